From an optimization exercise on the open Yosys and OpenROAD flow, aimed at a short achievable clock period and few clock cycles; shortcuts taken in it are not production practice.
RTL that was checked went through simulation tests only; none was proved equivalent to the original.
Order is by start time. A run may have started before the one above it ended, and the first run may already hold edits.
Not every run is shown, and edits may drop behaviour that the tests do not exercise.
No functional check of the RTL was part of runs 2, 3, 5 to 11, 13, 15, 16, 20 to 22, 24 to 26, 28 and 29.
Power figures rest on the tool's default switching activity, not on a simulated workload.

$ cat flow/run.sh
#!/bin/bash
# synth_recipe.tcl (not shown) runs the flow's synth.tcl, then flattens the netlist and writes it again
# the make line also repeats each setting of config.mk as NAME=value (left out here)
make -C /OpenROAD-flow-scripts/flow DESIGN_CONFIG=/design/flow/config.mk WORK_HOME=/design/flow/orfs CLKGATE_MAP_FILE= SYNTH_SCRIPT=/design/flow/synth_recipe.tcl finish
$ cat flow/config.mk
export PLATFORM = sky130hd
export DESIGN_NAME = cpu_8b
export DESIGN_NICKNAME = cpu_8b
export VERILOG_FILES = /design/flow/design.v
export SDC_FILE = /design/flow/constraint.sdc
export NUM_CORES = 4
export LEC_CHECK = 0
export CAP_MARGIN = 20
export CORE_MARGIN = 2
export CORE_UTILIZATION = 40
export SLEW_MARGIN = 20
$ cat flow/constraint.sdc
create_clock -name core_clock -period 5.0 [get_ports {clk}]
set_input_delay 1.0000 -clock core_clock [delete_from_list [all_inputs] [get_ports {clk}]]
set_output_delay 1.0000 -clock core_clock [all_outputs]
set_load 0.01 [all_outputs]
$ cat flow/design.v
module control_unit(
    input wire [7:0] instr,          
    input wire [2:0] state,          
    input wire zf,                   
    input wire reset,                
    output reg [2:0] next_state,     
    output reg pc_we,                
    output reg pc_sel,               
    output reg pc_jmp_sel,           
    output reg [3:0] pc_offset,      
    output reg addr_sel,             
    output reg [3:0] addr_offset,    
    output reg mem_sel,              
    output reg mem_we,               
    output reg [2:0] alu_opcode,     
    output reg alu_sel_a,            
    output reg alu_sel_b,            
    output reg alu_we,               
    output reg zf_we,                
    output reg ir_we,                
    output reg a_sel,                
    output reg a_we,                 
    output reg b_sel,                
    output reg b_we,                 
    output reg halt                  
);
    localparam ADD    = 3'b000;
    localparam AND    = 3'b001;
    localparam NOT    = 3'b010;
    localparam LOAD   = 3'b011;
    localparam STORE  = 3'b100;
    localparam JUMP   = 3'b101;
    localparam JUMPz  = 3'b110;
    localparam HALT   = 3'b111;
    localparam FETCH      = 3'b000; 
    localparam DECODE     = 3'b001;
    localparam EXECUTE    = 3'b010;
    localparam MEMORY     = 3'b011;
    localparam WRITEBACK  = 3'b100;
    localparam HALT_STATE = 3'b101;
    localparam IDLE       = 3'b110;
    always @(*) begin
        pc_we = 0;               
        pc_sel = 0;              
        pc_jmp_sel = 0;          
        pc_offset = 4'b0000;     
        addr_sel = 0;            
        addr_offset = 4'b0000;   
        mem_sel = 0;             
        mem_we = 0;              
        alu_opcode = 3'b000;     
        alu_sel_a = 0;           
        alu_sel_b = 0;           
        alu_we = 0;              
        zf_we = 0;               
        ir_we = 0;               
        a_sel = 0;               
        a_we = 0;                
        b_sel = 0;               
        b_we = 0;                
        halt = 0;                
        next_state = FETCH;      
        if (reset) begin
            next_state = FETCH;      
        end
        else begin
            case (state)
                FETCH: begin                     
                    next_state = DECODE;         
                    pc_we = 1;                   
                    ir_we = 1;                   
                end
                DECODE: begin    
                    case (instr[7:5])       
                        ADD, AND, NOT, JUMP, JUMPz: begin
                            next_state = EXECUTE;       
                        end
                        LOAD, STORE: begin
                            next_state = MEMORY;
                        end
                        HALT: begin
                            next_state = HALT_STATE;
                        end
                    endcase
                end
                EXECUTE: begin                           
                    case (instr[7:5])
                        ADD, AND: begin
                            alu_opcode = instr[7:5];     
                            alu_sel_a = instr[3];        
                            alu_sel_b = instr[2];        
                            alu_we = 1;                  
                            zf_we = 1;                   
                            next_state = WRITEBACK;
                        end
                        NOT: begin
                            alu_opcode = instr[7:5];     
                            alu_sel_a = instr[3];        
                            alu_we = 1;                  
                            zf_we = 1;                   
                            next_state = WRITEBACK;
                        end
                        JUMP: begin
                            pc_jmp_sel = instr[4];       
                            pc_offset = instr[3:0];      
                            pc_sel = 1;                  
                            pc_we = 1;                   
                            next_state = IDLE;
                        end
                        JUMPz: begin
                            if (zf == 1) begin
                                pc_jmp_sel = instr[4];   
                                pc_offset = instr[3:0];  
                                pc_sel = 1;              
                                pc_we = 1;               
                            end
                            next_state = IDLE;
                        end
                    endcase
                end
                MEMORY: begin                                    
                    case (instr[7:5])
                        LOAD: begin
                            addr_offset = instr[3:0];    
                            addr_sel = 1;                
                            next_state = WRITEBACK;
                        end
                        STORE: begin
                            addr_offset = instr[3:0];    
                            addr_sel = 1;                
                            mem_sel = instr[4];          
                            mem_we = 1;                  
                            next_state = IDLE;
                        end
                    endcase
                end
                WRITEBACK: begin                         
                    case (instr[7:5])
                        ADD, AND, NOT: begin
                            if (instr[4] == 0) begin
                                a_sel = 1;               
                                a_we = 1;                
                            end else begin
                                b_sel = 1;               
                                b_we = 1;                
                            end
                            next_state = FETCH;
                        end
                        LOAD: begin
                            if (instr[4] == 0) begin
                                a_we = 1;            
                            end else begin
                                b_we = 1;            
                            end
                            next_state = FETCH;
                        end
                    endcase
                end 
                HALT_STATE: begin
                    halt = 1;
                    next_state = HALT_STATE;
                end
                IDLE: begin
                    next_state = FETCH;
                end
            endcase
        end
    end
endmodule
module alu(
    input wire [2:0] opcode,         
    input wire [7:0] a,              
    input wire [7:0] b,              
    output reg [7:0] y,              
    output reg zf                    
);
    localparam ADD = 3'b000;         
    localparam AND = 3'b001;         
    localparam NOT = 3'b010;         
always @(*) begin
    zf = 0;
    case (opcode)
        ADD: begin             
            y = a + b;
        end
        AND: begin              
            y = a & b;
        end
        NOT: begin              
            y = ~a;
        end
        default: begin               
            y = 8'b00000000;
        end
    endcase
    if (y == 8'b00000000) begin
        zf = 1;
    end
end
endmodule
module register #(
    parameter WIDTH = 8
)(
    input wire clk,                  
    input wire rst,                  
    input wire we,                   
    input wire [WIDTH-1:0] d,        
    output reg [WIDTH-1:0] q         
);
    always @(posedge clk) begin      
        if (rst) begin
            q <= {WIDTH{1'b0}};      
        end else if (we) begin
            q <= d;                  
        end
    end
endmodule
module mux_2to1 (
    input wire [7:0] in0,    
    input wire [7:0] in1,    
    input wire sel,          
    output wire [7:0] out    
);
    assign out = sel ? in1 : in0;
endmodule
module adder(
    input wire [7:0] a,
    input wire [7:0] b,
    output wire [7:0] sum
);
    assign sum = a + b;
endmodule
module zext(
    input wire [3:0] in,
    output wire [7:0] out
);
assign out = {4'b0000, in};
endmodule
module cpu_8b(
    input wire clk,
    input wire rst,
    output wire halt,
    output wire mem_we,
    output wire [7:0] mem_addr,
    output wire [7:0] mem_wdata,
    input wire [7:0] mem_rdata
);
    wire [7:0] mem_d_i;
    wire [7:0] mem_d_o;
    assign mem_wdata = mem_d_i;
    assign mem_d_o = mem_rdata;
    wire [2:0] alu_opcode;
    wire [7:0] alu_a;
    wire [7:0] alu_b;
    wire a_we;
    wire [7:0] a_reg_i;
    wire [7:0] a_reg_o;
    wire b_we;
    wire [7:0] b_reg_i;
    wire [7:0] b_reg_o;
    wire alu_we;
    wire [7:0] alu_res_next;
    wire [7:0] alu_res;
    wire zf_we;
    wire zf_next;
    wire zf;
    wire ir_we;
    wire [7:0] instr;
    wire [2:0] next_state;
    wire [2:0] state;
    wire pc_we;
    wire [7:0] pc_next;
    wire [7:0] pc;
    wire alu_sel_a;
    wire alu_sel_b;
    wire a_sel;
    wire b_sel;
    wire mem_sel;
    wire [7:0] offset_addr;
    wire addr_sel;
    wire [7:0] addr_offset_zext;
    wire [3:0] addr_offset;
    wire [3:0] pc_offset;
    wire [7:0] pc_offset_zext;
    wire [7:0] inc_pc;
    wire [7:0] new_pc;
    wire pc_sel;
    wire [7:0] jmp_reg_val;
    wire pc_jmp_sel;
    control_unit cpu_control(
        .instr(instr),
        .state(state),
        .zf(zf),
        .reset(rst),
        .next_state(next_state),
        .pc_we(pc_we),
        .pc_sel(pc_sel),
        .pc_jmp_sel(pc_jmp_sel),
        .pc_offset(pc_offset),
        .addr_sel(addr_sel),
        .addr_offset(addr_offset),
        .mem_sel(mem_sel),
        .mem_we(mem_we),
        .alu_opcode(alu_opcode),
        .alu_sel_a(alu_sel_a),
        .alu_sel_b(alu_sel_b),
        .alu_we(alu_we),
        .zf_we(zf_we),
        .ir_we(ir_we),
        .a_sel(a_sel),
        .a_we(a_we),
        .b_sel(b_sel),
        .b_we(b_we),
        .halt(halt)
    );
    alu alu_unit(
        .opcode(alu_opcode),
        .a(alu_a),
        .b(alu_b),
        .y(alu_res_next),
        .zf(zf_next)
    );
    register #(.WIDTH(8)) a_register(
        .clk(clk),
        .rst(rst),
        .we(a_we),
        .d(a_reg_i),
        .q(a_reg_o)
    );
    register #(.WIDTH(8)) b_register(
        .clk(clk),
        .rst(rst),
        .we(b_we),
        .d(b_reg_i),
        .q(b_reg_o)
    );
    register #(.WIDTH(8)) alu_register(
        .clk(clk),
        .rst(rst),
        .we(alu_we),
        .d(alu_res_next),
        .q(alu_res)
    );
    register #(.WIDTH(1)) zf_register(
        .clk(clk),
        .rst(rst),
        .we(zf_we),
        .d(zf_next),
        .q(zf)
    );
    register #(.WIDTH(8)) instruction_register(
        .clk(clk),
        .rst(rst),
        .we(ir_we),
        .d(mem_d_o),
        .q(instr)
    );
    register #(.WIDTH(3)) state_register(
        .clk(clk),
        .rst(rst),
        .we(1'b1),
        .d(next_state),
        .q(state)
    );
    register #(.WIDTH(8)) program_counter(
        .clk(clk),
        .rst(rst),
        .we(pc_we),
        .d(pc_next),
        .q(pc)
    );
    mux_2to1 alu_a_mux(
        .in0(a_reg_o),
        .in1(b_reg_o),
        .sel(alu_sel_a),
        .out(alu_a)
    );
    mux_2to1 alu_b_mux(
        .in0(a_reg_o),
        .in1(b_reg_o),
        .sel(alu_sel_b),
        .out(alu_b)
    );
    mux_2to1 a_register_mux(
        .in0(mem_d_o),
        .in1(alu_res),
        .sel(a_sel),
        .out(a_reg_i)
    );
    mux_2to1 b_register_mux(
        .in0(mem_d_o),
        .in1(alu_res),
        .sel(b_sel),
        .out(b_reg_i)
    );
    mux_2to1 mem_data_mux(
        .in0(a_reg_o),
        .in1(b_reg_o),
        .sel(mem_sel),
        .out(mem_d_i)
    );
    mux_2to1 mem_addr_mux(
        .in0(pc),
        .in1(offset_addr),
        .sel(addr_sel),
        .out(mem_addr)
    );
    adder addr_adder(
        .a(addr_offset_zext),
        .b(pc),
        .sum(offset_addr)
    );
    zext addr_zext(
        .in(addr_offset),
        .out(addr_offset_zext)
    );
    zext pc_zext(
        .in(pc_offset),
        .out(pc_offset_zext)
    );
    mux_2to1 pc_mux(
        .in0(inc_pc),
        .in1(new_pc),
        .sel(pc_sel),
        .out(pc_next)
    );
    adder inc_pc_adder(
        .a(pc),
        .b(8'b00000001),
        .sum(inc_pc)
    );
    adder new_pc_adder(
        .a(pc_offset_zext),
        .b(jmp_reg_val),
        .sum(new_pc)
    );
    mux_2to1 jump_mux(
        .in0(a_reg_o),
        .in1(b_reg_o),
        .sel(pc_jmp_sel),
        .out(jmp_reg_val)
    );
endmodule
==> results of run 1 <==
[per-stage QoR]
| stage | instance area, sq um | cells |
|---|---|---|
| 3_3_place_gp | 4066 | 590 |
| 3_5_place_dp | 4066 | 590 |
| 2_1_floorplan | 3654 | 462 |
| 5_1_grt | 4165 | 598 |
| 4_1_cts | 4158 | 598 |
| 6_report | 4165 | 598 |
[report_power, final]
part	switching, uW	internal [uW]
clock network	142	100
logic	190	148
registers	58.4	411
[tightest hold or removal path, stage by stage (launching register included)]
cell	delay, ns
dfxtp_1	0.33
nand2_1	0.05
a21oi_1	0.05
[layout make-up]
cell class	instances	share of cell area, %
well taps	108	3.244
inverters	22	1.983
flip-flops and latches	47	22.59
multi-input cells	370	60.56
clock buffers	5	1.652
repair buffers	43	9.432
clock inverters	3	0.5407
[repair_timing]
action,4_1_cts,5_1_grt
buffers inserted,0,0
setup endpoints to repair,0,2
gates resized for setup,0,3
[flip-flops by register name, indices dropped and copies added, names as in the netlist, named ones only]
register and cells:
program_counter.q 8, alu_register.q 8, state_register.q 3, a_register.q 8, zf_register.q 1, b_register.q 8, instruction_register.q 8
[Yosys cell counts (7+ instances only)]
master | count | area share [%]
nor2_1 | 61 | 6.3
nand2_1 | 55 | 5.7
dfxtp_1 | 47 | 26
a21oi_1 | 27 | 3.7
mux2_2 | 24 | 7.4
a211oi_1 | 22 | 4.5
inv_1 | 21 | 2.2
o21ai_0 | 20 | 2.7
mux2i_1 | 19 | 5.2
ha_1 | 18 | 6.2
nand3_1 | 14 | 1.9
clkbuf_1 | 13 | 1.3
xnor2_1 | 12 | 2.9
nor2b_1 | 10 | 1.7
and2_1 | 7 | 1.2
nor3_1 | 7 | 0.96
xor2_1 | 7 | 1.7
[cells by family (layout without fill, tap and decap cells)]
family	count (synthesis)	in the layout	share of synthesized area [%]
AND/OR/NAND/NOR	183	183	24.62
AO/OA/AOI/OAI	103	103	18.77
flip-flops	47	47	25.75
buffers and inverters	45	73	5.479
multiplexers	44	44	13.01
adder cells (fa/ha/maj)	21	21	7.808
XOR/XNOR	19	19	4.555
[path summary, 6_finish.rpt]
path	from	end	slack [ns]	cells after the start
setup / recovery	rst	mem_addr[7]	0.24	15
hold / removal	alu_register.q[0]$_SDFFE_PP0P_	alu_register.q[0]$_SDFFE_PP0P_	0.48	2
setup reg to reg	instruction_register.q[6]$_SDFFE_PP0P_	zf_register.q$_SDFFE_PP0P_	0.92	12
hold reg to reg	alu_register.q[0]$_SDFFE_PP0P_	alu_register.q[0]$_SDFFE_PP0P_	0.48	2
[routing by layer]
| metal | GRT usage (%) | vias to the layer above | share of wire [%] |
|---|---|---|---|
| met3 | 2.249 | 9 | 3.5 |
| li1 | - | 1701 | - |
| met2 | 35.14 | 65 | 49 |
| met4 | 4.953 | 0 | 1.3 |
| met5 | 0 | - | 0 |
| met1 | 27.07 | 1592 | 46 |
==> impl_metrics.prom, run 1 <==
# TYPE chip_impl_metric gauge
chip_impl_info{name="critPathTopFamily",value="buffers and inverters"} 1
chip_impl_metric{name="clock-skew-final",unit="ns"} 0.01712
chip_impl_metric{name="least_setup_slack_across_all_paths_after_layout",unit="ns"} 0.2353
chip_impl_metric{name="first_global_vias",unit=""} 3106
chip_impl_metric{name="avgSynthCellArea",unit="sq um"} 7.908
chip_impl_metric{name="clock.fmax",unit="MHz"} 209.9
chip_impl_metric{name="weighted_congestion_at_the_end_of_routability_driven_global_placement",unit=""} 0.9447
chip_impl_metric{name="worst_setup_hold_path_clk_slew",unit="ns"} 0.10
chip_impl_metric{name="critPathBufInv",unit=""} 4
chip_impl_info{name="commonest_cells_after_routing_fill_and_taps_aside",value="nor2_1, nand2_1, dfxtp_1"} 1
chip_impl_metric{name="static-leakage-power",unit="uW"} 0.001689
chip_impl_info{name="layout_commonest_cell",value="nor2_1"} 1
chip_impl_metric{name="path_max_fanout",unit=""} 5
chip_impl_metric{name="cts.sink_count",unit=""} 47
chip_impl_metric{name="cap_viol_max_count",unit=""} 0
chip_impl_metric{name="clock_tree.htree_level_count",unit=""} 2
chip_impl_metric{name="route.detailed.vias_per_inst",unit=""} 5.630
chip_impl_metric{name="floorplan.die.height",unit="microns"} 99.57
chip_impl_info{name="setup_repair_after_global_routing_missed_its_margin",value="no"} 1
chip_impl_metric{name="fin_tns_setup",unit="ns"} 0
chip_impl_info{name="cp-end-kind",value="output pin"} 1
chip_impl_metric{name="report.final.setup_viol",unit=""} 0
chip_impl_metric{name="antenna_cells_inserted",unit=""} 0
chip_impl_info{name="holdCritPathClass",value="flop to flop"} 1
chip_impl_info{name="crit_path_launch_type",value="primary input"} 1
chip_impl_metric{name="ys_warn_count",unit=""} 5
chip_impl_metric{name="synth_seq_area_share",unit="%"} 25.75
chip_impl_metric{name="route.final.wire_length",unit="microns"} 9841
chip_impl_metric{name="slew_headroom",unit="%"} 59.51
chip_impl_info{name="worstSetupPathType",value="primary input to output pin"} 1
chip_impl_metric{name="maximum_vdd_ir_drop",unit="mV"} 0.1057
chip_impl_metric{name="proportion_of_synthesized_flip_flops_having_asynchronous_set_or_reset",unit="%"} 0
chip_impl_info{name="clockRootBuffer",value="clkbuf_8"} 1
chip_impl_metric{name="area_delta_synth_final",unit="%"} 14.01
chip_impl_metric{name="synth-seq-cells",unit=""} 47
chip_impl_info{name="dominantRegCellSynth",value="dfxtp_1"} 1
chip_impl_metric{name="netlist_instances",unit=""} 462
chip_impl_metric{name="post-route-min-period",unit="ns"} 4.765
chip_impl_metric{name="num-nets-final",unit=""} 520
chip_impl_metric{name="num_rows",unit=""} 34
chip_impl_metric{name="grt_max_degree",unit=""} 32
chip_impl_metric{name="drc_violation_count_after_routing",unit=""} 0
chip_impl_metric{name="antenna_violations_before_repair",unit=""} 0
chip_impl_metric{name="max_slew.worst_pin.slew",unit="ns"} 0.6040
chip_impl_metric{name="postLayoutCoreUtil",unit="%"} 47.30
chip_impl_metric{name="hold_slack",unit="ns"} 0.4773
chip_impl_metric{name="synth_edf_count",unit=""} 0
chip_impl_metric{name="dpl.hpwl",unit="microns"} 7648
chip_impl_metric{name="timing.final.crit_share",unit="%"} 95.29
chip_impl_metric{name="worstPathArrival",unit="ns"} 3.76
chip_impl_metric{name="worst_ep_required_time",unit="ns"} 4.00
chip_impl_metric{name="design.die.area",unit="sq um"} 9914
chip_impl_metric{name="final_antenna_net_count",unit=""} 0
chip_impl_metric{name="io_buffers",unit=""} 27
chip_impl_metric{name="drt_pass1_iterations",unit=""} 5
chip_impl_metric{name="cts-root-to-sink-buffers",unit=""} 2
chip_impl_metric{name="fill_cells",unit=""} 866
chip_impl_metric{name="detailedRoute.firstIterationViolations",unit=""} 179
chip_impl_metric{name="seqCellArea",unit="sq um"} 940.9
chip_impl_metric{name="floorplan.core_area",unit="sq um"} 8806
chip_impl_metric{name="detailroute.via_count",unit=""} 3367
chip_impl_metric{name="yosys.cell_types.count",unit=""} 64
chip_impl_metric{name="routedWlPerCell",unit="microns"} 16.46
chip_impl_metric{name="starting_density",unit="%"} 41.49
chip_impl_metric{name="power_per_cell_area",unit="nW/um^2"} 252.3
chip_impl_info{name="result_of_the_run",value="finished clean"} 1
chip_impl_metric{name="chipWidth",unit="microns"} 99.57
chip_impl_metric{name="worst_skew_pair.late_latency",unit="ns"} 0.31
chip_impl_metric{name="multi_input_comb_area",unit="sq um"} 2522
chip_impl_metric{name="number_of_hold_violations_in_the_final_report",unit=""} 0
chip_impl_metric{name="grt-ovfl-total",unit=""} 0
chip_impl_metric{name="place_worst_setup_slack",unit="ns"} 0.1170
chip_impl_metric{name="final_max_slew_viol_count",unit=""} 0
chip_impl_metric{name="timing.critical_path.slowest_cell_delay",unit="ns"} 0.55
chip_impl_metric{name="numCtsBuffers",unit=""} 5
chip_impl_info{name="critical_path.cell_chain",value="clkdlybuf4s50_1 > nor2_2 > nand2_1 > nor2b_1 > buf_4 > nand2_1 > inv_1 > ha_1 > a21o_1 > a21oi_1 > o21ai_0 > nand3_1 > nor2_1 > xor2_1 > clkdlybuf4s50_1"} 1
chip_impl_metric{name="post_synth_instance_area",unit="sq um"} 3654
chip_impl_info{name="cts_tree",value="yes"} 1
chip_impl_metric{name="total_power",unit="uW"} 1051
chip_impl_metric{name="drive_above_1_share",unit="%"} 13.47
chip_impl_info{name="worst_path_max_delay_cell",value="clkdlybuf4s50_1"} 1
chip_impl_metric{name="first_pass_grt_wire_length",unit="microns"} 16190
chip_impl_metric{name="num_io_pins",unit=""} 28
chip_impl_metric{name="grtUsageTotal",unit="%"} 20.31
chip_impl_metric{name="post_cts_hold_buffer_count",unit=""} 0
Testbench counts, summed over its fixed seeds: cycles 97,468.
==> run 2: changes to the inputs <==
--- a/flow/design.v
+++ b/flow/design.v
@@ -245,199 +245,123 @@
     output wire [7:0] mem_wdata,
     input wire [7:0] mem_rdata
 );
-    wire [7:0] mem_d_i;
-    wire [7:0] mem_d_o;
-    assign mem_wdata = mem_d_i;
-    assign mem_d_o = mem_rdata;
-    wire [2:0] alu_opcode;
-    wire [7:0] alu_a;
-    wire [7:0] alu_b;
-    wire a_we;
-    wire [7:0] a_reg_i;
-    wire [7:0] a_reg_o;
-    wire b_we;
-    wire [7:0] b_reg_i;
-    wire [7:0] b_reg_o;
-    wire alu_we;
-    wire [7:0] alu_res_next;
-    wire [7:0] alu_res;
-    wire zf_we;
-    wire zf_next;
-    wire zf;
-    wire ir_we;
-    wire [7:0] instr;
-    wire [2:0] next_state;
-    wire [2:0] state;
-    wire pc_we;
-    wire [7:0] pc_next;
-    wire [7:0] pc;
-    wire alu_sel_a;
-    wire alu_sel_b;
-    wire a_sel;
-    wire b_sel;
-    wire mem_sel;
-    wire [7:0] offset_addr;
-    wire addr_sel;
-    wire [7:0] addr_offset_zext;
-    wire [3:0] addr_offset;
-    wire [3:0] pc_offset;
-    wire [7:0] pc_offset_zext;
-    wire [7:0] inc_pc;
-    wire [7:0] new_pc;
-    wire pc_sel;
-    wire [7:0] jmp_reg_val;
-    wire pc_jmp_sel;
-    control_unit cpu_control(
-        .instr(instr),
-        .state(state),
-        .zf(zf),
-        .reset(rst),
-        .next_state(next_state),
-        .pc_we(pc_we),
-        .pc_sel(pc_sel),
-        .pc_jmp_sel(pc_jmp_sel),
-        .pc_offset(pc_offset),
-        .addr_sel(addr_sel),
-        .addr_offset(addr_offset),
-        .mem_sel(mem_sel),
-        .mem_we(mem_we),
-        .alu_opcode(alu_opcode),
-        .alu_sel_a(alu_sel_a),
-        .alu_sel_b(alu_sel_b),
-        .alu_we(alu_we),
-        .zf_we(zf_we),
-        .ir_we(ir_we),
-        .a_sel(a_sel),
-        .a_we(a_we),
-        .b_sel(b_sel),
-        .b_we(b_we),
-        .halt(halt)
-    );
-    alu alu_unit(
-        .opcode(alu_opcode),
-        .a(alu_a),
-        .b(alu_b),
-        .y(alu_res_next),
-        .zf(zf_next)
-    );
-    register #(.WIDTH(8)) a_register(
-        .clk(clk),
-        .rst(rst),
-        .we(a_we),
-        .d(a_reg_i),
-        .q(a_reg_o)
-    );
-    register #(.WIDTH(8)) b_register(
-        .clk(clk),
-        .rst(rst),
-        .we(b_we),
-        .d(b_reg_i),
-        .q(b_reg_o)
-    );
-    register #(.WIDTH(8)) alu_register(
-        .clk(clk),
-        .rst(rst),
-        .we(alu_we),
-        .d(alu_res_next),
-        .q(alu_res)
-    );
-    register #(.WIDTH(1)) zf_register(
-        .clk(clk),
-        .rst(rst),
-        .we(zf_we),
-        .d(zf_next),
-        .q(zf)
-    );
-    register #(.WIDTH(8)) instruction_register(
-        .clk(clk),
-        .rst(rst),
-        .we(ir_we),
-        .d(mem_d_o),
-        .q(instr)
-    );
-    register #(.WIDTH(3)) state_register(
-        .clk(clk),
-        .rst(rst),
-        .we(1'b1),
-        .d(next_state),
-        .q(state)
-    );
-    register #(.WIDTH(8)) program_counter(
-        .clk(clk),
-        .rst(rst),
-        .we(pc_we),
-        .d(pc_next),
-        .q(pc)
-    );
-    mux_2to1 alu_a_mux(
-        .in0(a_reg_o),
-        .in1(b_reg_o),
-        .sel(alu_sel_a),
-        .out(alu_a)
-    );
-    mux_2to1 alu_b_mux(
-        .in0(a_reg_o),
-        .in1(b_reg_o),
-        .sel(alu_sel_b),
-        .out(alu_b)
-    );
-    mux_2to1 a_register_mux(
-        .in0(mem_d_o),
-        .in1(alu_res),
-        .sel(a_sel),
-        .out(a_reg_i)
-    );
-    mux_2to1 b_register_mux(
-        .in0(mem_d_o),
-        .in1(alu_res),
-        .sel(b_sel),
-        .out(b_reg_i)
-    );
-    mux_2to1 mem_data_mux(
-        .in0(a_reg_o),
-        .in1(b_reg_o),
-        .sel(mem_sel),
-        .out(mem_d_i)
-    );
-    mux_2to1 mem_addr_mux(
-        .in0(pc),
-        .in1(offset_addr),
-        .sel(addr_sel),
-        .out(mem_addr)
-    );
-    adder addr_adder(
-        .a(addr_offset_zext),
-        .b(pc),
-        .sum(offset_addr)
-    );
-    zext addr_zext(
-        .in(addr_offset),
-        .out(addr_offset_zext)
-    );
-    zext pc_zext(
-        .in(pc_offset),
-        .out(pc_offset_zext)
-    );
-    mux_2to1 pc_mux(
-        .in0(inc_pc),
-        .in1(new_pc),
-        .sel(pc_sel),
-        .out(pc_next)
-    );
-    adder inc_pc_adder(
-        .a(pc),
-        .b(8'b00000001),
-        .sum(inc_pc)
-    );
-    adder new_pc_adder(
-        .a(pc_offset_zext),
-        .b(jmp_reg_val),
-        .sum(new_pc)
-    );
-    mux_2to1 jump_mux(
-        .in0(a_reg_o),
-        .in1(b_reg_o),
-        .sel(pc_jmp_sel),
-        .out(jmp_reg_val)
-    );
+    reg [7:0] ra, rb;
+    reg zf;
+    reg halted;
+    reg [7:0] pc;         
+    reg [7:0] addr;
+    reg we;
+    reg [7:0] wdata;
+    reg rvalid;           
+    reg s;                
+    reg w;                
+    reg lp;               
+    reg lpr;              
+    reg ld;               
+    reg ldr;              
+    assign halt = halted;
+    assign mem_we = we;
+    assign mem_addr = addr;
+    assign mem_wdata = wdata;
+    wire [7:0] ins = mem_rdata;
+    wire [2:0] op = ins[7:5];
+    wire [3:0] off = ins[3:0];
+    wire is_alu = (op == 3'd0) | (op == 3'd1) | (op == 3'd2);
+    wire is_ld = (op == 3'd3);
+    wire is_st = (op == 3'd4);
+    wire is_jmp = (op == 3'd5);
+    wire is_jz = (op == 3'd6);
+    wire is_halt = (op == 3'd7);
+    wire taken = is_jmp | (is_jz & zf);
+    wire rd3 = is_alu;                        
+    wire rd2 = (op == 3'd0) | (op == 3'd1);   
+    wire rd4 = is_st | taken;                 
+    wire wr4 = is_alu;                        
+    wire hz = lp & ((rd3 & (ins[3] == lpr)) | (rd2 & (ins[2] == lpr)) |
+                    ((rd4 | wr4) & (ins[4] == lpr)));
+    wire ex = rvalid & ~halted & ~hz;
+    wire [7:0] sa = ins[3] ? rb : ra;
+    wire [7:0] sb = ins[2] ? rb : ra;
+    wire [7:0] r4 = ins[4] ? rb : ra;
+    reg [7:0] y;
+    always @(*) begin
+        case (op[1:0])
+            2'd0: y = sa + sb;
+            2'd1: y = sa & sb;
+            default: y = ~sa;
+        endcase
+    end
+    wire [7:0] pc1 = pc + 8'd1;
+    wire [7:0] pc2 = pc + 8'd2;
+    wire [7:0] ea = pc1 + {4'd0, off};
+    wire [7:0] tgt = r4 + {4'd0, off};
+    always @(posedge clk) begin
+        if (rst) begin
+            ra <= 8'd0;
+            rb <= 8'd0;
+            zf <= 1'b0;
+            halted <= 1'b0;
+            pc <= 8'd0;
+            addr <= 8'd0;
+            we <= 1'b0;
+            wdata <= 8'd0;
+            rvalid <= 1'b1;
+            s <= 1'b0;
+            w <= 1'b0;
+            lp <= 1'b0;
+            lpr <= 1'b0;
+            ld <= 1'b0;
+            ldr <= 1'b0;
+        end else begin
+            we <= 1'b0;
+            lp <= 1'b0;
+            ld <= lp;
+            ldr <= lpr;
+            s <= 1'b0;
+            w <= 1'b0;
+            rvalid <= 1'b0;
+            if (ld) begin
+                if (ldr) rb <= mem_rdata;
+                else ra <= mem_rdata;
+            end
+            if (ex) begin
+                if (is_alu) begin
+                    if (ins[4]) rb <= y;
+                    else ra <= y;
+                    zf <= (y == 8'd0);
+                end
+                if (is_halt) halted <= 1'b1;
+                pc <= taken ? tgt : pc1;
+                if (is_ld) begin
+                    addr <= ea;
+                    lp <= 1'b1;
+                    lpr <= ins[4];
+                    rvalid <= s;
+                end else if (is_st) begin
+                    addr <= ea;
+                    we <= 1'b1;
+                    wdata <= r4;
+                    rvalid <= s & (off != 4'd0);
+                    w <= (off == 4'd0);
+                end else if (taken) begin
+                    addr <= tgt;
+                    w <= 1'b1;
+                end else if (s) begin
+                    addr <= pc2;
+                    rvalid <= 1'b1;
+                    s <= 1'b1;
+                end else begin
+                    addr <= pc1;
+                    w <= 1'b1;
+                end
+            end else if (w & ~rvalid) begin
+                addr <= pc1;
+                rvalid <= 1'b1;
+                s <= 1'b1;
+            end else begin
+                addr <= pc;
+                w <= 1'b1;
+            end
+        end
+    end
 endmodule
==> impl_metrics.prom, run 2 <==
# TYPE chip_impl_metric gauge
chip_impl_info{name="setup_repair_after_global_routing_missed_its_margin",value="no"} 1
chip_impl_info{name="dominantRegCellSynth",value="dfxtp_1"} 1
chip_impl_metric{name="max_slew.worst_pin.slew",unit="ns"} 0.8050
chip_impl_metric{name="drt_pass1_iterations",unit=""} 5
chip_impl_info{name="critPathTopFamily",value="compound AO/OA/AOI/OAI gates"} 1
chip_impl_metric{name="clock.fmax",unit="MHz"} 255.5
chip_impl_info{name="worstSetupPathType",value="primary input to flop"} 1
chip_impl_info{name="yosys.cell_count.top_type",value="nor2_1"} 1
chip_impl_metric{name="slew_headroom",unit="%"} 46.22
chip_impl_metric{name="maximum_vdd_ir_drop",unit="mV"} 0.1128
chip_impl_metric{name="timing.final.crit_share",unit="%"} 78.26
chip_impl_metric{name="chipWidth",unit="microns"} 101.6
chip_impl_info{name="synth_top_cell_by_area",value="dfxtp_1"} 1
chip_impl_metric{name="numCtsBuffers",unit=""} 5
chip_impl_metric{name="grt_max_degree",unit=""} 52
chip_impl_info{name="layout_commonest_cell",value="nor2_1"} 1
chip_impl_metric{name="postCtsSetupBuffers",unit=""} 0
chip_impl_metric{name="final_max_slew_viol_count",unit=""} 0
chip_impl_metric{name="synth.top_cell.area_share",unit="%"} 26.26
chip_impl_info{name="post_synth_main_area_contributors",value="dfxtp_1, ha_1, nor2_1"} 1
chip_impl_metric{name="cap_viol_max_count",unit=""} 0
chip_impl_info{name="yosys-top-cells-count",value="nor2_1, dfxtp_1, nand2_1"} 1
chip_impl_metric{name="placed_cells_incl_taps",unit=""} 611
chip_impl_metric{name="starting_density",unit="%"} 41.25
chip_impl_info{name="cts_tree",value="yes"} 1
chip_impl_metric{name="post_cts.resized_instances",unit=""} 0
chip_impl_metric{name="area_delta_synth_final",unit="%"} 11.06
chip_impl_metric{name="proportion_of_synthesized_flip_flops_having_asynchronous_set_or_reset",unit="%"} 0
chip_impl_metric{name="netlist_instances",unit=""} 480
chip_impl_metric{name="cts.sink_count",unit=""} 50
chip_impl_metric{name="drc_violation_count_after_routing",unit=""} 0
chip_impl_metric{name="floorplan.core_area",unit="sq um"} 9240
chip_impl_info{name="cp-end-kind",value="flop"} 1
chip_impl_metric{name="grtUsageTotal",unit="%"} 21.69
chip_impl_metric{name="post-route-min-period",unit="ns"} 3.913
chip_impl_metric{name="cts-root-to-sink-buffers",unit=""} 2
chip_impl_metric{name="num_io_pins",unit=""} 28
chip_impl_metric{name="antenna_violations_before_repair",unit=""} 0
chip_impl_metric{name="route.final.wire_length",unit="microns"} 10880
chip_impl_metric{name="report.final.setup_viol",unit=""} 0
chip_impl_metric{name="worst_ep_required_time",unit="ns"} 5.21
chip_impl_metric{name="first_pass_grt_wire_length",unit="microns"} 17640
chip_impl_metric{name="number_of_hold_violations_in_the_final_report",unit=""} 0
chip_impl_metric{name="timing.critical_path.slowest_cell_delay",unit="ns"} 0.55
chip_impl_metric{name="num-nets-final",unit=""} 520
chip_impl_metric{name="hold_slack",unit="ns"} 0.4979
chip_impl_metric{name="first_global_vias",unit=""} 3392
chip_impl_metric{name="yosys.cell_types.count",unit=""} 59
chip_impl_metric{name="route.detailed.vias_per_inst",unit=""} 5.924
chip_impl_metric{name="clock_tree.htree_level_count",unit=""} 2
chip_impl_info{name="critical_path.cell_chain",value="clkdlybuf4s50_1 > mux2_2 > ha_1 > fa_1 > a211oi_1 > o21ai_0 > and4_1 > nor3_1 > nor2_1 > a311oi_1"} 1
chip_impl_metric{name="worst_setup_hold_path_clk_slew",unit="ns"} 0.09
chip_impl_metric{name="routedWlPerCell",unit="microns"} 17.61
chip_impl_metric{name="instances_no_fill",unit=""} 618
chip_impl_metric{name="path_max_fanout",unit=""} 4
chip_impl_metric{name="io_buffers",unit=""} 27
chip_impl_metric{name="antenna_cells_inserted",unit=""} 0
chip_impl_metric{name="post_cts_hold_buffer_count",unit=""} 0
chip_impl_info{name="worst_path_max_delay_cell",value="clkdlybuf4s50_1"} 1
chip_impl_metric{name="detailedRoute.firstIterationViolations",unit=""} 217
chip_impl_metric{name="fin_tns_setup",unit="ns"} 0
chip_impl_info{name="result_of_the_run",value="finished clean"} 1
chip_impl_metric{name="avgSynthCellArea",unit="sq um"} 7.940
chip_impl_metric{name="least_setup_slack_across_all_paths_after_layout",unit="ns"} 1.087
chip_impl_metric{name="grt-ovfl-total",unit=""} 0
chip_impl_metric{name="synth_edf_count",unit=""} 0
chip_impl_metric{name="power_per_cell_area",unit="nW/um^2"} 249.0
chip_impl_metric{name="static-leakage-power",unit="uW"} 0.001557
chip_impl_metric{name="clock-skew-final",unit="ns"} 0.008167
chip_impl_info{name="clockRootBuffer",value="clkbuf_8"} 1
chip_impl_metric{name="synth_seq_area_share",unit="%"} 26.26
chip_impl_metric{name="final_antenna_net_count",unit=""} 0
chip_impl_metric{name="drive_above_1_share",unit="%"} 8.793
chip_impl_metric{name="design.die.area",unit="sq um"} 10320
chip_impl_info{name="commonest_cells_after_routing_fill_and_taps_aside",value="nor2_1, dfxtp_1, nand2_1"} 1
chip_impl_info{name="crit_path_launch_type",value="primary input"} 1
chip_impl_info{name="holdCritPathClass",value="flop to flop"} 1
chip_impl_metric{name="detailroute.via_count",unit=""} 3661
chip_impl_metric{name="floorplan.die.height",unit="microns"} 101.6
chip_impl_metric{name="place_worst_setup_slack",unit="ns"} 0.8237
chip_impl_metric{name="worst_skew_pair.late_latency",unit="ns"} 0.30
chip_impl_metric{name="dpl.hpwl",unit="microns"} 7847
chip_impl_metric{name="synth-seq-cells",unit=""} 50
chip_impl_metric{name="worstPathArrival",unit="ns"} 4.12
chip_impl_metric{name="post_synth_instance_area",unit="sq um"} 3811
chip_impl_metric{name="num_rows",unit=""} 35
chip_impl_metric{name="ys_warn_count",unit=""} 1
chip_impl_metric{name="critPathBufInv",unit=""} 1
chip_impl_metric{name="weighted_congestion_at_the_end_of_routability_driven_global_placement",unit=""} 0.8727
run 2: cell count changes after synthesis, moves of 8 or more:
| cell | previous run | this run |
|---|---|---|
| nor3_1 | 7 | 21 |
| o211ai_1 | 0 | 8 |
| buf_2 | 3 | 13 |
| nand2_1 | 55 | 36 |
| inv_1 | 21 | 9 |
| a311oi_1 | 1 | 11 |
run 2: cell families after synthesis:
family          share of synthesized area [%]
mux                                     9.061
simple gates                            22.49
buf+inv                                 4.563
xor+xnor                                6.205
flops                                   26.26
compound gates                          23.93
fa+ha+maj                               7.485
run 2: worst paths after layout:
path	depth (start not counted)	slack (ns)	to	from
worst max-delay path	10	1.09	rb[6]$_SDFF_PP0_	mem_rdata[3]
worst min-delay path	2	0.50	wdata[2]$_SDFFE_PP0P_	wdata[2]$_SDFFE_PP0P_
worst max register to register	9	2.05	rb[6]$_SDFF_PP0_	ra[0]$_SDFF_PP0_
worst min register to register	2	0.50	wdata[2]$_SDFFE_PP0P_	wdata[2]$_SDFFE_PP0P_
run 2: power by group:
group | internal, uW | total, uW | switching, uW
Clock | 94.3 | 226 | 131
Combinational | 155 | 358 | 203
Sequential | 431 | 470 | 39.0
run 2: layout make-up:
cell class,instances,area [sq um]
Clock inverter,2,10.01
Sequential cell,50,1001
Timing Repair Buffer,34,317.8
Inverter,9,33.78
Multi-Input combinational cell,389,2640
Clock buffer,5,68.82
Tap cell,129,161.4
Fill cell,938,5007
run 2: layer usage:
layer | GRT usage (%) | up-vias | wire, microns
li1 | - | 1779 | -
met1 | 30.27 | 1725 | 4992
met5 | 0 | - | 0
met3 | 3.106 | 25 | 643
met2 | 33.60 | 132 | 4935
met4 | 8.628 | 0 | 311
run 2: stage by stage:
step           power [uW]  cell area, sq um  util (%)
6_report             1054              4233     45.81
4_1_cts              1062              4229     45.77
5_1_grt              1127              4233     45.81
2_1_floorplan       723.0              3811         -
3_3_place_gp        828.3              4150     44.92
3_5_place_dp        833.3              4150     44.92
run 2: worst min-delay path, delay by kind of cell, from the launching register on:
family | cells | cell delay [ns]
and+or+nand+nor | 2 | 0.14
DFF | 1 | 0.32
==> run 3: changes to the inputs <==
--- a/flow/config.mk
+++ b/flow/config.mk
@@ -5,7 +5,10 @@
 export SDC_FILE = /design/flow/constraint.sdc
 export NUM_CORES = 4
 export LEC_CHECK = 0
+export ABC_CLOCK_PERIOD_IN_PS = 1500
 export CAP_MARGIN = 20
 export CORE_MARGIN = 2
 export CORE_UTILIZATION = 40
+export SETUP_SLACK_MARGIN = 3.3
 export SLEW_MARGIN = 20
+export TNS_END_PERCENT = 100
==> impl_metrics.prom, run 3 <==
# TYPE chip_impl_metric gauge
chip_impl_info{name="result_of_the_run",value="finished clean"} 1
chip_impl_metric{name="avgSynthCellArea",unit="sq um"} 7.940
chip_impl_metric{name="max_slew.worst_pin.slew",unit="ns"} 0.7255
chip_impl_metric{name="multi_input_comb_area",unit="sq um"} 3431
chip_impl_metric{name="report.final.setup_viol",unit=""} 0
chip_impl_metric{name="netlist_instances",unit=""} 480
chip_impl_metric{name="ys_warn_count",unit=""} 1
chip_impl_metric{name="timing.final.crit_share",unit="%"} 61.11
chip_impl_metric{name="route.detailed.vias_per_inst",unit=""} 6.015
chip_impl_metric{name="routedWlPerCell",unit="microns"} 19.39
chip_impl_metric{name="yosys.cell_types.count",unit=""} 59
chip_impl_metric{name="maximum_vdd_ir_drop",unit="mV"} 0.1582
chip_impl_info{name="crit_path_launch_type",value="primary input"} 1
chip_impl_metric{name="final_max_slew_viol_count",unit=""} 0
chip_impl_metric{name="cap_viol_max_count",unit=""} 0
chip_impl_metric{name="p_int",unit="uW"} 829.6
chip_impl_metric{name="first_pass_grt_wire_length",unit="microns"} 20230
chip_impl_metric{name="num_rows",unit=""} 35
chip_impl_metric{name="num-nets-final",unit=""} 579
chip_impl_metric{name="area_delta_synth_final",unit="%"} 47.67
chip_impl_metric{name="starting_density",unit="%"} 41.25
chip_impl_info{name="commonest_cells_after_routing_fill_and_taps_aside",value="nor2_1, buf_4, dfxtp_1"} 1
chip_impl_metric{name="cts-root-to-sink-buffers",unit=""} 2
chip_impl_metric{name="post-route-min-period",unit="ns"} 3.055
chip_impl_metric{name="cts.sink_count",unit=""} 50
chip_impl_metric{name="design.die.area",unit="sq um"} 10320
chip_impl_metric{name="number_of_hold_violations_in_the_final_report",unit=""} 0
chip_impl_info{name="r2r-start",value="ra[0]$_SDFF_PP0_"} 1
chip_impl_info{name="yosys.cell_count.top_type",value="nor2_1"} 1
chip_impl_metric{name="chipWidth",unit="microns"} 101.6
chip_impl_info{name="hold_end",value="wdata[1]$_SDFFE_PP0P_"} 1
chip_impl_metric{name="route.final.wire_length",unit="microns"} 13150
chip_impl_metric{name="power_per_cell_area",unit="nW/um^2"} 232.3
chip_impl_metric{name="drc_violation_count_after_routing",unit=""} 0
chip_impl_metric{name="seqCellArea",unit="sq um"} 1020
chip_impl_metric{name="detailedRoute.firstIterationViolations",unit=""} 414
chip_impl_metric{name="grtUsageTotal",unit="%"} 25.03
chip_impl_metric{name="io_buffers",unit=""} 27
chip_impl_metric{name="worst_skew_pair.late_latency",unit="ns"} 0.31
chip_impl_metric{name="floorplan.die.height",unit="microns"} 101.6
chip_impl_metric{name="switching_share",unit="%"} 36.55
chip_impl_metric{name="synth.top_cell.area_share",unit="%"} 26.26
chip_impl_metric{name="placed_cells_incl_taps",unit=""} 611
chip_impl_metric{name="path_max_fanout",unit=""} 5
chip_impl_metric{name="min_delay_path_depth",unit=""} 2
chip_impl_info{name="hold_path_startpoint",value="wdata[1]$_SDFFE_PP0P_"} 1
chip_impl_metric{name="total_switching_power",unit="uW"} 477.9
chip_impl_metric{name="instances_no_fill",unit=""} 678
chip_impl_metric{name="clock_tree.htree_level_count",unit=""} 2
chip_impl_info{name="synth_top_cell_by_area",value="dfxtp_1"} 1
chip_impl_info{name="cp-end-kind",value="flop"} 1
chip_impl_metric{name="place_worst_setup_slack",unit="ns"} 0.6176
chip_impl_metric{name="fin_tns_setup",unit="ns"} 0
chip_impl_metric{name="detailroute.via_count",unit=""} 4078
chip_impl_metric{name="synth_edf_count",unit=""} 0
chip_impl_metric{name="grt-ovfl-total",unit=""} 0
chip_impl_metric{name="first_global_vias",unit=""} 3810
chip_impl_metric{name="drive_above_1_share",unit="%"} 43.53
chip_impl_info{name="reg2reg_capture_point",value="zf$_SDFFE_PP0P_"} 1
chip_impl_info{name="post_synth_main_area_contributors",value="dfxtp_1, ha_1, nor2_1"} 1
chip_impl_metric{name="clock.fmax",unit="MHz"} 327.3
chip_impl_metric{name="share_clk_of_total_power",unit="%"} 22.7
chip_impl_metric{name="drt_pass1_iterations",unit=""} 6
chip_impl_metric{name="least_setup_slack_across_all_paths_after_layout",unit="ns"} 1.945
chip_impl_metric{name="numCtsBuffers",unit=""} 5
chip_impl_metric{name="static-leakage-power",unit="uW"} 0.002096
chip_impl_metric{name="clock-skew-final",unit="ns"} 0.005241
chip_impl_metric{name="total_power",unit="uW"} 1308
chip_impl_info{name="clockRootBuffer",value="clkbuf_8"} 1
chip_impl_metric{name="floorplan.core_area",unit="sq um"} 9240
chip_impl_metric{name="pwr-share-seq",unit="%"} 36.3
chip_impl_metric{name="synth-seq-cells",unit=""} 50
chip_impl_metric{name="slew_headroom",unit="%"} 51.42
chip_impl_info{name="dominantRegCellSynth",value="dfxtp_1"} 1
chip_impl_metric{name="weighted_congestion_at_the_end_of_routability_driven_global_placement",unit=""} 0.8664
chip_impl_metric{name="flop2flop_setup_slack",unit="ns"} 2.39
chip_impl_metric{name="post_synth_instance_area",unit="sq um"} 3811
chip_impl_info{name="cts_tree",value="yes"} 1
chip_impl_metric{name="num_io_pins",unit=""} 28
chip_impl_metric{name="postLayoutCoreUtil",unit="%"} 60.91
chip_impl_info{name="worstSetupPathType",value="primary input to flop"} 1
chip_impl_metric{name="worstRegToRegCells",unit=""} 8
chip_impl_metric{name="grt_max_degree",unit=""} 52
chip_impl_metric{name="final_antenna_net_count",unit=""} 0
chip_impl_metric{name="antenna_cells_inserted",unit=""} 0
chip_impl_info{name="setup_repair_after_global_routing_missed_its_margin",value="yes"} 1
chip_impl_metric{name="synth_seq_area_share",unit="%"} 26.26
chip_impl_metric{name="worst_setup_hold_path_clk_slew",unit="ns"} 0.10
chip_impl_metric{name="antenna_violations_before_repair",unit=""} 0
chip_impl_metric{name="dpl.hpwl",unit="microns"} 7575
chip_impl_metric{name="power_frac_comb",unit="%"} 41.0
chip_impl_metric{name="worstPathArrival",unit="ns"} 3.29
chip_impl_info{name="holdCritPathClass",value="flop to flop"} 1
chip_impl_info{name="yosys-top-cells-count",value="nor2_1, dfxtp_1, nand2_1"} 1
chip_impl_metric{name="fill_cells",unit=""} 744
chip_impl_info{name="layout_commonest_cell",value="nor2_1"} 1
chip_impl_metric{name="worst_ep_required_time",unit="ns"} 5.24
chip_impl_metric{name="proportion_of_synthesized_flip_flops_having_asynchronous_set_or_reset",unit="%"} 0
-- run 3: cell counts after synthesis --
No cell type changed its count.
-- run 3: final cells by class --
| cell class | instances | share of cell area, % |
|---|---|---|
| Clock buffer | 5 | 1.223 |
| Clock inverter | 3 | 0.7114 |
| Inverter | 9 | 0.6003 |
| Multi-Input combinational cell | 392 | 60.96 |
| Sequential cell | 50 | 18.12 |
| Tap cell | 129 | 2.868 |
| Timing Repair Buffer | 90 | 15.52 |
-- run 3: worst max-delay path, cell delays in order --
cell and delay (ns):
buf_12 0.11, buf_8 0.13, mux2_4 0.32, ha_4 0.23, or3_1 0.36, a31o_1 0.24, a211o_1 0.25, and3b_2 0.22
or2_1 0.21, o31ai_1 0.22
-- run 3: worst max path at each step --
stage                             from               to  slack, ns
after global routing      mem_rdata[3]  zf$_SDFFE_PP0P_       1.87
after detailed placement  mem_rdata[2]  zf$_SDFFE_PP0P_       0.62
after floorplan           mem_rdata[3]  zf$_SDFFE_PP0P_       1.64
after global placement    mem_rdata[2]  zf$_SDFFE_PP0P_       0.60
after CTS                 mem_rdata[3]  zf$_SDFFE_PP0P_       1.99
final                     mem_rdata[3]  zf$_SDFFE_PP0P_       1.94
-- run 3: per-layer routing --
layer  up-vias  global-route usage [%]  wire length [microns]
met1      1975                   35.63                   5814
met5         -                       0                      0
met3        30                   3.934                    924
met4         0                   8.524                    244
met2       175                   38.41                   6161
li1       1898                       -                      -
-- run 3: through the flow --
step                      hold WS [ns]  area, sq um
after CTS                       0.5036         5213
after detailed placement        0.4839         4323
after global placement          0.4793         4323
final                           0.4989         5628
after global routing            0.5230         5628
after floorplan                 0.4680         4098
-- run 3: timing repair --
item                                   4_1_cts  5_1_grt
buffers inserted                            38       15
cloned                                       4        2
setup endpoints to repair                   66       65
endpoints found under the hold margin        0        0
pin swaps                                   59       41
gates resized for setup                    232       64
hold buffers                                 0        0
-- run 3: cell families after synthesis --
| group | synth area share (%) |
|---|---|
| mux | 9.061 |
| buf+inv | 4.563 |
| compound gates | 23.93 |
| xor+xnor | 6.205 |
| simple gates | 22.49 |
| fa+ha+maj | 7.485 |
| flops | 26.26 |
-- run 3: power by group through the flow --
stage	registers (uW)	clock network, uW	logic [uW]
6_report	475	297	536
5_1_grt	480	313	577
4_1_cts	470	301	460
3_5_place_dp	478	0	367
3_3_place_gp	477	0	365
2_1_floorplan	465	0	294
==> run 4: changes to the inputs <==
--- a/flow/design.v
+++ b/flow/design.v
@@ -246,7 +246,7 @@
     input wire [7:0] mem_rdata
 );
     reg [7:0] ra, rb;
-    reg zf;
+    reg [7:0] res;        
     reg halted;
     reg [7:0] pc;         
     reg [7:0] addr;
@@ -259,47 +259,65 @@
     reg lpr;              
     reg ld;               
     reg ldr;              
+    reg kl;               
+    reg fw;
+    reg [1:0] fop;
+    reg f4, f3, f2;
     assign halt = halted;
     assign mem_we = we;
     assign mem_addr = addr;
     assign mem_wdata = wdata;
+    wire zf = (res == 8'd0);
     wire [7:0] ins = mem_rdata;
     wire [2:0] op = ins[7:5];
     wire [3:0] off = ins[3:0];
-    wire is_alu = (op == 3'd0) | (op == 3'd1) | (op == 3'd2);
+    wire is_add = (op == 3'd0);
+    wire is_alu = (op[2:1] == 2'b00) | (op == 3'd2);
     wire is_ld = (op == 3'd3);
     wire is_st = (op == 3'd4);
     wire is_jmp = (op == 3'd5);
     wire is_jz = (op == 3'd6);
     wire is_halt = (op == 3'd7);
     wire taken = is_jmp | (is_jz & zf);
-    wire rd3 = is_alu;                        
-    wire rd2 = (op == 3'd0) | (op == 3'd1);   
-    wire rd4 = is_st | taken;                 
-    wire wr4 = is_alu;                        
-    wire hz = lp & ((rd3 & (ins[3] == lpr)) | (rd2 & (ins[2] == lpr)) |
-                    ((rd4 | wr4) & (ins[4] == lpr)));
-    wire ex = rvalid & ~halted & ~hz;
-    wire [7:0] sa = ins[3] ? rb : ra;
-    wire [7:0] sb = ins[2] ? rb : ra;
-    wire [7:0] r4 = ins[4] ? rb : ra;
-    reg [7:0] y;
+    wire u3 = ins[3] == lpr;
+    wire u2 = ins[2] == lpr;
+    wire u4 = ins[4] == lpr;
+    wire rd_l = is_alu & (u3 | (~op[1] & u2));       
+    wire stall = lp & ((is_add & (ins[3] ^ ins[2]) & rd_l) |
+                       ((is_st | taken) & u4));
+    wire defer = lp & is_alu & rd_l & ~stall;          
+    wire kill = lp & is_alu & ~rd_l & u4;              
+    wire ex = rvalid & ~halted & ~stall;
+    wire [7:0] aa = ra + ra;
+    wire [7:0] ab = ra + rb;
+    wire [7:0] bb = rb + rb;
+    wire [7:0] nd = ra & rb;
+    wire [7:0] y_add = ins[3] ? (ins[2] ? bb : ab) : (ins[2] ? ab : aa);
+    wire [7:0] y_and = ins[3] ? (ins[2] ? rb : nd) : (ins[2] ? nd : ra);
+    wire [7:0] y_not = ins[3] ? ~rb : ~ra;
+    wire [7:0] y = op[1] ? y_not : (op[0] ? y_and : y_add);
+    wire [7:0] fs3 = (f3 == ldr) ? mem_rdata : (f3 ? rb : ra);
+    wire [7:0] fs2 = (f2 == ldr) ? mem_rdata : (f2 ? rb : ra);
+    reg [7:0] yf;
     always @(*) begin
-        case (op[1:0])
-            2'd0: y = sa + sb;
-            2'd1: y = sa & sb;
-            default: y = ~sa;
+        case (fop)
+            2'd0: yf = {fs3[6:0], 1'b0};
+            2'd1: yf = fs3 & fs2;
+            default: yf = ~fs3;
         endcase
     end
     wire [7:0] pc1 = pc + 8'd1;
     wire [7:0] pc2 = pc + 8'd2;
     wire [7:0] ea = pc1 + {4'd0, off};
-    wire [7:0] tgt = r4 + {4'd0, off};
+    wire [7:0] ta = ra + {4'd0, off};
+    wire [7:0] tb = rb + {4'd0, off};
+    wire [7:0] tgt = ins[4] ? tb : ta;
+    wire wr_alu = ex & is_alu & ~defer;
     always @(posedge clk) begin
         if (rst) begin
             ra <= 8'd0;
             rb <= 8'd0;
-            zf <= 1'b0;
+            res <= 8'd1;
             halted <= 1'b0;
             pc <= 8'd0;
             addr <= 8'd0;
@@ -312,24 +330,39 @@
             lpr <= 1'b0;
             ld <= 1'b0;
             ldr <= 1'b0;
+            kl <= 1'b0;
+            fw <= 1'b0;
+            fop <= 2'd0;
+            f4 <= 1'b0;
+            f3 <= 1'b0;
+            f2 <= 1'b0;
         end else begin
             we <= 1'b0;
             lp <= 1'b0;
             ld <= lp;
             ldr <= lpr;
+            kl <= ex & kill;
+            fw <= ex & defer;
+            fop <= op[1:0];
+            f4 <= ins[4];
+            f3 <= ins[3];
+            f2 <= ins[2];
             s <= 1'b0;
             w <= 1'b0;
             rvalid <= 1'b0;
-            if (ld) begin
-                if (ldr) rb <= mem_rdata;
-                else ra <= mem_rdata;
+            if (ld & ~kl & ~ldr & ~(fw & ~f4)) ra <= mem_rdata;
+            if (ld & ~kl & ldr & ~(fw & f4)) rb <= mem_rdata;
+            if (fw) begin
+                if (f4) rb <= yf;
+                else ra <= yf;
+                res <= yf;
+            end
+            if (wr_alu) begin
+                if (ins[4]) rb <= y;
+                else ra <= y;
+                res <= y;
             end
             if (ex) begin
-                if (is_alu) begin
-                    if (ins[4]) rb <= y;
-                    else ra <= y;
-                    zf <= (y == 8'd0);
-                end
                 if (is_halt) halted <= 1'b1;
                 pc <= taken ? tgt : pc1;
                 if (is_ld) begin
@@ -340,7 +373,7 @@
                 end else if (is_st) begin
                     addr <= ea;
                     we <= 1'b1;
-                    wdata <= r4;
+                    wdata <= ins[4] ? rb : ra;
                     rvalid <= s & (off != 4'd0);
                     w <= (off == 4'd0);
                 end else if (taken) begin
==> impl_metrics.prom, run 4 <==
# TYPE chip_impl_metric gauge
chip_impl_metric{name="synth.top_cell.area_share",unit="%"} 23.71
chip_impl_metric{name="synth-seq-cells",unit=""} 64
chip_impl_metric{name="floorplan.die.height",unit="microns"} 120.2
chip_impl_metric{name="final_design_area_no_fill",unit="sq um"} 7569
chip_impl_metric{name="proportion_of_synthesized_flip_flops_having_asynchronous_set_or_reset",unit="%"} 0
chip_impl_metric{name="static-leakage-power",unit="uW"} 0.002861
chip_impl_info{name="setup_repair_after_global_routing_missed_its_margin",value="yes"} 1
chip_impl_metric{name="share_of_synthesized_area_spent_on_multiplexers",unit="%"} 13.25
chip_impl_metric{name="synth_simple_gate_area_share",unit="%"} 19.50
chip_impl_metric{name="maximum_vdd_ir_drop",unit="mV"} 0.2083
chip_impl_info{name="cts_tree",value="yes"} 1
chip_impl_metric{name="yosys.cell_types.count",unit=""} 78
chip_impl_metric{name="total_power",unit="uW"} 1893
chip_impl_info{name="clockRootBuffer",value="clkbuf_16"} 1
chip_impl_info{name="critical_path.cell_chain",value="buf_12 > mux2_4 > ha_4 > inv_2 > fa_2 > nand2b_4 > a221oi_2 > xor2_1 > nand2_1 > a22oi_2 > o221ai_2"} 1
chip_impl_metric{name="timing.final.crit_share",unit="%"} 54.16
chip_impl_metric{name="final_max_slew_viol_count",unit=""} 0
chip_impl_metric{name="fraction_of_the_mapped_netlist_area_in_compound_gates",unit="%"} 27.12
chip_impl_info{name="worstSetupPathType",value="primary input to flop"} 1
chip_impl_metric{name="slew_headroom",unit="%"} 35.98
chip_impl_metric{name="avgSynthCellArea",unit="sq um"} 8.004
chip_impl_metric{name="synthAdderAreaFrac",unit="%"} 5.512
chip_impl_metric{name="synth_edf_count",unit=""} 0
chip_impl_info{name="crit_path_launch_type",value="primary input"} 1
chip_impl_metric{name="postLayoutCoreUtil",unit="%"} 57.15
chip_impl_metric{name="clock-skew-final",unit="ns"} 0.01238
chip_impl_metric{name="floorplan.core_area",unit="sq um"} 13240
chip_impl_metric{name="detailedRoute.firstIterationViolations",unit=""} 479
chip_impl_metric{name="timing.critical_path.slowest_cell_delay",unit="ns"} 0.36
chip_impl_info{name="cp-end-kind",value="flop"} 1
chip_impl_metric{name="synth-xor-area-share",unit="%"} 4.354
chip_impl_metric{name="clock.fmax",unit="MHz"} 369.2
chip_impl_metric{name="critPathBufInv",unit=""} 2
chip_impl_info{name="critPathTopFamily",value="compound AO/OA/AOI/OAI gates"} 1
chip_impl_metric{name="post-route-min-period",unit="ns"} 2.708
chip_impl_metric{name="grt_max_degree",unit=""} 50
chip_impl_metric{name="final_antenna_net_count",unit=""} 0
chip_impl_info{name="post_synth_main_area_contributors",value="dfxtp_1, mux2i_1, nand2_1"} 1
chip_impl_metric{name="first_global_vias",unit=""} 5762
chip_impl_metric{name="netlist_instances",unit=""} 675
chip_impl_metric{name="weighted_congestion_at_the_end_of_routability_driven_global_placement",unit=""} 0.9469
chip_impl_metric{name="cts.sink_count",unit=""} 64
chip_impl_info{name="result_of_the_run",value="finished clean"} 1
chip_impl_metric{name="worst_skew_pair.late_latency",unit="ns"} 0.35
chip_impl_metric{name="antenna_violations_before_repair",unit=""} 0
chip_impl_info{name="yosys-top-cells-count",value="nand2_1, dfxtp_1, nor2_1"} 1
chip_impl_info{name="layout_commonest_cell",value="nand2_1"} 1
chip_impl_info{name="commonest_cells_after_routing_fill_and_taps_aside",value="nand2_1, buf_4, mux2i_1"} 1
chip_impl_metric{name="starting_density",unit="%"} 40.80
chip_impl_metric{name="chipWidth",unit="microns"} 120.2
chip_impl_metric{name="route.final.wire_length",unit="microns"} 20240
chip_impl_metric{name="worst_ep_required_time",unit="ns"} 5.22
chip_impl_metric{name="max_slew.worst_pin.slew",unit="ns"} 0.9591
chip_impl_metric{name="area_delta_synth_final",unit="%"} 40.09
chip_impl_info{name="yosys.cell_count.top_type",value="nand2_1"} 1
chip_impl_metric{name="post_cts_hold_buffer_count",unit=""} 0
chip_impl_metric{name="design.die.area",unit="sq um"} 14450
chip_impl_metric{name="drt_pass1_iterations",unit=""} 9
chip_impl_metric{name="path_max_fanout",unit=""} 5
chip_impl_metric{name="io_buffers",unit=""} 27
chip_impl_metric{name="dpl.hpwl",unit="microns"} 12770
chip_impl_metric{name="detailroute.via_count",unit=""} 5857
chip_impl_metric{name="post_synth_instance_area",unit="sq um"} 5403
chip_impl_metric{name="fin_tns_setup",unit="ns"} 0
chip_impl_info{name="combinational_family_with_the_most_area_after_synthesis",value="compound AO/OA/AOI/OAI gates"} 1
chip_impl_metric{name="power_per_cell_area",unit="nW/um^2"} 250.1
chip_impl_metric{name="synth_seq_area_share",unit="%"} 23.71
chip_impl_metric{name="drc_violation_count_after_routing",unit=""} 0
chip_impl_metric{name="routedWlPerCell",unit="microns"} 21.81
chip_impl_info{name="holdCritPathClass",value="flop to flop"} 1
chip_impl_metric{name="worst_setup_hold_path_clk_slew",unit="ns"} 0.06
chip_impl_metric{name="worstPathArrival",unit="ns"} 2.92
chip_impl_metric{name="num-nets-final",unit=""} 779
chip_impl_metric{name="route.detailed.vias_per_inst",unit=""} 6.311
chip_impl_metric{name="first_pass_grt_wire_length",unit="microns"} 31590
chip_impl_metric{name="fill_cells",unit=""} 1185
chip_impl_metric{name="cap_viol_max_count",unit=""} 0
chip_impl_info{name="worst_path_max_delay_cell",value="fa_2"} 1
chip_impl_metric{name="num_rows",unit=""} 42
chip_impl_metric{name="clock_tree.htree_level_count",unit=""} 3
chip_impl_metric{name="grt-ovfl-total",unit=""} 0
chip_impl_metric{name="report.final.setup_viol",unit=""} 0
chip_impl_metric{name="grtUsageTotal",unit="%"} 28.07
chip_impl_metric{name="number_of_hold_violations_in_the_final_report",unit=""} 0
chip_impl_metric{name="num_io_pins",unit=""} 28
chip_impl_info{name="dominantRegCellSynth",value="dfxtp_1"} 1
chip_impl_metric{name="cts-root-to-sink-buffers",unit=""} 2
chip_impl_metric{name="placed_cell_area",unit="sq um"} 5983
chip_impl_metric{name="numCtsBuffers",unit=""} 9
chip_impl_metric{name="ys_warn_count",unit=""} 1
chip_impl_metric{name="drive_above_1_share",unit="%"} 38.16
chip_impl_metric{name="hold_slack",unit="ns"} 0.4852
chip_impl_info{name="synth_top_cell_by_area",value="dfxtp_1"} 1
chip_impl_metric{name="antenna_cells_inserted",unit=""} 0
## run 4: cell types whose count changed after synthesis, moves of 7 or more
cell | previous run | this run
a21oi_1 | 27 | 48
a311oi_1 | 11 | 1
buf_4 | 1 | 8
clkbuf_1 | 12 | 19
dfxtp_1 | 50 | 64
inv_1 | 9 | 19
mux2i_1 | 12 | 49
nand2_1 | 36 | 71
o211ai_1 | 8 | 20
o21ai_0 | 21 | 32
o22ai_1 | 0 | 14
## run 4: what timing repair did
| action | in CTS | in global routing |
|---|---|---|
| gates resized for setup | 272 | 39 |
| pin swaps | 50 | 26 |
| setup endpoints to repair | 78 | 76 |
| cloned | 5 | 0 |
| buffers inserted | 55 | 14 |
## run 4: cell type report
class	count	area, sq um	area share [%]
Clock buffer	10	239.0	3.158
Sequential cell	64	1313	17.34
Timing Repair Buffer	110	1107	14.63
Inverter	19	98.84	1.306
Clock inverter	6	67.56	0.8927
Multi-Input combinational cell	543	4523	59.76
Tap cell	176	220.2	2.910
## run 4: final timing paths
| path | cells past startpoint | slack (ns) | end | from |
|---|---|---|---|---|
| min | 2 | 0.49 | halted$_SDFFE_PP0P_ | halted$_SDFFE_PP0P_ |
| min reg2reg | 2 | 0.49 | halted$_SDFFE_PP0P_ | halted$_SDFFE_PP0P_ |
| max | 11 | 2.29 | addr[6]$_SDFF_PP0_ | mem_rdata[4] |
| max reg2reg | 10 | 2.43 | addr[6]$_SDFF_PP0_ | pc[0]$_SDFFE_PP0N_ |
## run 4: logic make-up (layout without fill, tap and decap cells)
family	count (synthesis)	after routing
and+or+nand+nor	215	215
AOI/OAI and AO/OA	211	213
buffers and inverters	70	145
muxes	67	67
DFF	64	64
xor gates and xnor gates	26	26
adders and majority gates	22	22
## run 4: per-layer routing
layer / share of wire (%) / wire length, microns / vias to the layer above / global-route usage, %
met3: 7.1 / 1427 / 69 / 4.717
met5: 0 / 0 / - / 0
met1: 40 / 8179 / 2845 / 34.66
li1: - / - / 2652 / -
met2: 48 / 9723 / 291 / 47.09
met4: 4.5 / 906 / 0 / 14.32
## run 4: where the power goes
part,total [uW],switching [uW],leakage (uW),internal [uW]
sequential,604,56.4,0.000533,548
clock,660,259,0.000145,401
combinational,628,338,0.00218,290
total,1890,653,0.00286,1240
## run 4: through the flow
| step | setup WS [ns] | cells |
|---|---|---|
| detailed placement | 1.166 | 838 |
| CTS | 2.312 | 914 |
| floorplan | 1.946 | 675 |
| finish | 2.292 | 928 |
| global route | 2.220 | 928 |
| global placement | 1.228 | 838 |
## run 4: worst reg2reg max path, cell delays in order, from the launching register on
cell	delay, ns
dfxtp_1	0.54
ha_1	0.31
nand2b_1	0.16
nand2_1	0.11
ha_1	0.36
a21o_1	0.21
a21oi_2	0.21
nor3_1	0.10
xor2_1	0.17
a22oi_2	0.16
o221ai_2	0.11
Testbench counts for the RTL of run 4, summed over its fixed seeds: cycles 35,084.
==> run 5: changes to the inputs <==
--- a/flow/design.v
+++ b/flow/design.v
@@ -249,7 +249,10 @@
     reg [7:0] res;        
     reg halted;
     reg [7:0] pc;         
-    reg [7:0] addr;
+    reg [7:0] pc1;        
+    reg pcfix;            
+    reg [7:0] sq, tq;
+    reg sel;              
     reg we;
     reg [7:0] wdata;
     reg rvalid;           
@@ -265,10 +268,120 @@
     reg f4, f3, f2;
     assign halt = halted;
     assign mem_we = we;
-    assign mem_addr = addr;
+    assign mem_addr = sel ? tq : sq;
     assign mem_wdata = wdata;
-    wire zf = (res == 8'd0);
-    wire [7:0] ins = mem_rdata;
+    wire [7:0] pcv, pcv1, pc2, seq, nox, aa, ab, bb, nd;
+    wire [3:0] pc1h1, rah1, rbh1;
+    wire [79:0] te, ta, tb;
+    wire zf, e0, wnr, lpa, lpb;
+    cpu_pre pre(
+        .ra(ra), .rb(rb), .res(res), .pc(pc), .pc1(pc1), .tq(tq), .pcfix(pcfix),
+        .halted(halted), .rvalid(rvalid), .s(s), .w(w), .lp(lp), .lpr(lpr),
+        .pcv(pcv), .pcv1(pcv1), .pc2(pc2), .seq(seq), .nox(nox),
+        .pc1h1(pc1h1), .rah1(rah1), .rbh1(rbh1), .te(te), .ta(ta), .tb(tb),
+        .aa(aa), .ab(ab), .bb(bb), .nd(nd),
+        .zf(zf), .e0(e0), .wnr(wnr), .lpa(lpa), .lpb(lpb)
+    );
+    wire [7:0] n_ra, n_rb, n_res, n_pc, n_pc1, n_sq, n_tq, n_wdata;
+    wire n_pcfix, n_sel, n_halted, n_we, n_rvalid, n_s, n_w, n_lp, n_lpr;
+    wire n_ld, n_ldr, n_kl, n_fw, n_f4, n_f3, n_f2;
+    wire [1:0] n_fop;
+    cpu_nxt nxt(
+        .rst(rst), .ins(mem_rdata),
+        .ra(ra), .rb(rb), .res(res), .pc(pc), .wdata(wdata),
+        .halted(halted), .s(s), .lp(lp), .lpr(lpr),
+        .ld(ld), .ldr(ldr), .kl(kl), .fw(fw), .fop(fop), .f4(f4), .f3(f3), .f2(f2),
+        .pc1(pc1), .pcv(pcv), .pcv1(pcv1), .pc2(pc2), .seq(seq), .nox(nox),
+        .pc1h1(pc1h1), .rah1(rah1), .rbh1(rbh1), .te(te), .ta(ta), .tb(tb),
+        .aa(aa), .ab(ab), .bb(bb), .nd(nd),
+        .zf(zf), .e0(e0), .wnr(wnr), .lpa(lpa), .lpb(lpb),
+        .n_ra(n_ra), .n_rb(n_rb), .n_res(n_res), .n_pc(n_pc), .n_pc1(n_pc1), .n_pcfix(n_pcfix),
+        .n_sq(n_sq), .n_tq(n_tq), .n_sel(n_sel),
+        .n_wdata(n_wdata), .n_halted(n_halted), .n_we(n_we), .n_rvalid(n_rvalid),
+        .n_s(n_s), .n_w(n_w), .n_lp(n_lp), .n_lpr(n_lpr), .n_ld(n_ld), .n_ldr(n_ldr),
+        .n_kl(n_kl), .n_fw(n_fw), .n_fop(n_fop), .n_f4(n_f4), .n_f3(n_f3), .n_f2(n_f2)
+    );
+    always @(posedge clk) begin
+        ra <= n_ra;
+        rb <= n_rb;
+        res <= n_res;
+        halted <= n_halted;
+        pc <= n_pc;
+        pc1 <= n_pc1;
+        pcfix <= n_pcfix;
+        sq <= n_sq;
+        tq <= n_tq;
+        sel <= n_sel;
+        we <= n_we;
+        wdata <= n_wdata;
+        rvalid <= n_rvalid;
+        s <= n_s;
+        w <= n_w;
+        lp <= n_lp;
+        lpr <= n_lpr;
+        ld <= n_ld;
+        ldr <= n_ldr;
+        kl <= n_kl;
+        fw <= n_fw;
+        fop <= n_fop;
+        f4 <= n_f4;
+        f3 <= n_f3;
+        f2 <= n_f2;
+    end
+endmodule
+module cpu_pre(
+    input wire [7:0] ra, rb, res, pc, pc1, tq,
+    input wire pcfix, halted, rvalid, s, w, lp, lpr,
+    output wire [7:0] pcv, pcv1, pc2, seq, nox,
+    output wire [3:0] pc1h1, rah1, rbh1,
+    output wire [79:0] te, ta, tb,
+    output wire [7:0] aa, ab, bb, nd,
+    output wire zf, e0, wnr, lpa, lpb
+);
+    assign pcv = pcfix ? tq : pc;
+    assign pcv1 = pcfix ? tq + 8'd1 : pc1;
+    assign pc2 = pc1 + 8'd1;
+    assign seq = s ? pc2 : pc1;
+    assign wnr = w & ~rvalid;
+    assign nox = wnr ? pcv1 : pcv;
+    assign pc1h1 = pc1[7:4] + 4'd1;
+    assign rah1 = ra[7:4] + 4'd1;
+    assign rbh1 = rb[7:4] + 4'd1;
+    genvar k;
+    generate
+        for (k = 0; k < 16; k = k + 1) begin : tab
+            assign te[5*k +: 5] = {1'b0, pc1[3:0]} + k;
+            assign ta[5*k +: 5] = {1'b0, ra[3:0]} + k;
+            assign tb[5*k +: 5] = {1'b0, rb[3:0]} + k;
+        end
+    endgenerate
+    assign aa = ra + ra;
+    assign ab = ra + rb;
+    assign bb = rb + rb;
+    assign nd = ra & rb;
+    assign zf = (res == 8'd0);
+    assign e0 = rvalid & ~halted;
+    assign lpa = lp & ~lpr;
+    assign lpb = lp & lpr;
+endmodule
+module cpu_nxt(
+    input wire rst,
+    input wire [7:0] ins,
+    input wire [7:0] ra, rb, res, pc, wdata,
+    input wire halted, s, lp, lpr, ld, ldr, kl, fw,
+    input wire [1:0] fop,
+    input wire f4, f3, f2,
+    input wire [7:0] pc1, pcv, pcv1, pc2, seq, nox,
+    input wire [3:0] pc1h1, rah1, rbh1,
+    input wire [79:0] te, ta, tb,
+    input wire [7:0] aa, ab, bb, nd,
+    input wire zf, e0, wnr, lpa, lpb,
+    output reg [7:0] n_ra, n_rb, n_res, n_pc, n_pc1, n_sq, n_tq, n_wdata,
+    output reg n_pcfix, n_sel, n_halted, n_we, n_rvalid, n_s, n_w, n_lp, n_lpr,
+    output reg n_ld, n_ldr, n_kl, n_fw,
+    output reg [1:0] n_fop,
+    output reg n_f4, n_f3, n_f2
+);
     wire [2:0] op = ins[7:5];
     wire [3:0] off = ins[3:0];
     wire is_add = (op == 3'd0);
@@ -279,25 +392,22 @@
     wire is_jz = (op == 3'd6);
     wire is_halt = (op == 3'd7);
     wire taken = is_jmp | (is_jz & zf);
-    wire u3 = ins[3] == lpr;
-    wire u2 = ins[2] == lpr;
-    wire u4 = ins[4] == lpr;
-    wire rd_l = is_alu & (u3 | (~op[1] & u2));       
-    wire stall = lp & ((is_add & (ins[3] ^ ins[2]) & rd_l) |
-                       ((is_st | taken) & u4));
-    wire defer = lp & is_alu & rd_l & ~stall;          
-    wire kill = lp & is_alu & ~rd_l & u4;              
-    wire ex = rvalid & ~halted & ~stall;
-    wire [7:0] aa = ra + ra;
-    wire [7:0] ab = ra + rb;
-    wire [7:0] bb = rb + rb;
-    wire [7:0] nd = ra & rb;
-    wire [7:0] y_add = ins[3] ? (ins[2] ? bb : ab) : (ins[2] ? ab : aa);
-    wire [7:0] y_and = ins[3] ? (ins[2] ? rb : nd) : (ins[2] ? nd : ra);
+    wire ldst = is_ld | is_st;
+    wire u3 = ins[3] ? lpb : lpa;
+    wire u2 = ins[2] ? lpb : lpa;
+    wire u4 = ins[4] ? lpb : lpa;
+    wire defer = is_alu & (u3 | (~op[1] & u2));   
+    wire x32 = ins[3] ^ ins[2];
+    wire stall = (is_add & lp & x32) |
+                 ((is_st | taken) & u4);
+    wire kill = is_alu & ~defer & u4;
+    wire ex = e0 & ~stall;
+    wire [7:0] y_add = x32 ? ab : (ins[3] ? bb : aa);
+    wire [7:0] y_and = x32 ? nd : (ins[3] ? rb : ra);
     wire [7:0] y_not = ins[3] ? ~rb : ~ra;
     wire [7:0] y = op[1] ? y_not : (op[0] ? y_and : y_add);
-    wire [7:0] fs3 = (f3 == ldr) ? mem_rdata : (f3 ? rb : ra);
-    wire [7:0] fs2 = (f2 == ldr) ? mem_rdata : (f2 ? rb : ra);
+    wire [7:0] fs3 = (f3 == ldr) ? ins : (f3 ? rb : ra);
+    wire [7:0] fs2 = (f2 == ldr) ? ins : (f2 ? rb : ra);
     reg [7:0] yf;
     always @(*) begin
         case (fop)
@@ -306,95 +416,107 @@
             default: yf = ~fs3;
         endcase
     end
-    wire [7:0] pc1 = pc + 8'd1;
-    wire [7:0] pc2 = pc + 8'd2;
-    wire [7:0] ea = pc1 + {4'd0, off};
-    wire [7:0] ta = ra + {4'd0, off};
-    wire [7:0] tb = rb + {4'd0, off};
-    wire [7:0] tgt = ins[4] ? tb : ta;
-    wire wr_alu = ex & is_alu & ~defer;
-    always @(posedge clk) begin
-        if (rst) begin
-            ra <= 8'd0;
-            rb <= 8'd0;
-            res <= 8'd1;
-            halted <= 1'b0;
-            pc <= 8'd0;
-            addr <= 8'd0;
-            we <= 1'b0;
-            wdata <= 8'd0;
-            rvalid <= 1'b1;
-            s <= 1'b0;
-            w <= 1'b0;
-            lp <= 1'b0;
-            lpr <= 1'b0;
-            ld <= 1'b0;
-            ldr <= 1'b0;
-            kl <= 1'b0;
-            fw <= 1'b0;
-            fop <= 2'd0;
-            f4 <= 1'b0;
-            f3 <= 1'b0;
-            f2 <= 1'b0;
-        end else begin
-            we <= 1'b0;
-            lp <= 1'b0;
-            ld <= lp;
-            ldr <= lpr;
-            kl <= ex & kill;
-            fw <= ex & defer;
-            fop <= op[1:0];
-            f4 <= ins[4];
-            f3 <= ins[3];
-            f2 <= ins[2];
-            s <= 1'b0;
-            w <= 1'b0;
-            rvalid <= 1'b0;
-            if (ld & ~kl & ~ldr & ~(fw & ~f4)) ra <= mem_rdata;
-            if (ld & ~kl & ldr & ~(fw & f4)) rb <= mem_rdata;
-            if (fw) begin
-                if (f4) rb <= yf;
-                else ra <= yf;
-                res <= yf;
-            end
-            if (wr_alu) begin
-                if (ins[4]) rb <= y;
-                else ra <= y;
-                res <= y;
-            end
-            if (ex) begin
-                if (is_halt) halted <= 1'b1;
-                pc <= taken ? tgt : pc1;
-                if (is_ld) begin
-                    addr <= ea;
-                    lp <= 1'b1;
-                    lpr <= ins[4];
-                    rvalid <= s;
-                end else if (is_st) begin
-                    addr <= ea;
-                    we <= 1'b1;
-                    wdata <= ins[4] ? rb : ra;
-                    rvalid <= s & (off != 4'd0);
-                    w <= (off == 4'd0);
-                end else if (taken) begin
-                    addr <= tgt;
-                    w <= 1'b1;
-                end else if (s) begin
-                    addr <= pc2;
-                    rvalid <= 1'b1;
-                    s <= 1'b1;
-                end else begin
-                    addr <= pc1;
-                    w <= 1'b1;
-                end
-            end else if (w & ~rvalid) begin
-                addr <= pc1;
-                rvalid <= 1'b1;
-                s <= 1'b1;
+    function [7:0] addoff(input [7:0] b, input [3:0] h1, input [79:0] t,
+                          input [3:0] o);
+        reg [4:0] lo;
+        begin
+            lo = t[5*o +: 5];
+            addoff = {lo[4] ? h1 : b[7:4], lo[3:0]};
+        end
+    endfunction
+    wire [7:0] ea = addoff(pc1, pc1h1, te, off);
+    wire [7:0] tga = addoff(ra, rah1, ta, off);
+    wire [7:0] tgb = addoff(rb, rbh1, tb, off);
+    wire wr_alu = e0 & is_alu & ~defer;
+    always @(*) begin
+        n_ra = ra;
+        n_rb = rb;
+        n_res = res;
+        n_halted = halted | (e0 & is_halt);
+        n_wdata = ins[4] ? rb : ra;
+        n_lp = e0 & is_ld;
+        n_lpr = ins[4];
+        n_ld = lp;
+        n_ldr = lpr;
+        n_kl = e0 & kill;
+        n_fw = e0 & defer & ~stall;
+        n_fop = op[1:0];
+        n_f4 = ins[4];
+        n_f3 = ins[3];
+        n_f2 = ins[2];
+        if (ld & ~kl & ~ldr & ~(fw & ~f4)) n_ra = ins;
+        if (ld & ~kl & ldr & ~(fw & f4)) n_rb = ins;
+        if (fw) begin
+            if (f4) n_rb = yf;
+            else n_ra = yf;
+            n_res = yf;
+        end
+        if (wr_alu) begin
+            if (ins[4]) n_rb = y;
+            else n_ra = y;
+            n_res = y;
+        end
+        n_tq = ldst ? ea : (ins[4] ? tgb : tga);
+        n_sel = ex & (ldst | taken);
+        n_sq = e0 ? (stall ? pc : seq) : nox;
+        n_pc = ex ? pc1 : pcv;
+        n_pc1 = ex ? pc2 : pcv1;
+        n_pcfix = ex & taken;
+        n_we = 1'b0;
+        n_s = 1'b0;
+        n_w = 1'b0;
+        if (e0) begin
+            if (is_ld) begin
+                n_rvalid = s;
+            end else if (is_st) begin
+                n_we = 1'b1;
+                n_rvalid = s & (off != 4'd0);
+                n_w = (off == 4'd0);
+            end else if (taken) begin
+                n_rvalid = 1'b0;
+                n_w = 1'b1;
             end else begin
-                addr <= pc;
-                w <= 1'b1;
+                n_rvalid = s;
+                n_s = s;
+                n_w = ~s;
             end
+        end else begin
+            n_rvalid = wnr;
+            n_s = wnr;
+            n_w = ~wnr;
+        end
+        if (stall & e0) begin
+            n_we = 1'b0;
+            n_rvalid = 1'b0;
+            n_s = 1'b0;
+            n_w = 1'b1;
+        end
+        if (rst) begin
+            n_ra = 8'd0;
+            n_rb = 8'd0;
+            n_res = 8'd1;
+            n_halted = 1'b0;
+            n_pc = 8'd0;
+            n_pc1 = 8'd1;
+            n_pcfix = 1'b0;
+            n_sq = 8'd0;
+            n_tq = 8'd0;
+            n_sel = 1'b0;
+            n_we = 1'b0;
+            n_wdata = 8'd0;
+            n_rvalid = 1'b1;
+            n_s = 1'b0;
+            n_w = 1'b0;
+            n_lp = 1'b0;
+            n_lpr = 1'b0;
+            n_ld = 1'b0;
+            n_ldr = 1'b0;
+            n_kl = 1'b0;
+            n_fw = 1'b0;
+            n_fop = 2'd0;
+            n_f4 = 1'b0;
+            n_f3 = 1'b0;
+            n_f2 = 1'b0;
         end
     end
 endmodule
--- a/flow/config.mk
+++ b/flow/config.mk
@@ -5,10 +5,10 @@
 export SDC_FILE = /design/flow/constraint.sdc
 export NUM_CORES = 4
 export LEC_CHECK = 0
-export ABC_CLOCK_PERIOD_IN_PS = 1500
 export CAP_MARGIN = 20
 export CORE_MARGIN = 2
 export CORE_UTILIZATION = 40
 export SETUP_SLACK_MARGIN = 3.3
 export SLEW_MARGIN = 20
+export SYNTH_HIERARCHICAL = 1
 export TNS_END_PERCENT = 100
==> impl_metrics.prom, run 5 <==
# TYPE chip_impl_metric gauge
chip_impl_info{name="result_of_the_run",value="finished clean"} 1
chip_impl_metric{name="antenna_cells_inserted",unit=""} 0
chip_impl_metric{name="power_per_cell_area",unit="nW/um^2"} 245.3
chip_impl_metric{name="floorplan.die.height",unit="microns"} 163.8
chip_impl_metric{name="proportion_of_synthesized_flip_flops_having_asynchronous_set_or_reset",unit="%"} 0
chip_impl_info{name="yosys.cell_count.top_type",value="buf_4"} 1
chip_impl_metric{name="grt.met1_usage",unit="%"} 29.60
chip_impl_info{name="reg2reg_capture_point",value="res[4]$_DFF_P_"} 1
chip_impl_metric{name="first_pass_grt_wire_length",unit="microns"} 47130
chip_impl_metric{name="io_buffers",unit=""} 27
chip_impl_metric{name="dpl.hpwl",unit="microns"} 17080
chip_impl_metric{name="grt_max_degree",unit=""} 50
chip_impl_metric{name="timing.final.crit_share",unit="%"} 52.25
chip_impl_info{name="post_synth_main_area_contributors",value="dfxtp_1, mux4_2, buf_4"} 1
chip_impl_metric{name="first_global_vias",unit=""} 8363
chip_impl_metric{name="floorplan.core_area",unit="sq um"} 25110
chip_impl_metric{name="detailedRoute.firstIterationViolations",unit=""} 975
chip_impl_metric{name="grt_use_met2",unit="%"} 36.65
chip_impl_metric{name="fin_tns_setup",unit="ns"} 0
chip_impl_metric{name="cts-root-to-sink-buffers",unit=""} 2
chip_impl_metric{name="yosys.cell_types.count",unit=""} 74
chip_impl_metric{name="static-leakage-power",unit="uW"} 0.005132
chip_impl_metric{name="post-route-min-period",unit="ns"} 2.613
chip_impl_info{name="cp-endpoint",value="res[4]$_DFF_P_"} 1
chip_impl_info{name="r2r-start",value="ra[1]$_DFF_P_"} 1
chip_impl_info{name="clockRootBuffer",value="clkbuf_16"} 1
chip_impl_metric{name="drive_above_1_share",unit="%"} 45.77
chip_impl_metric{name="routedWlPerCell",unit="microns"} 20.11
chip_impl_info{name="synth_top_cell_by_area",value="dfxtp_1"} 1
chip_impl_info{name="dominantRegCellSynth",value="dfxtp_1"} 1
chip_impl_metric{name="drt_pass1_iterations",unit=""} 6
chip_impl_metric{name="synth.top_cell.area_share",unit="%"} 16.08
chip_impl_info{name="commonest_cells_after_routing_fill_and_taps_aside",value="nand2_1, buf_4, nor2_1"} 1
chip_impl_info{name="holdCritPathClass",value="flop to flop"} 1
chip_impl_metric{name="synth-seq-cells",unit=""} 82
chip_impl_info{name="layout_commonest_cell",value="nand2_1"} 1
chip_impl_metric{name="synth_edf_count",unit=""} 0
chip_impl_metric{name="post_synth_instance_area",unit="sq um"} 10210
chip_impl_metric{name="numCtsBuffers",unit=""} 9
chip_impl_metric{name="final_max_slew_viol_count",unit=""} 0
chip_impl_metric{name="worst_setup_hold_path_clk_slew",unit="ns"} 0.08
chip_impl_metric{name="grt-ovfl-total",unit=""} 0
chip_impl_metric{name="path_max_fanout",unit=""} 4
chip_impl_metric{name="weighted_congestion_at_the_end_of_routability_driven_global_placement",unit=""} 0.8464
chip_impl_info{name="global_route.peak_usage_layer",value="met2"} 1
chip_impl_metric{name="least_setup_slack_across_all_paths_after_layout",unit="ns"} 2.387
chip_impl_metric{name="report.final.setup_viol",unit=""} 0
chip_impl_metric{name="starting_density",unit="%"} 40.66
chip_impl_metric{name="chipWidth",unit="microns"} 163.8
chip_impl_metric{name="max_slew.worst_pin.slew",unit="ns"} 0.7508
chip_impl_metric{name="detailroute.via_count",unit=""} 8649
chip_impl_metric{name="num_rows",unit=""} 58
chip_impl_metric{name="maximum_vdd_ir_drop",unit="mV"} 0.1987
chip_impl_metric{name="worst_skew_pair.late_latency",unit="ns"} 0.37
chip_impl_metric{name="route.final.wire_length",unit="microns"} 30140
chip_impl_metric{name="avgSynthCellArea",unit="sq um"} 8.593
chip_impl_info{name="crit_path_launch_type",value="flop"} 1
chip_impl_info{name="startpoint_of_the_most_critical_setup_path",value="ra[1]$_DFF_P_"} 1
chip_impl_metric{name="worstPathArrival",unit="ns"} 2.86
chip_impl_metric{name="min_delay_path_depth",unit=""} 1
chip_impl_info{name="worstSetupPathType",value="flop to flop"} 1
chip_impl_metric{name="slew_headroom",unit="%"} 49.80
chip_impl_metric{name="num-nets-final",unit=""} 1223
chip_impl_metric{name="num_io_pins",unit=""} 28
chip_impl_metric{name="final_antenna_net_count",unit=""} 0
chip_impl_metric{name="number_of_hold_violations_in_the_final_report",unit=""} 0
chip_impl_metric{name="worstRegToRegCells",unit=""} 12
chip_impl_metric{name="design.die.area",unit="sq um"} 26820
chip_impl_metric{name="cap_viol_max_count",unit=""} 0
chip_impl_metric{name="grtUsageTotal",unit="%"} 22.56
chip_impl_metric{name="place_worst_setup_slack",unit="ns"} 1.073
chip_impl_metric{name="clock-skew-final",unit="ns"} 0.01796
chip_impl_metric{name="worst_ep_required_time",unit="ns"} 5.25
chip_impl_metric{name="cts.sink_count",unit=""} 82
chip_impl_info{name="cp-end-kind",value="flop"} 1
chip_impl_metric{name="clock.fmax",unit="MHz"} 382.8
chip_impl_metric{name="area_delta_synth_final",unit="%"} 23.54
chip_impl_metric{name="ys_warn_count",unit=""} 8
chip_impl_info{name="yosys-top-cells-count",value="buf_4, nand2_1, dfxtp_1"} 1
chip_impl_metric{name="flop2flop_setup_slack",unit="ns"} 2.39
chip_impl_metric{name="netlist_instances",unit=""} 1188
chip_impl_metric{name="antenna_violations_before_repair",unit=""} 0
chip_impl_info{name="setup_repair_after_global_routing_missed_its_margin",value="yes"} 1
chip_impl_metric{name="synth_seq_area_share",unit="%"} 16.08
chip_impl_metric{name="groute.layer.met3.usage",unit="%"} 4.217
chip_impl_metric{name="drc_violation_count_after_routing",unit=""} 0
chip_impl_metric{name="route.detailed.vias_per_inst",unit=""} 5.770
chip_impl_metric{name="clock_tree.htree_level_count",unit=""} 3
chip_impl_info{name="cts_tree",value="yes"} 1
run 5: changes by cell type in the layout (fill, tap and decap cells not counted), moves of 33 or more:
| cell | delta |
|---|---|
| mux2_2 | +33 |
| buf_4 | +48 |
| nand2_1 | +41 |
| inv_1 | +38 |
| mux4_2 | +65 |
run 5: kinds of logic (layout without fill, tap and decap cells):
kind of cell,after synthesis,after routing,share of synthesized area (%)
other,1,5,0.03673
DFF,82,82,16.08
adders and majority gates,49,49,6.079
muxes,192,192,28.59
buffers and inverters,290,261,17.02
AOI/OAI and AO/OA,224,225,14.54
and+or+nand+nor,298,303,13.19
xor gates and xnor gates,52,52,4.461
run 5: worst min path at each step:
stage / slack, ns / end / from
after global routing: 0.51 / ldr$_DFF_P_ / lpr$_DFF_P_
final: 0.50 / ldr$_DFF_P_ / lpr$_DFF_P_
after floorplan: 0.45 / ldr$_DFF_P_ / lpr$_DFF_P_
after CTS: 0.49 / ldr$_DFF_P_ / lpr$_DFF_P_
after global placement: 0.47 / ldr$_DFF_P_ / lpr$_DFF_P_
after detailed placement: 0.48 / ldr$_DFF_P_ / lpr$_DFF_P_
run 5: critical path, stage by stage (launching register included):
cell	delay [ns]
dfxtp_4	0.41
clkinvlp_4	0.14
buf_6	0.13
fa_2	0.37
nor2b_2	0.15
o21ai_2	0.08
a21boi_2	0.20
nor2_1	0.08
mux4_2	0.50
nor2_4	0.13
a21oi_4	0.06
a32oi_1	0.15
nand2_1	0.06
run 5: metal layers:
layer  routed length [microns]  up-vias
met5                         0        -
met1                     12890     4212
met2                     14210      330
met4                      1185        0
met3                      1854       72
li1                          -     4035
run 5: metrics by stage:
stage	cells	utilization, %	hold slack (ns)	instance area [sq um]	power, uW
detailed placement	1343	38.31	0.4802	9620	1926
finish	1499	50.23	0.4961	12610	3094
floorplan	1192	-	0.4531	10540	1951
CTS	1474	47.53	0.4894	11940	2964
global route	1499	50.23	0.5094	12610	3249
global placement	1343	38.31	0.4672	9620	1906
run 5: layout make-up:
cell class / count / area [sq um]
Sequential cell: 82 / 1717
Multi-Input combinational cell: 826 / 7844
Clock inverter: 5 / 60.06
Inverter: 68 / 322.8
Fill cell: 2250 / 12500
Timing Repair Buffer: 177 / 2003
Tap cell: 330 / 412.9
Clock buffer: 11 / 252.7
run 5: power breakdown:
| group | internal, uW | leakage (uW) | switching [uW] | total [uW] |
|---|---|---|---|---|
| logic | 799 | 0.00429 | 750 | 1550 |
| clock network | 417 | 0.000152 | 314 | 731 |
| registers | 719 | 0.000688 | 94.2 | 814 |
| total | 1940 | 0.00513 | 1160 | 3090 |
run 5: modules after synthesis, one instance, submodules excluded:
module | cell area (sq um) | copies in the design | cells | flip-flops and latches
cpu_8b | 1773 | 1 | 91 | 82
cpu_nxt | 5127 | 1 | 635 | 0
cpu_pre | 3308 | 1 | 462 | 0
run 5: what timing repair did:
action | 4_1_cts | 5_1_grt
gates cloned | 17 | 0
pin swaps | 59 | 70
hold buffers | 0 | 0
gates resized for setup | 329 | 131
setup endpoints to repair | 97 | 84
setup buffers | 98 | 25
==> run 6: changes to the inputs <==
--- a/flow/design.v
+++ b/flow/design.v
@@ -249,7 +249,6 @@
     reg [7:0] res;        
     reg halted;
     reg [7:0] pc;         
-    reg [7:0] pc1;        
     reg pcfix;            
     reg [7:0] sq, tq;
     reg sel;              
@@ -270,19 +269,19 @@
     assign mem_we = we;
     assign mem_addr = sel ? tq : sq;
     assign mem_wdata = wdata;
-    wire [7:0] pcv, pcv1, pc2, seq, nox, aa, ab, bb, nd;
+    wire [7:0] pcv, pc1, seq, nox, aa, ab, bb, nd;
     wire [3:0] pc1h1, rah1, rbh1;
     wire [79:0] te, ta, tb;
     wire zf, e0, wnr, lpa, lpb;
     cpu_pre pre(
-        .ra(ra), .rb(rb), .res(res), .pc(pc), .pc1(pc1), .tq(tq), .pcfix(pcfix),
+        .ra(ra), .rb(rb), .res(res), .pc(pc), .tq(tq), .pcfix(pcfix),
         .halted(halted), .rvalid(rvalid), .s(s), .w(w), .lp(lp), .lpr(lpr),
-        .pcv(pcv), .pcv1(pcv1), .pc2(pc2), .seq(seq), .nox(nox),
+        .pcv(pcv), .pc1(pc1), .seq(seq), .nox(nox),
         .pc1h1(pc1h1), .rah1(rah1), .rbh1(rbh1), .te(te), .ta(ta), .tb(tb),
         .aa(aa), .ab(ab), .bb(bb), .nd(nd),
         .zf(zf), .e0(e0), .wnr(wnr), .lpa(lpa), .lpb(lpb)
     );
-    wire [7:0] n_ra, n_rb, n_res, n_pc, n_pc1, n_sq, n_tq, n_wdata;
+    wire [7:0] n_ra, n_rb, n_res, n_pc, n_sq, n_tq, n_wdata;
     wire n_pcfix, n_sel, n_halted, n_we, n_rvalid, n_s, n_w, n_lp, n_lpr;
     wire n_ld, n_ldr, n_kl, n_fw, n_f4, n_f3, n_f2;
     wire [1:0] n_fop;
@@ -291,11 +290,11 @@
         .ra(ra), .rb(rb), .res(res), .pc(pc), .wdata(wdata),
         .halted(halted), .s(s), .lp(lp), .lpr(lpr),
         .ld(ld), .ldr(ldr), .kl(kl), .fw(fw), .fop(fop), .f4(f4), .f3(f3), .f2(f2),
-        .pc1(pc1), .pcv(pcv), .pcv1(pcv1), .pc2(pc2), .seq(seq), .nox(nox),
+        .pcv(pcv), .pc1(pc1), .seq(seq), .nox(nox),
         .pc1h1(pc1h1), .rah1(rah1), .rbh1(rbh1), .te(te), .ta(ta), .tb(tb),
         .aa(aa), .ab(ab), .bb(bb), .nd(nd),
         .zf(zf), .e0(e0), .wnr(wnr), .lpa(lpa), .lpb(lpb),
-        .n_ra(n_ra), .n_rb(n_rb), .n_res(n_res), .n_pc(n_pc), .n_pc1(n_pc1), .n_pcfix(n_pcfix),
+        .n_ra(n_ra), .n_rb(n_rb), .n_res(n_res), .n_pc(n_pc), .n_pcfix(n_pcfix),
         .n_sq(n_sq), .n_tq(n_tq), .n_sel(n_sel),
         .n_wdata(n_wdata), .n_halted(n_halted), .n_we(n_we), .n_rvalid(n_rvalid),
         .n_s(n_s), .n_w(n_w), .n_lp(n_lp), .n_lpr(n_lpr), .n_ld(n_ld), .n_ldr(n_ldr),
@@ -307,7 +306,6 @@
         res <= n_res;
         halted <= n_halted;
         pc <= n_pc;
-        pc1 <= n_pc1;
         pcfix <= n_pcfix;
         sq <= n_sq;
         tq <= n_tq;
@@ -330,18 +328,18 @@
     end
 endmodule
 module cpu_pre(
-    input wire [7:0] ra, rb, res, pc, pc1, tq,
+    input wire [7:0] ra, rb, res, pc, tq,
     input wire pcfix, halted, rvalid, s, w, lp, lpr,
-    output wire [7:0] pcv, pcv1, pc2, seq, nox,
+    output wire [7:0] pcv, pc1, seq, nox,
     output wire [3:0] pc1h1, rah1, rbh1,
     output wire [79:0] te, ta, tb,
     output wire [7:0] aa, ab, bb, nd,
     output wire zf, e0, wnr, lpa, lpb
 );
     assign pcv = pcfix ? tq : pc;
-    assign pcv1 = pcfix ? tq + 8'd1 : pc1;
-    assign pc2 = pc1 + 8'd1;
-    assign seq = s ? pc2 : pc1;
+    assign pc1 = pc + 8'd1;
+    wire [7:0] pcv1 = pcv + 8'd1;
+    assign seq = s ? pc + 8'd2 : pc1;
     assign wnr = w & ~rvalid;
     assign nox = wnr ? pcv1 : pcv;
     assign pc1h1 = pc1[7:4] + 4'd1;
@@ -371,12 +369,12 @@
     input wire halted, s, lp, lpr, ld, ldr, kl, fw,
     input wire [1:0] fop,
     input wire f4, f3, f2,
-    input wire [7:0] pc1, pcv, pcv1, pc2, seq, nox,
+    input wire [7:0] pcv, pc1, seq, nox,
     input wire [3:0] pc1h1, rah1, rbh1,
     input wire [79:0] te, ta, tb,
     input wire [7:0] aa, ab, bb, nd,
     input wire zf, e0, wnr, lpa, lpb,
-    output reg [7:0] n_ra, n_rb, n_res, n_pc, n_pc1, n_sq, n_tq, n_wdata,
+    output reg [7:0] n_ra, n_rb, n_res, n_pc, n_sq, n_tq, n_wdata,
     output reg n_pcfix, n_sel, n_halted, n_we, n_rvalid, n_s, n_w, n_lp, n_lpr,
     output reg n_ld, n_ldr, n_kl, n_fw,
     output reg [1:0] n_fop,
@@ -397,13 +395,12 @@
     wire u2 = ins[2] ? lpb : lpa;
     wire u4 = ins[4] ? lpb : lpa;
     wire defer = is_alu & (u3 | (~op[1] & u2));   
-    wire x32 = ins[3] ^ ins[2];
-    wire stall = (is_add & lp & x32) |
+    wire stall = (is_add & lp & (ins[3] ? ~ins[2] : ins[2])) |
                  ((is_st | taken) & u4);
     wire kill = is_alu & ~defer & u4;
     wire ex = e0 & ~stall;
-    wire [7:0] y_add = x32 ? ab : (ins[3] ? bb : aa);
-    wire [7:0] y_and = x32 ? nd : (ins[3] ? rb : ra);
+    wire [7:0] y_add = ins[3] ? (ins[2] ? bb : ab) : (ins[2] ? ab : aa);
+    wire [7:0] y_and = ins[3] ? (ins[2] ? rb : nd) : (ins[2] ? nd : ra);
     wire [7:0] y_not = ins[3] ? ~rb : ~ra;
     wire [7:0] y = op[1] ? y_not : (op[0] ? y_and : y_add);
     wire [7:0] fs3 = (f3 == ldr) ? ins : (f3 ? rb : ra);
@@ -460,7 +457,6 @@
         n_sel = ex & (ldst | taken);
         n_sq = e0 ? (stall ? pc : seq) : nox;
         n_pc = ex ? pc1 : pcv;
-        n_pc1 = ex ? pc2 : pcv1;
         n_pcfix = ex & taken;
         n_we = 1'b0;
         n_s = 1'b0;
@@ -497,7 +493,6 @@
             n_res = 8'd1;
             n_halted = 1'b0;
             n_pc = 8'd0;
-            n_pc1 = 8'd1;
             n_pcfix = 1'b0;
             n_sq = 8'd0;
             n_tq = 8'd0;
==> impl_metrics.prom, run 6 <==
# TYPE chip_impl_metric gauge
chip_impl_info{name="layout_commonest_cell",value="buf_4"} 1
chip_impl_metric{name="synth_edf_count",unit=""} 0
chip_impl_metric{name="route.detailed.vias_per_inst",unit=""} 5.942
chip_impl_metric{name="post_cts_hold_buffer_count",unit=""} 0
chip_impl_metric{name="first_global_vias",unit=""} 8208
chip_impl_metric{name="route.final.wire_length",unit="microns"} 31010
chip_impl_metric{name="share_clk_of_total_power",unit="%"} 25.1
chip_impl_metric{name="total_power",unit="uW"} 2891
chip_impl_metric{name="post-route-min-period",unit="ns"} 2.911
chip_impl_info{name="yosys.cell_count.top_type",value="buf_4"} 1
chip_impl_info{name="dominantRegCellSynth",value="dfxtp_1"} 1
chip_impl_metric{name="drc_violation_count_after_routing",unit=""} 0
chip_impl_info{name="clockRootBuffer",value="clkbuf_16"} 1
chip_impl_info{name="critical_path.cell_chain",value="buf_12 > ha_4 > nand2_4 > xor2_4 > buf_6 > nor3_1 > mux4_2 > mux2i_4 > buf_4 > mux2_4 > nor3_2 > nor4_1 > nor4b_2"} 1
chip_impl_metric{name="cts.sink_count",unit=""} 74
chip_impl_metric{name="proportion_of_synthesized_flip_flops_having_asynchronous_set_or_reset",unit="%"} 0
chip_impl_metric{name="synth.top_cell.area_share",unit="%"} 14.85
chip_impl_info{name="cts_tree",value="yes"} 1
chip_impl_metric{name="final_antenna_net_count",unit=""} 0
chip_impl_metric{name="slew_headroom",unit="%"} 47.32
chip_impl_metric{name="num-nets-final",unit=""} 1208
chip_impl_metric{name="worstPathArrival",unit="ns"} 3.13
chip_impl_info{name="crit_path_launch_type",value="flop"} 1
chip_impl_metric{name="timing.final.crit_share",unit="%"} 58.23
chip_impl_metric{name="first_pass_grt_wire_length",unit="microns"} 47220
chip_impl_info{name="commonest_cells_after_routing_fill_and_taps_aside",value="buf_4, mux2i_1, nor2_1"} 1
chip_impl_metric{name="antenna_cells_inserted",unit=""} 0
chip_impl_metric{name="cap_viol_max_count",unit=""} 0
chip_impl_metric{name="drt_pass1_iterations",unit=""} 5
chip_impl_metric{name="clock_tree.htree_level_count",unit=""} 3
chip_impl_metric{name="pwr-share-seq",unit="%"} 25.0
chip_impl_metric{name="design.die.area",unit="sq um"} 26220
chip_impl_metric{name="final_max_slew_viol_count",unit=""} 0
chip_impl_metric{name="avgSynthCellArea",unit="sq um"} 8.638
chip_impl_metric{name="p_int",unit="uW"} 1839
chip_impl_metric{name="yosys.cell_types.count",unit=""} 79
chip_impl_info{name="result_of_the_run",value="finished clean"} 1
chip_impl_info{name="worst_path_max_delay_cell",value="mux4_2"} 1
chip_impl_metric{name="max_slew.worst_pin.slew",unit="ns"} 0.7872
chip_impl_info{name="holdCritPathClass",value="flop to flop"} 1
chip_impl_metric{name="num_rows",unit=""} 57
chip_impl_metric{name="dpl.hpwl",unit="microns"} 18080
chip_impl_metric{name="cts-root-to-sink-buffers",unit=""} 2
chip_impl_metric{name="grt_max_degree",unit=""} 51
chip_impl_metric{name="routedWlPerCell",unit="microns"} 20.91
chip_impl_metric{name="synth-seq-cells",unit=""} 74
chip_impl_metric{name="total_switching_power",unit="uW"} 1052
chip_impl_metric{name="io_buffers",unit=""} 27
chip_impl_metric{name="post_synth_instance_area",unit="sq um"} 9977
chip_impl_metric{name="fin_tns_setup",unit="ns"} 0
chip_impl_info{name="cp-end-kind",value="flop"} 1
chip_impl_metric{name="fill_cells",unit=""} 2115
chip_impl_metric{name="detailedRoute.firstIterationViolations",unit=""} 746
chip_impl_metric{name="grtUsageTotal",unit="%"} 22.75
chip_impl_metric{name="synth_seq_area_share",unit="%"} 14.85
chip_impl_info{name="worstSetupPathType",value="flop to flop"} 1
chip_impl_metric{name="worst_skew_pair.late_latency",unit="ns"} 0.35
chip_impl_metric{name="grt-ovfl-total",unit=""} 0
chip_impl_info{name="setup_repair_after_global_routing_missed_its_margin",value="yes"} 1
chip_impl_metric{name="multi_input_comb_area",unit="sq um"} 7746
chip_impl_metric{name="switching_share",unit="%"} 36.38
chip_impl_metric{name="placed_cells_incl_taps",unit=""} 1310
chip_impl_metric{name="seqCellArea",unit="sq um"} 1541
chip_impl_metric{name="chipWidth",unit="microns"} 161.9
chip_impl_metric{name="flop2flop_setup_slack",unit="ns"} 2.09
chip_impl_metric{name="numCtsBuffers",unit=""} 9
chip_impl_metric{name="detailroute.via_count",unit=""} 8812
chip_impl_metric{name="static-leakage-power",unit="uW"} 0.005204
chip_impl_metric{name="num_io_pins",unit=""} 28
chip_impl_info{name="yosys-top-cells-count",value="buf_4, mux2i_1, nand2_1"} 1
chip_impl_metric{name="clock-skew-final",unit="ns"} 0.01298
chip_impl_metric{name="floorplan.core_area",unit="sq um"} 24390
chip_impl_metric{name="worst_setup_hold_path_clk_slew",unit="ns"} 0.07
chip_impl_metric{name="weighted_congestion_at_the_end_of_routability_driven_global_placement",unit=""} 0.8433
chip_impl_metric{name="path_max_fanout",unit=""} 7
chip_impl_info{name="synth_top_cell_by_area",value="dfxtp_1"} 1
chip_impl_metric{name="starting_density",unit="%"} 40.90
chip_impl_metric{name="antenna_violations_before_repair",unit=""} 0
chip_impl_metric{name="power_per_cell_area",unit="nW/um^2"} 230.4
chip_impl_metric{name="ys_warn_count",unit=""} 8
chip_impl_metric{name="power_frac_comb",unit="%"} 49.9
chip_impl_metric{name="netlist_instances",unit=""} 1155
chip_impl_metric{name="report.final.setup_viol",unit=""} 0
chip_impl_metric{name="clock.fmax",unit="MHz"} 343.5
chip_impl_info{name="post_synth_main_area_contributors",value="dfxtp_1, mux4_2, buf_4"} 1
chip_impl_metric{name="drive_above_1_share",unit="%"} 42.02
chip_impl_metric{name="worst_ep_required_time",unit="ns"} 5.22
chip_impl_metric{name="maximum_vdd_ir_drop",unit="mV"} 0.1835
chip_impl_metric{name="timing.critical_path.slowest_cell_delay",unit="ns"} 0.51
chip_impl_metric{name="instances_no_fill",unit=""} 1483
chip_impl_metric{name="number_of_hold_violations_in_the_final_report",unit=""} 0
chip_impl_metric{name="area_delta_synth_final",unit="%"} 25.77
chip_impl_metric{name="floorplan.die.height",unit="microns"} 161.9
## run 6: changes by cell type after synthesis, moves of 9 or more
cell	change
nor3_1	+12
o22ai_1	+18
a31oi_1	-17
mux2_2	-17
mux2i_1	+24
mux4_2	-11
or3_1	+9
nand3_1	+13
nand2_1	-54
a21oi_1	-22
## run 6: area by class of cell
cell class	instances	share of cell area (%)
inverter	69	2.563
timing repair inverter	1	0.04986
clock buffer	9	1.795
multi-input combinational	798	61.73
clock inverter	7	0.7877
tap	324	3.231
sequential	74	12.28
timing repair buffer	201	17.56
## run 6: worst paths after layout
| path | to | cells past startpoint | startpoint |
|---|---|---|---|
| worst min-delay path | ldr$_DFF_P_ | 1 | lpr$_DFF_P_ |
| worst max-delay path | tq[7]$_DFF_P_ | 13 | pc[1]$_DFF_P_ |
| worst min register to register | ldr$_DFF_P_ | 1 | lpr$_DFF_P_ |
| worst max register to register | tq[7]$_DFF_P_ | 13 | pc[1]$_DFF_P_ |
## run 6: what timing repair did
| action | CTS | global route |
|---|---|---|
| resized for setup | 270 | 91 |
| pin swaps | 19 | 36 |
| buffers inserted | 120 | 26 |
| setup endpoints to repair | 88 | 74 |
| cloned | 8 | 3 |
## run 6: modules after synthesis (local to each module, per instance)
module	copies in the design	cell area, sq um
cpu_8b	1	1613
cpu_nxt	1	5102
cpu_pre	1	3262
## run 6: worst max-delay path, delay by kind of cell, from the launching register on
family | cells | cell delay [ns]
AND/OR/NAND/NOR | 5 | 0.46
adder cells (fa/ha/maj) | 1 | 0.17
XOR/XNOR | 1 | 0.28
flip-flops | 1 | 0.38
buffers and inverters | 3 | 0.47
multiplexers | 3 | 1.02
## run 6: power groups by stage
stage               Combinational, uW  Clock (uW)  Sequential [uW]
floorplan                        1050           0              702
global placement                  961           0              763
detailed placement                974           0              765
CTS                              1280         726              715
global route                     1530         750              726
finish                           1440         725              723
## run 6: cells by family (layout without fill, tap and decap cells)
family	count (synthesis)	count (layout)	synth area share, %
fa+ha+maj	44	44	5.593
flops	74	74	14.85
xor+xnor	60	60	5.907
mux	189	189	27.20
buf+inv	287	287	17.48
other cells	1	5	0.03759
simple gates	279	279	13.62
compound gates	221	221	15.31
## run 6: per-stage QoR
step	hold WS (ns)	util [%]	instance area (sq um)	worst slack, ns
after floorplan	0.4531	-	10670	1.950
after global placement	0.4974	39.69	9681	1.415
after detailed placement	0.5038	39.69	9681	1.357
after CTS	0.5118	48.81	11910	2.151
after global routing	0.5248	51.45	12550	2.016
final	0.5095	51.45	12550	2.089
## run 6: routing by layer
layer,track usage [%],wire length (microns),part of all wire [%],up-vias
met5,0,0,0,-
met4,5.551,700,2.3,0
met3,2.656,2201,7.1,63
met2,36.81,14410,46,370
met1,32.43,13700,44,4365
li1,-,-,-,4014
==> run 7: changes to the inputs <==
--- a/flow/design.v
+++ b/flow/design.v
@@ -249,9 +249,9 @@
     reg [7:0] res;        
     reg halted;
     reg [7:0] pc;         
+    reg [7:0] pc1;        
     reg pcfix;            
     reg [7:0] sq, tq;
-    reg sel;              
     reg we;
     reg [7:0] wdata;
     reg rvalid;           
@@ -267,82 +267,149 @@
     reg f4, f3, f2;
     assign halt = halted;
     assign mem_we = we;
-    assign mem_addr = sel ? tq : sq;
+    assign mem_addr = sq | tq;
     assign mem_wdata = wdata;
-    wire [7:0] pcv, pc1, seq, nox, aa, ab, bb, nd;
-    wire [3:0] pc1h1, rah1, rbh1;
+    wire [7:0] ins = mem_rdata;
+    wire [7:0] pcv, pcv1, pc2, seq, nox, ab, nd;
+    wire [3:0] peh, pe1, rah1, rbh1;
     wire [79:0] te, ta, tb;
     wire zf, e0, wnr, lpa, lpb;
     cpu_pre pre(
-        .ra(ra), .rb(rb), .res(res), .pc(pc), .tq(tq), .pcfix(pcfix),
+        .ra(ra), .rb(rb), .res(res), .pc(pc), .pc1(pc1), .tq(tq), .pcfix(pcfix),
         .halted(halted), .rvalid(rvalid), .s(s), .w(w), .lp(lp), .lpr(lpr),
-        .pcv(pcv), .pc1(pc1), .seq(seq), .nox(nox),
-        .pc1h1(pc1h1), .rah1(rah1), .rbh1(rbh1), .te(te), .ta(ta), .tb(tb),
-        .aa(aa), .ab(ab), .bb(bb), .nd(nd),
-        .zf(zf), .e0(e0), .wnr(wnr), .lpa(lpa), .lpb(lpb)
+        .pcv(pcv), .pcv1(pcv1), .pc2(pc2), .seq(seq), .nox(nox),
+        .pe1(pe1), .rah1(rah1), .rbh1(rbh1), .te(te), .ta(ta), .tb(tb),
+        .ab(ab), .nd(nd), .zf(zf), .e0(e0), .wnr(wnr), .lpa(lpa), .lpb(lpb)
     );
-    wire [7:0] n_ra, n_rb, n_res, n_pc, n_sq, n_tq, n_wdata;
-    wire n_pcfix, n_sel, n_halted, n_we, n_rvalid, n_s, n_w, n_lp, n_lpr;
-    wire n_ld, n_ldr, n_kl, n_fw, n_f4, n_f3, n_f2;
-    wire [1:0] n_fop;
-    cpu_nxt nxt(
-        .rst(rst), .ins(mem_rdata),
-        .ra(ra), .rb(rb), .res(res), .pc(pc), .wdata(wdata),
-        .halted(halted), .s(s), .lp(lp), .lpr(lpr),
-        .ld(ld), .ldr(ldr), .kl(kl), .fw(fw), .fop(fop), .f4(f4), .f3(f3), .f2(f2),
-        .pcv(pcv), .pc1(pc1), .seq(seq), .nox(nox),
-        .pc1h1(pc1h1), .rah1(rah1), .rbh1(rbh1), .te(te), .ta(ta), .tb(tb),
-        .aa(aa), .ab(ab), .bb(bb), .nd(nd),
-        .zf(zf), .e0(e0), .wnr(wnr), .lpa(lpa), .lpb(lpb),
-        .n_ra(n_ra), .n_rb(n_rb), .n_res(n_res), .n_pc(n_pc), .n_pcfix(n_pcfix),
-        .n_sq(n_sq), .n_tq(n_tq), .n_sel(n_sel),
-        .n_wdata(n_wdata), .n_halted(n_halted), .n_we(n_we), .n_rvalid(n_rvalid),
-        .n_s(n_s), .n_w(n_w), .n_lp(n_lp), .n_lpr(n_lpr), .n_ld(n_ld), .n_ldr(n_ldr),
-        .n_kl(n_kl), .n_fw(n_fw), .n_fop(n_fop), .n_f4(n_f4), .n_f3(n_f3), .n_f2(n_f2)
+    wire ex, stall, defer, kill, is_ld, is_st, is_halt, taken;
+    wire [7:0] gsel;      
+    wire wra, wrb, wrr;   
+    wire ge, ga, gb;      
+    wire gs, gp, gn;      
+    cpu_dec dec(
+        .rst(rst), .ins(ins[7:2]), .e0(e0), .zf(zf), .lp(lp), .lpa(lpa), .lpb(lpb),
+        .ex(ex), .stall(stall), .defer(defer), .kill(kill),
+        .is_ld(is_ld), .is_st(is_st), .is_halt(is_halt), .taken(taken),
+        .gsel(gsel), .wra(wra), .wrb(wrb), .wrr(wrr),
+        .ge(ge), .ga(ga), .gb(gb), .gs(gs), .gp(gp), .gn(gn)
     );
+    wire [7:0] yf;
+    cpu_fwd fwd(.ins(ins), .ra(ra), .rb(rb), .fop(fop), .f3(f3), .f2(f2),
+                .ldr(ldr), .yf(yf));
+    wire zr = ~rst & ~e0;
+    wire fwa = fw & ~f4;
+    wire fwb = fw & f4;
+    wire lda = ld & ~kl & ~ldr & ~fwa;
+    wire ldb = ld & ~kl & ldr & ~fwb;
+    wire [7:0] za = fwa ? yf : (lda ? ins : ra);
+    wire [7:0] zb = fwb ? yf : (ldb ? ins : rb);
+    wire [7:0] zres = fw ? yf : res;
+    wire [7:0] n_ra, n_rb, n_res0;
+    wire [7:0] n_res = {n_res0[7:1], n_res0[0] | rst};   
+    cpu_wr wr_a(.rst(rst), .e0(e0), .wr(wra), .gsel(gsel), .ra(ra), .rb(rb), .nd(nd),
+                .ab(ab), .hold(ra), .zr(zr), .z(za), .d(n_ra));
+    cpu_wr wr_b(.rst(rst), .e0(e0), .wr(wrb), .gsel(gsel), .ra(ra), .rb(rb), .nd(nd),
+                .ab(ab), .hold(rb), .zr(zr), .z(zb), .d(n_rb));
+    cpu_wr wr_r(.rst(rst), .e0(e0), .wr(wrr), .gsel(gsel), .ra(ra), .rb(rb), .nd(nd),
+                .ab(ab), .hold(res), .zr(zr), .z(zres), .d(n_res0));
+    wire [4:0] le, la, lb;
+    cpu_lk lk_e(.o(ins[3:0]), .t(te), .y(le));
+    cpu_lk lk_a(.o(ins[3:0]), .t(ta), .y(la));
+    cpu_lk lk_b(.o(ins[3:0]), .t(tb), .y(lb));
+    wire [7:0] n_tq, n_sq;
+    cpu_tq tqs(.ge(ge), .ga(ga), .gb(gb), .le(le), .la(la), .lb(lb),
+               .eh(pc1[7:4]), .eh1(pe1), .ah(ra[7:4]), .ah1(rah1),
+               .bh(rb[7:4]), .bh1(rbh1), .d(n_tq));
+    cpu_sq sqs(.gs(gs), .gp(gp), .gn(gn), .seq(seq), .pc(pc), .nox(nox), .d(n_sq));
     always @(posedge clk) begin
         ra <= n_ra;
         rb <= n_rb;
         res <= n_res;
-        halted <= n_halted;
-        pc <= n_pc;
-        pcfix <= n_pcfix;
-        sq <= n_sq;
         tq <= n_tq;
-        sel <= n_sel;
-        we <= n_we;
-        wdata <= n_wdata;
-        rvalid <= n_rvalid;
-        s <= n_s;
-        w <= n_w;
-        lp <= n_lp;
-        lpr <= n_lpr;
-        ld <= n_ld;
-        ldr <= n_ldr;
-        kl <= n_kl;
-        fw <= n_fw;
-        fop <= n_fop;
-        f4 <= n_f4;
-        f3 <= n_f3;
-        f2 <= n_f2;
+        sq <= n_sq;
+        if (rst) begin
+            halted <= 1'b0;
+            pc <= 8'd0;
+            pc1 <= 8'd1;
+            pcfix <= 1'b0;
+            we <= 1'b0;
+            wdata <= 8'd0;
+            rvalid <= 1'b1;
+            s <= 1'b0;
+            w <= 1'b0;
+            lp <= 1'b0;
+            lpr <= 1'b0;
+            ld <= 1'b0;
+            ldr <= 1'b0;
+            kl <= 1'b0;
+            fw <= 1'b0;
+            fop <= 2'd0;
+            f4 <= 1'b0;
+            f3 <= 1'b0;
+            f2 <= 1'b0;
+        end else begin
+            halted <= halted | (e0 & is_halt);
+            pc <= ex ? pc1 : pcv;
+            pc1 <= ex ? pc2 : pcv1;
+            pcfix <= ex & taken;
+            we <= ex & is_st;
+            wdata <= ins[4] ? rb : ra;
+            lp <= e0 & is_ld;
+            lpr <= ins[4];
+            ld <= lp;
+            ldr <= lpr;
+            kl <= e0 & kill;
+            fw <= e0 & defer & ~stall;
+            fop <= ins[6:5];
+            f4 <= ins[4];
+            f3 <= ins[3];
+            f2 <= ins[2];
+            if (e0 & ~stall) begin
+                if (is_ld) begin
+                    rvalid <= s;
+                    s <= 1'b0;
+                    w <= 1'b0;
+                end else if (is_st) begin
+                    rvalid <= s & (ins[3:0] != 4'd0);
+                    s <= 1'b0;
+                    w <= (ins[3:0] == 4'd0);
+                end else if (taken) begin
+                    rvalid <= 1'b0;
+                    s <= 1'b0;
+                    w <= 1'b1;
+                end else begin
+                    rvalid <= s;
+                    s <= s;
+                    w <= ~s;
+                end
+            end else if (e0) begin
+                rvalid <= 1'b0;
+                s <= 1'b0;
+                w <= 1'b1;
+            end else begin
+                rvalid <= wnr;
+                s <= wnr;
+                w <= ~wnr;
+            end
+        end
     end
 endmodule
 module cpu_pre(
-    input wire [7:0] ra, rb, res, pc, tq,
+    input wire [7:0] ra, rb, res, pc, pc1, tq,
     input wire pcfix, halted, rvalid, s, w, lp, lpr,
-    output wire [7:0] pcv, pc1, seq, nox,
-    output wire [3:0] pc1h1, rah1, rbh1,
+    output wire [7:0] pcv, pcv1, pc2, seq, nox,
+    output wire [3:0] pe1, rah1, rbh1,
     output wire [79:0] te, ta, tb,
-    output wire [7:0] aa, ab, bb, nd,
+    output wire [7:0] ab, nd,
     output wire zf, e0, wnr, lpa, lpb
 );
     assign pcv = pcfix ? tq : pc;
-    assign pc1 = pc + 8'd1;
-    wire [7:0] pcv1 = pcv + 8'd1;
-    assign seq = s ? pc + 8'd2 : pc1;
+    assign pcv1 = pcfix ? tq + 8'd1 : pc1;
+    assign pc2 = pc1 + 8'd1;
+    assign seq = s ? pc2 : pc1;
     assign wnr = w & ~rvalid;
     assign nox = wnr ? pcv1 : pcv;
-    assign pc1h1 = pc1[7:4] + 4'd1;
+    assign pe1 = pc1[7:4] + 4'd1;
     assign rah1 = ra[7:4] + 4'd1;
     assign rbh1 = rb[7:4] + 4'd1;
     genvar k;
@@ -353,59 +420,70 @@
             assign tb[5*k +: 5] = {1'b0, rb[3:0]} + k;
         end
     endgenerate
-    assign aa = ra + ra;
     assign ab = ra + rb;
-    assign bb = rb + rb;
     assign nd = ra & rb;
     assign zf = (res == 8'd0);
     assign e0 = rvalid & ~halted;
     assign lpa = lp & ~lpr;
     assign lpb = lp & lpr;
 endmodule
-module cpu_nxt(
+module cpu_dec(
     input wire rst,
-    input wire [7:0] ins,
-    input wire [7:0] ra, rb, res, pc, wdata,
-    input wire halted, s, lp, lpr, ld, ldr, kl, fw,
-    input wire [1:0] fop,
-    input wire f4, f3, f2,
-    input wire [7:0] pcv, pc1, seq, nox,
-    input wire [3:0] pc1h1, rah1, rbh1,
-    input wire [79:0] te, ta, tb,
-    input wire [7:0] aa, ab, bb, nd,
-    input wire zf, e0, wnr, lpa, lpb,
-    output reg [7:0] n_ra, n_rb, n_res, n_pc, n_sq, n_tq, n_wdata,
-    output reg n_pcfix, n_sel, n_halted, n_we, n_rvalid, n_s, n_w, n_lp, n_lpr,
-    output reg n_ld, n_ldr, n_kl, n_fw,
-    output reg [1:0] n_fop,
-    output reg n_f4, n_f3, n_f2
+    input wire [7:2] ins,
+    input wire e0, zf, lp, lpa, lpb,
+    output wire ex, stall, defer, kill, is_ld, is_st, is_halt, taken,
+    output wire [7:0] gsel,
+    output wire wra, wrb, wrr,
+    output wire ge, ga, gb, gs, gp, gn
 );
     wire [2:0] op = ins[7:5];
-    wire [3:0] off = ins[3:0];
     wire is_add = (op == 3'd0);
-    wire is_alu = (op[2:1] == 2'b00) | (op == 3'd2);
-    wire is_ld = (op == 3'd3);
-    wire is_st = (op == 3'd4);
+    wire is_and = (op == 3'd1);
+    wire is_not = (op == 3'd2);
+    wire is_alu = is_add | is_and | is_not;
+    assign is_ld = (op == 3'd3);
+    assign is_st = (op == 3'd4);
     wire is_jmp = (op == 3'd5);
     wire is_jz = (op == 3'd6);
-    wire is_halt = (op == 3'd7);
-    wire taken = is_jmp | (is_jz & zf);
+    assign is_halt = (op == 3'd7);
+    assign taken = is_jmp | (is_jz & zf);
     wire ldst = is_ld | is_st;
     wire u3 = ins[3] ? lpb : lpa;
     wire u2 = ins[2] ? lpb : lpa;
     wire u4 = ins[4] ? lpb : lpa;
-    wire defer = is_alu & (u3 | (~op[1] & u2));   
-    wire stall = (is_add & lp & (ins[3] ? ~ins[2] : ins[2])) |
-                 ((is_st | taken) & u4);
-    wire kill = is_alu & ~defer & u4;
-    wire ex = e0 & ~stall;
-    wire [7:0] y_add = ins[3] ? (ins[2] ? bb : ab) : (ins[2] ? ab : aa);
-    wire [7:0] y_and = ins[3] ? (ins[2] ? rb : nd) : (ins[2] ? nd : ra);
-    wire [7:0] y_not = ins[3] ? ~rb : ~ra;
-    wire [7:0] y = op[1] ? y_not : (op[0] ? y_and : y_add);
+    assign defer = is_alu & (u3 | (~op[1] & u2));
+    assign stall = (is_add & lp & (ins[3] != ins[2])) | ((is_st | taken) & u4);
+    assign kill = is_alu & ~defer & u4;
+    assign ex = e0 & ~stall;
+    wire b3 = ins[3], b2 = ins[2];
+    assign gsel[0] = is_add & (b3 != b2);      
+    assign gsel[1] = is_add & ~b3 & ~b2;       
+    assign gsel[2] = is_add & b3 & b2;         
+    assign gsel[3] = is_and & (b3 != b2);      
+    assign gsel[4] = (is_and & ~b3 & ~b2);     
+    assign gsel[5] = (is_and & b3 & b2);       
+    assign gsel[6] = is_not & ~b3;             
+    assign gsel[7] = is_not & b3;              
+    wire wr = e0 & is_alu & ~defer & ~rst;
+    assign wra = wr & ~ins[4];
+    assign wrb = wr & ins[4];
+    assign wrr = wr;
+    wire sel = ex & (ldst | taken) & ~rst;
+    assign ge = sel & ldst;
+    assign ga = sel & ~ldst & ~ins[4];
+    assign gb = sel & ~ldst & ins[4];
+    assign gs = ex & ~(ldst | taken) & ~rst;
+    assign gp = e0 & stall & ~rst;
+    assign gn = ~e0 & ~rst;
+endmodule
+module cpu_fwd(
+    input wire [7:0] ins, ra, rb,
+    input wire [1:0] fop,
+    input wire f3, f2, ldr,
+    output reg [7:0] yf
+);
     wire [7:0] fs3 = (f3 == ldr) ? ins : (f3 ? rb : ra);
     wire [7:0] fs2 = (f2 == ldr) ? ins : (f2 ? rb : ra);
-    reg [7:0] yf;
     always @(*) begin
         case (fop)
             2'd0: yf = {fs3[6:0], 1'b0};
@@ -413,105 +491,66 @@
             default: yf = ~fs3;
         endcase
     end
-    function [7:0] addoff(input [7:0] b, input [3:0] h1, input [79:0] t,
-                          input [3:0] o);
-        reg [4:0] lo;
-        begin
-            lo = t[5*o +: 5];
-            addoff = {lo[4] ? h1 : b[7:4], lo[3:0]};
-        end
-    endfunction
-    wire [7:0] ea = addoff(pc1, pc1h1, te, off);
-    wire [7:0] tga = addoff(ra, rah1, ta, off);
-    wire [7:0] tgb = addoff(rb, rbh1, tb, off);
-    wire wr_alu = e0 & is_alu & ~defer;
-    always @(*) begin
-        n_ra = ra;
-        n_rb = rb;
-        n_res = res;
-        n_halted = halted | (e0 & is_halt);
-        n_wdata = ins[4] ? rb : ra;
-        n_lp = e0 & is_ld;
-        n_lpr = ins[4];
-        n_ld = lp;
-        n_ldr = lpr;
-        n_kl = e0 & kill;
-        n_fw = e0 & defer & ~stall;
-        n_fop = op[1:0];
-        n_f4 = ins[4];
-        n_f3 = ins[3];
-        n_f2 = ins[2];
-        if (ld & ~kl & ~ldr & ~(fw & ~f4)) n_ra = ins;
-        if (ld & ~kl & ldr & ~(fw & f4)) n_rb = ins;
-        if (fw) begin
-            if (f4) n_rb = yf;
-            else n_ra = yf;
-            n_res = yf;
-        end
-        if (wr_alu) begin
-            if (ins[4]) n_rb = y;
-            else n_ra = y;
-            n_res = y;
-        end
-        n_tq = ldst ? ea : (ins[4] ? tgb : tga);
-        n_sel = ex & (ldst | taken);
-        n_sq = e0 ? (stall ? pc : seq) : nox;
-        n_pc = ex ? pc1 : pcv;
-        n_pcfix = ex & taken;
-        n_we = 1'b0;
-        n_s = 1'b0;
-        n_w = 1'b0;
-        if (e0) begin
-            if (is_ld) begin
-                n_rvalid = s;
-            end else if (is_st) begin
-                n_we = 1'b1;
-                n_rvalid = s & (off != 4'd0);
-                n_w = (off == 4'd0);
-            end else if (taken) begin
-                n_rvalid = 1'b0;
-                n_w = 1'b1;
-            end else begin
-                n_rvalid = s;
-                n_s = s;
-                n_w = ~s;
-            end
-        end else begin
-            n_rvalid = wnr;
-            n_s = wnr;
-            n_w = ~wnr;
-        end
-        if (stall & e0) begin
-            n_we = 1'b0;
-            n_rvalid = 1'b0;
-            n_s = 1'b0;
-            n_w = 1'b1;
-        end
-        if (rst) begin
-            n_ra = 8'd0;
-            n_rb = 8'd0;
-            n_res = 8'd1;
-            n_halted = 1'b0;
-            n_pc = 8'd0;
-            n_pcfix = 1'b0;
-            n_sq = 8'd0;
-            n_tq = 8'd0;
-            n_sel = 1'b0;
-            n_we = 1'b0;
-            n_wdata = 8'd0;
-            n_rvalid = 1'b1;
-            n_s = 1'b0;
-            n_w = 1'b0;
-            n_lp = 1'b0;
-            n_lpr = 1'b0;
-            n_ld = 1'b0;
-            n_ldr = 1'b0;
-            n_kl = 1'b0;
-            n_fw = 1'b0;
-            n_fop = 2'd0;
-            n_f4 = 1'b0;
-            n_f3 = 1'b0;
-            n_f2 = 1'b0;
-        end
-    end
+endmodule
+module cpu_wr(
+    input wire rst, e0, wr,
+    input wire [7:0] gsel,
+    input wire [7:0] ra, rb, nd, ab, hold,
+    input wire zr,
+    input wire [7:0] z,
+    output wire [7:0] d
+);
+    wire [7:0] r;
+    cpu_wr_rest rest(.rst(rst), .e0(e0), .wr(wr), .gsel(gsel[7:1]), .ra(ra), .rb(rb),
+                     .nd(nd), .hold(hold), .zr(zr), .z(z), .r(r));
+    cpu_or_and fin(.g(wr & gsel[0]), .a(ab), .r(r), .d(d));
+endmodule
+module cpu_wr_rest(
+    input wire rst, e0, wr,
+    input wire [7:1] gsel,
+    input wire [7:0] ra, rb, nd, hold,
+    input wire zr,
+    input wire [7:0] z,
+    output wire [7:0] r
+);
+    wire [7:0] aa = {ra[6:0], 1'b0};
+    wire [7:0] bb = {rb[6:0], 1'b0};
+    wire h = e0 & ~wr & ~rst;
+    assign r = ({8{wr & gsel[1]}} & aa) | ({8{wr & gsel[2]}} & bb) |
+               ({8{wr & gsel[3]}} & nd) | ({8{wr & gsel[4]}} & ra) |
+               ({8{wr & gsel[5]}} & rb) | ({8{wr & gsel[6]}} & ~ra) |
+               ({8{wr & gsel[7]}} & ~rb) | ({8{h}} & hold) | ({8{zr}} & z);
+endmodule
+module cpu_or_and(
+    input wire g,
+    input wire [7:0] a, r,
+    output wire [7:0] d
+);
+    assign d = ({8{g}} & a) | r;
+endmodule
+module cpu_lk(
+    input wire [3:0] o,
+    input wire [79:0] t,
+    output wire [4:0] y
+);
+    assign y = t[5*o +: 5];
+endmodule
+module cpu_tq(
+    input wire ge, ga, gb,
+    input wire [4:0] le, la, lb,
+    input wire [3:0] eh, eh1, ah, ah1, bh, bh1,
+    output wire [7:0] d
+);
+    wire [3:0] he = le[4] ? eh1 : eh;
+    wire [3:0] ha = la[4] ? ah1 : ah;
+    wire [3:0] hb = lb[4] ? bh1 : bh;
+    assign d = ({8{ge}} & {he, le[3:0]}) | ({8{ga}} & {ha, la[3:0]}) |
+               ({8{gb}} & {hb, lb[3:0]});
+endmodule
+module cpu_sq(
+    input wire gs, gp, gn,
+    input wire [7:0] seq, pc, nox,
+    output wire [7:0] d
+);
+    assign d = ({8{gs}} & seq) | ({8{gp}} & pc) | ({8{gn}} & nox);
 endmodule
==> impl_metrics.prom, run 7 <==
# TYPE chip_impl_metric gauge
chip_impl_info{name="result_of_the_run",value="finished clean"} 1
chip_impl_metric{name="drt_pass1_iterations",unit=""} 8
chip_impl_metric{name="netlist_instances",unit=""} 1223
chip_impl_metric{name="synth.top_cell.area_share",unit="%"} 14.96
chip_impl_metric{name="timing.critical_path.slowest_cell_delay",unit="ns"} 0.40
chip_impl_metric{name="synth-seq-cells",unit=""} 80
chip_impl_metric{name="report.final.setup_viol",unit=""} 0
chip_impl_metric{name="power_per_cell_area",unit="nW/um^2"} 169.4
chip_impl_metric{name="route.detailed.vias_per_inst",unit=""} 6.087
chip_impl_metric{name="post_cts_hold_buffer_count",unit=""} 0
chip_impl_metric{name="weighted_congestion_at_the_end_of_routability_driven_global_placement",unit=""} 0.8325
chip_impl_info{name="holdCritPathClass",value="flop to flop"} 1
chip_impl_metric{name="final_antenna_net_count",unit=""} 0
chip_impl_info{name="yosys.cell_count.top_type",value="buf_4"} 1
chip_impl_metric{name="pwr-share-seq",unit="%"} 31.4
chip_impl_metric{name="hold_slack",unit="ns"} 0.4829
chip_impl_metric{name="path_max_fanout",unit=""} 7
chip_impl_info{name="commonest_cells_after_routing_fill_and_taps_aside",value="buf_4, mux2i_1, inv_1"} 1
chip_impl_info{name="dominantRegCellSynth",value="dfxtp_1"} 1
chip_impl_metric{name="post_synth_instance_area",unit="sq um"} 10700
chip_impl_metric{name="antenna_violations_before_repair",unit=""} 0
chip_impl_metric{name="num_io_pins",unit=""} 28
chip_impl_info{name="worst_path_max_delay_cell",value="nor2b_1"} 1
chip_impl_metric{name="clock-skew-final",unit="ns"} 0.009590
chip_impl_info{name="critical_path.cell_chain",value="buf_12 > buf_12 > buf_4 > buf_4 > nor2b_1 > a22oi_2 > nand3_2 > mux2_2 > a222oi_1 > inv_1"} 1
chip_impl_metric{name="dpl.hpwl",unit="microns"} 19380
chip_impl_metric{name="grt-ovfl-total",unit=""} 0
chip_impl_metric{name="switching_share",unit="%"} 33.13
chip_impl_metric{name="power_frac_comb",unit="%"} 35.7
chip_impl_metric{name="grtUsageTotal",unit="%"} 23.40
chip_impl_metric{name="first_global_vias",unit=""} 9101
chip_impl_metric{name="timing.final.crit_share",unit="%"} 52.00
chip_impl_metric{name="yosys.cell_types.count",unit=""} 77
chip_impl_metric{name="clock.fmax",unit="MHz"} 384.6
chip_impl_metric{name="floorplan.core_area",unit="sq um"} 26130
chip_impl_metric{name="slew_headroom",unit="%"} 45.49
chip_impl_metric{name="grt_max_degree",unit=""} 46
chip_impl_metric{name="p_int",unit="uW"} 1470
chip_impl_metric{name="io_buffers",unit=""} 27
chip_impl_metric{name="synth_edf_count",unit=""} 0
chip_impl_metric{name="post-route-min-period",unit="ns"} 2.600
chip_impl_metric{name="synth_seq_area_share",unit="%"} 14.96
chip_impl_metric{name="number_of_hold_violations_in_the_final_report",unit=""} 0
chip_impl_metric{name="drive_above_1_share",unit="%"} 39.12
chip_impl_metric{name="route.final.wire_length",unit="microns"} 33790
chip_impl_metric{name="starting_density",unit="%"} 40.96
chip_impl_metric{name="share_clk_of_total_power",unit="%"} 32.9
chip_impl_metric{name="worst_skew_pair.late_latency",unit="ns"} 0.35
chip_impl_metric{name="avgSynthCellArea",unit="sq um"} 8.751
chip_impl_metric{name="design.die.area",unit="sq um"} 28080
chip_impl_metric{name="worst_setup_hold_path_clk_slew",unit="ns"} 0.07
chip_impl_metric{name="area_delta_synth_final",unit="%"} 21.19
chip_impl_info{name="crit_path_launch_type",value="primary input"} 1
chip_impl_metric{name="detailedRoute.firstIterationViolations",unit=""} 1035
chip_impl_metric{name="drc_violation_count_after_routing",unit=""} 0
chip_impl_metric{name="cts-root-to-sink-buffers",unit=""} 2
chip_impl_info{name="synth_top_cell_by_area",value="dfxtp_1"} 1
chip_impl_metric{name="antenna_cells_inserted",unit=""} 0
chip_impl_metric{name="num-nets-final",unit=""} 1284
chip_impl_info{name="yosys-top-cells-count",value="buf_4, mux2i_1, inv_1"} 1
chip_impl_metric{name="first_pass_grt_wire_length",unit="microns"} 52110
chip_impl_info{name="post_synth_main_area_contributors",value="dfxtp_1, mux4_2, mux2i_1"} 1
chip_impl_metric{name="critPathBufInv",unit=""} 5
chip_impl_info{name="worstSetupPathType",value="primary input to flop"} 1
chip_impl_metric{name="fin_tns_setup",unit="ns"} 0
chip_impl_metric{name="maximum_vdd_ir_drop",unit="mV"} 0.1624
chip_impl_metric{name="final_design_area_no_fill",unit="sq um"} 12970
chip_impl_metric{name="cts.sink_count",unit=""} 80
chip_impl_metric{name="clock_tree.htree_level_count",unit=""} 3
chip_impl_info{name="layout_commonest_cell",value="buf_4"} 1
chip_impl_info{name="cts_tree",value="yes"} 1
chip_impl_metric{name="worst_ep_required_time",unit="ns"} 5.23
chip_impl_metric{name="worstPathArrival",unit="ns"} 2.83
chip_impl_metric{name="numCtsBuffers",unit=""} 9
chip_impl_metric{name="cap_viol_max_count",unit=""} 0
chip_impl_info{name="setup_repair_after_global_routing_missed_its_margin",value="yes"} 1
chip_impl_metric{name="chipWidth",unit="microns"} 167.6
chip_impl_info{name="critPathTopFamily",value="simple AND/OR/NAND/NOR gates"} 1
chip_impl_metric{name="static-leakage-power",unit="uW"} 0.005609
chip_impl_info{name="clockRootBuffer",value="clkbuf_16"} 1
chip_impl_metric{name="proportion_of_synthesized_flip_flops_having_asynchronous_set_or_reset",unit="%"} 0
chip_impl_metric{name="ys_warn_count",unit=""} 8
chip_impl_metric{name="floorplan.die.height",unit="microns"} 167.6
chip_impl_metric{name="flop2flop_setup_slack",unit="ns"} 2.44
chip_impl_metric{name="max_slew.worst_pin.slew",unit="ns"} 0.8165
chip_impl_metric{name="num_rows",unit=""} 59
chip_impl_metric{name="detailroute.via_count",unit=""} 9539
chip_impl_metric{name="total_switching_power",unit="uW"} 728.1
chip_impl_info{name="cp-end-kind",value="flop"} 1
chip_impl_metric{name="routedWlPerCell",unit="microns"} 21.56
chip_impl_metric{name="placed_cell_area",unit="sq um"} 10270
chip_impl_metric{name="final_max_slew_viol_count",unit=""} 0
-- run 7: layout make-up --
| type | count | area [sq um] |
|---|---|---|
| clock buffer | 11 | 252.7 |
| clock inverter | 5 | 62.56 |
| fill | 2380 | 13160 |
| inverter | 90 | 384.1 |
| multi-input combinational | 855 | 8053 |
| sequential | 80 | 1698 |
| tap | 335 | 419.2 |
| timing repair buffer | 191 | 2102 |
-- run 7: worst register-to-register path: cells and delay by family (launching register included) --
family                   cells  cell delay (ns)
adder cells (fa/ha/maj)      1             0.26
multiplexers                 2             0.79
flip-flops                   1             0.38
buffers and inverters        2             0.23
AND/OR/NAND/NOR              2             0.26
AO/OA/AOI/OAI                2             0.52
-- run 7: path summary, 6_finish.rpt --
check	startpoint	depth (start not counted)	to
worst max-delay path	mem_rdata[2]	10	tq[7]$_DFF_P_
worst min-delay path	pc[0]$_SDFF_PP0_	2	sq[0]$_DFF_P_
worst max register to register	rb[3]$_DFF_P_	9	tq[5]$_DFF_P_
worst min register to register	pc[0]$_SDFF_PP0_	2	sq[0]$_DFF_P_
-- run 7: per-layer routing --
layer  up-vias  global-route usage [%]  share of wire, %
met1      4678                   32.42                45
met5         -                       0                 0
li1       4363                       -                 -
met2       446                   38.16                46
met3        52                   3.758               7.4
met4         0                   5.747               1.8
-- run 7: logic make-up (layout without fill, tap and decap cells) --
kind of cell               count (synthesis)  after routing  synth area share, %
AOI/OAI and AO/OA                        239            239                17.50
xor gates and xnor gates                  57             57                4.735
adders and majority gates                 47             47                5.565
buffers and inverters                    292            297                16.60
DFF                                       80             80                14.96
muxes                                    195            195                25.72
other                                      1              3              0.03504
and+or+nand+nor                          312            314                14.88
-- run 7: metrics by stage --
stage	worst slack (ns)	std cells	utilization, %	total power, uW
after global placement	1.073	1409	39.31	1262
after detailed placement	1.002	1409	39.31	1272
after CTS	2.430	1535	47.68	2148
after floorplan	2.300	1225	-	1237
after global routing	2.278	1567	49.64	2278
final	2.400	1567	49.64	2198
-- run 7: what timing repair did --
action,CTS,global route
endpoints found under the hold margin,0,0
pin swaps,81,48
setup buffers,94,30
gates cloned,16,2
setup endpoints to repair,94,81
resized for setup,319,69
-- run 7: power by group through the flow --
stage / Sequential, uW / Clock, uW / Combinational (uW)
floorplan: 701 / 0 / 537
CTS: 690 / 729 / 730
global route: 693 / 751 / 834
finish: 690 / 723 / 785
detailed placement: 728 / 0 / 544
global placement: 727 / 0 / 534
-- run 7: modules after synthesis (local to each module, per instance), a selection --
| module | area (sq um) | cells | flip-flops and latches |
|---|---|---|---|
| cpu_or_and | 71.32 | 9 | 0 |
| cpu_pre | 3203 | 464 | 0 |
| cpu_sq | 120.1 | 18 | 0 |
| cpu_wr_rest | 481.7 | 58 | 0 |
| cpu_dec | 331.6 | 50 | 0 |
| cpu_8b | 2660 | 239 | 80 |
| cpu_tq | 259.0 | 31 | 0 |
| cpu_lk | 600.6 | 47 | 0 |
| cpu_fwd | 649.4 | 76 | 0 |
==> run 8: changes to the inputs <==
--- a/flow/config.mk
+++ b/flow/config.mk
@@ -7,8 +7,9 @@
 export LEC_CHECK = 0
 export CAP_MARGIN = 20
 export CORE_MARGIN = 2
-export CORE_UTILIZATION = 40
-export SETUP_SLACK_MARGIN = 3.3
+export CORE_UTILIZATION = 60
+export PLACE_DENSITY = 0.7
+export SETUP_SLACK_MARGIN = 3.0
 export SLEW_MARGIN = 20
 export SYNTH_HIERARCHICAL = 1
 export TNS_END_PERCENT = 100
==> impl_metrics.prom, run 8 <==
# TYPE chip_impl_metric gauge
chip_impl_metric{name="drive_above_1_share",unit="%"} 37.49
chip_impl_info{name="commonest_cells_after_routing_fill_and_taps_aside",value="buf_4, mux2i_1, nand2_1"} 1
chip_impl_metric{name="static-leakage-power",unit="uW"} 0.005638
chip_impl_info{name="cp-end-kind",value="flop"} 1
chip_impl_info{name="cts_tree",value="yes"} 1
chip_impl_metric{name="numCtsBuffers",unit=""} 9
chip_impl_metric{name="io_buffers",unit=""} 27
chip_impl_metric{name="hold_slack",unit="ns"} 0.4882
chip_impl_metric{name="worst_ep_required_time",unit="ns"} 5.23
chip_impl_metric{name="chipWidth",unit="microns"} 137.6
chip_impl_info{name="worstSetupPathType",value="flop to flop"} 1
chip_impl_metric{name="num_rows",unit=""} 48
chip_impl_metric{name="detailedRoute.firstIterationViolations",unit=""} 1185
chip_impl_metric{name="cts.sink_count",unit=""} 80
chip_impl_metric{name="cts-root-to-sink-buffers",unit=""} 2
chip_impl_metric{name="clock-skew-final",unit="ns"} 0.01067
chip_impl_info{name="yosys-top-cells-count",value="buf_4, mux2i_1, inv_1"} 1
chip_impl_metric{name="first_global_vias",unit=""} 9366
chip_impl_metric{name="placed_cell_area",unit="sq um"} 10120
chip_impl_metric{name="design.die.area",unit="sq um"} 18920
chip_impl_metric{name="clock.fmax",unit="MHz"} 374.0
chip_impl_metric{name="synth-seq-cells",unit=""} 80
chip_impl_metric{name="dpl.hpwl",unit="microns"} 17960
chip_impl_metric{name="post-route-min-period",unit="ns"} 2.674
chip_impl_metric{name="synth.top_cell.area_share",unit="%"} 14.96
chip_impl_metric{name="antenna_cells_inserted",unit=""} 0
chip_impl_metric{name="worstPathArrival",unit="ns"} 2.90
chip_impl_metric{name="synth_edf_count",unit=""} 0
chip_impl_info{name="clockRootBuffer",value="clkbuf_16"} 1
chip_impl_metric{name="num_io_pins",unit=""} 28
chip_impl_info{name="layout_commonest_cell",value="buf_4"} 1
chip_impl_metric{name="fill_cells",unit=""} 1147
chip_impl_metric{name="route.final.wire_length",unit="microns"} 34900
chip_impl_metric{name="timing.final.crit_share",unit="%"} 53.47
chip_impl_info{name="holdCritPathClass",value="flop to flop"} 1
chip_impl_metric{name="worst_skew_pair.late_latency",unit="ns"} 0.35
chip_impl_metric{name="number_of_hold_violations_in_the_final_report",unit=""} 0
chip_impl_metric{name="clock_tree.htree_level_count",unit=""} 3
chip_impl_metric{name="post_synth_instance_area",unit="sq um"} 10700
chip_impl_info{name="crit_path_launch_type",value="flop"} 1
chip_impl_metric{name="path_max_fanout",unit=""} 4
chip_impl_metric{name="detailroute.via_count",unit=""} 10120
chip_impl_metric{name="grt-ovfl-total",unit=""} 0
chip_impl_metric{name="grt_max_degree",unit=""} 46
chip_impl_info{name="setup_repair_after_global_routing_missed_its_margin",value="yes"} 1
chip_impl_metric{name="netlist_instances",unit=""} 1223
chip_impl_metric{name="maximum_vdd_ir_drop",unit="mV"} 0.1796
chip_impl_metric{name="floorplan.die.height",unit="microns"} 137.6
chip_impl_metric{name="max_slew.worst_pin.slew",unit="ns"} 0.7769
chip_impl_metric{name="power_per_cell_area",unit="nW/um^2"} 175.3
chip_impl_info{name="result_of_the_run",value="finished clean"} 1
chip_impl_metric{name="synth_seq_area_share",unit="%"} 14.96
chip_impl_metric{name="report.final.setup_viol",unit=""} 0
chip_impl_metric{name="yosys.cell_types.count",unit=""} 77
chip_impl_metric{name="area_delta_synth_final",unit="%"} 20.26
chip_impl_metric{name="grtUsageTotal",unit="%"} 35.48
chip_impl_info{name="synth_top_cell_by_area",value="dfxtp_1"} 1
chip_impl_metric{name="weighted_congestion_at_the_end_of_routability_driven_global_placement",unit=""} 0.8562
chip_impl_metric{name="first_pass_grt_wire_length",unit="microns"} 52100
chip_impl_metric{name="num-nets-final",unit=""} 1287
chip_impl_metric{name="route.detailed.vias_per_inst",unit=""} 6.929
chip_impl_info{name="yosys.cell_count.top_type",value="buf_4"} 1
chip_impl_metric{name="worst_setup_hold_path_clk_slew",unit="ns"} 0.07
chip_impl_metric{name="final_antenna_net_count",unit=""} 0
chip_impl_metric{name="multi_input_comb_area",unit="sq um"} 8048
chip_impl_metric{name="cap_viol_max_count",unit=""} 0
chip_impl_info{name="post_synth_main_area_contributors",value="dfxtp_1, mux4_2, mux2i_1"} 1
chip_impl_metric{name="ys_warn_count",unit=""} 8
chip_impl_metric{name="slew_headroom",unit="%"} 48.13
chip_impl_metric{name="avgSynthCellArea",unit="sq um"} 8.751
chip_impl_metric{name="seqCellArea",unit="sq um"} 1683
chip_impl_metric{name="starting_density",unit="%"} 61.66
chip_impl_metric{name="final_max_slew_viol_count",unit=""} 0
chip_impl_metric{name="floorplan.core_area",unit="sq um"} 17360
chip_impl_metric{name="drt_pass1_iterations",unit=""} 6
chip_impl_metric{name="proportion_of_synthesized_flip_flops_having_asynchronous_set_or_reset",unit="%"} 0
chip_impl_metric{name="antenna_violations_before_repair",unit=""} 0
chip_impl_metric{name="final_design_area_no_fill",unit="sq um"} 12870
chip_impl_metric{name="fin_tns_setup",unit="ns"} 0
chip_impl_metric{name="routedWlPerCell",unit="microns"} 23.91
chip_impl_metric{name="drc_violation_count_after_routing",unit=""} 0
chip_impl_metric{name="post_cts_hold_buffer_count",unit=""} 0
chip_impl_info{name="dominantRegCellSynth",value="dfxtp_1"} 1
-- run 8: cell count changes in the layout (fill, tap and decap cells not counted), moves of 5 or more --
cell and delta:
buf_6 -11, dfxtp_1 +6, dlygate4sd2_1 +6, ha_1 -5
-- run 8: power breakdown --
| group | internal (uW) | switching (uW) |
|---|---|---|
| logic | 407 | 403 |
| clock network | 445 | 309 |
| registers | 655 | 37.1 |
-- run 8: final timing paths --
path | cells past startpoint | end | slack (ns) | startpoint
hold / removal | 2 | sq[2]$_DFF_P_ | 0.49 | pc[2]$_SDFF_PP0_
setup reg to reg | 10 | tq[6]$_DFF_P_ | 2.33 | rb[1]$_DFF_P_
setup / recovery | 10 | tq[6]$_DFF_P_ | 2.33 | rb[1]$_DFF_P_
hold reg to reg | 2 | sq[2]$_DFF_P_ | 0.49 | pc[2]$_SDFF_PP0_
-- run 8: cells by family (layout without fill, tap and decap cells) --
kind of cell               after synthesis  in the layout  synth area share, %
buffers and inverters                  292            301                16.60
other                                    1              3              0.03504
DFF                                     80             80                14.96
and+or+nand+nor                        312            313                14.88
AOI/OAI and AO/OA                      239            239                17.50
xor gates and xnor gates                57             57                4.735
muxes                                  195            195                25.72
adders and majority gates               47             47                5.565
-- run 8: per-module statistics from Yosys (local to each module, per instance) --
module       flops+latches  cells inside  copies in the design
cpu_pre                  0           464                     1
cpu_lk                   0            47                     3
cpu_fwd                  0            76                     1
cpu_8b                  80           239                     1
cpu_sq                   0            18                     1
cpu_or_and               0             9                     3
cpu_dec                  0            50                     1
cpu_wr                   0             1                     3
cpu_wr_rest              0            58                     3
cpu_tq                   0            31                     1
-- run 8: layout make-up --
| cell class | count | area share (%) |
|---|---|---|
| well taps | 225 | 2.187 |
| repair buffers | 195 | 16.68 |
| clock inverters | 7 | 0.8068 |
| inverters | 90 | 2.975 |
| flip-flops and latches | 80 | 13.07 |
| clock buffers | 9 | 1.750 |
| multi-input cells | 854 | 62.53 |
-- run 8: through the flow --
step | setup slack, ns | power, uW | utilization [%] | instances
finish | 2.326 | 2256 | 74.16 | 1460
global route | 2.270 | 2325 | 74.16 | 1460
CTS | 2.457 | 2183 | 71.58 | 1439
floorplan | 2.300 | 1237 | - | 1225
global placement | 1.273 | 1250 | 58.28 | 1297
detailed placement | 1.243 | 1259 | 58.28 | 1297
-- run 8: per-layer routing --
| layer | vias to the layer above | routed length [microns] | share of wire, % | GRT usage, % |
|---|---|---|---|---|
| met4 | 0 | 2015 | 5.8 | 14.26 |
| met5 | - | 0 | 0 | 0 |
| met3 | 183 | 3495 | 10 | 6.917 |
| li1 | 4371 | - | - | - |
| met2 | 735 | 16010 | 46 | 57.85 |
| met1 | 4827 | 13380 | 38 | 46.22 |
-- run 8: timing repair --
item / CTS / global route
setup buffers: 111 / 19
pin swaps: 82 / 42
resized for setup: 280 / 66
cloned: 15 / 2
endpoints found under the setup margin: 92 / 74
-- run 8: critical path, stage by stage, from the launching register on --
cell	delay, ns
dfxtp_4	0.39
inv_8	0.08
ha_4	0.15
inv_1	0.06
a21o_1	0.19
mux4_2	0.51
a22oi_2	0.26
nand3_4	0.16
mux2_4	0.32
a222oi_1	0.34
inv_1	0.07
==> run 9: changes to the inputs <==
--- a/flow/config.mk
+++ b/flow/config.mk
@@ -7,9 +7,7 @@
 export LEC_CHECK = 0
 export CAP_MARGIN = 20
 export CORE_MARGIN = 2
-export CORE_UTILIZATION = 60
-export PLACE_DENSITY = 0.7
-export SETUP_SLACK_MARGIN = 3.0
+export CORE_UTILIZATION = 40
+export SETUP_SLACK_MARGIN = 2.7
 export SLEW_MARGIN = 20
 export SYNTH_HIERARCHICAL = 1
-export TNS_END_PERCENT = 100
==> impl_metrics.prom, run 9 <==
# TYPE chip_impl_metric gauge
chip_impl_info{name="result_of_the_run",value="finished clean"} 1
chip_impl_metric{name="io_buffers",unit=""} 27
chip_impl_metric{name="worstPathArrival",unit="ns"} 2.81
chip_impl_metric{name="slew_headroom",unit="%"} 46.46
chip_impl_metric{name="design.die.area",unit="sq um"} 28080
chip_impl_info{name="dominantRegCellSynth",value="dfxtp_1"} 1
chip_impl_metric{name="worst_skew_pair.late_latency",unit="ns"} 0.35
chip_impl_metric{name="chipWidth",unit="microns"} 167.6
chip_impl_metric{name="synth.top_cell.area_share",unit="%"} 14.96
chip_impl_metric{name="ys_warn_count",unit=""} 8
chip_impl_info{name="r2r-start",value="pc1[2]$_SDFF_PP0_"} 1
chip_impl_info{name="layout_commonest_cell",value="buf_4"} 1
chip_impl_info{name="critPathTopFamily",value="buffers and inverters"} 1
chip_impl_metric{name="clock.fmax",unit="MHz"} 387.2
chip_impl_metric{name="power_per_cell_area",unit="nW/um^2"} 173.4
chip_impl_metric{name="detailedRoute.firstIterationViolations",unit=""} 1075
chip_impl_metric{name="drt_pass1_iterations",unit=""} 7
chip_impl_metric{name="clock_tree.htree_level_count",unit=""} 3
chip_impl_metric{name="number_of_hold_violations_in_the_final_report",unit=""} 0
chip_impl_metric{name="worst_setup_hold_path_clk_slew",unit="ns"} 0.06
chip_impl_info{name="worst_path_max_delay_cell",value="a222oi_1"} 1
chip_impl_metric{name="antenna_violations_before_repair",unit=""} 0
chip_impl_info{name="critical_path.cell_chain",value="buf_12 > buf_4 > bufbuf_16 > nor2b_2 > a22oi_2 > nand3_4 > mux2_4 > a222oi_1 > inv_1"} 1
chip_impl_info{name="synth_top_cell_by_area",value="dfxtp_1"} 1
chip_impl_metric{name="route.final.wire_length",unit="microns"} 33220
chip_impl_info{name="reg2reg_capture_point",value="tq[3]$_DFF_P_"} 1
chip_impl_metric{name="starting_density",unit="%"} 40.96
chip_impl_info{name="yosys.cell_count.top_type",value="buf_4"} 1
chip_impl_metric{name="proportion_of_synthesized_flip_flops_having_asynchronous_set_or_reset",unit="%"} 0
chip_impl_metric{name="detailroute.via_count",unit=""} 9445
chip_impl_info{name="worstSetupPathType",value="primary input to flop"} 1
chip_impl_metric{name="clock-skew-final",unit="ns"} 0.004934
chip_impl_metric{name="placed_cells_incl_taps",unit=""} 1406
chip_impl_info{name="clockRootBuffer",value="clkbuf_16"} 1
chip_impl_metric{name="timing.final.crit_share",unit="%"} 51.65
chip_impl_metric{name="instances_no_fill",unit=""} 1546
chip_impl_metric{name="min_delay_path_depth",unit=""} 2
chip_impl_metric{name="route.detailed.vias_per_inst",unit=""} 6.109
chip_impl_metric{name="critPathBufInv",unit=""} 4
chip_impl_metric{name="final_max_slew_viol_count",unit=""} 0
chip_impl_info{name="commonest_cells_after_routing_fill_and_taps_aside",value="buf_4, mux2i_1, nand2_1"} 1
chip_impl_metric{name="post_synth_instance_area",unit="sq um"} 10700
chip_impl_metric{name="static-leakage-power",unit="uW"} 0.005562
chip_impl_metric{name="floorplan.core_area",unit="sq um"} 26130
chip_impl_metric{name="max_slew.worst_pin.slew",unit="ns"} 0.8020
chip_impl_metric{name="first_pass_grt_wire_length",unit="microns"} 51170
chip_impl_metric{name="grt-ovfl-total",unit=""} 0
chip_impl_metric{name="antenna_cells_inserted",unit=""} 0
chip_impl_metric{name="first_global_vias",unit=""} 8945
chip_impl_info{name="hold_end",value="sq[2]$_DFF_P_"} 1
chip_impl_metric{name="num-nets-final",unit=""} 1264
chip_impl_metric{name="numCtsBuffers",unit=""} 9
chip_impl_metric{name="post-route-min-period",unit="ns"} 2.583
chip_impl_metric{name="num_io_pins",unit=""} 28
chip_impl_metric{name="cts.sink_count",unit=""} 80
chip_impl_metric{name="netlist_instances",unit=""} 1223
chip_impl_info{name="cp-end-kind",value="flop"} 1
chip_impl_metric{name="weighted_congestion_at_the_end_of_routability_driven_global_placement",unit=""} 0.8461
chip_impl_metric{name="drive_above_1_share",unit="%"} 36.42
chip_impl_info{name="holdCritPathClass",value="flop to flop"} 1
chip_impl_metric{name="grt_max_degree",unit=""} 46
chip_impl_metric{name="least_setup_slack_across_all_paths_after_layout",unit="ns"} 2.417
chip_impl_metric{name="synth-seq-cells",unit=""} 80
chip_impl_metric{name="area_delta_synth_final",unit="%"} 20.06
chip_impl_metric{name="yosys.cell_types.count",unit=""} 77
chip_impl_metric{name="synth_edf_count",unit=""} 0
chip_impl_info{name="hold_path_startpoint",value="pc[2]$_SDFF_PP0_"} 1
chip_impl_metric{name="place_worst_setup_slack",unit="ns"} 1.152
chip_impl_metric{name="timing.critical_path.slowest_cell_delay",unit="ns"} 0.34
chip_impl_metric{name="grtUsageTotal",unit="%"} 22.96
chip_impl_metric{name="cts-root-to-sink-buffers",unit=""} 2
chip_impl_metric{name="synth_seq_area_share",unit="%"} 14.96
chip_impl_metric{name="flop2flop_setup_slack",unit="ns"} 2.43
chip_impl_metric{name="post_cts_hold_buffer_count",unit=""} 0
chip_impl_metric{name="worstRegToRegCells",unit=""} 11
chip_impl_metric{name="num_rows",unit=""} 59
chip_impl_metric{name="maximum_vdd_ir_drop",unit="mV"} 0.1710
chip_impl_info{name="cts_tree",value="yes"} 1
chip_impl_info{name="crit_path_launch_type",value="primary input"} 1
chip_impl_metric{name="cap_viol_max_count",unit=""} 0
chip_impl_info{name="setup_repair_after_global_routing_missed_its_margin",value="yes"} 1
chip_impl_metric{name="fin_tns_setup",unit="ns"} 0
chip_impl_metric{name="worst_ep_required_time",unit="ns"} 5.23
chip_impl_metric{name="path_max_fanout",unit=""} 5
chip_impl_metric{name="drc_violation_count_after_routing",unit=""} 0
chip_impl_info{name="post_synth_main_area_contributors",value="dfxtp_1, mux4_2, mux2i_1"} 1
chip_impl_metric{name="avgSynthCellArea",unit="sq um"} 8.751
chip_impl_metric{name="dpl.hpwl",unit="microns"} 18780
chip_impl_metric{name="report.final.setup_viol",unit=""} 0
chip_impl_metric{name="routedWlPerCell",unit="microns"} 21.49
chip_impl_metric{name="floorplan.die.height",unit="microns"} 167.6
chip_impl_metric{name="final_antenna_net_count",unit=""} 0
chip_impl_info{name="yosys-top-cells-count",value="buf_4, mux2i_1, inv_1"} 1
run 9: cell counts after synthesis:
Identical to the previous run, type by type.
run 9: final cells by class:
type / count / area (sq um)
inverters: 90 / 389.1
well taps: 335 / 419.2
clock buffers: 9 / 225.2
flip-flops and latches: 80 / 1678
fillers: 2387 / 13280
multi-input cells: 855 / 8077
clock inverters: 6 / 116.4
repair buffers: 171 / 1946
run 9: power breakdown:
part / internal, uW / switching, uW
clock: 489 / 295
sequential: 656 / 40.0
combinational: 378 / 369
total: 1520 / 704
run 9: per-layer routing:
layer	global-route usage (%)	wire length, microns	vias up
li1	-	-	4320
met1	31.07	14550	4700
met2	37.16	15580	372
met3	4.562	2378	53
met4	6.692	710	0
met5	0	0	-
run 9: per-stage QoR:
stage                     utilization (%)  cell area [sq um]  power (uW)  hold slack [ns]
after detailed placement            39.19              10240        1260           0.4801
after floorplan                         -              10910        1237           0.4452
final                               49.17              12850        2228           0.4979
after global placement              39.19              10240        1253           0.4698
after global routing                49.17              12850        2318           0.5072
after CTS                           47.06              12300        2174           0.4947
run 9: cells by family (layout without fill, tap and decap cells):
kind of cell | Yosys count | count (layout) | share of synthesized area [%]
buf+inv | 292 | 276 | 16.60
fa+ha+maj | 47 | 47 | 5.565
compound gates | 239 | 239 | 17.50
other cells | 1 | 3 | 0.03504
simple gates | 312 | 314 | 14.88
xor+xnor | 57 | 57 | 4.735
flops | 80 | 80 | 14.96
mux | 195 | 195 | 25.72
run 9: worst min-delay path, cell delays in order (launching register included):
cell,delay (ns)
dfxtp_1,0.33
a222oi_1,0.09
inv_1,0.06
run 9: how the worst max path moves through the flow:
| stage | start | endpoint | slack [ns] | cells after the start |
|---|---|---|---|---|
| 2_1_floorplan | mem_rdata[0] | tq[5]$_DFF_P_ | 2.30 | 7 |
| 3_3_place_gp | mem_rdata[7] | tq[3]$_DFF_P_ | 1.20 | 6 |
| 3_5_place_dp | mem_rdata[7] | tq[3]$_DFF_P_ | 1.15 | 6 |
| 4_1_cts | mem_rdata[0] | res[0]$_DFF_P_ | 2.47 | 9 |
| 5_1_grt | ra[2]$_DFF_P_ | tq[3]$_DFF_P_ | 2.32 | 10 |
| 6_report | mem_rdata[2] | tq[6]$_DFF_P_ | 2.42 | 9 |
run 9: modules after synthesis, one instance, submodules excluded:
module / cells / flops+latches / cell area (sq um) / copies in the design
cpu_or_and: 9 / 0 / 71.32 / 3
cpu_wr: 1 / 0 / 6.256 / 3
cpu_lk: 47 / 0 / 600.6 / 3
cpu_dec: 50 / 0 / 331.6 / 1
cpu_8b: 239 / 80 / 2660 / 1
cpu_tq: 31 / 0 / 259.0 / 1
cpu_wr_rest: 58 / 0 / 481.7 / 3
cpu_fwd: 76 / 0 / 649.4 / 1
cpu_pre: 464 / 0 / 3203 / 1
cpu_sq: 18 / 0 / 120.1 / 1
run 9: timing repair:
item                                    4_1_cts  5_1_grt
buffers inserted                             88       15
endpoints found under the setup margin       73       67
pin swaps                                    50       51
gates resized for setup                     220       82
gates cloned                                 16        6
==> run 10: changes to the inputs <==
==> flow/design.v (replaced) <==
module control_unit(
    input wire [7:0] instr,          
    input wire [2:0] state,          
    input wire zf,                   
    input wire reset,                
    output reg [2:0] next_state,     
    output reg pc_we,                
    output reg pc_sel,               
    output reg pc_jmp_sel,           
    output reg [3:0] pc_offset,      
    output reg addr_sel,             
    output reg [3:0] addr_offset,    
    output reg mem_sel,              
    output reg mem_we,               
    output reg [2:0] alu_opcode,     
    output reg alu_sel_a,            
    output reg alu_sel_b,            
    output reg alu_we,               
    output reg zf_we,                
    output reg ir_we,                
    output reg a_sel,                
    output reg a_we,                 
    output reg b_sel,                
    output reg b_we,                 
    output reg halt                  
);
    localparam ADD    = 3'b000;
    localparam AND    = 3'b001;
    localparam NOT    = 3'b010;
    localparam LOAD   = 3'b011;
    localparam STORE  = 3'b100;
    localparam JUMP   = 3'b101;
    localparam JUMPz  = 3'b110;
    localparam HALT   = 3'b111;
    localparam FETCH      = 3'b000; 
    localparam DECODE     = 3'b001;
    localparam EXECUTE    = 3'b010;
    localparam MEMORY     = 3'b011;
    localparam WRITEBACK  = 3'b100;
    localparam HALT_STATE = 3'b101;
    localparam IDLE       = 3'b110;
    always @(*) begin
        pc_we = 0;               
        pc_sel = 0;              
        pc_jmp_sel = 0;          
        pc_offset = 4'b0000;     
        addr_sel = 0;            
        addr_offset = 4'b0000;   
        mem_sel = 0;             
        mem_we = 0;              
        alu_opcode = 3'b000;     
        alu_sel_a = 0;           
        alu_sel_b = 0;           
        alu_we = 0;              
        zf_we = 0;               
        ir_we = 0;               
        a_sel = 0;               
        a_we = 0;                
        b_sel = 0;               
        b_we = 0;                
        halt = 0;                
        next_state = FETCH;      
        if (reset) begin
            next_state = FETCH;      
        end
        else begin
            case (state)
                FETCH: begin                     
                    next_state = DECODE;         
                    pc_we = 1;                   
                    ir_we = 1;                   
                end
                DECODE: begin    
                    case (instr[7:5])       
                        ADD, AND, NOT, JUMP, JUMPz: begin
                            next_state = EXECUTE;       
                        end
                        LOAD, STORE: begin
                            next_state = MEMORY;
                        end
                        HALT: begin
                            next_state = HALT_STATE;
                        end
                    endcase
                end
                EXECUTE: begin                           
                    case (instr[7:5])
                        ADD, AND: begin
                            alu_opcode = instr[7:5];     
                            alu_sel_a = instr[3];        
                            alu_sel_b = instr[2];        
                            alu_we = 1;                  
                            zf_we = 1;                   
                            next_state = WRITEBACK;
                        end
                        NOT: begin
                            alu_opcode = instr[7:5];     
                            alu_sel_a = instr[3];        
                            alu_we = 1;                  
                            zf_we = 1;                   
                            next_state = WRITEBACK;
                        end
                        JUMP: begin
                            pc_jmp_sel = instr[4];       
                            pc_offset = instr[3:0];      
                            pc_sel = 1;                  
                            pc_we = 1;                   
                            next_state = IDLE;
                        end
                        JUMPz: begin
                            if (zf == 1) begin
                                pc_jmp_sel = instr[4];   
                                pc_offset = instr[3:0];  
                                pc_sel = 1;              
                                pc_we = 1;               
                            end
                            next_state = IDLE;
                        end
                    endcase
                end
                MEMORY: begin                                    
                    case (instr[7:5])
                        LOAD: begin
                            addr_offset = instr[3:0];    
                            addr_sel = 1;                
                            next_state = WRITEBACK;
                        end
                        STORE: begin
                            addr_offset = instr[3:0];    
                            addr_sel = 1;                
                            mem_sel = instr[4];          
                            mem_we = 1;                  
                            next_state = IDLE;
                        end
                    endcase
                end
                WRITEBACK: begin                         
                    case (instr[7:5])
                        ADD, AND, NOT: begin
                            if (instr[4] == 0) begin
                                a_sel = 1;               
                                a_we = 1;                
                            end else begin
                                b_sel = 1;               
                                b_we = 1;                
                            end
                            next_state = FETCH;
                        end
                        LOAD: begin
                            if (instr[4] == 0) begin
                                a_we = 1;            
                            end else begin
                                b_we = 1;            
                            end
                            next_state = FETCH;
                        end
                    endcase
                end 
                HALT_STATE: begin
                    halt = 1;
                    next_state = HALT_STATE;
                end
                IDLE: begin
                    next_state = FETCH;
                end
            endcase
        end
    end
endmodule
module alu(
    input wire [2:0] opcode,         
    input wire [7:0] a,              
    input wire [7:0] b,              
    output reg [7:0] y,              
    output reg zf                    
);
    localparam ADD = 3'b000;         
    localparam AND = 3'b001;         
    localparam NOT = 3'b010;         
always @(*) begin
    zf = 0;
    case (opcode)
        ADD: begin             
            y = a + b;
        end
        AND: begin              
            y = a & b;
        end
        NOT: begin              
            y = ~a;
        end
        default: begin               
            y = 8'b00000000;
        end
    endcase
    if (y == 8'b00000000) begin
        zf = 1;
    end
end
endmodule
module register #(
    parameter WIDTH = 8
)(
    input wire clk,                  
    input wire rst,                  
    input wire we,                   
    input wire [WIDTH-1:0] d,        
    output reg [WIDTH-1:0] q         
);
    always @(posedge clk) begin      
        if (rst) begin
            q <= {WIDTH{1'b0}};      
        end else if (we) begin
            q <= d;                  
        end
    end
endmodule
module mux_2to1 (
    input wire [7:0] in0,    
    input wire [7:0] in1,    
    input wire sel,          
    output wire [7:0] out    
);
    assign out = sel ? in1 : in0;
endmodule
module adder(
    input wire [7:0] a,
    input wire [7:0] b,
    output wire [7:0] sum
);
    assign sum = a + b;
endmodule
module zext(
    input wire [3:0] in,
    output wire [7:0] out
);
assign out = {4'b0000, in};
endmodule
module cpu_8b(
    input wire clk,
    input wire rst,
    output wire halt,
    output wire mem_we,
    output wire [7:0] mem_addr,
    output wire [7:0] mem_wdata,
    input wire [7:0] mem_rdata
);
    reg [7:0] ra, rb;
    reg [7:0] res;        
    reg halted;
    reg [7:0] ir;         
    reg irv;
    reg [7:0] ipc;        
    reg [7:0] ib;         
    reg ibv;
    reg [7:0] aq;         
    reg we;
    reg [7:0] wdata;
    reg pki;              
    reg pkl;              
    reg pkr;              
    reg rki;              
    reg rkl;              
    reg rkr;              
    reg kl;               
    reg [7:0] rpc;
    reg [7:0] fp;         
    assign halt = halted;
    assign mem_we = we;
    assign mem_addr = aq;
    assign mem_wdata = wdata;
    wire [2:0] op = ir[7:5];
    wire [3:0] off = ir[3:0];
    wire is_add = (op == 3'd0);
    wire is_and = (op == 3'd1);
    wire is_not = (op == 3'd2);
    wire is_alu = is_add | is_and | is_not;
    wire is_ld = (op == 3'd3);
    wire is_st = (op == 3'd4);
    wire is_jmp = (op == 3'd5);
    wire is_jz = (op == 3'd6);
    wire is_halt = (op == 3'd7);
    wire zf = (res == 8'd0);
    wire taken = is_jmp | (is_jz & zf);
    wire rd3 = is_alu;
    wire rd2 = is_add | is_and;
    wire rd4 = is_st | taken;
    wire reads_a = (rd3 & ~ir[3]) | (rd2 & ~ir[2]) | (rd4 & ~ir[4]);
    wire reads_b = (rd3 & ir[3]) | (rd2 & ir[2]) | (rd4 & ir[4]);
    wire fwd_ok = is_and | is_not | is_st | (is_add & (ir[3] == ir[2]));
    wire ldv = rkl & ~kl;                   
    wire stall = irv & ((pkl & (pkr ? reads_b : reads_a)) | (ldv & (rkr ? reads_b : reads_a) & ~fwd_ok));
    wire ex = irv & ~halted & ~stall;
    wire fwa = ldv & ~rkr;
    wire fwb = ldv & rkr;
    wire [7:0] va = fwa ? mem_rdata : ra;
    wire [7:0] vb = fwb ? mem_rdata : rb;
    wire [7:0] s3 = ir[3] ? vb : va;
    wire [7:0] s2 = ir[2] ? vb : va;
    wire [7:0] r4 = ir[4] ? vb : va;
    wire fwd = ldv & (rkr ? reads_b : reads_a);
    wire [7:0] sum = fwd ? {s3[6:0], 1'b0} : ((ir[3] ^ ir[2]) ? ra + rb :
                                             (ir[3] ? {rb[6:0], 1'b0} : {ra[6:0], 1'b0}));
    wire [7:0] y = is_add ? sum : (is_and ? (s3 & s2) : ~s3);
    wire [7:0] ea = ipc + 8'd1 + {4'd0, off};
    wire [7:0] tgt = (ir[4] ? rb : ra) + {4'd0, off};
    wire [1:0] n_ib = {1'b0, ibv};
    wire [1:0] n_rd = n_ib + {1'b0, rki};
    wire [1:0] n_all = n_rd + {1'b0, pki};
    wire st_fetch = ex & is_st & ({2'b00, off} <= {2'b00, n_all});
    wire drop_ib = (ex & taken) | (st_fetch & ibv & (off == 4'd0));
    wire drop_rd = (ex & taken) | (st_fetch & rki & ({2'b00, n_ib} >= {2'b00, off}));
    wire drop_f = (ex & taken) | (st_fetch & pki & ({2'b00, n_rd} >= {2'b00, off}));
    wire e0 = irv & ~ex;
    wire e1 = ibv & ~drop_ib;
    wire e2 = rki & ~drop_rd;
    wire over = e0 & e1 & e2;               
    wire fin = pki & ~drop_f & ~over;       
    wire nirv = e0 | e1 | e2;
    wire nibv = (e0 & (e1 | e2)) | (~e0 & e1 & e2);
    wire room = ({1'b0, nirv} + {1'b0, nibv} + {1'b0, fin}) <= 2'd2;
    wire nx_halt = ibv ? (ib[7:5] == 3'd7) : (rki & (mem_rdata[7:5] == 3'd7));
    wire nx_ok = ~irv | (ex & ~is_st & ~taken);
    wire early_halt = nx_halt & nx_ok & (ibv | rki);
    always @(posedge clk) begin
        if (rst) begin
            ra <= 8'd0;
            rb <= 8'd0;
            res <= 8'd1;
            halted <= 1'b0;
            ir <= 8'd0;
            irv <= 1'b0;
            ipc <= 8'd0;
            ib <= 8'd0;
            ibv <= 1'b0;
            aq <= 8'd0;
            we <= 1'b0;
            wdata <= 8'd0;
            pki <= 1'b0;
            pkl <= 1'b0;
            pkr <= 1'b0;
            rki <= 1'b1;
            rkl <= 1'b0;
            rkr <= 1'b0;
            kl <= 1'b0;
            rpc <= 8'd0;
            fp <= 8'd1;
        end else begin
            if (ldv & ~rkr & ~(ex & is_alu & ~ir[4])) ra <= mem_rdata;
            if (ldv & rkr & ~(ex & is_alu & ir[4])) rb <= mem_rdata;
            if (ex & is_alu) begin
                if (ir[4]) rb <= y;
                else ra <= y;
                res <= y;
            end
            if ((ex & is_halt) | early_halt) halted <= 1'b1;
            irv <= nirv;
            ibv <= nibv;
            if (e0) begin
                if (~e1 & e2) ib <= mem_rdata;
            end else if (e1) begin
                ir <= ib;
                ipc <= ipc + 8'd1;
                if (e2) ib <= mem_rdata;
            end else if (e2) begin
                ir <= mem_rdata;
                ipc <= rpc;
            end
            rki <= fin;
            rkl <= pkl;
            rkr <= pkr;
            kl <= ex & pkl & is_alu & (ir[4] == pkr);
            rpc <= aq;
            we <= 1'b0;
            pki <= 1'b0;
            pkl <= 1'b0;
            pkr <= ir[4];
            wdata <= r4;
            if (ex & is_ld) begin
                aq <= ea;
                pkl <= 1'b1;
            end else if (ex & is_st) begin
                aq <= ea;
                we <= 1'b1;
                if (st_fetch) begin
                    pki <= 1'b1;
                    fp <= ea + 8'd1;
                end
            end else if (ex & taken) begin
                aq <= tgt;
                pki <= 1'b1;
                fp <= tgt + 8'd1;
            end else if (over) begin
                fp <= rpc;
            end else if (room) begin
                aq <= fp;
                pki <= 1'b1;
                fp <= fp + 8'd1;
            end
        end
    end
endmodule
--- a/flow/config.mk
+++ b/flow/config.mk
@@ -8,6 +8,6 @@
 export CAP_MARGIN = 20
 export CORE_MARGIN = 2
 export CORE_UTILIZATION = 40
-export SETUP_SLACK_MARGIN = 2.7
+export SETUP_SLACK_MARGIN = 3.3
 export SLEW_MARGIN = 20
-export SYNTH_HIERARCHICAL = 1
+export TNS_END_PERCENT = 100
==> impl_metrics.prom, run 10 <==
# TYPE chip_impl_metric gauge
chip_impl_info{name="result_of_the_run",value="finished clean"} 1
chip_impl_metric{name="path_max_fanout",unit=""} 7
chip_impl_metric{name="fin_tns_setup",unit="ns"} 0
chip_impl_metric{name="dpl.hpwl",unit="microns"} 15720
chip_impl_metric{name="post_cts_hold_buffer_count",unit=""} 0
chip_impl_metric{name="post-route-min-period",unit="ns"} 3.895
chip_impl_metric{name="first_global_vias",unit=""} 6754
chip_impl_metric{name="route.detailed.vias_per_inst",unit=""} 6.092
chip_impl_info{name="synth_top_cell_by_area",value="dfxtp_1"} 1
chip_impl_metric{name="worstPathArrival",unit="ns"} 4.17
chip_impl_metric{name="area_delta_synth_final",unit="%"} 42.53
chip_impl_metric{name="numCtsBuffers",unit=""} 9
chip_impl_metric{name="antenna_violations_before_repair",unit=""} 0
chip_impl_metric{name="floorplan.core_area",unit="sq um"} 16410
chip_impl_metric{name="synth_edf_count",unit=""} 0
chip_impl_metric{name="synth-xor-area-share",unit="%"} 4.747
chip_impl_metric{name="max_slew.worst_pin.slew",unit="ns"} 0.7348
chip_impl_metric{name="clock_tree.htree_level_count",unit=""} 3
chip_impl_metric{name="grtUsageTotal",unit="%"} 27.53
chip_impl_metric{name="power_per_cell_area",unit="nW/um^2"} 354.7
chip_impl_info{name="cts_tree",value="yes"} 1
chip_impl_metric{name="first_pass_grt_wire_length",unit="microns"} 37920
chip_impl_info{name="post_synth_main_area_contributors",value="dfxtp_1, mux2i_1, ha_1"} 1
chip_impl_metric{name="detailroute.via_count",unit=""} 7048
chip_impl_metric{name="synth.top_cell.area_share",unit="%"} 27.43
chip_impl_metric{name="cap_viol_max_count",unit=""} 0
chip_impl_metric{name="timing.critical_path.slowest_cell_delay",unit="ns"} 0.43
chip_impl_metric{name="proportion_of_synthesized_flip_flops_having_asynchronous_set_or_reset",unit="%"} 0
chip_impl_metric{name="worst_setup_hold_path_clk_slew",unit="ns"} 0.07
chip_impl_metric{name="final_antenna_net_count",unit=""} 0
chip_impl_info{name="cp-end-kind",value="flop"} 1
chip_impl_metric{name="antenna_cells_inserted",unit=""} 0
chip_impl_info{name="commonest_cells_after_routing_fill_and_taps_aside",value="nor2_1, buf_4, dfxtp_1"} 1
chip_impl_metric{name="total_power",unit="uW"} 3358
chip_impl_metric{name="routedWlPerCell",unit="microns"} 21.45
chip_impl_metric{name="fill_cells",unit=""} 1379
chip_impl_metric{name="num-nets-final",unit=""} 974
chip_impl_info{name="critical_path.cell_chain",value="fa_2 > inv_2 > ha_4 > nor2b_4 > o21ai_2 > nand4_1 > o21ai_2 > a41oi_2 > nor3_4 > fa_1 > nor2_1 > o41a_1 > buf_6 > a2bb2oi_4 > buf_6 > a211oi_1 > nor3_1"} 1
chip_impl_info{name="clockRootBuffer",value="clkbuf_16"} 1
chip_impl_metric{name="cts.sink_count",unit=""} 91
chip_impl_metric{name="cts-root-to-sink-buffers",unit=""} 2
chip_impl_metric{name="post_synth_instance_area",unit="sq um"} 6643
chip_impl_metric{name="instances_no_fill",unit=""} 1157
chip_impl_metric{name="maximum_vdd_ir_drop",unit="mV"} 0.2208
chip_impl_info{name="dominantRegCellSynth",value="dfxtp_1"} 1
chip_impl_metric{name="drt_pass1_iterations",unit=""} 5
chip_impl_metric{name="detailedRoute.firstIterationViolations",unit=""} 710
chip_impl_metric{name="synth-seq-cells",unit=""} 91
chip_impl_metric{name="starting_density",unit="%"} 40.49
chip_impl_info{name="crit_path_launch_type",value="flop"} 1
chip_impl_metric{name="placed_cells_incl_taps",unit=""} 1026
chip_impl_metric{name="floorplan.die.height",unit="microns"} 132.9
chip_impl_metric{name="report.final.setup_viol",unit=""} 0
chip_impl_metric{name="synth_seq_area_share",unit="%"} 27.43
chip_impl_info{name="yosys-top-cells-count",value="dfxtp_1, nor2_1, nand2_1"} 1
chip_impl_metric{name="design.die.area",unit="sq um"} 17650
chip_impl_metric{name="share_of_synthesized_area_spent_on_multiplexers",unit="%"} 9.154
chip_impl_metric{name="worst_ep_required_time",unit="ns"} 5.27
chip_impl_metric{name="drive_above_1_share",unit="%"} 36.93
chip_impl_metric{name="place_worst_setup_slack",unit="ns"} 0.7483
chip_impl_info{name="setup_repair_after_global_routing_missed_its_margin",value="yes"} 1
chip_impl_metric{name="chipWidth",unit="microns"} 132.9
chip_impl_metric{name="final_max_slew_viol_count",unit=""} 0
chip_impl_info{name="yosys.cell_count.top_type",value="dfxtp_1"} 1
chip_impl_metric{name="synth_simple_gate_area_share",unit="%"} 22.62
chip_impl_metric{name="route.final.wire_length",unit="microns"} 24820
chip_impl_info{name="worstSetupPathType",value="flop to flop"} 1
chip_impl_metric{name="io_buffers",unit=""} 27
chip_impl_info{name="holdCritPathClass",value="flop to flop"} 1
chip_impl_metric{name="avgSynthCellArea",unit="sq um"} 8.121
chip_impl_metric{name="weighted_congestion_at_the_end_of_routability_driven_global_placement",unit=""} 0.9307
chip_impl_metric{name="least_setup_slack_across_all_paths_after_layout",unit="ns"} 1.105
chip_impl_metric{name="number_of_hold_violations_in_the_final_report",unit=""} 0
chip_impl_metric{name="drc_violation_count_after_routing",unit=""} 0
chip_impl_metric{name="num_rows",unit=""} 47
chip_impl_metric{name="static-leakage-power",unit="uW"} 0.003656
chip_impl_metric{name="num_io_pins",unit=""} 28
chip_impl_metric{name="netlist_instances",unit=""} 818
chip_impl_metric{name="clock-skew-final",unit="ns"} 0.01209
chip_impl_info{name="combinational_family_with_the_most_area_after_synthesis",value="compound AO/OA/AOI/OAI gates"} 1
chip_impl_metric{name="clock.fmax",unit="MHz"} 256.7
chip_impl_metric{name="yosys.cell_types.count",unit=""} 84
chip_impl_metric{name="grt_max_degree",unit=""} 35
chip_impl_metric{name="slew_headroom",unit="%"} 49.61
chip_impl_metric{name="worst_skew_pair.late_latency",unit="ns"} 0.36
chip_impl_metric{name="hold_slack",unit="ns"} 0.4817
chip_impl_info{name="layout_commonest_cell",value="nor2_1"} 1
chip_impl_metric{name="fraction_of_the_mapped_netlist_area_in_compound_gates",unit="%"} 24.79
chip_impl_metric{name="synthAdderAreaFrac",unit="%"} 6.593
chip_impl_metric{name="grt-ovfl-total",unit=""} 0
chip_impl_metric{name="timing.final.crit_share",unit="%"} 77.91
chip_impl_info{name="worst_path_max_delay_cell",value="fa_1"} 1
chip_impl_metric{name="ys_warn_count",unit=""} 1
[run 10: cell types whose count changed in the layout (fill, tap and decap cells not counted), sizes merged, moves of 17 or more]
cell and change:
a211oi +29, a21o -32, a221o -23, a22oi -33, a32o -19, ha -19, inv -54, mux2i -60
mux4 -60, nand2 -17, nand3 -19, o21ai +22, xnor2 -24
[run 10: where the power goes]
group          internal [uW]  switching, uW  total, uW
Combinational            737            867       1600
Clock                    455            325        780
Sequential               834            141        974
Total                   2030           1330       3360
[run 10: through the flow]
step | utilization [%] | cell area [sq um]
after floorplan | - | 7078
after detailed placement | 45.08 | 7397
after global routing | 57.71 | 9468
after global placement | 45.08 | 7397
final | 57.71 | 9468
after CTS | 54.85 | 8999
[run 10: kinds of logic (layout without fill, tap and decap cells)]
kind of cell	after synthesis	after routing
DFF	91	91
and+or+nand+nor	299	299
muxes	59	59
buffers and inverters	77	195
xor gates and xnor gates	36	36
adders and majority gates	32	32
AOI/OAI and AO/OA	224	225
[run 10: layer usage]
metal | GRT usage (%) | routed length, microns
met5 | 0 | 0
met4 | 10.87 | 719
met3 | 6.475 | 2238
met2 | 41.74 | 11040
met1 | 37.78 | 10820
[run 10: timing repair]
action,CTS,global route
cloned,4,0
pin swaps,38,43
setup buffers,90,21
endpoints found under the setup margin,98,101
resized for setup,217,83
[run 10: final timing paths]
check                 startpoint                   to  slack, ns  depth (start not counted)
max               rki$_SDFF_PP1_   aq[4]$_SDFFE_PP0P_       1.10                         17
min          res[3]$_SDFFE_PP0P_  res[3]$_SDFFE_PP0P_       0.48                          2
max reg2reg       rki$_SDFF_PP1_   aq[4]$_SDFFE_PP0P_       1.10                         17
min reg2reg  res[3]$_SDFFE_PP0P_  res[3]$_SDFFE_PP0P_       0.48                          2
[run 10: area by class of cell]
| cell class | count | area (sq um) | share of cell area, % |
|---|---|---|---|
| Inverter | 32 | 136.4 | 1.440 |
| Clock inverter | 5 | 82.58 | 0.8722 |
| Tap cell | 220 | 275.3 | 2.907 |
| Multi-Input combinational cell | 651 | 5484 | 57.92 |
| Clock buffer | 11 | 242.7 | 2.564 |
| Timing Repair Buffer | 147 | 1361 | 14.38 |
| Sequential cell | 91 | 1886 | 19.92 |
[run 10: critical path: cells and delay by family, from the launching register on]
family | cells | cell delay [ns]
AND/OR/NAND/NOR | 5 | 0.94
buffers and inverters | 3 | 0.38
adder cells (fa/ha/maj) | 3 | 1.02
AO/OA/AOI/OAI | 6 | 1.11
flip-flops | 1 | 0.36
==> run 11: changes to the inputs <==
--- a/flow/design.v
+++ b/flow/design.v
@@ -284,12 +284,13 @@
     wire taken = is_jmp | (is_jz & zf);
     wire rd3 = is_alu;
     wire rd2 = is_add | is_and;
-    wire rd4 = is_st | taken;
+    wire rd4 = is_st | is_jmp | is_jz;
     wire reads_a = (rd3 & ~ir[3]) | (rd2 & ~ir[2]) | (rd4 & ~ir[4]);
     wire reads_b = (rd3 & ir[3]) | (rd2 & ir[2]) | (rd4 & ir[4]);
     wire fwd_ok = is_and | is_not | is_st | (is_add & (ir[3] == ir[2]));
     wire ldv = rkl & ~kl;                   
-    wire stall = irv & ((pkl & (pkr ? reads_b : reads_a)) | (ldv & (rkr ? reads_b : reads_a) & ~fwd_ok));
+    wire stall = (pkl & (pkr ? reads_b : reads_a)) |
+                 (ldv & (rkr ? reads_b : reads_a) & ~fwd_ok);
     wire ex = irv & ~halted & ~stall;
     wire fwa = ldv & ~rkr;
     wire fwb = ldv & rkr;
@@ -302,26 +303,34 @@
     wire [7:0] sum = fwd ? {s3[6:0], 1'b0} : ((ir[3] ^ ir[2]) ? ra + rb :
                                              (ir[3] ? {rb[6:0], 1'b0} : {ra[6:0], 1'b0}));
     wire [7:0] y = is_add ? sum : (is_and ? (s3 & s2) : ~s3);
-    wire [7:0] ea = ipc + 8'd1 + {4'd0, off};
-    wire [7:0] tgt = (ir[4] ? rb : ra) + {4'd0, off};
-    wire [1:0] n_ib = {1'b0, ibv};
-    wire [1:0] n_rd = n_ib + {1'b0, rki};
-    wire [1:0] n_all = n_rd + {1'b0, pki};
-    wire st_fetch = ex & is_st & ({2'b00, off} <= {2'b00, n_all});
-    wire drop_ib = (ex & taken) | (st_fetch & ibv & (off == 4'd0));
-    wire drop_rd = (ex & taken) | (st_fetch & rki & ({2'b00, n_ib} >= {2'b00, off}));
-    wire drop_f = (ex & taken) | (st_fetch & pki & ({2'b00, n_rd} >= {2'b00, off}));
-    wire e0 = irv & ~ex;
-    wire e1 = ibv & ~drop_ib;
-    wire e2 = rki & ~drop_rd;
-    wire over = e0 & e1 & e2;               
-    wire fin = pki & ~drop_f & ~over;       
-    wire nirv = e0 | e1 | e2;
-    wire nibv = (e0 & (e1 | e2)) | (~e0 & e1 & e2);
-    wire room = ({1'b0, nirv} + {1'b0, nibv} + {1'b0, fin}) <= 2'd2;
+    wire [7:0] ea = ipc + {3'd0, off} + 8'd1;
+    wire [7:0] ea1 = ipc + {3'd0, off} + 8'd2;
+    wire [7:0] rj = ir[4] ? rb : ra;
+    wire [7:0] tgt = rj + {4'd0, off};
+    wire [7:0] tgt1 = rj + {3'd0, off} + 8'd1;
+    wire [7:0] fp1 = fp + 8'd1;
+    wire o0 = (off == 4'd0);
+    wire o1 = (off == 4'd1);
+    wire o2 = (off == 4'd2);
+    wire o3 = (off == 4'd3);
+    wire n1 = ibv | rki | pki;
+    wire n2 = (ibv & rki) | (ibv & pki) | (rki & pki);
+    wire n3 = ibv & rki & pki;
+    wire stf = is_st & (o0 | (o1 & n1) | (o2 & n2) | (o3 & n3));
+    wire ldf = is_ld & ((o0 & ~n1) | (o1 & n1 & ~n2) | (o2 & n2 & ~n3) | (o3 & n3));
+    wire dib = taken | (stf & ibv & o0);
+    wire drd = taken | (stf & rki & (o0 | (o1 & ibv)));
+    wire dfl = taken | (stf & pki & (o0 | (o1 & (ibv | rki)) | (o2 & ibv & rki)));
+    wire e1_1 = ibv & ~dib;
+    wire e2_1 = rki & ~drd;
+    wire fin1 = pki & ~dfl;
+    wire room1 = ~(e1_1 & e2_1 & fin1);
+    wire over0 = irv & ibv & rki;
+    wire fin0 = pki & ~over0;
+    wire nibv0 = (irv & (ibv | rki)) | (ibv & rki);
+    wire room0 = ~((irv | ibv | rki) & nibv0 & fin0);
     wire nx_halt = ibv ? (ib[7:5] == 3'd7) : (rki & (mem_rdata[7:5] == 3'd7));
-    wire nx_ok = ~irv | (ex & ~is_st & ~taken);
-    wire early_halt = nx_halt & nx_ok & (ibv | rki);
+    wire early_halt = nx_halt & (ibv | rki) & (~irv | (ex & ~is_st & ~taken));
     always @(posedge clk) begin
         if (rst) begin
             ra <= 8'd0;
@@ -354,48 +363,57 @@
                 res <= y;
             end
             if ((ex & is_halt) | early_halt) halted <= 1'b1;
-            irv <= nirv;
-            ibv <= nibv;
-            if (e0) begin
-                if (~e1 & e2) ib <= mem_rdata;
-            end else if (e1) begin
-                ir <= ib;
-                ipc <= ipc + 8'd1;
-                if (e2) ib <= mem_rdata;
-            end else if (e2) begin
-                ir <= mem_rdata;
-                ipc <= rpc;
+            if (ex) begin
+                irv <= e1_1 | e2_1;
+                ibv <= e1_1 & e2_1;
+                if (e1_1) begin
+                    ir <= ib;
+                    ipc <= ipc + 8'd1;
+                    ib <= mem_rdata;
+                end else begin
+                    ir <= mem_rdata;
+                    ipc <= rpc;
+                end
+            end else begin
+                irv <= irv | ibv | rki;
+                ibv <= nibv0;
+                if (irv) begin
+                    if (~ibv) ib <= mem_rdata;
+                end else if (ibv) begin
+                    ir <= ib;
+                    ipc <= ipc + 8'd1;
+                    ib <= mem_rdata;
+                end else begin
+                    ir <= mem_rdata;
+                    ipc <= rpc;
+                end
             end
-            rki <= fin;
+            rki <= ex ? fin1 : fin0;
             rkl <= pkl;
             rkr <= pkr;
             kl <= ex & pkl & is_alu & (ir[4] == pkr);
             rpc <= aq;
-            we <= 1'b0;
-            pki <= 1'b0;
-            pkl <= 1'b0;
+            we <= ex & is_st;
+            pkl <= ex & is_ld;
             pkr <= ir[4];
             wdata <= r4;
-            if (ex & is_ld) begin
-                aq <= ea;
-                pkl <= 1'b1;
-            end else if (ex & is_st) begin
+            if (ex & (is_ld | is_st)) begin
                 aq <= ea;
-                we <= 1'b1;
-                if (st_fetch) begin
-                    pki <= 1'b1;
-                    fp <= ea + 8'd1;
-                end
+                pki <= is_ld ? ldf : stf;
+                if (is_ld ? ldf : stf) fp <= ea1;
             end else if (ex & taken) begin
                 aq <= tgt;
                 pki <= 1'b1;
-                fp <= tgt + 8'd1;
-            end else if (over) begin
-                fp <= rpc;
-            end else if (room) begin
+                fp <= tgt1;
+            end else begin
                 aq <= fp;
-                pki <= 1'b1;
-                fp <= fp + 8'd1;
+                if (ex ? room1 : (room0 & ~over0)) begin
+                    pki <= 1'b1;
+                    fp <= fp1;
+                end else begin
+                    pki <= 1'b0;
+                    if (~ex & over0) fp <= rpc;
+                end
             end
         end
     end
==> impl_metrics.prom, run 11 <==
# TYPE chip_impl_metric gauge
chip_impl_metric{name="synth_seq_area_share",unit="%"} 26.85
chip_impl_info{name="crit_path_launch_type",value="flop"} 1
chip_impl_metric{name="num_io_pins",unit=""} 28
chip_impl_metric{name="power_frac_comb",unit="%"} 52.5
chip_impl_metric{name="pwr-share-seq",unit="%"} 28.3
chip_impl_metric{name="min_delay_path_depth",unit=""} 1
chip_impl_metric{name="worst_setup_hold_path_clk_slew",unit="ns"} 0.07
chip_impl_metric{name="post_synth_instance_area",unit="sq um"} 6785
chip_impl_metric{name="synth-seq-cells",unit=""} 91
chip_impl_info{name="post_synth_main_area_contributors",value="dfxtp_1, mux2i_1, a211oi_1"} 1
chip_impl_metric{name="power_per_cell_area",unit="nW/um^2"} 366.0
chip_impl_metric{name="final_antenna_net_count",unit=""} 0
chip_impl_metric{name="final_design_area_no_fill",unit="sq um"} 10220
chip_impl_metric{name="area_delta_synth_final",unit="%"} 50.65
chip_impl_metric{name="routedWlPerCell",unit="microns"} 22.08
chip_impl_metric{name="detailedRoute.firstIterationViolations",unit=""} 709
chip_impl_metric{name="total_switching_power",unit="uW"} 1573
chip_impl_info{name="holdCritPathClass",value="flop to flop"} 1
chip_impl_metric{name="yosys.cell_types.count",unit=""} 93
chip_impl_info{name="yosys-top-cells-count",value="dfxtp_1, nor2_1, a211oi_1"} 1
chip_impl_metric{name="flop2flop_setup_slack",unit="ns"} 2.25
chip_impl_info{name="commonest_cells_after_routing_fill_and_taps_aside",value="buf_4, nor2_1, buf_6"} 1
chip_impl_info{name="maxUsedRoutingLayer",value="met4"} 1
chip_impl_info{name="synth_top_cell_by_area",value="dfxtp_1"} 1
chip_impl_metric{name="first_global_vias",unit=""} 6847
chip_impl_metric{name="share_clk_of_total_power",unit="%"} 19.1
chip_impl_metric{name="fin_tns_setup",unit="ns"} 0
chip_impl_metric{name="static-leakage-power",unit="uW"} 0.003784
chip_impl_metric{name="met2_length",unit="microns"} 11690
chip_impl_metric{name="cap_viol_max_count",unit=""} 0
chip_impl_metric{name="grt-ovfl-total",unit=""} 0
chip_impl_metric{name="drt_pass1_iterations",unit=""} 6
chip_impl_metric{name="number_of_hold_violations_in_the_final_report",unit=""} 0
chip_impl_metric{name="drive_above_1_share",unit="%"} 46.35
chip_impl_metric{name="grt_max_degree",unit=""} 45
chip_impl_metric{name="synth.top_cell.area_share",unit="%"} 26.85
chip_impl_metric{name="route.final.wire_length",unit="microns"} 25720
chip_impl_info{name="reg2reg_capture_point",value="fp[5]$_SDFFE_PP0P_"} 1
chip_impl_metric{name="num-nets-final",unit=""} 974
chip_impl_metric{name="worstRegToRegCells",unit=""} 10
chip_impl_metric{name="clock.fmax",unit="MHz"} 363.2
chip_impl_metric{name="first_pass_grt_wire_length",unit="microns"} 38700
chip_impl_metric{name="p_int",unit="uW"} 2168
chip_impl_info{name="cp-end-kind",value="flop"} 1
chip_impl_info{name="clockRootBuffer",value="clkbuf_16"} 1
chip_impl_info{name="hold_path_startpoint",value="aq[7]$_SDFF_PP0_"} 1
chip_impl_metric{name="worst_ep_required_time",unit="ns"} 5.28
chip_impl_metric{name="switching_share",unit="%"} 42.05
chip_impl_metric{name="proportion_of_synthesized_flip_flops_having_asynchronous_set_or_reset",unit="%"} 0
chip_impl_metric{name="cts-root-to-sink-buffers",unit=""} 2
chip_impl_metric{name="timing.final.crit_share",unit="%"} 55.06
chip_impl_metric{name="num_rows",unit=""} 47
chip_impl_metric{name="least_setup_slack_across_all_paths_after_layout",unit="ns"} 2.247
chip_impl_info{name="hold_end",value="rpc[7]$_SDFF_PP0_"} 1
chip_impl_metric{name="dpl.hpwl",unit="microns"} 15990
chip_impl_metric{name="instances_no_fill",unit=""} 1165
chip_impl_metric{name="antenna_violations_before_repair",unit=""} 0
chip_impl_metric{name="clock-skew-final",unit="ns"} 0.006589
chip_impl_metric{name="detailroute.via_count",unit=""} 7186
chip_impl_metric{name="place_worst_setup_slack",unit="ns"} 1.466
chip_impl_metric{name="drc_violation_count_after_routing",unit=""} 0
chip_impl_info{name="result_of_the_run",value="finished clean"} 1
chip_impl_metric{name="numCtsBuffers",unit=""} 9
chip_impl_metric{name="max_slew.worst_pin.slew",unit="ns"} 0.5757
chip_impl_metric{name="cts.sink_count",unit=""} 91
chip_impl_metric{name="grtUsageTotal",unit="%"} 27.49
chip_impl_metric{name="route.detailed.vias_per_inst",unit=""} 6.168
chip_impl_metric{name="final_max_slew_viol_count",unit=""} 0
chip_impl_info{name="setup_repair_after_global_routing_missed_its_margin",value="yes"} 1
chip_impl_info{name="cts_tree",value="yes"} 1
chip_impl_metric{name="wl_met1",unit="microns"} 11400
chip_impl_metric{name="report.final.setup_viol",unit=""} 0
chip_impl_metric{name="placed_cells_incl_taps",unit=""} 1017
chip_impl_metric{name="avgSynthCellArea",unit="sq um"} 8.265
chip_impl_metric{name="antenna_cells_inserted",unit=""} 0
chip_impl_metric{name="clock_tree.htree_level_count",unit=""} 3
chip_impl_metric{name="chipWidth",unit="microns"} 134.2
chip_impl_info{name="r2r-start",value="ir[4]$_SDFFE_PP0P_"} 1
chip_impl_metric{name="netlist_instances",unit=""} 821
chip_impl_metric{name="slew_headroom",unit="%"} 61.62
chip_impl_metric{name="placed_cell_area",unit="sq um"} 7480
chip_impl_metric{name="hold_slack",unit="ns"} 0.4718
chip_impl_metric{name="floorplan.core_area",unit="sq um"} 16580
chip_impl_metric{name="ys_warn_count",unit=""} 1
chip_impl_info{name="layout_commonest_cell",value="buf_4"} 1
chip_impl_metric{name="synth_edf_count",unit=""} 0
chip_impl_metric{name="maximum_vdd_ir_drop",unit="mV"} 0.2230
chip_impl_metric{name="io_buffers",unit=""} 27
chip_impl_metric{name="worst_skew_pair.late_latency",unit="ns"} 0.36
chip_impl_metric{name="post-route-min-period",unit="ns"} 2.753
chip_impl_metric{name="starting_density",unit="%"} 40.92
chip_impl_metric{name="met3WireLength",unit="microns"} 1977
chip_impl_metric{name="floorplan.die.height",unit="microns"} 134.2
chip_impl_info{name="worstSetupPathType",value="flop to flop"} 1
chip_impl_metric{name="design.die.area",unit="sq um"} 18020
chip_impl_metric{name="weighted_congestion_at_the_end_of_routability_driven_global_placement",unit=""} 0.9236
chip_impl_info{name="yosys.cell_count.top_type",value="dfxtp_1"} 1
chip_impl_metric{name="path_max_fanout",unit=""} 5
chip_impl_info{name="dominantRegCellSynth",value="dfxtp_1"} 1
chip_impl_info{name="startpoint_of_the_most_critical_setup_path",value="ir[4]$_SDFFE_PP0P_"} 1
chip_impl_metric{name="worstPathArrival",unit="ns"} 3.04
[run 11: cell types whose count changed after synthesis, moves of 5 or more]
cell,delta
a211oi_1,+21
a21o_1,+10
and3_1,-6
mux2i_1,+5
a222oi_1,+5
nor3_1,-9
o211ai_1,+8
ha_1,-6
a221oi_1,-7
nand2_1,-12
buf_6,+5
inv_1,-15
nor2b_1,-9
[run 11: stage by stage]
step / power (uW) / utilization, %
floorplan: 2011 / -
global placement: 2296 / 45.10
detailed placement: 2319 / 45.10
CTS: 3465 / 56.85
global route: 3904 / 61.64
finish: 3742 / 61.64
[run 11: power by group through the flow]
stage          logic, uW  registers, uW  clock network (uW)
2_1_floorplan       1050            958                   0
3_3_place_gp        1240           1050                   0
3_5_place_dp        1260           1060                   0
4_1_cts             1700           1040                 723
5_1_grt             2080           1070                 752
6_report            1970           1060                 716
[run 11: routing by layer]
layer | track usage (%) | vias up
met5 | 0 | -
met4 | 8.187 | 0
met3 | 5.480 | 63
met2 | 42.38 | 304
met1 | 38.82 | 3504
li1 | - | 3315
[run 11: layout make-up]
class / instances / area, sq um
repair buffers: 160 / 1555
fillers: 1355 / 6361
clock inverters: 5 / 38.79
clock buffers: 11 / 264.0
inverters: 19 / 92.59
multi-input cells: 659 / 6080
flip-flops and latches: 91 / 1917
well taps: 220 / 275.3
[run 11: cell families (layout without fill, tap and decap cells)]
logic type	Yosys count	after routing	synth area share [%]
flip-flops	91	91	26.85
multiplexers	62	62	9.533
AND/OR/NAND/NOR	277	279	21.06
buffers and inverters	74	195	5.108
XOR/XNOR	38	38	5.126
adder cells (fa/ha/maj)	25	25	4.905
AO/OA/AOI/OAI	254	255	27.42
[run 11: worst max path at each step]
stage,slack (ns),cells after the start,end
CTS,2.26,10,fp[5]$_SDFFE_PP0P_
finish,2.25,10,fp[5]$_SDFFE_PP0P_
detailed placement,1.47,9,fp[2]$_SDFFE_PP0P_
global route,2.13,10,fp[7]$_SDFFE_PP0P_
floorplan,2.08,12,fp[5]$_SDFFE_PP0P_
global placement,1.53,9,fp[2]$_SDFFE_PP0P_
[run 11: repair_timing]
action	4_1_cts	5_1_grt
cloned	2	1
setup endpoints to repair	101	95
gates resized for setup	316	107
pin swaps	86	65
hold buffers	0	0
buffers inserted	96	33
[run 11: worst max-delay path: stages, from the launching register on]
cell,delay [ns]
dfxtp_4,0.39
mux2_4,0.33
ha_4,0.17
buf_6,0.11
a211o_1,0.34
a21o_4,0.27
nand3_2,0.08
nor3b_4,0.36
o21bai_1,0.16
a31o_4,0.25
o31ai_2,0.19
==> run 12: changes to the inputs <==
--- a/flow/design.v
+++ b/flow/design.v
@@ -248,173 +248,249 @@
     reg [7:0] ra, rb;
     reg [7:0] res;        
     reg halted;
-    reg [7:0] ir;         
-    reg irv;
-    reg [7:0] ipc;        
-    reg [7:0] ib;         
-    reg ibv;
-    reg [7:0] aq;         
+    reg [7:0] pc;         
+    reg [7:0] addr;
     reg we;
     reg [7:0] wdata;
-    reg pki;              
-    reg pkl;              
-    reg pkr;              
-    reg rki;              
-    reg rkl;              
-    reg rkr;              
+    reg rvalid;           
+    reg s;                
+    reg w;                
+    reg lp;               
+    reg lpr;              
+    reg ld;               
+    reg ldr;              
     reg kl;               
-    reg [7:0] rpc;
-    reg [7:0] fp;         
+    reg fw;
+    reg [1:0] fop;
+    reg f4, f3, f2;
     assign halt = halted;
     assign mem_we = we;
-    assign mem_addr = aq;
+    assign mem_addr = addr;
     assign mem_wdata = wdata;
-    wire [2:0] op = ir[7:5];
-    wire [3:0] off = ir[3:0];
+    wire [7:0] pc1, pc2, seq, nox, aa, ab, bb, nd;
+    wire [3:0] pc1h1, rah1, rbh1;
+    wire zf, e0, wnr;
+    cpu_pre pre(
+        .ra(ra), .rb(rb), .res(res), .pc(pc), .halted(halted),
+        .rvalid(rvalid), .s(s), .w(w),
+        .pc1(pc1), .pc2(pc2), .seq(seq), .nox(nox),
+        .pc1h1(pc1h1), .rah1(rah1), .rbh1(rbh1),
+        .aa(aa), .ab(ab), .bb(bb), .nd(nd), .zf(zf), .e0(e0), .wnr(wnr)
+    );
+    wire [7:0] n_ra, n_rb, n_res, n_pc, n_addr, n_wdata;
+    wire n_halted, n_we, n_rvalid, n_s, n_w, n_lp, n_lpr, n_ld, n_ldr, n_kl;
+    wire n_fw, n_f4, n_f3, n_f2;
+    wire [1:0] n_fop;
+    cpu_nxt nxt(
+        .rst(rst), .ins(mem_rdata),
+        .ra(ra), .rb(rb), .res(res), .pc(pc), .halted(halted),
+        .addr(addr), .wdata(wdata), .s(s), .lp(lp), .lpr(lpr),
+        .ld(ld), .ldr(ldr), .kl(kl), .fw(fw), .fop(fop), .f4(f4), .f3(f3), .f2(f2),
+        .pc1(pc1), .pc2(pc2), .seq(seq), .nox(nox),
+        .pc1h1(pc1h1), .rah1(rah1), .rbh1(rbh1),
+        .aa(aa), .ab(ab), .bb(bb), .nd(nd), .zf(zf), .e0(e0), .wnr(wnr),
+        .n_ra(n_ra), .n_rb(n_rb), .n_res(n_res), .n_pc(n_pc), .n_addr(n_addr),
+        .n_wdata(n_wdata), .n_halted(n_halted), .n_we(n_we), .n_rvalid(n_rvalid),
+        .n_s(n_s), .n_w(n_w), .n_lp(n_lp), .n_lpr(n_lpr), .n_ld(n_ld), .n_ldr(n_ldr),
+        .n_kl(n_kl), .n_fw(n_fw), .n_fop(n_fop), .n_f4(n_f4), .n_f3(n_f3), .n_f2(n_f2)
+    );
+    always @(posedge clk) begin
+        ra <= n_ra;
+        rb <= n_rb;
+        res <= n_res;
+        halted <= n_halted;
+        pc <= n_pc;
+        addr <= n_addr;
+        we <= n_we;
+        wdata <= n_wdata;
+        rvalid <= n_rvalid;
+        s <= n_s;
+        w <= n_w;
+        lp <= n_lp;
+        lpr <= n_lpr;
+        ld <= n_ld;
+        ldr <= n_ldr;
+        kl <= n_kl;
+        fw <= n_fw;
+        fop <= n_fop;
+        f4 <= n_f4;
+        f3 <= n_f3;
+        f2 <= n_f2;
+    end
+endmodule
+module cpu_pre(
+    input wire [7:0] ra, rb, res, pc,
+    input wire halted, rvalid, s, w,
+    output wire [7:0] pc1, pc2, seq, nox,
+    output wire [3:0] pc1h1, rah1, rbh1,
+    output wire [7:0] aa, ab, bb, nd,
+    output wire zf, e0, wnr
+);
+    assign pc1 = pc + 8'd1;
+    assign pc2 = pc + 8'd2;
+    assign seq = s ? pc2 : pc1;
+    assign wnr = w & ~rvalid;
+    assign nox = wnr ? pc1 : pc;
+    assign pc1h1 = pc1[7:4] + 4'd1;
+    assign rah1 = ra[7:4] + 4'd1;
+    assign rbh1 = rb[7:4] + 4'd1;
+    assign aa = ra + ra;
+    assign ab = ra + rb;
+    assign bb = rb + rb;
+    assign nd = ra & rb;
+    assign zf = (res == 8'd0);
+    assign e0 = rvalid & ~halted;
+endmodule
+module cpu_nxt(
+    input wire rst,
+    input wire [7:0] ins,
+    input wire [7:0] ra, rb, res, pc, addr, wdata,
+    input wire halted, s, lp, lpr, ld, ldr, kl, fw,
+    input wire [1:0] fop,
+    input wire f4, f3, f2,
+    input wire [7:0] pc1, pc2, seq, nox,
+    input wire [3:0] pc1h1, rah1, rbh1,
+    input wire [7:0] aa, ab, bb, nd,
+    input wire zf, e0, wnr,
+    output reg [7:0] n_ra, n_rb, n_res, n_pc, n_addr, n_wdata,
+    output reg n_halted, n_we, n_rvalid, n_s, n_w, n_lp, n_lpr, n_ld, n_ldr, n_kl,
+    output reg n_fw,
+    output reg [1:0] n_fop,
+    output reg n_f4, n_f3, n_f2
+);
+    wire [2:0] op = ins[7:5];
+    wire [3:0] off = ins[3:0];
     wire is_add = (op == 3'd0);
-    wire is_and = (op == 3'd1);
-    wire is_not = (op == 3'd2);
-    wire is_alu = is_add | is_and | is_not;
+    wire is_alu = (op[2:1] == 2'b00) | (op == 3'd2);
     wire is_ld = (op == 3'd3);
     wire is_st = (op == 3'd4);
     wire is_jmp = (op == 3'd5);
     wire is_jz = (op == 3'd6);
     wire is_halt = (op == 3'd7);
-    wire zf = (res == 8'd0);
     wire taken = is_jmp | (is_jz & zf);
-    wire rd3 = is_alu;
-    wire rd2 = is_add | is_and;
-    wire rd4 = is_st | is_jmp | is_jz;
-    wire reads_a = (rd3 & ~ir[3]) | (rd2 & ~ir[2]) | (rd4 & ~ir[4]);
-    wire reads_b = (rd3 & ir[3]) | (rd2 & ir[2]) | (rd4 & ir[4]);
-    wire fwd_ok = is_and | is_not | is_st | (is_add & (ir[3] == ir[2]));
-    wire ldv = rkl & ~kl;                   
-    wire stall = (pkl & (pkr ? reads_b : reads_a)) |
-                 (ldv & (rkr ? reads_b : reads_a) & ~fwd_ok);
-    wire ex = irv & ~halted & ~stall;
-    wire fwa = ldv & ~rkr;
-    wire fwb = ldv & rkr;
-    wire [7:0] va = fwa ? mem_rdata : ra;
-    wire [7:0] vb = fwb ? mem_rdata : rb;
-    wire [7:0] s3 = ir[3] ? vb : va;
-    wire [7:0] s2 = ir[2] ? vb : va;
-    wire [7:0] r4 = ir[4] ? vb : va;
-    wire fwd = ldv & (rkr ? reads_b : reads_a);
-    wire [7:0] sum = fwd ? {s3[6:0], 1'b0} : ((ir[3] ^ ir[2]) ? ra + rb :
-                                             (ir[3] ? {rb[6:0], 1'b0} : {ra[6:0], 1'b0}));
-    wire [7:0] y = is_add ? sum : (is_and ? (s3 & s2) : ~s3);
-    wire [7:0] ea = ipc + {3'd0, off} + 8'd1;
-    wire [7:0] ea1 = ipc + {3'd0, off} + 8'd2;
-    wire [7:0] rj = ir[4] ? rb : ra;
-    wire [7:0] tgt = rj + {4'd0, off};
-    wire [7:0] tgt1 = rj + {3'd0, off} + 8'd1;
-    wire [7:0] fp1 = fp + 8'd1;
-    wire o0 = (off == 4'd0);
-    wire o1 = (off == 4'd1);
-    wire o2 = (off == 4'd2);
-    wire o3 = (off == 4'd3);
-    wire n1 = ibv | rki | pki;
-    wire n2 = (ibv & rki) | (ibv & pki) | (rki & pki);
-    wire n3 = ibv & rki & pki;
-    wire stf = is_st & (o0 | (o1 & n1) | (o2 & n2) | (o3 & n3));
-    wire ldf = is_ld & ((o0 & ~n1) | (o1 & n1 & ~n2) | (o2 & n2 & ~n3) | (o3 & n3));
-    wire dib = taken | (stf & ibv & o0);
-    wire drd = taken | (stf & rki & (o0 | (o1 & ibv)));
-    wire dfl = taken | (stf & pki & (o0 | (o1 & (ibv | rki)) | (o2 & ibv & rki)));
-    wire e1_1 = ibv & ~dib;
-    wire e2_1 = rki & ~drd;
-    wire fin1 = pki & ~dfl;
-    wire room1 = ~(e1_1 & e2_1 & fin1);
-    wire over0 = irv & ibv & rki;
-    wire fin0 = pki & ~over0;
-    wire nibv0 = (irv & (ibv | rki)) | (ibv & rki);
-    wire room0 = ~((irv | ibv | rki) & nibv0 & fin0);
-    wire nx_halt = ibv ? (ib[7:5] == 3'd7) : (rki & (mem_rdata[7:5] == 3'd7));
-    wire early_halt = nx_halt & (ibv | rki) & (~irv | (ex & ~is_st & ~taken));
-    always @(posedge clk) begin
-        if (rst) begin
-            ra <= 8'd0;
-            rb <= 8'd0;
-            res <= 8'd1;
-            halted <= 1'b0;
-            ir <= 8'd0;
-            irv <= 1'b0;
-            ipc <= 8'd0;
-            ib <= 8'd0;
-            ibv <= 1'b0;
-            aq <= 8'd0;
-            we <= 1'b0;
-            wdata <= 8'd0;
-            pki <= 1'b0;
-            pkl <= 1'b0;
-            pkr <= 1'b0;
-            rki <= 1'b1;
-            rkl <= 1'b0;
-            rkr <= 1'b0;
-            kl <= 1'b0;
-            rpc <= 8'd0;
-            fp <= 8'd1;
-        end else begin
-            if (ldv & ~rkr & ~(ex & is_alu & ~ir[4])) ra <= mem_rdata;
-            if (ldv & rkr & ~(ex & is_alu & ir[4])) rb <= mem_rdata;
-            if (ex & is_alu) begin
-                if (ir[4]) rb <= y;
-                else ra <= y;
-                res <= y;
-            end
-            if ((ex & is_halt) | early_halt) halted <= 1'b1;
-            if (ex) begin
-                irv <= e1_1 | e2_1;
-                ibv <= e1_1 & e2_1;
-                if (e1_1) begin
-                    ir <= ib;
-                    ipc <= ipc + 8'd1;
-                    ib <= mem_rdata;
-                end else begin
-                    ir <= mem_rdata;
-                    ipc <= rpc;
-                end
-            end else begin
-                irv <= irv | ibv | rki;
-                ibv <= nibv0;
-                if (irv) begin
-                    if (~ibv) ib <= mem_rdata;
-                end else if (ibv) begin
-                    ir <= ib;
-                    ipc <= ipc + 8'd1;
-                    ib <= mem_rdata;
-                end else begin
-                    ir <= mem_rdata;
-                    ipc <= rpc;
-                end
-            end
-            rki <= ex ? fin1 : fin0;
-            rkl <= pkl;
-            rkr <= pkr;
-            kl <= ex & pkl & is_alu & (ir[4] == pkr);
-            rpc <= aq;
-            we <= ex & is_st;
-            pkl <= ex & is_ld;
-            pkr <= ir[4];
-            wdata <= r4;
-            if (ex & (is_ld | is_st)) begin
-                aq <= ea;
-                pki <= is_ld ? ldf : stf;
-                if (is_ld ? ldf : stf) fp <= ea1;
-            end else if (ex & taken) begin
-                aq <= tgt;
-                pki <= 1'b1;
-                fp <= tgt1;
+    wire u3 = ins[3] == lpr;
+    wire u2 = ins[2] == lpr;
+    wire u4 = ins[4] == lpr;
+    wire rd_l = is_alu & (u3 | (~op[1] & u2));
+    wire stall = lp & ((is_add & (ins[3] ^ ins[2])) |
+                       ((is_st | taken) & u4));
+    wire defer = lp & rd_l;                 
+    wire kill = lp & is_alu & ~rd_l & u4;
+    wire ex = e0 & ~stall;
+    wire [7:0] y_add = ins[3] ? (ins[2] ? bb : ab) : (ins[2] ? ab : aa);
+    wire [7:0] y_and = ins[3] ? (ins[2] ? rb : nd) : (ins[2] ? nd : ra);
+    wire [7:0] y_not = ins[3] ? ~rb : ~ra;
+    wire [7:0] y = op[1] ? y_not : (op[0] ? y_and : y_add);
+    wire [7:0] fs3 = (f3 == ldr) ? ins : (f3 ? rb : ra);
+    wire [7:0] fs2 = (f2 == ldr) ? ins : (f2 ? rb : ra);
+    reg [7:0] yf;
+    always @(*) begin
+        case (fop)
+            2'd0: yf = {fs3[6:0], 1'b0};
+            2'd1: yf = fs3 & fs2;
+            default: yf = ~fs3;
+        endcase
+    end
+    function [7:0] addoff(input [7:0] b, input [3:0] h1, input [3:0] o);
+        reg [4:0] lo;
+        begin
+            lo = {1'b0, b[3:0]} + {1'b0, o};
+            addoff = {lo[4] ? h1 : b[7:4], lo[3:0]};
+        end
+    endfunction
+    wire [7:0] ea = addoff(pc1, pc1h1, off);
+    wire [7:0] ta = addoff(ra, rah1, off);
+    wire [7:0] tb = addoff(rb, rbh1, off);
+    wire [7:0] tgt = ins[4] ? tb : ta;
+    wire wr_alu = e0 & is_alu & ~defer;
+    always @(*) begin
+        n_ra = ra;
+        n_rb = rb;
+        n_res = res;
+        n_halted = halted | (e0 & is_halt);
+        n_wdata = ins[4] ? rb : ra;
+        n_lp = e0 & is_ld;
+        n_lpr = ins[4];
+        n_ld = lp;
+        n_ldr = lpr;
+        n_kl = e0 & kill;
+        n_fw = e0 & defer & ~stall;
+        n_fop = op[1:0];
+        n_f4 = ins[4];
+        n_f3 = ins[3];
+        n_f2 = ins[2];
+        if (ld & ~kl & ~ldr & ~(fw & ~f4)) n_ra = ins;
+        if (ld & ~kl & ldr & ~(fw & f4)) n_rb = ins;
+        if (fw) begin
+            if (f4) n_rb = yf;
+            else n_ra = yf;
+            n_res = yf;
+        end
+        if (wr_alu) begin
+            if (ins[4]) n_rb = y;
+            else n_ra = y;
+            n_res = y;
+        end
+        n_we = 1'b0;
+        n_s = 1'b0;
+        n_w = 1'b0;
+        if (e0) begin
+            n_pc = taken ? tgt : pc1;
+            if (is_ld) begin
+                n_addr = ea;
+                n_rvalid = s;
+            end else if (is_st) begin
+                n_addr = ea;
+                n_we = 1'b1;
+                n_rvalid = s & (off != 4'd0);
+                n_w = (off == 4'd0);
+            end else if (taken) begin
+                n_addr = tgt;
+                n_rvalid = 1'b0;
+                n_w = 1'b1;
             end else begin
-                aq <= fp;
-                if (ex ? room1 : (room0 & ~over0)) begin
-                    pki <= 1'b1;
-                    fp <= fp1;
-                end else begin
-                    pki <= 1'b0;
-                    if (~ex & over0) fp <= rpc;
-                end
+                n_addr = seq;
+                n_rvalid = s;
+                n_s = s;
+                n_w = ~s;
             end
+        end else begin
+            n_pc = pc;
+            n_addr = nox;
+            n_rvalid = wnr;
+            n_s = wnr;
+            n_w = ~wnr;
+        end
+        if (stall & e0) begin
+            n_pc = pc;
+            n_addr = pc;
+            n_we = 1'b0;
+            n_rvalid = 1'b0;
+            n_s = 1'b0;
+            n_w = 1'b1;
+        end
+        if (rst) begin
+            n_ra = 8'd0;
+            n_rb = 8'd0;
+            n_res = 8'd1;
+            n_halted = 1'b0;
+            n_pc = 8'd0;
+            n_addr = 8'd0;
+            n_we = 1'b0;
+            n_wdata = 8'd0;
+            n_rvalid = 1'b1;
+            n_s = 1'b0;
+            n_w = 1'b0;
+            n_lp = 1'b0;
+            n_lpr = 1'b0;
+            n_ld = 1'b0;
+            n_ldr = 1'b0;
+            n_kl = 1'b0;
+            n_fw = 1'b0;
+            n_fop = 2'd0;
+            n_f4 = 1'b0;
+            n_f3 = 1'b0;
+            n_f2 = 1'b0;
         end
     end
 endmodule
--- a/flow/config.mk
+++ b/flow/config.mk
@@ -10,4 +10,5 @@
 export CORE_UTILIZATION = 40
 export SETUP_SLACK_MARGIN = 3.3
 export SLEW_MARGIN = 20
+export SYNTH_HIERARCHICAL = 1
 export TNS_END_PERCENT = 100
==> impl_metrics.prom, run 12 <==
# TYPE chip_impl_metric gauge
chip_impl_metric{name="starting_density",unit="%"} 40.94
chip_impl_metric{name="clock-skew-final",unit="ns"} 0.008927
chip_impl_metric{name="total_switching_power",unit="uW"} 825.9
chip_impl_metric{name="netlist_instances",unit=""} 717
chip_impl_metric{name="drive_above_1_share",unit="%"} 39.30
chip_impl_metric{name="timing.final.crit_share",unit="%"} 51.78
chip_impl_info{name="hold_path_startpoint",value="res[5]$_DFF_P_"} 1
chip_impl_metric{name="grt-ovfl-total",unit=""} 0
chip_impl_metric{name="number_of_hold_violations_in_the_final_report",unit=""} 0
chip_impl_metric{name="worst_setup_hold_path_clk_slew",unit="ns"} 0.06
chip_impl_info{name="commonest_cells_after_routing_fill_and_taps_aside",value="mux2i_1, nor2_1, buf_4"} 1
chip_impl_metric{name="cts-root-to-sink-buffers",unit=""} 2
chip_impl_metric{name="clock.fmax",unit="MHz"} 386.3
chip_impl_metric{name="report.final.setup_viol",unit=""} 0
chip_impl_metric{name="grtUsageTotal",unit="%"} 27.34
chip_impl_metric{name="share_clk_of_total_power",unit="%"} 32.4
chip_impl_metric{name="routedWlPerCell",unit="microns"} 23.45
chip_impl_metric{name="num_rows",unit=""} 44
chip_impl_metric{name="drc_violation_count_after_routing",unit=""} 0
chip_impl_info{name="result_of_the_run",value="finished clean"} 1
chip_impl_info{name="clockRootBuffer",value="clkbuf_16"} 1
chip_impl_metric{name="route.detailed.vias_per_inst",unit=""} 6.503
chip_impl_metric{name="route.final.wire_length",unit="microns"} 22510
chip_impl_metric{name="worst_ep_required_time",unit="ns"} 5.25
chip_impl_metric{name="cap_viol_max_count",unit=""} 0
chip_impl_info{name="cts_tree",value="yes"} 1
chip_impl_metric{name="drt_pass1_iterations",unit=""} 9
chip_impl_info{name="cp-end-kind",value="flop"} 1
chip_impl_metric{name="final_max_slew_viol_count",unit=""} 0
chip_impl_metric{name="weighted_congestion_at_the_end_of_routability_driven_global_placement",unit=""} 0.9461
chip_impl_info{name="crit_path_launch_type",value="primary input"} 1
chip_impl_metric{name="multi_input_comb_area",unit="sq um"} 5060
chip_impl_metric{name="numCtsBuffers",unit=""} 9
chip_impl_info{name="layout_commonest_cell",value="mux2i_1"} 1
chip_impl_metric{name="area_delta_synth_final",unit="%"} 36.87
chip_impl_metric{name="num_io_pins",unit=""} 28
chip_impl_metric{name="first_pass_grt_wire_length",unit="microns"} 33950
chip_impl_metric{name="path_max_fanout",unit=""} 4
chip_impl_metric{name="seqCellArea",unit="sq um"} 1334
chip_impl_metric{name="ys_warn_count",unit=""} 8
chip_impl_metric{name="final_antenna_net_count",unit=""} 0
chip_impl_info{name="setup_repair_after_global_routing_missed_its_margin",value="yes"} 1
chip_impl_metric{name="detailroute.via_count",unit=""} 6243
chip_impl_metric{name="post-route-min-period",unit="ns"} 2.589
chip_impl_metric{name="switching_share",unit="%"} 35.47
chip_impl_metric{name="num-nets-final",unit=""} 811
chip_impl_metric{name="chipWidth",unit="microns"} 126.2
chip_impl_metric{name="io_buffers",unit=""} 27
chip_impl_metric{name="clock_tree.htree_level_count",unit=""} 3
chip_impl_metric{name="design.die.area",unit="sq um"} 15930
chip_impl_metric{name="fill_cells",unit=""} 1225
chip_impl_info{name="r2r-start",value="pc[0]$_DFF_P_"} 1
chip_impl_metric{name="power_per_cell_area",unit="nW/um^2"} 284.8
chip_impl_metric{name="avgSynthCellArea",unit="sq um"} 8.331
chip_impl_metric{name="power_frac_comb",unit="%"} 38.3
chip_impl_metric{name="post_synth_instance_area",unit="sq um"} 5973
chip_impl_info{name="startpoint_of_the_most_critical_setup_path",value="mem_rdata[0]"} 1
chip_impl_metric{name="static-leakage-power",unit="uW"} 0.003327
chip_impl_metric{name="worst_skew_pair.late_latency",unit="ns"} 0.35
chip_impl_metric{name="antenna_violations_before_repair",unit=""} 0
chip_impl_metric{name="dpl.hpwl",unit="microns"} 13760
chip_impl_metric{name="maximum_vdd_ir_drop",unit="mV"} 0.1709
chip_impl_metric{name="detailedRoute.firstIterationViolations",unit=""} 749
chip_impl_metric{name="worstPathArrival",unit="ns"} 2.84
chip_impl_metric{name="grt_max_degree",unit=""} 46
chip_impl_info{name="worstSetupPathType",value="primary input to flop"} 1
chip_impl_metric{name="pwr-share-seq",unit="%"} 29.3
chip_impl_metric{name="antenna_cells_inserted",unit=""} 0
chip_impl_metric{name="p_int",unit="uW"} 1502
chip_impl_metric{name="cts.sink_count",unit=""} 64
chip_impl_metric{name="total_power",unit="uW"} 2328
chip_impl_metric{name="floorplan.core_area",unit="sq um"} 14590
chip_impl_info{name="holdCritPathClass",value="flop to flop"} 1
chip_impl_metric{name="first_global_vias",unit=""} 5993
chip_impl_metric{name="floorplan.die.height",unit="microns"} 126.2
chip_impl_metric{name="max_slew.worst_pin.slew",unit="ns"} 0.7480
chip_impl_metric{name="slew_headroom",unit="%"} 49.98
chip_impl_metric{name="fin_tns_setup",unit="ns"} 0
==> run 12: worst paths after layout <==
check / endpoint / slack (ns) / cells past startpoint
hold reg to reg: res[5]$_DFF_P_ / 0.54 / 2
setup / recovery: addr[4]$_DFF_P_ / 2.41 / 8
setup reg to reg: addr[4]$_DFF_P_ / 2.43 / 8
hold / removal: res[5]$_DFF_P_ / 0.54 / 2
==> run 12: stage by stage <==
step / cell area [sq um] / setup WS [ns] / hold slack, ns / instances / util [%]
after CTS: 7774 / 2.432 / 0.5414 / 940 / 53.28
after floorplan: 6480 / 2.384 / 0.4596 / 718 / -
after global placement: 6523 / 1.179 / 0.4891 / 871 / 44.71
after detailed placement: 6523 / 1.129 / 0.5176 / 871 / 44.71
final: 8175 / 2.411 / 0.5377 / 960 / 56.04
after global routing: 8175 / 2.321 / 0.5649 / 960 / 56.04
==> run 12: critical path: stages <==
cell and delay [ns]:
buf_12 0.11, ha_4 0.16, fa_2 0.37, a21o_1 0.19, a21oi_4 0.26, mux2i_1 0.13
a311o_1 0.38, a221oi_2 0.24
==> run 12: cell type report <==
cell class	instances	area share, %
Clock buffer	11	2.969
Sequential cell	64	16.31
Timing Repair Buffer	108	13.45
Multi-Input combinational cell	563	61.89
Clock inverter	5	1.270
Tap cell	184	2.816
Inverter	25	1.286
==> run 12: per-layer routing <==
| metal | GRT usage (%) | up-vias | wire length (microns) |
|---|---|---|---|
| li1 | - | 2782 | - |
| met1 | 35.87 | 3015 | 9231 |
| met2 | 42.38 | 358 | 10030 |
| met3 | 6.330 | 88 | 2165 |
| met4 | 13.19 | 0 | 1079 |
| met5 | 0 | - | 0 |
==> run 12: repair_timing <==
| action | 4_1_cts | 5_1_grt |
|---|---|---|
| setup endpoints to repair | 77 | 65 |
| gates cloned | 4 | 1 |
| gates resized for setup | 235 | 49 |
| hold endpoints to repair | 0 | 0 |
| setup buffers | 49 | 19 |
| hold buffers | 0 | 0 |
| pin swaps | 51 | 35 |
==> run 12: power by group through the flow <==
| stage | clock network, uW | logic (uW) | registers (uW) |
|---|---|---|---|
| after floorplan | 0 | 559 | 637 |
| after global placement | 0 | 653 | 688 |
| after detailed placement | 0 | 667 | 691 |
| after CTS | 757 | 799 | 672 |
| after global routing | 779 | 951 | 687 |
| final | 755 | 892 | 681 |
Testbench counts for the RTL of run 12, summed over its fixed seeds: cycles 35,084.
==> run 13: changes to the inputs <==
--- a/flow/design.v
+++ b/flow/design.v
@@ -248,249 +248,190 @@
     reg [7:0] ra, rb;
     reg [7:0] res;        
     reg halted;
-    reg [7:0] pc;         
-    reg [7:0] addr;
+    reg [7:0] ir;         
+    reg irv;
+    reg [7:0] ipc;        
+    reg [7:0] ipc1;       
+    reg [7:0] ib;         
+    reg ibv;
+    reg [7:0] aq;         
     reg we;
     reg [7:0] wdata;
-    reg rvalid;           
-    reg s;                
-    reg w;                
-    reg lp;               
-    reg lpr;              
-    reg ld;               
-    reg ldr;              
+    reg pki;              
+    reg pkl;              
+    reg pkr;              
+    reg rki;              
+    reg rkl;              
+    reg rkr;              
     reg kl;               
-    reg fw;
-    reg [1:0] fop;
-    reg f4, f3, f2;
+    reg [7:0] rpc;
+    reg [7:0] fp;         
+    reg jf;               
     assign halt = halted;
     assign mem_we = we;
-    assign mem_addr = addr;
+    assign mem_addr = aq;
     assign mem_wdata = wdata;
-    wire [7:0] pc1, pc2, seq, nox, aa, ab, bb, nd;
-    wire [3:0] pc1h1, rah1, rbh1;
-    wire zf, e0, wnr;
-    cpu_pre pre(
-        .ra(ra), .rb(rb), .res(res), .pc(pc), .halted(halted),
-        .rvalid(rvalid), .s(s), .w(w),
-        .pc1(pc1), .pc2(pc2), .seq(seq), .nox(nox),
-        .pc1h1(pc1h1), .rah1(rah1), .rbh1(rbh1),
-        .aa(aa), .ab(ab), .bb(bb), .nd(nd), .zf(zf), .e0(e0), .wnr(wnr)
-    );
-    wire [7:0] n_ra, n_rb, n_res, n_pc, n_addr, n_wdata;
-    wire n_halted, n_we, n_rvalid, n_s, n_w, n_lp, n_lpr, n_ld, n_ldr, n_kl;
-    wire n_fw, n_f4, n_f3, n_f2;
-    wire [1:0] n_fop;
-    cpu_nxt nxt(
-        .rst(rst), .ins(mem_rdata),
-        .ra(ra), .rb(rb), .res(res), .pc(pc), .halted(halted),
-        .addr(addr), .wdata(wdata), .s(s), .lp(lp), .lpr(lpr),
-        .ld(ld), .ldr(ldr), .kl(kl), .fw(fw), .fop(fop), .f4(f4), .f3(f3), .f2(f2),
-        .pc1(pc1), .pc2(pc2), .seq(seq), .nox(nox),
-        .pc1h1(pc1h1), .rah1(rah1), .rbh1(rbh1),
-        .aa(aa), .ab(ab), .bb(bb), .nd(nd), .zf(zf), .e0(e0), .wnr(wnr),
-        .n_ra(n_ra), .n_rb(n_rb), .n_res(n_res), .n_pc(n_pc), .n_addr(n_addr),
-        .n_wdata(n_wdata), .n_halted(n_halted), .n_we(n_we), .n_rvalid(n_rvalid),
-        .n_s(n_s), .n_w(n_w), .n_lp(n_lp), .n_lpr(n_lpr), .n_ld(n_ld), .n_ldr(n_ldr),
-        .n_kl(n_kl), .n_fw(n_fw), .n_fop(n_fop), .n_f4(n_f4), .n_f3(n_f3), .n_f2(n_f2)
-    );
-    always @(posedge clk) begin
-        ra <= n_ra;
-        rb <= n_rb;
-        res <= n_res;
-        halted <= n_halted;
-        pc <= n_pc;
-        addr <= n_addr;
-        we <= n_we;
-        wdata <= n_wdata;
-        rvalid <= n_rvalid;
-        s <= n_s;
-        w <= n_w;
-        lp <= n_lp;
-        lpr <= n_lpr;
-        ld <= n_ld;
-        ldr <= n_ldr;
-        kl <= n_kl;
-        fw <= n_fw;
-        fop <= n_fop;
-        f4 <= n_f4;
-        f3 <= n_f3;
-        f2 <= n_f2;
-    end
-endmodule
-module cpu_pre(
-    input wire [7:0] ra, rb, res, pc,
-    input wire halted, rvalid, s, w,
-    output wire [7:0] pc1, pc2, seq, nox,
-    output wire [3:0] pc1h1, rah1, rbh1,
-    output wire [7:0] aa, ab, bb, nd,
-    output wire zf, e0, wnr
-);
-    assign pc1 = pc + 8'd1;
-    assign pc2 = pc + 8'd2;
-    assign seq = s ? pc2 : pc1;
-    assign wnr = w & ~rvalid;
-    assign nox = wnr ? pc1 : pc;
-    assign pc1h1 = pc1[7:4] + 4'd1;
-    assign rah1 = ra[7:4] + 4'd1;
-    assign rbh1 = rb[7:4] + 4'd1;
-    assign aa = ra + ra;
-    assign ab = ra + rb;
-    assign bb = rb + rb;
-    assign nd = ra & rb;
-    assign zf = (res == 8'd0);
-    assign e0 = rvalid & ~halted;
-endmodule
-module cpu_nxt(
-    input wire rst,
-    input wire [7:0] ins,
-    input wire [7:0] ra, rb, res, pc, addr, wdata,
-    input wire halted, s, lp, lpr, ld, ldr, kl, fw,
-    input wire [1:0] fop,
-    input wire f4, f3, f2,
-    input wire [7:0] pc1, pc2, seq, nox,
-    input wire [3:0] pc1h1, rah1, rbh1,
-    input wire [7:0] aa, ab, bb, nd,
-    input wire zf, e0, wnr,
-    output reg [7:0] n_ra, n_rb, n_res, n_pc, n_addr, n_wdata,
-    output reg n_halted, n_we, n_rvalid, n_s, n_w, n_lp, n_lpr, n_ld, n_ldr, n_kl,
-    output reg n_fw,
-    output reg [1:0] n_fop,
-    output reg n_f4, n_f3, n_f2
-);
-    wire [2:0] op = ins[7:5];
-    wire [3:0] off = ins[3:0];
+    wire [2:0] op = ir[7:5];
+    wire [3:0] off = ir[3:0];
     wire is_add = (op == 3'd0);
-    wire is_alu = (op[2:1] == 2'b00) | (op == 3'd2);
+    wire is_and = (op == 3'd1);
+    wire is_not = (op == 3'd2);
+    wire is_alu = is_add | is_and | is_not;
     wire is_ld = (op == 3'd3);
     wire is_st = (op == 3'd4);
     wire is_jmp = (op == 3'd5);
     wire is_jz = (op == 3'd6);
     wire is_halt = (op == 3'd7);
+    wire zf = (res == 8'd0);
     wire taken = is_jmp | (is_jz & zf);
-    wire u3 = ins[3] == lpr;
-    wire u2 = ins[2] == lpr;
-    wire u4 = ins[4] == lpr;
-    wire rd_l = is_alu & (u3 | (~op[1] & u2));
-    wire stall = lp & ((is_add & (ins[3] ^ ins[2])) |
-                       ((is_st | taken) & u4));
-    wire defer = lp & rd_l;                 
-    wire kill = lp & is_alu & ~rd_l & u4;
-    wire ex = e0 & ~stall;
-    wire [7:0] y_add = ins[3] ? (ins[2] ? bb : ab) : (ins[2] ? ab : aa);
-    wire [7:0] y_and = ins[3] ? (ins[2] ? rb : nd) : (ins[2] ? nd : ra);
-    wire [7:0] y_not = ins[3] ? ~rb : ~ra;
-    wire [7:0] y = op[1] ? y_not : (op[0] ? y_and : y_add);
-    wire [7:0] fs3 = (f3 == ldr) ? ins : (f3 ? rb : ra);
-    wire [7:0] fs2 = (f2 == ldr) ? ins : (f2 ? rb : ra);
-    reg [7:0] yf;
-    always @(*) begin
-        case (fop)
-            2'd0: yf = {fs3[6:0], 1'b0};
-            2'd1: yf = fs3 & fs2;
-            default: yf = ~fs3;
-        endcase
-    end
-    function [7:0] addoff(input [7:0] b, input [3:0] h1, input [3:0] o);
+    wire rd3 = is_alu;
+    wire rd2 = is_add | is_and;
+    wire rd4 = is_st | is_jmp | is_jz;
+    wire reads_a = (rd3 & ~ir[3]) | (rd2 & ~ir[2]) | (rd4 & ~ir[4]);
+    wire reads_b = (rd3 & ir[3]) | (rd2 & ir[2]) | (rd4 & ir[4]);
+    wire fwd_ok = is_and | is_not | is_st | (is_add & (ir[3] == ir[2]));
+    wire ldv = rkl & ~kl;                   
+    wire stall = (pkl & (pkr ? reads_b : reads_a)) |
+                 (ldv & (rkr ? reads_b : reads_a) & ~fwd_ok);
+    wire ex = irv & ~halted & ~stall;
+    wire fwa = ldv & ~rkr;
+    wire fwb = ldv & rkr;
+    wire [7:0] va = fwa ? mem_rdata : ra;
+    wire [7:0] vb = fwb ? mem_rdata : rb;
+    wire [7:0] s3 = ir[3] ? vb : va;
+    wire [7:0] s2 = ir[2] ? vb : va;
+    wire [7:0] r4 = ir[4] ? vb : va;
+    wire fwd = ldv & (rkr ? reads_b : reads_a);
+    wire [7:0] sum = fwd ? {s3[6:0], 1'b0} : ((ir[3] ^ ir[2]) ? ra + rb :
+                                             (ir[3] ? {rb[6:0], 1'b0} : {ra[6:0], 1'b0}));
+    wire [7:0] y = is_add ? sum : (is_and ? (s3 & s2) : ~s3);
+    function [7:0] addoff(input [7:0] b, input [3:0] o);
         reg [4:0] lo;
         begin
             lo = {1'b0, b[3:0]} + {1'b0, o};
-            addoff = {lo[4] ? h1 : b[7:4], lo[3:0]};
+            addoff = {lo[4] ? b[7:4] + 4'd1 : b[7:4], lo[3:0]};
         end
     endfunction
-    wire [7:0] ea = addoff(pc1, pc1h1, off);
-    wire [7:0] ta = addoff(ra, rah1, off);
-    wire [7:0] tb = addoff(rb, rbh1, off);
-    wire [7:0] tgt = ins[4] ? tb : ta;
-    wire wr_alu = e0 & is_alu & ~defer;
-    always @(*) begin
-        n_ra = ra;
-        n_rb = rb;
-        n_res = res;
-        n_halted = halted | (e0 & is_halt);
-        n_wdata = ins[4] ? rb : ra;
-        n_lp = e0 & is_ld;
-        n_lpr = ins[4];
-        n_ld = lp;
-        n_ldr = lpr;
-        n_kl = e0 & kill;
-        n_fw = e0 & defer & ~stall;
-        n_fop = op[1:0];
-        n_f4 = ins[4];
-        n_f3 = ins[3];
-        n_f2 = ins[2];
-        if (ld & ~kl & ~ldr & ~(fw & ~f4)) n_ra = ins;
-        if (ld & ~kl & ldr & ~(fw & f4)) n_rb = ins;
-        if (fw) begin
-            if (f4) n_rb = yf;
-            else n_ra = yf;
-            n_res = yf;
-        end
-        if (wr_alu) begin
-            if (ins[4]) n_rb = y;
-            else n_ra = y;
-            n_res = y;
-        end
-        n_we = 1'b0;
-        n_s = 1'b0;
-        n_w = 1'b0;
-        if (e0) begin
-            n_pc = taken ? tgt : pc1;
-            if (is_ld) begin
-                n_addr = ea;
-                n_rvalid = s;
-            end else if (is_st) begin
-                n_addr = ea;
-                n_we = 1'b1;
-                n_rvalid = s & (off != 4'd0);
-                n_w = (off == 4'd0);
-            end else if (taken) begin
-                n_addr = tgt;
-                n_rvalid = 1'b0;
-                n_w = 1'b1;
+    wire [7:0] ea = addoff(ipc1, off);
+    wire [7:0] ta = addoff(ra, off);
+    wire [7:0] tb = addoff(rb, off);
+    wire [7:0] tgt = ir[4] ? tb : ta;
+    wire [7:0] fpv = jf ? aq + 8'd1 : fp;
+    wire [7:0] fp1 = fpv + 8'd1;
+    wire o0 = (off == 4'd0);
+    wire o1 = (off == 4'd1);
+    wire o2 = (off == 4'd2);
+    wire o3 = (off == 4'd3);
+    wire n1 = ibv | rki | pki;
+    wire n2 = (ibv & rki) | (ibv & pki) | (rki & pki);
+    wire n3 = ibv & rki & pki;
+    wire stf = is_st & (o0 | (o1 & n1) | (o2 & n2) | (o3 & n3));
+    wire ldf = is_ld & ((o0 & ~n1) | (o1 & n1 & ~n2) | (o2 & n2 & ~n3) | (o3 & n3));
+    wire dib = taken | (stf & ibv & o0);
+    wire drd = taken | (stf & rki & (o0 | (o1 & ibv)));
+    wire dfl = taken | (stf & pki & (o0 | (o1 & (ibv | rki)) | (o2 & ibv & rki)));
+    wire e1_1 = ibv & ~dib;
+    wire e2_1 = rki & ~drd;
+    wire fin1 = pki & ~dfl;
+    wire room1 = ~(e1_1 & e2_1 & fin1);
+    wire over0 = irv & ibv & rki;
+    wire fin0 = pki & ~over0;
+    wire nibv0 = (irv & (ibv | rki)) | (ibv & rki);
+    wire room0 = ~((irv | ibv | rki) & nibv0 & fin0);
+    wire nx_halt = ibv ? (ib[7:5] == 3'd7) : (rki & (mem_rdata[7:5] == 3'd7));
+    wire early_halt = nx_halt & (ibv | rki) & (~irv | (ex & ~is_st & ~taken));
+    always @(posedge clk) begin
+        if (rst) begin
+            ra <= 8'd0;
+            rb <= 8'd0;
+            res <= 8'd1;
+            halted <= 1'b0;
+            ir <= 8'd0;
+            irv <= 1'b0;
+            ipc <= 8'd0;
+            ipc1 <= 8'd1;
+            ib <= 8'd0;
+            ibv <= 1'b0;
+            aq <= 8'd0;
+            we <= 1'b0;
+            wdata <= 8'd0;
+            pki <= 1'b0;
+            pkl <= 1'b0;
+            pkr <= 1'b0;
+            rki <= 1'b1;
+            rkl <= 1'b0;
+            rkr <= 1'b0;
+            kl <= 1'b0;
+            rpc <= 8'd0;
+            fp <= 8'd1;
+            jf <= 1'b0;
+        end else begin
+            if (ldv & ~rkr & ~(ex & is_alu & ~ir[4])) ra <= mem_rdata;
+            if (ldv & rkr & ~(ex & is_alu & ir[4])) rb <= mem_rdata;
+            if (ex & is_alu) begin
+                if (ir[4]) rb <= y;
+                else ra <= y;
+                res <= y;
+            end
+            if ((ex & is_halt) | early_halt) halted <= 1'b1;
+            if (ex) begin
+                irv <= e1_1 | e2_1;
+                ibv <= e1_1 & e2_1;
+                if (e1_1) begin
+                    ir <= ib;
+                    ipc <= ipc1;
+                    ipc1 <= ipc1 + 8'd1;
+                    ib <= mem_rdata;
+                end else begin
+                    ir <= mem_rdata;
+                    ipc <= rpc;
+                    ipc1 <= rpc + 8'd1;
+                end
             end else begin
-                n_addr = seq;
-                n_rvalid = s;
-                n_s = s;
-                n_w = ~s;
+                irv <= irv | ibv | rki;
+                ibv <= nibv0;
+                if (irv) begin
+                    if (~ibv) ib <= mem_rdata;
+                end else if (ibv) begin
+                    ir <= ib;
+                    ipc <= ipc1;
+                    ipc1 <= ipc1 + 8'd1;
+                    ib <= mem_rdata;
+                end else begin
+                    ir <= mem_rdata;
+                    ipc <= rpc;
+                    ipc1 <= rpc + 8'd1;
+                end
+            end
+            rki <= ex ? fin1 : fin0;
+            rkl <= pkl;
+            rkr <= pkr;
+            kl <= ex & pkl & is_alu & (ir[4] == pkr);
+            rpc <= aq;
+            we <= ex & is_st;
+            pkl <= ex & is_ld;
+            pkr <= ir[4];
+            wdata <= r4;
+            jf <= 1'b0;
+            fp <= fpv;
+            if (ex & (is_ld | is_st)) begin
+                aq <= ea;
+                pki <= is_ld ? ldf : stf;
+                if (is_ld ? ldf : stf) jf <= 1'b1;
+            end else if (ex & taken) begin
+                aq <= tgt;
+                pki <= 1'b1;
+                jf <= 1'b1;
+            end else begin
+                aq <= fpv;
+                if (ex ? room1 : (room0 & ~over0)) begin
+                    pki <= 1'b1;
+                    fp <= fp1;
+                end else begin
+                    pki <= 1'b0;
+                    if (~ex & over0) fp <= rpc;
+                end
             end
-        end else begin
-            n_pc = pc;
-            n_addr = nox;
-            n_rvalid = wnr;
-            n_s = wnr;
-            n_w = ~wnr;
-        end
-        if (stall & e0) begin
-            n_pc = pc;
-            n_addr = pc;
-            n_we = 1'b0;
-            n_rvalid = 1'b0;
-            n_s = 1'b0;
-            n_w = 1'b1;
-        end
-        if (rst) begin
-            n_ra = 8'd0;
-            n_rb = 8'd0;
-            n_res = 8'd1;
-            n_halted = 1'b0;
-            n_pc = 8'd0;
-            n_addr = 8'd0;
-            n_we = 1'b0;
-            n_wdata = 8'd0;
-            n_rvalid = 1'b1;
-            n_s = 1'b0;
-            n_w = 1'b0;
-            n_lp = 1'b0;
-            n_lpr = 1'b0;
-            n_ld = 1'b0;
-            n_ldr = 1'b0;
-            n_kl = 1'b0;
-            n_fw = 1'b0;
-            n_fop = 2'd0;
-            n_f4 = 1'b0;
-            n_f3 = 1'b0;
-            n_f2 = 1'b0;
         end
     end
 endmodule
--- a/flow/config.mk
+++ b/flow/config.mk
@@ -10,5 +10,4 @@
 export CORE_UTILIZATION = 40
 export SETUP_SLACK_MARGIN = 3.3
 export SLEW_MARGIN = 20
-export SYNTH_HIERARCHICAL = 1
 export TNS_END_PERCENT = 100
==> impl_metrics.prom, run 13 <==
# TYPE chip_impl_metric gauge
chip_impl_metric{name="final_max_slew_viol_count",unit=""} 0
chip_impl_metric{name="fin_tns_setup",unit="ns"} 0
chip_impl_metric{name="io_buffers",unit=""} 27
chip_impl_metric{name="static-leakage-power",unit="uW"} 0.003283
chip_impl_info{name="setup_repair_after_global_routing_missed_its_margin",value="yes"} 1
chip_impl_metric{name="hold_slack",unit="ns"} 0.4864
chip_impl_info{name="dominantRegCellSynth",value="dfxtp_1"} 1
chip_impl_info{name="yosys-top-cells-count",value="dfxtp_1, nor2_1, nand2_1"} 1
chip_impl_info{name="crit_path_launch_type",value="flop"} 1
chip_impl_metric{name="dpl.hpwl",unit="microns"} 14800
chip_impl_metric{name="met2_length",unit="microns"} 11010
chip_impl_metric{name="post-route-min-period",unit="ns"} 2.633
chip_impl_info{name="clockRootBuffer",value="clkbuf_16"} 1
chip_impl_info{name="critical_path.cell_chain",value="clkinv_8 > ha_4 > or4b_4 > o211ai_1 > a21boi_4 > nor3_4 > mux2_4 > a311oi_2 > a2111oi_2"} 1
chip_impl_metric{name="routedWlPerCell",unit="microns"} 20.52
chip_impl_metric{name="drt_pass1_iterations",unit=""} 5
chip_impl_info{name="hold_end",value="res[0]$_SDFFE_PP1N_"} 1
chip_impl_info{name="post_synth_main_area_contributors",value="dfxtp_1, mux2i_1, ha_1"} 1
chip_impl_metric{name="report.final.setup_viol",unit=""} 0
chip_impl_metric{name="grt_max_degree",unit=""} 102
chip_impl_info{name="synth_top_cell_by_area",value="dfxtp_1"} 1
chip_impl_metric{name="design.die.area",unit="sq um"} 17470
chip_impl_info{name="layout_commonest_cell",value="nor2_1"} 1
chip_impl_metric{name="timing.final.crit_share",unit="%"} 52.66
chip_impl_metric{name="synth-seq-cells",unit=""} 92
chip_impl_info{name="critPathTopFamily",value="compound AO/OA/AOI/OAI gates"} 1
chip_impl_metric{name="route.final.wire_length",unit="microns"} 22490
chip_impl_metric{name="grtUsageTotal",unit="%"} 25.28
chip_impl_metric{name="route.detailed.vias_per_inst",unit=""} 6.056
chip_impl_metric{name="num_io_pins",unit=""} 28
chip_impl_metric{name="power_frac_comb",unit="%"} 42.6
chip_impl_metric{name="p_int",unit="uW"} 1883
chip_impl_metric{name="switching_share",unit="%"} 38.44
chip_impl_metric{name="floorplan.core_area",unit="sq um"} 16000
chip_impl_metric{name="clock-skew-final",unit="ns"} 0.01166
chip_impl_metric{name="max_slew.worst_pin.slew",unit="ns"} 0.8002
chip_impl_info{name="reg2reg_capture_point",value="fp[5]$_SDFF_PP0_"} 1
chip_impl_metric{name="clock_tree.htree_level_count",unit=""} 3
chip_impl_metric{name="pwr-share-seq",unit="%"} 32.4
chip_impl_metric{name="power_per_cell_area",unit="nW/um^2"} 344.4
chip_impl_metric{name="worstRegToRegCells",unit=""} 9
chip_impl_info{name="worstSetupPathType",value="flop to flop"} 1
chip_impl_metric{name="cts-root-to-sink-buffers",unit=""} 2
chip_impl_metric{name="drc_violation_count_after_routing",unit=""} 0
chip_impl_metric{name="slew_headroom",unit="%"} 46.65
chip_impl_metric{name="detailedRoute.firstIterationViolations",unit=""} 447
chip_impl_metric{name="worst_setup_hold_path_clk_slew",unit="ns"} 0.07
chip_impl_metric{name="avgSynthCellArea",unit="sq um"} 8.288
chip_impl_metric{name="netlist_instances",unit=""} 793
chip_impl_metric{name="area_delta_synth_final",unit="%"} 35.14
chip_impl_metric{name="wl_met1",unit="microns"} 9524
chip_impl_metric{name="cap_viol_max_count",unit=""} 0
chip_impl_metric{name="path_max_fanout",unit=""} 8
chip_impl_metric{name="num-nets-final",unit=""} 916
chip_impl_metric{name="flop2flop_setup_slack",unit="ns"} 2.37
chip_impl_metric{name="worst_ep_required_time",unit="ns"} 5.21
chip_impl_metric{name="maximum_vdd_ir_drop",unit="mV"} 0.2077
chip_impl_metric{name="numCtsBuffers",unit=""} 9
chip_impl_metric{name="timing.critical_path.slowest_cell_delay",unit="ns"} 0.44
chip_impl_metric{name="yosys.cell_types.count",unit=""} 86
chip_impl_info{name="maxUsedRoutingLayer",value="met4"} 1
chip_impl_metric{name="critPathBufInv",unit=""} 1
chip_impl_metric{name="worst_skew_pair.late_latency",unit="ns"} 0.36
chip_impl_metric{name="drive_above_1_share",unit="%"} 33.86
chip_impl_metric{name="antenna_violations_before_repair",unit=""} 0
chip_impl_metric{name="floorplan.die.height",unit="microns"} 132.2
chip_impl_metric{name="synth_seq_area_share",unit="%"} 28.02
chip_impl_metric{name="synth.top_cell.area_share",unit="%"} 28.02
chip_impl_metric{name="post_synth_instance_area",unit="sq um"} 6573
chip_impl_info{name="cp-end-kind",value="flop"} 1
chip_impl_metric{name="antenna_cells_inserted",unit=""} 0
chip_impl_metric{name="chipWidth",unit="microns"} 132.2
chip_impl_metric{name="cts.sink_count",unit=""} 92
chip_impl_metric{name="number_of_hold_violations_in_the_final_report",unit=""} 0
chip_impl_metric{name="min_delay_path_depth",unit=""} 1
chip_impl_metric{name="weighted_congestion_at_the_end_of_routability_driven_global_placement",unit=""} 0.8955
chip_impl_info{name="holdCritPathClass",value="flop to flop"} 1
chip_impl_metric{name="detailroute.via_count",unit=""} 6637
chip_impl_metric{name="num_rows",unit=""} 46
chip_impl_metric{name="final_antenna_net_count",unit=""} 0
chip_impl_metric{name="total_switching_power",unit="uW"} 1176
chip_impl_info{name="r2r-start",value="ir[3]$_SDFFE_PP0P_"} 1
chip_impl_metric{name="met3WireLength",unit="microns"} 954
chip_impl_metric{name="ys_warn_count",unit=""} 1
chip_impl_metric{name="worstPathArrival",unit="ns"} 2.84
chip_impl_info{name="cts_tree",value="yes"} 1
chip_impl_metric{name="clock.fmax",unit="MHz"} 379.8
chip_impl_metric{name="first_pass_grt_wire_length",unit="microns"} 35180
chip_impl_metric{name="proportion_of_synthesized_flip_flops_having_asynchronous_set_or_reset",unit="%"} 0
chip_impl_metric{name="first_global_vias",unit=""} 6497
chip_impl_metric{name="starting_density",unit="%"} 41.08
chip_impl_metric{name="grt-ovfl-total",unit=""} 0
chip_impl_info{name="yosys.cell_count.top_type",value="dfxtp_1"} 1
chip_impl_metric{name="synth_edf_count",unit=""} 0
chip_impl_metric{name="share_clk_of_total_power",unit="%"} 25.0
chip_impl_info{name="commonest_cells_after_routing_fill_and_taps_aside",value="nor2_1, dfxtp_1, nand2_1"} 1
chip_impl_info{name="worst_path_max_delay_cell",value="or4b_4"} 1
chip_impl_info{name="hold_path_startpoint",value="res[0]$_SDFFE_PP1N_"} 1
chip_impl_info{name="result_of_the_run",value="finished clean"} 1
run 13: cell type report:
type                    instances  area (sq um)
fillers                      1457          7118
multi-input cells             629          5160
flip-flops and latches         92          1916
repair buffers                116          1094
well taps                     216         270.3
clock buffers                   9         225.2
inverters                      27         121.4
clock inverters                 7         96.34
run 13: how the worst max path moves through the flow:
stage | end | slack (ns) | cells after the start | start
after floorplan | ib[0]$_SDFFE_PP0P_ | 2.39 | 11 | ir[3]$_SDFFE_PP0P_
after global placement | rb[3]$_SDFF_PP0_ | 1.58 | 9 | ir[3]$_SDFFE_PP0P_
after detailed placement | rb[3]$_SDFF_PP0_ | 1.54 | 9 | ir[3]$_SDFFE_PP0P_
after CTS | ipc1[6]$_SDFFE_PP0P_ | 2.42 | 10 | ir[3]$_SDFFE_PP0P_
after global routing | fp[5]$_SDFF_PP0_ | 2.29 | 9 | ir[3]$_SDFFE_PP0P_
final | fp[5]$_SDFF_PP0_ | 2.37 | 9 | ir[3]$_SDFFE_PP0P_
run 13: power groups by stage:
stage	Combinational, uW	Sequential [uW]	Clock [uW]
floorplan	732	915	0
global placement	887	997	0
detailed placement	904	998	0
CTS	1180	977	772
global route	1390	1000	800
finish	1300	991	764
run 13: worst reg2reg max path, delay by kind of cell, from the launching register on:
kind	cells	cell delay (ns)
AOI/OAI and AO/OA	4	0.81
and+or+nand+nor	2	0.57
muxes	1	0.38
buffers and inverters	1	0.06
adders and majority gates	1	0.26
DFF	1	0.41
run 13: timing repair:
item                                    in CTS  in global routing
hold buffers                                 0                  0
buffers inserted                            72                 12
gates cloned                                 2                  0
endpoints found under the setup margin     101                 96
gates resized for setup                    250                 75
pin swaps                                   44                 37
run 13: routing by layer:
layer  up-vias  track usage (%)
met5         -                0
met4         0            12.49
met3        71            4.306
met2       223            42.56
met1      3238            31.28
li1       3105                -
run 13: cells by family after synthesis:
kind of cell	share of synthesized area, %
DFF	28.02
and+or+nand+nor	21.51
xor gates and xnor gates	4.531
AOI/OAI and AO/OA	25.55
buffers and inverters	4.759
adders and majority gates	6.358
muxes	9.271
run 13: stage by stage:
step,cell area (sq um),setup slack [ns],cells,total power [uW],utilization [%]
after global routing,8882,2.294,1096,3196,55.51
after global placement,6999,1.577,994,1883,43.74
after CTS,8504,2.418,1084,2928,53.15
after floorplan,6690,2.389,793,1647,-
final,8882,2.367,1096,3059,55.51
after detailed placement,6999,1.543,994,1902,43.74
==> run 14: changes to the inputs <==
--- a/flow/design.v
+++ b/flow/design.v
@@ -271,25 +271,30 @@
     assign mem_we = we;
     assign mem_addr = aq;
     assign mem_wdata = wdata;
-    wire [2:0] op = ir[7:5];
+    reg [16:0] dv;
+    wire [16:0] dv_ib, dv_rd;
+    cpu_dec dec_ib(.i(ib), .d(dv_ib));
+    cpu_dec dec_rd(.i(mem_rdata), .d(dv_rd));
     wire [3:0] off = ir[3:0];
-    wire is_add = (op == 3'd0);
-    wire is_and = (op == 3'd1);
-    wire is_not = (op == 3'd2);
-    wire is_alu = is_add | is_and | is_not;
-    wire is_ld = (op == 3'd3);
-    wire is_st = (op == 3'd4);
-    wire is_jmp = (op == 3'd5);
-    wire is_jz = (op == 3'd6);
-    wire is_halt = (op == 3'd7);
+    wire is_add = dv[0];
+    wire is_and = dv[1];
+    wire is_not = dv[2];
+    wire is_alu = dv[3];
+    wire is_ld = dv[4];
+    wire is_st = dv[5];
+    wire is_jmp = dv[6];
+    wire is_jz = dv[7];
+    wire is_halt = dv[8];
+    wire reads_a = dv[9];
+    wire reads_b = dv[10];
+    wire fwd_ok = dv[11];
+    wire o0 = dv[12];
+    wire o1 = dv[13];
+    wire o2 = dv[14];
+    wire o3 = dv[15];
+    wire x32 = dv[16];
     wire zf = (res == 8'd0);
     wire taken = is_jmp | (is_jz & zf);
-    wire rd3 = is_alu;
-    wire rd2 = is_add | is_and;
-    wire rd4 = is_st | is_jmp | is_jz;
-    wire reads_a = (rd3 & ~ir[3]) | (rd2 & ~ir[2]) | (rd4 & ~ir[4]);
-    wire reads_b = (rd3 & ir[3]) | (rd2 & ir[2]) | (rd4 & ir[4]);
-    wire fwd_ok = is_and | is_not | is_st | (is_add & (ir[3] == ir[2]));
     wire ldv = rkl & ~kl;                   
     wire stall = (pkl & (pkr ? reads_b : reads_a)) |
                  (ldv & (rkr ? reads_b : reads_a) & ~fwd_ok);
@@ -302,7 +307,7 @@
     wire [7:0] s2 = ir[2] ? vb : va;
     wire [7:0] r4 = ir[4] ? vb : va;
     wire fwd = ldv & (rkr ? reads_b : reads_a);
-    wire [7:0] sum = fwd ? {s3[6:0], 1'b0} : ((ir[3] ^ ir[2]) ? ra + rb :
+    wire [7:0] sum = fwd ? {s3[6:0], 1'b0} : (x32 ? ra + rb :
                                              (ir[3] ? {rb[6:0], 1'b0} : {ra[6:0], 1'b0}));
     wire [7:0] y = is_add ? sum : (is_and ? (s3 & s2) : ~s3);
     function [7:0] addoff(input [7:0] b, input [3:0] o);
@@ -318,10 +323,6 @@
     wire [7:0] tgt = ir[4] ? tb : ta;
     wire [7:0] fpv = jf ? aq + 8'd1 : fp;
     wire [7:0] fp1 = fpv + 8'd1;
-    wire o0 = (off == 4'd0);
-    wire o1 = (off == 4'd1);
-    wire o2 = (off == 4'd2);
-    wire o3 = (off == 4'd3);
     wire n1 = ibv | rki | pki;
     wire n2 = (ibv & rki) | (ibv & pki) | (rki & pki);
     wire n3 = ibv & rki & pki;
@@ -347,6 +348,7 @@
             res <= 8'd1;
             halted <= 1'b0;
             ir <= 8'd0;
+            dv <= 17'd0;
             irv <= 1'b0;
             ipc <= 8'd0;
             ipc1 <= 8'd1;
@@ -379,11 +381,13 @@
                 ibv <= e1_1 & e2_1;
                 if (e1_1) begin
                     ir <= ib;
+                    dv <= dv_ib;
                     ipc <= ipc1;
                     ipc1 <= ipc1 + 8'd1;
                     ib <= mem_rdata;
                 end else begin
                     ir <= mem_rdata;
+                    dv <= dv_rd;
                     ipc <= rpc;
                     ipc1 <= rpc + 8'd1;
                 end
@@ -394,11 +398,13 @@
                     if (~ibv) ib <= mem_rdata;
                 end else if (ibv) begin
                     ir <= ib;
+                    dv <= dv_ib;
                     ipc <= ipc1;
                     ipc1 <= ipc1 + 8'd1;
                     ib <= mem_rdata;
                 end else begin
                     ir <= mem_rdata;
+                    dv <= dv_rd;
                     ipc <= rpc;
                     ipc1 <= rpc + 8'd1;
                 end
@@ -435,3 +441,32 @@
         end
     end
 endmodule
+module cpu_dec(
+    input wire [7:0] i,
+    output wire [16:0] d
+);
+    wire [2:0] op = i[7:5];
+    wire is_add = (op == 3'd0);
+    wire is_and = (op == 3'd1);
+    wire is_not = (op == 3'd2);
+    wire is_alu = is_add | is_and | is_not;
+    wire rd2 = is_add | is_and;
+    wire rd4 = (op == 3'd4) | (op == 3'd5) | (op == 3'd6);
+    assign d[0] = is_add;
+    assign d[1] = is_and;
+    assign d[2] = is_not;
+    assign d[3] = is_alu;
+    assign d[4] = (op == 3'd3);
+    assign d[5] = (op == 3'd4);
+    assign d[6] = (op == 3'd5);
+    assign d[7] = (op == 3'd6);
+    assign d[8] = (op == 3'd7);
+    assign d[9] = (is_alu & ~i[3]) | (rd2 & ~i[2]) | (rd4 & ~i[4]);
+    assign d[10] = (is_alu & i[3]) | (rd2 & i[2]) | (rd4 & i[4]);
+    assign d[11] = is_and | is_not | (op == 3'd4) | (is_add & (i[3] == i[2]));
+    assign d[12] = (i[3:0] == 4'd0);
+    assign d[13] = (i[3:0] == 4'd1);
+    assign d[14] = (i[3:0] == 4'd2);
+    assign d[15] = (i[3:0] == 4'd3);
+    assign d[16] = i[3] ^ i[2];
+endmodule
==> impl_metrics.prom, run 14 <==
# TYPE chip_impl_metric gauge
chip_impl_info{name="result_of_the_run",value="finished clean"} 1
chip_impl_metric{name="fill_cells",unit=""} 1510
chip_impl_metric{name="total_power",unit="uW"} 2559
chip_impl_info{name="yosys.cell_count.top_type",value="dfxtp_1"} 1
chip_impl_metric{name="drc_violation_count_after_routing",unit=""} 0
chip_impl_metric{name="floorplan.core_area",unit="sq um"} 17300
chip_impl_metric{name="ys_warn_count",unit=""} 1
chip_impl_metric{name="static-leakage-power",unit="uW"} 0.003756
chip_impl_info{name="global_route.peak_usage_layer",value="met2"} 1
chip_impl_metric{name="yosys.cell_types.count",unit=""} 84
chip_impl_metric{name="multi_input_comb_area",unit="sq um"} 5798
chip_impl_info{name="reg2reg_capture_point",value="ipc1[2]$_SDFFE_PP0P_"} 1
chip_impl_metric{name="area_delta_synth_final",unit="%"} 41.12
chip_impl_metric{name="synth_seq_area_share",unit="%"} 29.70
chip_impl_info{name="yosys-top-cells-count",value="dfxtp_1, nor2_1, nand2_1"} 1
chip_impl_metric{name="num_io_pins",unit=""} 28
chip_impl_info{name="startpoint_of_the_most_critical_setup_path",value="rkr$_SDFF_PP0_"} 1
chip_impl_metric{name="io_buffers",unit=""} 27
chip_impl_info{name="post_synth_main_area_contributors",value="dfxtp_1, mux2i_1, nor2_1"} 1
chip_impl_metric{name="placed_cell_area",unit="sq um"} 7750
chip_impl_info{name="layout_commonest_cell",value="nor2_1"} 1
chip_impl_metric{name="design.die.area",unit="sq um"} 18770
chip_impl_metric{name="grt_max_degree",unit=""} 91
chip_impl_metric{name="timing.final.crit_share",unit="%"} 43.82
chip_impl_metric{name="fin_tns_setup",unit="ns"} 0
chip_impl_metric{name="num_rows",unit=""} 48
chip_impl_metric{name="detailedRoute.firstIterationViolations",unit=""} 415
chip_impl_metric{name="floorplan.die.height",unit="microns"} 137.0
chip_impl_metric{name="timing.critical_path.slowest_cell_delay",unit="ns"} 0.38
chip_impl_metric{name="detailroute.via_count",unit=""} 6984
chip_impl_info{name="cp-endpoint",value="ipc1[2]$_SDFFE_PP0P_"} 1
chip_impl_metric{name="weighted_congestion_at_the_end_of_routability_driven_global_placement",unit=""} 0.8599
chip_impl_info{name="synth_top_cell_by_area",value="dfxtp_1"} 1
chip_impl_metric{name="slew_headroom",unit="%"} 35.80
chip_impl_metric{name="synth_edf_count",unit=""} 0
chip_impl_info{name="r2r-start",value="rkr$_SDFF_PP0_"} 1
chip_impl_metric{name="path_max_fanout",unit=""} 31
chip_impl_metric{name="final_max_slew_viol_count",unit=""} 0
chip_impl_info{name="cts_tree",value="yes"} 1
chip_impl_metric{name="first_global_vias",unit=""} 6621
chip_impl_info{name="cell_repeated_most_along_the_worst_path",value="buf_12"} 1
chip_impl_info{name="setup_repair_after_global_routing_missed_its_margin",value="yes"} 1
chip_impl_info{name="dominantRegCellSynth",value="dfxtp_1"} 1
chip_impl_metric{name="num-nets-final",unit=""} 988
chip_impl_metric{name="hold_slack",unit="ns"} 0.5067
chip_impl_info{name="commonest_cells_after_routing_fill_and_taps_aside",value="nor2_1, dfxtp_1, nand2_1"} 1
chip_impl_metric{name="grt_use_met2",unit="%"} 43.20
chip_impl_metric{name="final_design_area_no_fill",unit="sq um"} 9987
chip_impl_metric{name="numCtsBuffers",unit=""} 9
chip_impl_metric{name="cts-root-to-sink-buffers",unit=""} 2
chip_impl_metric{name="routedWlPerCell",unit="microns"} 19.60
chip_impl_metric{name="clock_tree.htree_level_count",unit=""} 3
chip_impl_metric{name="power_per_cell_area",unit="nW/um^2"} 256.2
chip_impl_metric{name="grt-ovfl-total",unit=""} 0
chip_impl_metric{name="number_of_flip_flops_under_the_largest_register_name",unit=""} 16
chip_impl_metric{name="synth.top_cell.area_share",unit="%"} 29.70
chip_impl_info{name="cp-end-kind",value="flop"} 1
chip_impl_metric{name="groute.layer.met3.usage",unit="%"} 4.111
chip_impl_metric{name="instances_no_fill",unit=""} 1176
chip_impl_metric{name="critPathBufInv",unit=""} 3
chip_impl_metric{name="post-route-min-period",unit="ns"} 2.191
chip_impl_metric{name="synth-seq-cells",unit=""} 105
chip_impl_metric{name="worst-path-stages",unit=""} 9
chip_impl_info{name="clockRootBuffer",value="clkbuf_16"} 1
chip_impl_metric{name="avgSynthCellArea",unit="sq um"} 8.106
chip_impl_metric{name="dpl.hpwl",unit="microns"} 14090
chip_impl_metric{name="netlist_instances",unit=""} 873
chip_impl_info{name="worst_path_max_delay_cell",value="dfxtp_4"} 1
chip_impl_metric{name="chipWidth",unit="microns"} 137.0
chip_impl_metric{name="report.final.setup_viol",unit=""} 0
chip_impl_info{name="critPathTopFamily",value="compound AO/OA/AOI/OAI gates"} 1
chip_impl_metric{name="worstRegToRegCells",unit=""} 9
chip_impl_metric{name="max_slew.worst_pin.slew",unit="ns"} 0.9617
chip_impl_metric{name="proportion_of_synthesized_flip_flops_having_asynchronous_set_or_reset",unit="%"} 0
chip_impl_metric{name="post_synth_instance_area",unit="sq um"} 7077
chip_impl_metric{name="number_of_hold_violations_in_the_final_report",unit=""} 0
chip_impl_metric{name="drive_above_1_share",unit="%"} 38.38
chip_impl_metric{name="worst_ep_required_time",unit="ns"} 5.25
chip_impl_metric{name="clock.fmax",unit="MHz"} 456.4
chip_impl_metric{name="worst_skew_pair.late_latency",unit="ns"} 0.37
chip_impl_metric{name="grt.met1_usage",unit="%"} 32.58
chip_impl_metric{name="starting_density",unit="%"} 40.91
chip_impl_metric{name="seqCellArea",unit="sq um"} 2196
chip_impl_info{name="registers.top_by_ff_count",value="dv"} 1
chip_impl_metric{name="grtUsageTotal",unit="%"} 25.20
chip_impl_metric{name="antenna_cells_inserted",unit=""} 0
chip_impl_info{name="critical_path.cell_chain",value="mux2i_4 > o221ai_4 > buf_12 > buf_4 > o31a_1 > buf_12 > nand3_1 > o21ai_1 > a2111oi_1"} 1
chip_impl_metric{name="route.final.wire_length",unit="microns"} 23050
chip_impl_metric{name="worst_setup_hold_path_clk_slew",unit="ns"} 0.08
chip_impl_info{name="crit_path_launch_type",value="flop"} 1
chip_impl_metric{name="cap_viol_max_count",unit=""} 0
chip_impl_metric{name="drt_pass1_iterations",unit=""} 5
chip_impl_metric{name="cts.sink_count",unit=""} 105
chip_impl_metric{name="worstPathArrival",unit="ns"} 2.44
chip_impl_metric{name="final_antenna_net_count",unit=""} 0
chip_impl_metric{name="flop2flop_setup_slack",unit="ns"} 2.81
chip_impl_metric{name="maximum_vdd_ir_drop",unit="mV"} 0.1677
chip_impl_info{name="worstSetupPathType",value="flop to flop"} 1
chip_impl_metric{name="first_pass_grt_wire_length",unit="microns"} 36480
chip_impl_metric{name="clock-skew-final",unit="ns"} 0.01323
chip_impl_metric{name="placed_cells_incl_taps",unit=""} 1070
chip_impl_metric{name="antenna_violations_before_repair",unit=""} 0
chip_impl_info{name="holdCritPathClass",value="flop to flop"} 1
chip_impl_metric{name="route.detailed.vias_per_inst",unit=""} 5.939
==> run 14: worst min path at each step <==
stage                   startpoint                  end  slack [ns]  cells after the start
2_1_floorplan   dv[8]$_SDFFE_PP0P_  halted$_SDFFE_PP0P_        0.46                      2
3_3_place_gp    dv[7]$_SDFFE_PP0P_   dv[7]$_SDFFE_PP0P_        0.48                      2
3_5_place_dp   res[3]$_SDFFE_PP0P_  res[3]$_SDFFE_PP0P_        0.49                      2
4_1_cts        res[3]$_SDFFE_PP0P_  res[3]$_SDFFE_PP0P_        0.51                      2
5_1_grt           aq[6]$_SDFF_PP0_    rpc[6]$_SDFF_PP0_        0.53                      1
6_report       res[3]$_SDFFE_PP0P_  res[3]$_SDFFE_PP0P_        0.51                      2
==> run 14: per-layer routing <==
| layer | share of wire [%] | vias up | routed length (microns) |
|---|---|---|---|
| met1 | 44 | 3413 | 10130 |
| met4 | 2.5 | 0 | 579 |
| met5 | 0 | - | 0 |
| met2 | 49 | 175 | 11380 |
| li1 | - | 3351 | - |
| met3 | 4.2 | 45 | 966 |
==> run 14: power by group <==
part	switching (uW)	total, uW	internal [uW]
Sequential	109	1010	899
Combinational	417	807	390
Clock	350	744	394
==> run 14: what timing repair did <==
action	CTS	global route
gates resized for setup	312	79
hold buffers	0	0
pin swaps	88	62
buffers inserted	73	12
setup endpoints to repair	111	106
gates cloned	4	1
==> run 14: cell type report <==
class / instances / area share [%]
clock buffer: 11 / 2.330
clock inverter: 5 / 0.6389
inverter: 23 / 0.8770
multi-input combinational: 685 / 58.06
sequential: 105 / 21.99
tap: 225 / 2.819
timing repair buffer: 122 / 13.29
==> run 14: stage by stage <==
stage / utilization (%) / setup slack, ns
2_1_floorplan: - / 2.841
3_3_place_gp: 44.81 / 1.894
3_5_place_dp: 44.81 / 1.826
4_1_cts: 55.18 / 2.767
5_1_grt: 57.74 / 2.708
6_report: 57.74 / 2.809
==> run 14: cell families (layout without fill, tap and decap cells) <==
group / count (synthesis) / after routing / share of synthesized area, %
and+or+nand+nor: 328 / 330 / 23.13
AOI/OAI and AO/OA: 225 / 225 / 22.37
DFF: 105 / 105 / 29.70
buffers and inverters: 85 / 161 / 4.915
muxes: 62 / 62 / 9.317
adders and majority gates: 34 / 34 / 6.365
xor gates and xnor gates: 34 / 34 / 4.208
==> run 14: worst min-delay path, delay by kind of cell, from the launching register on <==
family	cells	cell delay [ns]
and+or+nand+nor	2	0.14
DFF	1	0.34
Testbench counts for the RTL of run 14, summed over its fixed seeds: cycles 36,310.
==> run 15: changes to the inputs <==
--- a/flow/design.v
+++ b/flow/design.v
@@ -258,12 +258,9 @@
     reg we;
     reg [7:0] wdata;
     reg pki;              
-    reg pkl;              
-    reg pkr;              
+    reg pa, pb;           
     reg rki;              
-    reg rkl;              
-    reg rkr;              
-    reg kl;               
+    reg la, lb;           
     reg [7:0] rpc;
     reg [7:0] fp;         
     reg jf;               
@@ -295,18 +292,15 @@
     wire x32 = dv[16];
     wire zf = (res == 8'd0);
     wire taken = is_jmp | (is_jz & zf);
-    wire ldv = rkl & ~kl;                   
-    wire stall = (pkl & (pkr ? reads_b : reads_a)) |
-                 (ldv & (rkr ? reads_b : reads_a) & ~fwd_ok);
+    wire stall = (pa & reads_a) | (pb & reads_b) |
+                 (((la & reads_a) | (lb & reads_b)) & ~fwd_ok);
     wire ex = irv & ~halted & ~stall;
-    wire fwa = ldv & ~rkr;
-    wire fwb = ldv & rkr;
-    wire [7:0] va = fwa ? mem_rdata : ra;
-    wire [7:0] vb = fwb ? mem_rdata : rb;
+    wire [7:0] va = la ? mem_rdata : ra;
+    wire [7:0] vb = lb ? mem_rdata : rb;
     wire [7:0] s3 = ir[3] ? vb : va;
     wire [7:0] s2 = ir[2] ? vb : va;
     wire [7:0] r4 = ir[4] ? vb : va;
-    wire fwd = ldv & (rkr ? reads_b : reads_a);
+    wire fwd = (la & reads_a) | (lb & reads_b);
     wire [7:0] sum = fwd ? {s3[6:0], 1'b0} : (x32 ? ra + rb :
                                              (ir[3] ? {rb[6:0], 1'b0} : {ra[6:0], 1'b0}));
     wire [7:0] y = is_add ? sum : (is_and ? (s3 & s2) : ~s3);
@@ -358,18 +352,17 @@
             we <= 1'b0;
             wdata <= 8'd0;
             pki <= 1'b0;
-            pkl <= 1'b0;
-            pkr <= 1'b0;
+            pa <= 1'b0;
+            pb <= 1'b0;
             rki <= 1'b1;
-            rkl <= 1'b0;
-            rkr <= 1'b0;
-            kl <= 1'b0;
+            la <= 1'b0;
+            lb <= 1'b0;
             rpc <= 8'd0;
             fp <= 8'd1;
             jf <= 1'b0;
         end else begin
-            if (ldv & ~rkr & ~(ex & is_alu & ~ir[4])) ra <= mem_rdata;
-            if (ldv & rkr & ~(ex & is_alu & ir[4])) rb <= mem_rdata;
+            if (la & ~(ex & is_alu & ~ir[4])) ra <= mem_rdata;
+            if (lb & ~(ex & is_alu & ir[4])) rb <= mem_rdata;
             if (ex & is_alu) begin
                 if (ir[4]) rb <= y;
                 else ra <= y;
@@ -410,13 +403,12 @@
                 end
             end
             rki <= ex ? fin1 : fin0;
-            rkl <= pkl;
-            rkr <= pkr;
-            kl <= ex & pkl & is_alu & (ir[4] == pkr);
+            la <= pa & ~(ex & is_alu & ~ir[4]);
+            lb <= pb & ~(ex & is_alu & ir[4]);
             rpc <= aq;
             we <= ex & is_st;
-            pkl <= ex & is_ld;
-            pkr <= ir[4];
+            pa <= ex & is_ld & ~ir[4];
+            pb <= ex & is_ld & ir[4];
             wdata <= r4;
             jf <= 1'b0;
             fp <= fpv;
==> impl_metrics.prom, run 15 <==
# TYPE chip_impl_metric gauge
chip_impl_metric{name="num-nets-final",unit=""} 1030
chip_impl_metric{name="antenna_cells_inserted",unit=""} 0
chip_impl_metric{name="clock.fmax",unit="MHz"} 447.9
chip_impl_metric{name="antenna_violations_before_repair",unit=""} 0
chip_impl_metric{name="report.final.setup_viol",unit=""} 0
chip_impl_info{name="post_synth_main_area_contributors",value="dfxtp_1, nor2_1, mux2i_1"} 1
chip_impl_metric{name="drt_pass1_iterations",unit=""} 5
chip_impl_info{name="cts_tree",value="yes"} 1
chip_impl_metric{name="routedWlPerCell",unit="microns"} 21.33
chip_impl_metric{name="fin_tns_setup",unit="ns"} 0
chip_impl_info{name="worstSetupPathType",value="flop to flop"} 1
chip_impl_metric{name="synth_edf_count",unit=""} 0
chip_impl_metric{name="floorplan.core_area",unit="sq um"} 17120
chip_impl_metric{name="grtUsageTotal",unit="%"} 26.78
chip_impl_metric{name="met3WireLength",unit="microns"} 1942
chip_impl_metric{name="detailroute.via_count",unit=""} 7409
chip_impl_metric{name="post_cts_hold_buffer_count",unit=""} 0
chip_impl_metric{name="first_global_vias",unit=""} 6817
chip_impl_metric{name="proportion_of_synthesized_flip_flops_having_asynchronous_set_or_reset",unit="%"} 0
chip_impl_metric{name="route.final.wire_length",unit="microns"} 25970
chip_impl_metric{name="route.detailed.vias_per_inst",unit=""} 6.083
chip_impl_metric{name="cts-root-to-sink-buffers",unit=""} 2
chip_impl_metric{name="number_of_flip_flops_under_the_largest_register_name",unit=""} 16
chip_impl_metric{name="path_max_fanout",unit=""} 5
chip_impl_metric{name="synth-seq-cells",unit=""} 104
chip_impl_info{name="dominantRegCellSynth",value="dfxtp_1"} 1
chip_impl_metric{name="least_setup_slack_across_all_paths_after_layout",unit="ns"} 2.768
chip_impl_metric{name="cap_viol_max_count",unit=""} 0
chip_impl_metric{name="slew_headroom",unit="%"} 31.67
chip_impl_metric{name="place_worst_setup_slack",unit="ns"} 1.711
chip_impl_info{name="yosys.cell_count.top_type",value="nor2_1"} 1
chip_impl_metric{name="post-route-min-period",unit="ns"} 2.232
chip_impl_metric{name="floorplan.die.height",unit="microns"} 135.8
chip_impl_metric{name="worstPathArrival",unit="ns"} 2.52
chip_impl_info{name="commonest_cells_after_routing_fill_and_taps_aside",value="nor2_1, buf_4, dfxtp_1"} 1
chip_impl_metric{name="final_max_slew_viol_count",unit=""} 0
chip_impl_metric{name="drc_violation_count_after_routing",unit=""} 0
chip_impl_metric{name="total_power",unit="uW"} 3525
chip_impl_metric{name="worst_setup_hold_path_clk_slew",unit="ns"} 0.08
chip_impl_metric{name="grt-ovfl-total",unit=""} 0
chip_impl_metric{name="postLayoutCoreUtil",unit="%"} 60.65
chip_impl_metric{name="static-leakage-power",unit="uW"} 0.003893
chip_impl_metric{name="numCtsBuffers",unit=""} 9
chip_impl_info{name="registers.top_by_ff_count",value="dv"} 1
chip_impl_metric{name="post_synth_instance_area",unit="sq um"} 6944
chip_impl_metric{name="worst_skew_pair.late_latency",unit="ns"} 0.36
chip_impl_metric{name="timing.critical_path.slowest_cell_delay",unit="ns"} 0.46
chip_impl_info{name="crit_path_launch_type",value="flop"} 1
chip_impl_metric{name="avgSynthCellArea",unit="sq um"} 7.900
chip_impl_metric{name="dpl.hpwl",unit="microns"} 14580
chip_impl_metric{name="max_slew.worst_pin.slew",unit="ns"} 1.024
chip_impl_info{name="synth_top_cell_by_area",value="dfxtp_1"} 1
chip_impl_info{name="cell_repeated_most_along_the_worst_path",value="buf_12"} 1
chip_impl_metric{name="wl_met1",unit="microns"} 11220
chip_impl_info{name="layout_commonest_cell",value="nor2_1"} 1
chip_impl_metric{name="power_per_cell_area",unit="nW/um^2"} 339.6
chip_impl_info{name="setup_repair_after_global_routing_missed_its_margin",value="yes"} 1
chip_impl_metric{name="hold_slack",unit="ns"} 0.4886
chip_impl_metric{name="clock_tree.htree_level_count",unit=""} 3
chip_impl_metric{name="maximum_vdd_ir_drop",unit="mV"} 0.2478
chip_impl_metric{name="clock-skew-final",unit="ns"} 0.009876
chip_impl_info{name="clockRootBuffer",value="clkbuf_16"} 1
chip_impl_metric{name="weighted_congestion_at_the_end_of_routability_driven_global_placement",unit=""} 0.9098
chip_impl_metric{name="detailedRoute.firstIterationViolations",unit=""} 686
chip_impl_metric{name="timing.final.crit_share",unit="%"} 44.65
chip_impl_info{name="holdCritPathClass",value="flop to flop"} 1
chip_impl_metric{name="cts.sink_count",unit=""} 104
chip_impl_info{name="result_of_the_run",value="finished clean"} 1
chip_impl_metric{name="io_buffers",unit=""} 27
chip_impl_metric{name="synth.top_cell.area_share",unit="%"} 29.98
chip_impl_metric{name="chipWidth",unit="microns"} 135.8
chip_impl_metric{name="number_of_hold_violations_in_the_final_report",unit=""} 0
chip_impl_info{name="cp-end-kind",value="flop"} 1
chip_impl_metric{name="num_io_pins",unit=""} 28
chip_impl_metric{name="grt_max_degree",unit=""} 61
chip_impl_info{name="worst_path_max_delay_cell",value="a311oi_4"} 1
chip_impl_metric{name="worst_ep_required_time",unit="ns"} 5.29
chip_impl_metric{name="first_pass_grt_wire_length",unit="microns"} 38290
chip_impl_metric{name="design.die.area",unit="sq um"} 18430
chip_impl_metric{name="yosys.cell_types.count",unit=""} 72
chip_impl_metric{name="num_rows",unit=""} 48
chip_impl_metric{name="area_delta_synth_final",unit="%"} 49.50
chip_impl_info{name="yosys-top-cells-count",value="nor2_1, dfxtp_1, nand2_1"} 1
chip_impl_metric{name="netlist_instances",unit=""} 879
chip_impl_info{name="maxUsedRoutingLayer",value="met4"} 1
chip_impl_info{name="critPathTopFamily",value="compound AO/OA/AOI/OAI gates"} 1
chip_impl_info{name="critical_path.cell_chain",value="nor3_4 > buf_12 > a311oi_4 > mux2i_4 > buf_12 > buf_16 > or4_4 > a311oi_2"} 1
chip_impl_metric{name="starting_density",unit="%"} 40.57
chip_impl_metric{name="synth_seq_area_share",unit="%"} 29.98
chip_impl_metric{name="critPathBufInv",unit=""} 3
chip_impl_metric{name="fill_cells",unit=""} 1444
chip_impl_metric{name="drive_above_1_share",unit="%"} 44.41
chip_impl_metric{name="ys_warn_count",unit=""} 1
chip_impl_metric{name="met2_length",unit="microns"} 12250
chip_impl_metric{name="final_antenna_net_count",unit=""} 0
[run 15: cell types whose count changed in the layout (fill, tap and decap cells not counted), sizes merged, moves of 6 or more]
cell / change
o21ai: +14
o21a: +6
a21o: -12
mux2i: -6
buf: +40
nand3b: -7
nand3: +12
inv: +7
nor3b: -10
a211oi: +9
[run 15: layout make-up]
class	instances	area, sq um	area share (%)
multi-input cells	684	5764	55.53
flip-flops and latches	104	2187	21.07
repair buffers	161	1748	16.84
well taps	225	281.5	2.712
clock buffers	9	225.2	2.169
inverters	28	111.4	1.073
clock inverters	7	63.81	0.6147
[run 15: timing repair]
item | CTS | global route
pin swaps | 88 | 58
cloned | 9 | 1
gates resized for setup | 384 | 106
setup buffers | 100 | 16
setup endpoints to repair | 114 | 102
[run 15: worst reg2reg max path: cells and delay by family (launching register included)]
kind	cells	cell delay, ns
AO/OA/AOI/OAI	2	0.72
AND/OR/NAND/NOR	2	0.47
buffers and inverters	3	0.44
flip-flops	1	0.36
multiplexers	1	0.18
[run 15: kinds of logic after synthesis]
logic type	after synthesis	share of synthesized area (%)
and+or+nand+nor	324	22.20
buffers and inverters	92	5.441
DFF	104	29.98
adders and majority gates	33	6.342
muxes	59	8.883
xor gates and xnor gates	30	3.784
AOI/OAI and AO/OA	237	23.37
[run 15: metal layers]
layer	global-route usage [%]	vias to the layer above
li1	-	3431
met1	37.45	3626
met2	42.42	306
met3	4.302	46
met4	8.102	0
met5	0	-
[run 15: final timing paths]
check	cells past startpoint	from	end	slack, ns
max	8	res[1]$_SDFFE_PP0P_	dv[7]$_SDFFE_PP0P_	2.77
min	2	res[5]$_SDFFE_PP0P_	res[5]$_SDFFE_PP0P_	0.49
max reg2reg	8	res[1]$_SDFFE_PP0P_	dv[7]$_SDFFE_PP0P_	2.77
min reg2reg	2	res[5]$_SDFFE_PP0P_	res[5]$_SDFFE_PP0P_	0.49
[run 15: stage by stage]
step	instance area, sq um	cells
after floorplan	7318	879
after global placement	7565	1076
after detailed placement	7565	1076
after CTS	9749	1201
after global routing	10380	1218
final	10380	1218
[run 15: power by group]
group	internal, uW	switching, uW
clock network	350	362
logic	797	856
registers	961	200
total	2110	1420
==> run 16: changes to the inputs <==
--- a/flow/design.v
+++ b/flow/design.v
@@ -292,9 +292,13 @@
     wire x32 = dv[16];
     wire zf = (res == 8'd0);
     wire taken = is_jmp | (is_jz & zf);
+    reg fl;
+    wire irv_e = irv & ~fl;
+    wire ibv_e = ibv & ~fl;
+    wire rki_e = rki & ~fl;
     wire stall = (pa & reads_a) | (pb & reads_b) |
                  (((la & reads_a) | (lb & reads_b)) & ~fwd_ok);
-    wire ex = irv & ~halted & ~stall;
+    wire ex = irv_e & ~halted & ~stall;
     wire [7:0] va = la ? mem_rdata : ra;
     wire [7:0] vb = lb ? mem_rdata : rb;
     wire [7:0] s3 = ir[3] ? vb : va;
@@ -317,24 +321,24 @@
     wire [7:0] tgt = ir[4] ? tb : ta;
     wire [7:0] fpv = jf ? aq + 8'd1 : fp;
     wire [7:0] fp1 = fpv + 8'd1;
-    wire n1 = ibv | rki | pki;
-    wire n2 = (ibv & rki) | (ibv & pki) | (rki & pki);
-    wire n3 = ibv & rki & pki;
+    wire n1 = ibv_e | rki_e | pki;
+    wire n2 = (ibv_e & rki_e) | (ibv_e & pki) | (rki_e & pki);
+    wire n3 = ibv_e & rki_e & pki;
     wire stf = is_st & (o0 | (o1 & n1) | (o2 & n2) | (o3 & n3));
     wire ldf = is_ld & ((o0 & ~n1) | (o1 & n1 & ~n2) | (o2 & n2 & ~n3) | (o3 & n3));
-    wire dib = taken | (stf & ibv & o0);
-    wire drd = taken | (stf & rki & (o0 | (o1 & ibv)));
-    wire dfl = taken | (stf & pki & (o0 | (o1 & (ibv | rki)) | (o2 & ibv & rki)));
-    wire e1_1 = ibv & ~dib;
-    wire e2_1 = rki & ~drd;
+    wire dib = (stf & ibv_e & o0);
+    wire drd = (stf & rki_e & (o0 | (o1 & ibv_e)));
+    wire dfl = (stf & pki & (o0 | (o1 & (ibv_e | rki_e)) | (o2 & ibv_e & rki_e)));
+    wire e1_1 = ibv_e & ~dib;
+    wire e2_1 = rki_e & ~drd;
     wire fin1 = pki & ~dfl;
     wire room1 = ~(e1_1 & e2_1 & fin1);
-    wire over0 = irv & ibv & rki;
+    wire over0 = irv_e & ibv_e & rki_e;
     wire fin0 = pki & ~over0;
-    wire nibv0 = (irv & (ibv | rki)) | (ibv & rki);
-    wire room0 = ~((irv | ibv | rki) & nibv0 & fin0);
-    wire nx_halt = ibv ? (ib[7:5] == 3'd7) : (rki & (mem_rdata[7:5] == 3'd7));
-    wire early_halt = nx_halt & (ibv | rki) & (~irv | (ex & ~is_st & ~taken));
+    wire nibv0 = (irv_e & (ibv_e | rki_e)) | (ibv_e & rki_e);
+    wire room0 = ~((irv_e | ibv_e | rki_e) & nibv0 & fin0);
+    wire nx_halt = ibv_e ? (ib[7:5] == 3'd7) : (rki_e & (mem_rdata[7:5] == 3'd7));
+    wire early_halt = nx_halt & (ibv_e | rki_e) & (~irv_e | (ex & ~is_st & ~taken));
     always @(posedge clk) begin
         if (rst) begin
             ra <= 8'd0;
@@ -360,6 +364,7 @@
             rpc <= 8'd0;
             fp <= 8'd1;
             jf <= 1'b0;
+            fl <= 1'b0;
         end else begin
             if (la & ~(ex & is_alu & ~ir[4])) ra <= mem_rdata;
             if (lb & ~(ex & is_alu & ir[4])) rb <= mem_rdata;
@@ -385,11 +390,11 @@
                     ipc1 <= rpc + 8'd1;
                 end
             end else begin
-                irv <= irv | ibv | rki;
+                irv <= irv_e | ibv_e | rki_e;
                 ibv <= nibv0;
-                if (irv) begin
-                    if (~ibv) ib <= mem_rdata;
-                end else if (ibv) begin
+                if (irv_e) begin
+                    if (~ibv_e) ib <= mem_rdata;
+                end else if (ibv_e) begin
                     ir <= ib;
                     dv <= dv_ib;
                     ipc <= ipc1;
@@ -411,6 +416,7 @@
             pb <= ex & is_ld & ir[4];
             wdata <= r4;
             jf <= 1'b0;
+            fl <= ex & taken;
             fp <= fpv;
             if (ex & (is_ld | is_st)) begin
                 aq <= ea;
==> impl_metrics.prom, run 16 <==
# TYPE chip_impl_metric gauge
chip_impl_metric{name="antenna_cells_inserted",unit=""} 0
chip_impl_metric{name="synth_seq_area_share",unit="%"} 29.60
chip_impl_info{name="clockRootBuffer",value="clkbuf_16"} 1
chip_impl_metric{name="synth.top_cell.area_share",unit="%"} 29.60
chip_impl_metric{name="slew_headroom",unit="%"} 46.42
chip_impl_metric{name="grtUsageTotal",unit="%"} 27.29
chip_impl_metric{name="final_antenna_net_count",unit=""} 0
chip_impl_metric{name="avgSynthCellArea",unit="sq um"} 8.098
chip_impl_info{name="commonest_cells_after_routing_fill_and_taps_aside",value="buf_4, nor2_1, buf_6"} 1
chip_impl_metric{name="detailroute.via_count",unit=""} 7855
chip_impl_metric{name="io_buffers",unit=""} 27
chip_impl_metric{name="grt_max_degree",unit=""} 69
chip_impl_info{name="layout_commonest_cell",value="buf_4"} 1
chip_impl_metric{name="weighted_congestion_at_the_end_of_routability_driven_global_placement",unit=""} 0.8804
chip_impl_metric{name="routedWlPerCell",unit="microns"} 22.55
chip_impl_metric{name="netlist_instances",unit=""} 877
chip_impl_metric{name="ys_warn_count",unit=""} 1
chip_impl_metric{name="design.die.area",unit="sq um"} 18840
chip_impl_metric{name="grt-ovfl-total",unit=""} 0
chip_impl_metric{name="number_of_hold_violations_in_the_final_report",unit=""} 0
chip_impl_metric{name="static-leakage-power",unit="uW"} 0.004218
chip_impl_metric{name="proportion_of_synthesized_flip_flops_having_asynchronous_set_or_reset",unit="%"} 0
chip_impl_metric{name="numCtsBuffers",unit=""} 9
chip_impl_metric{name="place_worst_setup_slack",unit="ns"} 1.737
chip_impl_metric{name="drive_above_1_share",unit="%"} 46.03
chip_impl_metric{name="least_setup_slack_across_all_paths_after_layout",unit="ns"} 2.656
chip_impl_metric{name="worstPathArrival",unit="ns"} 2.57
chip_impl_metric{name="clock.fmax",unit="MHz"} 426.7
chip_impl_info{name="dominantRegCellSynth",value="dfxtp_1"} 1
chip_impl_metric{name="min_delay_path_depth",unit=""} 2
chip_impl_metric{name="maximum_vdd_ir_drop",unit="mV"} 0.1823
chip_impl_metric{name="drc_violation_count_after_routing",unit=""} 0
chip_impl_metric{name="route.final.wire_length",unit="microns"} 28390
chip_impl_info{name="holdCritPathClass",value="flop to flop"} 1
chip_impl_metric{name="worstRegToRegCells",unit=""} 11
chip_impl_info{name="synth_top_cell_by_area",value="dfxtp_1"} 1
chip_impl_info{name="yosys.cell_count.top_type",value="dfxtp_1"} 1
chip_impl_metric{name="floorplan.core_area",unit="sq um"} 17360
chip_impl_metric{name="worst_ep_required_time",unit="ns"} 5.23
chip_impl_metric{name="post_synth_instance_area",unit="sq um"} 7102
chip_impl_metric{name="number_of_flip_flops_under_the_largest_register_name",unit=""} 16
chip_impl_metric{name="fill_cells",unit=""} 1323
chip_impl_metric{name="post_cts_hold_buffer_count",unit=""} 0
chip_impl_metric{name="fin_tns_setup",unit="ns"} 0
chip_impl_metric{name="postLayoutCoreUtil",unit="%"} 63.18
chip_impl_metric{name="cts-root-to-sink-buffers",unit=""} 2
chip_impl_info{name="worstSetupPathType",value="flop to flop"} 1
chip_impl_metric{name="report.final.setup_viol",unit=""} 0
chip_impl_metric{name="post-route-min-period",unit="ns"} 2.344
chip_impl_metric{name="num_rows",unit=""} 48
chip_impl_metric{name="cap_viol_max_count",unit=""} 0
chip_impl_info{name="registers.top_by_ff_count",value="dv"} 1
chip_impl_info{name="setup_repair_after_global_routing_missed_its_margin",value="yes"} 1
chip_impl_metric{name="worst_skew_pair.late_latency",unit="ns"} 0.37
chip_impl_metric{name="drt_pass1_iterations",unit=""} 7
chip_impl_metric{name="first_global_vias",unit=""} 6947
chip_impl_metric{name="starting_density",unit="%"} 40.92
chip_impl_metric{name="num-nets-final",unit=""} 1071
chip_impl_metric{name="num_io_pins",unit=""} 28
chip_impl_metric{name="area_delta_synth_final",unit="%"} 54.42
chip_impl_metric{name="synth_edf_count",unit=""} 0
chip_impl_metric{name="timing.final.crit_share",unit="%"} 46.87
chip_impl_metric{name="first_pass_grt_wire_length",unit="microns"} 39580
chip_impl_metric{name="chipWidth",unit="microns"} 137.2
chip_impl_metric{name="clock-skew-final",unit="ns"} 0.01721
chip_impl_metric{name="dpl.hpwl",unit="microns"} 14640
chip_impl_metric{name="antenna_violations_before_repair",unit=""} 0
chip_impl_info{name="cp-end-kind",value="flop"} 1
chip_impl_metric{name="max_slew.worst_pin.slew",unit="ns"} 0.8025
chip_impl_info{name="crit_path_launch_type",value="flop"} 1
chip_impl_metric{name="path_max_fanout",unit=""} 6
chip_impl_metric{name="synth-seq-cells",unit=""} 105
chip_impl_info{name="cts_tree",value="yes"} 1
chip_impl_metric{name="yosys.cell_types.count",unit=""} 71
chip_impl_info{name="yosys-top-cells-count",value="dfxtp_1, nor2_1, nand2_1"} 1
chip_impl_metric{name="clock_tree.htree_level_count",unit=""} 3
chip_impl_info{name="post_synth_main_area_contributors",value="dfxtp_1, mux2i_1, nor2_1"} 1
chip_impl_metric{name="final_max_slew_viol_count",unit=""} 0
chip_impl_metric{name="floorplan.die.height",unit="microns"} 137.2
chip_impl_metric{name="worst_setup_hold_path_clk_slew",unit="ns"} 0.09
chip_impl_metric{name="route.detailed.vias_per_inst",unit=""} 6.239
chip_impl_metric{name="power_per_cell_area",unit="nW/um^2"} 329.8
chip_impl_metric{name="cts.sink_count",unit=""} 105
chip_impl_info{name="result_of_the_run",value="finished clean"} 1
chip_impl_metric{name="detailedRoute.firstIterationViolations",unit=""} 988
-- run 16: final timing paths --
| kind | start | endpoint | slack (ns) |
|---|---|---|---|
| worst max-delay path | pb$_SDFF_PP0_ | ipc1[6]$_SDFFE_PP0P_ | 2.66 |
| worst min register to register | res[4]$_SDFFE_PP0P_ | res[4]$_SDFFE_PP0P_ | 0.46 |
| worst max register to register | pb$_SDFF_PP0_ | ipc1[6]$_SDFFE_PP0P_ | 2.66 |
| worst min-delay path | res[4]$_SDFFE_PP0P_ | res[4]$_SDFFE_PP0P_ | 0.46 |
-- run 16: routing by layer --
layer / vias up / global-route usage (%) / wire, microns
met5: - / 0 / 0
met4: 0 / 7.102 / 916
met3: 97 / 5.519 / 2127
met2: 383 / 42.95 / 13410
met1: 3820 / 38.12 / 11940
li1: 3555 / - / -
-- run 16: layout make-up --
class                   count  area [sq um]  share of cell area (%)
clock buffers               9         225.2                   2.054
clock inverters             7         77.57                  0.7074
inverters                  24         93.84                  0.8557
multi-input cells         693          6093                   55.56
flip-flops and latches    105          2216                   20.21
well taps                 225         281.5                   2.567
repair buffers            195          1972                   17.98
repair inverters            1         7.507                 0.06845
-- run 16: logic make-up after synthesis --
group / synth area share [%]
and+or+nand+nor: 21.37
buffers and inverters: 4.986
adders and majority gates: 6.484
xor gates and xnor gates: 3.083
AOI/OAI and AO/OA: 24.81
muxes: 9.672
DFF: 29.60
-- run 16: where the power goes --
group | internal (uW) | switching [uW] | total [uW]
Sequential | 960 | 209 | 1170
Combinational | 830 | 853 | 1680
Clock | 395 | 369 | 764
-- run 16: through the flow --
stage / total power (uW) / cells / area [sq um] / hold WS (ns)
2_1_floorplan: 1792 / 877 / 7297 / 0.4363
3_3_place_gp: 2042 / 1071 / 7557 / 0.4494
3_5_place_dp: 2046 / 1071 / 7557 / 0.4488
4_1_cts: 3228 / 1194 / 9737 / 0.4598
5_1_grt: 3754 / 1259 / 10970 / 0.4917
6_report: 3616 / 1259 / 10970 / 0.4612
-- run 16: timing repair --
action | in CTS | in global routing
endpoints found under the hold margin | 0 | 0
gates resized for setup | 395 | 157
pin swaps | 117 | 83
gates cloned | 9 | 3
setup endpoints to repair | 115 | 104
buffers inserted | 98 | 62
-- run 16: critical path, stage by stage, from the launching register on --
cell and delay (ns):
dfxtp_1 0.36, a221oi_4 0.36, buf_4 0.19, o211ai_4 0.15, buf_6 0.17, buf_6 0.11
buf_6 0.12, o21ai_4 0.21, buf_6 0.16, a21oi_1 0.04, o21ai_1 0.20, a21oi_1 0.13
==> run 17: changes to the inputs <==
--- a/flow/design.v
+++ b/flow/design.v
@@ -301,13 +301,18 @@
     wire ex = irv_e & ~halted & ~stall;
     wire [7:0] va = la ? mem_rdata : ra;
     wire [7:0] vb = lb ? mem_rdata : rb;
-    wire [7:0] s3 = ir[3] ? vb : va;
-    wire [7:0] s2 = ir[2] ? vb : va;
     wire [7:0] r4 = ir[4] ? vb : va;
     wire fwd = (la & reads_a) | (lb & reads_b);
-    wire [7:0] sum = fwd ? {s3[6:0], 1'b0} : (x32 ? ra + rb :
-                                             (ir[3] ? {rb[6:0], 1'b0} : {ra[6:0], 1'b0}));
-    wire [7:0] y = is_add ? sum : (is_and ? (s3 & s2) : ~s3);
+    wire [7:0] ab = ra + rb;
+    wire [7:0] s3n = ir[3] ? rb : ra;
+    wire [7:0] yadd = x32 ? ab : {s3n[6:0], 1'b0};
+    wire [7:0] yand = x32 ? (ra & rb) : s3n;
+    wire [7:0] yn = is_add ? yadd : (is_and ? yand : ~s3n);
+    wire [7:0] m = ~x32 ? 8'hff : (lb ? ra : rb);
+    wire [7:0] rd = mem_rdata;
+    wire [7:0] yfw = ({8{is_add}} & {rd[6:0], 1'b0}) | ({8{is_and}} & rd & m) |
+                     ({8{is_not}} & ~rd);
+    wire [7:0] y = fwd ? yfw : yn;
     function [7:0] addoff(input [7:0] b, input [3:0] o);
         reg [4:0] lo;
         begin
==> impl_metrics.prom, run 17 <==
# TYPE chip_impl_metric gauge
chip_impl_info{name="result_of_the_run",value="finished clean"} 1
chip_impl_metric{name="multi_input_comb_area",unit="sq um"} 5654
chip_impl_metric{name="final_antenna_net_count",unit=""} 0
chip_impl_metric{name="numCtsBuffers",unit=""} 9
chip_impl_info{name="critPathTopFamily",value="compound AO/OA/AOI/OAI gates"} 1
chip_impl_metric{name="path_max_fanout",unit=""} 9
chip_impl_info{name="holdCritPathClass",value="flop to flop"} 1
chip_impl_metric{name="timing.final.crit_share",unit="%"} 44.57
chip_impl_info{name="worst_path_max_delay_cell",value="dfxtp_4"} 1
chip_impl_info{name="yosys-top-cells-count",value="dfxtp_1, nor2_1, nand2_1"} 1
chip_impl_metric{name="timing.critical_path.slowest_cell_delay",unit="ns"} 0.38
chip_impl_metric{name="fill_cells",unit=""} 1519
chip_impl_metric{name="area_delta_synth_final",unit="%"} 42.94
chip_impl_metric{name="yosys.cell_types.count",unit=""} 68
chip_impl_metric{name="clock_tree.htree_level_count",unit=""} 3
chip_impl_metric{name="detailedRoute.firstIterationViolations",unit=""} 887
chip_impl_metric{name="drive_above_1_share",unit="%"} 39.27
chip_impl_info{name="layout_commonest_cell",value="nor2_1"} 1
chip_impl_metric{name="final_design_area_no_fill",unit="sq um"} 10250
chip_impl_metric{name="hold_slack",unit="ns"} 0.4769
chip_impl_metric{name="grtUsageTotal",unit="%"} 27.84
chip_impl_metric{name="worst_skew_pair.late_latency",unit="ns"} 0.37
chip_impl_metric{name="dpl.hpwl",unit="microns"} 15000
chip_impl_metric{name="antenna_cells_inserted",unit=""} 0
chip_impl_metric{name="routedWlPerCell",unit="microns"} 20.87
chip_impl_metric{name="synth_edf_count",unit=""} 0
chip_impl_metric{name="grt-ovfl-total",unit=""} 0
chip_impl_metric{name="maximum_vdd_ir_drop",unit="mV"} 0.1904
chip_impl_metric{name="starting_density",unit="%"} 41.16
chip_impl_metric{name="num-nets-final",unit=""} 1082
chip_impl_metric{name="cts.sink_count",unit=""} 106
chip_impl_metric{name="seqCellArea",unit="sq um"} 2230
chip_impl_metric{name="placed_cell_area",unit="sq um"} 7804
chip_impl_metric{name="post_synth_instance_area",unit="sq um"} 7168
chip_impl_metric{name="route.final.wire_length",unit="microns"} 26490
chip_impl_metric{name="drc_violation_count_after_routing",unit=""} 0
chip_impl_metric{name="design.die.area",unit="sq um"} 19010
chip_impl_metric{name="static-leakage-power",unit="uW"} 0.003824
chip_impl_metric{name="floorplan.die.height",unit="microns"} 137.9
chip_impl_metric{name="num_rows",unit=""} 48
chip_impl_metric{name="route.detailed.vias_per_inst",unit=""} 6.234
chip_impl_metric{name="report.final.setup_viol",unit=""} 0
chip_impl_metric{name="fin_tns_setup",unit="ns"} 0
chip_impl_info{name="cts_tree",value="yes"} 1
chip_impl_metric{name="synth-seq-cells",unit=""} 106
chip_impl_metric{name="ys_warn_count",unit=""} 1
chip_impl_metric{name="max_slew.worst_pin.slew",unit="ns"} 0.7779
chip_impl_info{name="post_synth_main_area_contributors",value="dfxtp_1, nor2_1, mux2i_1"} 1
chip_impl_info{name="cell_repeated_most_along_the_worst_path",value="buf_6"} 1
chip_impl_metric{name="grt_max_degree",unit=""} 52
chip_impl_metric{name="post_cts_hold_buffer_count",unit=""} 0
chip_impl_info{name="critical_path.cell_chain",value="a22oi_2 > buf_4 > o211ai_4 > buf_6 > buf_6 > o21ai_4 > buf_12 > nand2_1 > a311oi_1"} 1
chip_impl_metric{name="post-route-min-period",unit="ns"} 2.229
chip_impl_metric{name="synth_seq_area_share",unit="%"} 29.60
chip_impl_metric{name="cts-root-to-sink-buffers",unit=""} 2
chip_impl_metric{name="clock-skew-final",unit="ns"} 0.01381
chip_impl_metric{name="drt_pass1_iterations",unit=""} 5
chip_impl_info{name="registers.top_by_ff_count",value="dv"} 1
chip_impl_metric{name="instances_no_fill",unit=""} 1269
chip_impl_metric{name="proportion_of_synthesized_flip_flops_having_asynchronous_set_or_reset",unit="%"} 0
chip_impl_info{name="commonest_cells_after_routing_fill_and_taps_aside",value="nor2_1, nand2_1, buf_4"} 1
chip_impl_metric{name="avgSynthCellArea",unit="sq um"} 7.724
chip_impl_metric{name="io_buffers",unit=""} 27
chip_impl_info{name="dominantRegCellSynth",value="dfxtp_1"} 1
chip_impl_metric{name="netlist_instances",unit=""} 928
chip_impl_metric{name="clock.fmax",unit="MHz"} 448.7
chip_impl_metric{name="floorplan.core_area",unit="sq um"} 17420
chip_impl_info{name="cp-end-kind",value="flop"} 1
chip_impl_metric{name="first_pass_grt_wire_length",unit="microns"} 40540
chip_impl_info{name="crit_path_launch_type",value="flop"} 1
chip_impl_metric{name="worst_ep_required_time",unit="ns"} 5.25
chip_impl_info{name="clockRootBuffer",value="clkbuf_16"} 1
chip_impl_metric{name="critPathBufInv",unit=""} 4
chip_impl_metric{name="synth.top_cell.area_share",unit="%"} 29.60
chip_impl_metric{name="chipWidth",unit="microns"} 137.9
chip_impl_metric{name="weighted_congestion_at_the_end_of_routability_driven_global_placement",unit=""} 0.8321
chip_impl_metric{name="power_per_cell_area",unit="nW/um^2"} 270.5
chip_impl_metric{name="number_of_hold_violations_in_the_final_report",unit=""} 0
chip_impl_metric{name="detailroute.via_count",unit=""} 7911
chip_impl_metric{name="worst_setup_hold_path_clk_slew",unit="ns"} 0.08
chip_impl_info{name="worstSetupPathType",value="flop to flop"} 1
chip_impl_metric{name="number_of_flip_flops_under_the_largest_register_name",unit=""} 17
chip_impl_metric{name="antenna_violations_before_repair",unit=""} 0
chip_impl_metric{name="first_global_vias",unit=""} 7211
chip_impl_metric{name="num_io_pins",unit=""} 28
chip_impl_metric{name="total_power",unit="uW"} 2772
chip_impl_metric{name="final_max_slew_viol_count",unit=""} 0
chip_impl_metric{name="worstPathArrival",unit="ns"} 2.48
chip_impl_info{name="setup_repair_after_global_routing_missed_its_margin",value="yes"} 1
chip_impl_metric{name="slew_headroom",unit="%"} 46.66
chip_impl_metric{name="cap_viol_max_count",unit=""} 0
chip_impl_info{name="yosys.cell_count.top_type",value="dfxtp_1"} 1
chip_impl_info{name="synth_top_cell_by_area",value="dfxtp_1"} 1
chip_impl_metric{name="placed_cells_incl_taps",unit=""} 1111
run 17: worst paths after layout:
path	startpoint	end	slack [ns]	depth (start not counted)
setup / recovery	dv[10]$_SDFFE_PP0P_	ir[0]$_SDFFE_PP0P_	2.77	9
hold / removal	res[2]$_SDFFE_PP0P_	res[2]$_SDFFE_PP0P_	0.48	2
setup reg to reg	dv[10]$_SDFFE_PP0P_	ir[0]$_SDFFE_PP0P_	2.77	9
hold reg to reg	res[2]$_SDFFE_PP0P_	res[2]$_SDFFE_PP0P_	0.48	2
run 17: repair_timing:
action                                  CTS  global route
gates cloned                              7             1
buffers inserted                        113            21
gates resized for setup                 290            92
endpoints found under the setup margin  116           109
pin swaps                                84            80
run 17: metrics by stage:
step | worst slack [ns] | util (%)
CTS | 2.815 | 55.71
detailed placement | 1.644 | 44.81
global route | 2.730 | 58.83
floorplan | 3.049 | -
finish | 2.771 | 58.83
global placement | 1.723 | 44.81
run 17: routing by layer:
layer / wire (microns) / vias to the layer above / global-route usage, % / share of wire [%]
met5: 0 / - / 0 / 0
met4: 846 / 0 / 8.900 / 3.2
met3: 2018 / 73 / 5.154 / 7.6
met2: 12040 / 377 / 42.93 / 45
met1: 11580 / 3830 / 39.22 / 44
li1: - / 3631 / - / -
run 17: final cells by class:
cell class | instances | area share [%]
Clock buffer | 9 | 2.198
Clock inverter | 7 | 0.8182
Inverter | 24 | 1.014
Multi-Input combinational cell | 729 | 55.18
Sequential cell | 106 | 21.76
Tap cell | 225 | 2.748
Timing Repair Buffer | 169 | 16.28
run 17: report_power, final:
part | internal (uW) | switching (uW) | total (uW)
clock | 400 | 369 | 769
sequential | 916 | 126 | 1040
combinational | 464 | 497 | 961
total | 1780 | 993 | 2770
run 17: cell families after synthesis:
logic type	synth area share, %
AOI/OAI and AO/OA	24.07
xor gates and xnor gates	3.177
adders and majority gates	6.458
buffers and inverters	5.463
DFF	29.60
muxes	7.366
and+or+nand+nor	23.86
run 17: worst register-to-register path: stages, from the launching register on:
cell,delay (ns)
dfxtp_4,0.38
a22oi_2,0.29
buf_4,0.20
o211ai_4,0.11
buf_6,0.15
buf_6,0.11
o21ai_4,0.22
buf_12,0.18
nand2_1,0.10
a311oi_1,0.38
Testbench counts for the RTL of run 17, summed over its fixed seeds: cycles 36,310.
==> run 18: changes to the inputs <==
--- a/flow/config.mk
+++ b/flow/config.mk
@@ -8,6 +8,6 @@
 export CAP_MARGIN = 20
 export CORE_MARGIN = 2
 export CORE_UTILIZATION = 40
-export SETUP_SLACK_MARGIN = 3.3
+export SETUP_SLACK_MARGIN = 2.9
 export SLEW_MARGIN = 20
 export TNS_END_PERCENT = 100
==> impl_metrics.prom, run 18 <==
# TYPE chip_impl_metric gauge
chip_impl_metric{name="grtUsageTotal",unit="%"} 24.37
chip_impl_metric{name="number_of_flip_flops_under_the_largest_register_name",unit=""} 17
chip_impl_metric{name="floorplan.core_area",unit="sq um"} 17420
chip_impl_metric{name="grt_max_degree",unit=""} 61
chip_impl_metric{name="synth_simple_gate_area_share",unit="%"} 23.86
chip_impl_info{name="post_synth_main_area_contributors",value="dfxtp_1, nor2_1, mux2i_1"} 1
chip_impl_info{name="yosys-top-cells-count",value="dfxtp_1, nor2_1, nand2_1"} 1
chip_impl_info{name="cts_tree",value="yes"} 1
chip_impl_info{name="registers.top_by_ff_count",value="dv"} 1
chip_impl_metric{name="num_io_pins",unit=""} 28
chip_impl_metric{name="number_of_hold_violations_in_the_final_report",unit=""} 0
chip_impl_info{name="layout_commonest_cell",value="nor2_1"} 1
chip_impl_metric{name="detailroute.via_count",unit=""} 7440
chip_impl_metric{name="maximum_vdd_ir_drop",unit="mV"} 0.2102
chip_impl_info{name="synth_top_cell_by_area",value="dfxtp_1"} 1
chip_impl_info{name="critical_path.cell_chain",value="a221oi_4 > buf_4 > buf_4 > buf_4 > o2111a_2 > a21oi_4 > and3_1 > o21ai_0 > a21oi_1"} 1
chip_impl_metric{name="synth_edf_count",unit=""} 0
chip_impl_metric{name="io_buffers",unit=""} 27
chip_impl_metric{name="path_max_fanout",unit=""} 10
chip_impl_metric{name="power_per_cell_area",unit="nW/um^2"} 289.5
chip_impl_metric{name="numCtsBuffers",unit=""} 9
chip_impl_metric{name="proportion_of_synthesized_flip_flops_having_asynchronous_set_or_reset",unit="%"} 0
chip_impl_metric{name="netlist_instances",unit=""} 928
chip_impl_metric{name="fill_cells",unit=""} 1600
chip_impl_metric{name="design.die.area",unit="sq um"} 19010
chip_impl_metric{name="post-route-min-period",unit="ns"} 2.220
chip_impl_metric{name="yosys.cell_types.count",unit=""} 68
chip_impl_metric{name="share_of_synthesized_area_spent_on_multiplexers",unit="%"} 7.366
chip_impl_metric{name="report.final.setup_viol",unit=""} 0
chip_impl_metric{name="worstRegToRegCells",unit=""} 9
chip_impl_metric{name="worst_skew_pair.late_latency",unit="ns"} 0.36
chip_impl_metric{name="detailedRoute.firstIterationViolations",unit=""} 668
chip_impl_metric{name="first_global_vias",unit=""} 6693
chip_impl_metric{name="num-nets-final",unit=""} 1026
chip_impl_metric{name="area_delta_synth_final",unit="%"} 30.25
chip_impl_metric{name="synth_seq_area_share",unit="%"} 29.60
chip_impl_metric{name="place_worst_setup_slack",unit="ns"} 1.904
chip_impl_metric{name="timing.final.crit_share",unit="%"} 44.39
chip_impl_metric{name="synth.top_cell.area_share",unit="%"} 29.60
chip_impl_metric{name="drc_violation_count_after_routing",unit=""} 0
chip_impl_metric{name="clock-skew-final",unit="ns"} 0.01148
chip_impl_metric{name="avgSynthCellArea",unit="sq um"} 7.724
chip_impl_metric{name="floorplan.die.height",unit="microns"} 137.9
chip_impl_metric{name="routedWlPerCell",unit="microns"} 19.58
chip_impl_metric{name="clock_tree.htree_level_count",unit=""} 3
chip_impl_metric{name="post_synth_instance_area",unit="sq um"} 7168
chip_impl_info{name="result_of_the_run",value="finished clean"} 1
chip_impl_metric{name="dpl.hpwl",unit="microns"} 14680
chip_impl_metric{name="weighted_congestion_at_the_end_of_routability_driven_global_placement",unit=""} 0.9532
chip_impl_metric{name="synthAdderAreaFrac",unit="%"} 6.458
chip_impl_metric{name="drive_above_1_share",unit="%"} 27.73
chip_impl_metric{name="antenna_violations_before_repair",unit=""} 1
chip_impl_info{name="holdCritPathClass",value="flop to flop"} 1
chip_impl_metric{name="route.detailed.vias_per_inst",unit=""} 6.129
chip_impl_info{name="worst_path_max_delay_cell",value="a221oi_4"} 1
chip_impl_metric{name="instances_no_fill",unit=""} 1214
chip_impl_metric{name="placed_cells_incl_taps",unit=""} 1114
chip_impl_metric{name="post_cts_hold_buffer_count",unit=""} 0
chip_impl_metric{name="final_antenna_net_count",unit=""} 0
chip_impl_metric{name="fraction_of_the_mapped_netlist_area_in_compound_gates",unit="%"} 24.07
chip_impl_metric{name="worst_setup_hold_path_clk_slew",unit="ns"} 0.07
chip_impl_info{name="dominantRegCellSynth",value="dfxtp_1"} 1
chip_impl_metric{name="synth-xor-area-share",unit="%"} 3.177
chip_impl_info{name="worstSetupPathType",value="flop to flop"} 1
chip_impl_metric{name="drt_pass1_iterations",unit=""} 5
chip_impl_metric{name="min_delay_path_depth",unit=""} 2
chip_impl_metric{name="chipWidth",unit="microns"} 137.9
chip_impl_metric{name="num_rows",unit=""} 48
chip_impl_metric{name="grt-ovfl-total",unit=""} 0
chip_impl_metric{name="fin_tns_setup",unit="ns"} 0
chip_impl_metric{name="slew_headroom",unit="%"} 50.58
chip_impl_info{name="commonest_cells_after_routing_fill_and_taps_aside",value="nor2_1, nand2_1, dfxtp_1"} 1
chip_impl_info{name="setup_repair_after_global_routing_missed_its_margin",value="yes"} 1
chip_impl_metric{name="final_max_slew_viol_count",unit=""} 0
chip_impl_metric{name="total_power",unit="uW"} 2703
chip_impl_metric{name="ys_warn_count",unit=""} 1
chip_impl_metric{name="worst_ep_required_time",unit="ns"} 5.22
chip_impl_metric{name="clock.fmax",unit="MHz"} 450.5
chip_impl_metric{name="worstPathArrival",unit="ns"} 2.44
chip_impl_metric{name="least_setup_slack_across_all_paths_after_layout",unit="ns"} 2.780
chip_impl_info{name="cp-end-kind",value="flop"} 1
chip_impl_info{name="yosys.cell_count.top_type",value="dfxtp_1"} 1
chip_impl_info{name="crit_path_launch_type",value="flop"} 1
chip_impl_metric{name="cts.sink_count",unit=""} 106
chip_impl_metric{name="hold_slack",unit="ns"} 0.4633
chip_impl_metric{name="cap_viol_max_count",unit=""} 0
chip_impl_metric{name="route.final.wire_length",unit="microns"} 23770
chip_impl_metric{name="timing.critical_path.slowest_cell_delay",unit="ns"} 0.38
chip_impl_metric{name="starting_density",unit="%"} 41.16
chip_impl_info{name="combinational_family_with_the_most_area_after_synthesis",value="compound AO/OA/AOI/OAI gates"} 1
chip_impl_metric{name="static-leakage-power",unit="uW"} 0.003492
chip_impl_metric{name="first_pass_grt_wire_length",unit="microns"} 36210
chip_impl_info{name="clockRootBuffer",value="clkbuf_16"} 1
chip_impl_info{name="cell_repeated_most_along_the_worst_path",value="buf_4"} 1
chip_impl_metric{name="synth-seq-cells",unit=""} 106
chip_impl_metric{name="cts-root-to-sink-buffers",unit=""} 2
chip_impl_metric{name="max_slew.worst_pin.slew",unit="ns"} 0.7402
-- run 18: cell counts after synthesis --
Identical to the previous run, type by type.
-- run 18: kinds of logic (layout without fill, tap and decap cells) --
| kind of cell | after synthesis | after routing |
|---|---|---|
| compound gates | 257 | 262 |
| xor+xnor | 26 | 26 |
| fa+ha+maj | 35 | 35 |
| buf+inv | 98 | 153 |
| flops | 106 | 106 |
| mux | 51 | 51 |
| other cells | 0 | 1 |
| simple gates | 355 | 355 |
-- run 18: final timing paths --
kind	start	end	slack [ns]
max	dv[10]$_SDFFE_PP0P_	fp[2]$_SDFF_PP0_	2.78
min	res[1]$_SDFFE_PP0P_	res[1]$_SDFFE_PP0P_	0.46
max reg2reg	dv[10]$_SDFFE_PP0P_	fp[2]$_SDFF_PP0_	2.78
min reg2reg	res[1]$_SDFFE_PP0P_	res[1]$_SDFFE_PP0P_	0.46
-- run 18: cell type report --
cell class / instances / area (sq um) / area share, %
well taps: 225 / 281.5 / 3.015
flip-flops and latches: 106 / 2208 / 23.65
repair buffers: 113 / 1084 / 11.61
multi-input cells: 729 / 5299 / 56.75
clock inverters: 6 / 136.4 / 1.461
diodes: 1 / 2.502 / 0.02680
clock buffers: 10 / 229.0 / 2.452
inverters: 24 / 96.34 / 1.032
-- run 18: worst max-delay path: cells and delay by family (launching register included) --
family | cells | cell delay, ns
flip-flops | 1 | 0.37
AND/OR/NAND/NOR | 1 | 0.18
buffers and inverters | 3 | 0.38
AO/OA/AOI/OAI | 5 | 1.16
-- run 18: power by group --
group          internal, uW  switching, uW  total, uW  leakage [uW]
registers               916            123       1040      0.000884
clock network           543            343        886      0.000173
logic                   355            423        778       0.00244
-- run 18: layer usage --
| layer | up-vias | share of wire [%] | track usage (%) |
|---|---|---|---|
| li1 | 3514 | - | - |
| met1 | 3562 | 44 | 33.47 |
| met3 | 63 | 7.4 | 5.300 |
| met5 | - | 0 | 0 |
| met2 | 301 | 46 | 38.20 |
| met4 | 0 | 2.6 | 7.540 |
-- run 18: through the flow --
step / utilization [%] / area, sq um
2_1_floorplan: - / 7177
3_3_place_gp: 42.96 / 7482
3_5_place_dp: 42.96 / 7482
4_1_cts: 49.70 / 8656
5_1_grt: 53.59 / 9334
6_report: 53.61 / 9336
-- run 18: repair_timing --
action	4_1_cts	5_1_grt
gates resized for setup	160	105
pin swaps	45	56
endpoints found under the setup margin	106	70
setup buffers	33	41
cloned	6	3
==> run 19: changes to the inputs <==
--- a/flow/config.mk
+++ b/flow/config.mk
@@ -8,6 +8,7 @@
 export CAP_MARGIN = 20
 export CORE_MARGIN = 2
 export CORE_UTILIZATION = 40
-export SETUP_SLACK_MARGIN = 2.9
+export SETUP_SLACK_MARGIN = 3.3
 export SLEW_MARGIN = 20
+export SYNTH_HIERARCHICAL = 1
 export TNS_END_PERCENT = 100
==> impl_metrics.prom, run 19 <==
# TYPE chip_impl_metric gauge
chip_impl_info{name="result_of_the_run",value="finished clean"} 1
chip_impl_metric{name="report.final.setup_viol",unit=""} 0
chip_impl_metric{name="netlist_instances",unit=""} 912
chip_impl_metric{name="first_pass_grt_wire_length",unit="microns"} 37400
chip_impl_metric{name="clock.fmax",unit="MHz"} 470.9
chip_impl_metric{name="grt_max_degree",unit=""} 54
chip_impl_info{name="commonest_cells_after_routing_fill_and_taps_aside",value="nor2_1, nand2_1, dfxtp_1"} 1
chip_impl_metric{name="weighted_congestion_at_the_end_of_routability_driven_global_placement",unit=""} 0.8453
chip_impl_info{name="holdCritPathClass",value="flop to flop"} 1
chip_impl_metric{name="cap_viol_max_count",unit=""} 0
chip_impl_info{name="yosys-top-cells-count",value="nand2_1, dfxtp_1, nor2_1"} 1
chip_impl_metric{name="multi_input_comb_area",unit="sq um"} 5824
chip_impl_info{name="cp-end-kind",value="flop"} 1
chip_impl_info{name="clockRootBuffer",value="clkbuf_16"} 1
chip_impl_metric{name="design.die.area",unit="sq um"} 19280
chip_impl_metric{name="clock-skew-final",unit="ns"} 0.009072
chip_impl_metric{name="post_cts_hold_buffer_count",unit=""} 0
chip_impl_metric{name="clock_tree.htree_level_count",unit=""} 3
chip_impl_metric{name="post_synth_instance_area",unit="sq um"} 7273
chip_impl_info{name="post_synth_main_area_contributors",value="dfxtp_1, nand2_1, nor2_1"} 1
chip_impl_metric{name="worst_skew_pair.late_latency",unit="ns"} 0.36
chip_impl_metric{name="drive_above_1_share",unit="%"} 39.52
chip_impl_info{name="reg2reg_capture_point",value="ra[4]$_SDFF_PP0_"} 1
chip_impl_info{name="yosys.cell_count.top_type",value="nand2_1"} 1
chip_impl_metric{name="postLayoutCoreUtil",unit="%"} 55.95
chip_impl_metric{name="first_global_vias",unit=""} 6769
chip_impl_info{name="registers.top_by_ff_count",value="dv"} 1
chip_impl_metric{name="min_delay_path_depth",unit=""} 2
chip_impl_metric{name="num_io_pins",unit=""} 28
chip_impl_metric{name="maximum_vdd_ir_drop",unit="mV"} 0.2088
chip_impl_metric{name="pwr-share-seq",unit="%"} 34.8
chip_impl_info{name="synth_top_cell_by_area",value="dfxtp_1"} 1
chip_impl_metric{name="worst_setup_hold_path_clk_slew",unit="ns"} 0.07
chip_impl_info{name="worstSetupPathType",value="flop to flop"} 1
chip_impl_metric{name="total_switching_power",unit="uW"} 1398
chip_impl_info{name="cts_tree",value="yes"} 1
chip_impl_metric{name="floorplan.core_area",unit="sq um"} 17900
chip_impl_metric{name="num_rows",unit=""} 49
chip_impl_metric{name="timing.final.crit_share",unit="%"} 42.47
chip_impl_metric{name="synth-seq-cells",unit=""} 106
chip_impl_metric{name="proportion_of_synthesized_flip_flops_having_asynchronous_set_or_reset",unit="%"} 0
chip_impl_metric{name="synth_seq_area_share",unit="%"} 29.18
chip_impl_metric{name="avgSynthCellArea",unit="sq um"} 7.975
chip_impl_metric{name="share_clk_of_total_power",unit="%"} 19.9
chip_impl_metric{name="post-route-min-period",unit="ns"} 2.124
chip_impl_info{name="dominantRegCellSynth",value="dfxtp_1"} 1
chip_impl_info{name="setup_repair_after_global_routing_missed_its_margin",value="yes"} 1
chip_impl_metric{name="fin_tns_setup",unit="ns"} 0
chip_impl_metric{name="grtUsageTotal",unit="%"} 24.11
chip_impl_info{name="hold_end",value="res[2]$_SDFFE_PP0P_"} 1
chip_impl_metric{name="route.detailed.vias_per_inst",unit=""} 6.051
chip_impl_metric{name="area_delta_synth_final",unit="%"} 37.71
chip_impl_metric{name="io_buffers",unit=""} 27
chip_impl_metric{name="static-leakage-power",unit="uW"} 0.003777
chip_impl_metric{name="numCtsBuffers",unit=""} 9
chip_impl_metric{name="fill_cells",unit=""} 1582
chip_impl_metric{name="drc_violation_count_after_routing",unit=""} 0
chip_impl_metric{name="power_per_cell_area",unit="nW/um^2"} 350.7
chip_impl_metric{name="max_slew.worst_pin.slew",unit="ns"} 0.5871
chip_impl_metric{name="worstRegToRegCells",unit=""} 9
chip_impl_metric{name="power_frac_comb",unit="%"} 45.4
chip_impl_metric{name="route.final.wire_length",unit="microns"} 24750
chip_impl_metric{name="antenna_violations_before_repair",unit=""} 0
chip_impl_metric{name="cts.sink_count",unit=""} 106
chip_impl_metric{name="worstPathArrival",unit="ns"} 2.40
chip_impl_metric{name="path_max_fanout",unit=""} 3
chip_impl_metric{name="yosys.cell_types.count",unit=""} 77
chip_impl_metric{name="flop2flop_setup_slack",unit="ns"} 2.88
chip_impl_metric{name="slew_headroom",unit="%"} 60.80
chip_impl_metric{name="antenna_cells_inserted",unit=""} 0
chip_impl_metric{name="dpl.hpwl",unit="microns"} 14670
chip_impl_metric{name="seqCellArea",unit="sq um"} 2243
chip_impl_metric{name="chipWidth",unit="microns"} 138.8
chip_impl_metric{name="final_antenna_net_count",unit=""} 0
chip_impl_metric{name="synth.top_cell.area_share",unit="%"} 29.18
chip_impl_metric{name="num-nets-final",unit=""} 1035
chip_impl_info{name="crit_path_launch_type",value="flop"} 1
chip_impl_metric{name="final_max_slew_viol_count",unit=""} 0
chip_impl_metric{name="detailedRoute.firstIterationViolations",unit=""} 687
chip_impl_metric{name="cts-root-to-sink-buffers",unit=""} 2
chip_impl_metric{name="routedWlPerCell",unit="microns"} 20.19
chip_impl_metric{name="floorplan.die.height",unit="microns"} 138.8
chip_impl_info{name="hold_path_startpoint",value="res[2]$_SDFFE_PP0P_"} 1
chip_impl_info{name="r2r-start",value="rb[0]$_SDFF_PP0_"} 1
chip_impl_metric{name="number_of_hold_violations_in_the_final_report",unit=""} 0
chip_impl_metric{name="ys_warn_count",unit=""} 7
chip_impl_metric{name="worst_ep_required_time",unit="ns"} 5.27
chip_impl_metric{name="detailroute.via_count",unit=""} 7418
chip_impl_metric{name="starting_density",unit="%"} 40.63
chip_impl_metric{name="grt-ovfl-total",unit=""} 0
chip_impl_metric{name="drt_pass1_iterations",unit=""} 7
chip_impl_metric{name="number_of_flip_flops_under_the_largest_register_name",unit=""} 17
chip_impl_metric{name="switching_share",unit="%"} 39.81
chip_impl_metric{name="synth_edf_count",unit=""} 0
chip_impl_metric{name="p_int",unit="uW"} 2114
run 19: cell types whose count changed after synthesis, moves of 10 or more:
cell / previous run / this run
clkbuf_1: 54 / 31
nand2_1: 93 / 115
a21oi_1: 62 / 42
nor3_1: 31 / 12
nand3_1: 31 / 17
o21ai_0: 61 / 48
buf_4: 2 / 14
nor3b_1: 1 / 12
a31oi_1: 10 / 20
run 19: what timing repair did:
action,in CTS,in global routing
gates cloned,5,1
endpoints found under the hold margin,0,0
setup endpoints to repair,118,109
pin swaps,66,69
gates resized for setup,269,115
setup buffers,65,35
run 19: layout make-up:
cell class,count,area share [%]
clock buffer,11,2.536
tap,229,2.861
multi-input combinational,713,58.15
sequential,106,22.40
inverter,30,1.124
timing repair buffer,132,12.65
clock inverter,5,0.2748
run 19: critical path, stage by stage (launching register included):
cell	delay (ns)
dfxtp_4	0.38
ha_4	0.14
inv_2	0.04
fa_2	0.38
nor2b_4	0.15
o21ai_2	0.09
and4b_1	0.20
o31a_1	0.24
o22a_2	0.23
a211oi_2	0.19
run 19: power by group through the flow:
stage | Combinational [uW] | Sequential [uW] | Clock [uW]
after floorplan | 892 | 1110 | 0
after global placement | 1050 | 1210 | 0
after detailed placement | 1060 | 1210 | 0
after CTS | 1360 | 1200 | 706
after global routing | 1710 | 1240 | 738
final | 1590 | 1220 | 698
run 19: cells by family (layout without fill, tap and decap cells):
logic type                 after synthesis  after routing  synth area share, %
xor gates and xnor gates                27             27                3.251
and+or+nand+nor                        344            344                22.62
adders and majority gates               37             37                6.640
DFF                                    106            106                29.18
buffers and inverters                   98            178                6.262
AOI/OAI and AO/OA                      255            260                25.37
muxes                                   45             45                6.675
run 19: layer usage:
metal / routed length, microns / share of wire [%] / global-route usage [%]
met1: 11270 / 46 / 33.97
met2: 11510 / 46 / 38.19
met3: 1511 / 6.1 / 3.246
met4: 464 / 1.9 / 7.974
met5: 0 / 0 / 0
run 19: how the worst max path moves through the flow:
stage                        start            endpoint  slack, ns
6_report          rb[0]$_SDFF_PP0_    ra[4]$_SDFF_PP0_       2.88
3_5_place_dp         lb$_SDFF_PP0_    fp[3]$_SDFF_PP0_       1.55
5_1_grt           ra[0]$_SDFF_PP0_    ra[4]$_SDFF_PP0_       2.80
2_1_floorplan     rb[0]$_SDFF_PP0_    ra[4]$_SDFF_PP0_       3.06
3_3_place_gp         lb$_SDFF_PP0_  ib[7]$_SDFFE_PP0P_       1.64
4_1_cts        dv[10]$_SDFFE_PP0P_    fp[1]$_SDFF_PP0_       2.87
run 19: stage by stage:
stage,setup WS (ns),hold slack (ns),cell area (sq um),instances,power [uW]
6_report,2.876,0.4638,10020,1226,3513
5_1_grt,2.800,0.4947,10020,1226,3684
3_3_place_gp,1.641,0.4500,7863,1104,2258
2_1_floorplan,3.063,0.4363,7711,912,1999
3_5_place_dp,1.550,0.4538,7863,1104,2266
4_1_cts,2.868,0.4638,9265,1190,3266
run 19: per-module statistics from Yosys (local to each module, per instance):
module   cells  area, sq um
cpu_8b     844         6790
cpu_dec     34        241.5
==> run 20: changes to the inputs <==
--- a/flow/design.v
+++ b/flow/design.v
@@ -303,9 +303,10 @@
     wire [7:0] vb = lb ? mem_rdata : rb;
     wire [7:0] r4 = ir[4] ? vb : va;
     wire fwd = (la & reads_a) | (lb & reads_b);
-    wire [7:0] ab = ra + rb;
+    wire [7:0] ab;
+    cpu_add add(.a(ra), .b(rb), .s(ab));
     wire [7:0] s3n = ir[3] ? rb : ra;
-    wire [7:0] yadd = x32 ? ab : {s3n[6:0], 1'b0};
+    wire [7:0] yadd = x32 ? 8'h00 : {s3n[6:0], 1'b0};
     wire [7:0] yand = x32 ? (ra & rb) : s3n;
     wire [7:0] yn = is_add ? yadd : (is_and ? yand : ~s3n);
     wire [7:0] m = ~x32 ? 8'hff : (lb ? ra : rb);
@@ -313,6 +314,16 @@
     wire [7:0] yfw = ({8{is_add}} & {rd[6:0], 1'b0}) | ({8{is_and}} & rd & m) |
                      ({8{is_not}} & ~rd);
     wire [7:0] y = fwd ? yfw : yn;
+    wire gsum = ex & is_add & x32 & ~fwd & ~rst;
+    wire wra = ex & is_alu & ~ir[4];
+    wire wrb = ex & is_alu & ir[4];
+    wire [7:0] qa = rst ? 8'h00 : (wra ? y : (la ? mem_rdata : ra));
+    wire [7:0] qb = rst ? 8'h00 : (wrb ? y : (lb ? mem_rdata : rb));
+    wire [7:0] qr = rst ? 8'h01 : ((ex & is_alu) ? y : res);
+    wire [7:0] n_ra, n_rb, n_res;
+    cpu_or_and fa_(.g(gsum & ~ir[4]), .a(ab), .r(qa), .d(n_ra));
+    cpu_or_and fb_(.g(gsum & ir[4]), .a(ab), .r(qb), .d(n_rb));
+    cpu_or_and fr_(.g(gsum), .a(ab), .r(qr), .d(n_res));
     function [7:0] addoff(input [7:0] b, input [3:0] o);
         reg [4:0] lo;
         begin
@@ -346,9 +357,9 @@
     wire early_halt = nx_halt & (ibv_e | rki_e) & (~irv_e | (ex & ~is_st & ~taken));
     always @(posedge clk) begin
         if (rst) begin
-            ra <= 8'd0;
-            rb <= 8'd0;
-            res <= 8'd1;
+            ra <= n_ra;
+            rb <= n_rb;
+            res <= n_res;
             halted <= 1'b0;
             ir <= 8'd0;
             dv <= 17'd0;
@@ -371,13 +382,9 @@
             jf <= 1'b0;
             fl <= 1'b0;
         end else begin
-            if (la & ~(ex & is_alu & ~ir[4])) ra <= mem_rdata;
-            if (lb & ~(ex & is_alu & ir[4])) rb <= mem_rdata;
-            if (ex & is_alu) begin
-                if (ir[4]) rb <= y;
-                else ra <= y;
-                res <= y;
-            end
+            ra <= n_ra;
+            rb <= n_rb;
+            res <= n_res;
             if ((ex & is_halt) | early_halt) halted <= 1'b1;
             if (ex) begin
                 irv <= e1_1 | e2_1;
@@ -473,3 +480,16 @@
     assign d[15] = (i[3:0] == 4'd3);
     assign d[16] = i[3] ^ i[2];
 endmodule
+module cpu_add(
+    input wire [7:0] a, b,
+    output wire [7:0] s
+);
+    assign s = a + b;
+endmodule
+module cpu_or_and(
+    input wire g,
+    input wire [7:0] a, r,
+    output wire [7:0] d
+);
+    assign d = ({8{g}} & a) | r;
+endmodule
==> impl_metrics.prom, run 20 <==
# TYPE chip_impl_metric gauge
chip_impl_info{name="result_of_the_run",value="finished clean"} 1
chip_impl_info{name="clockRootBuffer",value="clkbuf_16"} 1
chip_impl_metric{name="slew_headroom",unit="%"} 58.22
chip_impl_metric{name="antenna_cells_inserted",unit=""} 0
chip_impl_metric{name="worst_ep_required_time",unit="ns"} 5.22
chip_impl_metric{name="clock-skew-final",unit="ns"} 0.01259
chip_impl_metric{name="drc_violation_count_after_routing",unit=""} 0
chip_impl_metric{name="clock.fmax",unit="MHz"} 473.5
chip_impl_metric{name="grt_max_degree",unit=""} 92
chip_impl_metric{name="report.final.setup_viol",unit=""} 0
chip_impl_metric{name="worstPathArrival",unit="ns"} 2.33
chip_impl_metric{name="synth-seq-cells",unit=""} 106
chip_impl_metric{name="yosys.cell_types.count",unit=""} 83
chip_impl_metric{name="floorplan.die.height",unit="microns"} 141.8
chip_impl_info{name="post_synth_main_area_contributors",value="dfxtp_1, mux2i_1, nor2_1"} 1
chip_impl_info{name="setup_repair_after_global_routing_missed_its_margin",value="yes"} 1
chip_impl_info{name="synth_top_cell_by_area",value="dfxtp_1"} 1
chip_impl_info{name="holdCritPathClass",value="flop to flop"} 1
chip_impl_metric{name="route.detailed.vias_per_inst",unit=""} 5.916
chip_impl_metric{name="io_buffers",unit=""} 27
chip_impl_metric{name="dpl.hpwl",unit="microns"} 14260
chip_impl_metric{name="route.final.wire_length",unit="microns"} 24430
chip_impl_metric{name="worst-path-stages",unit=""} 10
chip_impl_info{name="cell_repeated_most_along_the_worst_path",value="buf_6"} 1
chip_impl_metric{name="area_delta_synth_final",unit="%"} 33.60
chip_impl_info{name="critical_path.cell_chain",value="a22oi_2 > buf_4 > o211ai_4 > buf_6 > buf_6 > o21ai_4 > buf_6 > buf_12 > mux2i_2 > a211oi_1"} 1
chip_impl_info{name="worstSetupPathType",value="flop to flop"} 1
chip_impl_info{name="layout_commonest_cell",value="nor2_1"} 1
chip_impl_metric{name="synth_seq_area_share",unit="%"} 27.93
chip_impl_metric{name="fill_cells",unit=""} 1659
chip_impl_metric{name="starting_density",unit="%"} 40.75
chip_impl_metric{name="design.die.area",unit="sq um"} 20110
chip_impl_metric{name="post_synth_instance_area",unit="sq um"} 7597
chip_impl_metric{name="cap_viol_max_count",unit=""} 0
chip_impl_metric{name="synth_edf_count",unit=""} 0
chip_impl_metric{name="routedWlPerCell",unit="microns"} 19.59
chip_impl_metric{name="cts.sink_count",unit=""} 106
chip_impl_metric{name="worstRegToRegCells",unit=""} 10
chip_impl_info{name="cts_tree",value="yes"} 1
chip_impl_info{name="reg2reg_capture_point",value="ir[3]$_SDFFE_PP0P_"} 1
chip_impl_metric{name="power_per_cell_area",unit="nW/um^2"} 315.5
chip_impl_metric{name="netlist_instances",unit=""} 926
chip_impl_metric{name="post-route-min-period",unit="ns"} 2.112
chip_impl_info{name="critPathTopFamily",value="buffers and inverters"} 1
chip_impl_metric{name="post_cts_hold_buffer_count",unit=""} 0
chip_impl_metric{name="first_pass_grt_wire_length",unit="microns"} 37670
chip_impl_metric{name="timing.final.crit_share",unit="%"} 42.24
chip_impl_metric{name="timing.critical_path.slowest_cell_delay",unit="ns"} 0.37
chip_impl_metric{name="weighted_congestion_at_the_end_of_routability_driven_global_placement",unit=""} 0.8757
chip_impl_info{name="registers.top_by_ff_count",value="dv"} 1
chip_impl_info{name="startpoint_of_the_most_critical_setup_path",value="dv[10]$_SDFFE_PP0P_"} 1
chip_impl_metric{name="cts-root-to-sink-buffers",unit=""} 2
chip_impl_metric{name="static-leakage-power",unit="uW"} 0.004100
chip_impl_metric{name="detailedRoute.firstIterationViolations",unit=""} 547
chip_impl_metric{name="synth.top_cell.area_share",unit="%"} 27.93
chip_impl_metric{name="min_delay_path_depth",unit=""} 1
chip_impl_metric{name="worst_skew_pair.late_latency",unit="ns"} 0.37
chip_impl_metric{name="num-nets-final",unit=""} 1051
chip_impl_metric{name="numCtsBuffers",unit=""} 9
chip_impl_info{name="worst_path_max_delay_cell",value="dfxtp_4"} 1
chip_impl_metric{name="grtUsageTotal",unit="%"} 23.68
chip_impl_metric{name="path_max_fanout",unit=""} 6
chip_impl_metric{name="chipWidth",unit="microns"} 141.8
chip_impl_metric{name="max_slew.worst_pin.slew",unit="ns"} 0.6267
chip_impl_metric{name="avgSynthCellArea",unit="sq um"} 8.204
chip_impl_metric{name="maximum_vdd_ir_drop",unit="mV"} 0.1995
chip_impl_metric{name="final_antenna_net_count",unit=""} 0
chip_impl_metric{name="drt_pass1_iterations",unit=""} 6
chip_impl_metric{name="antenna_violations_before_repair",unit=""} 0
chip_impl_metric{name="fin_tns_setup",unit="ns"} 0
chip_impl_metric{name="ys_warn_count",unit=""} 7
chip_impl_metric{name="detailroute.via_count",unit=""} 7377
chip_impl_metric{name="drive_above_1_share",unit="%"} 35.64
chip_impl_info{name="r2r-start",value="dv[10]$_SDFFE_PP0P_"} 1
chip_impl_info{name="dominantRegCellSynth",value="dfxtp_1"} 1
chip_impl_metric{name="floorplan.core_area",unit="sq um"} 18640
chip_impl_metric{name="proportion_of_synthesized_flip_flops_having_asynchronous_set_or_reset",unit="%"} 0
chip_impl_metric{name="number_of_flip_flops_under_the_largest_register_name",unit=""} 17
chip_impl_metric{name="grt-ovfl-total",unit=""} 0
chip_impl_metric{name="num_rows",unit=""} 50
chip_impl_info{name="commonest_cells_after_routing_fill_and_taps_aside",value="nor2_1, nand2_1, dfxtp_1"} 1
chip_impl_info{name="crit_path_launch_type",value="flop"} 1
chip_impl_metric{name="num_io_pins",unit=""} 28
chip_impl_info{name="yosys.cell_count.top_type",value="dfxtp_1"} 1
chip_impl_metric{name="flop2flop_setup_slack",unit="ns"} 2.89
chip_impl_info{name="cp-end-kind",value="flop"} 1
chip_impl_info{name="yosys-top-cells-count",value="dfxtp_1, nor2_1, nand2_1"} 1
chip_impl_metric{name="first_global_vias",unit=""} 6936
chip_impl_metric{name="worst_setup_hold_path_clk_slew",unit="ns"} 0.08
chip_impl_metric{name="number_of_hold_violations_in_the_final_report",unit=""} 0
chip_impl_metric{name="clock_tree.htree_level_count",unit=""} 3
chip_impl_metric{name="total_power",unit="uW"} 3202
chip_impl_metric{name="critPathBufInv",unit=""} 5
chip_impl_info{name="cp-endpoint",value="ir[3]$_SDFFE_PP0P_"} 1
chip_impl_metric{name="final_max_slew_viol_count",unit=""} 0
[run 20: worst min-delay path by stage]
stage	slack, ns	from	to
2_1_floorplan	0.46	dv[8]$_SDFFE_PP0P_	halted$_SDFFE_PP0P_
3_3_place_gp	0.48	pb$_SDFF_PP0_	lb$_SDFF_PP0_
3_5_place_dp	0.48	pb$_SDFF_PP0_	lb$_SDFF_PP0_
4_1_cts	0.48	pb$_SDFF_PP0_	lb$_SDFF_PP0_
5_1_grt	0.50	pb$_SDFF_PP0_	lb$_SDFF_PP0_
6_report	0.47	pb$_SDFF_PP0_	lb$_SDFF_PP0_
[run 20: repair_timing]
action	CTS	global route
gates resized for setup	256	91
pin swaps	68	55
endpoints found under the setup margin	124	106
setup buffers	78	23
gates cloned	6	4
[run 20: cell families after synthesis]
group                      after synthesis  synth area share [%]
AOI/OAI and AO/OA                      273                 25.91
xor gates and xnor gates                32                 3.689
adders and majority gates               34                 5.929
buffers and inverters                   95                 6.637
DFF                                    106                 27.93
muxes                                   62                 8.366
and+or+nand+nor                        324                 21.54
[run 20: area by class of cell]
cell class / count / area [sq um] / area share [%]
multi-input combinational: 727 / 5761 / 56.76
sequential: 106 / 2222 / 21.89
timing repair buffer: 139 / 1478 / 14.56
tap: 234 / 292.8 / 2.885
clock buffer: 9 / 225.2 / 2.219
inverter: 26 / 97.59 / 0.9615
clock inverter: 6 / 73.82 / 0.7273
[run 20: Yosys stat by module, one instance, submodules excluded]
module / cells inside / times used / flip-flops and latches
cpu_8b: 793 / 1 / 106
cpu_add: 38 / 1 / 0
cpu_dec: 34 / 2 / 0
cpu_or_and: 9 / 3 / 0
[run 20: worst reg2reg max path, delay by kind of cell (launching register included)]
family	cells	cell delay [ns]
AO/OA/AOI/OAI	4	0.61
buffers and inverters	5	0.75
flip-flops	1	0.37
multiplexers	1	0.25
[run 20: report_power, final]
part / switching [uW] / internal [uW] / total, uW / leakage [uW]
Clock: 360 / 393 / 752 / 0.000140
Combinational: 667 / 653 / 1320 / 0.00307
Sequential: 173 / 957 / 1130 / 0.000888
[run 20: layer usage]
metal  vias to the layer above  global-route usage, %  wire [microns]
met5                         -                      0               0
met3                        35                  4.185            1162
met1                      3602                  31.82           11070
met4                         0                  7.895             460
met2                       208                  38.53           11730
li1                       3532                      -               -
[run 20: through the flow]
step	instances	hold WS, ns	setup slack [ns]	utilization [%]	instance area, sq um
detailed placement	1121	0.4783	1.813	42.84	7986
floorplan	926	0.4630	3.102	-	7848
global placement	1121	0.4779	1.887	42.84	7986
CTS	1220	0.4787	2.912	51.13	9533
finish	1247	0.4718	2.888	54.44	10150
global route	1247	0.4960	2.830	54.44	10150
==> run 21: changes to the inputs <==
--- a/flow/design.v
+++ b/flow/design.v
@@ -298,7 +298,10 @@
     wire rki_e = rki & ~fl;
     wire stall = (pa & reads_a) | (pb & reads_b) |
                  (((la & reads_a) | (lb & reads_b)) & ~fwd_ok);
-    wire ex = irv_e & ~halted & ~stall;
+    wire ex, exq, exr;
+    cpu_ex ex0(.v(irv_e), .halted(halted), .stall(stall), .ex(ex));
+    cpu_ex ex1(.v(irv_e), .halted(halted), .stall(stall), .ex(exq));
+    cpu_ex ex2(.v(irv_e), .halted(halted), .stall(stall), .ex(exr));
     wire [7:0] va = la ? mem_rdata : ra;
     wire [7:0] vb = lb ? mem_rdata : rb;
     wire [7:0] r4 = ir[4] ? vb : va;
@@ -314,12 +317,12 @@
     wire [7:0] yfw = ({8{is_add}} & {rd[6:0], 1'b0}) | ({8{is_and}} & rd & m) |
                      ({8{is_not}} & ~rd);
     wire [7:0] y = fwd ? yfw : yn;
-    wire gsum = ex & is_add & x32 & ~fwd & ~rst;
-    wire wra = ex & is_alu & ~ir[4];
-    wire wrb = ex & is_alu & ir[4];
+    wire gsum = exr & is_add & x32 & ~fwd & ~rst;
+    wire wra = exr & is_alu & ~ir[4];
+    wire wrb = exr & is_alu & ir[4];
     wire [7:0] qa = rst ? 8'h00 : (wra ? y : (la ? mem_rdata : ra));
     wire [7:0] qb = rst ? 8'h00 : (wrb ? y : (lb ? mem_rdata : rb));
-    wire [7:0] qr = rst ? 8'h01 : ((ex & is_alu) ? y : res);
+    wire [7:0] qr = rst ? 8'h01 : ((exr & is_alu) ? y : res);
     wire [7:0] n_ra, n_rb, n_res;
     cpu_or_and fa_(.g(gsum & ~ir[4]), .a(ab), .r(qa), .d(n_ra));
     cpu_or_and fb_(.g(gsum & ir[4]), .a(ab), .r(qb), .d(n_rb));
@@ -353,6 +356,9 @@
     wire fin0 = pki & ~over0;
     wire nibv0 = (irv_e & (ibv_e | rki_e)) | (ibv_e & rki_e);
     wire room0 = ~((irv_e | ibv_e | rki_e) & nibv0 & fin0);
+    wire take = exq | ~irv_e;
+    wire src_ib = ibv_e & ~dib;
+    wire hold_ib = ibv_e & ~exq;
     wire nx_halt = ibv_e ? (ib[7:5] == 3'd7) : (rki_e & (mem_rdata[7:5] == 3'd7));
     wire early_halt = nx_halt & (ibv_e | rki_e) & (~irv_e | (ex & ~is_st & ~taken));
     always @(posedge clk) begin
@@ -386,32 +392,14 @@
             rb <= n_rb;
             res <= n_res;
             if ((ex & is_halt) | early_halt) halted <= 1'b1;
-            if (ex) begin
-                irv <= e1_1 | e2_1;
-                ibv <= e1_1 & e2_1;
-                if (e1_1) begin
+            irv <= exq ? (e1_1 | e2_1) : (irv_e | ibv_e | rki_e);
+            ibv <= exq ? (e1_1 & e2_1) : nibv0;
+            if (take) begin
+                if (src_ib) begin
                     ir <= ib;
                     dv <= dv_ib;
                     ipc <= ipc1;
                     ipc1 <= ipc1 + 8'd1;
-                    ib <= mem_rdata;
-                end else begin
-                    ir <= mem_rdata;
-                    dv <= dv_rd;
-                    ipc <= rpc;
-                    ipc1 <= rpc + 8'd1;
-                end
-            end else begin
-                irv <= irv_e | ibv_e | rki_e;
-                ibv <= nibv0;
-                if (irv_e) begin
-                    if (~ibv_e) ib <= mem_rdata;
-                end else if (ibv_e) begin
-                    ir <= ib;
-                    dv <= dv_ib;
-                    ipc <= ipc1;
-                    ipc1 <= ipc1 + 8'd1;
-                    ib <= mem_rdata;
                 end else begin
                     ir <= mem_rdata;
                     dv <= dv_rd;
@@ -419,6 +407,7 @@
                     ipc1 <= rpc + 8'd1;
                 end
             end
+            if (~hold_ib) ib <= mem_rdata;
             rki <= ex ? fin1 : fin0;
             la <= pa & ~(ex & is_alu & ~ir[4]);
             lb <= pb & ~(ex & is_alu & ir[4]);
@@ -493,3 +482,9 @@
 );
     assign d = ({8{g}} & a) | r;
 endmodule
+module cpu_ex(
+    input wire v, halted, stall,
+    output wire ex
+);
+    assign ex = v & ~halted & ~stall;
+endmodule
==> impl_metrics.prom, run 21 <==
# TYPE chip_impl_metric gauge
chip_impl_info{name="result_of_the_run",value="finished clean"} 1
chip_impl_info{name="cts_tree",value="yes"} 1
chip_impl_metric{name="switching_share",unit="%"} 37.35
chip_impl_metric{name="antenna_violations_before_repair",unit=""} 0
chip_impl_metric{name="area_delta_synth_final",unit="%"} 35.64
chip_impl_metric{name="path_max_fanout",unit=""} 7
chip_impl_metric{name="drive_above_1_share",unit="%"} 36.31
chip_impl_metric{name="p_int",unit="uW"} 1955
chip_impl_metric{name="post_cts_hold_buffer_count",unit=""} 0
chip_impl_metric{name="maximum_vdd_ir_drop",unit="mV"} 0.1732
chip_impl_metric{name="starting_density",unit="%"} 40.72
chip_impl_metric{name="antenna_cells_inserted",unit=""} 0
chip_impl_info{name="yosys.cell_count.top_type",value="nand2_1"} 1
chip_impl_metric{name="synth_seq_area_share",unit="%"} 27.86
chip_impl_metric{name="synth-xor-area-share",unit="%"} 2.070
chip_impl_metric{name="cts.sink_count",unit=""} 106
chip_impl_metric{name="num_io_pins",unit=""} 28
chip_impl_metric{name="num-nets-final",unit=""} 1089
chip_impl_metric{name="ys_warn_count",unit=""} 7
chip_impl_info{name="crit_path_launch_type",value="flop"} 1
chip_impl_metric{name="final_antenna_net_count",unit=""} 0
chip_impl_metric{name="numCtsBuffers",unit=""} 9
chip_impl_metric{name="synth_edf_count",unit=""} 0
chip_impl_info{name="clockRootBuffer",value="clkbuf_16"} 1
chip_impl_metric{name="instances_no_fill",unit=""} 1286
chip_impl_metric{name="grtUsageTotal",unit="%"} 24.95
chip_impl_metric{name="timing.final.crit_share",unit="%"} 43.71
chip_impl_info{name="yosys-top-cells-count",value="nand2_1, dfxtp_1, nor2_1"} 1
chip_impl_info{name="post_synth_main_area_contributors",value="dfxtp_1, nand2_1, mux2i_1"} 1
chip_impl_info{name="holdCritPathClass",value="flop to flop"} 1
chip_impl_metric{name="fraction_of_the_mapped_netlist_area_in_compound_gates",unit="%"} 27.45
chip_impl_metric{name="yosys.cell_types.count",unit=""} 77
chip_impl_metric{name="clock.fmax",unit="MHz"} 457.5
chip_impl_metric{name="grt-ovfl-total",unit=""} 0
chip_impl_metric{name="first_pass_grt_wire_length",unit="microns"} 39600
chip_impl_metric{name="route.final.wire_length",unit="microns"} 25810
chip_impl_metric{name="cts-root-to-sink-buffers",unit=""} 2
chip_impl_info{name="cp-end-kind",value="flop"} 1
chip_impl_metric{name="proportion_of_synthesized_flip_flops_having_asynchronous_set_or_reset",unit="%"} 0
chip_impl_info{name="commonest_cells_after_routing_fill_and_taps_aside",value="nand2_1, nor2_1, dfxtp_1"} 1
chip_impl_metric{name="routedWlPerCell",unit="microns"} 20.07
chip_impl_info{name="layout_commonest_cell",value="nand2_1"} 1
chip_impl_metric{name="pwr-share-seq",unit="%"} 36.3
chip_impl_metric{name="clock-skew-final",unit="ns"} 0.009844
chip_impl_metric{name="total_switching_power",unit="uW"} 1165
chip_impl_metric{name="fill_cells",unit=""} 1623
chip_impl_metric{name="worst_setup_hold_path_clk_slew",unit="ns"} 0.08
chip_impl_metric{name="chipWidth",unit="microns"} 142.0
chip_impl_info{name="setup_repair_after_global_routing_missed_its_margin",value="yes"} 1
chip_impl_info{name="dominantRegCellSynth",value="dfxtp_1"} 1
chip_impl_metric{name="fin_tns_setup",unit="ns"} 0
chip_impl_metric{name="slew_headroom",unit="%"} 59.65
chip_impl_metric{name="dpl.hpwl",unit="microns"} 15690
chip_impl_metric{name="worstRegToRegCells",unit=""} 10
chip_impl_metric{name="min_delay_path_depth",unit=""} 2
chip_impl_metric{name="number_of_hold_violations_in_the_final_report",unit=""} 0
chip_impl_metric{name="max_slew.worst_pin.slew",unit="ns"} 0.6044
chip_impl_metric{name="detailroute.via_count",unit=""} 7804
chip_impl_metric{name="place_worst_setup_slack",unit="ns"} 1.631
chip_impl_metric{name="report.final.setup_viol",unit=""} 0
chip_impl_metric{name="static-leakage-power",unit="uW"} 0.004046
chip_impl_metric{name="synthAdderAreaFrac",unit="%"} 5.749
chip_impl_metric{name="netlist_instances",unit=""} 969
chip_impl_info{name="synth_top_cell_by_area",value="dfxtp_1"} 1
chip_impl_metric{name="flop2flop_setup_slack",unit="ns"} 2.81
chip_impl_metric{name="floorplan.die.height",unit="microns"} 142.0
chip_impl_metric{name="share_clk_of_total_power",unit="%"} 23.2
chip_impl_metric{name="design.die.area",unit="sq um"} 20160
chip_impl_metric{name="share_of_synthesized_area_spent_on_multiplexers",unit="%"} 7.507
chip_impl_metric{name="cap_viol_max_count",unit=""} 0
chip_impl_metric{name="post-route-min-period",unit="ns"} 2.186
chip_impl_metric{name="post_synth_instance_area",unit="sq um"} 7617
chip_impl_metric{name="least_setup_slack_across_all_paths_after_layout",unit="ns"} 2.814
chip_impl_metric{name="clock_tree.htree_level_count",unit=""} 3
chip_impl_metric{name="worstPathArrival",unit="ns"} 2.42
chip_impl_info{name="registers.top_by_ff_count",value="dv"} 1
chip_impl_metric{name="drt_pass1_iterations",unit=""} 5
chip_impl_metric{name="grt_max_degree",unit=""} 51
chip_impl_metric{name="weighted_congestion_at_the_end_of_routability_driven_global_placement",unit=""} 0.8466
chip_impl_info{name="combinational_family_with_the_most_area_after_synthesis",value="compound AO/OA/AOI/OAI gates"} 1
chip_impl_metric{name="synth-seq-cells",unit=""} 106
chip_impl_metric{name="power_per_cell_area",unit="nW/um^2"} 302.0
chip_impl_metric{name="floorplan.core_area",unit="sq um"} 18710
chip_impl_metric{name="worst_ep_required_time",unit="ns"} 5.23
chip_impl_metric{name="route.detailed.vias_per_inst",unit=""} 6.068
chip_impl_metric{name="placed_cells_incl_taps",unit=""} 1164
chip_impl_metric{name="first_global_vias",unit=""} 7107
chip_impl_metric{name="io_buffers",unit=""} 27
chip_impl_metric{name="power_frac_comb",unit="%"} 40.5
chip_impl_metric{name="final_max_slew_viol_count",unit=""} 0
chip_impl_metric{name="number_of_flip_flops_under_the_largest_register_name",unit=""} 17
chip_impl_metric{name="detailedRoute.firstIterationViolations",unit=""} 606
chip_impl_metric{name="num_rows",unit=""} 50
chip_impl_metric{name="avgSynthCellArea",unit="sq um"} 7.861
chip_impl_info{name="worstSetupPathType",value="flop to flop"} 1
chip_impl_metric{name="synth_simple_gate_area_share",unit="%"} 22.49
chip_impl_metric{name="drc_violation_count_after_routing",unit=""} 0
chip_impl_metric{name="worst_skew_pair.late_latency",unit="ns"} 0.36
chip_impl_metric{name="synth.top_cell.area_share",unit="%"} 27.86
[run 21: power by group through the flow]
stage	Sequential [uW]	Clock [uW]	Combinational (uW)
after floorplan	1050	0	725
after global placement	1130	0	832
after detailed placement	1130	0	842
after CTS	1120	732	1110
after global routing	1140	766	1350
final	1130	725	1260
[run 21: path summary, 6_finish.rpt]
| kind | startpoint | to |
|---|---|---|
| max | la$_SDFF_PP0_ | ir[2]$_SDFFE_PP0P_ |
| min | pa$_SDFF_PP0_ | la$_SDFF_PP0_ |
| max reg2reg | la$_SDFF_PP0_ | ir[2]$_SDFFE_PP0P_ |
| min reg2reg | pa$_SDFF_PP0_ | la$_SDFF_PP0_ |
[run 21: Yosys stat by module (local to each module, per instance)]
| module | times used | cells inside | flip-flops and latches | area, sq um |
|---|---|---|---|---|
| cpu_8b | 1 | 833 | 106 | 6571 |
| cpu_add | 1 | 38 | 0 | 311.5 |
| cpu_dec | 2 | 34 | 0 | 241.5 |
| cpu_ex | 3 | 1 | 0 | 12.51 |
| cpu_or_and | 3 | 9 | 0 | 71.32 |
[run 21: timing repair]
item                                    4_1_cts  5_1_grt
pin swaps                                    77       47
endpoints found under the setup margin      116      113
resized for setup                           280       93
buffers inserted                             73       22
gates cloned                                 12        0
[run 21: cells by family after synthesis]
family,count (synthesis)
compound gates,299
xor+xnor,18
fa+ha+maj,33
buf+inv,109
flops,106
mux,55
simple gates,349
[run 21: final cells by class]
type	count	area [sq um]	area share, %
Tap cell	234	292.8	2.834
Timing Repair Buffer	137	1428	13.82
Clock inverter	5	56.30	0.5449
Multi-Input combinational cell	760	5979	57.87
Clock buffer	10	229.0	2.216
Inverter	34	136.4	1.320
Sequential cell	106	2211	21.40
[run 21: metal layers]
metal,track usage (%),part of all wire [%],wire [microns],vias up
li1,-,-,-,3694
met1,32.86,43,11180,3754
met2,40.91,47,12200,288
met3,4.172,5.4,1402,68
met4,9.579,3.9,1017,0
met5,0,0,0,-
[run 21: metrics by stage]
stage	hold WS, ns	total power [uW]	util [%]	cell area, sq um
6_report	0.4611	3120	55.24	10330
5_1_grt	0.4779	3263	55.24	10330
4_1_cts	0.4505	2960	52.41	9803
3_5_place_dp	0.4271	1975	43.75	8183
3_3_place_gp	0.4465	1967	43.75	8183
2_1_floorplan	0.4086	1772	-	8083
[run 21: critical path: stages (launching register included)]
cell and delay (ns):
dfxtp_4 0.35, a22oi_2 0.25, o21ai_4 0.09, buf_4 0.16
buf_4 0.14, nor3b_4 0.23, buf_4 0.15, nand2b_4 0.22
buf_6 0.14, bufbuf_16 0.25, a311oi_1 0.08
==> run 22: changes to the inputs <==
--- a/flow/design.v
+++ b/flow/design.v
@@ -296,8 +296,8 @@
     wire irv_e = irv & ~fl;
     wire ibv_e = ibv & ~fl;
     wire rki_e = rki & ~fl;
-    wire stall = (pa & reads_a) | (pb & reads_b) |
-                 (((la & reads_a) | (lb & reads_b)) & ~fwd_ok);
+    reg stall_r;
+    wire stall = stall_r;
     wire ex, exq, exr;
     cpu_ex ex0(.v(irv_e), .halted(halted), .stall(stall), .ex(ex));
     cpu_ex ex1(.v(irv_e), .halted(halted), .stall(stall), .ex(exq));
@@ -359,6 +359,18 @@
     wire take = exq | ~irv_e;
     wire src_ib = ibv_e & ~dib;
     wire hold_ib = ibv_e & ~exq;
+    function stl(input pa_, pb_, la_, lb_, rda, rdb, fo);
+        stl = ((pa_ | (la_ & ~fo)) & rda) | ((pb_ | (lb_ & ~fo)) & rdb);
+    endfunction
+    wire pa1 = is_ld & ~ir[4];
+    wire pb1 = is_ld & ir[4];
+    wire la1 = pa & ~(is_alu & ~ir[4]);
+    wire lb1 = pb & ~(is_alu & ir[4]);
+    wire s1_ib = stl(pa1, pb1, la1, lb1, dv_ib[9], dv_ib[10], dv_ib[11]);
+    wire s1_rd = stl(pa1, pb1, la1, lb1, dv_rd[9], dv_rd[10], dv_rd[11]);
+    wire s0_ir = stl(1'b0, 1'b0, pa, pb, reads_a, reads_b, fwd_ok);
+    wire s0_rd = stl(1'b0, 1'b0, pa, pb, dv_rd[9], dv_rd[10], dv_rd[11]);
+    wire n_stall = exq ? (src_ib ? s1_ib : s1_rd) : (irv_e ? s0_ir : s0_rd);
     wire nx_halt = ibv_e ? (ib[7:5] == 3'd7) : (rki_e & (mem_rdata[7:5] == 3'd7));
     wire early_halt = nx_halt & (ibv_e | rki_e) & (~irv_e | (ex & ~is_st & ~taken));
     always @(posedge clk) begin
@@ -387,7 +399,9 @@
             fp <= 8'd1;
             jf <= 1'b0;
             fl <= 1'b0;
+            stall_r <= 1'b0;
         end else begin
+            stall_r <= n_stall;
             ra <= n_ra;
             rb <= n_rb;
             res <= n_res;
==> impl_metrics.prom, run 22 <==
# TYPE chip_impl_metric gauge
chip_impl_metric{name="num_rows",unit=""} 50
chip_impl_metric{name="path_max_fanout",unit=""} 6
chip_impl_info{name="dominantRegCellSynth",value="dfxtp_1"} 1
chip_impl_metric{name="antenna_cells_inserted",unit=""} 0
chip_impl_metric{name="final_max_slew_viol_count",unit=""} 0
chip_impl_info{name="result_of_the_run",value="finished clean"} 1
chip_impl_metric{name="yosys.cell_types.count",unit=""} 78
chip_impl_info{name="yosys.cell_count.top_type",value="nand2_1"} 1
chip_impl_metric{name="fin_tns_setup",unit="ns"} 0
chip_impl_metric{name="routedWlPerCell",unit="microns"} 21.12
chip_impl_metric{name="first_global_vias",unit=""} 7430
chip_impl_metric{name="switching_share",unit="%"} 40.83
chip_impl_metric{name="placed_cell_area",unit="sq um"} 8029
chip_impl_metric{name="detailroute.via_count",unit=""} 8129
chip_impl_metric{name="timing.final.crit_share",unit="%"} 43.64
chip_impl_metric{name="synth_seq_area_share",unit="%"} 28.22
chip_impl_info{name="holdCritPathClass",value="flop to flop"} 1
chip_impl_metric{name="route.final.wire_length",unit="microns"} 27480
chip_impl_metric{name="starting_density",unit="%"} 40.72
chip_impl_info{name="hold_path_startpoint",value="dv[8]$_SDFFE_PP0P_"} 1
chip_impl_metric{name="clock.fmax",unit="MHz"} 458.3
chip_impl_info{name="post_synth_main_area_contributors",value="dfxtp_1, nand2_1, mux2i_1"} 1
chip_impl_metric{name="dpl.hpwl",unit="microns"} 16270
chip_impl_metric{name="avgSynthCellArea",unit="sq um"} 7.826
chip_impl_info{name="crit_path_launch_type",value="flop"} 1
chip_impl_metric{name="cts.sink_count",unit=""} 107
chip_impl_metric{name="cap_viol_max_count",unit=""} 0
chip_impl_info{name="worstSetupPathType",value="flop to flop"} 1
chip_impl_metric{name="weighted_congestion_at_the_end_of_routability_driven_global_placement",unit=""} 0.9049
chip_impl_metric{name="static-leakage-power",unit="uW"} 0.003938
chip_impl_metric{name="io_buffers",unit=""} 27
chip_impl_info{name="yosys-top-cells-count",value="nand2_1, dfxtp_1, nor2_1"} 1
chip_impl_metric{name="grtUsageTotal",unit="%"} 26.43
chip_impl_metric{name="netlist_instances",unit=""} 970
chip_impl_info{name="registers.top_by_ff_count",value="dv"} 1
chip_impl_metric{name="clock_tree.htree_level_count",unit=""} 3
chip_impl_metric{name="worstPathArrival",unit="ns"} 2.47
chip_impl_metric{name="floorplan.die.height",unit="microns"} 141.8
chip_impl_metric{name="number_of_flip_flops_under_the_largest_register_name",unit=""} 17
chip_impl_metric{name="pwr-share-seq",unit="%"} 33.5
chip_impl_metric{name="number_of_hold_violations_in_the_final_report",unit=""} 0
chip_impl_info{name="layout_commonest_cell",value="nand2_1"} 1
chip_impl_metric{name="worst_skew_pair.late_latency",unit="ns"} 0.37
chip_impl_metric{name="antenna_violations_before_repair",unit=""} 0
chip_impl_metric{name="design.die.area",unit="sq um"} 20100
chip_impl_metric{name="post_synth_instance_area",unit="sq um"} 7591
chip_impl_metric{name="clock-skew-final",unit="ns"} 0.01899
chip_impl_metric{name="drc_violation_count_after_routing",unit=""} 0
chip_impl_info{name="cp-end-kind",value="flop"} 1
chip_impl_metric{name="synth_edf_count",unit=""} 0
chip_impl_metric{name="area_delta_synth_final",unit="%"} 35.83
chip_impl_metric{name="total_switching_power",unit="uW"} 1513
chip_impl_info{name="startpoint_of_the_most_critical_setup_path",value="fl$_SDFF_PP0_"} 1
chip_impl_metric{name="num-nets-final",unit=""} 1103
chip_impl_metric{name="hold_slack",unit="ns"} 0.5049
chip_impl_info{name="r2r-start",value="fl$_SDFF_PP0_"} 1
chip_impl_info{name="clockRootBuffer",value="clkbuf_16"} 1
chip_impl_metric{name="power_per_cell_area",unit="nW/um^2"} 359.3
chip_impl_metric{name="share_clk_of_total_power",unit="%"} 20.6
chip_impl_metric{name="place_worst_setup_slack",unit="ns"} 1.791
chip_impl_metric{name="route.detailed.vias_per_inst",unit=""} 6.248
chip_impl_metric{name="placed_cells_incl_taps",unit=""} 1163
chip_impl_metric{name="first_pass_grt_wire_length",unit="microns"} 41720
chip_impl_info{name="commonest_cells_after_routing_fill_and_taps_aside",value="nand2_1, buf_4, nor2_1"} 1
chip_impl_metric{name="proportion_of_synthesized_flip_flops_having_asynchronous_set_or_reset",unit="%"} 0
chip_impl_metric{name="numCtsBuffers",unit=""} 9
chip_impl_metric{name="grt_max_degree",unit=""} 89
chip_impl_metric{name="detailedRoute.firstIterationViolations",unit=""} 849
chip_impl_metric{name="p_int",unit="uW"} 2192
chip_impl_metric{name="slew_headroom",unit="%"} 57.79
chip_impl_metric{name="floorplan.core_area",unit="sq um"} 18640
chip_impl_info{name="synth_top_cell_by_area",value="dfxtp_1"} 1
chip_impl_info{name="cts_tree",value="yes"} 1
chip_impl_metric{name="drive_above_1_share",unit="%"} 35.99
chip_impl_metric{name="chipWidth",unit="microns"} 141.8
chip_impl_metric{name="synth-seq-cells",unit=""} 107
chip_impl_metric{name="grt-ovfl-total",unit=""} 0
chip_impl_metric{name="synth.top_cell.area_share",unit="%"} 28.22
chip_impl_info{name="setup_repair_after_global_routing_missed_its_margin",value="yes"} 1
chip_impl_metric{name="final_antenna_net_count",unit=""} 0
chip_impl_metric{name="worst_ep_required_time",unit="ns"} 5.29
chip_impl_metric{name="post-route-min-period",unit="ns"} 2.182
chip_impl_metric{name="instances_no_fill",unit=""} 1301
chip_impl_metric{name="cts-root-to-sink-buffers",unit=""} 2
chip_impl_metric{name="worst_setup_hold_path_clk_slew",unit="ns"} 0.08
chip_impl_metric{name="report.final.setup_viol",unit=""} 0
chip_impl_metric{name="final_design_area_no_fill",unit="sq um"} 10310
chip_impl_metric{name="max_slew.worst_pin.slew",unit="ns"} 0.6265
chip_impl_metric{name="drt_pass1_iterations",unit=""} 6
chip_impl_metric{name="num_io_pins",unit=""} 28
chip_impl_metric{name="least_setup_slack_across_all_paths_after_layout",unit="ns"} 2.818
chip_impl_metric{name="maximum_vdd_ir_drop",unit="mV"} 0.2069
chip_impl_metric{name="power_frac_comb",unit="%"} 45.9
chip_impl_metric{name="ys_warn_count",unit=""} 7
[run 22: changes by cell type after synthesis, moves of 6 or more]
cell | previous run | this run
a21oi_1 | 65 | 51
nor2_1 | 90 | 76
a2bb2oi_1 | 7 | 1
a31oi_1 | 7 | 14
or3_1 | 4 | 11
a211oi_1 | 23 | 16
o211ai_1 | 10 | 19
nand2_1 | 124 | 139
a221oi_1 | 12 | 5
o22ai_1 | 2 | 12
a311oi_1 | 23 | 30
mux2_2 | 16 | 7
[run 22: timing repair]
action | 4_1_cts | 5_1_grt
cloned | 6 | 2
pin swaps | 66 | 44
setup endpoints to repair | 123 | 106
hold buffers | 0 | 0
buffers inserted | 88 | 26
resized for setup | 286 | 107
[run 22: final cells by class]
class | count | area, sq um
clock buffers | 9 | 225.2
clock inverters | 7 | 81.33
fillers | 1669 | 8332
inverters | 32 | 132.6
multi-input cells | 763 | 5888
flip-flops and latches | 107 | 2252
well taps | 234 | 292.8
repair buffers | 148 | 1434
repair inverters | 1 | 5.005
[run 22: per-layer routing]
layer | GRT usage [%] | part of all wire (%) | vias up
li1 | - | - | 3770
met1 | 35.94 | 43 | 3929
met2 | 42.00 | 47 | 376
met3 | 5.805 | 8.1 | 54
met4 | 8.105 | 2.1 | 0
met5 | 0 | 0 | -
[run 22: cells by family after synthesis]
group / after synthesis / synth area share (%)
XOR/XNOR: 18 / 2.077
adder cells (fa/ha/maj): 34 / 5.917
AO/OA/AOI/OAI: 305 / 28.15
AND/OR/NAND/NOR: 356 / 22.83
buffers and inverters: 106 / 6.890
flip-flops: 107 / 28.22
multiplexers: 44 / 5.917
[run 22: modules after synthesis (local to each module, per instance)]
module / area [sq um] / cells
cpu_8b: 6545 / 834
cpu_or_and: 71.32 / 9
cpu_ex: 12.51 / 1
cpu_dec: 241.5 / 34
cpu_add: 311.5 / 38
[run 22: power by group through the flow]
| stage | logic (uW) | registers (uW) | clock network [uW] |
|---|---|---|---|
| after global routing | 1820 | 1260 | 811 |
| after detailed placement | 1090 | 1230 | 0 |
| after floorplan | 910 | 1110 | 0 |
| final | 1700 | 1240 | 764 |
| after CTS | 1460 | 1220 | 776 |
| after global placement | 1090 | 1230 | 0 |
[run 22: through the flow]
stage	power, uW	util, %
after floorplan	2024	-
after global placement	2316	43.07
after detailed placement	2323	43.07
after CTS	3455	51.97
after global routing	3885	55.31
final	3705	55.31
[run 22: final timing paths]
path,depth (start not counted),endpoint,slack [ns]
max,9,fp[5]$_SDFF_PP0_,2.82
min,2,dv[8]$_SDFFE_PP0P_,0.50
max reg2reg,9,fp[5]$_SDFF_PP0_,2.82
min reg2reg,2,dv[8]$_SDFFE_PP0P_,0.50
[run 22: worst max-delay path: stages, from the launching register on]
cell and delay (ns):
dfxtp_4 0.36, nand2b_4 0.16, inv_4 0.06, nor3b_4 0.31, clkinvlp_4 0.24, and4b_4 0.28, buf_6 0.15, nand4bb_1 0.18
a31o_2 0.25, a21oi_1 0.12
==> run 23: changes to the inputs <==
--- a/flow/design.v
+++ b/flow/design.v
@@ -338,8 +338,8 @@
     wire [7:0] ta = addoff(ra, off);
     wire [7:0] tb = addoff(rb, off);
     wire [7:0] tgt = ir[4] ? tb : ta;
-    wire [7:0] fpv = jf ? aq + 8'd1 : fp;
-    wire [7:0] fp1 = fpv + 8'd1;
+    reg fi;
+    wire [7:0] fpv = jf ? aq + 8'd1 : (fi ? fp + 8'd1 : fp);
     wire n1 = ibv_e | rki_e | pki;
     wire n2 = (ibv_e & rki_e) | (ibv_e & pki) | (rki_e & pki);
     wire n3 = ibv_e & rki_e & pki;
@@ -398,6 +398,7 @@
             rpc <= 8'd0;
             fp <= 8'd1;
             jf <= 1'b0;
+            fi <= 1'b0;
             fl <= 1'b0;
             stall_r <= 1'b0;
         end else begin
@@ -431,6 +432,7 @@
             pb <= ex & is_ld & ir[4];
             wdata <= r4;
             jf <= 1'b0;
+            fi <= 1'b0;
             fl <= ex & taken;
             fp <= fpv;
             if (ex & (is_ld | is_st)) begin
@@ -445,7 +447,7 @@
                 aq <= fpv;
                 if (ex ? room1 : (room0 & ~over0)) begin
                     pki <= 1'b1;
-                    fp <= fp1;
+                    fi <= 1'b1;
                 end else begin
                     pki <= 1'b0;
                     if (~ex & over0) fp <= rpc;
==> impl_metrics.prom, run 23 <==
# TYPE chip_impl_metric gauge
chip_impl_info{name="result_of_the_run",value="finished clean"} 1
chip_impl_metric{name="min_delay_path_depth",unit=""} 2
chip_impl_metric{name="detailroute.via_count",unit=""} 7694
chip_impl_metric{name="timing.critical_path.slowest_cell_delay",unit="ns"} 0.32
chip_impl_metric{name="antenna_violations_before_repair",unit=""} 0
chip_impl_metric{name="grt-ovfl-total",unit=""} 0
chip_impl_metric{name="path_max_fanout",unit=""} 4
chip_impl_metric{name="area_delta_synth_final",unit="%"} 41.13
chip_impl_metric{name="chipWidth",unit="microns"} 140.4
chip_impl_metric{name="clock_tree.htree_level_count",unit=""} 3
chip_impl_info{name="synth_top_cell_by_area",value="dfxtp_1"} 1
chip_impl_metric{name="post_cts_hold_buffer_count",unit=""} 0
chip_impl_metric{name="flop2flop_setup_slack",unit="ns"} 2.96
chip_impl_metric{name="num-nets-final",unit=""} 1068
chip_impl_metric{name="io_buffers",unit=""} 27
chip_impl_metric{name="place_worst_setup_slack",unit="ns"} 1.744
chip_impl_info{name="yosys-top-cells-count",value="nand2_1, dfxtp_1, nor2_1"} 1
chip_impl_metric{name="pwr-share-seq",unit="%"} 34.3
chip_impl_metric{name="route.detailed.vias_per_inst",unit=""} 6.102
chip_impl_metric{name="design.die.area",unit="sq um"} 19700
chip_impl_metric{name="grt_use_met2",unit="%"} 42.05
chip_impl_metric{name="num_io_pins",unit=""} 28
chip_impl_metric{name="avgSynthCellArea",unit="sq um"} 7.997
chip_impl_metric{name="power_per_cell_area",unit="nW/um^2"} 339.4
chip_impl_info{name="registers.top_by_ff_count",value="dv"} 1
chip_impl_metric{name="post_synth_instance_area",unit="sq um"} 7437
chip_impl_metric{name="yosys.cell_types.count",unit=""} 75
chip_impl_info{name="commonest_cells_after_routing_fill_and_taps_aside",value="nand2_1, buf_4, nor2_1"} 1
chip_impl_metric{name="final_antenna_net_count",unit=""} 0
chip_impl_metric{name="seqCellArea",unit="sq um"} 2261
chip_impl_metric{name="starting_density",unit="%"} 41.12
chip_impl_info{name="setup_repair_after_global_routing_missed_its_margin",value="yes"} 1
chip_impl_info{name="reg2reg_capture_point",value="stall_r$_SDFF_PP0_"} 1
chip_impl_metric{name="num_rows",unit=""} 49
chip_impl_metric{name="weighted_congestion_at_the_end_of_routability_driven_global_placement",unit=""} 0.9351
chip_impl_info{name="holdCritPathClass",value="flop to flop"} 1
chip_impl_metric{name="grt.met1_usage",unit="%"} 33.21
chip_impl_metric{name="share_clk_of_total_power",unit="%"} 22.3
chip_impl_metric{name="synth.top_cell.area_share",unit="%"} 29.07
chip_impl_metric{name="antenna_cells_inserted",unit=""} 0
chip_impl_metric{name="power_frac_comb",unit="%"} 43.3
chip_impl_info{name="cp-end-kind",value="flop"} 1
chip_impl_metric{name="cts-root-to-sink-buffers",unit=""} 2
chip_impl_metric{name="critPathBufInv",unit=""} 4
chip_impl_metric{name="drt_pass1_iterations",unit=""} 6
chip_impl_metric{name="detailedRoute.firstIterationViolations",unit=""} 719
chip_impl_info{name="clockRootBuffer",value="clkbuf_16"} 1
chip_impl_metric{name="total_power",unit="uW"} 3562
chip_impl_metric{name="worstRegToRegCells",unit=""} 7
chip_impl_metric{name="floorplan.core_area",unit="sq um"} 18090
chip_impl_metric{name="p_int",unit="uW"} 2121
chip_impl_info{name="cts_tree",value="yes"} 1
chip_impl_metric{name="synth_seq_area_share",unit="%"} 29.07
chip_impl_metric{name="grtUsageTotal",unit="%"} 25.03
chip_impl_info{name="r2r-start",value="ib[7]$_SDFFE_PP0N_"} 1
chip_impl_metric{name="groute.layer.met3.usage",unit="%"} 3.932
chip_impl_info{name="post_synth_main_area_contributors",value="dfxtp_1, mux2i_1, nand2_1"} 1
chip_impl_metric{name="cap_viol_max_count",unit=""} 0
chip_impl_metric{name="first_pass_grt_wire_length",unit="microns"} 39430
chip_impl_info{name="cell_repeated_most_along_the_worst_path",value="buf_4"} 1
chip_impl_metric{name="total_switching_power",unit="uW"} 1441
chip_impl_metric{name="clock.fmax",unit="MHz"} 488.0
chip_impl_metric{name="dpl.hpwl",unit="microns"} 15640
chip_impl_metric{name="clock-skew-final",unit="ns"} 0.01180
chip_impl_metric{name="final_max_slew_viol_count",unit=""} 0
chip_impl_metric{name="fin_tns_setup",unit="ns"} 0
chip_impl_info{name="crit_path_launch_type",value="primary input"} 1
chip_impl_metric{name="slew_headroom",unit="%"} 49.61
chip_impl_info{name="layout_commonest_cell",value="nand2_1"} 1
chip_impl_metric{name="static-leakage-power",unit="uW"} 0.004153
chip_impl_metric{name="number_of_hold_violations_in_the_final_report",unit=""} 0
chip_impl_metric{name="worstPathArrival",unit="ns"} 2.31
chip_impl_metric{name="cts.sink_count",unit=""} 108
chip_impl_metric{name="maximum_vdd_ir_drop",unit="mV"} 0.2250
chip_impl_info{name="yosys.cell_count.top_type",value="nand2_1"} 1
chip_impl_metric{name="least_setup_slack_across_all_paths_after_layout",unit="ns"} 2.951
chip_impl_metric{name="post-route-min-period",unit="ns"} 2.049
chip_impl_metric{name="drive_above_1_share",unit="%"} 38.28
chip_impl_info{name="dominantRegCellSynth",value="dfxtp_1"} 1
chip_impl_info{name="critical_path.cell_chain",value="buf_12 > buf_8 > maj3_2 > a21oi_4 > buf_4 > buf_4 > nor3_1 > o31ai_1 > nor2_1"} 1
chip_impl_metric{name="max_slew.worst_pin.slew",unit="ns"} 0.7558
chip_impl_metric{name="numCtsBuffers",unit=""} 9
chip_impl_metric{name="worst_setup_hold_path_clk_slew",unit="ns"} 0.09
chip_impl_metric{name="synth-seq-cells",unit=""} 108
chip_impl_info{name="worstSetupPathType",value="primary input to flop"} 1
chip_impl_metric{name="worst_ep_required_time",unit="ns"} 5.26
chip_impl_metric{name="first_global_vias",unit=""} 7041
chip_impl_info{name="hold_end",value="lb$_SDFF_PP0_"} 1
chip_impl_info{name="critPathTopFamily",value="buffers and inverters"} 1
chip_impl_metric{name="synth_edf_count",unit=""} 0
chip_impl_metric{name="routedWlPerCell",unit="microns"} 21.54
chip_impl_metric{name="floorplan.die.height",unit="microns"} 140.4
chip_impl_metric{name="grt_max_degree",unit=""} 43
chip_impl_metric{name="timing.final.crit_share",unit="%"} 40.99
chip_impl_metric{name="proportion_of_synthesized_flip_flops_having_asynchronous_set_or_reset",unit="%"} 0
chip_impl_metric{name="fill_cells",unit=""} 1544
chip_impl_metric{name="netlist_instances",unit=""} 930
chip_impl_info{name="hold_path_startpoint",value="pb$_SDFF_PP0_"} 1
chip_impl_info{name="worst_path_max_delay_cell",value="maj3_2"} 1
chip_impl_metric{name="report.final.setup_viol",unit=""} 0
chip_impl_metric{name="postLayoutCoreUtil",unit="%"} 58.04
chip_impl_metric{name="worst_skew_pair.late_latency",unit="ns"} 0.38
chip_impl_info{name="global_route.peak_usage_layer",value="met2"} 1
chip_impl_metric{name="ys_warn_count",unit=""} 7
chip_impl_metric{name="route.final.wire_length",unit="microns"} 27160
chip_impl_metric{name="multi_input_comb_area",unit="sq um"} 5936
chip_impl_metric{name="drc_violation_count_after_routing",unit=""} 0
chip_impl_metric{name="switching_share",unit="%"} 40.46
chip_impl_metric{name="number_of_flip_flops_under_the_largest_register_name",unit=""} 17
run 23: worst min-delay path, stage by stage, from the launching register on:
cell      delay, ns
dfxtp_1        0.35
inv_1          0.06
a311oi_1       0.03
run 23: modules after synthesis, one instance, submodules excluded:
module      cells inside  flops+latches
cpu_ex                 1              0
cpu_add               38              0
cpu_8b               794            108
cpu_dec               34              0
cpu_or_and             9              0
run 23: layout make-up:
type | instances | share of cell area, %
multi-input combinational | 726 | 56.55
sequential | 108 | 21.54
timing repair buffer | 151 | 14.92
tap | 229 | 2.730
clock buffer | 9 | 2.146
inverter | 30 | 1.144
clock inverter | 7 | 0.8821
timing repair inverter | 1 | 0.08344
run 23: worst max-delay path by stage:
stage	startpoint	depth (start not counted)	slack (ns)	endpoint
4_1_cts	mem_rdata[6]	9	2.95	stall_r$_SDFF_PP0_
5_1_grt	ib[7]$_SDFFE_PP0N_	7	2.82	stall_r$_SDFF_PP0_
6_report	mem_rdata[6]	9	2.95	stall_r$_SDFF_PP0_
3_3_place_gp	mem_rdata[5]	8	1.80	stall_r$_SDFF_PP0_
3_5_place_dp	mem_rdata[5]	8	1.74	stall_r$_SDFF_PP0_
2_1_floorplan	mem_rdata[7]	7	2.90	stall_r$_SDFF_PP0_
run 23: what timing repair did:
item | 4_1_cts | 5_1_grt
setup buffers | 65 | 45
setup endpoints to repair | 118 | 97
pin swaps | 45 | 83
gates cloned | 3 | 6
gates resized for setup | 300 | 131
run 23: cells by family after synthesis:
logic type,synth area share [%]
compound gates,26.25
xor+xnor,3.769
fa+ha+maj,6.040
flops,29.07
simple gates,21.48
buf+inv,6.612
mux,6.780
run 23: power by group through the flow:
stage	registers [uW]	logic (uW)	clock network (uW)
global route	1240	1650	836
global placement	1220	923	0
floorplan	1110	791	0
detailed placement	1220	929	0
CTS	1200	1230	803
finish	1220	1540	796
run 23: per-layer routing:
metal	part of all wire (%)	routed length [microns]
met1	43	11620
met5	0	0
met3	6.2	1681
met2	48	13040
met4	3.0	818
run 23: metrics by stage:
step / cells / area, sq um / hold slack [ns]
2_1_floorplan: 930 / 7774 / 0.4293
3_3_place_gp: 1126 / 7884 / 0.4536
3_5_place_dp: 1126 / 7884 / 0.4623
4_1_cts: 1210 / 9438 / 0.4709
5_1_grt: 1261 / 10500 / 0.5156
6_report: 1261 / 10500 / 0.4744
Testbench counts for the RTL of run 23, summed over its fixed seeds: cycles 36,310.
==> run 24: changes to the inputs <==
--- a/flow/design.v
+++ b/flow/design.v
@@ -270,7 +270,8 @@
     assign mem_wdata = wdata;
     reg [16:0] dv;
     wire [16:0] dv_ib, dv_rd;
-    cpu_dec dec_ib(.i(ib), .d(dv_ib));
+    reg [16:0] dvb;       
+    assign dv_ib = dvb;
     cpu_dec dec_rd(.i(mem_rdata), .d(dv_rd));
     wire [3:0] off = ir[3:0];
     wire is_add = dv[0];
@@ -385,6 +386,7 @@
             ipc <= 8'd0;
             ipc1 <= 8'd1;
             ib <= 8'd0;
+            dvb <= 17'd0;
             ibv <= 1'b0;
             aq <= 8'd0;
             we <= 1'b0;
@@ -422,7 +424,10 @@
                     ipc1 <= rpc + 8'd1;
                 end
             end
-            if (~hold_ib) ib <= mem_rdata;
+            if (~hold_ib) begin
+                ib <= mem_rdata;
+                dvb <= dv_rd;
+            end
             rki <= ex ? fin1 : fin0;
             la <= pa & ~(ex & is_alu & ~ir[4]);
             lb <= pb & ~(ex & is_alu & ir[4]);
==> impl_metrics.prom, run 24 <==
# TYPE chip_impl_metric gauge
chip_impl_metric{name="report.final.setup_viol",unit=""} 0
chip_impl_metric{name="multi_input_comb_area",unit="sq um"} 5862
chip_impl_info{name="cp-end-kind",value="flop"} 1
chip_impl_metric{name="seqCellArea",unit="sq um"} 2611
chip_impl_metric{name="worstPathArrival",unit="ns"} 2.49
chip_impl_metric{name="num-nets-final",unit=""} 1147
chip_impl_metric{name="instances_no_fill",unit=""} 1385
chip_impl_metric{name="route.detailed.vias_per_inst",unit=""} 6.002
chip_impl_info{name="cts_tree",value="yes"} 1
chip_impl_metric{name="synth-seq-cells",unit=""} 125
chip_impl_metric{name="drc_violation_count_after_routing",unit=""} 0
chip_impl_metric{name="fin_tns_setup",unit="ns"} 0
chip_impl_metric{name="route.final.wire_length",unit="microns"} 28440
chip_impl_metric{name="share_of_synthesized_area_spent_on_multiplexers",unit="%"} 4.532
chip_impl_metric{name="area_delta_synth_final",unit="%"} 40.48
chip_impl_info{name="yosys.cell_count.top_type",value="nand2_1"} 1
chip_impl_metric{name="floorplan.core_area",unit="sq um"} 19330
chip_impl_metric{name="post_synth_instance_area",unit="sq um"} 7814
chip_impl_info{name="setup_repair_after_global_routing_missed_its_margin",value="yes"} 1
chip_impl_metric{name="slew_headroom",unit="%"} 65.01
chip_impl_info{name="dominantRegCellSynth",value="dfxtp_1"} 1
chip_impl_metric{name="total_power",unit="uW"} 4309
chip_impl_metric{name="postLayoutCoreUtil",unit="%"} 56.77
chip_impl_metric{name="synthAdderAreaFrac",unit="%"} 5.444
chip_impl_metric{name="power_per_cell_area",unit="nW/um^2"} 392.6
chip_impl_info{name="synth_top_cell_by_area",value="dfxtp_1"} 1
chip_impl_metric{name="num_io_pins",unit=""} 28
chip_impl_metric{name="starting_density",unit="%"} 40.41
chip_impl_metric{name="post-route-min-period",unit="ns"} 2.131
chip_impl_metric{name="final_antenna_net_count",unit=""} 0
chip_impl_metric{name="cts.sink_count",unit=""} 125
chip_impl_metric{name="weighted_congestion_at_the_end_of_routability_driven_global_placement",unit=""} 0.8690
chip_impl_metric{name="path_max_fanout",unit=""} 4
chip_impl_info{name="crit_path_launch_type",value="primary input"} 1
chip_impl_metric{name="antenna_violations_before_repair",unit=""} 0
chip_impl_metric{name="floorplan.die.height",unit="microns"} 143.8
chip_impl_metric{name="chipWidth",unit="microns"} 143.8
chip_impl_metric{name="drive_above_1_share",unit="%"} 36.25
chip_impl_metric{name="yosys.cell_types.count",unit=""} 73
chip_impl_info{name="layout_commonest_cell",value="nand2_1"} 1
chip_impl_metric{name="numCtsBuffers",unit=""} 17
chip_impl_metric{name="maximum_vdd_ir_drop",unit="mV"} 0.2679
chip_impl_metric{name="worst_skew_pair.late_latency",unit="ns"} 0.43
chip_impl_metric{name="timing.final.crit_share",unit="%"} 42.63
chip_impl_metric{name="cts-root-to-sink-buffers",unit=""} 2
chip_impl_metric{name="routedWlPerCell",unit="microns"} 20.54
chip_impl_metric{name="placed_cells_incl_taps",unit=""} 1234
chip_impl_info{name="yosys-top-cells-count",value="nand2_1, dfxtp_1, a21oi_1"} 1
chip_impl_metric{name="static-leakage-power",unit="uW"} 0.004336
chip_impl_metric{name="worst_setup_hold_path_clk_slew",unit="ns"} 0.06
chip_impl_metric{name="number_of_hold_violations_in_the_final_report",unit=""} 0
chip_impl_metric{name="antenna_cells_inserted",unit=""} 0
chip_impl_metric{name="fill_cells",unit=""} 1655
chip_impl_metric{name="detailroute.via_count",unit=""} 8313
chip_impl_metric{name="synth.top_cell.area_share",unit="%"} 32.03
chip_impl_metric{name="io_buffers",unit=""} 27
chip_impl_info{name="registers_with_the_most_flip_flops",value="dv (17), dvb (17)"} 1
chip_impl_info{name="combinational_family_with_the_most_area_after_synthesis",value="compound AO/OA/AOI/OAI gates"} 1
chip_impl_metric{name="avgSynthCellArea",unit="sq um"} 7.721
chip_impl_metric{name="num_rows",unit=""} 51
chip_impl_metric{name="synth_simple_gate_area_share",unit="%"} 23.63
chip_impl_metric{name="dpl.hpwl",unit="microns"} 14990
chip_impl_metric{name="synth-xor-area-share",unit="%"} 3.699
chip_impl_info{name="result_of_the_run",value="finished clean"} 1
chip_impl_metric{name="final_max_slew_viol_count",unit=""} 0
chip_impl_metric{name="design.die.area",unit="sq um"} 20670
chip_impl_metric{name="synth_seq_area_share",unit="%"} 32.03
chip_impl_metric{name="grt-ovfl-total",unit=""} 0
chip_impl_metric{name="fraction_of_the_mapped_netlist_area_in_compound_gates",unit="%"} 24.50
chip_impl_info{name="clockRootBuffer",value="clkbuf_16"} 1
chip_impl_info{name="post_synth_main_area_contributors",value="dfxtp_1, nand2_1, a21oi_1"} 1
chip_impl_metric{name="max_slew.worst_pin.slew",unit="ns"} 0.5248
chip_impl_metric{name="first_global_vias",unit=""} 7256
chip_impl_metric{name="ys_warn_count",unit=""} 7
chip_impl_metric{name="grt_max_degree",unit=""} 65
chip_impl_metric{name="clock.fmax",unit="MHz"} 469.2
chip_impl_metric{name="first_pass_grt_wire_length",unit="microns"} 40540
chip_impl_metric{name="proportion_of_synthesized_flip_flops_having_asynchronous_set_or_reset",unit="%"} 0
chip_impl_metric{name="clock_tree.htree_level_count",unit=""} 4
chip_impl_info{name="worstSetupPathType",value="primary input to flop"} 1
chip_impl_info{name="commonest_cells_after_routing_fill_and_taps_aside",value="nand2_1, dfxtp_1, buf_4"} 1
chip_impl_metric{name="synth_edf_count",unit=""} 0
chip_impl_metric{name="worst_ep_required_time",unit="ns"} 5.35
chip_impl_info{name="holdCritPathClass",value="flop to flop"} 1
chip_impl_metric{name="grtUsageTotal",unit="%"} 25.42
chip_impl_metric{name="least_setup_slack_across_all_paths_after_layout",unit="ns"} 2.869
chip_impl_metric{name="cap_viol_max_count",unit=""} 0
chip_impl_metric{name="drt_pass1_iterations",unit=""} 5
chip_impl_metric{name="clock-skew-final",unit="ns"} 0.008021
chip_impl_metric{name="place_worst_setup_slack",unit="ns"} 1.567
chip_impl_metric{name="detailedRoute.firstIterationViolations",unit=""} 829
chip_impl_metric{name="netlist_instances",unit=""} 1012
run 24: cell types whose count changed after synthesis, moves of 19 or more:
cell       previous run  this run
nand2_1             123       173
o21ai_0              34        70
a21oi_1              48        79
mux2i_1              47        26
nor2_1               95        75
a2bb2oi_1            19         0
run 24: worst paths after layout:
kind                                    startpoint  depth (start not counted)                 end  slack [ns]
worst max-delay path                  mem_rdata[3]                          9  stall_r$_SDFF_PP0_        2.87
worst min-delay path            ib[3]$_SDFFE_PP0N_                          2  ib[3]$_SDFFE_PP0N_        0.45
worst max register to register  ir[0]$_SDFFE_PP0P_                          9    aq[6]$_SDFF_PP0_        3.01
worst min register to register  ib[3]$_SDFFE_PP0N_                          2  ib[3]$_SDFFE_PP0N_        0.45
run 24: layout make-up:
class	instances	share of cell area (%)
tap	265	3.021
clock inverter	13	1.071
inverter	23	0.9005
clock buffer	19	4.138
multi-input combinational	798	53.40
timing repair buffer	142	13.68
sequential	125	23.79
run 24: critical path: stages:
cell      delay (ns)
buf_12          0.11
nor2b_4         0.12
o21a_1          0.18
a221oi_4        0.21
a22oi_1         0.16
nor3_1          0.23
nor3_1          0.06
a311o_1         0.27
a31oi_1         0.13
run 24: cell families after synthesis:
kind of cell               count (synthesis)
DFF                                      125
xor gates and xnor gates                  33
muxes                                     34
and+or+nand+nor                          393
buffers and inverters                     99
AOI/OAI and AO/OA                        296
adders and majority gates                 32
run 24: per-layer routing:
metal	vias up	global-route usage, %	wire length (microns)
li1	3820	-	-
met1	4001	34.99	11990
met2	430	39.80	13310
met3	62	4.199	2452
met4	0	9.856	690
met5	-	0	0
run 24: through the flow:
step                hold slack, ns  area, sq um
floorplan                   0.4319         8143
global placement            0.4387         8285
detailed placement          0.4436         8285
CTS                         0.4514         9897
global route                0.4721        10980
finish                      0.4518        10980
run 24: power by group:
part           internal, uW  total (uW)  switching, uW  leakage, uW
Sequential             1160        1400            249      0.00105
Combinational           787        1700            915      0.00302
Clock                   712        1200            491     0.000266
Total                  2660        4310           1650      0.00434
run 24: timing repair:
| item | in CTS | in global routing |
|---|---|---|
| hold buffers | 0 | 0 |
| resized for setup | 276 | 175 |
| buffers inserted | 60 | 42 |
| endpoints found under the setup margin | 130 | 121 |
| pin swaps | 46 | 78 |
| gates cloned | 8 | 9 |
run 24: Yosys stat by module (local to each module, per instance):
module | cells | cell area [sq um] | copies in the design
cpu_dec | 34 | 241.5 | 1
cpu_add | 38 | 311.5 | 1
cpu_or_and | 9 | 71.32 | 3
cpu_ex | 1 | 12.51 | 3
cpu_8b | 910 | 7009 | 1
==> run 25: changes to the inputs <==
--- a/flow/design.v
+++ b/flow/design.v
@@ -293,10 +293,10 @@
     wire x32 = dv[16];
     wire zf = (res == 8'd0);
     wire taken = is_jmp | (is_jz & zf);
-    reg fl;
-    wire irv_e = irv & ~fl;
-    wire ibv_e = ibv & ~fl;
-    wire rki_e = rki & ~fl;
+    wire irv_e = irv;
+    wire ibv_e = ibv;
+    wire rki_e = rki;
+    wire kill = ex & taken;
     reg stall_r;
     wire stall = stall_r;
     wire ex, exq, exr;
@@ -401,7 +401,6 @@
             fp <= 8'd1;
             jf <= 1'b0;
             fi <= 1'b0;
-            fl <= 1'b0;
             stall_r <= 1'b0;
         end else begin
             stall_r <= n_stall;
@@ -409,8 +408,8 @@
             rb <= n_rb;
             res <= n_res;
             if ((ex & is_halt) | early_halt) halted <= 1'b1;
-            irv <= exq ? (e1_1 | e2_1) : (irv_e | ibv_e | rki_e);
-            ibv <= exq ? (e1_1 & e2_1) : nibv0;
+            irv <= (exq ? (e1_1 | e2_1) : (irv_e | ibv_e | rki_e)) & ~kill;
+            ibv <= (exq ? (e1_1 & e2_1) : nibv0) & ~kill;
             if (take) begin
                 if (src_ib) begin
                     ir <= ib;
@@ -428,7 +427,7 @@
                 ib <= mem_rdata;
                 dvb <= dv_rd;
             end
-            rki <= ex ? fin1 : fin0;
+            rki <= (ex ? fin1 : fin0) & ~kill;
             la <= pa & ~(ex & is_alu & ~ir[4]);
             lb <= pb & ~(ex & is_alu & ir[4]);
             rpc <= aq;
@@ -438,7 +437,6 @@
             wdata <= r4;
             jf <= 1'b0;
             fi <= 1'b0;
-            fl <= ex & taken;
             fp <= fpv;
             if (ex & (is_ld | is_st)) begin
                 aq <= ea;
==> impl_metrics.prom, run 25 <==
# TYPE chip_impl_metric gauge
chip_impl_info{name="yosys.cell_count.top_type",value="nand2_1"} 1
chip_impl_info{name="layout_commonest_cell",value="nand2_1"} 1
chip_impl_metric{name="starting_density",unit="%"} 40.82
chip_impl_info{name="worstSetupPathType",value="primary input to flop"} 1
chip_impl_metric{name="numCtsBuffers",unit=""} 17
chip_impl_metric{name="area_delta_synth_final",unit="%"} 37.49
chip_impl_metric{name="routedWlPerCell",unit="microns"} 19.78
chip_impl_metric{name="num_rows",unit=""} 51
chip_impl_info{name="dominantRegCellSynth",value="dfxtp_1"} 1
chip_impl_metric{name="drc_violation_count_after_routing",unit=""} 0
chip_impl_metric{name="max_slew.worst_pin.slew",unit="ns"} 0.5410
chip_impl_metric{name="synth-seq-cells",unit=""} 124
chip_impl_metric{name="detailedRoute.firstIterationViolations",unit=""} 672
chip_impl_metric{name="yosys.cell_types.count",unit=""} 75
chip_impl_info{name="registers_with_the_most_flip_flops",value="dv (17), dvb (17)"} 1
chip_impl_metric{name="dpl.hpwl",unit="microns"} 15460
chip_impl_info{name="commonest_cells_after_routing_fill_and_taps_aside",value="nand2_1, dfxtp_1, buf_4"} 1
chip_impl_metric{name="antenna_cells_inserted",unit=""} 0
chip_impl_metric{name="first_pass_grt_wire_length",unit="microns"} 42350
chip_impl_metric{name="cap_viol_max_count",unit=""} 0
chip_impl_metric{name="post_cts_hold_buffer_count",unit=""} 0
chip_impl_metric{name="avgSynthCellArea",unit="sq um"} 7.796
chip_impl_metric{name="floorplan.core_area",unit="sq um"} 19460
chip_impl_metric{name="clock-skew-final",unit="ns"} 0.01104
chip_impl_metric{name="detailroute.via_count",unit=""} 8186
chip_impl_metric{name="hold_slack",unit="ns"} 0.4506
chip_impl_metric{name="cts.sink_count",unit=""} 124
chip_impl_metric{name="worst_skew_pair.late_latency",unit="ns"} 0.44
chip_impl_metric{name="timing.final.crit_share",unit="%"} 45.31
chip_impl_metric{name="grtUsageTotal",unit="%"} 25.15
chip_impl_info{name="result_of_the_run",value="finished clean"} 1
chip_impl_info{name="cp-end-kind",value="flop"} 1
chip_impl_metric{name="io_buffers",unit=""} 27
chip_impl_metric{name="chipWidth",unit="microns"} 144.9
chip_impl_metric{name="worstPathArrival",unit="ns"} 2.62
chip_impl_metric{name="post-route-min-period",unit="ns"} 2.266
chip_impl_metric{name="floorplan.die.height",unit="microns"} 144.9
chip_impl_info{name="holdCritPathClass",value="flop to flop"} 1
chip_impl_metric{name="ys_warn_count",unit=""} 7
chip_impl_metric{name="slew_headroom",unit="%"} 63.84
chip_impl_metric{name="num-nets-final",unit=""} 1158
chip_impl_metric{name="design.die.area",unit="sq um"} 21000
chip_impl_metric{name="final_antenna_net_count",unit=""} 0
chip_impl_info{name="yosys-top-cells-count",value="nand2_1, dfxtp_1, a21oi_1"} 1
chip_impl_metric{name="power_per_cell_area",unit="nW/um^2"} 362.2
chip_impl_metric{name="instances_no_fill",unit=""} 1396
chip_impl_metric{name="proportion_of_synthesized_flip_flops_having_asynchronous_set_or_reset",unit="%"} 0
chip_impl_metric{name="num_io_pins",unit=""} 28
chip_impl_info{name="post_synth_main_area_contributors",value="dfxtp_1, nand2_1, a21oi_1"} 1
chip_impl_info{name="worst_path_max_delay_cell",value="mux2_4"} 1
chip_impl_metric{name="maximum_vdd_ir_drop",unit="mV"} 0.2390
chip_impl_metric{name="first_global_vias",unit=""} 7612
chip_impl_metric{name="cts-root-to-sink-buffers",unit=""} 2
chip_impl_info{name="synth_top_cell_by_area",value="dfxtp_1"} 1
chip_impl_metric{name="synth.top_cell.area_share",unit="%"} 31.25
chip_impl_metric{name="grt_max_degree",unit=""} 80
chip_impl_metric{name="final_max_slew_viol_count",unit=""} 0
chip_impl_metric{name="total_switching_power",unit="uW"} 1413
chip_impl_metric{name="route.detailed.vias_per_inst",unit=""} 5.864
chip_impl_metric{name="worst_ep_required_time",unit="ns"} 5.36
chip_impl_metric{name="switching_share",unit="%"} 35.72
chip_impl_info{name="cts_tree",value="yes"} 1
chip_impl_metric{name="static-leakage-power",unit="uW"} 0.004364
chip_impl_metric{name="post_synth_instance_area",unit="sq um"} 7944
chip_impl_metric{name="route.final.wire_length",unit="microns"} 27610
chip_impl_metric{name="pwr-share-seq",unit="%"} 33.0
chip_impl_metric{name="drive_above_1_share",unit="%"} 32.98
chip_impl_metric{name="p_int",unit="uW"} 2543
chip_impl_metric{name="number_of_hold_violations_in_the_final_report",unit=""} 0
chip_impl_metric{name="share_clk_of_total_power",unit="%"} 33.0
chip_impl_metric{name="power_frac_comb",unit="%"} 34.0
chip_impl_metric{name="clock.fmax",unit="MHz"} 441.4
chip_impl_metric{name="worst_setup_hold_path_clk_slew",unit="ns"} 0.06
chip_impl_metric{name="weighted_congestion_at_the_end_of_routability_driven_global_placement",unit=""} 0.8917
chip_impl_info{name="clockRootBuffer",value="clkbuf_16"} 1
chip_impl_metric{name="timing.critical_path.slowest_cell_delay",unit="ns"} 0.28
chip_impl_info{name="crit_path_launch_type",value="primary input"} 1
chip_impl_metric{name="grt-ovfl-total",unit=""} 0
chip_impl_metric{name="placed_cells_incl_taps",unit=""} 1239
chip_impl_metric{name="synth_edf_count",unit=""} 0
chip_impl_metric{name="path_max_fanout",unit=""} 4
chip_impl_metric{name="netlist_instances",unit=""} 1019
chip_impl_metric{name="antenna_violations_before_repair",unit=""} 0
chip_impl_metric{name="report.final.setup_viol",unit=""} 0
chip_impl_metric{name="postLayoutCoreUtil",unit="%"} 56.12
chip_impl_info{name="critical_path.cell_chain",value="buf_12 > nor2b_4 > o21a_1 > a221oi_2 > nor3b_2 > o21ai_1 > mux2_4 > a22o_1 > a211oi_2"} 1
chip_impl_metric{name="total_power",unit="uW"} 3956
chip_impl_metric{name="fin_tns_setup",unit="ns"} 0
chip_impl_metric{name="drt_pass1_iterations",unit=""} 5
chip_impl_metric{name="clock_tree.htree_level_count",unit=""} 4
chip_impl_metric{name="synth_seq_area_share",unit="%"} 31.25
chip_impl_info{name="setup_repair_after_global_routing_missed_its_margin",value="yes"} 1
[run 25: changes by cell type in the layout (fill, tap and decap cells not counted), sizes merged, moves of 10 or more]
cell | before | now
a211oi | 12 | 22
and3 | 8 | 18
buf | 137 | 148
nand2b | 14 | 26
nand3 | 37 | 11
nand3b | 0 | 10
o21ai | 72 | 32
[run 25: final timing paths]
| kind | startpoint | endpoint | slack, ns | depth (start not counted) |
|---|---|---|---|---|
| hold / removal | dvb[6]$_SDFFE_PP0N_ | dvb[6]$_SDFFE_PP0N_ | 0.45 | 2 |
| setup / recovery | mem_rdata[3] | stall_r$_SDFF_PP0_ | 2.73 | 9 |
| hold reg to reg | dvb[6]$_SDFFE_PP0N_ | dvb[6]$_SDFFE_PP0N_ | 0.45 | 2 |
| setup reg to reg | ir[0]$_SDFFE_PP0P_ | aq[7]$_SDFF_PP0_ | 2.86 | 10 |
[run 25: logic make-up (layout without fill, tap and decap cells)]
family	count (synthesis)	in the layout	synth area share, %
muxes	39	39	5.056
xor gates and xnor gates	33	33	3.638
and+or+nand+nor	398	403	23.99
adders and majority gates	32	32	5.355
AOI/OAI and AO/OA	289	295	24.92
DFF	124	124	31.25
buffers and inverters	104	205	5.796
[run 25: final cells by class]
type | count | area (sq um)
sequential | 124 | 2577
clock buffer | 17 | 425.4
clock inverter | 15 | 185.2
tap | 265 | 331.6
timing repair buffer | 150 | 1490
inverter | 23 | 93.84
fill | 1741 | 8541
multi-input combinational | 802 | 5818
[run 25: repair_timing]
item / 4_1_cts / 5_1_grt
cloned: 8 / 5
setup endpoints to repair: 133 / 113
hold endpoints to repair: 0 / 0
resized for setup: 255 / 82
pin swaps: 37 / 61
buffers inserted: 79 / 33
[run 25: power by group through the flow]
stage	Combinational [uW]	Sequential, uW	Clock [uW]
floorplan	733	1230	0
global placement	893	1320	0
detailed placement	899	1320	0
CTS	1150	1290	1320
global route	1450	1320	1360
finish	1350	1300	1300
[run 25: modules after synthesis, one instance, submodules excluded]
module / flip-flops and latches / area (sq um) / times used
cpu_ex: 0 / 12.51 / 3
cpu_dec: 0 / 241.5 / 1
cpu_8b: 124 / 7139 / 1
cpu_or_and: 0 / 71.32 / 3
cpu_add: 0 / 311.5 / 1
[run 25: through the flow]
step / area [sq um] / worst slack [ns]
finish: 10920 / 2.734
floorplan: 8308 / 2.514
detailed placement: 8548 / 1.398
global placement: 8548 / 1.438
global route: 10920 / 2.666
CTS: 10220 / 2.816
[run 25: metal layers]
metal,vias up,GRT usage (%),wire length (microns)
met2,348,40.33,13210
met1,3900,33.05,11680
met4,0,10.50,855
met3,69,4.969,1872
met5,-,0,0
li1,3869,-,-
[run 25: worst max-delay path, delay by kind of cell]
kind                   cells  cell delay, ns
AO/OA/AOI/OAI              5            0.89
buffers and inverters      1            0.11
multiplexers               1            0.28
AND/OR/NAND/NOR            2            0.34
==> run 26: changes to the inputs <==
--- a/flow/design.v
+++ b/flow/design.v
@@ -268,9 +268,9 @@
     assign mem_we = we;
     assign mem_addr = aq;
     assign mem_wdata = wdata;
-    reg [16:0] dv;
-    wire [16:0] dv_ib, dv_rd;
-    reg [16:0] dvb;       
+    reg [18:0] dv;
+    wire [18:0] dv_ib, dv_rd;
+    reg [18:0] dvb;       
     assign dv_ib = dvb;
     cpu_dec dec_rd(.i(mem_rdata), .d(dv_rd));
     wire [3:0] off = ir[3:0];
@@ -360,18 +360,22 @@
     wire take = exq | ~irv_e;
     wire src_ib = ibv_e & ~dib;
     wire hold_ib = ibv_e & ~exq;
-    function stl(input pa_, pb_, la_, lb_, rda, rdb, fo);
-        stl = ((pa_ | (la_ & ~fo)) & rda) | ((pb_ | (lb_ & ~fo)) & rdb);
+    function stl(input pa_, pb_, la_, lb_, rda, rdb, nfa, nfb);
+        stl = (pa_ & rda) | (pb_ & rdb) | (la_ & nfa) | (lb_ & nfb);
     endfunction
     wire pa1 = is_ld & ~ir[4];
     wire pb1 = is_ld & ir[4];
     wire la1 = pa & ~(is_alu & ~ir[4]);
     wire lb1 = pb & ~(is_alu & ir[4]);
-    wire s1_ib = stl(pa1, pb1, la1, lb1, dv_ib[9], dv_ib[10], dv_ib[11]);
-    wire s1_rd = stl(pa1, pb1, la1, lb1, dv_rd[9], dv_rd[10], dv_rd[11]);
-    wire s0_ir = stl(1'b0, 1'b0, pa, pb, reads_a, reads_b, fwd_ok);
-    wire s0_rd = stl(1'b0, 1'b0, pa, pb, dv_rd[9], dv_rd[10], dv_rd[11]);
-    wire n_stall = exq ? (src_ib ? s1_ib : s1_rd) : (irv_e ? s0_ir : s0_rd);
+    wire use_rd = exq ? ~src_ib : ~irv_e;
+    wire xpa = exq & pa1;
+    wire xpb = exq & pb1;
+    wire xla = exq ? la1 : pa;
+    wire xlb = exq ? lb1 : pb;
+    wire s_rd = stl(xpa, xpb, xla, xlb, dv_rd[9], dv_rd[10], dv_rd[17], dv_rd[18]);
+    wire s1_ib = stl(pa1, pb1, la1, lb1, dv_ib[9], dv_ib[10], dv_ib[17], dv_ib[18]);
+    wire s0_ir = stl(1'b0, 1'b0, pa, pb, reads_a, reads_b, dv[17], dv[18]);
+    wire n_stall = use_rd ? s_rd : (exq ? s1_ib : s0_ir);
     wire nx_halt = ibv_e ? (ib[7:5] == 3'd7) : (rki_e & (mem_rdata[7:5] == 3'd7));
     wire early_halt = nx_halt & (ibv_e | rki_e) & (~irv_e | (ex & ~is_st & ~taken));
     always @(posedge clk) begin
@@ -381,12 +385,12 @@
             res <= n_res;
             halted <= 1'b0;
             ir <= 8'd0;
-            dv <= 17'd0;
+            dv <= 19'd0;
             irv <= 1'b0;
             ipc <= 8'd0;
             ipc1 <= 8'd1;
             ib <= 8'd0;
-            dvb <= 17'd0;
+            dvb <= 19'd0;
             ibv <= 1'b0;
             aq <= 8'd0;
             we <= 1'b0;
@@ -461,7 +465,7 @@
 endmodule
 module cpu_dec(
     input wire [7:0] i,
-    output wire [16:0] d
+    output wire [18:0] d
 );
     wire [2:0] op = i[7:5];
     wire is_add = (op == 3'd0);
@@ -487,6 +491,8 @@
     assign d[14] = (i[3:0] == 4'd2);
     assign d[15] = (i[3:0] == 4'd3);
     assign d[16] = i[3] ^ i[2];
+    assign d[17] = d[9] & ~d[11];
+    assign d[18] = d[10] & ~d[11];
 endmodule
 module cpu_add(
     input wire [7:0] a, b,
==> impl_metrics.prom, run 26 <==
# TYPE chip_impl_metric gauge
chip_impl_metric{name="p_int",unit="uW"} 2953
chip_impl_metric{name="routedWlPerCell",unit="microns"} 21.17
chip_impl_info{name="setup_repair_after_global_routing_missed_its_margin",value="yes"} 1
chip_impl_metric{name="number_of_hold_violations_in_the_final_report",unit=""} 0
chip_impl_metric{name="instances_no_fill",unit=""} 1413
chip_impl_info{name="clockRootBuffer",value="clkbuf_16"} 1
chip_impl_metric{name="report.final.setup_viol",unit=""} 0
chip_impl_info{name="commonest_cells_after_routing_fill_and_taps_aside",value="nand2_1, dfxtp_1, buf_4"} 1
chip_impl_info{name="crit_path_launch_type",value="primary input"} 1
chip_impl_metric{name="pwr-share-seq",unit="%"} 30.0
chip_impl_metric{name="ys_warn_count",unit=""} 7
chip_impl_metric{name="worst_setup_hold_path_clk_slew",unit="ns"} 0.06
chip_impl_metric{name="antenna_violations_before_repair",unit=""} 0
chip_impl_metric{name="chipWidth",unit="microns"} 144.5
chip_impl_metric{name="critPathBufInv",unit=""} 2
chip_impl_metric{name="post_synth_instance_area",unit="sq um"} 7899
chip_impl_metric{name="num_rows",unit=""} 51
chip_impl_info{name="cp-end-kind",value="flop"} 1
chip_impl_metric{name="worst_skew_pair.late_latency",unit="ns"} 0.44
chip_impl_metric{name="drive_above_1_share",unit="%"} 37.46
chip_impl_metric{name="route.final.wire_length",unit="microns"} 29920
chip_impl_metric{name="first_pass_grt_wire_length",unit="microns"} 41430
chip_impl_metric{name="grtUsageTotal",unit="%"} 26.06
chip_impl_metric{name="numCtsBuffers",unit=""} 17
chip_impl_metric{name="timing.final.crit_share",unit="%"} 41.93
chip_impl_metric{name="hold_slack",unit="ns"} 0.4527
chip_impl_metric{name="max_slew.worst_pin.slew",unit="ns"} 0.6450
chip_impl_metric{name="maximum_vdd_ir_drop",unit="mV"} 0.2548
chip_impl_info{name="layout_commonest_cell",value="nand2_1"} 1
chip_impl_metric{name="dpl.hpwl",unit="microns"} 15280
chip_impl_metric{name="cap_viol_max_count",unit=""} 0
chip_impl_metric{name="cts.sink_count",unit=""} 126
chip_impl_metric{name="post_cts_hold_buffer_count",unit=""} 0
chip_impl_metric{name="first_global_vias",unit=""} 7401
chip_impl_info{name="cts_tree",value="yes"} 1
chip_impl_info{name="holdCritPathClass",value="flop to flop"} 1
chip_impl_metric{name="final_max_slew_viol_count",unit=""} 0
chip_impl_metric{name="worst_ep_required_time",unit="ns"} 5.36
chip_impl_metric{name="final_antenna_net_count",unit=""} 0
chip_impl_metric{name="final_design_area_no_fill",unit="sq um"} 11390
chip_impl_metric{name="share_clk_of_total_power",unit="%"} 28.3
chip_impl_metric{name="grt-ovfl-total",unit=""} 0
chip_impl_metric{name="power_frac_comb",unit="%"} 41.7
chip_impl_metric{name="clock.fmax",unit="MHz"} 477.0
chip_impl_metric{name="starting_density",unit="%"} 40.72
chip_impl_metric{name="path_max_fanout",unit=""} 8
chip_impl_metric{name="placed_cells_incl_taps",unit=""} 1244
chip_impl_metric{name="avgSynthCellArea",unit="sq um"} 7.669
chip_impl_metric{name="worstPathArrival",unit="ns"} 2.46
chip_impl_metric{name="detailedRoute.firstIterationViolations",unit=""} 1020
chip_impl_metric{name="floorplan.die.height",unit="microns"} 144.5
chip_impl_metric{name="clock-skew-final",unit="ns"} 0.009088
chip_impl_metric{name="floorplan.core_area",unit="sq um"} 19400
chip_impl_metric{name="antenna_cells_inserted",unit=""} 0
chip_impl_info{name="critical_path.cell_chain",value="buf_8 > buf_8 > nor3_4 > a21oi_4 > nor2b_4 > nand2_2 > a31oi_1 > a21oi_1 > a31oi_1 > o21ai_1 > a21oi_1"} 1
chip_impl_metric{name="placed_cell_area",unit="sq um"} 8329
chip_impl_metric{name="cts-root-to-sink-buffers",unit=""} 2
chip_impl_metric{name="total_switching_power",unit="uW"} 1833
chip_impl_metric{name="switching_share",unit="%"} 38.30
chip_impl_metric{name="power_per_cell_area",unit="nW/um^2"} 420.3
chip_impl_metric{name="fin_tns_setup",unit="ns"} 0
chip_impl_metric{name="drc_violation_count_after_routing",unit=""} 0
chip_impl_metric{name="route.detailed.vias_per_inst",unit=""} 6.032
chip_impl_metric{name="slew_headroom",unit="%"} 56.94
chip_impl_metric{name="weighted_congestion_at_the_end_of_routability_driven_global_placement",unit=""} 0.8302
chip_impl_metric{name="num_io_pins",unit=""} 28
chip_impl_metric{name="drt_pass1_iterations",unit=""} 5
chip_impl_metric{name="timing.critical_path.slowest_cell_delay",unit="ns"} 0.21
chip_impl_metric{name="grt_max_degree",unit=""} 43
chip_impl_info{name="result_of_the_run",value="finished clean"} 1
chip_impl_info{name="worstSetupPathType",value="primary input to flop"} 1
chip_impl_metric{name="design.die.area",unit="sq um"} 20890
chip_impl_metric{name="num-nets-final",unit=""} 1175
chip_impl_metric{name="io_buffers",unit=""} 27
chip_impl_info{name="worst_path_max_delay_cell",value="nor3_4"} 1
chip_impl_metric{name="area_delta_synth_final",unit="%"} 44.18
chip_impl_metric{name="clock_tree.htree_level_count",unit=""} 4
chip_impl_info{name="critPathTopFamily",value="compound AO/OA/AOI/OAI gates"} 1
chip_impl_metric{name="detailroute.via_count",unit=""} 8523
chip_impl_metric{name="post-route-min-period",unit="ns"} 2.096
chip_impl_metric{name="static-leakage-power",unit="uW"} 0.004645
chip_impl_info{name="registers_with_the_most_flip_flops",value="dv (18), dvb (18)"} 1
chip_impl_metric{name="netlist_instances",unit=""} 1030
[run 26: changes by cell type in the layout (fill, tap and decap cells not counted), sizes merged, moves of 6 or more]
| cell | before | now |
|---|---|---|
| nand3b | 10 | 1 |
| nor3 | 10 | 17 |
| nor2 | 80 | 93 |
| o21ai | 32 | 43 |
| and3 | 18 | 9 |
| a211oi | 22 | 15 |
| buf | 148 | 156 |
| mux2i | 30 | 41 |
| nand3 | 11 | 43 |
| xor2 | 14 | 20 |
| or2 | 8 | 1 |
| a21oi | 83 | 73 |
| nand2 | 179 | 189 |
| a21boi | 7 | 1 |
[run 26: final timing paths]
| kind | start | end | slack [ns] | depth (start not counted) |
|---|---|---|---|---|
| worst min register to register | dvb[14]$_SDFFE_PP0N_ | dvb[14]$_SDFFE_PP0N_ | 0.45 | 2 |
| worst max-delay path | mem_rdata[7] | stall_r$_SDFF_PP0_ | 2.90 | 11 |
| worst max register to register | ir[0]$_SDFFE_PP0P_ | aq[7]$_SDFF_PP0_ | 2.91 | 9 |
| worst min-delay path | dvb[14]$_SDFFE_PP0N_ | dvb[14]$_SDFFE_PP0N_ | 0.45 | 2 |
[run 26: final cells by class]
cell class,instances,area [sq um]
timing repair inverter,1,6.256
inverter,23,105.1
fill,1666,8010
multi-input combinational,806,6036
clock inverter,13,186.4
sequential,126,2618
tap,265,331.6
timing repair buffer,160,1653
clock buffer,19,452.9
[run 26: worst reg2reg max path, stage by stage (launching register included)]
cell	delay, ns
dfxtp_4	0.38
ha_4	0.14
inv_2	0.04
fa_2	0.36
nand2b_4	0.16
a21oi_4	0.19
nand4_1	0.13
xnor2_1	0.18
mux2i_2	0.26
a31oi_1	0.12
[run 26: repair_timing]
action / 4_1_cts / 5_1_grt
resized for setup: 283 / 175
setup endpoints to repair: 133 / 113
pin swaps: 46 / 82
setup buffers: 81 / 41
cloned: 6 / 9
[run 26: power by group through the flow]
stage	clock [uW]	combinational, uW	sequential (uW)
2_1_floorplan	0	964	1310
3_3_place_gp	0	1140	1440
4_1_cts	1360	1530	1410
5_1_grt	1410	2120	1450
6_report	1360	1990	1440
3_5_place_dp	0	1150	1440
[run 26: through the flow]
stage	total power (uW)	utilization (%)	setup slack, ns
after detailed placement	2591	42.94	1.620
after global placement	2577	42.94	1.674
after CTS	4295	52.86	2.919
after floorplan	2271	-	2.833
final	4787	58.71	2.904
after global routing	4982	58.71	2.840
[run 26: metal layers]
layer | track usage, % | vias up | share of wire (%)
li1 | - | 3894 | -
met1 | 35.30 | 4036 | 40
met2 | 41.21 | 480 | 46
met3 | 4.801 | 113 | 9.4
met4 | 9.964 | 0 | 4.9
met5 | 0 | - | 0
==> run 27: changes to the inputs <==
--- a/flow/design.v
+++ b/flow/design.v
@@ -372,7 +372,8 @@
     wire xpb = exq & pb1;
     wire xla = exq ? la1 : pa;
     wire xlb = exq ? lb1 : pb;
-    wire s_rd = stl(xpa, xpb, xla, xlb, dv_rd[9], dv_rd[10], dv_rd[17], dv_rd[18]);
+    wire s_rd;
+    cpu_srd srd(.i(mem_rdata), .pa(xpa), .pb(xpb), .la(xla), .lb(xlb), .s(s_rd));
     wire s1_ib = stl(pa1, pb1, la1, lb1, dv_ib[9], dv_ib[10], dv_ib[17], dv_ib[18]);
     wire s0_ir = stl(1'b0, 1'b0, pa, pb, reads_a, reads_b, dv[17], dv[18]);
     wire n_stall = use_rd ? s_rd : (exq ? s1_ib : s0_ir);
@@ -513,3 +514,18 @@
 );
     assign ex = v & ~halted & ~stall;
 endmodule
+module cpu_srd(
+    input wire [7:0] i,
+    input wire pa, pb, la, lb,
+    output wire s
+);
+    wire [2:0] op = i[7:5];
+    wire is_add = (op == 3'd0);
+    wire is_alu = (op == 3'd0) | (op == 3'd1) | (op == 3'd2);
+    wire rd2 = (op == 3'd0) | (op == 3'd1);
+    wire rd4 = (op == 3'd4) | (op == 3'd5) | (op == 3'd6);
+    wire ra_ = (is_alu & ~i[3]) | (rd2 & ~i[2]) | (rd4 & ~i[4]);
+    wire rb_ = (is_alu & i[3]) | (rd2 & i[2]) | (rd4 & i[4]);
+    wire nf = (is_add & (i[3] != i[2])) | (op == 3'd5) | (op == 3'd6);
+    assign s = (pa & ra_) | (pb & rb_) | (la & ra_ & nf) | (lb & rb_ & nf);
+endmodule
==> impl_metrics.prom, run 27 <==
# TYPE chip_impl_metric gauge
chip_impl_info{name="cp-end-kind",value="output pin"} 1
chip_impl_metric{name="grt-ovfl-total",unit=""} 0
chip_impl_metric{name="avgSynthCellArea",unit="sq um"} 7.912
chip_impl_metric{name="clock.fmax",unit="MHz"} 500.6
chip_impl_metric{name="chipWidth",unit="microns"} 145.6
chip_impl_metric{name="worstPathArrival",unit="ns"} 1.00
chip_impl_metric{name="antenna_violations_before_repair",unit=""} 0
chip_impl_metric{name="total_power",unit="uW"} 4419
chip_impl_metric{name="floorplan.die.height",unit="microns"} 145.6
chip_impl_info{name="registers_with_the_most_flip_flops",value="dv (18), dvb (18)"} 1
chip_impl_info{name="clockRootBuffer",value="clkbuf_16"} 1
chip_impl_metric{name="design.die.area",unit="sq um"} 21210
chip_impl_metric{name="routedWlPerCell",unit="microns"} 20.33
chip_impl_metric{name="grt_max_degree",unit=""} 40
chip_impl_metric{name="io_buffers",unit=""} 27
chip_impl_metric{name="netlist_instances",unit=""} 1014
chip_impl_metric{name="route.detailed.vias_per_inst",unit=""} 5.976
chip_impl_metric{name="cts-root-to-sink-buffers",unit=""} 2
chip_impl_metric{name="first_pass_grt_wire_length",unit="microns"} 41300
chip_impl_metric{name="clock_tree.htree_level_count",unit=""} 4
chip_impl_metric{name="area_delta_synth_final",unit="%"} 33.84
chip_impl_metric{name="route.final.wire_length",unit="microns"} 27790
chip_impl_metric{name="num_rows",unit=""} 51
chip_impl_metric{name="numCtsBuffers",unit=""} 17
chip_impl_metric{name="worst_skew_pair.late_latency",unit="ns"} 0.43
chip_impl_metric{name="num-nets-final",unit=""} 1129
chip_impl_metric{name="multi_input_comb_area",unit="sq um"} 5838
chip_impl_info{name="worstSetupPathType",value="flop to output pin"} 1
chip_impl_metric{name="ys_warn_count",unit=""} 7
chip_impl_info{name="setup_repair_after_global_routing_missed_its_margin",value="yes"} 1
chip_impl_metric{name="drive_above_1_share",unit="%"} 32.03
chip_impl_metric{name="timing.final.crit_share",unit="%"} 39.95
chip_impl_metric{name="fill_cells",unit=""} 1782
chip_impl_info{name="layout_commonest_cell",value="nand2_1"} 1
chip_impl_metric{name="detailroute.via_count",unit=""} 8169
chip_impl_metric{name="post_cts_hold_buffer_count",unit=""} 0
chip_impl_metric{name="report.final.setup_viol",unit=""} 0
chip_impl_info{name="maxUsedRoutingLayer",value="met4"} 1
chip_impl_metric{name="worst_ep_required_time",unit="ns"} 4.00
chip_impl_metric{name="placed_cell_area",unit="sq um"} 8601
chip_impl_info{name="result_of_the_run",value="finished clean"} 1
chip_impl_metric{name="max_slew.worst_pin.slew",unit="ns"} 0.6034
chip_impl_info{name="cts_tree",value="yes"} 1
chip_impl_metric{name="fin_tns_setup",unit="ns"} 0
chip_impl_metric{name="worst_setup_hold_path_clk_slew",unit="ns"} 0.06
chip_impl_metric{name="cts.sink_count",unit=""} 126
chip_impl_metric{name="final_design_area_no_fill",unit="sq um"} 10740
chip_impl_info{name="crit_path_launch_type",value="flop"} 1
chip_impl_metric{name="clock-skew-final",unit="ns"} 0.01049
chip_impl_metric{name="path_max_fanout",unit=""} 2
chip_impl_metric{name="antenna_cells_inserted",unit=""} 0
chip_impl_metric{name="power_per_cell_area",unit="nW/um^2"} 411.5
chip_impl_info{name="commonest_cells_after_routing_fill_and_taps_aside",value="nand2_1, dfxtp_1, a21oi_1"} 1
chip_impl_metric{name="seqCellArea",unit="sq um"} 2633
chip_impl_metric{name="drt_pass1_iterations",unit=""} 5
chip_impl_metric{name="first_global_vias",unit=""} 7442
chip_impl_metric{name="detailedRoute.firstIterationViolations",unit=""} 790
chip_impl_metric{name="final_antenna_net_count",unit=""} 0
chip_impl_metric{name="starting_density",unit="%"} 40.95
chip_impl_metric{name="cap_viol_max_count",unit=""} 0
chip_impl_metric{name="maximum_vdd_ir_drop",unit="mV"} 0.3118
chip_impl_metric{name="static-leakage-power",unit="uW"} 0.004269
chip_impl_metric{name="met2_length",unit="microns"} 12800
chip_impl_metric{name="dpl.hpwl",unit="microns"} 15970
chip_impl_metric{name="slew_headroom",unit="%"} 59.72
chip_impl_metric{name="number_of_hold_violations_in_the_final_report",unit=""} 0
chip_impl_metric{name="final_max_slew_viol_count",unit=""} 0
chip_impl_metric{name="num_io_pins",unit=""} 28
chip_impl_metric{name="met3WireLength",unit="microns"} 2195
chip_impl_metric{name="post-route-min-period",unit="ns"} 1.997
chip_impl_metric{name="grtUsageTotal",unit="%"} 24.57
chip_impl_metric{name="wl_met1",unit="microns"} 11980
chip_impl_info{name="holdCritPathClass",value="flop to flop"} 1
chip_impl_metric{name="post_synth_instance_area",unit="sq um"} 8023
chip_impl_metric{name="floorplan.core_area",unit="sq um"} 19590
chip_impl_metric{name="weighted_congestion_at_the_end_of_routability_driven_global_placement",unit=""} 0.8878
chip_impl_metric{name="drc_violation_count_after_routing",unit=""} 0
[run 27: critical path, cell delays in order, from the launching register on]
cell     delay [ns]
dfxtp_4        0.35
buf_6          0.11
buf_6          0.11
[run 27: final cells by class]
type                            instances  area share, %
Clock buffer                           23          4.358
Clock inverter                          9          1.025
Inverter                               22         0.8739
Sequential cell                       126          24.52
Tap cell                              265          3.088
Multi-Input combinational cell        798          54.37
Timing Repair Buffer                  124          11.77
[run 27: final timing paths]
check                                     startpoint  cells past startpoint  slack, ns                   end
worst min register to register  dvb[13]$_SDFFE_PP0N_                      2       0.45  dvb[13]$_SDFFE_PP0N_
worst max register to register         rb[0]$_DFF_P_                      9       3.00      aq[7]$_SDFF_PP0_
worst min-delay path            dvb[13]$_SDFFE_PP0N_                      2       0.45  dvb[13]$_SDFFE_PP0N_
worst max-delay path             halted$_SDFFE_PP0P_                      2       3.00                  halt
[run 27: repair_timing]
action / CTS / global route
resized for setup: 267 / 82
setup endpoints to repair: 135 / 106
cloned: 7 / 5
setup buffers: 53 / 32
pin swaps: 47 / 43
[run 27: stage by stage]
stage / setup WS (ns) / utilization [%] / hold WS (ns) / instances
after global routing: 2.919 / 54.81 / 0.4663 / 1367
after global placement: 1.834 / 43.85 / 0.4387 / 1238
after detailed placement: 1.812 / 43.90 / 0.4438 / 1238
after floorplan: 3.067 / - / 0.4321 / 1014
after CTS: 2.989 / 51.67 / 0.4512 / 1330
final: 3.003 / 54.81 / 0.4505 / 1367
[run 27: routing by layer]
layer  vias to the layer above  track usage, %
li1                       3813               -
met1                      3910           33.13
met2                       371           39.36
met3                        75           4.608
met4                         0           8.873
met5                         -               0
[run 27: power breakdown]
group	internal [uW]	switching (uW)	leakage [uW]	total, uW
clock	760	487	0.000274	1250
sequential	1190	250	0.00105	1440
combinational	796	939	0.00294	1730
Testbench counts for the RTL of run 27, summed over its fixed seeds: cycles 36,310.
==> run 28: changes to the inputs <==
--- a/flow/design.v
+++ b/flow/design.v
@@ -300,9 +300,10 @@
     reg stall_r;
     wire stall = stall_r;
     wire ex, exq, exr;
-    cpu_ex ex0(.v(irv_e), .halted(halted), .stall(stall), .ex(ex));
-    cpu_ex ex1(.v(irv_e), .halted(halted), .stall(stall), .ex(exq));
-    cpu_ex ex2(.v(irv_e), .halted(halted), .stall(stall), .ex(exr));
+    reg go;
+    cpu_ex ex0(.v(go), .halted(1'b0), .stall(stall), .ex(ex));
+    cpu_ex ex1(.v(go), .halted(1'b0), .stall(stall), .ex(exq));
+    cpu_ex ex2(.v(go), .halted(1'b0), .stall(stall), .ex(exr));
     wire [7:0] va = la ? mem_rdata : ra;
     wire [7:0] vb = lb ? mem_rdata : rb;
     wire [7:0] r4 = ir[4] ? vb : va;
@@ -335,9 +336,10 @@
             addoff = {lo[4] ? b[7:4] + 4'd1 : b[7:4], lo[3:0]};
         end
     endfunction
-    wire [7:0] ea = addoff(ipc1, off);
-    wire [7:0] ta = addoff(ra, off);
-    wire [7:0] tb = addoff(rb, off);
+    wire [7:0] ea, ta, tb;
+    cpu_addoff ao_e(.b(ipc1), .o(off), .s(ea));
+    cpu_addoff ao_a(.b(ra), .o(off), .s(ta));
+    cpu_addoff ao_b(.b(rb), .o(off), .s(tb));
     wire [7:0] tgt = ir[4] ? tb : ta;
     reg fi;
     wire [7:0] fpv = jf ? aq + 8'd1 : (fi ? fp + 8'd1 : fp);
@@ -360,6 +362,7 @@
     wire take = exq | ~irv_e;
     wire src_ib = ibv_e & ~dib;
     wire hold_ib = ibv_e & ~exq;
+    wire n_irv = (exq ? (e1_1 | e2_1) : (irv_e | ibv_e | rki_e)) & ~kill;
     function stl(input pa_, pb_, la_, lb_, rda, rdb, nfa, nfb);
         stl = (pa_ & rda) | (pb_ & rdb) | (la_ & nfa) | (lb_ & nfb);
     endfunction
@@ -385,6 +388,7 @@
             rb <= n_rb;
             res <= n_res;
             halted <= 1'b0;
+            go <= 1'b0;
             ir <= 8'd0;
             dv <= 19'd0;
             irv <= 1'b0;
@@ -413,7 +417,8 @@
             rb <= n_rb;
             res <= n_res;
             if ((ex & is_halt) | early_halt) halted <= 1'b1;
-            irv <= (exq ? (e1_1 | e2_1) : (irv_e | ibv_e | rki_e)) & ~kill;
+            go <= n_irv & ~(halted | (ex & is_halt) | early_halt);
+            irv <= n_irv;
             ibv <= (exq ? (e1_1 & e2_1) : nibv0) & ~kill;
             if (take) begin
                 if (src_ib) begin
@@ -529,3 +534,12 @@
     wire nf = (is_add & (i[3] != i[2])) | (op == 3'd5) | (op == 3'd6);
     assign s = (pa & ra_) | (pb & rb_) | (la & ra_ & nf) | (lb & rb_ & nf);
 endmodule
+module cpu_addoff(
+    input wire [7:0] b,
+    input wire [3:0] o,
+    output wire [7:0] s
+);
+    wire [4:0] lo = {1'b0, b[3:0]} + {1'b0, o};
+    wire [3:0] h1 = b[7:4] + 4'd1;
+    assign s = {lo[4] ? h1 : b[7:4], lo[3:0]};
+endmodule
==> impl_metrics.prom, run 28 <==
# TYPE chip_impl_metric gauge
chip_impl_metric{name="post_cts_hold_buffer_count",unit=""} 0
chip_impl_metric{name="timing.final.crit_share",unit="%"} 45.08
chip_impl_metric{name="io_buffers",unit=""} 27
chip_impl_metric{name="netlist_instances",unit=""} 1033
chip_impl_metric{name="slew_headroom",unit="%"} 53.06
chip_impl_metric{name="fin_tns_setup",unit="ns"} 0
chip_impl_metric{name="post-route-min-period",unit="ns"} 2.254
chip_impl_metric{name="fill_cells",unit=""} 1741
chip_impl_metric{name="clock_tree.htree_level_count",unit=""} 4
chip_impl_metric{name="floorplan.core_area",unit="sq um"} 20230
chip_impl_metric{name="report.final.setup_viol",unit=""} 0
chip_impl_metric{name="grt_max_degree",unit=""} 67
chip_impl_metric{name="static-leakage-power",unit="uW"} 0.004646
chip_impl_metric{name="first_pass_grt_wire_length",unit="microns"} 42560
chip_impl_info{name="crit_path_launch_type",value="flop"} 1
chip_impl_metric{name="total_power",unit="uW"} 3553
chip_impl_info{name="reg2reg_capture_point",value="aq[5]$_SDFF_PP0_"} 1
chip_impl_metric{name="route.final.wire_length",unit="microns"} 28700
chip_impl_metric{name="grtUsageTotal",unit="%"} 24.91
chip_impl_metric{name="cts-root-to-sink-buffers",unit=""} 2
chip_impl_info{name="worstSetupPathType",value="flop to flop"} 1
chip_impl_metric{name="antenna_cells_inserted",unit=""} 0
chip_impl_info{name="layout_commonest_cell",value="nand2_1"} 1
chip_impl_info{name="holdCritPathClass",value="flop to flop"} 1
chip_impl_metric{name="cts.sink_count",unit=""} 127
chip_impl_metric{name="starting_density",unit="%"} 40.84
chip_impl_metric{name="path_max_fanout",unit=""} 3
chip_impl_metric{name="route.detailed.vias_per_inst",unit=""} 5.897
chip_impl_metric{name="final_max_slew_viol_count",unit=""} 0
chip_impl_metric{name="dpl.hpwl",unit="microns"} 16040
chip_impl_metric{name="drt_pass1_iterations",unit=""} 5
chip_impl_metric{name="numCtsBuffers",unit=""} 17
chip_impl_metric{name="chipWidth",unit="microns"} 147.7
chip_impl_metric{name="power_per_cell_area",unit="nW/um^2"} 309.9
chip_impl_metric{name="design.die.area",unit="sq um"} 21820
chip_impl_metric{name="grt-ovfl-total",unit=""} 0
chip_impl_metric{name="maximum_vdd_ir_drop",unit="mV"} 0.2752
chip_impl_metric{name="num_io_pins",unit=""} 28
chip_impl_metric{name="clock-skew-final",unit="ns"} 0.01476
chip_impl_metric{name="number_of_hold_violations_in_the_final_report",unit=""} 0
chip_impl_metric{name="worstRegToRegCells",unit=""} 9
chip_impl_metric{name="flop2flop_setup_slack",unit="ns"} 2.75
chip_impl_info{name="hold_path_startpoint",value="dvb[12]$_SDFFE_PP0N_"} 1
chip_impl_metric{name="worst_ep_required_time",unit="ns"} 5.31
chip_impl_metric{name="cap_viol_max_count",unit=""} 0
chip_impl_metric{name="num_rows",unit=""} 52
chip_impl_metric{name="antenna_violations_before_repair",unit=""} 0
chip_impl_metric{name="drc_violation_count_after_routing",unit=""} 0
chip_impl_metric{name="detailedRoute.firstIterationViolations",unit=""} 683
chip_impl_metric{name="area_delta_synth_final",unit="%"} 38.75
chip_impl_info{name="clockRootBuffer",value="clkbuf_16"} 1
chip_impl_info{name="startpoint_of_the_most_critical_setup_path",value="ir[0]$_SDFFE_PP0P_"} 1
chip_impl_metric{name="worst_setup_hold_path_clk_slew",unit="ns"} 0.06
chip_impl_metric{name="drive_above_1_share",unit="%"} 35.73
chip_impl_info{name="hold_end",value="dvb[12]$_SDFFE_PP0N_"} 1
chip_impl_metric{name="first_global_vias",unit=""} 7688
chip_impl_metric{name="clock.fmax",unit="MHz"} 443.7
chip_impl_metric{name="worstPathArrival",unit="ns"} 2.56
chip_impl_metric{name="worst_skew_pair.late_latency",unit="ns"} 0.43
chip_impl_metric{name="routedWlPerCell",unit="microns"} 20.33
chip_impl_info{name="result_of_the_run",value="finished clean"} 1
chip_impl_info{name="r2r-start",value="ir[0]$_SDFFE_PP0P_"} 1
chip_impl_metric{name="avgSynthCellArea",unit="sq um"} 7.999
chip_impl_metric{name="multi_input_comb_area",unit="sq um"} 6201
chip_impl_metric{name="max_slew.worst_pin.slew",unit="ns"} 0.7024
chip_impl_metric{name="ys_warn_count",unit=""} 7
chip_impl_metric{name="min_delay_path_depth",unit=""} 2
chip_impl_metric{name="hold_slack",unit="ns"} 0.4507
chip_impl_info{name="cts_tree",value="yes"} 1
chip_impl_metric{name="floorplan.die.height",unit="microns"} 147.7
chip_impl_metric{name="postLayoutCoreUtil",unit="%"} 56.66
chip_impl_info{name="cp-end-kind",value="flop"} 1
chip_impl_metric{name="final_antenna_net_count",unit=""} 0
chip_impl_metric{name="seqCellArea",unit="sq um"} 2655
chip_impl_info{name="commonest_cells_after_routing_fill_and_taps_aside",value="nand2_1, dfxtp_1, buf_4"} 1
chip_impl_metric{name="detailroute.via_count",unit=""} 8326
chip_impl_info{name="setup_repair_after_global_routing_missed_its_margin",value="yes"} 1
chip_impl_info{name="registers_with_the_most_flip_flops",value="dv (18), dvb (18)"} 1
chip_impl_metric{name="weighted_congestion_at_the_end_of_routability_driven_global_placement",unit=""} 0.8616
chip_impl_metric{name="num-nets-final",unit=""} 1169
chip_impl_metric{name="post_synth_instance_area",unit="sq um"} 8263
run 28: how the worst max path moves through the flow:
stage                  endpoint  slack (ns)  depth (start not counted)
5_1_grt        aq[5]$_SDFF_PP0_        2.69                          9
4_1_cts        aq[5]$_SDFF_PP0_        2.78                          9
6_report       aq[5]$_SDFF_PP0_        2.75                          9
3_5_place_dp      ra[7]$_DFF_P_        1.74                          7
2_1_floorplan  aq[5]$_SDFF_PP0_        2.90                          9
3_3_place_gp      ra[7]$_DFF_P_        1.80                          7
run 28: layout make-up:
type / instances / share of cell area (%)
clock inverter: 12 / 1.790
inverter: 26 / 0.9276
sequential: 127 / 23.16
clock buffer: 20 / 3.983
timing repair buffer: 149 / 13.11
tap: 270 / 2.947
multi-input combinational: 808 / 54.09
run 28: per-stage QoR:
step / std cells / setup WS [ns] / cell area [sq um]
final: 1412 / 2.746 / 11460
after global routing: 1412 / 2.691 / 11460
after CTS: 1373 / 2.777 / 10580
after detailed placement: 1264 / 1.742 / 8720
after global placement: 1264 / 1.797 / 8720
after floorplan: 1035 / 2.897 / 8577
run 28: where the power goes:
part	internal [uW]	switching, uW	total, uW
Combinational	408	497	905
Sequential	1100	139	1240
Clock	915	490	1400
run 28: metal layers:
| metal | GRT usage [%] | wire length, microns | vias up |
|---|---|---|---|
| met5 | 0 | 0 | - |
| li1 | - | - | 3910 |
| met2 | 38.88 | 13320 | 343 |
| met3 | 5.031 | 1859 | 83 |
| met4 | 10.77 | 1077 | 0 |
| met1 | 33.49 | 12450 | 3990 |
run 28: repair_timing:
item                                   4_1_cts  5_1_grt
gates cloned                                 5        4
endpoints found under the hold margin        0        0
resized for setup                          289      116
setup endpoints to repair                  140       97
buffers inserted                            72       35
pin swaps                                   47       58
run 28: worst max-delay path, cell delays in order, from the launching register on:
cell      delay (ns)
dfxtp_4         0.39
ha_4            0.15
inv_2           0.03
fa_2            0.33
nand2b_4        0.17
a21oi_4         0.16
mux2_4          0.32
mux2_4          0.28
a32oi_2         0.21
o21ai_1         0.08
==> run 29: changes to the inputs <==
--- a/flow/design.v
+++ b/flow/design.v
@@ -336,10 +336,9 @@
             addoff = {lo[4] ? b[7:4] + 4'd1 : b[7:4], lo[3:0]};
         end
     endfunction
-    wire [7:0] ea, ta, tb;
-    cpu_addoff ao_e(.b(ipc1), .o(off), .s(ea));
-    cpu_addoff ao_a(.b(ra), .o(off), .s(ta));
-    cpu_addoff ao_b(.b(rb), .o(off), .s(tb));
+    wire [7:0] ea = addoff(ipc1, off);
+    wire [7:0] ta = addoff(ra, off);
+    wire [7:0] tb = addoff(rb, off);
     wire [7:0] tgt = ir[4] ? tb : ta;
     reg fi;
     wire [7:0] fpv = jf ? aq + 8'd1 : (fi ? fp + 8'd1 : fp);
@@ -534,12 +533,3 @@
     wire nf = (is_add & (i[3] != i[2])) | (op == 3'd5) | (op == 3'd6);
     assign s = (pa & ra_) | (pb & rb_) | (la & ra_ & nf) | (lb & rb_ & nf);
 endmodule
-module cpu_addoff(
-    input wire [7:0] b,
-    input wire [3:0] o,
-    output wire [7:0] s
-);
-    wire [4:0] lo = {1'b0, b[3:0]} + {1'b0, o};
-    wire [3:0] h1 = b[7:4] + 4'd1;
-    assign s = {lo[4] ? h1 : b[7:4], lo[3:0]};
-endmodule
==> impl_metrics.prom, run 29 <==
# TYPE chip_impl_metric gauge
chip_impl_metric{name="grt_max_degree",unit=""} 46
chip_impl_metric{name="max_slew.worst_pin.slew",unit="ns"} 0.5963
chip_impl_metric{name="fin_tns_setup",unit="ns"} 0
chip_impl_metric{name="route.final.wire_length",unit="microns"} 26270
chip_impl_metric{name="clock_tree.htree_level_count",unit=""} 4
chip_impl_metric{name="detailedRoute.firstIterationViolations",unit=""} 595
chip_impl_metric{name="area_delta_synth_final",unit="%"} 30.69
chip_impl_info{name="layout_commonest_cell",value="nand2_1"} 1
chip_impl_metric{name="worst_ep_required_time",unit="ns"} 5.34
chip_impl_metric{name="route.detailed.vias_per_inst",unit=""} 5.676
chip_impl_metric{name="detailroute.via_count",unit=""} 7833
chip_impl_metric{name="num-nets-final",unit=""} 1137
chip_impl_metric{name="critPathBufInv",unit=""} 1
chip_impl_metric{name="netlist_instances",unit=""} 1045
chip_impl_metric{name="timing.final.crit_share",unit="%"} 43.79
chip_impl_metric{name="least_setup_slack_across_all_paths_after_layout",unit="ns"} 2.811
chip_impl_info{name="holdCritPathClass",value="flop to flop"} 1
chip_impl_metric{name="clock.fmax",unit="MHz"} 456.8
chip_impl_metric{name="design.die.area",unit="sq um"} 21420
chip_impl_metric{name="worstPathArrival",unit="ns"} 2.53
chip_impl_metric{name="drt_pass1_iterations",unit=""} 5
chip_impl_metric{name="number_of_hold_violations_in_the_final_report",unit=""} 0
chip_impl_metric{name="static-leakage-power",unit="uW"} 0.004117
chip_impl_metric{name="worst-path-stages",unit=""} 8
chip_impl_metric{name="grtUsageTotal",unit="%"} 23.65
chip_impl_metric{name="worstRegToRegCells",unit=""} 8
chip_impl_metric{name="worst_skew_pair.late_latency",unit="ns"} 0.43
chip_impl_metric{name="chipWidth",unit="microns"} 146.4
chip_impl_metric{name="grt-ovfl-total",unit=""} 0
chip_impl_info{name="clockRootBuffer",value="clkbuf_16"} 1
chip_impl_metric{name="num_rows",unit=""} 52
chip_impl_metric{name="power_per_cell_area",unit="nW/um^2"} 322.5
chip_impl_metric{name="routedWlPerCell",unit="microns"} 19.04
chip_impl_info{name="result_of_the_run",value="finished clean"} 1
chip_impl_metric{name="numCtsBuffers",unit=""} 17
chip_impl_metric{name="maximum_vdd_ir_drop",unit="mV"} 0.2471
chip_impl_metric{name="placed_cell_area",unit="sq um"} 8574
chip_impl_info{name="worst_path_max_delay_cell",value="dfxtp_4"} 1
chip_impl_metric{name="timing.critical_path.slowest_cell_delay",unit="ns"} 0.42
chip_impl_metric{name="avgSynthCellArea",unit="sq um"} 7.756
chip_impl_metric{name="ys_warn_count",unit=""} 7
chip_impl_metric{name="post-route-min-period",unit="ns"} 2.189
chip_impl_metric{name="place_worst_setup_slack",unit="ns"} 1.841
chip_impl_metric{name="path_max_fanout",unit=""} 7
chip_impl_metric{name="fill_cells",unit=""} 1890
chip_impl_metric{name="first_pass_grt_wire_length",unit="microns"} 40430
chip_impl_metric{name="final_antenna_net_count",unit=""} 0
chip_impl_info{name="startpoint_of_the_most_critical_setup_path",value="rb[1]$_DFF_P_"} 1
chip_impl_metric{name="slew_headroom",unit="%"} 60.20
chip_impl_metric{name="antenna_violations_before_repair",unit=""} 0
chip_impl_info{name="commonest_cells_after_routing_fill_and_taps_aside",value="nand2_1, nor2_1, dfxtp_1"} 1
chip_impl_metric{name="io_buffers",unit=""} 27
chip_impl_info{name="reg2reg_capture_point",value="aq[7]$_SDFF_PP0_"} 1
chip_impl_info{name="critical_path.cell_chain",value="inv_1 > fa_2 > nand2b_4 > o2bb2ai_4 > or3_1 > nand3_2 > o211ai_1 > a221oi_2"} 1
chip_impl_info{name="cp-end-kind",value="flop"} 1
chip_impl_metric{name="cts-root-to-sink-buffers",unit=""} 2
chip_impl_info{name="cp-endpoint",value="aq[7]$_SDFF_PP0_"} 1
chip_impl_metric{name="final_design_area_no_fill",unit="sq um"} 10590
chip_impl_metric{name="cap_viol_max_count",unit=""} 0
chip_impl_metric{name="drc_violation_count_after_routing",unit=""} 0
chip_impl_metric{name="final_max_slew_viol_count",unit=""} 0
chip_impl_metric{name="post_synth_instance_area",unit="sq um"} 8105
chip_impl_metric{name="flop2flop_setup_slack",unit="ns"} 2.81
chip_impl_metric{name="weighted_congestion_at_the_end_of_routability_driven_global_placement",unit=""} 0.8372
chip_impl_info{name="crit_path_launch_type",value="flop"} 1
chip_impl_metric{name="cts.sink_count",unit=""} 127
chip_impl_metric{name="floorplan.core_area",unit="sq um"} 20040
chip_impl_metric{name="floorplan.die.height",unit="microns"} 146.4
chip_impl_metric{name="clock-skew-final",unit="ns"} 0.008824
chip_impl_metric{name="worst_setup_hold_path_clk_slew",unit="ns"} 0.06
chip_impl_info{name="r2r-start",value="rb[1]$_DFF_P_"} 1
chip_impl_metric{name="report.final.setup_viol",unit=""} 0
chip_impl_info{name="cts_tree",value="yes"} 1
chip_impl_metric{name="hold_slack",unit="ns"} 0.4502
chip_impl_info{name="setup_repair_after_global_routing_missed_its_margin",value="yes"} 1
chip_impl_metric{name="first_global_vias",unit=""} 7280
chip_impl_metric{name="drive_above_1_share",unit="%"} 29.46
chip_impl_metric{name="dpl.hpwl",unit="microns"} 15440
chip_impl_info{name="registers_with_the_most_flip_flops",value="dv (18), dvb (18)"} 1
chip_impl_metric{name="num_io_pins",unit=""} 28
chip_impl_info{name="critPathTopFamily",value="compound AO/OA/AOI/OAI gates"} 1
chip_impl_metric{name="antenna_cells_inserted",unit=""} 0
chip_impl_metric{name="starting_density",unit="%"} 40.45
chip_impl_info{name="worstSetupPathType",value="flop to flop"} 1
## run 29: how the worst min path moves through the flow
stage	depth (start not counted)	slack [ns]	start	endpoint
after floorplan	2	0.43	ib[0]$_SDFFE_PP0N_	ib[0]$_SDFFE_PP0N_
after global placement	2	0.44	ib[4]$_SDFFE_PP0N_	ib[4]$_SDFFE_PP0N_
after detailed placement	2	0.44	dvb[6]$_SDFFE_PP0N_	dvb[6]$_SDFFE_PP0N_
after CTS	2	0.45	ib[2]$_SDFFE_PP0N_	ib[2]$_SDFFE_PP0N_
after global routing	2	0.47	ib[1]$_SDFFE_PP0N_	ib[1]$_SDFFE_PP0N_
final	2	0.45	dvb[4]$_SDFFE_PP0N_	dvb[4]$_SDFFE_PP0N_
## run 29: worst min-delay path, delay by kind of cell (launching register included)
family          cells  cell delay, ns
compound gates      1            0.05
simple gates        1            0.05
flops               1            0.31
## run 29: area by class of cell
| type | instances | area, sq um | share of cell area (%) |
|---|---|---|---|
| Clock buffer | 19 | 464.2 | 4.382 |
| Clock inverter | 13 | 126.4 | 1.193 |
| Inverter | 18 | 70.07 | 0.6615 |
| Multi-Input combinational cell | 822 | 5802 | 54.77 |
| Sequential cell | 127 | 2661 | 25.12 |
| Tap cell | 270 | 337.8 | 3.189 |
| Timing Repair Buffer | 111 | 1131 | 10.68 |
## run 29: stage by stage
stage          util, %  cells  power [uW]
2_1_floorplan        -   1047        1764
3_3_place_gp     42.79   1271        1949
3_5_place_dp     42.79   1271        1954
4_1_cts          49.61   1349        3325
5_1_grt          52.86   1380        3580
6_report         52.86   1380        3416
## run 29: what timing repair did
action	in CTS	in global routing
hold buffers	0	0
buffers inserted	44	29
setup endpoints to repair	136	79
pin swaps	37	41
gates resized for setup	241	93
cloned	2	2
## run 29: report_power, final
| group | switching [uW] | internal [uW] | leakage [uW] | total [uW] |
|---|---|---|---|---|
| Sequential | 135 | 1110 | 0.00106 | 1250 |
| Combinational | 515 | 409 | 0.00278 | 924 |
| Clock | 511 | 734 | 0.000272 | 1250 |
## run 29: routing by layer
metal	global-route usage [%]	share of wire [%]
met1	33.04	45
met2	36.77	47
met5	0	0
met3	4.813	6.2
met4	7.379	1.8
==> run 30: changes to the inputs <==
--- a/flow/design.v
+++ b/flow/design.v
@@ -300,10 +300,9 @@
     reg stall_r;
     wire stall = stall_r;
     wire ex, exq, exr;
-    reg go;
-    cpu_ex ex0(.v(go), .halted(1'b0), .stall(stall), .ex(ex));
-    cpu_ex ex1(.v(go), .halted(1'b0), .stall(stall), .ex(exq));
-    cpu_ex ex2(.v(go), .halted(1'b0), .stall(stall), .ex(exr));
+    cpu_ex ex0(.v(irv_e), .halted(halted), .stall(stall), .ex(ex));
+    cpu_ex ex1(.v(irv_e), .halted(halted), .stall(stall), .ex(exq));
+    cpu_ex ex2(.v(irv_e), .halted(halted), .stall(stall), .ex(exr));
     wire [7:0] va = la ? mem_rdata : ra;
     wire [7:0] vb = lb ? mem_rdata : rb;
     wire [7:0] r4 = ir[4] ? vb : va;
@@ -361,7 +360,6 @@
     wire take = exq | ~irv_e;
     wire src_ib = ibv_e & ~dib;
     wire hold_ib = ibv_e & ~exq;
-    wire n_irv = (exq ? (e1_1 | e2_1) : (irv_e | ibv_e | rki_e)) & ~kill;
     function stl(input pa_, pb_, la_, lb_, rda, rdb, nfa, nfb);
         stl = (pa_ & rda) | (pb_ & rdb) | (la_ & nfa) | (lb_ & nfb);
     endfunction
@@ -387,7 +385,6 @@
             rb <= n_rb;
             res <= n_res;
             halted <= 1'b0;
-            go <= 1'b0;
             ir <= 8'd0;
             dv <= 19'd0;
             irv <= 1'b0;
@@ -416,8 +413,7 @@
             rb <= n_rb;
             res <= n_res;
             if ((ex & is_halt) | early_halt) halted <= 1'b1;
-            go <= n_irv & ~(halted | (ex & is_halt) | early_halt);
-            irv <= n_irv;
+            irv <= (exq ? (e1_1 | e2_1) : (irv_e | ibv_e | rki_e)) & ~kill;
             ibv <= (exq ? (e1_1 & e2_1) : nibv0) & ~kill;
             if (take) begin
                 if (src_ib) begin
--- a/flow/config.mk
+++ b/flow/config.mk
@@ -7,7 +7,7 @@
 export LEC_CHECK = 0
 export CAP_MARGIN = 20
 export CORE_MARGIN = 2
-export CORE_UTILIZATION = 40
+export CORE_UTILIZATION = 55
 export SETUP_SLACK_MARGIN = 3.3
 export SLEW_MARGIN = 20
 export SYNTH_HIERARCHICAL = 1
==> impl_metrics.prom, run 30 <==
# TYPE chip_impl_metric gauge
chip_impl_info{name="result_of_the_run",value="finished clean"} 1
chip_impl_info{name="clockRootBuffer",value="clkbuf_16"} 1
chip_impl_info{name="worstSetupPathType",value="flop to flop"} 1
chip_impl_metric{name="num-nets-final",unit=""} 1184
chip_impl_metric{name="number_of_hold_violations_in_the_final_report",unit=""} 0
chip_impl_metric{name="maximum_vdd_ir_drop",unit="mV"} 0.3116
chip_impl_metric{name="postLayoutCoreUtil",unit="%"} 81.07
chip_impl_metric{name="floorplan.core_area",unit="sq um"} 14370
chip_impl_info{name="cp-end-kind",value="flop"} 1
chip_impl_metric{name="total_switching_power",unit="uW"} 1909
chip_impl_metric{name="first_pass_grt_wire_length",unit="microns"} 43650
chip_impl_metric{name="floorplan.die.height",unit="microns"} 124.8
chip_impl_metric{name="detailedRoute.firstIterationViolations",unit=""} 1110
chip_impl_metric{name="netlist_instances",unit=""} 1014
chip_impl_info{name="commonest_cells_after_routing_fill_and_taps_aside",value="nand2_1, buf_4, dfxtp_1"} 1
chip_impl_metric{name="num_io_pins",unit=""} 28
chip_impl_metric{name="hold_slack",unit="ns"} 0.4606
chip_impl_metric{name="grtUsageTotal",unit="%"} 35.44
chip_impl_metric{name="drt_pass1_iterations",unit=""} 6
chip_impl_metric{name="first_global_vias",unit=""} 8059
chip_impl_metric{name="flop2flop_setup_slack",unit="ns"} 2.80
chip_impl_metric{name="clock-skew-final",unit="ns"} 0.008656
chip_impl_metric{name="routedWlPerCell",unit="microns"} 24.10
chip_impl_metric{name="switching_share",unit="%"} 39.17
chip_impl_metric{name="p_int",unit="uW"} 2964
chip_impl_metric{name="weighted_congestion_at_the_end_of_routability_driven_global_placement",unit=""} 0.9154
chip_impl_metric{name="worst_skew_pair.late_latency",unit="ns"} 0.44
chip_impl_metric{name="share_clk_of_total_power",unit="%"} 26.5
chip_impl_info{name="layout_commonest_cell",value="nand2_1"} 1
chip_impl_metric{name="ys_warn_count",unit=""} 7
chip_impl_metric{name="final_max_slew_viol_count",unit=""} 0
chip_impl_info{name="hold_end",value="dvb[8]$_SDFFE_PP0N_"} 1
chip_impl_metric{name="static-leakage-power",unit="uW"} 0.004743
chip_impl_metric{name="timing.critical_path.slowest_cell_delay",unit="ns"} 0.35
chip_impl_metric{name="antenna_violations_before_repair",unit=""} 1
chip_impl_metric{name="drc_violation_count_after_routing",unit=""} 0
chip_impl_metric{name="route.final.wire_length",unit="microns"} 32320
chip_impl_metric{name="antenna_cells_inserted",unit=""} 0
chip_impl_metric{name="avgSynthCellArea",unit="sq um"} 7.912
chip_impl_info{name="hold_path_startpoint",value="dvb[8]$_SDFFE_PP0N_"} 1
chip_impl_metric{name="route.detailed.vias_per_inst",unit=""} 6.823
chip_impl_metric{name="numCtsBuffers",unit=""} 17
chip_impl_metric{name="dpl.hpwl",unit="microns"} 16030
chip_impl_metric{name="chipWidth",unit="microns"} 124.8
chip_impl_metric{name="drive_above_1_share",unit="%"} 42.44
chip_impl_info{name="cts_tree",value="yes"} 1
chip_impl_metric{name="grt_max_degree",unit=""} 72
chip_impl_metric{name="report.final.setup_viol",unit=""} 0
chip_impl_metric{name="min_delay_path_depth",unit=""} 2
chip_impl_metric{name="clock.fmax",unit="MHz"} 454.5
chip_impl_metric{name="post_cts_hold_buffer_count",unit=""} 0
chip_impl_info{name="worst_path_max_delay_cell",value="dfxtp_4"} 1
chip_impl_info{name="crit_path_launch_type",value="flop"} 1
chip_impl_metric{name="worst_ep_required_time",unit="ns"} 5.35
chip_impl_info{name="setup_repair_after_global_routing_missed_its_margin",value="yes"} 1
chip_impl_metric{name="final_antenna_net_count",unit=""} 0
chip_impl_metric{name="pwr-share-seq",unit="%"} 29.4
chip_impl_metric{name="worstRegToRegCells",unit=""} 10
chip_impl_info{name="critPathTopFamily",value="simple AND/OR/NAND/NOR gates"} 1
chip_impl_metric{name="fill_cells",unit=""} 845
chip_impl_metric{name="cts.sink_count",unit=""} 126
chip_impl_info{name="r2r-start",value="halted$_SDFFE_PP0P_"} 1
chip_impl_metric{name="max_slew.worst_pin.slew",unit="ns"} 0.5805
chip_impl_metric{name="slew_headroom",unit="%"} 61.25
chip_impl_info{name="critical_path.cell_chain",value="buf_6 > nor3b_4 > buf_4 > nand2_2 > nor2_4 > a2bb2oi_1 > o31ai_1 > nor4_4 > nand2_1 > a21oi_1"} 1
chip_impl_info{name="holdCritPathClass",value="flop to flop"} 1
chip_impl_metric{name="power_per_cell_area",unit="nW/um^2"} 418.3
chip_impl_metric{name="cts-root-to-sink-buffers",unit=""} 2
chip_impl_metric{name="clock_tree.htree_level_count",unit=""} 4
chip_impl_metric{name="worst_setup_hold_path_clk_slew",unit="ns"} 0.06
chip_impl_metric{name="starting_density",unit="%"} 55.83
chip_impl_metric{name="area_delta_synth_final",unit="%"} 45.20
chip_impl_info{name="registers_with_the_most_flip_flops",value="dv (18), dvb (18)"} 1
chip_impl_metric{name="num_rows",unit=""} 44
chip_impl_metric{name="grt-ovfl-total",unit=""} 0
chip_impl_metric{name="design.die.area",unit="sq um"} 15570
chip_impl_metric{name="worstPathArrival",unit="ns"} 2.55
chip_impl_metric{name="detailroute.via_count",unit=""} 9150
chip_impl_metric{name="critPathBufInv",unit=""} 2
chip_impl_info{name="reg2reg_capture_point",value="stall_r$_SDFF_PP0_"} 1
chip_impl_metric{name="fin_tns_setup",unit="ns"} 0
chip_impl_metric{name="path_max_fanout",unit=""} 5
chip_impl_metric{name="post-route-min-period",unit="ns"} 2.200
chip_impl_metric{name="io_buffers",unit=""} 27
chip_impl_metric{name="timing.final.crit_share",unit="%"} 44.00
chip_impl_metric{name="power_frac_comb",unit="%"} 44.0
chip_impl_metric{name="post_synth_instance_area",unit="sq um"} 8023
chip_impl_metric{name="cap_viol_max_count",unit=""} 0
## run 30: how the worst max path moves through the flow
stage	from	endpoint	cells past startpoint	slack (ns)
global route	ir[0]$_SDFFE_PP0P_	aq[7]$_SDFF_PP0_	9	2.81
finish	halted$_SDFFE_PP0P_	stall_r$_SDFF_PP0_	10	2.80
floorplan	mem_rdata[4]	stall_r$_SDFF_PP0_	5	3.07
CTS	ir[0]$_SDFFE_PP0P_	aq[7]$_SDFF_PP0_	9	2.93
detailed placement	mem_rdata[6]	stall_r$_SDFF_PP0_	6	1.75
global placement	mem_rdata[6]	stall_r$_SDFF_PP0_	6	1.80
## run 30: through the flow
step                      cell area [sq um]  cells  worst slack [ns]  total power (uW)
after global routing                  11650   1341             2.812              5020
after floorplan                        8419   1014             3.067              2293
final                                 11650   1341             2.800              4872
after CTS                             10400   1278             2.930              4309
after global placement                 8472   1155             1.802              2568
after detailed placement               8472   1155             1.751              2614
## run 30: cell type report
class,instances,area [sq um],share of cell area [%]
Clock buffer,21,481.7,4.135
Timing Repair Buffer,176,1808,15.52
Clock inverter,11,130.1,1.117
Inverter,22,93.84,0.8056
Multi-Input combinational cell,801,6269,53.81
Tap cell,184,230.2,1.976
Sequential cell,126,2636,22.63
## run 30: power groups by stage
stage	registers [uW]	logic (uW)	clock network, uW
floorplan	1310	980	0
global placement	1440	1130	0
detailed placement	1440	1170	0
CTS	1400	1620	1290
global route	1440	2240	1330
finish	1430	2150	1290
## run 30: repair_timing
item | CTS | global route
buffers inserted | 81 | 53
pin swaps | 55 | 113
setup endpoints to repair | 134 | 119
gates resized for setup | 284 | 190
gates cloned | 10 | 10
## run 30: worst min-delay path: stages (launching register included)
cell and delay, ns:
dfxtp_1 0.31, nand2_1 0.05, a21oi_1 0.05
## run 30: routing by layer
metal  global-route usage, %  up-vias  share of wire (%)
li1                        -     3924                  -
met5                       0        -                  0
met3                   7.388      192                 11
met2                   57.18      691                 45
met4                   14.54        0                6.1
met1                   46.27     4343                 38
Testbench counts for the RTL of run 30, summed over its fixed seeds: cycles 36,310.
==> run 31: changes to the inputs <==
--- a/flow/config.mk
+++ b/flow/config.mk
@@ -6,8 +6,11 @@
 export NUM_CORES = 4
 export LEC_CHECK = 0
 export CAP_MARGIN = 20
+export CELL_PAD_IN_SITES_DETAIL_PLACEMENT = 0
+export CELL_PAD_IN_SITES_GLOBAL_PLACEMENT = 0
 export CORE_MARGIN = 2
-export CORE_UTILIZATION = 55
+export CORE_UTILIZATION = 40
+export GPL_TIMING_DRIVEN = 1
 export SETUP_SLACK_MARGIN = 3.3
 export SLEW_MARGIN = 20
 export SYNTH_HIERARCHICAL = 1
==> impl_metrics.prom, run 31 <==
# TYPE chip_impl_metric gauge
chip_impl_metric{name="area_delta_synth_final",unit="%"} 33.84
chip_impl_metric{name="worst_skew_pair.late_latency",unit="ns"} 0.43
chip_impl_metric{name="num-nets-final",unit=""} 1129
chip_impl_metric{name="power_per_cell_area",unit="nW/um^2"} 411.5
chip_impl_metric{name="report.final.setup_viol",unit=""} 0
chip_impl_info{name="cp-end-kind",value="output pin"} 1
chip_impl_metric{name="starting_density",unit="%"} 40.95
chip_impl_info{name="clockRootBuffer",value="clkbuf_16"} 1
chip_impl_info{name="commonest_cells_after_routing_fill_and_taps_aside",value="nand2_1, dfxtp_1, a21oi_1"} 1
chip_impl_metric{name="max_slew.worst_pin.slew",unit="ns"} 0.6034
chip_impl_metric{name="final_max_slew_viol_count",unit=""} 0
chip_impl_metric{name="first_pass_grt_wire_length",unit="microns"} 41300
chip_impl_metric{name="final_antenna_net_count",unit=""} 0
chip_impl_metric{name="num_io_pins",unit=""} 28
chip_impl_metric{name="floorplan.core_area",unit="sq um"} 19590
chip_impl_metric{name="num_rows",unit=""} 51
chip_impl_metric{name="antenna_cells_inserted",unit=""} 0
chip_impl_metric{name="routedWlPerCell",unit="microns"} 20.33
chip_impl_metric{name="worst-path-stages",unit=""} 2
chip_impl_metric{name="timing.final.crit_share",unit="%"} 39.95
chip_impl_metric{name="first_global_vias",unit=""} 7442
chip_impl_metric{name="avgSynthCellArea",unit="sq um"} 7.912
chip_impl_metric{name="ys_warn_count",unit=""} 7
chip_impl_metric{name="worst_ep_required_time",unit="ns"} 4.00
chip_impl_info{name="layout_commonest_cell",value="nand2_1"} 1
chip_impl_info{name="holdCritPathClass",value="flop to flop"} 1
chip_impl_metric{name="path_max_fanout",unit=""} 2
chip_impl_metric{name="worstRegToRegCells",unit=""} 9
chip_impl_info{name="setup_repair_after_global_routing_missed_its_margin",value="yes"} 1
chip_impl_metric{name="chipWidth",unit="microns"} 145.6
chip_impl_metric{name="clock-skew-final",unit="ns"} 0.01049
chip_impl_metric{name="fin_tns_setup",unit="ns"} 0
chip_impl_info{name="crit_path_launch_type",value="flop"} 1
chip_impl_metric{name="grtUsageTotal",unit="%"} 24.57
chip_impl_metric{name="critPathBufInv",unit=""} 2
chip_impl_metric{name="fill_cells",unit=""} 1782
chip_impl_metric{name="timing.critical_path.slowest_cell_delay",unit="ns"} 0.35
chip_impl_info{name="critPathTopFamily",value="flip-flops"} 1
chip_impl_info{name="result_of_the_run",value="finished clean"} 1
chip_impl_metric{name="total_power",unit="uW"} 4419
chip_impl_metric{name="worst_setup_hold_path_clk_slew",unit="ns"} 0.06
chip_impl_info{name="critical_path.cell_chain",value="buf_6 > buf_6"} 1
chip_impl_metric{name="weighted_congestion_at_the_end_of_routability_driven_global_placement",unit=""} 0.8878
chip_impl_metric{name="cts-root-to-sink-buffers",unit=""} 2
chip_impl_metric{name="netlist_instances",unit=""} 1014
chip_impl_metric{name="io_buffers",unit=""} 27
chip_impl_metric{name="slew_headroom",unit="%"} 59.72
chip_impl_metric{name="static-leakage-power",unit="uW"} 0.004269
chip_impl_metric{name="number_of_hold_violations_in_the_final_report",unit=""} 0
chip_impl_metric{name="clock.fmax",unit="MHz"} 500.6
chip_impl_metric{name="clock_tree.htree_level_count",unit=""} 4
chip_impl_metric{name="drc_violation_count_after_routing",unit=""} 0
chip_impl_metric{name="floorplan.die.height",unit="microns"} 145.6
chip_impl_metric{name="dpl.hpwl",unit="microns"} 15970
chip_impl_metric{name="post_synth_instance_area",unit="sq um"} 8023
chip_impl_metric{name="final_design_area_no_fill",unit="sq um"} 10740
chip_impl_metric{name="route.detailed.vias_per_inst",unit=""} 5.976
chip_impl_metric{name="antenna_violations_before_repair",unit=""} 0
chip_impl_metric{name="design.die.area",unit="sq um"} 21210
chip_impl_metric{name="numCtsBuffers",unit=""} 17
chip_impl_metric{name="cts.sink_count",unit=""} 126
chip_impl_metric{name="detailroute.via_count",unit=""} 8169
chip_impl_metric{name="grt-ovfl-total",unit=""} 0
chip_impl_info{name="cell_repeated_most_along_the_worst_path",value="buf_6"} 1
chip_impl_metric{name="route.final.wire_length",unit="microns"} 27790
chip_impl_info{name="registers_with_the_most_flip_flops",value="dv (18), dvb (18)"} 1
chip_impl_info{name="worstSetupPathType",value="flop to output pin"} 1
chip_impl_metric{name="detailedRoute.firstIterationViolations",unit=""} 790
chip_impl_metric{name="drive_above_1_share",unit="%"} 32.03
chip_impl_info{name="worst_path_max_delay_cell",value="dfxtp_4"} 1
chip_impl_metric{name="drt_pass1_iterations",unit=""} 5
chip_impl_metric{name="cap_viol_max_count",unit=""} 0
chip_impl_metric{name="grt_max_degree",unit=""} 40
chip_impl_metric{name="maximum_vdd_ir_drop",unit="mV"} 0.3118
chip_impl_metric{name="placed_cell_area",unit="sq um"} 8601
chip_impl_metric{name="min_delay_path_depth",unit=""} 2
chip_impl_metric{name="worstPathArrival",unit="ns"} 1.00
chip_impl_metric{name="post_cts_hold_buffer_count",unit=""} 0
chip_impl_info{name="cts_tree",value="yes"} 1
chip_impl_metric{name="post-route-min-period",unit="ns"} 1.997
-- run 31: cell types whose count changed in the layout (fill, tap and decap cells not counted), sizes merged --
cell	change
clkinv	-4
buf	-47
clkbuf	-1
bufbuf	-2
nand2b	-3
clkinvlp	+2
-- run 31: repair_timing --
item | 4_1_cts | 5_1_grt
cloned | 7 | 5
pin swaps | 47 | 43
buffers inserted | 53 | 32
resized for setup | 267 | 82
endpoints found under the setup margin | 135 | 106
-- run 31: path summary, 6_finish.rpt --
| kind | startpoint | end | slack, ns |
|---|---|---|---|
| min reg2reg | dvb[13]$_SDFFE_PP0N_ | dvb[13]$_SDFFE_PP0N_ | 0.45 |
| max reg2reg | rb[0]$_DFF_P_ | aq[7]$_SDFF_PP0_ | 3.00 |
| min | dvb[13]$_SDFFE_PP0N_ | dvb[13]$_SDFFE_PP0N_ | 0.45 |
| max | halted$_SDFFE_PP0P_ | halt | 3.00 |
-- run 31: area by class of cell --
type	instances	area, sq um	area share (%)
well taps	265	331.6	3.088
inverters	22	93.84	0.8739
clock buffers	23	467.9	4.358
repair buffers	124	1264	11.77
multi-input cells	798	5838	54.37
flip-flops and latches	126	2633	24.52
clock inverters	9	110.1	1.025
-- run 31: metrics by stage --
step	setup slack (ns)	instances	util (%)	hold WS, ns
after global routing	2.919	1367	54.81	0.4663
after CTS	2.989	1330	51.67	0.4512
final	3.003	1367	54.81	0.4505
after detailed placement	1.812	1238	43.90	0.4438
after floorplan	3.067	1014	-	0.4321
after global placement	1.834	1238	43.85	0.4387
-- run 31: tightest hold or removal path, delay by kind of cell, from the launching register on --
family           cells  cell delay (ns)
flip-flops           1             0.31
AND/OR/NAND/NOR      1             0.05
AO/OA/AOI/OAI        1             0.05
-- run 31: power breakdown --
group | total (uW) | switching [uW] | leakage [uW] | internal [uW]
Combinational | 1730 | 939 | 0.00294 | 796
Clock | 1250 | 487 | 0.000274 | 760
Sequential | 1440 | 250 | 0.00105 | 1190
-- run 31: routing by layer --
metal / GRT usage [%] / routed length, microns
met2: 39.36 / 12800
met3: 4.608 / 2195
met1: 33.13 / 11980
met4: 8.873 / 817
met5: 0 / 0

[afterwards: timing with drivers on the ports]
How much do the figures lean on ideal ports? The routed layouts below were timed once more, with nothing changed but the port constraints. Step 1 assumes that a clkbuf_16 drives the clock port and a buf_2 every other input. Step 2 moves the port delays by t, midway between the first and last clock arrival at a register: inputs arrive t later, outputs are due t later. That takes back most of the time a late clock gives input paths. Three values: ideal, step 1, step 2; two values: the first two.
| run | t, ns | slack for setup (ns) | clock arrival spread, ns | slew at the worst register clock pin (ns) | cell pins on the clock port's net |
|---|---|---|---|---|---|
| run 1 | 0.335 | 0.235 / 0.215 / 0.130 | 0.017 / 0.018 | 0.10 / 0.10 | 1 |
| run 2 | 0.329 | 1.087 / 1.064 / 0.735 | 0.008 / 0.009 | 0.09 / 0.09 | 1 |
| run 3 | 0.342 | 1.945 / 1.929 / 1.587 | 0.005 / 0.005 | 0.10 / 0.10 | 1 |
| run 4 | 0.378 | 2.292 / 2.283 / 1.905 | 0.012 / 0.012 | 0.06 / 0.06 | 1 |
| run 5 | 0.401 | 2.387 / 2.368 / 1.966 | 0.019 / 0.019 | 0.08 / 0.08 | 1 |
| run 6 | 0.385 | 2.089 / 2.089 / 2.009 | 0.014 / 0.013 | 0.07 / 0.07 | 1 |
| run 7 | 0.391 | 2.400 / 2.205 / 1.814 | 0.010 / 0.010 | 0.07 / 0.07 | 1 |
| run 8 | 0.388 | 2.326 / 2.106 / 1.719 | 0.012 / 0.011 | 0.07 / 0.07 | 1 |
| run 9 | 0.397 | 2.417 / 2.133 / 1.736 | 0.005 / 0.005 | 0.06 / 0.06 | 1 |
| run 10 | 0.402 | 1.105 / 1.105 / 1.105 | 0.014 / 0.014 | 0.07 / 0.07 | 1 |
| run 11 | 0.399 | 2.247 / 2.247 / 2.247 | 0.008 / 0.007 | 0.07 / 0.07 | 1 |
| run 12 | 0.391 | 2.411 / 2.414 / 2.023 | 0.009 / 0.009 | 0.06 / 0.06 | 1 |
| run 13 | 0.403 | 2.367 / 2.367 / 2.207 | 0.012 / 0.012 | 0.07 / 0.07 | 1 |
| run 14 | 0.406 | 2.809 / 2.809 / 2.521 | 0.013 / 0.014 | 0.08 / 0.08 | 1 |
| run 15 | 0.404 | 2.768 / 2.768 / 2.419 | 0.010 / 0.010 | 0.08 / 0.08 | 1 |
| run 16 | 0.406 | 2.656 / 2.656 / 2.522 | 0.018 / 0.017 | 0.09 / 0.09 | 1 |
| run 17 | 0.410 | 2.771 / 2.771 / 2.666 | 0.014 / 0.014 | 0.08 / 0.08 | 1 |
| run 18 | 0.399 | 2.780 / 2.780 / 2.557 | 0.012 / 0.012 | 0.08 / 0.08 | 1 |
| run 19 | 0.404 | 2.876 / 2.876 / 2.668 | 0.009 / 0.009 | 0.08 / 0.08 | 1 |
| run 20 | 0.406 | 2.888 / 2.888 / 2.731 | 0.014 / 0.013 | 0.08 / 0.08 | 1 |
| run 21 | 0.403 | 2.814 / 2.814 / 2.634 | 0.009 / 0.010 | 0.08 / 0.08 | 1 |
| run 22 | 0.400 | 2.818 / 2.818 / 2.555 | 0.020 / 0.019 | 0.08 / 0.08 | 1 |
| run 23 | 0.414 | 2.951 / 2.945 / 2.531 | 0.013 / 0.013 | 0.09 / 0.09 | 1 |
| run 24 | 0.470 | 2.869 / 2.866 / 2.396 | 0.009 / 0.009 | 0.06 / 0.06 | 1 |
| run 25 | 0.478 | 2.734 / 2.730 / 2.252 | 0.011 / 0.012 | 0.06 / 0.06 | 1 |
| run 26 | 0.482 | 2.904 / 2.905 / 2.423 | 0.011 / 0.011 | 0.06 / 0.06 | 1 |
| run 27 | 0.475 | 3.003 / 2.955 / 2.604 | 0.010 / 0.011 | 0.06 / 0.06 | 1 |
| run 28 | 0.474 | 2.746 / 2.746 / 2.678 | 0.015 / 0.014 | 0.06 / 0.06 | 1 |
| run 29 | 0.466 | 2.811 / 2.811 / 2.715 | 0.010 / 0.010 | 0.06 / 0.06 | 1 |
| run 30 | 0.481 | 2.800 / 2.800 / 2.435 | 0.009 / 0.008 | 0.06 / 0.06 | 1 |
| run 31 | 0.475 | 3.003 / 2.955 / 2.604 | 0.010 / 0.011 | 0.06 / 0.06 | 1 |
After both steps every run listed still meets setup and hold. For run 9, which loses most, drivers alone change the setup slack by -0.284 ns; drivers and shift together by -0.681 ns.
